From an optimization exercise on the open Yosys and OpenROAD flow, aimed at small area and a short achievable clock period; shortcuts taken in it are not production practice.
At most, simulation tests tie the RTL to the original design; equivalence was not proved.
Order is by start time. A run may have started before the one above it ended, and the first run may already hold edits.
The series may have gaps, and a smaller design here may also do less where the tests do not look.
Only the layout flow was run in runs 5 to 9, 14 to 21, 26 to 29, 37 and 38; the RTL was not checked for function there.

$ cat flow/run.sh
#!/bin/bash
# synth_recipe.tcl (not shown) runs the flow's synth.tcl, then flattens the netlist and writes it again
# the make line also repeats each setting of config.mk as NAME=value (left out here)
make -C /OpenROAD-flow-scripts/flow DESIGN_CONFIG=/design/flow/config.mk WORK_HOME=/design/flow/orfs CLKGATE_MAP_FILE= SYNTH_SCRIPT=/design/flow/synth_recipe.tcl finish
$ cat flow/config.mk
export PLATFORM = sky130hd
export DESIGN_NAME = PE
export DESIGN_NICKNAME = PE
export VERILOG_FILES = /design/flow/design.v
export SDC_FILE = /design/flow/constraint.sdc
export NUM_CORES = 4
export LEC_CHECK = 0
export CAP_MARGIN = 20
export CORE_MARGIN = 2
export CORE_UTILIZATION = 40
export SLEW_MARGIN = 20
$ cat flow/constraint.sdc
create_clock -name core_clock -period 12.0 [get_ports {clk}]
set_input_delay 2.4000 -clock core_clock [delete_from_list [all_inputs] [get_ports {clk}]]
set_output_delay 2.4000 -clock core_clock [all_outputs]
set_load 0.01 [all_outputs]
$ cat flow/design.v
`timescale 1ns/1ps
module fp_mult (
    input logic clk,
    input logic rst,
    input logic en,
    input logic [31:0] a,
    input logic [31:0] b,
    output logic [31:0] result,  
    output logic ready
);
    logic [2:0] counter;
    logic sign_a_s1, sign_b_s1;
    logic [7:0] exp_a_s1, exp_b_s1;
    logic [23:0] mantissa_a_s1, mantissa_b_s1;
    logic [47:0] mantissa_r_s2;
    logic [7:0] exp_r_s2;
    logic sign_s2;
    logic [23:0] mantissa_r_s3;
    logic [7:0] exp_r_s3;
    logic sign_s3;
    always@(posedge clk or negedge rst) begin
        if (!rst) begin
            sign_a_s1 <= 0;
            sign_b_s1 <= 0;
            exp_a_s1 <= 8'b0;
            exp_b_s1 <= 8'b0;
            mantissa_a_s1 <= 24'b0;
            mantissa_b_s1 <= 24'b0;
            counter <= 0;
        end
        else begin
            if (en) begin
                sign_a_s1 <= a[31];
                sign_b_s1 <= b[31];
                exp_a_s1 <= a[30:23];
                exp_b_s1 <= b[30:23];
                mantissa_a_s1 <= {1'b1, a[22:0]};
                mantissa_b_s1 <= {1'b1, b[22:0]};
            end
            if (counter <= 3'b011) begin
                counter <= counter + 1;
            end 
            else begin
                counter <= 0;
            end
        end
    end
    always@(posedge clk or negedge rst) begin
        if (!rst) begin
            mantissa_r_s2 <= 48'b0;
            exp_r_s2 <= 8'b0;
            sign_s2 <= 0;
        end
        else begin
            if ((exp_a_s1 == 8'b0 && mantissa_a_s1[22:0] == 23'b0) || exp_b_s1 == 8'b0 && mantissa_b_s1[22:0] == 23'b0) begin
                mantissa_r_s2 <= 0;
                exp_r_s2 <= 0;
                sign_s2 <= 0; 
            end
            else begin
                mantissa_r_s2 <= mantissa_a_s1 * mantissa_b_s1;
                exp_r_s2 <= exp_a_s1 + exp_b_s1 - 127;
                sign_s2 <= sign_a_s1 ^ sign_b_s1;
            end
        end
    end
    always @(posedge clk or negedge rst) begin
        if (!rst) begin
            mantissa_r_s3 <= 0;
            exp_r_s3 <= 0;
            sign_s3 <= 0;
        end
        else begin
            if (mantissa_r_s2[47] == 1'b1) begin
                mantissa_r_s3 <= mantissa_r_s2[46:24];
                exp_r_s3 <= exp_r_s2 + 1;
                sign_s3 <= sign_s2;
            end
            else begin
                mantissa_r_s3 <= mantissa_r_s2[45:23];
                exp_r_s3 <= exp_r_s2;
                sign_s3 <= sign_s2;
            end
        end
    end
    always @(posedge clk or negedge rst) begin
        if (!rst) begin
            result <= 32'b0;
            ready <= 1;
        end
        else begin
            if (counter == 3'b011) begin
                if (exp_r_s3 >= 8'hFF) begin
                    result <= {sign_s3, 8'hFF, 23'b0};
                    ready <= 1;
                end
                else if (exp_r_s3 <= 8'h00) begin
                    result <= {sign_s3, 8'h00, 23'b0};
                    ready <= 1;
                end
                else begin
                    result <= {sign_s3, exp_r_s3[7:0], mantissa_r_s3[22:0]};
                    ready <= 1;
                end    
            end
            else begin
               ready <= 0; 
            end
        end
    end
endmodule
`timescale 1ns/1ps
module fp_add
(
    input logic clk,
    input logic rst,
    input logic en,
    input logic [31:0] a,
    input logic [31:0] b,
    output logic [31:0] sum,
    output logic ready
);
    logic [2:0] counter;
    logic sign_a_s1;
    logic [7:0] exp_a_s1;
    logic [23:0] mantissa_a_s1;
    logic sign_b_s1;
    logic [7:0] exp_b_s1;
    logic [23:0] mantissa_b_s1;
    logic larger_mantissa_s1;
    logic is_a_zero;
    logic is_b_zero;
    logic [7:0] exp_r_s2;
    logic [47:0] mantissa_r_s2;
    logic [7:0] exp_r_s3;
    logic [7:0] exp_r_s3_temp;
    logic [23:0] mantissa_r_s3;
    logic [47:0] mantissa_r_s3_temp;    
    logic [8:0] shift_amt;
    logic sign_r_s4;
    logic [7:0] exp_r_s4;
    logic [23:0] mantissa_r_s4;
    always @(posedge clk or negedge rst) begin
        if (!rst) begin
           sign_a_s1 <= 0;
           exp_a_s1 <= 0;
           mantissa_a_s1 <= 0;
           sign_b_s1 <= 0;
           exp_b_s1 <= 0;
           mantissa_b_s1 <= 0;
           larger_mantissa_s1 <= 0;
           is_a_zero <= 0;
           is_b_zero <= 0;
           counter <= 0;
        end
        else begin
            if (en) begin
                sign_a_s1 <= a[31];
                exp_a_s1 <= a[30:23];
                mantissa_a_s1 <= {1'b1, a[22:0]};
                sign_b_s1 <= b[31];
                exp_b_s1 <= b[30:23];
                mantissa_b_s1 <= {1'b1, b[22:0]};
                is_a_zero <= (a[30:23] == 8'b0 && a[22:0] == 23'b0);
                is_b_zero <= (b[30:23] == 8'b0 && b[22:0] == 23'b0);
                if (exp_a_s1 > exp_b_s1 || (exp_a_s1 == exp_b_s1 && mantissa_a_s1 > mantissa_b_s1)) begin
                    larger_mantissa_s1 <= 1;
                end 
                else begin
                    larger_mantissa_s1 <= 0;
                end
            end
            if (counter <= 3'b100) begin
                counter <= counter + 1;
            end
            else begin
                counter <= 0;
            end
        end
    end
    always @(posedge clk or negedge rst) begin
        if (!rst) begin
            mantissa_r_s2 <= 0;
            exp_r_s2 <= 0;
        end
        else begin
           if (is_a_zero && is_b_zero) begin
                mantissa_r_s2 <= 0;
                exp_r_s2 <= 0;
           end
           else if (!is_a_zero && is_b_zero) begin
                mantissa_r_s2 <= mantissa_a_s1;
                exp_r_s2 <= exp_a_s1;
           end
           else if (is_a_zero && !is_b_zero) begin
                mantissa_r_s2 <= mantissa_b_s1;
                exp_r_s2 <= exp_b_s1;
           end
           else begin
                if (exp_a_s1 == exp_b_s1) begin
                    mantissa_r_s2 <= mantissa_a_s1 + mantissa_b_s1;
                    exp_r_s2 <= exp_b_s1;
                end
                else if (exp_a_s1 < exp_b_s1) begin
                    mantissa_r_s2 <= (mantissa_a_s1 >> (exp_b_s1 - exp_a_s1)) + mantissa_b_s1;
                    exp_r_s2 <= exp_b_s1;
                end 
                else begin
                    mantissa_r_s2 <= (mantissa_b_s1 >> (exp_a_s1 - exp_b_s1)) + mantissa_a_s1;
                    exp_r_s2 <= exp_a_s1;
                end
           end
        end
    end
    always @(posedge clk or negedge rst) begin
        if (!rst) begin
            mantissa_r_s3 <= 0;
            exp_r_s3 <= 0;
        end
        else begin
            mantissa_r_s3_temp = mantissa_r_s2;
            exp_r_s3_temp = exp_r_s2;
            shift_amt = 9'd256 - {1'b0, exp_r_s3_temp};
            if (mantissa_r_s3_temp[23] == 0 && exp_r_s3_temp > 0) begin
                for (int k = 47; k >= 24; k--) begin
                    if (mantissa_r_s3_temp[k] && (k - 23) < shift_amt) begin
                        shift_amt = k - 23;
                    end
                end
                mantissa_r_s3_temp = mantissa_r_s3_temp >> shift_amt;
                exp_r_s3_temp = exp_r_s3_temp + shift_amt[7:0];
            end
            mantissa_r_s3 <= mantissa_r_s3_temp[23:0];
            exp_r_s3 <= exp_r_s3_temp;
        end
    end
    always@(posedge clk or negedge rst) begin
        if (!rst) begin
            sign_r_s4 <= 0;
            exp_r_s4 <= 0;
            mantissa_r_s4 <= 0;
        end
        else begin
            mantissa_r_s4 <= mantissa_r_s3;
            exp_r_s4 <= exp_r_s3;
            if (sign_a_s1 == sign_b_s1) begin
                sign_r_s4 <= sign_b_s1;
            end
            else begin
                if (larger_mantissa_s1) begin
                    sign_r_s4 <= sign_a_s1;
                end
                else begin
                    sign_r_s4 <= sign_b_s1;
                end
            end
        end
    end
    always @(posedge clk or negedge rst) begin
        if (!rst) begin
            sum <= 0;
            ready <= 1;
        end
        else begin
            if (counter == 3'b100) begin
                if (exp_r_s4 == 8'b0 && mantissa_r_s4 == 24'b0) begin
                    if (is_a_zero && is_b_zero) begin
                        sum <= 32'b0;
                        ready <= 1;
                    end
                    else if (is_a_zero) begin
                        sum <= {sign_b_s1, 31'b0};
                        ready <= 1;
                    end
                    else if (is_b_zero) begin
                        sum <= {sign_a_s1, 31'b0};
                        ready <= 1;
                    end 
                end
                else begin
                    if (exp_r_s4 > 8'hFF) begin
                        sum <= {sign_r_s4, 8'hFF, 23'b0};
                        ready <= 1;
                    end
                    else if (exp_r_s4 < 8'h00) begin
                        sum <= {sign_r_s4, 8'h00, 23'b0};
                        ready <= 1;
                    end
                    else begin
                        sum <= {sign_r_s4, exp_r_s4[7:0], mantissa_r_s4[22:0]};
                        ready <= 1; 
                    end
                end 
            end
            else begin
                ready <= 0;
            end
        end
    end
endmodule
`timescale 1ns/1ps
module PE (
    input clk,
    input rst,
    input logic [31:0] PE_in_a,
    input logic [31:0] PE_in_b,
    output logic [31:0] PE_out_r
);
    logic [31:0] accumulated_value;
    logic [31:0] mult_out;
    logic [31:0] add_out;
    logic en_mult;
    logic en_add;
    logic ready_mult;
    logic ready_add;
    logic [31:0] mult_latch;
    fp_mult uut_1(.clk(clk), 
                  .rst(rst), 
                  .en(en_mult), 
                  .a(PE_in_a), 
                  .b(PE_in_b), 
                  .result(mult_out),
                  .ready(ready_mult));
    always@(posedge clk or negedge rst) begin
        if (!rst) begin
            mult_latch <= 32'b0;
        end 
        else begin
            mult_latch <= mult_out;
        end   
    end
    fp_add uut_2(.clk(clk), 
                 .rst(rst), 
                 .en(en_add), 
                 .a(accumulated_value), 
                 .b(mult_latch), 
                 .sum(add_out),
                 .ready(ready_add));
    always@(posedge clk or negedge rst) begin
        if (!rst) begin
            accumulated_value <= 0;
            en_mult <= 1;
            en_add <= 1;
        end
        else begin
            if (ready_mult) begin
                en_mult <= 1;
            end
            else begin
               en_mult <= 0; 
            end
            if (ready_add) begin
                en_add <= 1;
                accumulated_value <= add_out;
            end
            else begin
                en_add <= 0;
            end
        end
    end
    assign PE_out_r = accumulated_value;
endmodule
==> summary.md, run 1 <==
| Metric | Value |
|---|---|
| Slew Viols, Final | 0 |
| Yosys top cell area share | 0.2502 |
| CTS tree | built |
| Least-Margin Pin Slew | 1.135 ns |
| Drt wl/cell | 21.21 um |
| Number of port buffers | 97 |
| Root buffer cell | clkbuf_16 |
| Clock Sinks | 435 |
| Endpoint class of the critical path | flop |
| Initial antenna violation count | 1 |
| Starting Density | 0.4032 |
| CP required | 12.55 ns |
| Crit path launch type | flop |
| Fin area | 47260 um2 |
| Hpwl dp | 96970 um |
| Global-route usage over all layers | 0.2332 |
| Largest cells by area after synthesis | dfrtp_1 (25%), fa_1 (23%), ha_1 (8.7%) |
| Final WL | 127600 um |
| Vias/cell | 5.478 |
| WS Path Type | reg2reg |
| Io pins | 98 |
| Hold crit path type | reg2reg |
| DRT iter0 DRCs | 2712 |
| R2R Setup Slk | 4.12 ns |
| CTS Buf Count | 51 |
| Ant. Diodes | 0 |
| Cts repair resizes | 0 |
| Post-layout util | 0.4421 |
| Unique masters post-synth | 94 |
| Final sum of negative setup slack | 0 ns |
| Synth Warn # | 3 |
| Core Area | 106900 um2 |
| Via count | 32970 |
| EDFF count, synth | 0 |
| Clock Latency Late Sink | 0.68 ns |
| Post-synth ARST share | 1.000 |
| Die area | 110400 um2 |
| # Max-Cap Violations | 0 |
| Die Height | 332.3 um |
| # hold bufs at CTS | 0 |
| FF-to-FF path depth | 23 |
| # H-tree levels | 2 |
| Outcome | timing/DRC/antenna clean |
| Hold Crit Depth | 0 |
| # fillers | 10410 |
| Leading area contributor after synthesis | dfrtp_1 |
| Period utilization | 0.6564 |
| Global route total overflow | 0 |
| GP Congestion | 0.9412 |
| Vias in the first global route | 33000 |
| Synth Area per Inst | 9.380 um2 |
| Ys flop type | dfrtp_1 |
| DRC | 0 |
| ANT nets after route | 0 |
| CTS clk-pin slew, worst paths | 0.06 ns |
| Rel. slew slack | 0.2434 |
| Final net count | 5428 |
| Upper clock frequency limit | 0.1270 GHz |
| Largest net degree at the start of global routing | 170 |
| Min cycle time layout | 7.877 ns |
| Die Span X | 332.3 um |
| Hold Fails Final Rpt | 0 |
| Post-CTS Setup Repair Bufs | 0 |
| RSZ-0062 raised after global routing | no |
| Worst Clk Skew | 0.04677 ns |
| Clock Tree Buf Depth | 3 |
| Area after DPL | 45390 um2 |
| Final Setup Violations | 0 |
| Layout area overhead | 9.652% |
| CP Max Fanout | 26 |
| Synth Instances | 4595 |
| Cell Rows | 120 |
| Share of cells above drive strength 1 | 0.08429 |
| First-pass GRT wire length | 200400 um |
| Synth Register Bits | 435 |
| Pre-antenna DRT Iters | 6 |
| Seq/Total Area, Yosys | 0.2527 |
| Cell Area, Synth | 43100 um2 |
| CP arrival | 8.43 ns |
cell families (layout without fill, tap and decap cells):
family	after synthesis	count (layout)	share of synthesized area
multiplexers	238	238	0.06532
XOR/XNOR	101	101	0.02052
AND/OR/NAND/NOR	1417	1417	0.1588
AO/OA/AOI/OAI	736	736	0.1106
flip-flops	435	435	0.2527
adder cells (fa/ha/maj)	787	787	0.3133
buffers and inverters	881	901	0.07879
synth_stat cells (7+ instances only):
cell and instances:
inv_1 645, nand2_1 627, fa_1 487, dfrtp_1 431, ha_1 300, and2_1 285
clkbuf_1 201, o21ai_0 193, a21oi_1 186, nor2_1 168, mux2_2 156, xnor2_1 67
mux2i_1 63, nor3_1 56, a21o_1 54, nand3_1 49, a22o_1 48, nor4_1 47
a211oi_1 39, nand4_1 37, xor2_1 34, nor2b_1 30, and3_1 25, a31oi_1 24
o211ai_1 23, or2_2 20, mux4_2 19, nand2b_1 19, o21bai_1 17, buf_1 15
or3_1 15, o21a_1 14, a22oi_1 13, o22ai_1 11, o31ai_1 11, a21boi_0 8
a221oi_1 8, buf_2 8, or4_1 7
metrics by stage:
step / cells / worst slack [ns] / hold WS, ns
after global placement: 5924 / 4.268 / 0.3318
after floorplan: 4595 / 4.832 / 0.3312
after detailed placement: 5924 / 4.207 / 0.3355
after CTS: 6017 / 4.166 / 0.3420
after global routing: 6018 / 3.780 / 0.3536
final: 6018 / 4.123 / 0.3390
worst max-delay path: stages, from the launching register on:
cell and delay, ns:
dfrtp_1 1.01, nand2_1 0.19, fa_1 0.57, inv_1 0.05, fa_1 0.53, inv_1 0.05, fa_1 0.45, fa_1 0.51
inv_1 0.05, fa_1 0.47, fa_1 0.55, inv_1 0.05, fa_1 0.53, inv_1 0.04, ha_1 0.33, a21o_1 0.21
a31o_2 0.23, a211oi_1 0.21, a311oi_1 0.15, a31o_2 0.39, a31o_2 0.33, a2111oi_0 0.52, nor3_1 0.12, nor3_1 0.21
routing by layer:
| metal | wire, um | track usage |
|---|---|---|
| met5 | 0 | 0 |
| met4 | 4148 | 0.07041 |
| met3 | 7391 | 0.03106 |
| met2 | 57980 | 0.3627 |
| met1 | 58090 | 0.3383 |
state kept, by name, indices dropped and copies added, names as in the netlist, 3 cells and up:
name	cells
uut_2.mantissa_r_s2	25
uut_2.mantissa_r_s3	24
mult_latch	32
uut_1.mantissa_a_s1	24
uut_1.exp_a_s1	8
uut_2.exp_b_s1	8
uut_1.exp_r_s2	8
uut_2.mantissa_a_s1	23
uut_1.mantissa_b_s1	23
uut_1.mantissa_r_s3	23
uut_1.mantissa_r_s2	25
uut_1.exp_b_s1	8
uut_2.exp_r_s2	8
uut_2.exp_a_s1	8
uut_1.counter	3
accumulated_value	32
uut_2.mantissa_r_s4	24
uut_1.exp_r_s3	8
uut_2.exp_r_s3	8
uut_2.counter	3
uut_2.sum	32
uut_1.result	32
uut_2.exp_r_s4	8
uut_2.mantissa_b_s1	24
area by class of cell:
class / instances / area, um2 / share of cell area
multi-input cells: 3279 / 28850 / 0.6105
flip-flops and latches: 435 / 10900 / 0.2306
inverters: 647 / 2429 / 0.05139
well taps: 1403 / 1755 / 0.03714
repair buffers: 161 / 1490 / 0.03153
clock buffers: 69 / 1454 / 0.03076
clock inverters: 24 / 381.6 / 0.008075
placed cells by master (no fill, tap or decap), types with 47 or more instances in the layout:
cell,n
inv_1,644
nand2_1,627
fa_1,487
dfrtp_1,431
ha_1,299
and2_1,285
o21ai_0,192
a21oi_1,185
nor2_1,165
mux2_2,156
clkdlybuf4s50_1,96
xnor2_1,67
mux2i_1,63
buf_4,61
nor3_1,56
a21o_1,54
clkbuf_16,52
nand3_1,49
a22o_1,48
nor4_1,47
final timing paths:
| kind | startpoint | end |
|---|---|---|
| worst max-delay path | uut_1.mantissa_b_s1[5]$_DFFE_PN0P_ | uut_1.mantissa_r_s2[39]$_DFF_PN0_ |
| min in group asynchronous | rst | accumulated_value[5]$_DFFE_PN0P_ |
| worst min-delay path | uut_2.mantissa_r_s3[18]$_DFF_PN0_ | uut_2.mantissa_r_s4[18]$_DFF_PN0_ |
| worst min register to register | uut_2.mantissa_r_s3[18]$_DFF_PN0_ | uut_2.mantissa_r_s4[18]$_DFF_PN0_ |
| worst max register to register | uut_1.mantissa_b_s1[5]$_DFFE_PN0P_ | uut_1.mantissa_r_s2[39]$_DFF_PN0_ |
| max in group asynchronous | rst | uut_1.mantissa_r_s2[31]$_DFF_PN0_ |
Power of run 1 is not shown: the default activity estimate is doubtful for this run.
==> inputs of run 2 (changes only) <==
==> flow/design.v (replaced) <==
`timescale 1ns/1ps
module fp_mult (
    input  logic        clk,
    input  logic [2:0]  phase,
    input  logic        skip,
    input  logic [31:0] a,
    input  logic [31:0] b,
    output logic [31:0] result
);
    logic        sgn;        
    logic [7:0]  exp_a, exp_b;
    logic [22:0] man_a;
    logic [22:0] man_b;      
    logic        nz_b;       
    logic [25:0] acc;        
    logic        first, last;
    assign first = (phase == 3'd1);
    assign last  = (phase == 3'd0);
    logic [4:0] digit;
    assign digit = last ? {2'b01, man_b[2:0]} : man_b[4:0];
    logic [30:0] step;
    assign step = (first ? 26'd0 : acc) + {1'b1, man_a, 2'b00} * digit;
    always @(posedge clk) begin
        if (last) begin
            sgn   <= a[31] ^ b[31];
            exp_a <= a[30:23];
            exp_b <= b[30:23];
            man_a <= a[22:0];
            man_b <= b[22:0];
        end
        else begin
            man_b <= man_b >> 5;
        end
        nz_b <= (first ? 1'b0 : nz_b) | (|digit[4:0] & ~last) | (|man_b[2:0] & last);
        acc  <= step[30:5];
    end
    logic [7:0] e2;
    logic       s2, z2;
    always @(posedge clk) begin
        e2 <= exp_a + exp_b + 8'd129;
        s2 <= sgn;
        z2 <= (exp_a == 8'd0 && man_a == 23'd0) ||
              (exp_b == 8'd0 && !nz_b && man_b[2:0] == 3'd0);
    end
    logic [7:0]  e3;
    logic [22:0] m3;
    assign e3 = e2 + {7'd0, acc[24]};
    assign m3 = acc[24] ? acc[23:1] : acc[22:0];
    always @(posedge clk) begin
        if (first && !skip) begin
            if (z2)
                result <= 32'd0;
            else if (e3 == 8'hFF)
                result <= {s2, 8'hFF, 23'd0};
            else if (e3 == 8'h00)
                result <= {s2, 8'h00, 23'd0};
            else
                result <= {s2, e3, m3};
        end
    end
endmodule
`timescale 1ns/1ps
module fp_add (
    input  logic        clk,
    input  logic        rst,
    input  logic [2:0]  phase,
    input  logic        run,
    input  logic [31:0] b,
    output logic [31:0] sum
);
    logic [31:0] a;
    assign a = sum;
    logic za, zb;
    assign za = (a[30:0] == 31'd0);
    assign zb = (b[30:0] == 31'd0);
    logic       swap;
    logic [4:0] shamt;
    logic [7:0] diff;
    assign diff = (a[30:23] < b[30:23]) ? b[30:23] - a[30:23] : a[30:23] - b[30:23];
    always @(posedge clk) begin
        swap <= (a[30:23] < b[30:23]);
        shamt <= (diff[7:5] != 3'd0) ? 5'd31 : diff[4:0];
    end
    logic [23:0] man_a, man_b, major, minor;
    assign man_a = {~za, a[22:0]};
    assign man_b = {~zb, b[22:0]};
    assign major   = swap ? man_b : man_a;
    assign minor = swap ? man_a : man_b;
    logic        larger;     
    logic        s_sgn;
    logic [7:0]  s_exp;
    logic [24:0] s_man;
    always @(posedge clk) begin
        if (phase == 3'd3) begin
            s_sgn <= (za && zb) ? 1'b0 : (larger ? a[31] : b[31]);
            s_exp <= swap ? b[30:23] : a[30:23];
            s_man <= {1'b0, major} + {1'b0, minor >> shamt};
        end
    end
    always @(posedge clk or negedge rst) begin
        if (!rst)
            larger <= 1'b0;
        else if (phase == 3'd3 && run)
            larger <= (a[30:0] > b[30:0]);
    end
    logic norm;
    assign norm = s_man[24] && !s_man[23] && (s_exp != 8'd0);
    always @(posedge clk or negedge rst) begin
        if (!rst)
            sum <= 32'd0;
        else if (phase == 3'd5 && run)
            sum <= {s_sgn, s_exp + {7'd0, norm}, norm ? s_man[23:1] : s_man[22:0]};
    end
endmodule
`timescale 1ns/1ps
module PE (
    input clk,
    input rst,
    input logic [31:0] PE_in_a,
    input logic [31:0] PE_in_b,
    output logic [31:0] PE_out_r
);
    logic [2:0] cm;      
    logic [2:0] ca;      
    logic       run;     
    always @(posedge clk or negedge rst) begin
        if (!rst) begin
            cm  <= 3'd0;
            ca  <= 3'd0;
            run <= 1'b0;
        end
        else begin
            cm <= (cm == 3'd4) ? 3'd0 : cm + 3'd1;
            ca <= (ca == 3'd5) ? 3'd0 : ca + 3'd1;
            if (ca == 3'd5)
                run <= 1'b1;
        end
    end
    logic [31:0] prod;
    fp_mult uut_1 (.clk(clk),
                   .phase(cm),
                   .skip(ca == 3'd2),
                   .a(PE_in_a),
                   .b(PE_in_b),
                   .result(prod));
    fp_add uut_2 (.clk(clk),
                  .rst(rst),
                  .phase(ca),
                  .run(run),
                  .b(prod),
                  .sum(PE_out_r));
endmodule
==> run 2 against run 1 <==
- sequential cell count down 223
- count of clock-buffer cells in the layout down 35
- highest routed layer unchanged
- register-to-register slack better by 0.62 ns
- critical path type unchanged
- clock skew down 0.021 ns
==> summary.md, run 2 <==
| Metric | Value |
|---|---|
| Ant. Diodes | 0 |
| Wl on met1 | 17560 um |
| Layout area overhead | 14.71% |
| Critical path buffers and inverters | 4 |
| Synth Warn # | 3 |
| Period utilization | 0.6046 |
| Hold crit path type | reg2reg |
| Slew Viols, Final | 0 |
| Final Setup Violations | 0 |
| Synth Register Bits | 212 |
| Least-Margin Pin Slew | 1.009 ns |
| Synth Instances | 1757 |
| DRC | 0 |
| Cell Rows | 74 |
| Pre-antenna DRT Iters | 5 |
| Clock Latency Late Sink | 0.56 ns |
| Count leader, synth | nand2_1 |
| CP required | 12.43 ns |
| Most frequent cells in the layout | nand2_1 (223), inv_1 (156), ha_1 (145), edfxtp_1 (106), nor2_1 (105) |
| RSZ-0062 raised after global routing | no |
| Starting Density | 0.4078 |
| Top Layer Used | met4 |
| Seq/Total Area, Yosys | 0.3291 |
| CTS tree | built |
| First-pass GRT wire length | 65510 um |
| Cell Area, Synth | 16730 um2 |
| Vias in the first global route | 12840 |
| Post-synth ARST share | 0.1887 |
| Die Span X | 208.5 um |
| Clock Sinks | 212 |
| DRT iter0 DRCs | 557 |
| Biggest regs | uut_1.result (32), uut_2.sum (32), uut_1.acc (26) |
| WL met3 | 1555 um |
| ANT nets after route | 0 |
| Global-route usage over all layers | 0.1836 |
| Synth Area per Inst | 9.521 um2 |
| Via count | 12510 |
| CP arrival | 7.69 ns |
| Core Area | 41020 um2 |
| Largest net degree at the start of global routing | 68 |
| Global route total overflow | 0 |
| Drt wl/cell | 16.45 um |
| Upper clock frequency limit | 0.1378 GHz |
| Root buffer cell | clkbuf_16 |
| Number of port buffers | 97 |
| Crit path launch type | flop |
| Min cycle time layout | 7.255 ns |
| Top delay family on crit path | adder cells |
| # hold bufs at CTS | 0 |
| Die area | 43470 um2 |
| Largest cells by area after synthesis | edfxtp_1 (19%), ha_1 (11%), fa_1 (8.4%) |
| Initial antenna violation count | 0 |
| GP Congestion | 0.8759 |
| CTS clk-pin slew, worst paths | 0.06 ns |
| Synth cell count leaders | nand2_1 (223), inv_1 (157), ha_1 (145) |
| Clock Tree Buf Depth | 3 |
| Outcome | timing/DRC/antenna clean |
| Final WL | 39130 um |
| WS Path Type | reg2reg |
| # Max-Cap Violations | 0 |
| Worst path max stage delay | 0.56 ns |
| Endpoint class of the critical path | flop |
| Post-CTS Setup Repair Bufs | 0 |
| Met2 Wirelength | 18530 um |
| Io pins | 98 |
| Hold Fails Final Rpt | 0 |
| Final sum of negative setup slack | 0 ns |
| CP Max Fanout | 38 |
| Die Height | 208.5 um |
| Yosys top cell area share | 0.1903 |
| Hpwl dp | 30300 um |
| Share of cells above drive strength 1 | 0.07688 |
| Worst Clk Skew | 0.02557 ns |
| CTS Buf Count | 26 |
| Commonest non-fill, non-tap cell in the layout | nand2_1 |
| Vias/cell | 5.259 |
| CP max-delay cell | fa_1 |
| Leading area contributor after synthesis | edfxtp_1 |
| Rel. slew slack | 0.3185 |
| Ys flop type | edfxtp_1 |
| # H-tree levels | 1 |
| Cts repair resizes | 0 |
| Unique masters post-synth | 75 |
| Final net count | 2108 |
| EDFF count, synth | 106 |
[run 2: cell types whose count changed in the layout (fill, tap and decap cells not counted), sizes merged, moves of 65 or more]
cell / previous run / this run
inv: 648 / 156
fa: 487 / 70
nand2: 628 / 223
dfrtp: 431 / 40
and2: 286 / 92
ha: 300 / 145
o21ai: 197 / 79
mux2: 156 / 44
a21oi: 188 / 82
edfxtp: 0 / 106
dfxtp: 0 / 66
nor2: 171 / 106
[run 2: final cells by class]
cell class,count,area (um2)
Clock inverter,14,212.7
Sequential cell,212,5507
Inverter,158,594.3
Fill cell,3882,21830
Timing Repair Buffer,106,1056
Clock buffer,34,733.2
Tap cell,532,665.6
Multi-Input combinational cell,1323,10420
[run 2: kinds of logic (layout without fill, tap and decap cells)]
logic type                 Yosys count  after routing  synth area share
and+or+nand+nor                    604            604            0.1757
muxes                              130            130           0.09753
DFF                                212            212            0.3291
xor gates and xnor gates            83             83           0.04346
AOI/OAI and AO/OA                  291            291            0.1120
buffers and inverters              222            312           0.04996
adders and majority gates          215            215            0.1922
[run 2: worst paths after layout]
| path | cells after the start | slack (ns) | end | startpoint |
|---|---|---|---|---|
| setup reg to reg | 26 | 4.74 | uut_1.acc[20]$_DFF_P_ | cm[0]$_DFF_PN0_ |
| setup / recovery | 26 | 4.74 | uut_1.acc[20]$_DFF_P_ | cm[0]$_DFF_PN0_ |
| max in group asynchronous | 1 | 9.71 | uut_2.sum[31]$_DFFE_PN0P_ | rst |
| hold reg to reg | 0 | 0.38 | uut_1.s2$_DFF_P_ | uut_1.sgn$_DFFE_PP_ |
| hold / removal | 0 | 0.38 | uut_1.s2$_DFF_P_ | uut_1.sgn$_DFFE_PP_ |
| min in group asynchronous | 1 | 1.87 | uut_2.sum[28]$_DFFE_PN0P_ | rst |
[run 2: through the flow]
stage                     cell area (um2)  worst slack, ns    util  std cells  hold WS [ns]
final                               19190            4.745  0.4678       2379        0.3758
after global routing                19190            4.101  0.4678       2379        0.3864
after CTS                           19160            4.728  0.4671       2378        0.3803
after detailed placement            18210            4.761  0.4440       2330        0.3572
after global placement              18210            4.864  0.4440       2330        0.3447
after floorplan                     16730            5.708       -       1757        0.3233
[run 2: layer usage]
layer,track usage,vias up
li1,-,6245
met1,0.2308,5949
met2,0.3198,243
met3,0.02823,73
met4,0.06524,0
met5,0,-
Power of run 2 is not shown: the default activity estimate is doubtful for this run.
==> inputs of run 3 (changes only) <==
--- a/flow/config.mk
+++ b/flow/config.mk
@@ -6,6 +6,8 @@
 export NUM_CORES = 4
 export LEC_CHECK = 0
+export ABC_CLOCK_PERIOD_IN_PS = 3500
 export CAP_MARGIN = 20
 export CORE_MARGIN = 2
 export CORE_UTILIZATION = 40
+export SETUP_SLACK_MARGIN = 5
 export SLEW_MARGIN = 20
==> run 3 against run 2 <==
- die area unchanged
- sequential share of layout area barely moved
- still clean
- critical path type unchanged
- non-clock buffer count stayed put
- area after synthesis unchanged
- utilization up 0.073 points
- cell count about the same
==> summary.md, run 3 <==
| Metric | Value |
|---|---|
| Period utilization | 0.5407 |
| Hold Fails Final Rpt | 0 |
| Hpwl dp | 30300 um |
| Count leader, synth | nand2_1 |
| # fillers | 3877 |
| WS Path Type | reg2reg |
| Cells after DPL | 2330 |
| CTS clk-pin slew, worst paths | 0.06 ns |
| Hold WS | 0.3758 ns |
| Final WL | 39260 um |
| Share of cells above drive strength 1 | 0.07900 |
| Synth Register Bits | 212 |
| Unique masters post-synth | 75 |
| Rel. slew slack | 0.3148 |
| Clock Latency Late Sink | 0.56 ns |
| Via count | 12540 |
| Die area | 43470 um2 |
| RSZ-0062 raised after global routing | no |
| Crit path launch type | flop |
| Post-synth ARST share | 0.1887 |
| Number of port buffers | 97 |
| Outcome | timing/DRC/antenna clean |
| Ant. Diodes | 0 |
| Largest net degree at the start of global routing | 68 |
| Layout area overhead | 14.89% |
| Final net count | 2109 |
| Vias/cell | 5.270 |
| Least-Margin Pin Slew | 1.015 ns |
| Global-route usage over all layers | 0.1835 |
| Ys flop type | edfxtp_1 |
| Cell Rows | 74 |
| DRT iter0 DRCs | 561 |
| Die Height | 208.5 um |
| CP Max Fanout | 39 |
| Worst Clk Skew | 0.02533 ns |
| ANT nets after route | 0 |
| Final sum of negative setup slack | 0 ns |
| Pre-antenna DRT Iters | 5 |
| Root buffer cell | clkbuf_16 |
| DRC | 0 |
| CTS Buf Count | 26 |
| Synth Warn # | 3 |
| Biggest regs | uut_1.result (32), uut_2.sum (32), uut_1.acc (26) |
| EDFF count, synth | 106 |
| Drt wl/cell | 16.49 um |
| Leading area contributor after synthesis | edfxtp_1 |
| Clock Sinks | 212 |
| Seq/Total Area, Yosys | 0.3291 |
| CP arrival | 6.92 ns |
| Core Area | 41020 um2 |
| CTS tree | built |
| CP required | 12.43 ns |
| Most frequent cells in the layout | nand2_1 (223), inv_1 (156), ha_1 (145), edfxtp_1 (106), nor2_1 (105) |
| Endpoint class of the critical path | flop |
| Vias in the first global route | 12840 |
| Clock Tree Buf Depth | 3 |
| # Max-Cap Violations | 0 |
| Die Span X | 208.5 um |
| Largest cells by area after synthesis | edfxtp_1 (19%), ha_1 (11%), fa_1 (8.4%) |
| Post-layout util | 0.4686 |
| Initial antenna violation count | 0 |
| Min cycle time layout | 6.489 ns |
| Slew Viols, Final | 0 |
| Starting Density | 0.4078 |
| Synth cell count leaders | nand2_1 (223), inv_1 (157), ha_1 (145) |
| Io pins | 98 |
| Commonest non-fill, non-tap cell in the layout | nand2_1 |
| GP Congestion | 0.8759 |
| Cell Area, Synth | 16730 um2 |
| # H-tree levels | 1 |
| Post-CTS Setup Repair Bufs | 0 |
| Final Non-Filler Cells | 2380 |
| First-pass GRT wire length | 65490 um |
| Synth Area per Inst | 9.521 um2 |
| Upper clock frequency limit | 0.1541 GHz |
| Final Setup Violations | 0 |
| Yosys top cell area share | 0.1903 |
| Global route total overflow | 0 |
| # hold bufs at CTS | 0 |
| Hold crit path type | reg2reg |
| Synth Instances | 1757 |
-- run 3: cell counts after synthesis --
Identical to the previous run, type by type.
-- run 3: final timing paths --
| check | from | endpoint | slack, ns | depth (start not counted) |
|---|---|---|---|---|
| hold / removal | uut_1.sgn$_DFFE_PP_ | uut_1.s2$_DFF_P_ | 0.38 | 0 |
| max in group asynchronous | rst | uut_2.sum[31]$_DFFE_PN0P_ | 9.71 | 1 |
| setup reg to reg | cm[0]$_DFF_PN0_ | uut_1.acc[20]$_DFF_P_ | 5.51 | 26 |
| min in group asynchronous | rst | uut_2.sum[28]$_DFFE_PN0P_ | 1.87 | 1 |
| hold reg to reg | uut_1.sgn$_DFFE_PP_ | uut_1.s2$_DFF_P_ | 0.38 | 0 |
| setup / recovery | cm[0]$_DFF_PN0_ | uut_1.acc[20]$_DFF_P_ | 5.51 | 26 |
-- run 3: timing repair --
action / 4_1_cts / 5_1_grt
endpoints found under the setup margin: 6 / 9
cloned: 0 / 1
gates resized for setup: 2 / 6
pin swaps: 0 / 0
-- run 3: cells by family after synthesis --
group	after synthesis	synth area share
muxes	130	0.09753
DFF	212	0.3291
xor gates and xnor gates	83	0.04346
buffers and inverters	222	0.04996
adders and majority gates	215	0.1922
AOI/OAI and AO/OA	291	0.1120
and+or+nand+nor	604	0.1757
-- run 3: metrics by stage --
stage | instance area, um2 | setup slack (ns)
floorplan | 16730 | 5.708
CTS | 19170 | 5.013
detailed placement | 18210 | 4.761
finish | 19220 | 5.511
global route | 19220 | 5.017
global placement | 18210 | 4.864
-- run 3: routing by layer --
layer / GRT usage / up-vias / share of wire / wire length (um)
met4: 0.06524 / 0 / 0.041 / 1596
met5: 0 / - / 0 / 0
li1: - / 6254 / - / -
met3: 0.02823 / 82 / 0.039 / 1545
met1: 0.2306 / 5963 / 0.45 / 17500
met2: 0.3199 / 244 / 0.47 / 18610
-- run 3: worst max-delay path: stages, from the launching register on --
cell	delay, ns
dfrtp_1	0.39
inv_1	0.06
ha_1	0.23
nand2b_1	0.12
buf_8	0.25
nand2b_4	0.14
and2_1	0.20
fa_1	0.49
fa_1	0.56
inv_1	0.06
fa_1	0.52
inv_1	0.04
ha_1	0.25
or4_4	0.55
o221a_4	0.26
or3_2	0.44
a21oi_1	0.19
xnor2_1	0.08
ha_1	0.33
nand3_1	0.08
nor2_1	0.08
o21ai_0	0.16
a21oi_2	0.22
o31ai_1	0.11
a21boi_1	0.24
mux2i_1	0.21
o211ai_1	0.10
-- run 3: cell type report --
class	count	area, um2	area share
inverter	158	594.3	0.03092
sequential	212	5507	0.2865
clock inverter	14	212.7	0.01107
multi-input combinational	1324	10440	0.5434
tap	532	665.6	0.03463
clock buffer	34	733.2	0.03815
timing repair buffer	106	1064	0.05533
Power of run 3 is not shown: the default activity estimate is doubtful for this run.
==> inputs of run 4 (changes only) <==
--- a/flow/config.mk
+++ b/flow/config.mk
@@ -10,4 +10,3 @@
 export CORE_MARGIN = 2
 export CORE_UTILIZATION = 40
-export SETUP_SLACK_MARGIN = 5
 export SLEW_MARGIN = 20
==> run 4 against run 3 <==
- fmax down 11%
- wire length is 0.32% lower
- non-clock buffer count is the same
- worst hold slack about the same
- cell count hardly changed
- design area is 0.16% lower
- count of clock-buffer cells in the layout unchanged
- utilization is 0.073 points lower
==> summary.md, run 4 <==
| Metric | Value |
|---|---|
| Outcome | timing/DRC/antenna clean |
| First-pass GRT wire length | 65510 um |
| CTS Buf Count | 26 |
| CTS tree | built |
| Drt wl/cell | 16.45 um |
| Hold Fails Final Rpt | 0 |
| Number of port buffers | 97 |
| Synth Instances | 1757 |
| Min cycle time layout | 7.255 ns |
| Vias in the first global route | 12840 |
| Pre-antenna DRT Iters | 5 |
| Vias/cell | 5.259 |
| Rel. slew slack | 0.3185 |
| Final Non-Filler Cells | 2379 |
| Leading area contributor after synthesis | edfxtp_1 |
| CP max-delay cell | fa_1 |
| DRC | 0 |
| Post-synth ARST share | 0.1887 |
| Share of cells above drive strength 1 | 0.07688 |
| Final sum of negative setup slack | 0 ns |
| Yosys top cell area share | 0.1903 |
| Largest net degree at the start of global routing | 68 |
| Multi-input logic area | 10420 um2 |
| RSZ-0062 raised after global routing | no |
| Clock Sinks | 212 |
| Initial antenna violation count | 0 |
| Synth cell count leaders | nand2_1 (223), inv_1 (157), ha_1 (145) |
| Final Setup Violations | 0 |
| EDFF count, synth | 106 |
| GP Congestion | 0.8759 |
| Synth Register Bits | 212 |
| CP arrival | 7.69 ns |
| CP required | 12.43 ns |
| Most frequent cells in the layout | nand2_1 (223), inv_1 (156), ha_1 (145), edfxtp_1 (106), nor2_1 (105) |
| Synth Area per Inst | 9.521 um2 |
| Least-Margin Pin Slew | 1.009 ns |
| ANT nets after route | 0 |
| Clock Tree Buf Depth | 3 |
| Biggest regs | uut_1.result (32), uut_2.sum (32), uut_1.acc (26) |
| Io pins | 98 |
| Cells after DPL | 2330 |
| Synth Warn # | 3 |
| Count leader, synth | nand2_1 |
| Unique masters post-synth | 75 |
| CP Max Fanout | 38 |
| Slew Viols, Final | 0 |
| Die area | 43470 um2 |
| Period utilization | 0.6046 |
| # fillers | 3882 |
| FF/Latch Area | 5507 um2 |
| Commonest non-fill, non-tap cell in the layout | nand2_1 |
| Post-CTS Setup Repair Bufs | 0 |
| Largest cells by area after synthesis | edfxtp_1 (19%), ha_1 (11%), fa_1 (8.4%) |
| Core Area | 41020 um2 |
| Seq/Total Area, Yosys | 0.3291 |
| Worst path max stage delay | 0.56 ns |
| Layout area overhead | 14.71% |
| Final WL | 39130 um |
| Hpwl dp | 30300 um |
| DRT iter0 DRCs | 557 |
| Root buffer cell | clkbuf_16 |
| Global-route usage over all layers | 0.1836 |
| # H-tree levels | 1 |
| Endpoint class of the critical path | flop |
| Final net count | 2108 |
| Crit path launch type | flop |
| WS Path Type | reg2reg |
| Die Span X | 208.5 um |
| Via count | 12510 |
| Worst Clk Skew | 0.02557 ns |
| Cell Rows | 74 |
| # Max-Cap Violations | 0 |
| Global route total overflow | 0 |
| # hold bufs at CTS | 0 |
| Starting Density | 0.4078 |
| Cell Area, Synth | 16730 um2 |
| Clock Latency Late Sink | 0.56 ns |
| Cts repair resizes | 0 |
| Hold crit path type | reg2reg |
| CTS clk-pin slew, worst paths | 0.06 ns |
| Upper clock frequency limit | 0.1378 GHz |
| Ant. Diodes | 0 |
| Ys flop type | edfxtp_1 |
| Die Height | 208.5 um |
## run 4: cell counts after synthesis
No cell type changed its count.
## run 4: final timing paths
kind / depth (start not counted) / slack (ns) / end / startpoint
max: 26 / 4.74 / uut_1.acc[20]$_DFF_P_ / cm[0]$_DFF_PN0_
min reg2reg: 0 / 0.38 / uut_1.s2$_DFF_P_ / uut_1.sgn$_DFFE_PP_
max reg2reg: 26 / 4.74 / uut_1.acc[20]$_DFF_P_ / cm[0]$_DFF_PN0_
max in group asynchronous: 1 / 9.71 / uut_2.sum[31]$_DFFE_PN0P_ / rst
min in group asynchronous: 1 / 1.87 / uut_2.sum[28]$_DFFE_PN0P_ / rst
min: 0 / 0.38 / uut_1.s2$_DFF_P_ / uut_1.sgn$_DFFE_PP_
## run 4: cells by family (layout without fill, tap and decap cells)
group,Yosys count,count (layout),share of synthesized area
AND/OR/NAND/NOR,604,604,0.1757
AO/OA/AOI/OAI,291,291,0.1120
buffers and inverters,222,312,0.04996
adder cells (fa/ha/maj),215,215,0.1922
multiplexers,130,130,0.09753
flip-flops,212,212,0.3291
XOR/XNOR,83,83,0.04346
## run 4: metrics by stage
stage | setup WS, ns | hold WS, ns | utilization | cell area (um2)
global route | 4.101 | 0.3864 | 0.4678 | 19190
CTS | 4.728 | 0.3803 | 0.4671 | 19160
detailed placement | 4.761 | 0.3572 | 0.4440 | 18210
floorplan | 5.708 | 0.3233 | - | 16730
finish | 4.745 | 0.3758 | 0.4678 | 19190
global placement | 4.864 | 0.3447 | 0.4440 | 18210
## run 4: cell type report
class	instances	area share
clock inverters	14	0.01108
clock buffers	34	0.03821
inverters	158	0.03097
flip-flops and latches	212	0.2870
repair buffers	106	0.05503
well taps	532	0.03469
multi-input cells	1323	0.5431
## run 4: routing by layer
layer	GRT usage	routed length, um
met5	0	0
met4	0.06524	1475
met3	0.02823	1555
met2	0.3198	18530
met1	0.2308	17560
## run 4: worst max-delay path: cells and delay by family (launching register included)
family / cells / cell delay [ns]
mux: 1 / 0.22
simple gates: 7 / 2.14
buf+inv: 4 / 0.50
compound gates: 7 / 1.42
xor+xnor: 1 / 0.08
fa+ha+maj: 6 / 2.37
flops: 1 / 0.39
Power of run 4 is not shown: the default activity estimate is doubtful for this run.
==> inputs of run 5 (changes only) <==
==> flow/design.v (replaced) <==
`timescale 1ns/1ps
module fp_mult (
    input  logic        clk,
    input  logic        load,
    input  logic        first,
    input  logic        store,
    input  logic [31:0] a,
    input  logic [31:0] b,
    output logic [31:0] result
);
    logic        sgn;        
    logic [7:0]  exp_a, exp_b;
    logic [22:0] man_a;
    logic [23:0] man_b;      
    logic        nz_b;       
    always @(posedge clk) begin
        if (load) begin
            sgn   <= a[31] ^ b[31];
            exp_a <= a[30:23];
            exp_b <= b[30:23];
            man_a <= a[22:0];
            man_b <= {1'b1, b[22:0]};
        end
        else begin
            man_b <= man_b >> 5;
        end
    end
    logic [4:0] digit;
    assign digit = man_b[4:0];
    always @(posedge clk)
        nz_b <= (first ? 1'b0 : nz_b) | (load ? |digit[2:0] : |digit);
    logic [25:0] acc_s, acc_c;
    logic        acc_e;
    logic [25:0] x;
    assign x = {1'b1, man_a, 2'b00};
    logic [30:0] r0, r1, r2, r3, r4, r5, r6;
    assign r0 = {5'd0, x & {26{digit[0]}}};
    assign r1 = {4'd0, x & {26{digit[1]}}, acc_e & ~first};
    assign r2 = {3'd0, x & {26{digit[2]}}, 2'd0};
    assign r3 = {2'd0, x & {26{digit[3]}}, 3'd0};
    assign r4 = {1'd0, x & {26{digit[4]}}, 4'd0};
    assign r5 = first ? 31'd0 : {5'd0, acc_s};
    assign r6 = first ? 31'd0 : {5'd0, acc_c};
    logic [30:0] s1a, c1a, s1b, c1b, s2a, c2a, s2b, c2b, s3, c3, ts, tc;
    assign s1a = r0 ^ r1 ^ r2;
    assign c1a = ((r0 & r1) | (r0 & r2) | (r1 & r2)) << 1;
    assign s1b = r3 ^ r4 ^ r5;
    assign c1b = ((r3 & r4) | (r3 & r5) | (r4 & r5)) << 1;
    assign s2a = s1a ^ c1a ^ s1b;
    assign c2a = ((s1a & c1a) | (s1a & s1b) | (c1a & s1b)) << 1;
    assign s2b = c1b ^ r6;
    assign c2b = (c1b & r6) << 1;
    assign s3  = s2a ^ c2a ^ s2b;
    assign c3  = ((s2a & c2a) | (s2a & s2b) | (c2a & s2b)) << 1;
    assign ts  = s3 ^ c3 ^ c2b;
    assign tc  = ((s3 & c3) | (s3 & c2b) | (c3 & c2b)) << 1;
    logic [5:0] low;
    assign low = {1'b0, ts[4:0]} + {1'b0, tc[4:0]};
    always @(posedge clk) begin
        acc_s <= ts[30:5];
        acc_c <= tc[30:5];
        acc_e <= low[5];
    end
    logic [7:0] e2;
    logic       s2, z2, e2_ff, e2_fe, e2_00;
    logic [7:0] e2n;
    assign e2n = exp_a + exp_b + 8'd129;
    always @(posedge clk) begin
        e2    <= e2n;
        e2_ff <= (e2n == 8'hFF);
        e2_fe <= (e2n == 8'hFE);
        e2_00 <= (e2n == 8'h00);
        s2    <= sgn;
        z2    <= (exp_a == 8'd0 && man_a == 23'd0) ||
                 (exp_b == 8'd0 && !nz_b && digit[2:0] == 3'd0);
    end
    logic [25:0] p;
    assign p = acc_s + acc_c + {25'd0, acc_e};
    logic [7:0]  e3;
    logic [22:0] m3;
    logic        ovf, unf;
    assign e3  = p[24] ? e2 + 8'd1 : e2;
    assign m3  = p[24] ? p[23:1] : p[22:0];
    assign ovf = p[24] ? e2_fe : e2_ff;
    assign unf = p[24] ? e2_ff : e2_00;
    always @(posedge clk) begin
        if (store) begin
            if (z2)
                result <= 32'd0;
            else if (ovf)
                result <= {s2, 8'hFF, 23'd0};
            else if (unf)
                result <= {s2, 8'h00, 23'd0};
            else
                result <= {s2, e3, m3};
        end
    end
endmodule
`timescale 1ns/1ps
module fp_add (
    input  logic        clk,
    input  logic        rst,
    input  logic        add,
    input  logic        update,
    input  logic        run,
    input  logic [31:0] b,
    output logic [31:0] sum
);
    logic [31:0] a;
    assign a = sum;
    logic za, zb;
    assign za = (a[30:0] == 31'd0);
    assign zb = (b[30:23] == 8'd0);
    logic       swap;
    logic [4:0] shamt;
    logic [8:0] diff;
    logic [7:0] mag;
    assign diff = {1'b0, a[30:23]} - {1'b0, b[30:23]};
    assign mag  = diff[8] ? -diff[7:0] : diff[7:0];
    always @(posedge clk) begin
        swap  <= diff[8];
        shamt <= (mag[7:5] != 3'd0) ? 5'd31 : mag[4:0];
    end
    logic [23:0] man_a, man_b, major, minor;
    assign man_a = {~za, a[22:0]};
    assign man_b = {~zb, b[22:0]};
    assign major = swap ? man_b : man_a;
    assign minor = swap ? man_a : man_b;
    logic        larger;     
    logic        s_sgn;
    logic [7:0]  s_exp;
    logic [24:0] s_man;
    always @(posedge clk) begin
        if (add) begin
            s_sgn <= (za && zb) ? 1'b0 : (larger ? a[31] : b[31]);
            s_exp <= swap ? b[30:23] : a[30:23];
            s_man <= {1'b0, major} + {1'b0, minor >> shamt};
        end
    end
    always @(posedge clk or negedge rst) begin
        if (!rst)
            larger <= 1'b0;
        else if (add && run)
            larger <= (a[30:0] > b[30:0]);
    end
    logic norm;
    assign norm = s_man[24] && !s_man[23] && (s_exp != 8'd0);
    always @(posedge clk or negedge rst) begin
        if (!rst)
            sum <= 32'd0;
        else if (update)
            sum <= {s_sgn, s_exp + {7'd0, norm}, norm ? s_man[23:1] : s_man[22:0]};
    end
endmodule
`timescale 1ns/1ps
module PE (
    input clk,
    input rst,
    input logic [31:0] PE_in_a,
    input logic [31:0] PE_in_b,
    output logic [31:0] PE_out_r
);
    logic [4:0] pm;      
    logic [5:0] pa;      
    logic       run;     
    always @(posedge clk or negedge rst) begin
        if (!rst) begin
            pm  <= 5'b00001;
            pa  <= 6'b000001;
            run <= 1'b0;
        end
        else begin
            pm <= {pm[3:0], pm[4]};
            pa <= {pa[4:0], pa[5]};
            if (pa[5])
                run <= 1'b1;
        end
    end
    logic [31:0] prod;
    fp_mult uut_1 (.clk(clk),
                   .load(pm[0]),
                   .first(pm[1]),
                   .store(pm[1] & ~pa[2]),
                   .a(PE_in_a),
                   .b(PE_in_b),
                   .result(prod));
    fp_add uut_2 (.clk(clk),
                  .rst(rst),
                  .add(pa[3]),
                  .update(pa[5] & run),
                  .run(run),
                  .b(prod),
                  .sum(PE_out_r));
endmodule
--- a/flow/config.mk
+++ b/flow/config.mk
@@ -6,7 +6,8 @@
 export NUM_CORES = 4
 export LEC_CHECK = 0
-export ABC_CLOCK_PERIOD_IN_PS = 3500
+export ABC_AREA = 1
 export CAP_MARGIN = 20
 export CORE_MARGIN = 2
 export CORE_UTILIZATION = 40
+export SETUP_SLACK_MARGIN = 5
 export SLEW_MARGIN = 20
==> run 5 against run 4 <==
- still clean on timing, DRC and antenna
- die area rose by 11%
- sequential share of layout area rose by 0.70 points
- register-to-register slack improved by 2.3 ns
- critical path depth fell by 7
==> summary.md, run 5 <==
| Metric | Value |
|---|---|
| Outcome | timing/DRC/antenna clean |
| CP Max Fanout | 103 |
| Post-synth ARST share | 0.1815 |
| ANT nets after route | 0 |
| Final net count | 2778 |
| # Max-Cap Violations | 0 |
| Die area | 48460 um2 |
| Period utilization | 0.4127 |
| CTS tree | built |
| Synth cell count leaders | nand2_1 (616), inv_1 (435), nor2_1 (186) |
| Leading area contributor after synthesis | edfxtp_1 |
| HP Start | uut_1.sgn$_DFFE_PP_ |
| Global route total overflow | 0 |
| R2R Path End | uut_2.s_man[16]$_DFFE_PP_ |
| Synth Warn # | 3 |
| Pre-antenna DRT Iters | 6 |
| Number of port buffers | 97 |
| Slew Viols, Final | 0 |
| CTS Buf Count | 31 |
| Count leader, synth | nand2_1 |
| # hold bufs at CTS | 0 |
| Core Area | 46360 um2 |
| Worst Hold End | uut_1.s2$_DFF_P_ |
| Yosys top cell area share | 0.1703 |
| Hold crit path type | reg2reg |
| Hold Crit Depth | 0 |
| WS Path Type | reg2reg |
| Largest net degree at the start of global routing | 104 |
| Die Height | 220.1 um |
| Unique masters post-synth | 46 |
| CP arrival | 5.28 ns |
| Hpwl dp | 39050 um |
| Reg-to-reg startpoint | uut_2.swap$_DFF_P_ |
| Root buffer cell | clkbuf_16 |
| Final Setup Violations | 0 |
| Initial antenna violation count | 0 |
| Synth Area per Inst | 7.825 um2 |
| CP max-delay cell | buf_4 |
| RSZ-0062 raised after global routing | no |
| Final Non-Filler Cells | 3089 |
| # H-tree levels | 1 |
| Min cycle time layout | 4.953 ns |
| Post-CTS Setup Repair Bufs | 0 |
| Rel. slew slack | 0.3089 |
| Final sum of negative setup slack | 0 ns |
| Cells after DPL | 3031 |
| Commonest non-fill, non-tap cell in the layout | nand2_1 |
| Via count | 15240 |
| FF-to-FF path depth | 19 |
| CTS clk-pin slew, worst paths | 0.06 ns |
| Largest cells by area after synthesis | edfxtp_1 (17%), fa_1 (13%), nand2_1 (12%) |
| Worst Clk Skew | 0.01959 ns |
| Cell Rows | 79 |
| Least-Margin Pin Slew | 1.034 ns |
| Global-route usage over all layers | 0.2074 |
| Clock Latency Late Sink | 0.59 ns |
| Vias/cell | 4.932 |
| Final WL | 49070 um |
| DRT iter0 DRCs | 953 |
| Endpoint class of the critical path | flop |
| Crit path launch type | flop |
| First-pass GRT wire length | 79640 um |
| CP required | 12.33 ns |
| Top delay family on crit path | compound AO/OA/AOI/OAI gates |
| Synth Register Bits | 248 |
| Most frequent cells in the layout | nand2_1 (616), inv_1 (435), nor2_1 (185), o21ai_0 (156), ha_1 (137) |
| Seq/Total Area, Yosys | 0.3347 |
| Cts repair resizes | 0 |
| Drt wl/cell | 15.88 um |
| Ys flop type | edfxtp_1 |
| Io pins | 98 |
| Ant. Diodes | 0 |
| Starting Density | 0.4031 |
| Clock Sinks | 248 |
| Hold Fails Final Rpt | 0 |
| Worst path max stage delay | 0.66 ns |
| GP Congestion | 0.9364 |
| Layout area overhead | 13.89% |
| Die Span X | 220.1 um |
| Critical path buffers and inverters | 2 |
| R2R Setup Slk | 7.05 ns |
| EDFF count, synth | 106 |
| CP cell instances | buf_4 > inv_1 > nand2_1 > nand3_1 > o21a_1 > nand2_1 > o21ai_0 > or2_2 > nand3_1 > nand2_1 > nor2_1 > a21oi_1 > ha_1 > nand3_1 > and2_1 > o21ai_0 > a21oi_1 > o21ai_0 > xor2_1 |
| Clock Tree Buf Depth | 3 |
| Synth Instances | 2388 |
| DRC | 0 |
| Upper clock frequency limit | 0.2019 GHz |
| Biggest regs | uut_1.result (32), uut_2.sum (32) |
| Cell Area, Synth | 18690 um2 |
| Share of cells above drive strength 1 | 0.04472 |
| Vias in the first global route | 15390 |
-- run 5: how the worst max path moves through the flow --
stage	from	endpoint	cells after the start
floorplan	uut_2.shamt[0]$_SDFF_PP1_	uut_2.s_man[16]$_DFFE_PP_	18
global placement	uut_2.swap$_DFF_P_	uut_2.s_man[16]$_DFFE_PP_	19
detailed placement	uut_2.swap$_DFF_P_	uut_2.s_man[16]$_DFFE_PP_	19
CTS	uut_2.swap$_DFF_P_	uut_2.s_man[16]$_DFFE_PP_	19
global route	uut_2.swap$_DFF_P_	uut_2.s_man[16]$_DFFE_PP_	19
finish	uut_2.swap$_DFF_P_	uut_2.s_man[16]$_DFFE_PP_	19
-- run 5: cell families after synthesis --
| kind of cell | Yosys count | share of synthesized area |
|---|---|---|
| AO/OA/AOI/OAI | 306 | 0.08852 |
| buffers and inverters | 510 | 0.1039 |
| multiplexers | 8 | 0.004286 |
| flip-flops | 248 | 0.3347 |
| adder cells (fa/ha/maj) | 255 | 0.2182 |
| XOR/XNOR | 62 | 0.02906 |
| AND/OR/NAND/NOR | 999 | 0.2214 |
-- run 5: final cells by class --
cell class,instances,area [um2]
Inverter,439,1648
Timing Repair Buffer,107,1044
Tap cell,607,759.5
Multi-Input combinational cell,1630,10490
Fill cell,4579,25080
Clock inverter,20,202.7
Sequential cell,248,6256
Clock buffer,38,877.1
-- run 5: worst reg2reg max path: stages (launching register included) --
cell and delay [ns]:
dfxtp_2 0.31, buf_4 0.66, inv_1 0.57, nand2_1 0.20, nand3_1 0.08, o21a_1 0.16, nand2_1 0.06, o21ai_0 0.11
or2_2 0.31, nand3_1 0.07, nand2_1 0.09, nor2_1 0.13, a21oi_1 0.08, ha_1 0.42, nand3_1 0.09, and2_1 0.19
o21ai_0 0.63, a21oi_1 0.21, o21ai_0 0.25, xor2_1 0.09
-- run 5: metrics by stage --
stage            util  hold slack [ns]  setup slack [ns]  cell area [um2]
2_1_floorplan       -           0.3233             8.736            18690
5_1_grt        0.4590           0.3494             6.711            21280
4_1_cts        0.4590           0.3431             7.203            21280
3_5_place_dp   0.4357           0.3294             7.256            20200
3_3_place_gp   0.4357           0.3306             7.278            20200
6_report       0.4590           0.3408             7.047            21280
-- run 5: metal layers --
layer	vias up	GRT usage	wire length, um
met5	-	0	0
met4	0	0.06957	1736
met3	80	0.01883	1943
met2	357	0.3788	24550
met1	7135	0.2565	20830
li1	7664	-	-
Power of run 5 is not shown: the default activity estimate is doubtful for this run.
==> inputs of run 6 (changes only) <==
--- a/flow/config.mk
+++ b/flow/config.mk
@@ -6,5 +6,4 @@
 export NUM_CORES = 4
 export LEC_CHECK = 0
-export ABC_AREA = 1
 export CAP_MARGIN = 20
 export CORE_MARGIN = 2
==> run 6 against run 5 <==
- cell count down 22%
- worst setup slack got worse by 0.26 ns
- sequential cell count is the same
- utilization rose by 0.56 points
- non-clock buffer count stayed put
- count of clock-buffer cells in the layout is 4 higher
- synthesized cell count shrank 29%
- wire length decreased by 13%
- still clean
- via count decreased by 18%
- worst hold slack got worse by 0.0046 ns
- die area down 3.7%
- design area shrank 3.2%
==> summary.md, run 6 <==
| Metric | Value |
|---|---|
| CTS tree | built |
| CP required | 12.34 ns |
| Clock Latency Late Sink | 0.58 ns |
| WS Path Type | reg2reg |
| ANT nets after route | 0 |
| Largest net degree at the start of global routing | 67 |
| Hpwl dp | 33030 um |
| Synth Warn # | 3 |
| Die Span X | 216.0 um |
| # fillers | 4176 |
| Seq/Total Area, Yosys | 0.3478 |
| Leading area contributor after synthesis | edfxtp_1 |
| Cell Area, Synth | 17980 um2 |
| EDFF count, synth | 106 |
| # hold bufs at CTS | 0 |
| Global route total overflow | 0 |
| Hold Fails Final Rpt | 0 |
| CTS clk-pin slew, worst paths | 0.07 ns |
| Number of port buffers | 97 |
| Endpoint class of the critical path | flop |
| Starting Density | 0.4057 |
| Hold crit path type | reg2reg |
| Ys flop type | edfxtp_1 |
| DRT iter0 DRCs | 821 |
| CTS Buf Count | 31 |
| RSZ-0062 raised after global routing | no |
| Largest cells by area after synthesis | edfxtp_1 (18%), fa_1 (13%), dfxtp_1 (11%) |
| Layout area overhead | 14.53% |
| Initial antenna violation count | 0 |
| Synth Instances | 1698 |
| Via count | 12440 |
| Met2 Wirelength | 20230 um |
| Period utilization | 0.4346 |
| Final sum of negative setup slack | 0 ns |
| Final Setup Violations | 0 |
| Cts repair resizes | 0 |
| Vias in the first global route | 13170 |
| Synth Area per Inst | 10.59 um2 |
| Yosys top cell area share | 0.1770 |
| Io pins | 98 |
| Least-Margin Pin Slew | 1.048 ns |
| Wl on met1 | 19000 um |
| CP arrival | 5.55 ns |
| Clock Sinks | 248 |
| Final WL | 42660 um |
| Rel. slew slack | 0.2993 |
| Die area | 46660 um2 |
| Synth cell count leaders | inv_1 (179), ha_1 (137), and2_1 (119) |
| Post-CTS Setup Repair Bufs | 0 |
| Vias/cell | 5.196 |
| Clock Tree Buf Depth | 3 |
| Top Layer Used | met4 |
| Ant. Diodes | 0 |
| Die Height | 216.0 um |
| Upper clock frequency limit | 0.1918 GHz |
| Unique masters post-synth | 69 |
| Final net count | 2098 |
| Crit path launch type | flop |
| Synth Register Bits | 248 |
| Slew Viols, Final | 0 |
| GP Congestion | 0.9100 |
| Worst Clk Skew | 0.01359 ns |
| Most frequent cells in the layout | inv_1 (179), ha_1 (137), and2_1 (118), fa_1 (118), edfxtp_1 (106) |
| Commonest non-fill, non-tap cell in the layout | inv_1 |
| # H-tree levels | 1 |
| Global-route usage over all layers | 0.1868 |
| CP Max Fanout | 5 |
| First-pass GRT wire length | 70230 um |
| DRC | 0 |
| Core Area | 44320 um2 |
| WL met3 | 2037 um |
| Drt wl/cell | 17.82 um |
| Cell Rows | 77 |
| Outcome | timing/DRC/antenna clean |
| Post-synth ARST share | 0.1815 |
| Min cycle time layout | 5.215 ns |
| Pre-antenna DRT Iters | 5 |
| # Max-Cap Violations | 0 |
| Biggest regs | uut_1.result (32), uut_2.sum (32) |
| Share of cells above drive strength 1 | 0.1093 |
| Count leader, synth | inv_1 |
| Root buffer cell | clkbuf_16 |
==> run 6: cell count changes after synthesis, sizes merged, moves of 31 or more <==
cell	change
mux2i	+39
nor2b	+56
and2	+116
mux2	+75
nand3	-84
o21ai	-110
nand2	-552
nor2	-102
a21o	+31
inv	-256
==> run 6: final timing paths <==
path                                            from                         to  slack (ns)  cells past startpoint
hold reg to reg                  uut_1.sgn$_DFFE_PP_           uut_1.s2$_DFF_P_        0.34                      0
max in group asynchronous                        rst            pa[2]$_DFF_PN0_        9.61                      2
min in group asynchronous                        rst   uut_2.sum[9]$_DFFE_PN0P_        1.95                      2
hold / removal                   uut_1.sgn$_DFFE_PP_           uut_1.s2$_DFF_P_        0.34                      0
setup reg to reg           uut_2.sum[26]$_DFFE_PN0P_  uut_2.s_man[22]$_DFFE_PP_        6.79                     18
setup / recovery           uut_2.sum[26]$_DFFE_PN0P_  uut_2.s_man[22]$_DFFE_PP_        6.79                     18
==> run 6: cell families (layout without fill, tap and decap cells) <==
| group | after synthesis | in the layout | synth area share |
|---|---|---|---|
| AND/OR/NAND/NOR | 471 | 471 | 0.1403 |
| flip-flops | 248 | 248 | 0.3478 |
| adder cells (fa/ha/maj) | 255 | 255 | 0.2267 |
| buffers and inverters | 241 | 345 | 0.05310 |
| XOR/XNOR | 65 | 65 | 0.03166 |
| multiplexers | 145 | 145 | 0.1019 |
| AO/OA/AOI/OAI | 273 | 273 | 0.09847 |
==> run 6: per-layer routing <==
metal | up-vias | track usage
li1 | 6024 | -
met1 | 6014 | 0.2443
met2 | 313 | 0.3169
met3 | 89 | 0.02974
met4 | 0 | 0.06005
met5 | - | 0
==> run 6: critical path, cell delays in order, from the launching register on <==
cell      delay, ns
dfrtp_1        0.42
nor4_1         0.62
nand4_1        0.30
nor2_1         0.21
mux4_2         0.28
o21ai_0        0.12
mux2i_1        0.28
o22ai_1        0.14
ha_1           0.24
fa_1           0.46
a21o_1         0.18
a21oi_1        0.27
o21ai_0        0.17
a31oi_1        0.38
o2111a_1       0.29
o31a_1         0.24
o21bai_1       0.10
a21oi_1        0.18
xnor2_1        0.08
==> run 6: through the flow <==
step | cell area, um2 | hold WS [ns] | worst slack [ns] | std cells | util
after floorplan | 17980 | 0.3233 | 7.652 | 1698 | -
after global routing | 20590 | 0.3553 | 6.580 | 2394 | 0.4647
final | 20590 | 0.3362 | 6.785 | 2394 | 0.4647
after detailed placement | 19510 | 0.3279 | 6.878 | 2336 | 0.4401
after global placement | 19510 | 0.3281 | 6.947 | 2336 | 0.4401
after CTS | 20590 | 0.3466 | 6.849 | 2394 | 0.4647
==> run 6: layout make-up <==
class,count,area (um2),share of cell area
clock inverter,16,177.7,0.008628
multi-input combinational,1209,10790,0.5241
inverter,180,675.6,0.03281
tap,592,740.7,0.03597
clock buffer,42,909.6,0.04417
timing repair buffer,107,1041,0.05055
sequential,248,6255,0.3037
Power of run 6 is not shown: the default activity estimate is doubtful for this run.
==> inputs of run 7 (changes only) <==
--- a/flow/design.v
+++ b/flow/design.v
@@ -110,6 +110,8 @@
     assign a = sum;
     logic za, zb;
-    assign za = (a[30:0] == 31'd0);
-    assign zb = (b[30:23] == 8'd0);
+    always @(posedge clk) begin
+        za <= (a[30:0] == 31'd0);
+        zb <= (b[30:23] == 8'd0);
+    end
     logic       swap;
     logic [4:0] shamt;
==> run 7 against run 6 <==
- clock skew up 0.0036 ns
- count of clock-buffer cells in the layout grew 5
- cell count rose by 2.0%
- via count increased by 3.3%
- sequential cell count up 2
- synthesized cell count is 2.9% higher
- first-iteration DRC count down 30%
- critical endpoint unchanged
- die area is 0.21% higher
- global-route usage rose by 0.47 points
==> summary.md, run 7 <==
| Metric | Value |
|---|---|
| Outcome | timing/DRC/antenna clean |
| Final net count | 2146 |
| Via count | 12860 |
| Upper clock frequency limit | 0.1940 GHz |
| RSZ-0062 raised after global routing | no |
| Vias/cell | 5.266 |
| Leading area contributor after synthesis | edfxtp_1 |
| Critical Path Sink | uut_2.s_man[22]$_DFFE_PP_ |
| Yosys top cell area share | 0.1767 |
| Count leader, synth | inv_1 |
| Vias in the first global route | 13330 |
| Hold Crit Depth | 0 |
| Min cycle time layout | 5.154 ns |
| Drt wl/cell | 18.08 um |
| CP max-delay cell | buf_4 |
| Clock Tree Buf Depth | 3 |
| Wl on met1 | 18850 um |
| Hpwl dp | 33950 um |
| DRC | 0 |
| FF-to-FF path depth | 18 |
| Final WL | 44150 um |
| Worst Clk Skew | 0.01719 ns |
| CTS clk-pin slew, worst paths | 0.06 ns |
| Largest net degree at the start of global routing | 67 |
| R2R Setup Slk | 6.85 ns |
| Unique masters post-synth | 73 |
| Cell Rows | 77 |
| Rel. slew slack | 0.2652 |
| Met2 Wirelength | 21960 um |
| Root buffer cell | clkbuf_16 |
| Cell Area, Synth | 18020 um2 |
| Worst path max stage delay | 0.57 ns |
| Synth Register Bits | 250 |
| CP required | 12.34 ns |
| Global route total overflow | 0 |
| CTS Buf Count | 31 |
| # H-tree levels | 1 |
| Ys flop type | edfxtp_1 |
| Seq/Total Area, Yosys | 0.3493 |
| Largest cells by area after synthesis | edfxtp_1 (18%), fa_1 (13%), dfxtp_1 (11%) |
| Synth Area per Inst | 10.31 um2 |
| Slew Viols, Final | 0 |
| Clock Latency Late Sink | 0.60 ns |
| CP cell instances | buf_4 > nor2_1 > a211oi_1 > mux2i_1 > or2_2 > nand2_1 > o21ai_0 > o22ai_1 > ha_1 > nand2_1 > nand2b_1 > or3_1 > o211ai_1 > o31ai_1 > a31o_2 > o31a_1 > a211oi_1 > xnor2_1 |
| Final sum of negative setup slack | 0 ns |
| Critical path buffers and inverters | 1 |
| Initial antenna violation count | 0 |
| Crit path launch type | flop |
| CTS tree | built |
| Cts repair resizes | 0 |
| Top delay family on crit path | compound AO/OA/AOI/OAI gates |
| # hold bufs at CTS | 0 |
| DRT iter0 DRCs | 571 |
| Period utilization | 0.4295 |
| Global-route usage over all layers | 0.1915 |
| Hold crit path type | reg2reg |
| Pre-antenna DRT Iters | 5 |
| R2R Path End | uut_2.s_man[22]$_DFFE_PP_ |
| Die Height | 216.2 um |
| Share of cells above drive strength 1 | 0.09248 |
| # Max-Cap Violations | 0 |
| Commonest non-fill, non-tap cell in the layout | inv_1 |
| CP arrival | 5.49 ns |
| Critical path startpoint | uut_2.swap$_DFF_P_ |
| Layout area overhead | 14.33% |
| Hold Fails Final Rpt | 0 |
| Endpoint class of the critical path | flop |
| Number of port buffers | 97 |
| Post-CTS Setup Repair Bufs | 0 |
| WL met3 | 1795 um |
| Clock Sinks | 250 |
| Die area | 46760 um2 |
| Io pins | 98 |
| First-pass GRT wire length | 71230 um |
| GP Congestion | 0.8751 |
| Post-synth ARST share | 0.1800 |
| Least-Margin Pin Slew | 1.092 ns |
| Ant. Diodes | 0 |
| Synth Instances | 1748 |
| Top Layer Used | met4 |
| Synth Warn # | 3 |
| Most frequent cells in the layout | inv_1 (187), ha_1 (137), and2_1 (127), fa_1 (118), nand2_1 (113) |
| Die Span X | 216.2 um |
| WS Path Type | reg2reg |
| Starting Density | 0.4066 |
| Core Area | 44320 um2 |
| ANT nets after route | 0 |
| # fillers | 4256 |
| Final Setup Violations | 0 |
| Reg-to-reg startpoint | uut_2.swap$_DFF_P_ |
| Critical Path Stages | 18 |
| CP Max Fanout | 51 |
| EDFF count, synth | 106 |
| Synth cell count leaders | inv_1 (187), ha_1 (137), and2_1 (128) |
| Biggest regs | uut_1.result (32), uut_2.sum (32) |
-- run 7: changes by cell type after synthesis, sizes merged, moves of 4 or more --
cell / before / now
inv: 179 / 187
and3: 11 / 15
nand3: 15 / 19
o31ai: 2 / 6
nand3b: 5 / 0
xor2: 32 / 19
xnor2: 33 / 48
nor3: 20 / 26
a21oi: 107 / 112
mux2: 75 / 52
nand2: 70 / 113
mux2i: 47 / 36
and2: 119 / 128
a21o: 35 / 25
-- run 7: routing by layer --
| layer | track usage | up-vias |
|---|---|---|
| met4 | 0.07009 | 0 |
| met5 | 0 | - |
| li1 | - | 6164 |
| met3 | 0.02260 | 79 |
| met2 | 0.3424 | 291 |
| met1 | 0.2371 | 6321 |
-- run 7: how the worst min path moves through the flow --
stage / from / end / slack, ns
6_report: uut_1.sgn$_DFFE_PP_ / uut_1.s2$_DFF_P_ / 0.34
5_1_grt: pm[3]$_DFF_PN0_ / pm[4]$_DFF_PN0_ / 0.36
4_1_cts: uut_1.sgn$_DFFE_PP_ / uut_1.s2$_DFF_P_ / 0.34
3_5_place_dp: uut_1.sgn$_DFFE_PP_ / uut_1.s2$_DFF_P_ / 0.33
3_3_place_gp: uut_1.sgn$_DFFE_PP_ / uut_1.s2$_DFF_P_ / 0.33
2_1_floorplan: uut_1.sgn$_DFFE_PP_ / uut_1.s2$_DFF_P_ / 0.32
-- run 7: metrics by stage --
stage	setup WS, ns	hold slack, ns	util	std cells	area [um2]
after floorplan	7.704	0.3233	-	1748	18020
after global placement	7.025	0.3317	0.4410	2384	19540
after detailed placement	6.929	0.3285	0.4410	2384	19540
after CTS	6.911	0.3397	0.4648	2441	20600
after global routing	6.486	0.3551	0.4648	2441	20600
final	6.846	0.3370	0.4648	2441	20600
-- run 7: logic make-up after synthesis --
logic type	after synthesis	share of synthesized area
xor+xnor	67	0.03257
flops	250	0.3493
mux	111	0.08124
buf+inv	252	0.05493
simple gates	523	0.1512
compound gates	290	0.1046
fa+ha+maj	255	0.2262
-- run 7: area by class of cell --
cell class,count,area (um2),share of cell area
well taps,592,740.7,0.03596
clock buffers,47,960.9,0.04665
multi-input cells,1246,10750,0.5219
repair buffers,109,1056,0.05126
inverters,187,701.9,0.03407
flip-flops and latches,250,6295,0.3056
clock inverters,10,95.09,0.004616
Power of run 7 is not shown: the default activity estimate is doubtful for this run.
==> inputs of run 8 (changes only) <==
==> flow/flow/run.sh (new file) <==
#!/bin/bash
set -euo pipefail
bash standard.sh finish SETUP_SLACK_MARGIN=8 > flow.log 2>&1
==> flow/standard.sh (new file) <==
#!/bin/bash
# synth_recipe.tcl (not shown) runs the flow's synth.tcl, then flattens the netlist and writes it again
# the make line also repeats each setting of config.mk as NAME=value (left out here)
make -C /OpenROAD-flow-scripts/flow DESIGN_CONFIG=/design/flow/config.mk WORK_HOME=/design/flow/orfs CLKGATE_MAP_FILE= SYNTH_SCRIPT=/design/flow/synth_recipe.tcl "${@:-finish}"
--- a/flow/config.mk
+++ b/flow/config.mk
@@ -9,4 +9,3 @@
 export CORE_MARGIN = 2
 export CORE_UTILIZATION = 40
-export SETUP_SLACK_MARGIN = 5
 export SLEW_MARGIN = 20
removed: flow/run.sh
==> run 8 against run 7 <==
- critical path depth increased by 3
- largest cell class unchanged
- design area increased by 4.5%
- utilization increased by 2.1 points
- register-to-register slack improved by 0.98 ns
- still clean
- critical endpoint unchanged
- synthesized cell count unchanged
==> summary.md, run 8 <==
| Metric | Value |
|---|---|
| Outcome | timing/DRC/antenna clean |
| Vias in the first global route | 13770 |
| Largest net degree at the start of global routing | 67 |
| Cell Rows | 77 |
| CTS tree | built |
| Vias/cell | 5.281 |
| FF-to-FF path depth | 21 |
| Synth Warn # | 3 |
| Layout area overhead | 19.46% |
| WS Path Type | reg2reg |
| Post-synth ARST share | 0.1800 |
| Final WL | 46650 um |
| R2R Setup Slk | 7.83 ns |
| Largest cells by area after synthesis | edfxtp_1 (18%), fa_1 (13%), dfxtp_1 (11%) |
| Clock Latency Late Sink | 0.59 ns |
| RSZ-0062 raised after global routing | yes |
| Ys flop type | edfxtp_1 |
| Count leader, synth | inv_1 |
| Core Area | 44320 um2 |
| Reg-to-reg startpoint | uut_2.shamt[0]$_SDFF_PP1_ |
| Number of port buffers | 97 |
| Unique masters post-synth | 73 |
| Critical path startpoint | uut_2.shamt[0]$_SDFF_PP1_ |
| Pre-antenna DRT Iters | 5 |
| Final Setup Violations | 0 |
| CTS Buf Count | 30 |
| Initial antenna violation count | 1 |
| # H-tree levels | 1 |
| Final sum of negative setup slack | 0 ns |
| Leading area contributor after synthesis | edfxtp_1 |
| R2R Path End | uut_2.s_man[22]$_DFFE_PP_ |
| ANT nets after route | 0 |
| Endpoint class of the critical path | flop |
| Ant. Diodes | 0 |
| Critical Path Sink | uut_2.s_man[22]$_DFFE_PP_ |
| # Max-Cap Violations | 0 |
| CP required | 12.33 ns |
| First-pass GRT wire length | 74730 um |
| Die Height | 216.2 um |
| Synth cell count leaders | inv_1 (187), ha_1 (137), and2_1 (128) |
| Hold crit path type | reg2reg |
| DRT iter0 DRCs | 732 |
| Crit path launch type | flop |
| Most frequent cells in the layout | inv_1 (184), ha_1 (133), and2_1 (124), fa_1 (117), nand2_1 (111) |
| Commonest non-fill, non-tap cell in the layout | inv_1 |
| FF/Latch Area | 6349 um2 |
| CP arrival | 4.51 ns |
| Die area | 46760 um2 |
| Synth Area per Inst | 10.31 um2 |
| Slew Viols, Final | 0 |
| CP Max Fanout | 6 |
| Global-route usage over all layers | 0.2014 |
| Seq/Total Area, Yosys | 0.3493 |
| Cell Area, Synth | 18020 um2 |
| Root buffer cell | clkbuf_16 |
| Synth Instances | 1748 |
| Period utilization | 0.3478 |
| Worst path max stage delay | 0.38 ns |
| Clock Sinks | 250 |
| Global route total overflow | 0 |
| DRC | 0 |
| Drt wl/cell | 18.59 um |
| # fillers | 4105 |
| CTS clk-pin slew, worst paths | 0.06 ns |
| Share of cells above drive strength 1 | 0.1695 |
| Starting Density | 0.4066 |
| Hold Fails Final Rpt | 0 |
| Min cycle time layout | 4.174 ns |
| Yosys top cell area share | 0.1767 |
| CP max-delay cell | mux4_2 |
| Synth Register Bits | 250 |
| Via count | 13250 |
| Worst Clk Skew | 0.01442 ns |
| Final net count | 2214 |
| Die Span X | 216.2 um |
| Multi-input logic area | 11010 um2 |
| Least-Margin Pin Slew | 1.140 ns |
| GP Congestion | 0.8738 |
| EDFF count, synth | 106 |
| Worst path most repeated cell | buf_4 |
| Clock Tree Buf Depth | 3 |
| Upper clock frequency limit | 0.2396 GHz |
| CP cell instances | buf_12 > buf_16 > mux4_2 > mux2i_4 > buf_4 > a21oi_4 > mux2i_1 > o22ai_1 > ha_2 > inv_2 > fa_2 > nor2b_2 > o21ai_2 > a21oi_2 > o211ai_1 > buf_4 > o31ai_4 > a31o_2 > o31a_1 > a211oi_2 > xnor2_1 |
| Hpwl dp | 33920 um |
| Rel. slew slack | 0.2327 |
| Biggest regs | uut_1.result (32), uut_2.sum (32) |
| Io pins | 98 |
| # hold bufs at CTS | 0 |
-- run 8: timing repair --
action,CTS,global route
resized for setup,104,21
setup buffers,57,6
gates cloned,6,0
endpoints found under the setup margin,71,34
pin swaps,28,14
-- run 8: metal layers --
layer	global-route usage	vias to the layer above	wire, um
li1	-	6308	-
met5	0	-	0
met2	0.3566	330	23030
met4	0.07466	0	1912
met3	0.02891	98	2072
met1	0.2487	6513	19630
-- run 8: cell type report --
type | count | share of cell area
clock buffer | 34 | 0.03604
sequential | 250 | 0.2949
timing repair inverter | 2 | 0.0004650
clock inverter | 22 | 0.01116
timing repair buffer | 176 | 0.07876
inverter | 187 | 0.03296
multi-input combinational | 1246 | 0.5113
tap | 592 | 0.03441
-- run 8: worst min-delay path by stage --
stage	startpoint	end	slack, ns	depth (start not counted)
after floorplan	uut_1.sgn$_DFFE_PP_	uut_1.s2$_DFF_P_	0.32	0
after global placement	uut_1.sgn$_DFFE_PP_	uut_1.s2$_DFF_P_	0.33	0
after detailed placement	uut_1.sgn$_DFFE_PP_	uut_1.s2$_DFF_P_	0.33	0
after CTS	uut_1.sgn$_DFFE_PP_	uut_1.s2$_DFF_P_	0.35	0
after global routing	pm[4]$_DFF_PN0_	pm[0]$_DFF_PN1_	0.36	0
final	uut_1.sgn$_DFFE_PP_	uut_1.s2$_DFF_P_	0.34	0
-- run 8: per-stage QoR --
step                instances  setup slack, ns  instance area (um2)  hold slack, ns  utilization
global route             2509            7.689                21530          0.3602       0.4857
floorplan                1748            8.011                18040          0.3233            -
finish                   2509            7.826                21530          0.3407       0.4857
detailed placement       2384            6.975                19550          0.3293       0.4411
CTS                      2503            7.847                21370          0.3494       0.4823
global placement         2384            7.047                19550          0.3313       0.4411
-- run 8: kinds of logic (layout without fill, tap and decap cells) --
| logic type | count (synthesis) | after routing | share of synthesized area |
|---|---|---|---|
| AND/OR/NAND/NOR | 523 | 523 | 0.1512 |
| AO/OA/AOI/OAI | 290 | 290 | 0.1046 |
| adder cells (fa/ha/maj) | 255 | 255 | 0.2262 |
| buffers and inverters | 252 | 421 | 0.05493 |
| flip-flops | 250 | 250 | 0.3493 |
| multiplexers | 111 | 111 | 0.08124 |
| XOR/XNOR | 67 | 67 | 0.03257 |
-- run 8: critical path, delay by kind of cell (launching register included) --
kind                       cells  cell delay, ns
buffers and inverters          5            0.60
DFF                            1            0.37
muxes                          3            0.56
and+or+nand+nor                1            0.13
adders and majority gates      2            0.59
xor gates and xnor gates       1            0.13
AOI/OAI and AO/OA              9            1.52
Power of run 8 is not shown: the default activity estimate is doubtful for this run.
==> inputs of run 9 (changes only) <==
--- a/flow/design.v
+++ b/flow/design.v
@@ -34,31 +34,18 @@
     logic [25:0] x;
     assign x = {1'b1, man_a, 2'b00};
-    logic [30:0] r0, r1, r2, r3, r4, r5, r6;
-    assign r0 = {5'd0, x & {26{digit[0]}}};
-    assign r1 = {4'd0, x & {26{digit[1]}}, acc_e & ~first};
-    assign r2 = {3'd0, x & {26{digit[2]}}, 2'd0};
-    assign r3 = {2'd0, x & {26{digit[3]}}, 3'd0};
-    assign r4 = {1'd0, x & {26{digit[4]}}, 4'd0};
-    assign r5 = first ? 31'd0 : {5'd0, acc_s};
-    assign r6 = first ? 31'd0 : {5'd0, acc_c};
-    logic [30:0] s1a, c1a, s1b, c1b, s2a, c2a, s2b, c2b, s3, c3, ts, tc;
-    assign s1a = r0 ^ r1 ^ r2;
-    assign c1a = ((r0 & r1) | (r0 & r2) | (r1 & r2)) << 1;
-    assign s1b = r3 ^ r4 ^ r5;
-    assign c1b = ((r3 & r4) | (r3 & r5) | (r4 & r5)) << 1;
-    assign s2a = s1a ^ c1a ^ s1b;
-    assign c2a = ((s1a & c1a) | (s1a & s1b) | (c1a & s1b)) << 1;
-    assign s2b = c1b ^ r6;
-    assign c2b = (c1b & r6) << 1;
-    assign s3  = s2a ^ c2a ^ s2b;
-    assign c3  = ((s2a & c2a) | (s2a & s2b) | (c2a & s2b)) << 1;
-    assign ts  = s3 ^ c3 ^ c2b;
-    assign tc  = ((s3 & c3) | (s3 & c2b) | (c3 & c2b)) << 1;
-    logic [5:0] low;
-    assign low = {1'b0, ts[4:0]} + {1'b0, tc[4:0]};
+    logic [25:0] ns, nc;
+    logic        ne;
+    fp_mult_step step (.x(x),
+                       .d(digit),
+                       .s(first ? 26'd0 : acc_s),
+                       .c(first ? 26'd0 : acc_c),
+                       .e(acc_e & ~first),
+                       .ns(ns),
+                       .nc(nc),
+                       .ne(ne));
     always @(posedge clk) begin
-        acc_s <= ts[30:5];
-        acc_c <= tc[30:5];
-        acc_e <= low[5];
+        acc_s <= ns;
+        acc_c <= nc;
+        acc_e <= ne;
     end
     logic [7:0] e2;
@@ -97,4 +84,586 @@
     end
 endmodule
+module fp_mult_step (
+    input  logic [25:0] x,
+    input  logic [4:0]  d,
+    input  logic [25:0] s,
+    input  logic [25:0] c,
+    input  logic        e,
+    output logic [25:0] ns,
+    output logic [25:0] nc,
+    output logic        ne
+);
+    logic [25:0] pp0;
+    assign pp0 = x & {26{d[0]}};
+    logic [25:0] pp1;
+    assign pp1 = x & {26{d[1]}};
+    logic [25:0] pp2;
+    assign pp2 = x & {26{d[2]}};
+    logic [25:0] pp3;
+    assign pp3 = x & {26{d[3]}};
+    logic [25:0] pp4;
+    assign pp4 = x & {26{d[4]}};
+    logic hs1;
+    logic hc2;
+    logic fs3;
+    logic fc4;
+    logic fs5;
+    logic fc6;
+    logic fs7;
+    logic fc8;
+    logic fs9;
+    logic fc10;
+    logic fs11;
+    logic fc12;
+    logic fs13;
+    logic fc14;
+    logic fs15;
+    logic fc16;
+    logic fs17;
+    logic fc18;
+    logic fs19;
+    logic fc20;
+    logic fs21;
+    logic fc22;
+    logic fs23;
+    logic fc24;
+    logic fs25;
+    logic fc26;
+    logic fs27;
+    logic fc28;
+    logic fs29;
+    logic fc30;
+    logic fs31;
+    logic fc32;
+    logic fs33;
+    logic fc34;
+    logic fs35;
+    logic fc36;
+    logic fs37;
+    logic fc38;
+    logic fs39;
+    logic fc40;
+    logic hs41;
+    logic hc42;
+    logic fs43;
+    logic fc44;
+    logic hs45;
+    logic hc46;
+    logic fs47;
+    logic fc48;
+    logic fs49;
+    logic fc50;
+    logic fs51;
+    logic fc52;
+    logic fs53;
+    logic fc54;
+    logic fs55;
+    logic fc56;
+    logic fs57;
+    logic fc58;
+    logic fs59;
+    logic fc60;
+    logic fs61;
+    logic fc62;
+    logic fs63;
+    logic fc64;
+    logic fs65;
+    logic fc66;
+    logic fs67;
+    logic fc68;
+    logic fs69;
+    logic fc70;
+    logic fs71;
+    logic fc72;
+    logic fs73;
+    logic fc74;
+    logic fs75;
+    logic fc76;
+    logic fs77;
+    logic fc78;
+    logic fs79;
+    logic fc80;
+    logic fs81;
+    logic fc82;
+    logic fs83;
+    logic fc84;
+    logic fs85;
+    logic fc86;
+    logic fs87;
+    logic fc88;
+    logic fs89;
+    logic fc90;
+    logic fs91;
+    logic fc92;
+    logic fs93;
+    logic fc94;
+    logic fs95;
+    logic fc96;
+    logic fs97;
+    logic fc98;
+    logic fs99;
+    logic fc100;
+    logic fs101;
+    logic fc102;
+    logic fs103;
+    logic fc104;
+    logic fs105;
+    logic fc106;
+    logic fs107;
+    logic fc108;
+    logic fs109;
+    logic fc110;
+    logic fs111;
+    logic fc112;
+    logic fs113;
+    logic fc114;
+    logic fs115;
+    logic fc116;
+    logic fs117;
+    logic fc118;
+    logic fs119;
+    logic fc120;
+    logic fs121;
+    logic fc122;
+    logic fs123;
+    logic fc124;
+    logic fs125;
+    logic fc126;
+    logic fs127;
+    logic fc128;
+    logic hs129;
+    logic hc130;
+    logic hs131;
+    logic hc132;
+    logic hs133;
+    logic hc134;
+    logic fs135;
+    logic fc136;
+    logic fs137;
+    logic fc138;
+    logic fs139;
+    logic fc140;
+    logic fs141;
+    logic fc142;
+    logic fs143;
+    logic fc144;
+    logic fs145;
+    logic fc146;
+    logic fs147;
+    logic fc148;
+    logic fs149;
+    logic fc150;
+    logic fs151;
+    logic fc152;
+    logic fs153;
+    logic fc154;
+    logic fs155;
+    logic fc156;
+    logic fs157;
+    logic fc158;
+    logic fs159;
+    logic fc160;
+    logic fs161;
+    logic fc162;
+    logic fs163;
+    logic fc164;
+    logic fs165;
+    logic fc166;
+    logic fs167;
+    logic fc168;
+    logic fs169;
+    logic fc170;
+    logic fs171;
+    logic fc172;
+    logic fs173;
+    logic fc174;
+    logic fs175;
+    logic fc176;
+    logic fs177;
+    logic fc178;
+    logic fs179;
+    logic fc180;
+    logic fs181;
+    logic fc182;
+    logic hs183;
+    logic hc184;
+    logic hs185;
+    logic hc186;
+    logic hs187;
+    logic hc188;
+    logic fs189;
+    logic fc190;
+    logic fs191;
+    logic fc192;
+    logic fs193;
+    logic fc194;
+    logic fs195;
+    logic fc196;
+    logic fs197;
+    logic fc198;
+    logic fs199;
+    logic fc200;
+    logic fs201;
+    logic fc202;
+    logic fs203;
+    logic fc204;
+    logic fs205;
+    logic fc206;
+    logic fs207;
+    logic fc208;
+    logic fs209;
+    logic fc210;
+    logic fs211;
+    logic fc212;
+    logic fs213;
+    logic fc214;
+    logic fs215;
+    logic fc216;
+    logic fs217;
+    logic fc218;
+    logic fs219;
+    logic fc220;
+    logic fs221;
+    logic fc222;
+    logic fs223;
+    logic fc224;
+    logic fs225;
+    logic fc226;
+    logic fs227;
+    logic fc228;
+    logic fs229;
+    logic fc230;
+    logic fs231;
+    logic fc232;
+    logic fs233;
+    logic fc234;
+    logic fs235;
+    logic fc236;
+    logic fs237;
+    logic fc238;
+    logic fs239;
+    logic fc240;
+    logic fs241;
+    logic fc242;
+    logic hs243;
+    logic hc244;
+    logic hs245;
+    logic hc246;
+    logic fs247;
+    logic fc248;
+    logic fs249;
+    logic fc250;
+    logic fs251;
+    logic fc252;
+    logic fs253;
+    logic fc254;
+    assign hs1 = s[6] ^ c[6];
+    assign hc2 = s[6] & c[6];
+    assign fs3 = s[7] ^ c[7] ^ pp0[7];
+    assign fc4 = (s[7] & c[7]) | (s[7] & pp0[7]) | (c[7] & pp0[7]);
+    assign fs5 = s[8] ^ c[8] ^ pp0[8];
+    assign fc6 = (s[8] & c[8]) | (s[8] & pp0[8]) | (c[8] & pp0[8]);
+    assign fs7 = s[9] ^ c[9] ^ pp0[9];
+    assign fc8 = (s[9] & c[9]) | (s[9] & pp0[9]) | (c[9] & pp0[9]);
+    assign fs9 = s[10] ^ c[10] ^ pp0[10];
+    assign fc10 = (s[10] & c[10]) | (s[10] & pp0[10]) | (c[10] & pp0[10]);
+    assign fs11 = s[11] ^ c[11] ^ pp0[11];
+    assign fc12 = (s[11] & c[11]) | (s[11] & pp0[11]) | (c[11] & pp0[11]);
+    assign fs13 = s[12] ^ c[12] ^ pp0[12];
+    assign fc14 = (s[12] & c[12]) | (s[12] & pp0[12]) | (c[12] & pp0[12]);
+    assign fs15 = s[13] ^ c[13] ^ pp0[13];
+    assign fc16 = (s[13] & c[13]) | (s[13] & pp0[13]) | (c[13] & pp0[13]);
+    assign fs17 = s[14] ^ c[14] ^ pp0[14];
+    assign fc18 = (s[14] & c[14]) | (s[14] & pp0[14]) | (c[14] & pp0[14]);
+    assign fs19 = s[15] ^ c[15] ^ pp0[15];
+    assign fc20 = (s[15] & c[15]) | (s[15] & pp0[15]) | (c[15] & pp0[15]);
+    assign fs21 = s[16] ^ c[16] ^ pp0[16];
+    assign fc22 = (s[16] & c[16]) | (s[16] & pp0[16]) | (c[16] & pp0[16]);
+    assign fs23 = s[17] ^ c[17] ^ pp0[17];
+    assign fc24 = (s[17] & c[17]) | (s[17] & pp0[17]) | (c[17] & pp0[17]);
+    assign fs25 = s[18] ^ c[18] ^ pp0[18];
+    assign fc26 = (s[18] & c[18]) | (s[18] & pp0[18]) | (c[18] & pp0[18]);
+    assign fs27 = s[19] ^ c[19] ^ pp0[19];
+    assign fc28 = (s[19] & c[19]) | (s[19] & pp0[19]) | (c[19] & pp0[19]);
+    assign fs29 = s[20] ^ c[20] ^ pp0[20];
+    assign fc30 = (s[20] & c[20]) | (s[20] & pp0[20]) | (c[20] & pp0[20]);
+    assign fs31 = s[21] ^ c[21] ^ pp0[21];
+    assign fc32 = (s[21] & c[21]) | (s[21] & pp0[21]) | (c[21] & pp0[21]);
+    assign fs33 = s[22] ^ c[22] ^ pp0[22];
+    assign fc34 = (s[22] & c[22]) | (s[22] & pp0[22]) | (c[22] & pp0[22]);
+    assign fs35 = s[23] ^ c[23] ^ pp0[23];
+    assign fc36 = (s[23] & c[23]) | (s[23] & pp0[23]) | (c[23] & pp0[23]);
+    assign fs37 = s[24] ^ c[24] ^ pp0[24];
+    assign fc38 = (s[24] & c[24]) | (s[24] & pp0[24]) | (c[24] & pp0[24]);
+    assign fs39 = s[25] ^ c[25] ^ pp0[25];
+    assign fc40 = (s[25] & c[25]) | (s[25] & pp0[25]) | (c[25] & pp0[25]);
+    assign hs41 = s[4] ^ c[4];
+    assign hc42 = s[4] & c[4];
+    assign fs43 = s[5] ^ c[5] ^ pp0[5];
+    assign fc44 = (s[5] & c[5]) | (s[5] & pp0[5]) | (c[5] & pp0[5]);
+    assign hs45 = pp1[4] ^ pp2[3];
+    assign hc46 = pp1[4] & pp2[3];
+    assign fs47 = hs1 ^ pp0[6] ^ pp1[5];
+    assign fc48 = (hs1 & pp0[6]) | (hs1 & pp1[5]) | (pp0[6] & pp1[5]);
+    assign fs49 = pp2[4] ^ pp3[3] ^ pp4[2];
+    assign fc50 = (pp2[4] & pp3[3]) | (pp2[4] & pp4[2]) | (pp3[3] & pp4[2]);
+    assign fs51 = fs3 ^ pp1[6] ^ pp2[5];
+    assign fc52 = (fs3 & pp1[6]) | (fs3 & pp2[5]) | (pp1[6] & pp2[5]);
+    assign fs53 = pp3[4] ^ pp4[3] ^ hc2;
+    assign fc54 = (pp3[4] & pp4[3]) | (pp3[4] & hc2) | (pp4[3] & hc2);
+    assign fs55 = fs5 ^ pp1[7] ^ pp2[6];
+    assign fc56 = (fs5 & pp1[7]) | (fs5 & pp2[6]) | (pp1[7] & pp2[6]);
+    assign fs57 = pp3[5] ^ pp4[4] ^ fc4;
+    assign fc58 = (pp3[5] & pp4[4]) | (pp3[5] & fc4) | (pp4[4] & fc4);
+    assign fs59 = fs7 ^ pp1[8] ^ pp2[7];
+    assign fc60 = (fs7 & pp1[8]) | (fs7 & pp2[7]) | (pp1[8] & pp2[7]);
+    assign fs61 = pp3[6] ^ pp4[5] ^ fc6;
+    assign fc62 = (pp3[6] & pp4[5]) | (pp3[6] & fc6) | (pp4[5] & fc6);
+    assign fs63 = fs9 ^ pp1[9] ^ pp2[8];
+    assign fc64 = (fs9 & pp1[9]) | (fs9 & pp2[8]) | (pp1[9] & pp2[8]);
+    assign fs65 = pp3[7] ^ pp4[6] ^ fc8;
+    assign fc66 = (pp3[7] & pp4[6]) | (pp3[7] & fc8) | (pp4[6] & fc8);
+    assign fs67 = fs11 ^ pp1[10] ^ pp2[9];
+    assign fc68 = (fs11 & pp1[10]) | (fs11 & pp2[9]) | (pp1[10] & pp2[9]);
+    assign fs69 = pp3[8] ^ pp4[7] ^ fc10;
+    assign fc70 = (pp3[8] & pp4[7]) | (pp3[8] & fc10) | (pp4[7] & fc10);
+    assign fs71 = fs13 ^ pp1[11] ^ pp2[10];
+    assign fc72 = (fs13 & pp1[11]) | (fs13 & pp2[10]) | (pp1[11] & pp2[10]);
+    assign fs73 = pp3[9] ^ pp4[8] ^ fc12;
+    assign fc74 = (pp3[9] & pp4[8]) | (pp3[9] & fc12) | (pp4[8] & fc12);
+    assign fs75 = fs15 ^ pp1[12] ^ pp2[11];
+    assign fc76 = (fs15 & pp1[12]) | (fs15 & pp2[11]) | (pp1[12] & pp2[11]);
+    assign fs77 = pp3[10] ^ pp4[9] ^ fc14;
+    assign fc78 = (pp3[10] & pp4[9]) | (pp3[10] & fc14) | (pp4[9] & fc14);
+    assign fs79 = fs17 ^ pp1[13] ^ pp2[12];
+    assign fc80 = (fs17 & pp1[13]) | (fs17 & pp2[12]) | (pp1[13] & pp2[12]);
+    assign fs81 = pp3[11] ^ pp4[10] ^ fc16;
+    assign fc82 = (pp3[11] & pp4[10]) | (pp3[11] & fc16) | (pp4[10] & fc16);
+    assign fs83 = fs19 ^ pp1[14] ^ pp2[13];
+    assign fc84 = (fs19 & pp1[14]) | (fs19 & pp2[13]) | (pp1[14] & pp2[13]);
+    assign fs85 = pp3[12] ^ pp4[11] ^ fc18;
+    assign fc86 = (pp3[12] & pp4[11]) | (pp3[12] & fc18) | (pp4[11] & fc18);
+    assign fs87 = fs21 ^ pp1[15] ^ pp2[14];
+    assign fc88 = (fs21 & pp1[15]) | (fs21 & pp2[14]) | (pp1[15] & pp2[14]);
+    assign fs89 = pp3[13] ^ pp4[12] ^ fc20;
+    assign fc90 = (pp3[13] & pp4[12]) | (pp3[13] & fc20) | (pp4[12] & fc20);
+    assign fs91 = fs23 ^ pp1[16] ^ pp2[15];
+    assign fc92 = (fs23 & pp1[16]) | (fs23 & pp2[15]) | (pp1[16] & pp2[15]);
+    assign fs93 = pp3[14] ^ pp4[13] ^ fc22;
+    assign fc94 = (pp3[14] & pp4[13]) | (pp3[14] & fc22) | (pp4[13] & fc22);
+    assign fs95 = fs25 ^ pp1[17] ^ pp2[16];
+    assign fc96 = (fs25 & pp1[17]) | (fs25 & pp2[16]) | (pp1[17] & pp2[16]);
+    assign fs97 = pp3[15] ^ pp4[14] ^ fc24;
+    assign fc98 = (pp3[15] & pp4[14]) | (pp3[15] & fc24) | (pp4[14] & fc24);
+    assign fs99 = fs27 ^ pp1[18] ^ pp2[17];
+    assign fc100 = (fs27 & pp1[18]) | (fs27 & pp2[17]) | (pp1[18] & pp2[17]);
+    assign fs101 = pp3[16] ^ pp4[15] ^ fc26;
+    assign fc102 = (pp3[16] & pp4[15]) | (pp3[16] & fc26) | (pp4[15] & fc26);
+    assign fs103 = fs29 ^ pp1[19] ^ pp2[18];
+    assign fc104 = (fs29 & pp1[19]) | (fs29 & pp2[18]) | (pp1[19] & pp2[18]);
+    assign fs105 = pp3[17] ^ pp4[16] ^ fc28;
+    assign fc106 = (pp3[17] & pp4[16]) | (pp3[17] & fc28) | (pp4[16] & fc28);
+    assign fs107 = fs31 ^ pp1[20] ^ pp2[19];
+    assign fc108 = (fs31 & pp1[20]) | (fs31 & pp2[19]) | (pp1[20] & pp2[19]);
+    assign fs109 = pp3[18] ^ pp4[17] ^ fc30;
+    assign fc110 = (pp3[18] & pp4[17]) | (pp3[18] & fc30) | (pp4[17] & fc30);
+    assign fs111 = fs33 ^ pp1[21] ^ pp2[20];
+    assign fc112 = (fs33 & pp1[21]) | (fs33 & pp2[20]) | (pp1[21] & pp2[20]);
+    assign fs113 = pp3[19] ^ pp4[18] ^ fc32;
+    assign fc114 = (pp3[19] & pp4[18]) | (pp3[19] & fc32) | (pp4[18] & fc32);
+    assign fs115 = fs35 ^ pp1[22] ^ pp2[21];
+    assign fc116 = (fs35 & pp1[22]) | (fs35 & pp2[21]) | (pp1[22] & pp2[21]);
+    assign fs117 = pp3[20] ^ pp4[19] ^ fc34;
+    assign fc118 = (pp3[20] & pp4[19]) | (pp3[20] & fc34) | (pp4[19] & fc34);
+    assign fs119 = fs37 ^ pp1[23] ^ pp2[22];
+    assign fc120 = (fs37 & pp1[23]) | (fs37 & pp2[22]) | (pp1[23] & pp2[22]);
+    assign fs121 = pp3[21] ^ pp4[20] ^ fc36;
+    assign fc122 = (pp3[21] & pp4[20]) | (pp3[21] & fc36) | (pp4[20] & fc36);
+    assign fs123 = fs39 ^ pp1[24] ^ pp2[23];
+    assign fc124 = (fs39 & pp1[24]) | (fs39 & pp2[23]) | (pp1[24] & pp2[23]);
+    assign fs125 = pp3[22] ^ pp4[21] ^ fc38;
+    assign fc126 = (pp3[22] & pp4[21]) | (pp3[22] & fc38) | (pp4[21] & fc38);
+    assign fs127 = pp1[25] ^ pp2[24] ^ pp3[23];
+    assign fc128 = (pp1[25] & pp2[24]) | (pp1[25] & pp3[23]) | (pp2[24] & pp3[23]);
+    assign hs129 = pp4[22] ^ fc40;
+    assign hc130 = pp4[22] & fc40;
+    assign hs131 = pp2[25] ^ pp3[24];
+    assign hc132 = pp2[25] & pp3[24];
+    assign hs133 = s[3] ^ c[3];
+    assign hc134 = s[3] & c[3];
+    assign fs135 = hs41 ^ pp0[4] ^ pp1[3];
+    assign fc136 = (hs41 & pp0[4]) | (hs41 & pp1[3]) | (pp0[4] & pp1[3]);
+    assign fs137 = fs43 ^ hs45 ^ pp3[2];
+    assign fc138 = (fs43 & hs45) | (fs43 & pp3[2]) | (hs45 & pp3[2]);
+    assign fs139 = fs47 ^ fs49 ^ fc44;
+    assign fc140 = (fs47 & fs49) | (fs47 & fc44) | (fs49 & fc44);
+    assign fs141 = fs51 ^ fs53 ^ fc48;
+    assign fc142 = (fs51 & fs53) | (fs51 & fc48) | (fs53 & fc48);
+    assign fs143 = fs55 ^ fs57 ^ fc52;
+    assign fc144 = (fs55 & fs57) | (fs55 & fc52) | (fs57 & fc52);
+    assign fs145 = fs59 ^ fs61 ^ fc56;
+    assign fc146 = (fs59 & fs61) | (fs59 & fc56) | (fs61 & fc56);
+    assign fs147 = fs63 ^ fs65 ^ fc60;
+    assign fc148 = (fs63 & fs65) | (fs63 & fc60) | (fs65 & fc60);
+    assign fs149 = fs67 ^ fs69 ^ fc64;
+    assign fc150 = (fs67 & fs69) | (fs67 & fc64) | (fs69 & fc64);
+    assign fs151 = fs71 ^ fs73 ^ fc68;
+    assign fc152 = (fs71 & fs73) | (fs71 & fc68) | (fs73 & fc68);
+    assign fs153 = fs75 ^ fs77 ^ fc72;
+    assign fc154 = (fs75 & fs77) | (fs75 & fc72) | (fs77 & fc72);
+    assign fs155 = fs79 ^ fs81 ^ fc76;
+    assign fc156 = (fs79 & fs81) | (fs79 & fc76) | (fs81 & fc76);
+    assign fs157 = fs83 ^ fs85 ^ fc80;
+    assign fc158 = (fs83 & fs85) | (fs83 & fc80) | (fs85 & fc80);
+    assign fs159 = fs87 ^ fs89 ^ fc84;
+    assign fc160 = (fs87 & fs89) | (fs87 & fc84) | (fs89 & fc84);
+    assign fs161 = fs91 ^ fs93 ^ fc88;
+    assign fc162 = (fs91 & fs93) | (fs91 & fc88) | (fs93 & fc88);
+    assign fs163 = fs95 ^ fs97 ^ fc92;
+    assign fc164 = (fs95 & fs97) | (fs95 & fc92) | (fs97 & fc92);
+    assign fs165 = fs99 ^ fs101 ^ fc96;
+    assign fc166 = (fs99 & fs101) | (fs99 & fc96) | (fs101 & fc96);
+    assign fs167 = fs103 ^ fs105 ^ fc100;
+    assign fc168 = (fs103 & fs105) | (fs103 & fc100) | (fs105 & fc100);
+    assign fs169 = fs107 ^ fs109 ^ fc104;
+    assign fc170 = (fs107 & fs109) | (fs107 & fc104) | (fs109 & fc104);
+    assign fs171 = fs111 ^ fs113 ^ fc108;
+    assign fc172 = (fs111 & fs113) | (fs111 & fc108) | (fs113 & fc108);
+    assign fs173 = fs115 ^ fs117 ^ fc112;
+    assign fc174 = (fs115 & fs117) | (fs115 & fc112) | (fs117 & fc112);
+    assign fs175 = fs119 ^ fs121 ^ fc116;
+    assign fc176 = (fs119 & fs121) | (fs119 & fc116) | (fs121 & fc116);
+    assign fs177 = fs123 ^ fs125 ^ fc120;
+    assign fc178 = (fs123 & fs125) | (fs123 & fc120) | (fs125 & fc120);
+    assign fs179 = fs127 ^ hs129 ^ fc124;
+    assign fc180 = (fs127 & hs129) | (fs127 & fc124) | (hs129 & fc124);
+    assign fs181 = hs131 ^ pp4[23] ^ fc128;
+    assign fc182 = (hs131 & pp4[23]) | (hs131 & fc128) | (pp4[23] & fc128);
+    assign hs183 = pp3[25] ^ pp4[24];
+    assign hc184 = pp3[25] & pp4[24];
+    assign hs185 = s[0] ^ c[0];
+    assign hc186 = s[0] & c[0];
+    assign hs187 = s[1] ^ c[1];
+    assign hc188 = s[1] & c[1];
+    assign fs189 = s[2] ^ c[2] ^ pp0[2];
+    assign fc190 = (s[2] & c[2]) | (s[2] & pp0[2]) | (c[2] & pp0[2]);
+    assign fs191 = hs133 ^ pp0[3] ^ pp1[2];
+    assign fc192 = (hs133 & pp0[3]) | (hs133 & pp1[2]) | (pp0[3] & pp1[2]);
+    assign fs193 = fs135 ^ pp2[2] ^ hc134;
+    assign fc194 = (fs135 & pp2[2]) | (fs135 & hc134) | (pp2[2] & hc134);
+    assign fs195 = fs137 ^ hc42 ^ fc136;
+    assign fc196 = (fs137 & hc42) | (fs137 & fc136) | (hc42 & fc136);
+    assign fs197 = fs139 ^ hc46 ^ fc138;
+    assign fc198 = (fs139 & hc46) | (fs139 & fc138) | (hc46 & fc138);
+    assign fs199 = fs141 ^ fc50 ^ fc140;
+    assign fc200 = (fs141 & fc50) | (fs141 & fc140) | (fc50 & fc140);
+    assign fs201 = fs143 ^ fc54 ^ fc142;
+    assign fc202 = (fs143 & fc54) | (fs143 & fc142) | (fc54 & fc142);
+    assign fs203 = fs145 ^ fc58 ^ fc144;
+    assign fc204 = (fs145 & fc58) | (fs145 & fc144) | (fc58 & fc144);
+    assign fs205 = fs147 ^ fc62 ^ fc146;
+    assign fc206 = (fs147 & fc62) | (fs147 & fc146) | (fc62 & fc146);
+    assign fs207 = fs149 ^ fc66 ^ fc148;
+    assign fc208 = (fs149 & fc66) | (fs149 & fc148) | (fc66 & fc148);
+    assign fs209 = fs151 ^ fc70 ^ fc150;
+    assign fc210 = (fs151 & fc70) | (fs151 & fc150) | (fc70 & fc150);
+    assign fs211 = fs153 ^ fc74 ^ fc152;
+    assign fc212 = (fs153 & fc74) | (fs153 & fc152) | (fc74 & fc152);
+    assign fs213 = fs155 ^ fc78 ^ fc154;
+    assign fc214 = (fs155 & fc78) | (fs155 & fc154) | (fc78 & fc154);
+    assign fs215 = fs157 ^ fc82 ^ fc156;
+    assign fc216 = (fs157 & fc82) | (fs157 & fc156) | (fc82 & fc156);
+    assign fs217 = fs159 ^ fc86 ^ fc158;
+    assign fc218 = (fs159 & fc86) | (fs159 & fc158) | (fc86 & fc158);
+    assign fs219 = fs161 ^ fc90 ^ fc160;
+    assign fc220 = (fs161 & fc90) | (fs161 & fc160) | (fc90 & fc160);
+    assign fs221 = fs163 ^ fc94 ^ fc162;
+    assign fc222 = (fs163 & fc94) | (fs163 & fc162) | (fc94 & fc162);
+    assign fs223 = fs165 ^ fc98 ^ fc164;
+    assign fc224 = (fs165 & fc98) | (fs165 & fc164) | (fc98 & fc164);
+    assign fs225 = fs167 ^ fc102 ^ fc166;
+    assign fc226 = (fs167 & fc102) | (fs167 & fc166) | (fc102 & fc166);
+    assign fs227 = fs169 ^ fc106 ^ fc168;
+    assign fc228 = (fs169 & fc106) | (fs169 & fc168) | (fc106 & fc168);
+    assign fs229 = fs171 ^ fc110 ^ fc170;
+    assign fc230 = (fs171 & fc110) | (fs171 & fc170) | (fc110 & fc170);
+    assign fs231 = fs173 ^ fc114 ^ fc172;
+    assign fc232 = (fs173 & fc114) | (fs173 & fc172) | (fc114 & fc172);
+    assign fs233 = fs175 ^ fc118 ^ fc174;
+    assign fc234 = (fs175 & fc118) | (fs175 & fc174) | (fc118 & fc174);
+    assign fs235 = fs177 ^ fc122 ^ fc176;
+    assign fc236 = (fs177 & fc122) | (fs177 & fc176) | (fc122 & fc176);
+    assign fs237 = fs179 ^ fc126 ^ fc178;
+    assign fc238 = (fs179 & fc126) | (fs179 & fc178) | (fc126 & fc178);
+    assign fs239 = fs181 ^ hc130 ^ fc180;
+    assign fc240 = (fs181 & hc130) | (fs181 & fc180) | (hc130 & fc180);
+    assign fs241 = hs183 ^ hc132 ^ fc182;
+    assign fc242 = (hs183 & hc132) | (hs183 & fc182) | (hc132 & fc182);
+    assign hs243 = pp4[25] ^ hc184;
+    assign hc244 = pp4[25] & hc184;
+    assign hs245 = hs185 ^ e;
+    assign hc246 = hs185 & e;
+    assign fs247 = hs187 ^ hc186 ^ hc246;
+    assign fc248 = (hs187 & hc186) | (hs187 & hc246) | (hc186 & hc246);
+    assign fs249 = fs189 ^ hc188 ^ fc248;
+    assign fc250 = (fs189 & hc188) | (fs189 & fc248) | (hc188 & fc248);
+    assign fs251 = fs191 ^ fc190 ^ fc250;
+    assign fc252 = (fs191 & fc190) | (fs191 & fc250) | (fc190 & fc250);
+    assign fs253 = fs193 ^ fc192 ^ fc252;
+    assign fc254 = (fs193 & fc192) | (fs193 & fc252) | (fc192 & fc252);
+    assign ns[0] = fs195;
+    assign nc[0] = fc194;
+    assign ns[1] = fs197;
+    assign nc[1] = fc196;
+    assign ns[2] = fs199;
+    assign nc[2] = fc198;
+    assign ns[3] = fs201;
+    assign nc[3] = fc200;
+    assign ns[4] = fs203;
+    assign nc[4] = fc202;
+    assign ns[5] = fs205;
+    assign nc[5] = fc204;
+    assign ns[6] = fs207;
+    assign nc[6] = fc206;
+    assign ns[7] = fs209;
+    assign nc[7] = fc208;
+    assign ns[8] = fs211;
+    assign nc[8] = fc210;
+    assign ns[9] = fs213;
+    assign nc[9] = fc212;
+    assign ns[10] = fs215;
+    assign nc[10] = fc214;
+    assign ns[11] = fs217;
+    assign nc[11] = fc216;
+    assign ns[12] = fs219;
+    assign nc[12] = fc218;
+    assign ns[13] = fs221;
+    assign nc[13] = fc220;
+    assign ns[14] = fs223;
+    assign nc[14] = fc222;
+    assign ns[15] = fs225;
+    assign nc[15] = fc224;
+    assign ns[16] = fs227;
+    assign nc[16] = fc226;
+    assign ns[17] = fs229;
+    assign nc[17] = fc228;
+    assign ns[18] = fs231;
+    assign nc[18] = fc230;
+    assign ns[19] = fs233;
+    assign nc[19] = fc232;
+    assign ns[20] = fs235;
+    assign nc[20] = fc234;
+    assign ns[21] = fs237;
+    assign nc[21] = fc236;
+    assign ns[22] = fs239;
+    assign nc[22] = fc238;
+    assign ns[23] = fs241;
+    assign nc[23] = fc240;
+    assign ns[24] = hs243;
+    assign nc[24] = fc242;
+    assign ns[25] = hc244;
+    assign nc[25] = 1'b0;
+    assign ne = fc254;
+endmodule
 `timescale 1ns/1ps
 module fp_add (
==> run 9 against run 8 <==
- design area decreased by 3.1%
- first-iteration DRC count increased by 2.9%
- register-to-register slack improved by 0.11 ns
- clock skew decreased by 0.0045 ns
- worst setup slack improved by 0.11 ns
- critical path type unchanged
- largest cell class unchanged
==> summary.md, run 9 <==
| Metric | Value |
|---|---|
| Synth Register Bits | 249 |
| Combinational family with the most area after synthesis | adder cells |
| Number of port buffers | 97 |
| Reg-to-reg startpoint | uut_2.shamt[0]$_SDFF_PP1_ |
| Leading area contributor after synthesis | edfxtp_1 |
| Hold Crit Depth | 0 |
| Synth cell count leaders | nand2_1 (193), inv_1 (191), fa_1 (116) |
| CP required | 12.33 ns |
| Ant. Diodes | 0 |
| Io pins | 98 |
| DRC | 0 |
| Period utilization | 0.3386 |
| Hold Fails Final Rpt | 0 |
| Crit path launch type | flop |
| Pre-antenna DRT Iters | 5 |
| Starting Density | 0.4039 |
| Biggest regs | uut_1.result (32), uut_2.sum (32), uut_1.acc_s (26) |
| Cell Area, Synth | 17360 um2 |
| Via count | 12750 |
| Final Non-Filler Cells | 2469 |
| RSZ-0062 raised after global routing | yes |
| Clock Tree Buf Depth | 3 |
| Most frequent cells in the layout | inv_1 (190), nand2_1 (188), fa_1 (115), edfxtp_1 (106), a21oi_1 (105) |
| Post-Synth XOR/XNOR Area | 0.03639 |
| Worst path max stage delay | 0.54 ns |
| Cell Rows | 76 |
| Place WS | 6.794 ns |
| EDFF count, synth | 106 |
| Endpoint class of the critical path | flop |
| FF-to-FF path depth | 18 |
| CP arrival | 4.39 ns |
| Final sum of negative setup slack | 0 ns |
| Drt wl/cell | 17.24 um |
| DRT iter0 DRCs | 753 |
| Die Height | 212.3 um |
| Largest net degree at the start of global routing | 67 |
| Global route total overflow | 0 |
| Largest cells by area after synthesis | edfxtp_1 (18%), fa_1 (13%), dfxtp_1 (11%) |
| # hold bufs at CTS | 0 |
| Layout area overhead | 20.18% |
| Die Span X | 212.3 um |
| Root buffer cell | clkbuf_16 |
| HP Start | uut_1.sgn$_DFFE_PP_ |
| Core Area | 42980 um2 |
| Critical Path Stages | 18 |
| Hpwl dp | 30520 um |
| Global-route usage over all layers | 0.1918 |
| Least-Margin Pin Slew | 1.375 ns |
| CTS clk-pin slew, worst paths | 0.06 ns |
| Worst Clk Skew | 0.009939 ns |
| First-pass GRT wire length | 68280 um |
| Outcome | timing/DRC/antenna clean |
| CTS Buf Count | 29 |
| Synth Area in Compound Gates | 0.09434 |
| Critical path startpoint | uut_2.shamt[0]$_SDFF_PP1_ |
| Ys flop type | edfxtp_1 |
| Vias in the first global route | 12810 |
| Initial antenna violation count | 1 |
| Critical path buffers and inverters | 2 |
| Synth Warn # | 3 |
| Share of cells above drive strength 1 | 0.1608 |
| CP max-delay cell | mux4_2 |
| Synth Instances | 1717 |
| Commonest non-fill, non-tap cell in the layout | inv_1 |
| Unique masters post-synth | 67 |
| CP Max Fanout | 6 |
| Final net count | 2150 |
| Cells after DPL | 2344 |
| # Max-Cap Violations | 0 |
| Seq/Total Area, Yosys | 0.3613 |
| Simple-gate share of the synthesized area | 0.1459 |
| Synth Area per Inst | 10.11 um2 |
| # H-tree levels | 1 |
| Upper clock frequency limit | 0.2461 GHz |
| Adder-cell share of the synthesized area | 0.2132 |
| Yosys top cell area share | 0.1833 |
| Clock Sinks | 249 |
| Hold crit path type | reg2reg |
| WS Path Type | reg2reg |
| Clock Latency Late Sink | 0.58 ns |
| Min cycle time layout | 4.064 ns |
| GP Congestion | 0.9137 |
| Rel. slew slack | 0.08039 |
| Die area | 45090 um2 |
| CTS tree | built |
| CP cell instances | buf_12 > buf_12 > mux4_2 > nand2_1 > nand2_1 > mux2i_1 > mux2_4 > o22ai_1 > ha_1 > nor2b_2 > o31a_1 > nor4_2 > nor2_2 > a41oi_2 > a21oi_2 > a31oi_2 > nor2b_4 > xnor2_1 |
| Mux cell area share after synthesis | 0.09253 |
| Post-synth ARST share | 0.1807 |
| Slew Viols, Final | 0 |
| Setup ws final | 7.936 ns |
| Vias/cell | 5.162 |
| # fillers | 4030 |
| Top delay family on crit path | compound AO/OA/AOI/OAI gates |
| Count leader, synth | nand2_1 |
| Final Setup Violations | 0 |
| ANT nets after route | 0 |
| Final WL | 42580 um |
==> run 9: cell count changes in the layout (fill, tap and decap cells not counted), moves of 10 or more <==
cell | previous run | this run
o21ai_0 | 42 | 26
buf_4 | 71 | 61
nor2b_1 | 54 | 64
nand2_1 | 111 | 188
ha_1 | 133 | 104
a211oi_1 | 3 | 16
and2_1 | 124 | 41
==> run 9: kinds of logic (layout without fill, tap and decap cells) <==
| group | Yosys count | after routing |
|---|---|---|
| muxes | 124 | 124 |
| xor gates and xnor gates | 70 | 72 |
| DFF | 249 | 249 |
| and+or+nand+nor | 529 | 529 |
| buffers and inverters | 257 | 422 |
| AOI/OAI and AO/OA | 261 | 261 |
| adders and majority gates | 227 | 227 |
==> run 9: worst paths after layout <==
check,endpoint,slack [ns]
max in group asynchronous,uut_2.sum[3]$_DFFE_PN0P_,9.70
hold reg to reg,uut_1.s2$_DFF_P_,0.34
min in group asynchronous,uut_2.sum[21]$_DFFE_PN0P_,1.84
hold / removal,uut_1.s2$_DFF_P_,0.34
setup / recovery,uut_2.s_man[20]$_DFFE_PP_,7.94
setup reg to reg,uut_2.s_man[20]$_DFFE_PP_,7.94
==> run 9: timing repair <==
action	4_1_cts	5_1_grt
resized for setup	69	44
cloned	4	1
buffers inserted	52	13
hold endpoints to repair	0	0
setup endpoints to repair	76	29
pin swaps	10	24
==> run 9: cell type report <==
type	count	area, um2	share of cell area
tap	585	732.0	0.03508
clock inverter	17	153.9	0.007376
timing repair buffer	176	1794	0.08599
sequential	249	6321	0.3030
multi-input combinational	1213	10360	0.4966
inverter	192	725.7	0.03478
clock buffer	37	775.7	0.03718
==> run 9: metrics by stage <==
step	cell area (um2)	hold slack (ns)	util
2_1_floorplan	17370	0.3233	-
3_3_place_gp	18900	0.3257	0.4398
3_5_place_dp	18900	0.3324	0.4398
4_1_cts	20560	0.3460	0.4784
5_1_grt	20870	0.3579	0.4854
6_report	20870	0.3423	0.4854
==> run 9: routing by layer <==
metal	vias up	GRT usage	part of all wire
li1	6147	-	-
met1	6247	0.2589	0.45
met2	289	0.3269	0.48
met3	63	0.02408	0.045
met4	0	0.04919	0.026
met5	-	0	0
Power of run 9 is not shown: the default activity estimate is doubtful for this run.
==> inputs of run 10 (changes only) <==
--- a/flow/design.v
+++ b/flow/design.v
@@ -696,6 +696,4 @@
     assign man_a = {~za, a[22:0]};
     assign man_b = {~zb, b[22:0]};
-    assign major = swap ? man_b : man_a;
-    assign minor = swap ? man_a : man_b;
     logic        larger;     
     logic        s_sgn;
@@ -703,10 +701,13 @@
     logic [24:0] s_man;
     always @(posedge clk) begin
+        major <= swap ? man_b : man_a;
+        minor <= (swap ? man_a : man_b) >> shamt;
         if (add) begin
             s_sgn <= (za && zb) ? 1'b0 : (larger ? a[31] : b[31]);
             s_exp <= swap ? b[30:23] : a[30:23];
-            s_man <= {1'b0, major} + {1'b0, minor >> shamt};
         end
     end
+    always @(posedge clk)
+        s_man <= {1'b0, major} + {1'b0, minor};
     always @(posedge clk or negedge rst) begin
         if (!rst)
==> flow/flow/run.sh (replaced) <==
#!/bin/bash
set -euo pipefail
bash standard.sh finish SETUP_SLACK_MARGIN=8.5 > flow.log 2>&1
==> run 10 against run 9 <==
- still clean on timing, DRC and antenna
- cell count rose by 1.5%
- count of clock-buffer cells in the layout rose by 15
- worst hold slack got worse by 0.0034 ns
- clock skew rose by 0.0084 ns
- sequential cell count rose by 48
- worst setup slack improved by 0.52 ns
- design area rose by 2.3%
- register-to-register slack improved by 0.77 ns
- critical path type is now reg2out
- largest cell class unchanged
==> summary.md, run 10 <==
| Metric | Value |
|---|---|
| Crit path launch type | flop |
| Starting Density | 0.4044 |
| Period utilization | 0.2953 |
| Most frequent cells in the layout | inv_1 (200), dfxtp_1 (168), nor2_1 (116), fa_1 (116), nand2_1 (113) |
| Min cycle time layout | 3.544 ns |
| Simple-gate share of the synthesized area | 0.1425 |
| R2R Path End | uut_1.result[19]$_SDFFCE_PP0P_ |
| ANT nets after route | 0 |
| Critical path startpoint | uut_2.sum[7]$_DFFE_PN0P_ |
| Final sum of negative setup slack | 0 ns |
| DRC | 0 |
| # fillers | 4221 |
| CTS Buf Count | 36 |
| Rel. slew slack | 0.2652 |
| Synth Instances | 1763 |
| Clock Latency Late Sink | 0.54 ns |
| Synth Area per Inst | 10.36 um2 |
| CP Max Fanout | 2 |
| CTS tree | built |
| First-pass GRT wire length | 68400 um |
| Cell Area, Synth | 18270 um2 |
| # H-tree levels | 2 |
| Cells after DPL | 2408 |
| DRT iter0 DRCs | 768 |
| CP max-delay cell | dfrtp_2 |
| # hold bufs at CTS | 0 |
| Hpwl dp | 31360 um |
| Final Setup Violations | 0 |
| Place WS | 8.109 ns |
| Ys flop type | dfxtp_1 |
| Root buffer cell | clkbuf_16 |
| Post-Synth XOR/XNOR Area | 0.03061 |
| Count leader, synth | inv_1 |
| Initial antenna violation count | 0 |
| RSZ-0062 raised after global routing | yes |
| Ant. Diodes | 0 |
| Synth cell count leaders | inv_1 (200), dfxtp_1 (171), fa_1 (116), nor2_1 (116), nand2_1 (113) |
| Post-synth ARST share | 0.1515 |
| CP arrival | 1.14 ns |
| Commonest non-fill, non-tap cell in the layout | inv_1 |
| WS Path Type | reg2out |
| EDFF count, synth | 81 |
| Cell Rows | 78 |
| Yosys top cell area share | 0.1874 |
| Die Span X | 217.7 um |
| Via count | 12800 |
| Top delay family on crit path | flip-flops |
| Clock Sinks | 297 |
| Outcome | timing/DRC/antenna clean |
| Setup ws final | 8.456 ns |
| CP cell instances | buf_6 |
| Endpoint class of the critical path | output pin |
| Mux cell area share after synthesis | 0.09258 |
| Final WL | 41970 um |
| Worst path max stage delay | 0.46 ns |
| Clock Tree Buf Depth | 3 |
| Io pins | 98 |
| Pre-antenna DRT Iters | 5 |
| # Max-Cap Violations | 0 |
| Global-route usage over all layers | 0.1819 |
| Upper clock frequency limit | 0.2822 GHz |
| CP required | 9.60 ns |
| Drt wl/cell | 16.74 um |
| Synth Register Bits | 297 |
| CTS clk-pin slew, worst paths | 0.06 ns |
| Synth Warn # | 3 |
| Largest cells by area after synthesis | dfxtp_1 (19%), edfxtp_1 (13%), fa_1 (13%) |
| Critical Path Sink | PE_out_r[7] |
| Hold crit path type | reg2reg |
| Layout area overhead | 16.78% |
| Slew Viols, Final | 0 |
| Leading area contributor after synthesis | dfxtp_1 |
| Least-Margin Pin Slew | 1.101 ns |
| Adder-cell share of the synthesized area | 0.2026 |
| Seq/Total Area, Yosys | 0.3823 |
| Final net count | 2171 |
| Reg-to-reg startpoint | uut_1.acc_e$_DFF_P_ |
| Worst Clk Skew | 0.01829 ns |
| R2R Setup Slk | 8.71 ns |
| Die Height | 217.7 um |
| Combinational family with the most area after synthesis | adder cells |
| Largest net degree at the start of global routing | 67 |
| Unique masters post-synth | 72 |
| Die area | 47400 um2 |
| Synth Area in Compound Gates | 0.09457 |
| Critical Path Stages | 1 |
| GP Congestion | 0.8782 |
| Global route total overflow | 0 |
| Post-layout util | 0.4722 |
| Share of cells above drive strength 1 | 0.1447 |
| FF-to-FF path depth | 13 |
| Core Area | 45190 um2 |
| Critical path buffers and inverters | 1 |
| Hold Fails Final Rpt | 0 |
| Vias/cell | 5.104 |
| Biggest regs | uut_1.result (32), uut_2.sum (32), uut_1.acc_s (26) |
| Number of port buffers | 97 |
| Vias in the first global route | 13310 |
| Final Non-Filler Cells | 2507 |
## run 10: changes by cell type after synthesis, sizes merged, moves of 8 or more
cell,change
nand2,-80
dfxtp,+73
and2,+42
o21ai,+26
edfxtp,-25
a21oi,-20
a21o,+14
nor2,+14
mux2i,+13
inv,+9
nor3,-8
## run 10: through the flow
stage	hold slack, ns	cell area, um2
CTS	0.3421	21240
global placement	0.3291	19820
detailed placement	0.3285	19820
floorplan	0.3233	18270
finish	0.3389	21340
global route	0.3595	21340
## run 10: final cells by class
type | instances | area (um2) | share of cell area
Clock buffer | 52 | 1064 | 0.04984
Tap cell | 600 | 750.7 | 0.03518
Clock inverter | 11 | 90.09 | 0.004222
Inverter | 200 | 750.7 | 0.03518
Timing Repair Buffer | 140 | 1301 | 0.06098
Sequential cell | 297 | 7024 | 0.3292
Multi-Input combinational cell | 1207 | 10360 | 0.4854
## run 10: how the worst min path moves through the flow
stage,from,to,slack (ns),cells after the start
3_5_place_dp,uut_1.sgn$_DFFE_PP_,uut_1.s2$_DFF_P_,0.33,0
4_1_cts,uut_1.sgn$_DFFE_PP_,uut_1.s2$_DFF_P_,0.34,0
2_1_floorplan,uut_1.sgn$_DFFE_PP_,uut_1.s2$_DFF_P_,0.32,0
5_1_grt,pm[2]$_DFF_PN0_,pm[3]$_DFF_PN0_,0.36,0
3_3_place_gp,uut_1.sgn$_DFFE_PP_,uut_1.s2$_DFF_P_,0.33,0
6_report,uut_1.sgn$_DFFE_PP_,uut_1.s2$_DFF_P_,0.34,0
## run 10: cells by family after synthesis
kind of cell,after synthesis
flip-flops,297
buffers and inverters,261
AO/OA/AOI/OAI,274
AND/OR/NAND/NOR,507
multiplexers,134
XOR/XNOR,63
adder cells (fa/ha/maj),227
## run 10: timing repair
action / 4_1_cts / 5_1_grt
setup endpoints to repair: 68 / 72
cloned: 0 / 2
gates resized for setup: 180 / 9
pin swaps: 0 / 1
buffers inserted: 31 / 3
## run 10: routing by layer
metal  track usage  part of all wire  vias up  wire length [um]
li1              -                 -     6246                 -
met2        0.3016              0.47      257             19880
met4       0.09338             0.047        0              1970
met1        0.2302              0.44     6195             18530
met5             0                 0        -                 0
met3       0.02775             0.038       97              1585
Power of run 10 is not shown: the default activity estimate is doubtful for this run.
==> inputs of run 11 (changes only) <==
==> flow/flow/run.sh (replaced) <==
#!/bin/bash
set -euo pipefail
bash standard.sh finish SETUP_SLACK_MARGIN=8.5 "BUFFER_PORTS_ARGS=-buffer_cell sky130_fd_sc_hd__buf_2" > flow.log 2>&1
==> run 11 against run 10 <==
- still clean
- sequential share of layout area is 0.61 points higher
- via count shrank 1.2%
- worst setup slack got worse by 0.020 ns
- synthesized cell count unchanged
- die area is the same
- cell count is essentially flat
- count of clock-buffer cells in the layout fell by 6
- highest routed layer unchanged
==> summary.md, run 11 <==
| Metric | Value |
|---|---|
| R2R Path End | uut_1.result[30]$_SDFFCE_PP0P_ |
| Most frequent cells in the layout | inv_1 (200), dfxtp_1 (167), nor2_1 (116), fa_1 (116), nand2_1 (113) |
| Wl on met1 | 18370 um |
| Period utilization | 0.2970 |
| Via count | 12650 |
| Least-Margin Pin Slew | 1.071 ns |
| Synth Warn # | 3 |
| ANT nets after route | 0 |
| Upper clock frequency limit | 0.2806 GHz |
| Drt wl/cell | 15.98 um |
| Cell Area, Synth | 18270 um2 |
| Min cycle time layout | 3.564 ns |
| Largest cells by area after synthesis | dfxtp_1 (19%), edfxtp_1 (13%), fa_1 (13%) |
| Leading area contributor after synthesis | dfxtp_1 |
| Clock Tree Buf Depth | 3 |
| Endpoint class of the critical path | output pin |
| Root buffer cell | clkbuf_16 |
| Synth Area per Inst | 10.36 um2 |
| Global route total overflow | 0 |
| Yosys top cell area share | 0.1874 |
| HP Start | uut_1.sgn$_DFFE_PP_ |
| Worst Clk Skew | 0.02820 ns |
| Share of cells above drive strength 1 | 0.1768 |
| Post-synth ARST share | 0.1515 |
| Clock Sinks | 297 |
| Synth Register Bits | 297 |
| Layout area overhead | 14.62% |
| Final net count | 2170 |
| Die area | 47400 um2 |
| # Max-Cap Violations | 0 |
| Slew Viols, Final | 0 |
| DRC | 0 |
| Io pins | 98 |
| Hold crit path type | reg2reg |
| DRT iter0 DRCs | 600 |
| Reg-to-reg startpoint | uut_1.acc_e$_DFF_P_ |
| Number of port buffers | 97 |
| CP Max Fanout | 2 |
| Seq/Total Area, Yosys | 0.3823 |
| Biggest regs | uut_1.result (32), uut_2.sum (32), uut_1.acc_s (26) |
| GP Congestion | 0.8918 |
| Count leader, synth | inv_1 |
| Hold Fails Final Rpt | 0 |
| # H-tree levels | 2 |
| Hold Crit Depth | 0 |
| CP required | 9.60 ns |
| RSZ-0062 raised after global routing | yes |
| Global-route usage over all layers | 0.1738 |
| Die Height | 217.7 um |
| Crit path launch type | flop |
| Core Area | 45190 um2 |
| Unique masters post-synth | 72 |
| Synth Instances | 1763 |
| Pre-antenna DRT Iters | 5 |
| WS Path Type | reg2out |
| EDFF count, synth | 81 |
| Commonest non-fill, non-tap cell in the layout | inv_1 |
| CTS Buf Count | 35 |
| Initial antenna violation count | 0 |
| R2R Setup Slk | 8.71 ns |
| Worst Hold End | uut_1.s2$_DFF_P_ |
| Met2 Wirelength | 19220 um |
| Final Setup Violations | 0 |
| Ys flop type | dfxtp_1 |
| Rel. slew slack | 0.2851 |
| # hold bufs at CTS | 0 |
| CP arrival | 1.16 ns |
| Vias in the first global route | 13080 |
| CTS tree | built |
| Final sum of negative setup slack | 0 ns |
| CTS clk-pin slew, worst paths | 0.06 ns |
| Vias/cell | 5.047 |
| Hpwl dp | 29900 um |
| Outcome | timing/DRC/antenna clean |
| Starting Density | 0.4044 |
| Clock Latency Late Sink | 0.55 ns |
| Largest net degree at the start of global routing | 67 |
| Final WL | 40050 um |
| Top Layer Used | met4 |
| Ant. Diodes | 0 |
| Die Span X | 217.7 um |
| Synth cell count leaders | inv_1 (200), dfxtp_1 (171), fa_1 (116), nor2_1 (116), nand2_1 (113) |
| FF-to-FF path depth | 14 |
| First-pass GRT wire length | 65980 um |
| Cell Rows | 78 |
| WL met3 | 1325 um |
## run 11: cell counts after synthesis
Identical to the previous run, type by type.
## run 11: timing repair
action | CTS | global route
setup buffers | 32 | 4
pin swaps | 0 | 2
resized for setup | 37 | 23
endpoints found under the setup margin | 53 | 87
endpoints found under the hold margin | 0 | 0
cloned | 0 | 2
## run 11: worst max-delay path by stage
stage / cells after the start / slack, ns / start / to
floorplan: 9 / 8.81 / pm[1]$_DFF_PN0_ / uut_1.acc_s[2]$_DFF_P_
global placement: 13 / 8.27 / uut_1.acc_c[0]$_DFF_P_ / uut_1.result[0]$_SDFFCE_PP0P_
detailed placement: 13 / 8.25 / uut_1.acc_c[0]$_DFF_P_ / uut_1.result[5]$_SDFFCE_PP0P_
CTS: 2 / 8.40 / uut_2.sum[7]$_DFFE_PN0P_ / PE_out_r[7]
global route: 2 / 8.39 / uut_2.sum[7]$_DFFE_PN0P_ / PE_out_r[7]
finish: 2 / 8.44 / uut_2.sum[7]$_DFFE_PN0P_ / PE_out_r[7]
## run 11: logic make-up after synthesis
| kind of cell | after synthesis | synth area share |
|---|---|---|
| compound gates | 274 | 0.09457 |
| mux | 134 | 0.09258 |
| fa+ha+maj | 227 | 0.2026 |
| flops | 297 | 0.3822 |
| simple gates | 507 | 0.1425 |
| xor+xnor | 63 | 0.03061 |
| buf+inv | 261 | 0.05492 |
## run 11: critical path: stages, from the launching register on
cell and delay (ns):
dfrtp_1 0.37, buf_6 0.14, buf_6 0.12
## run 11: area by class of cell
| class | instances | area, um2 |
|---|---|---|
| clock inverters | 16 | 95.09 |
| flip-flops and latches | 297 | 7022 |
| repair buffers | 140 | 997.2 |
| well taps | 600 | 750.7 |
| fillers | 4186 | 24240 |
| inverters | 200 | 750.7 |
| multi-input cells | 1207 | 10350 |
| clock buffers | 46 | 978.4 |
## run 11: stage by stage
stage	hold slack [ns]	util	instances	instance area, um2	setup slack [ns]
after detailed placement	0.3343	0.4277	2406	19320	8.247
final	0.3439	0.4635	2506	20940	8.436
after floorplan	0.3233	-	1763	18270	8.811
after CTS	0.3473	0.4590	2500	20740	8.398
after global routing	0.3585	0.4635	2506	20940	8.394
after global placement	0.3300	0.4277	2406	19320	8.274
## run 11: layer usage
| metal | GRT usage | vias to the layer above |
|---|---|---|
| li1 | - | 6236 |
| met5 | 0 | - |
| met4 | 0.05479 | 0 |
| met1 | 0.2222 | 6126 |
| met3 | 0.03291 | 71 |
| met2 | 0.2968 | 214 |
Power of run 11 is not shown: the default activity estimate is doubtful for this run.
==> inputs of run 12 (changes only) <==
--- a/flow/config.mk
+++ b/flow/config.mk
@@ -9,3 +9,5 @@
 export CORE_MARGIN = 2
 export CORE_UTILIZATION = 40
+export CTS_CLUSTER_DIAMETER = 80
+export CTS_CLUSTER_SIZE = 24
 export SLEW_MARGIN = 20
==> run 12 against run 11 <==
- cell count fell by 0.64%
- synthesized cell count did not move
- clock skew fell by 0.0086 ns
- sequential share of layout area rose by 0.35 points
- global-route usage fell by 0.42 points
- largest cell class unchanged
==> summary.md, run 12 <==
| Metric | Value |
|---|---|
| Outcome | timing/DRC/antenna clean |
| GP Congestion | 0.8918 |
| Unique masters post-synth | 72 |
| Final net count | 2161 |
| Clock Tree Buf Depth | 3 |
| CTS Buf Count | 24 |
| CP required | 9.60 ns |
| Count leader, synth | inv_1 |
| # Max-Cap Violations | 0 |
| Worst Clk Skew | 0.01961 ns |
| Upper clock frequency limit | 0.2794 GHz |
| Hold crit path type | reg2reg |
| Drt wl/cell | 15.83 um |
| Clock Sinks | 297 |
| Root buffer cell | clkbuf_16 |
| Clock Latency Late Sink | 0.55 ns |
| FF-to-FF path depth | 8 |
| Vias in the first global route | 12950 |
| Slew Viols, Final | 0 |
| Io pins | 98 |
| Most frequent cells in the layout | inv_1 (200), dfxtp_1 (167), nor2_1 (116), fa_1 (116), nand2_1 (113) |
| HP Start | uut_1.sgn$_DFFE_PP_ |
| Layout area overhead | 13.42% |
| Cell Rows | 78 |
| CTS tree | built |
| Largest net degree at the start of global routing | 67 |
| Initial antenna violation count | 0 |
| CP Max Fanout | 2 |
| Synth cell count leaders | inv_1 (200), dfxtp_1 (171), fa_1 (116), nor2_1 (116), nand2_1 (113) |
| Biggest regs | uut_1.result (32), uut_2.sum (32), uut_1.acc_s (26) |
| Rel. slew slack | 0.2945 |
| Worst Hold End | uut_1.s2$_DFF_P_ |
| Ys flop type | dfxtp_1 |
| Commonest non-fill, non-tap cell in the layout | inv_1 |
| CP cell instances | buf_6 > buf_6 |
| Period utilization | 0.2982 |
| Post-synth ARST share | 0.1515 |
| Cell Area, Synth | 18270 um2 |
| EDFF count, synth | 81 |
| Starting Density | 0.4044 |
| Die Span X | 217.7 um |
| Critical path startpoint | uut_2.sum[7]$_DFFE_PN0P_ |
| Core Area | 45190 um2 |
| Global route total overflow | 0 |
| Yosys top cell area share | 0.1874 |
| Critical path buffers and inverters | 2 |
| RSZ-0062 raised after global routing | yes |
| # hold bufs at CTS | 0 |
| Hold Crit Depth | 0 |
| Place WS | 8.247 ns |
| Fin area | 20720 um2 |
| Least-Margin Pin Slew | 1.056 ns |
| Die Height | 217.7 um |
| ANT nets after route | 0 |
| Endpoint class of the critical path | output pin |
| Seq/Total Area, Yosys | 0.3823 |
| Synth Warn # | 3 |
| Final WL | 39410 um |
| Synth Area per Inst | 10.36 um2 |
| Area after DPL | 19320 um2 |
| Reg-to-reg startpoint | pm[1]$_DFF_PN0_ |
| Largest cells by area after synthesis | dfxtp_1 (19%), edfxtp_1 (13%), fa_1 (13%) |
| Ant. Diodes | 0 |
| Final sum of negative setup slack | 0 ns |
| Global-route usage over all layers | 0.1696 |
| Crit path launch type | flop |
| Final Setup Violations | 0 |
| Top delay family on crit path | flip-flops |
| CTS clk-pin slew, worst paths | 0.09 ns |
| Number of port buffers | 97 |
| CP max-delay cell | dfrtp_1 |
| Hpwl dp | 29900 um |
| R2R Setup Slk | 8.74 ns |
| DRT iter0 DRCs | 632 |
| DRC | 0 |
| First-pass GRT wire length | 65400 um |
| Setup ws final | 8.421 ns |
| # fillers | 4178 |
| Vias/cell | 5.040 |
| Worst path most repeated cell | buf_6 |
| WS Path Type | reg2out |
| Leading area contributor after synthesis | dfxtp_1 |
| CP arrival | 1.18 ns |
| Via count | 12550 |
| Synth Instances | 1763 |
| Die area | 47400 um2 |
| Share of cells above drive strength 1 | 0.1725 |
| # H-tree levels | 1 |
| Hold Fails Final Rpt | 0 |
| R2R Path End | uut_1.acc_s[12]$_DFF_P_ |
| Pre-antenna DRT Iters | 5 |
| Min cycle time layout | 3.579 ns |
| Worst path max stage delay | 0.38 ns |
| Synth Register Bits | 297 |
-- run 12: cell counts after synthesis --
Identical to the previous run, type by type.
-- run 12: area by class of cell --
class | instances | area (um2) | area share
inverter | 200 | 750.7 | 0.03623
tap | 600 | 750.7 | 0.03623
clock inverter | 13 | 166.4 | 0.008030
clock buffer | 31 | 671.9 | 0.03242
timing repair buffer | 142 | 1018 | 0.04915
sequential | 297 | 7022 | 0.3388
multi-input combinational | 1207 | 10340 | 0.4991
-- run 12: layer usage --
metal / vias up / GRT usage / part of all wire
met3: 69 / 0.02008 / 0.026
met5: - / 0 / 0
met4: 0 / 0.05046 / 0.031
met2: 183 / 0.2934 / 0.48
met1: 6088 / 0.2224 / 0.46
li1: 6209 / - / -
-- run 12: logic make-up after synthesis --
logic type	share of synthesized area
and+or+nand+nor	0.1425
DFF	0.3822
AOI/OAI and AO/OA	0.09457
buffers and inverters	0.05492
adders and majority gates	0.2026
muxes	0.09258
xor gates and xnor gates	0.03061
-- run 12: worst register-to-register path: cells and delay by family, from the launching register on --
family	cells	cell delay, ns
fa+ha+maj	4	2.05
buf+inv	3	0.34
flops	1	0.39
simple gates	1	0.35
-- run 12: repair_timing --
item | in CTS | in global routing
pin swaps | 0 | 1
buffers inserted | 32 | 6
resized for setup | 55 | 6
setup endpoints to repair | 51 | 82
hold endpoints to repair | 0 | 0
gates cloned | 0 | 2
-- run 12: worst max-delay path by stage --
stage                     cells past startpoint  slack, ns                            end
after detailed placement                     13       8.25  uut_1.result[5]$_SDFFCE_PP0P_
final                                         2       8.42                    PE_out_r[7]
after CTS                                     2       8.38                    PE_out_r[7]
after global routing                          2       8.38                    PE_out_r[7]
after global placement                       13       8.27  uut_1.result[0]$_SDFFCE_PP0P_
after floorplan                               9       8.81         uut_1.acc_s[2]$_DFF_P_
-- run 12: per-stage QoR --
| stage | util | hold slack (ns) | cells |
|---|---|---|---|
| after floorplan | - | 0.3233 | 1763 |
| after global placement | 0.4277 | 0.3300 | 2406 |
| after detailed placement | 0.4277 | 0.3343 | 2406 |
| after CTS | 0.4561 | 0.3558 | 2482 |
| after global routing | 0.4586 | 0.3631 | 2490 |
| final | 0.4586 | 0.3521 | 2490 |
Power of run 12 is not shown: the default activity estimate is doubtful for this run.
==> inputs of run 13 (changes only) <==
--- a/flow/config.mk
+++ b/flow/config.mk
@@ -9,5 +9,6 @@
 export CORE_MARGIN = 2
 export CORE_UTILIZATION = 40
-export CTS_CLUSTER_DIAMETER = 80
-export CTS_CLUSTER_SIZE = 24
+export CTS_BUF_LIST = sky130_fd_sc_hd__clkbuf_8
+export CTS_CLUSTER_DIAMETER = 60
+export CTS_CLUSTER_SIZE = 16
 export SLEW_MARGIN = 20
==> run 13 against run 12 <==
- global-route usage is 0.076 points higher
- fmax is 3.1% lower
- sequential cell count stayed put
- critical path depth stayed put
- worst hold slack hardly changed
- utilization is 0.24 points lower
- clock skew is 0.013 ns higher
- count of clock-buffer cells in the layout stayed put
- design area is 0.52% lower
- area after synthesis stayed put
- wire length is 0.41% higher
- die area stayed put
==> summary.md, run 13 <==
| Metric | Value |
|---|---|
| Outcome | timing/DRC/antenna clean |
| CTS tree | built |
| # H-tree levels | 1 |
| # hold bufs at CTS | 0 |
| Final Setup Violations | 0 |
| CP max-delay cell | dfrtp_1 |
| Die Height | 217.7 um |
| Vias in the first global route | 12970 |
| CP Max Fanout | 2 |
| Clock Tree Buf Depth | 3 |
| CP arrival | 1.29 ns |
| CTS clk-pin slew, worst paths | 0.10 ns |
| Via count | 12620 |
| Worst Clk Skew | 0.03249 ns |
| CP required | 9.60 ns |
| Clock Sinks | 297 |
| Met1 usage | 0.2211 |
| Critical path buffers and inverters | 2 |
| Grt peak-use layer | met2 |
| Cell Area, Synth | 18270 um2 |
| Initial antenna violation count | 0 |
| Upper clock frequency limit | 0.2709 GHz |
| Die area | 47400 um2 |
| Least-Margin Pin Slew | 1.048 ns |
| First-pass GRT wire length | 65540 um |
| Worst path most repeated cell | buf_6 |
| Synth Area per Inst | 10.36 um2 |
| Count leader, synth | inv_1 |
| DRT iter0 DRCs | 559 |
| ANT nets after route | 0 |
| Hpwl dp | 29900 um |
| DRC | 0 |
| CTS Buf Count | 31 |
| # fillers | 4229 |
| Drt wl/cell | 15.80 um |
| Clock Latency Late Sink | 0.66 ns |
| Slew Viols, Final | 0 |
| # Max-Cap Violations | 0 |
| Core Area | 45190 um2 |
| Synth Register Bits | 297 |
| Root buffer cell | clkbuf_8 |
| Rel. slew slack | 0.2998 |
| Share of cells above drive strength 1 | 0.1780 |
| Final sum of negative setup slack | 0 ns |
| Ant. Diodes | 0 |
| Largest net degree at the start of global routing | 67 |
| Io pins | 98 |
| Starting Density | 0.4044 |
| Global route total overflow | 0 |
| Yosys top cell area share | 0.1874 |
| Hold Fails Final Rpt | 0 |
| Crit path launch type | flop |
| Final net count | 2169 |
| Hold crit path type | reg2reg |
| Pre-antenna DRT Iters | 5 |
| Met2 Use GR | 0.2954 |
| RSZ-0062 raised after global routing | yes |
| Final WL | 39570 um |
| Global-route usage over all layers | 0.1703 |
| Worst path max stage delay | 0.39 ns |
| GP Congestion | 0.8918 |
| Cell Rows | 78 |
| Number of port buffers | 97 |
| Leading area contributor after synthesis | dfxtp_1 |
| CP cell instances | buf_6 > buf_6 |
| Largest cells by area after synthesis | dfxtp_1 (19%), edfxtp_1 (13%), fa_1 (13%) |
| Ys flop type | dfxtp_1 |
| Period utilization | 0.3076 |
| Synth Warn # | 3 |
| Synth cell count leaders | inv_1 (200), dfxtp_1 (171), fa_1 (116), nor2_1 (116), nand2_1 (113) |
| Met3 Usage GRT | 0.02092 |
| Synth Instances | 1763 |
| Min cycle time layout | 3.692 ns |
| EDFF count, synth | 81 |
| Die Span X | 217.7 um |
| Multi-input logic area | 10350 um2 |
| Endpoint class of the critical path | output pin |
| Post-synth ARST share | 0.1515 |
| Seq/Total Area, Yosys | 0.3823 |
| WS Path Type | reg2out |
| Vias/cell | 5.036 |
| Biggest regs | uut_1.result (32), uut_2.sum (32), uut_1.acc_s (26) |
| Most frequent cells in the layout | inv_1 (206), dfxtp_1 (167), nor2_1 (116), fa_1 (116), nand2_1 (113) |
| Layout area overhead | 12.83% |
| Top delay family on crit path | flip-flops |
| Unique masters post-synth | 72 |
| Commonest non-fill, non-tap cell in the layout | inv_1 |
| FF/Latch Area | 7022 um2 |
run 13: cell counts after synthesis:
Identical to the previous run, type by type.
run 13: cells by family after synthesis:
logic type / Yosys count / synth area share
simple gates: 507 / 0.1425
flops: 297 / 0.3822
compound gates: 274 / 0.09457
buf+inv: 261 / 0.05492
fa+ha+maj: 227 / 0.2026
mux: 134 / 0.09258
xor+xnor: 63 / 0.03061
run 13: timing repair:
item	4_1_cts	5_1_grt
gates cloned	0	2
setup buffers	32	7
resized for setup	57	5
pin swaps	0	2
endpoints found under the setup margin	52	86
run 13: worst paths after layout:
kind | start | endpoint | slack, ns | depth (start not counted)
worst min-delay path | uut_1.sgn$_DFFE_PP_ | uut_1.s2$_DFF_P_ | 0.35 | 0
worst max-delay path | uut_2.sum[7]$_DFFE_PN0P_ | PE_out_r[7] | 8.31 | 2
worst min register to register | uut_1.sgn$_DFFE_PP_ | uut_1.s2$_DFF_P_ | 0.35 | 0
max in group asynchronous | rst | uut_2.sum[3]$_DFFE_PN0P_ | 9.69 | 2
min in group asynchronous | rst | pm[3]$_DFF_PN0_ | 1.85 | 2
worst max register to register | uut_1.acc_e$_DFF_P_ | uut_1.result[30]$_SDFFCE_PP0P_ | 8.72 | 14
run 13: layer usage:
metal  wire length [um]  vias to the layer above
li1                   -                     6228
met3               1231                       74
met1              18150                     6080
met4               1265                        0
met2              18920                      233
met5                  0                        -
run 13: cell type report:
| cell class | count | share of cell area |
|---|---|---|
| Clock buffer | 31 | 0.02070 |
| Clock inverter | 27 | 0.01414 |
| Inverter | 200 | 0.03641 |
| Multi-Input combinational cell | 1207 | 0.5020 |
| Sequential cell | 297 | 0.3406 |
| Tap cell | 600 | 0.03641 |
| Timing Repair Buffer | 143 | 0.04977 |
run 13: stage by stage:
step                area (um2)  hold WS [ns]  cells  setup slack (ns)  utilization
floorplan                18270        0.3233   1763             8.811            -
global placement         19320        0.3300   2406             8.274       0.4277
detailed placement       19320        0.3343   2406             8.247       0.4277
CTS                      20500        0.3560   2496             8.245       0.4537
global route             20620        0.3694   2505             8.256       0.4563
finish                   20620        0.3522   2505             8.308       0.4563
Power of run 13 is not shown: the default activity estimate is doubtful for this run.
==> inputs of run 14 (changes only) <==
--- a/flow/design.v
+++ b/flow/design.v
@@ -50,12 +50,7 @@
     end
     logic [7:0] e2;
-    logic       s2, z2, e2_ff, e2_fe, e2_00;
-    logic [7:0] e2n;
-    assign e2n = exp_a + exp_b + 8'd129;
+    logic       s2, z2;
     always @(posedge clk) begin
-        e2    <= e2n;
-        e2_ff <= (e2n == 8'hFF);
-        e2_fe <= (e2n == 8'hFE);
-        e2_00 <= (e2n == 8'h00);
+        e2    <= exp_a + exp_b + 8'd129;
         s2    <= sgn;
         z2    <= (exp_a == 8'd0 && man_a == 23'd0) ||
@@ -69,6 +64,6 @@
     assign e3  = p[24] ? e2 + 8'd1 : e2;
     assign m3  = p[24] ? p[23:1] : p[22:0];
-    assign ovf = p[24] ? e2_fe : e2_ff;
-    assign unf = p[24] ? e2_ff : e2_00;
+    assign ovf = p[24] ? (e2 == 8'hFE) : (e2 == 8'hFF);
+    assign unf = p[24] ? (e2 == 8'hFF) : (e2 == 8'h00);
     always @(posedge clk) begin
         if (store) begin
@@ -679,21 +674,24 @@
     assign a = sum;
     logic za, zb;
-    always @(posedge clk) begin
+    always @(posedge clk)
         za <= (a[30:0] == 31'd0);
-        zb <= (b[30:23] == 8'd0);
-    end
+    assign zb = (b[30:23] == 8'd0);
+    logic [23:0] man_a, man_b;
+    assign man_a = {~za, a[22:0]};
+    assign man_b = {~zb, b[22:0]};
     logic       swap;
     logic [4:0] shamt;
     logic [8:0] diff;
     logic [7:0] mag;
-    assign diff = {1'b0, a[30:23]} - {1'b0, b[30:23]};
-    assign mag  = diff[8] ? -diff[7:0] : diff[7:0];
+    assign diff  = {1'b0, a[30:23]} - {1'b0, b[30:23]};
+    assign swap  = diff[8];
+    assign mag   = swap ? -diff[7:0] : diff[7:0];
+    assign shamt = (mag[7:5] != 3'd0) ? 5'd31 : mag[4:0];
+    logic        swap_r;
+    logic [23:0] minor;
     always @(posedge clk) begin
-        swap  <= diff[8];
-        shamt <= (mag[7:5] != 3'd0) ? 5'd31 : mag[4:0];
+        swap_r <= swap;
+        minor  <= (swap ? man_a : man_b) >> shamt;
     end
-    logic [23:0] man_a, man_b, major, minor;
-    assign man_a = {~za, a[22:0]};
-    assign man_b = {~zb, b[22:0]};
     logic        larger;     
     logic        s_sgn;
@@ -701,18 +699,15 @@
     logic [24:0] s_man;
     always @(posedge clk) begin
-        major <= swap ? man_b : man_a;
-        minor <= (swap ? man_a : man_b) >> shamt;
         if (add) begin
             s_sgn <= (za && zb) ? 1'b0 : (larger ? a[31] : b[31]);
-            s_exp <= swap ? b[30:23] : a[30:23];
+            s_exp <= swap_r ? b[30:23] : a[30:23];
+            s_man <= {1'b0, swap_r ? man_b : man_a} + {1'b0, minor};
         end
     end
-    always @(posedge clk)
-        s_man <= {1'b0, major} + {1'b0, minor};
     always @(posedge clk or negedge rst) begin
         if (!rst)
             larger <= 1'b0;
         else if (add && run)
-            larger <= (a[30:0] > b[30:0]);
+            larger <= !swap && (diff[7:0] != 8'd0 || a[22:0] > b[22:0]);
     end
     logic norm;
--- a/flow/config.mk
+++ b/flow/config.mk
@@ -9,6 +9,3 @@
 export CORE_MARGIN = 2
 export CORE_UTILIZATION = 40
-export CTS_BUF_LIST = sky130_fd_sc_hd__clkbuf_8
-export CTS_CLUSTER_DIAMETER = 60
-export CTS_CLUSTER_SIZE = 16
 export SLEW_MARGIN = 20
==> run 14 against run 13 <==
- fmax fell by 8.3%
- wire length rose by 21%
- cell count rose by 4.8%
- worst hold slack got worse by 0.012 ns
- sequential cell count fell by 33
- utilization rose by 6.2 points
- still clean
- area after synthesis fell by 2.0%
==> summary.md, run 14 <==
| Metric | Value |
|---|---|
| Cell Area, Synth | 17910 um2 |
| EDFF count, synth | 106 |
| Outcome | timing/DRC/antenna clean |
| Clock Tree Buf Depth | 3 |
| Ys flop type | dfxtp_1 |
| Period utilization | 0.3353 |
| Ant. Diodes | 0 |
| First-pass GRT wire length | 76240 um |
| Core Area | 44220 um2 |
| Hpwl dp | 33280 um |
| Via count | 13830 |
| CP Max Fanout | 8 |
| Vias in the first global route | 14280 |
| Global route total overflow | 0 |
| Final net count | 2299 |
| Final sum of negative setup slack | 0 ns |
| Synth Instances | 1783 |
| Final WL | 47770 um |
| Die Height | 215.6 um |
| CP required | 12.51 ns |
| R2R Path End | uut_2.minor[1]$_DFF_P_ |
| Top delay family on crit path | simple AND/OR/NAND/NOR gates |
| Global-route usage over all layers | 0.2035 |
| Layout area overhead | 27.85% |
| CTS Buf Count | 31 |
| Starting Density | 0.4050 |
| Share of cells above drive strength 1 | 0.2911 |
| Endpoint class of the critical path | flop |
| Final Setup Violations | 0 |
| Io pins | 98 |
| FF-to-FF path depth | 16 |
| Min cycle time layout | 4.024 ns |
| Crit path launch type | flop |
| Drt wl/cell | 18.19 um |
| Biggest regs | uut_1.result (32), uut_2.sum (32), uut_1.acc_s (26) |
| Seq/Total Area, Yosys | 0.3670 |
| # H-tree levels | 1 |
| Largest cells by area after synthesis | edfxtp_1 (18%), fa_1 (13%), dfxtp_1 (13%) |
| CP max-delay cell | mux4_2 |
| CTS tree | built |
| Unique masters post-synth | 72 |
| DRT iter0 DRCs | 878 |
| Rel. slew slack | 0.2483 |
| Yosys top cell area share | 0.1777 |
| Least-Margin Pin Slew | 1.126 ns |
| Hold Fails Final Rpt | 0 |
| Die area | 46490 um2 |
| Leading area contributor after synthesis | edfxtp_1 |
| Hold Crit Depth | 0 |
| Most frequent cells in the layout | inv_1 (187), nand2_1 (150), fa_1 (112), buf_4 (109), dfxtp_1 (108) |
| Post-synth ARST share | 0.1705 |
| Synth Warn # | 3 |
| Critical Path Stages | 16 |
| CP cell instances | inv_2 > ha_4 > inv_2 > fa_2 > a211oi_4 > nor2_2 > xor2_1 > or3_4 > or3_4 > a32oi_4 > buf_12 > nor2_4 > mux2i_1 > mux2_4 > mux4_2 > o211ai_1 |
| Die Span X | 215.6 um |
| Largest net degree at the start of global routing | 67 |
| ANT nets after route | 0 |
| Cell Rows | 77 |
| Initial antenna violation count | 0 |
| Reg-to-reg startpoint | uut_2.sum[23]$_DFFE_PN0P_ |
| R2R Setup Slk | 7.98 ns |
| Vias/cell | 5.265 |
| CTS clk-pin slew, worst paths | 0.06 ns |
| Synth cell count leaders | inv_1 (194), nand2_1 (164), nor2_1 (135) |
| WS Path Type | reg2reg |
| Root buffer cell | clkbuf_16 |
| Pre-antenna DRT Iters | 5 |
| Synth Register Bits | 264 |
| Slew Viols, Final | 0 |
| Upper clock frequency limit | 0.2485 GHz |
| Synth Area per Inst | 10.05 um2 |
| Clock Latency Late Sink | 0.60 ns |
| CP arrival | 4.54 ns |
| HP Start | uut_1.sgn$_DFFE_PP_ |
| Worst Clk Skew | 0.01481 ns |
| Critical path buffers and inverters | 3 |
| Worst Hold End | uut_1.s2$_DFF_P_ |
| Number of port buffers | 97 |
| # Max-Cap Violations | 0 |
| Clock Sinks | 264 |
| Worst path max stage delay | 0.46 ns |
| Commonest non-fill, non-tap cell in the layout | inv_1 |
| DRC | 0 |
| GP Congestion | 0.8531 |
| Hold crit path type | reg2reg |
| RSZ-0062 raised after global routing | yes |
| Count leader, synth | inv_1 |
-- run 14: cell count changes after synthesis, moves of 9 or more --
cell,delta
dfxtp_1,-58
nand2_1,+51
and2_1,-42
edfxtp_1,+25
nor2_1,+19
a22oi_1,+17
mux4_2,-14
a211oi_1,+10
o21a_1,+9
o21ai_1,-9
-- run 14: layout make-up --
class / count / area [um2]
Inverter: 194 / 732.0
Multi-Input combinational cell: 1270 / 11450
Timing Repair inverter: 1 / 5.005
Timing Repair Buffer: 247 / 2143
Tap cell: 592 / 740.7
Clock buffer: 35 / 810.8
Clock inverter: 23 / 404.1
Sequential cell: 264 / 6618
Fill cell: 3925 / 21320
-- run 14: worst max path at each step --
| stage | from | end | slack (ns) |
|---|---|---|---|
| final | uut_2.sum[23]$_DFFE_PN0P_ | uut_2.minor[1]$_DFF_P_ | 7.98 |
| after global routing | uut_2.sum[23]$_DFFE_PN0P_ | uut_2.minor[3]$_DFF_P_ | 7.87 |
| after CTS | uut_2.sum[23]$_DFFE_PN0P_ | uut_2.minor[2]$_DFF_P_ | 8.03 |
| after detailed placement | uut_1.acc_e$_DFF_P_ | uut_1.result[0]$_SDFFCE_PP0P_ | 7.13 |
| after global placement | uut_1.acc_e$_DFF_P_ | uut_1.result[0]$_SDFFCE_PP0P_ | 7.22 |
| after floorplan | uut_2.sum[23]$_DFFE_PN0P_ | uut_2.minor[4]$_DFF_P_ | 8.04 |
-- run 14: repair_timing --
action                                  CTS  global route
gates cloned                             12             3
endpoints found under the setup margin   96           113
pin swaps                                60            91
setup buffers                            99            37
gates resized for setup                 222           108
hold buffers                              0             0
-- run 14: stage by stage --
stage                 util  cell area, um2  worst slack (ns)  hold slack, ns  std cells
floorplan                -           18060             8.043          0.3233       1783
global placement    0.4309           19050             7.218          0.3270       2417
detailed placement  0.4309           19050             7.132          0.3296       2417
CTS                 0.4990           22070             8.026          0.3439       2586
global route        0.5178           22900             7.867          0.3580       2626
finish              0.5178           22900             7.976          0.3404       2626
-- run 14: cells by family (layout without fill, tap and decap cells) --
group | after synthesis | after routing | synth area share
simple gates | 527 | 531 | 0.1416
compound gates | 315 | 318 | 0.1151
flops | 264 | 264 | 0.3670
buf+inv | 256 | 500 | 0.05589
fa+ha+maj | 228 | 228 | 0.2073
mux | 127 | 127 | 0.08075
xor+xnor | 66 | 66 | 0.03227
-- run 14: routing by layer --
metal | vias up | part of all wire | GRT usage
li1 | 6613 | - | -
met1 | 6746 | 0.43 | 0.2674
met2 | 374 | 0.48 | 0.3426
met3 | 94 | 0.056 | 0.03679
met4 | 0 | 0.033 | 0.06023
met5 | - | 0 | 0
Power of run 14 is not shown: the default activity estimate is doubtful for this run.
==> inputs of run 15 (changes only) <==
--- a/flow/design.v
+++ b/flow/design.v
@@ -10,13 +10,13 @@
 );
     logic        sgn;        
-    logic [7:0]  exp_a, exp_b;
+    logic [7:0]  exp_s;      
+    logic        zero;       
     logic [22:0] man_a;
     logic [23:0] man_b;      
-    logic        nz_b;       
     always @(posedge clk) begin
         if (load) begin
             sgn   <= a[31] ^ b[31];
-            exp_a <= a[30:23];
-            exp_b <= b[30:23];
+            exp_s <= a[30:23] + b[30:23] + 8'd129;
+            zero  <= (a[30:0] == 31'd0) || (b[30:0] == 31'd0);
             man_a <= a[22:0];
             man_b <= {1'b1, b[22:0]};
@@ -28,6 +28,4 @@
     logic [4:0] digit;
     assign digit = man_b[4:0];
-    always @(posedge clk)
-        nz_b <= (first ? 1'b0 : nz_b) | (load ? |digit[2:0] : |digit);
     logic [25:0] acc_s, acc_c;
     logic        acc_e;
@@ -52,8 +50,7 @@
     logic       s2, z2;
     always @(posedge clk) begin
-        e2    <= exp_a + exp_b + 8'd129;
-        s2    <= sgn;
-        z2    <= (exp_a == 8'd0 && man_a == 23'd0) ||
-                 (exp_b == 8'd0 && !nz_b && digit[2:0] == 3'd0);
+        e2 <= exp_s;
+        s2 <= sgn;
+        z2 <= zero;
     end
     logic [25:0] p;
==> run 15 against run 14 <==
- still clean on timing, DRC and antenna
- worst setup slack got worse by 0.15 ns
- design area fell by 0.58%
- fmax fell by 3.7%
- wire length rose by 3.9%
- synthesized cell count rose by 0.45%
- clock skew rose by 0.0043 ns
- sequential share of layout area fell by 0.85 points
- critical path depth rose by 4
- count of clock-buffer cells in the layout rose by 1
- cell count rose by 1.0%
- area after synthesis fell by 0.71%
- non-clock buffer count rose by 24
- critical endpoint is now uut_2.minor[0]$_DFF_P_
- highest routed layer unchanged
==> summary.md, run 15 <==
| Metric | Value |
|---|---|
| CTS tree | built |
| Drt wl/cell | 18.71 um |
| CP required | 12.47 ns |
| Share of cells above drive strength 1 | 0.2906 |
| FF/Latch Area | 6385 um2 |
| Leading area contributor after synthesis | edfxtp_1 |
| Root buffer cell | clkbuf_16 |
| R2R Setup Slk | 7.82 ns |
| Largest cells by area after synthesis | edfxtp_1 (17%), fa_1 (13%), dfxtp_1 (13%) |
| Initial antenna violation count | 0 |
| Synth Area per Inst | 9.929 um2 |
| Synth Register Bits | 256 |
| Post-synth ARST share | 0.1758 |
| Min cycle time layout | 4.177 ns |
| Count leader, synth | inv_1 |
| Number of port buffers | 97 |
| Outcome | timing/DRC/antenna clean |
| Worst path max stage delay | 0.38 ns |
| Layout area overhead | 28.02% |
| Ys flop type | dfxtp_1 |
| Clock Sinks | 256 |
| CP max-delay cell | dfrtp_1 |
| Global route total overflow | 0 |
| WS Path Type | reg2reg |
| Vias in the first global route | 14300 |
| Most frequent cells in the layout | inv_1 (177), nand2_1 (154), buf_4 (116), fa_1 (111), dfxtp_1 (109) |
| Synth Instances | 1791 |
| Slew Viols, Final | 0 |
| Clock Tree Buf Depth | 3 |
| Post-layout util | 0.5171 |
| EDFF count, synth | 99 |
| # H-tree levels | 1 |
| Via count | 14060 |
| Least-Margin Pin Slew | 1.037 ns |
| Multi-input logic area | 11460 um2 |
| Final net count | 2326 |
| Crit path launch type | flop |
| # Max-Cap Violations | 0 |
| Worst path most repeated cell | buf_4 |
| Endpoint class of the critical path | flop |
| ANT nets after route | 0 |
| CP Max Fanout | 7 |
| DRT iter0 DRCs | 837 |
| Die Span X | 214.9 um |
| Rel. slew slack | 0.3078 |
| GP Congestion | 0.8842 |
| # fillers | 3970 |
| Period utilization | 0.3481 |
| Biggest regs | uut_1.result (32), uut_2.sum (32), uut_1.acc_s (26) |
| Clock Latency Late Sink | 0.61 ns |
| Seq/Total Area, Yosys | 0.3567 |
| Global-route usage over all layers | 0.2126 |
| CP cell instances | inv_2 > ha_4 > inv_2 > fa_2 > a211oi_4 > nor2_2 > or3_4 > a2111oi_4 > buf_4 > nor3_4 > o211ai_1 > buf_4 > buf_4 > buf_12 > nand2_1 > nand3_1 > o21ai_4 > o211ai_1 > buf_4 > o211ai_1 |
| Vias/cell | 5.300 |
| Die Height | 214.9 um |
| Core Area | 44030 um2 |
| Io pins | 98 |
| Commonest non-fill, non-tap cell in the layout | inv_1 |
| Hpwl dp | 34370 um |
| CTS Buf Count | 31 |
| Largest net degree at the start of global routing | 63 |
| RSZ-0062 raised after global routing | yes |
| CTS clk-pin slew, worst paths | 0.06 ns |
| Final sum of negative setup slack | 0 ns |
| Hold crit path type | reg2reg |
| Synth cell count leaders | inv_1 (189), nand2_1 (159), fa_1 (116) |
| Hold Fails Final Rpt | 0 |
| Upper clock frequency limit | 0.2394 GHz |
| Worst Clk Skew | 0.01909 ns |
| Yosys top cell area share | 0.1672 |
| Unique masters post-synth | 78 |
| Die area | 46160 um2 |
| Starting Density | 0.4039 |
| Pre-antenna DRT Iters | 7 |
| Ant. Diodes | 0 |
| Final WL | 49630 um |
| Cell Area, Synth | 17780 um2 |
| Final Setup Violations | 0 |
| Cell Rows | 77 |
| CP arrival | 4.65 ns |
| First-pass GRT wire length | 78690 um |
| DRC | 0 |
| Synth Warn # | 3 |
-- run 15: worst max-delay path: cells and delay by family (launching register included) --
kind	cells	cell delay, ns
AOI/OAI and AO/OA	6	1.51
buffers and inverters	7	0.94
adders and majority gates	2	0.51
DFF	1	0.38
and+or+nand+nor	5	0.69
-- run 15: kinds of logic (layout without fill, tap and decap cells) --
kind of cell,count (synthesis),after routing,synth area share
AND/OR/NAND/NOR,528,528,0.1445
XOR/XNOR,74,74,0.03645
adder cells (fa/ha/maj),228,228,0.2088
multiplexers,131,131,0.08035
AO/OA/AOI/OAI,322,326,0.1186
buffers and inverters,252,518,0.05453
flip-flops,256,256,0.3567
-- run 15: timing repair --
action,CTS,global route
gates cloned,12,1
hold buffers,0,0
setup endpoints to repair,99,106
pin swaps,92,75
resized for setup,219,98
setup buffers,120,30
-- run 15: cell type report --
class / count / share of cell area
multi-input cells: 1287 / 0.5034
flip-flops and latches: 256 / 0.2804
repair buffers: 271 / 0.1062
clock buffers: 36 / 0.03583
well taps: 592 / 0.03253
inverters: 189 / 0.03144
clock inverters: 22 / 0.01017
-- run 15: path summary, 6_finish.rpt --
check,startpoint,to,cells after the start
max,uut_2.sum[23]$_DFFE_PN0P_,uut_2.minor[0]$_DFF_P_,20
min,uut_1.exp_s[0]$_DFFE_PP_,uut_1.e2[0]$_DFF_P_,0
max reg2reg,uut_2.sum[23]$_DFFE_PN0P_,uut_2.minor[0]$_DFF_P_,20
min reg2reg,uut_1.exp_s[0]$_DFFE_PP_,uut_1.e2[0]$_DFF_P_,0
max in group asynchronous,rst,uut_2.sum[28]$_DFFE_PN0P_,2
min in group asynchronous,rst,uut_2.sum[21]$_DFFE_PN0P_,2
-- run 15: layer usage --
| metal | up-vias | share of wire | global-route usage |
|---|---|---|---|
| met2 | 404 | 0.48 | 0.3551 |
| met1 | 6886 | 0.44 | 0.2855 |
| li1 | 6670 | - | - |
| met5 | - | 0 | 0 |
| met4 | 0 | 0.033 | 0.06690 |
| met3 | 101 | 0.054 | 0.02987 |
-- run 15: through the flow --
stage	hold WS (ns)	instances	cell area [um2]	worst slack, ns
6_report	0.3363	2653	22770	7.823
5_1_grt	0.3445	2653	22770	7.694
3_3_place_gp	0.3271	2431	19110	7.099
3_5_place_dp	0.3278	2431	19110	7.079
4_1_cts	0.3379	2621	22150	7.926
2_1_floorplan	0.3233	1791	18060	8.002
Power of run 15 is not shown: the default activity estimate is doubtful for this run.
==> inputs of run 16 (changes only) <==
--- a/flow/design.v
+++ b/flow/design.v
@@ -677,12 +677,14 @@
     assign man_a = {~za, a[22:0]};
     assign man_b = {~zb, b[22:0]};
-    logic       swap;
-    logic [4:0] shamt;
     logic [8:0] diff;
     logic [7:0] mag;
-    assign diff  = {1'b0, a[30:23]} - {1'b0, b[30:23]};
-    assign swap  = diff[8];
-    assign mag   = swap ? -diff[7:0] : diff[7:0];
-    assign shamt = (mag[7:5] != 3'd0) ? 5'd31 : mag[4:0];
+    assign diff = {1'b0, a[30:23]} - {1'b0, b[30:23]};
+    assign mag  = diff[8] ? -diff[7:0] : diff[7:0];
+    logic       swap;
+    logic [4:0] shamt;
+    always @(posedge clk) begin
+        swap  <= diff[8];
+        shamt <= (mag[7:5] != 3'd0) ? 5'd31 : mag[4:0];
+    end
     logic        swap_r;
     logic [23:0] minor;
@@ -706,5 +708,5 @@
             larger <= 1'b0;
         else if (add && run)
-            larger <= !swap && (diff[7:0] != 8'd0 || a[22:0] > b[22:0]);
+            larger <= !diff[8] && (diff[7:0] != 8'd0 || a[22:0] > b[22:0]);
     end
     logic norm;
@@ -751,5 +753,5 @@
     fp_add uut_2 (.clk(clk),
                   .rst(rst),
-                  .add(pa[3]),
+                  .add((pa[4] & ~pm[2]) | (pa[3] & pm[1])),
                   .update(pa[5] & run),
                   .run(run),
==> run 16 against run 15 <==
- still clean on timing, DRC and antenna
- first-iteration DRC count grew 0.24%
- design area down 9.7%
- die area is 1.3% lower
- via count down 9.4%
- critical endpoint is now uut_1.exp_s[7]$_DFFE_PP_
==> summary.md, run 16 <==
| Metric | Value |
|---|---|
| Outcome | timing/DRC/antenna clean |
| Root buffer cell | clkbuf_16 |
| Starting Density | 0.4066 |
| Final net count | 2145 |
| Clock Latency Late Sink | 0.59 ns |
| R2R Path End | uut_1.result[26]$_SDFFCE_PP0P_ |
| Hpwl dp | 31420 um |
| Least-Margin Pin Slew | 1.115 ns |
| GP Congestion | 0.8729 |
| Critical Path Sink | uut_1.exp_s[7]$_DFFE_PP_ |
| CP max-delay cell | fa_2 |
| Final sum of negative setup slack | 0 ns |
| Leading area contributor after synthesis | edfxtp_1 |
| DRT iter0 DRCs | 839 |
| Share of cells above drive strength 1 | 0.1980 |
| Clock Tree Buf Depth | 3 |
| Worst path most repeated cell | ha_4 |
| Slew Viols, Final | 0 |
| Worst Clk Skew | 0.03285 ns |
| Synth cell count leaders | inv_1 (191), nand2_1 (136), dfxtp_1 (118) |
| Clock Sinks | 262 |
| Biggest regs | uut_1.result (32), uut_2.sum (32), uut_1.acc_s (26) |
| Met2 Use GR | 0.3174 |
| Largest net degree at the start of global routing | 63 |
| Ys flop type | dfxtp_1 |
| Yosys top cell area share | 0.1693 |
| Combinational family with the most area after synthesis | adder cells |
| R2R Setup Slk | 8.62 ns |
| Die Height | 213.5 um |
| Synth Area per Inst | 10.15 um2 |
| CTS tree | built |
| Pre-antenna DRT Iters | 5 |
| # H-tree levels | 1 |
| Grt peak-use layer | met2 |
| Cell Area, Synth | 17560 um2 |
| CP required | 12.35 ns |
| Synth Warn # | 3 |
| RSZ-0062 raised after global routing | yes |
| Io pins | 98 |
| CTS Buf Count | 30 |
| First-pass GRT wire length | 67560 um |
| Commonest non-fill, non-tap cell in the layout | inv_1 |
| Hold crit path type | reg2reg |
| Vias in the first global route | 12910 |
| Met3 Usage GRT | 0.02680 |
| Count leader, synth | inv_1 |
| Seq/Total Area, Yosys | 0.3682 |
| Rel. slew slack | 0.2556 |
| Simple-gate share of the synthesized area | 0.1468 |
| CP cell instances | buf_8 > ha_4 > ha_4 > fa_2 > a21oi_2 > nor2_1 > nor2_2 > o21bai_1 > a21oi_1 > xnor2_1 |
| Adder-cell share of the synthesized area | 0.2115 |
| Upper clock frequency limit | 0.2827 GHz |
| EDFF count, synth | 99 |
| HP Start | uut_1.exp_s[0]$_DFFE_PP_ |
| Drt wl/cell | 16.96 um |
| ANT nets after route | 0 |
| Global-route usage over all layers | 0.1866 |
| Hold Fails Final Rpt | 0 |
| # Max-Cap Violations | 0 |
| Final Setup Violations | 0 |
| Number of port buffers | 97 |
| Post-synth ARST share | 0.1718 |
| Endpoint class of the critical path | flop |
| Ant. Diodes | 0 |
| Crit path launch type | primary input |
| CP arrival | 3.88 ns |
| WS Path Type | in2reg |
| Die area | 45580 um2 |
| Critical path startpoint | PE_in_b[24] |
| DRC | 0 |
| Met1 usage | 0.2534 |
| CP Max Fanout | 2 |
| Synth Instances | 1730 |
| FF-to-FF path depth | 13 |
| Largest cells by area after synthesis | edfxtp_1 (17%), dfxtp_1 (13%), fa_1 (13%) |
| Via count | 12740 |
| Reg-to-reg startpoint | uut_1.acc_s[0]$_DFF_P_ |
| CTS clk-pin slew, worst paths | 0.06 ns |
| Most frequent cells in the layout | inv_1 (184), nand2_1 (136), dfxtp_1 (115), fa_1 (113), ha_1 (102) |
| Worst path max stage delay | 0.37 ns |
| Cell Rows | 76 |
| Synth Register Bits | 262 |
| Die Span X | 213.5 um |
| Unique masters post-synth | 74 |
| Layout area overhead | 17.08% |
| Core Area | 43170 um2 |
| # hold bufs at CTS | 0 |
| Final WL | 41790 um |
| Period utilization | 0.2948 |
| Vias/cell | 5.170 |
| Synth Area in Compound Gates | 0.1087 |
| Post-Synth XOR/XNOR Area | 0.02972 |
| Min cycle time layout | 3.538 ns |
| Mux cell area share after synthesis | 0.07982 |
| Global route total overflow | 0 |
| Initial antenna violation count | 0 |
## run 16: repair_timing
action | in CTS | in global routing
pin swaps | 13 | 18
setup endpoints to repair | 69 | 103
cloned | 1 | 2
gates resized for setup | 82 | 36
buffers inserted | 38 | 10
## run 16: worst max-delay path: cells and delay by family
family                   cells  cell delay (ns)
AO/OA/AOI/OAI                3             0.37
AND/OR/NAND/NOR              2             0.17
XOR/XNOR                     1             0.09
adder cells (fa/ha/maj)      3             0.77
buffers and inverters        1             0.10
## run 16: final cells by class
cell class | instances | area (um2)
well taps | 585 | 732.0
fillers | 4052 | 22620
inverters | 192 | 720.7
clock inverters | 19 | 214.0
flip-flops and latches | 262 | 6506
clock buffers | 37 | 787.0
multi-input cells | 1214 | 10400
repair buffers | 155 | 1191
## run 16: logic make-up (layout without fill, tap and decap cells)
logic type	Yosys count	in the layout
buf+inv	256	403
flops	262	262
mux	113	113
fa+ha+maj	228	228
compound gates	296	298
xor+xnor	58	58
simple gates	517	517
## run 16: worst min-delay path by stage
stage,endpoint,slack (ns),cells after the start
floorplan,uut_1.e2[0]$_DFF_P_,0.32,0
global placement,uut_1.s2$_DFF_P_,0.33,0
detailed placement,uut_1.e2[0]$_DFF_P_,0.33,0
CTS,uut_1.e2[0]$_DFF_P_,0.34,0
global route,uut_1.e2[6]$_DFF_P_,0.35,0
finish,uut_1.e2[0]$_DFF_P_,0.34,0
## run 16: routing by layer
metal / up-vias / routed length (um)
li1: 6204 / -
met1: 6174 / 18850
met2: 301 / 20020
met3: 60 / 1985
met4: 0 / 925
met5: - / 0
## run 16: metrics by stage
| step | std cells | cell area [um2] | hold WS, ns | utilization | setup WS (ns) |
|---|---|---|---|---|---|
| 2_1_floorplan | 1730 | 17630 | 0.3233 | - | 7.998 |
| 3_3_place_gp | 2356 | 18690 | 0.3292 | 0.4329 | 7.796 |
| 3_5_place_dp | 2356 | 18690 | 0.3285 | 0.4329 | 7.749 |
| 4_1_cts | 2451 | 20290 | 0.3410 | 0.4701 | 8.430 |
| 5_1_grt | 2464 | 20550 | 0.3477 | 0.4761 | 8.433 |
| 6_report | 2464 | 20550 | 0.3406 | 0.4761 | 8.462 |
Power of run 16 is not shown: the default activity estimate is doubtful for this run.
==> inputs of run 17 (changes only) <==
==> flow/flow/run.sh (replaced) <==
#!/bin/bash
set -euo pipefail
bash standard.sh finish SETUP_SLACK_MARGIN=9 "BUFFER_PORTS_ARGS=-buffer_cell sky130_fd_sc_hd__buf_2" > flow.log 2>&1
==> run 17 against run 16 <==
- still clean on timing, DRC and antenna
- register-to-register slack better by 0.05 ns
- sequential share of layout area decreased by 3.0 points
- via count up 3.8%
==> summary.md, run 17 <==
| Metric | Value |
|---|---|
| Clock Sinks | 262 |
| CP max-delay cell | fa_2 |
| Rel. slew slack | 0.3028 |
| Leading area contributor after synthesis | edfxtp_1 |
| Worst Clk Skew | 0.01783 ns |
| Outcome | timing/DRC/antenna clean |
| ANT nets after route | 0 |
| Crit path launch type | primary input |
| Core Area | 43170 um2 |
| CP Max Fanout | 2 |
| Hold Fails Final Rpt | 0 |
| Slew Viols, Final | 0 |
| CP required | 12.34 ns |
| CTS clk-pin slew, worst paths | 0.06 ns |
| R2R Path End | uut_1.result[21]$_SDFFCE_PP0P_ |
| CP arrival | 3.91 ns |
| # Max-Cap Violations | 0 |
| Period utilization | 0.2974 |
| Vias in the first global route | 13700 |
| Cell Rows | 76 |
| Endpoint class of the critical path | flop |
| Ant. Diodes | 0 |
| Final Setup Violations | 0 |
| Global route total overflow | 0 |
| Die area | 45580 um2 |
| DRC | 0 |
| CTS tree | built |
| Cell Area, Synth | 17560 um2 |
| HP Start | uut_1.sgn$_DFFE_PP_ |
| Unique masters post-synth | 74 |
| Synth Area per Inst | 10.15 um2 |
| Count leader, synth | inv_1 |
| Yosys top cell area share | 0.1693 |
| GP Congestion | 0.8525 |
| Seq/Total Area, Yosys | 0.3682 |
| Biggest regs | uut_1.result (32), uut_2.sum (32), uut_1.acc_s (26) |
| # H-tree levels | 1 |
| Vias/cell | 5.198 |
| WS Path Type | in2reg |
| FF-to-FF path depth | 15 |
| Synth Warn # | 3 |
| Final WL | 44240 um |
| Global-route usage over all layers | 0.1970 |
| Worst Hold End | uut_1.s2$_DFF_P_ |
| Drt wl/cell | 17.40 um |
| EDFF count, synth | 99 |
| Upper clock frequency limit | 0.2802 GHz |
| Via count | 13220 |
| Largest net degree at the start of global routing | 63 |
| Ys flop type | dfxtp_1 |
| Layout area overhead | 29.34% |
| Commonest non-fill, non-tap cell in the layout | inv_1 |
| DRT iter0 DRCs | 692 |
| Hold Crit Depth | 0 |
| Least-Margin Pin Slew | 1.043 ns |
| Reg-to-reg startpoint | uut_1.acc_c[0]$_DFF_P_ |
| Starting Density | 0.4066 |
| Critical path startpoint | PE_in_b[24] |
| Share of cells above drive strength 1 | 0.3233 |
| Synth Instances | 1730 |
| Most frequent cells in the layout | inv_1 (159), nand2_1 (133), dfxtp_1 (113), nor2_1 (99), edfxtp_1 (99) |
| Synth cell count leaders | inv_1 (191), nand2_1 (136), dfxtp_1 (118) |
| Die Span X | 213.5 um |
| Clock Tree Buf Depth | 3 |
| Io pins | 98 |
| Die Height | 213.5 um |
| Post-synth ARST share | 0.1718 |
| Hpwl dp | 31090 um |
| Final net count | 2223 |
| CP cell instances | buf_8 > ha_4 > ha_4 > fa_2 > a21oi_2 > nor2_1 > nor2_1 > o21bai_1 > a21oi_1 > xnor2_1 |
| Min cycle time layout | 3.569 ns |
| Final sum of negative setup slack | 0 ns |
| R2R Setup Slk | 8.67 ns |
| Number of port buffers | 97 |
| Synth Register Bits | 262 |
| Pre-antenna DRT Iters | 5 |
| Clock Latency Late Sink | 0.59 ns |
| Worst path max stage delay | 0.36 ns |
| Largest cells by area after synthesis | edfxtp_1 (17%), dfxtp_1 (13%), fa_1 (13%) |
| Hold crit path type | reg2reg |
| First-pass GRT wire length | 71960 um |
| RSZ-0062 raised after global routing | yes |
| Initial antenna violation count | 0 |
| CTS Buf Count | 31 |
| Root buffer cell | clkbuf_16 |
[run 17: cell counts after synthesis]
No cell type changed its count.
[run 17: kinds of logic (layout without fill, tap and decap cells)]
| logic type | after synthesis | after routing | share of synthesized area |
|---|---|---|---|
| AND/OR/NAND/NOR | 517 | 517 | 0.1468 |
| AO/OA/AOI/OAI | 296 | 296 | 0.1087 |
| flip-flops | 262 | 262 | 0.3682 |
| buffers and inverters | 256 | 484 | 0.05523 |
| adder cells (fa/ha/maj) | 228 | 228 | 0.2115 |
| multiplexers | 113 | 113 | 0.07982 |
| XOR/XNOR | 58 | 58 | 0.02972 |
[run 17: repair_timing]
item | in CTS | in global routing
pin swaps | 121 | 78
hold buffers | 0 | 0
gates cloned | 10 | 0
buffers inserted | 93 | 24
endpoints found under the setup margin | 128 | 127
resized for setup | 252 | 92
[run 17: per-stage QoR]
stage | instance area, um2 | util | hold WS [ns] | instances | setup slack (ns)
final | 22710 | 0.5260 | 0.3372 | 2543 | 8.431
after global routing | 22710 | 0.5260 | 0.3510 | 2543 | 8.385
after CTS | 22080 | 0.5114 | 0.3410 | 2518 | 8.407
after detailed placement | 18930 | 0.4385 | 0.3286 | 2357 | 7.756
after global placement | 18930 | 0.4385 | 0.3260 | 2357 | 7.769
after floorplan | 17960 | - | 0.3233 | 1730 | 7.998
[run 17: final cells by class]
| type | instances | area, um2 |
|---|---|---|
| clock inverters | 18 | 285.3 |
| fillers | 3853 | 20460 |
| flip-flops and latches | 262 | 6510 |
| repair buffers | 234 | 2210 |
| well taps | 585 | 732.0 |
| inverters | 192 | 723.2 |
| clock buffers | 40 | 870.8 |
| multi-input cells | 1212 | 11380 |
[run 17: how the worst max path moves through the flow]
stage	cells past startpoint	endpoint	slack, ns
floorplan	9	uut_1.exp_s[7]$_DFFE_PP_	8.00
global placement	12	uut_1.exp_s[7]$_DFFE_PP_	7.77
detailed placement	12	uut_1.exp_s[7]$_DFFE_PP_	7.76
CTS	1	PE_out_r[30]	8.41
global route	10	uut_1.exp_s[7]$_DFFE_PP_	8.38
finish	10	uut_1.exp_s[7]$_DFFE_PP_	8.43
[run 17: routing by layer]
metal / track usage / part of all wire
met5: 0 / 0
met4: 0.05627 / 0.030
met3: 0.02182 / 0.036
met2: 0.3410 / 0.49
met1: 0.2614 / 0.44
[run 17: worst max-delay path, delay by kind of cell]
kind / cells / cell delay, ns
xor gates and xnor gates: 1 / 0.09
and+or+nand+nor: 2 / 0.20
AOI/OAI and AO/OA: 3 / 0.38
buffers and inverters: 1 / 0.10
adders and majority gates: 3 / 0.75
Power of run 17 is not shown: the default activity estimate is doubtful for this run.
==> inputs of run 18 (changes only) <==
==> flow/flow/run.sh (replaced) <==
#!/bin/bash
set -euo pipefail
bash standard.sh finish SETUP_SLACK_MARGIN=8.5 "BUFFER_PORTS_ARGS=-buffer_cell sky130_fd_sc_hd__buf_2" > flow.log 2>&1
--- a/flow/config.mk
+++ b/flow/config.mk
@@ -9,3 +9,5 @@
 export CORE_MARGIN = 2
 export CORE_UTILIZATION = 40
+export CTS_CLUSTER_DIAMETER = 80
+export CTS_CLUSTER_SIZE = 24
 export SLEW_MARGIN = 20
==> run 18 against run 17 <==
- utilization fell by 5.2 points
- worst hold slack got worse by 0.0011 ns
- critical path depth did not move
- wire length fell by 5.5%
- area after synthesis did not move
- largest cell class unchanged
==> summary.md, run 18 <==
| Metric | Value |
|---|---|
| Outcome | timing/DRC/antenna clean |
| Final net count | 2141 |
| Synth Warn # | 3 |
| Vias/cell | 5.151 |
| Critical Path Sink | uut_1.exp_s[7]$_DFFE_PP_ |
| Min cycle time layout | 3.560 ns |
| Synth Area per Inst | 10.15 um2 |
| DRT iter0 DRCs | 742 |
| Ys flop type | dfxtp_1 |
| Root buffer cell | clkbuf_16 |
| Yosys top cell area share | 0.1693 |
| Clock Tree Buf Depth | 3 |
| Global route total overflow | 0 |
| Reg-to-reg startpoint | uut_2.swap_r$_DFF_P_ |
| Ant. Diodes | 0 |
| Period utilization | 0.2966 |
| Pre-antenna DRT Iters | 5 |
| Largest net degree at the start of global routing | 63 |
| Least-Margin Pin Slew | 1.117 ns |
| Endpoint class of the critical path | flop |
| RSZ-0062 raised after global routing | yes |
| Vias in the first global route | 12820 |
| Seq/Total Area, Yosys | 0.3682 |
| Biggest regs | uut_1.result (32), uut_2.sum (32), uut_1.acc_s (26) |
| Largest cells by area after synthesis | edfxtp_1 (17%), dfxtp_1 (13%), fa_1 (13%) |
| R2R Setup Slk | 8.63 ns |
| Upper clock frequency limit | 0.2809 GHz |
| Global-route usage over all layers | 0.1875 |
| WS Path Type | in2reg |
| R2R Path End | uut_2.s_man[22]$_DFFE_PN_ |
| Unique masters post-synth | 74 |
| Clock Latency Late Sink | 0.57 ns |
| # hold bufs at CTS | 0 |
| # Max-Cap Violations | 0 |
| Share of cells above drive strength 1 | 0.1942 |
| Hpwl dp | 31420 um |
| FF-to-FF path depth | 12 |
| CP required | 12.32 ns |
| Synth Register Bits | 262 |
| Number of port buffers | 97 |
| CTS tree | built |
| Starting Density | 0.4066 |
| Worst Clk Skew | 0.02388 ns |
| Commonest non-fill, non-tap cell in the layout | inv_1 |
| CTS clk-pin slew, worst paths | 0.09 ns |
| EDFF count, synth | 99 |
| CTS Buf Count | 24 |
| Layout area overhead | 16.67% |
| Via count | 12640 |
| Initial antenna violation count | 0 |
| Critical path startpoint | PE_in_b[24] |
| Synth cell count leaders | inv_1 (191), nand2_1 (136), dfxtp_1 (118) |
| Hold Crit Depth | 0 |
| Slew Viols, Final | 0 |
| Rel. slew slack | 0.2545 |
| Most frequent cells in the layout | inv_1 (187), nand2_1 (136), dfxtp_1 (116), fa_1 (113), ha_1 (102) |
| Cell Rows | 76 |
| DRC | 0 |
| CP Max Fanout | 2 |
| Hold crit path type | reg2reg |
| Post-synth ARST share | 0.1718 |
| Cell Area, Synth | 17560 um2 |
| Post-layout util | 0.4744 |
| Die Span X | 213.5 um |
| # fillers | 4054 |
| # H-tree levels | 1 |
| CP arrival | 3.88 ns |
| Hold Fails Final Rpt | 0 |
| First-pass GRT wire length | 67650 um |
| Leading area contributor after synthesis | edfxtp_1 |
| Final WL | 41790 um |
| Clock Sinks | 262 |
| GP Congestion | 0.8729 |
| Hold WS | 0.3361 ns |
| Core Area | 43170 um2 |
| Io pins | 98 |
| Final Setup Violations | 0 |
| Drt wl/cell | 17.03 um |
| Crit path launch type | primary input |
| Count leader, synth | inv_1 |
| Final sum of negative setup slack | 0 ns |
| ANT nets after route | 0 |
| Synth Instances | 1730 |
| Die area | 45580 um2 |
| Die Height | 213.5 um |
[run 18: changes by cell type in the layout (fill, tap and decap cells not counted), sizes merged, moves of 2 or more]
| cell | change |
|---|---|
| buf | -78 |
| clkbuf | -12 |
| bufinv | -6 |
| inv | +6 |
| a311o | +2 |
[run 18: final cells by class]
| type | count | area, um2 | share of cell area |
|---|---|---|---|
| Sequential cell | 262 | 6505 | 0.3176 |
| Timing Repair Buffer | 157 | 1205 | 0.05883 |
| Clock inverter | 18 | 307.8 | 0.01503 |
| Inverter | 192 | 720.7 | 0.03519 |
| Clock buffer | 26 | 629.4 | 0.03073 |
| Multi-Input combinational cell | 1214 | 10380 | 0.5069 |
| Tap cell | 585 | 732.0 | 0.03574 |
[run 18: stage by stage]
step                      cells  area [um2]  setup WS (ns)
after floorplan            1730       17630          7.998
after global placement     2356       18690          7.796
after detailed placement   2356       18690          7.749
after CTS                  2440       20240          8.421
after global routing       2454       20480          8.413
final                      2454       20480          8.440
[run 18: critical path, cell delays in order]
cell and delay [ns]:
buf_8 0.10, ha_4 0.24, ha_4 0.16, fa_2 0.37, a21oi_2 0.13, nor2_1 0.06, nor2_2 0.11, o21bai_1 0.08
a21oi_1 0.15, xnor2_1 0.09
[run 18: cells by family (layout without fill, tap and decap cells)]
family / Yosys count / in the layout / share of synthesized area
AND/OR/NAND/NOR: 517 / 517 / 0.1468
buffers and inverters: 256 / 393 / 0.05523
AO/OA/AOI/OAI: 296 / 298 / 0.1087
multiplexers: 113 / 113 / 0.07982
XOR/XNOR: 58 / 58 / 0.02972
flip-flops: 262 / 262 / 0.3682
adder cells (fa/ha/maj): 228 / 228 / 0.2115
[run 18: worst min-delay path by stage]
stage,from,end,slack [ns]
2_1_floorplan,uut_1.exp_s[0]$_DFFE_PP_,uut_1.e2[0]$_DFF_P_,0.32
3_5_place_dp,uut_1.exp_s[0]$_DFFE_PP_,uut_1.e2[0]$_DFF_P_,0.33
6_report,uut_1.exp_s[0]$_DFFE_PP_,uut_1.e2[0]$_DFF_P_,0.34
4_1_cts,uut_1.exp_s[0]$_DFFE_PP_,uut_1.e2[0]$_DFF_P_,0.34
5_1_grt,uut_1.exp_s[0]$_DFFE_PP_,uut_1.e2[0]$_DFF_P_,0.34
3_3_place_gp,uut_1.sgn$_DFFE_PP_,uut_1.s2$_DFF_P_,0.33
[run 18: repair_timing]
item,in CTS,in global routing
endpoints found under the setup margin,73,106
setup buffers,39,10
pin swaps,14,11
gates resized for setup,83,28
gates cloned,1,3
[run 18: per-layer routing]
metal  GRT usage  wire [um]
met5           0          0
met4     0.04334       1063
met3     0.02665       1748
met2      0.3183      19900
met1      0.2543      19080
Power of run 18 is not shown: the default activity estimate is doubtful for this run.
==> inputs of run 19 (changes only) <==
--- a/flow/design.v
+++ b/flow/design.v
@@ -54,24 +54,30 @@
         z2 <= zero;
     end
+    logic [26:0] p2;
     logic [25:0] p;
-    assign p = acc_s + acc_c + {25'd0, acc_e};
-    logic [7:0]  e3;
-    logic [22:0] m3;
-    logic        ovf, unf;
-    assign e3  = p[24] ? e2 + 8'd1 : e2;
-    assign m3  = p[24] ? p[23:1] : p[22:0];
-    assign ovf = p[24] ? (e2 == 8'hFE) : (e2 == 8'hFF);
-    assign unf = p[24] ? (e2 == 8'hFF) : (e2 == 8'h00);
+    assign p2 = {acc_s, 1'b1} + {acc_c, acc_e};
+    assign p  = p2[26:1];
+    logic [31:0] r0, r1;
+    always @(*) begin
+        if (z2)
+            r0 = 32'd0;
+        else if (e2 == 8'hFF)
+            r0 = {s2, 8'hFF, 23'd0};
+        else if (e2 == 8'h00)
+            r0 = {s2, 8'h00, 23'd0};
+        else
+            r0 = {s2, e2, p[22:0]};
+        if (z2)
+            r1 = 32'd0;
+        else if (e2 == 8'hFE)
+            r1 = {s2, 8'hFF, 23'd0};
+        else if (e2 == 8'hFF)
+            r1 = {s2, 8'h00, 23'd0};
+        else
+            r1 = {s2, e2 + 8'd1, p[23:1]};
+    end
     always @(posedge clk) begin
-        if (store) begin
-            if (z2)
-                result <= 32'd0;
-            else if (ovf)
-                result <= {s2, 8'hFF, 23'd0};
-            else if (unf)
-                result <= {s2, 8'h00, 23'd0};
-            else
-                result <= {s2, e3, m3};
-        end
+        if (store)
+            result <= p[24] ? r1 : r0;
     end
 endmodule
--- a/flow/config.mk
+++ b/flow/config.mk
@@ -9,5 +9,3 @@
 export CORE_MARGIN = 2
 export CORE_UTILIZATION = 40
-export CTS_CLUSTER_DIAMETER = 80
-export CTS_CLUSTER_SIZE = 24
 export SLEW_MARGIN = 20
==> run 19 against run 18 <==
- highest routed layer unchanged
- clock skew fell by 0.0095 ns
- worst setup slack got worse by 0.085 ns
- utilization fell by 0.90 points
- synthesized cell count rose by 0.81%
- sequential cell count did not move
- first-iteration DRC count rose by 2.4%
- non-clock buffer count fell by 10
==> summary.md, run 19 <==
| Metric | Value |
|---|---|
| CP required | 9.60 ns |
| GP Congestion | 0.8802 |
| # H-tree levels | 1 |
| CP cell instances | buf_6 |
| Post-synth ARST share | 0.1718 |
| Cell Rows | 77 |
| Hold Fails Final Rpt | 0 |
| Endpoint class of the critical path | output pin |
| Synth Register Bits | 262 |
| Root buffer cell | clkbuf_16 |
| Biggest regs | uut_1.result (32), uut_2.sum (32), uut_1.acc_s (26) |
| Clock Latency Late Sink | 0.59 ns |
| Reg-to-reg startpoint | uut_2.swap_r$_DFF_P_ |
| Largest cells by area after synthesis | edfxtp_1 (17%), dfxtp_1 (13%), fa_1 (13%) |
| Synth cell count leaders | inv_1 (184), nand2_1 (149), dfxtp_1 (118) |
| Hpwl dp | 32400 um |
| Most frequent cells in the layout | inv_1 (181), nand2_1 (149), dfxtp_1 (117), fa_1 (114), nor2_1 (110) |
| Initial antenna violation count | 0 |
| WS Path Type | reg2out |
| Met2 Use GR | 0.3345 |
| Met1 usage | 0.2526 |
| Slew Viols, Final | 0 |
| Final WL | 43380 um |
| CP Max Fanout | 7 |
| Final sum of negative setup slack | 0 ns |
| Layout area overhead | 15.27% |
| Starting Density | 0.4038 |
| Upper clock frequency limit | 0.2743 GHz |
| EDFF count, synth | 99 |
| First-pass GRT wire length | 71380 um |
| Worst path max stage delay | 0.50 ns |
| Global-route usage over all layers | 0.1914 |
| Clock Tree Buf Depth | 3 |
| Ys flop type | dfxtp_1 |
| Die Height | 214.8 um |
| Largest net degree at the start of global routing | 63 |
| Ant. Diodes | 0 |
| HP Start | uut_1.exp_s[4]$_DFFE_PP_ |
| Crit path launch type | flop |
| ANT nets after route | 0 |
| CTS tree | built |
| Post-Synth XOR/XNOR Area | 0.03245 |
| Commonest non-fill, non-tap cell in the layout | inv_1 |
| Vias in the first global route | 13510 |
| Io pins | 98 |
| Met3 Usage GRT | 0.02449 |
| Die area | 46150 um2 |
| Rel. slew slack | 0.2384 |
| Worst Clk Skew | 0.01437 ns |
| Die Span X | 214.8 um |
| CP arrival | 1.25 ns |
| Least-Margin Pin Slew | 1.141 ns |
| Synth Warn # | 3 |
| Count leader, synth | inv_1 |
| Adder-cell share of the synthesized area | 0.2085 |
| Clock Sinks | 262 |
| CTS Buf Count | 31 |
| Period utilization | 0.3038 |
| Critical path startpoint | uut_2.sum[18]$_DFFE_PN0P_ |
| CTS clk-pin slew, worst paths | 0.06 ns |
| Unique masters post-synth | 84 |
| Synth Area in Compound Gates | 0.1109 |
| FF/Latch Area | 6501 um2 |
| Via count | 12930 |
| Critical path buffers and inverters | 1 |
| Top delay family on crit path | flip-flops |
| Mux cell area share after synthesis | 0.08249 |
| Share of cells above drive strength 1 | 0.1900 |
| Synth Area per Inst | 10.19 um2 |
| Final Setup Violations | 0 |
| Final net count | 2149 |
| Cell Area, Synth | 17780 um2 |
| Yosys top cell area share | 0.1672 |
| Grt peak-use layer | met2 |
| Seq/Total Area, Yosys | 0.3636 |
| # Max-Cap Violations | 0 |
| Pre-antenna DRT Iters | 7 |
| Combinational family with the most area after synthesis | adder cells |
| Hold crit path type | reg2reg |
| Simple-gate share of the synthesized area | 0.1474 |
| Synth Instances | 1744 |
| DRT iter0 DRCs | 760 |
| Number of port buffers | 97 |
| Core Area | 44030 um2 |
| Leading area contributor after synthesis | edfxtp_1 |
| CP max-delay cell | dfrtp_2 |
| Drt wl/cell | 17.52 um |
| Outcome | timing/DRC/antenna clean |
| Global route total overflow | 0 |
| DRC | 0 |
| # fillers | 4155 |
| Multi-input logic area | 10460 um2 |
| RSZ-0062 raised after global routing | yes |
| Min cycle time layout | 3.645 ns |
| Vias/cell | 5.223 |
-- run 19: changes by cell type in the layout (fill, tap and decap cells not counted), sizes merged, moves of 6 or more --
cell	delta
clkbuf	+16
nand2	+13
a21oi	+12
inv	-12
o21ai	-12
o31ai	-10
nor2	+9
buf	-8
a22o	-7
nand4	+7
xnor2	+7
nand2b	-6
-- run 19: layout make-up --
class | count | area share
Clock buffer | 44 | 0.04286
Clock inverter | 14 | 0.006778
Inverter | 185 | 0.03389
Multi-Input combinational cell | 1232 | 0.5106
Sequential cell | 262 | 0.3173
Tap cell | 592 | 0.03615
Timing Repair Buffer | 147 | 0.05245
-- run 19: cell families (layout without fill, tap and decap cells) --
family,count (synthesis),in the layout
AOI/OAI and AO/OA,296,296
muxes,116,116
buffers and inverters,250,390
xor gates and xnor gates,65,65
adders and majority gates,228,228
and+or+nand+nor,527,527
DFF,262,262
-- run 19: per-stage QoR --
| stage | cells | cell area, um2 | worst slack, ns | hold slack, ns | util |
|---|---|---|---|---|---|
| floorplan | 1744 | 17840 | 7.983 | 0.3233 | - |
| global placement | 2378 | 18890 | 7.789 | 0.3293 | 0.4290 |
| detailed placement | 2378 | 18890 | 7.760 | 0.3310 | 0.4290 |
| CTS | 2471 | 20430 | 8.340 | 0.3405 | 0.4640 |
| global route | 2476 | 20490 | 8.325 | 0.3469 | 0.4654 |
| finish | 2476 | 20490 | 8.355 | 0.3399 | 0.4654 |
-- run 19: worst register-to-register path, cell delays in order (launching register included) --
cell       delay [ns]
dfxtp_1          0.35
buf_12           0.23
mux2_2           0.37
ha_1             0.35
o21ai_0          0.11
o21bai_1         0.30
o41ai_2          0.12
buf_4            0.15
a21boi_2         0.23
o21ai_1          0.10
a2111oi_1        0.40
nor2_1           0.15
o21ai_1          0.26
xor2_1           0.10
-- run 19: layer usage --
metal,wire length (um),part of all wire
met1,19650,0.45
met5,0,0
met4,847,0.020
met3,1677,0.039
met2,21210,0.49
-- run 19: repair_timing --
action,in CTS,in global routing
gates resized for setup,72,7
endpoints found under the setup margin,40,63
hold buffers,0,0
pin swaps,9,4
setup buffers,35,5
-- run 19: final timing paths --
path	end	slack, ns	cells after the start
setup reg to reg	uut_2.s_man[23]$_DFFE_PN_	8.52	13
min in group asynchronous	uut_2.sum[0]$_DFFE_PN0P_	1.94	2
setup / recovery	PE_out_r[18]	8.35	1
hold reg to reg	uut_1.e2[4]$_DFF_P_	0.34	0
hold / removal	uut_1.e2[4]$_DFF_P_	0.34	0
max in group asynchronous	uut_2.sum[21]$_DFFE_PN0P_	9.57	2
Power of run 19 is not shown: the default activity estimate is doubtful for this run.
==> inputs of run 20 (changes only) <==
==> flow/design.v (replaced) <==
`timescale 1ns/1ps
module fp_mult (
    input  logic        clk,
    input  logic        load,
    input  logic        first,
    input  logic        store,
    input  logic [31:0] a,
    input  logic [31:0] b,
    output logic [31:0] result
);
    logic        sgn;        
    logic [7:0]  exp_s;      
    logic        zero;       
    logic [22:0] man_a;
    logic [23:0] man_b;      
    always @(posedge clk) begin
        if (load) begin
            sgn   <= a[31] ^ b[31];
            exp_s <= a[30:23] + b[30:23] + 8'd129;
            zero  <= (a[30:0] == 31'd0) || (b[30:0] == 31'd0);
            man_a <= a[22:0];
            man_b <= {1'b1, b[22:0]};
        end
        else begin
            man_b <= man_b >> 5;
        end
    end
    logic [4:0] digit;
    assign digit = man_b[4:0];
    logic [25:0] acc_s, acc_c;
    logic        acc_e;
    logic [25:0] x;
    assign x = {1'b1, man_a, 2'b00};
    logic [25:0] ns, nc;
    logic        ne;
    fp_mult_step step (.x(x),
                       .d(digit),
                       .s(first ? 26'd0 : acc_s),
                       .c(first ? 26'd0 : acc_c),
                       .e(acc_e & ~first),
                       .ns(ns),
                       .nc(nc),
                       .ne(ne));
    always @(posedge clk) begin
        acc_s <= ns;
        acc_c <= nc;
        acc_e <= ne;
    end
    logic [7:0] e2;
    logic       s2, z2;
    always @(posedge clk) begin
        e2 <= exp_s;
        s2 <= sgn;
        z2 <= zero;
    end
    logic [26:0] p2;
    logic [25:0] p;
    assign p2 = {acc_s, 1'b1} + {acc_c, acc_e};
    assign p  = p2[26:1];
    logic [31:0] r0, r1;
    always @(*) begin
        if (z2)
            r0 = 32'd0;
        else if (e2 == 8'hFF)
            r0 = {s2, 8'hFF, 23'd0};
        else if (e2 == 8'h00)
            r0 = {s2, 8'h00, 23'd0};
        else
            r0 = {s2, e2, p[22:0]};
        if (z2)
            r1 = 32'd0;
        else if (e2 == 8'hFE)
            r1 = {s2, 8'hFF, 23'd0};
        else if (e2 == 8'hFF)
            r1 = {s2, 8'h00, 23'd0};
        else
            r1 = {s2, e2 + 8'd1, p[23:1]};
    end
    always @(posedge clk) begin
        if (store)
            result <= p[24] ? r1 : r0;
    end
endmodule
module fp_mult_step (
    input  logic [25:0] x,
    input  logic [4:0]  d,
    input  logic [25:0] s,
    input  logic [25:0] c,
    input  logic        e,
    output logic [25:0] ns,
    output logic [25:0] nc,
    output logic        ne
);
    logic [25:0] pp0;
    assign pp0 = x & {26{d[0]}};
    logic [25:0] pp1;
    assign pp1 = x & {26{d[1]}};
    logic [25:0] pp2;
    assign pp2 = x & {26{d[2]}};
    logic [25:0] pp3;
    assign pp3 = x & {26{d[3]}};
    logic [25:0] pp4;
    assign pp4 = x & {26{d[4]}};
    logic hs1;
    logic hc2;
    logic fs3;
    logic fc4;
    logic fs5;
    logic fc6;
    logic fs7;
    logic fc8;
    logic fs9;
    logic fc10;
    logic fs11;
    logic fc12;
    logic fs13;
    logic fc14;
    logic fs15;
    logic fc16;
    logic fs17;
    logic fc18;
    logic fs19;
    logic fc20;
    logic fs21;
    logic fc22;
    logic fs23;
    logic fc24;
    logic fs25;
    logic fc26;
    logic fs27;
    logic fc28;
    logic fs29;
    logic fc30;
    logic fs31;
    logic fc32;
    logic fs33;
    logic fc34;
    logic fs35;
    logic fc36;
    logic fs37;
    logic fc38;
    logic fs39;
    logic fc40;
    logic hs41;
    logic hc42;
    logic fs43;
    logic fc44;
    logic hs45;
    logic hc46;
    logic fs47;
    logic fc48;
    logic fs49;
    logic fc50;
    logic fs51;
    logic fc52;
    logic fs53;
    logic fc54;
    logic fs55;
    logic fc56;
    logic fs57;
    logic fc58;
    logic fs59;
    logic fc60;
    logic fs61;
    logic fc62;
    logic fs63;
    logic fc64;
    logic fs65;
    logic fc66;
    logic fs67;
    logic fc68;
    logic fs69;
    logic fc70;
    logic fs71;
    logic fc72;
    logic fs73;
    logic fc74;
    logic fs75;
    logic fc76;
    logic fs77;
    logic fc78;
    logic fs79;
    logic fc80;
    logic fs81;
    logic fc82;
    logic fs83;
    logic fc84;
    logic fs85;
    logic fc86;
    logic fs87;
    logic fc88;
    logic fs89;
    logic fc90;
    logic fs91;
    logic fc92;
    logic fs93;
    logic fc94;
    logic fs95;
    logic fc96;
    logic fs97;
    logic fc98;
    logic fs99;
    logic fc100;
    logic fs101;
    logic fc102;
    logic fs103;
    logic fc104;
    logic fs105;
    logic fc106;
    logic fs107;
    logic fc108;
    logic fs109;
    logic fc110;
    logic fs111;
    logic fc112;
    logic fs113;
    logic fc114;
    logic fs115;
    logic fc116;
    logic fs117;
    logic fc118;
    logic fs119;
    logic fc120;
    logic fs121;
    logic fc122;
    logic fs123;
    logic fc124;
    logic fs125;
    logic fc126;
    logic fs127;
    logic fc128;
    logic hs129;
    logic hc130;
    logic hs131;
    logic hc132;
    logic hs133;
    logic hc134;
    logic fs135;
    logic fc136;
    logic fs137;
    logic fc138;
    logic fs139;
    logic fc140;
    logic fs141;
    logic fc142;
    logic fs143;
    logic fc144;
    logic fs145;
    logic fc146;
    logic fs147;
    logic fc148;
    logic fs149;
    logic fc150;
    logic fs151;
    logic fc152;
    logic fs153;
    logic fc154;
    logic fs155;
    logic fc156;
    logic fs157;
    logic fc158;
    logic fs159;
    logic fc160;
    logic fs161;
    logic fc162;
    logic fs163;
    logic fc164;
    logic fs165;
    logic fc166;
    logic fs167;
    logic fc168;
    logic fs169;
    logic fc170;
    logic fs171;
    logic fc172;
    logic fs173;
    logic fc174;
    logic fs175;
    logic fc176;
    logic fs177;
    logic fc178;
    logic fs179;
    logic fc180;
    logic fs181;
    logic fc182;
    logic hs183;
    logic hc184;
    logic hs185;
    logic hc186;
    logic hs187;
    logic hc188;
    logic fs189;
    logic fc190;
    logic fs191;
    logic fc192;
    logic fs193;
    logic fc194;
    logic fs195;
    logic fc196;
    logic fs197;
    logic fc198;
    logic fs199;
    logic fc200;
    logic fs201;
    logic fc202;
    logic fs203;
    logic fc204;
    logic fs205;
    logic fc206;
    logic fs207;
    logic fc208;
    logic fs209;
    logic fc210;
    logic fs211;
    logic fc212;
    logic fs213;
    logic fc214;
    logic fs215;
    logic fc216;
    logic fs217;
    logic fc218;
    logic fs219;
    logic fc220;
    logic fs221;
    logic fc222;
    logic fs223;
    logic fc224;
    logic fs225;
    logic fc226;
    logic fs227;
    logic fc228;
    logic fs229;
    logic fc230;
    logic fs231;
    logic fc232;
    logic fs233;
    logic fc234;
    logic fs235;
    logic fc236;
    logic fs237;
    logic fc238;
    logic fs239;
    logic fc240;
    logic fs241;
    logic fc242;
    logic hs243;
    logic hc244;
    logic hs245;
    logic hc246;
    logic fs247;
    logic fc248;
    logic fs249;
    logic fc250;
    logic fs251;
    logic fc252;
    logic fs253;
    logic fc254;
    assign hs1 = s[6] ^ c[6];
    assign hc2 = s[6] & c[6];
    fp_fa u_fs3 (.a(s[7]), .b(c[7]), .c(pp0[7]), .s(fs3), .co(fc4));
    fp_fa u_fs5 (.a(s[8]), .b(c[8]), .c(pp0[8]), .s(fs5), .co(fc6));
    fp_fa u_fs7 (.a(s[9]), .b(c[9]), .c(pp0[9]), .s(fs7), .co(fc8));
    fp_fa u_fs9 (.a(s[10]), .b(c[10]), .c(pp0[10]), .s(fs9), .co(fc10));
    fp_fa u_fs11 (.a(s[11]), .b(c[11]), .c(pp0[11]), .s(fs11), .co(fc12));
    fp_fa u_fs13 (.a(s[12]), .b(c[12]), .c(pp0[12]), .s(fs13), .co(fc14));
    fp_fa u_fs15 (.a(s[13]), .b(c[13]), .c(pp0[13]), .s(fs15), .co(fc16));
    fp_fa u_fs17 (.a(s[14]), .b(c[14]), .c(pp0[14]), .s(fs17), .co(fc18));
    fp_fa u_fs19 (.a(s[15]), .b(c[15]), .c(pp0[15]), .s(fs19), .co(fc20));
    fp_fa u_fs21 (.a(s[16]), .b(c[16]), .c(pp0[16]), .s(fs21), .co(fc22));
    fp_fa u_fs23 (.a(s[17]), .b(c[17]), .c(pp0[17]), .s(fs23), .co(fc24));
    fp_fa u_fs25 (.a(s[18]), .b(c[18]), .c(pp0[18]), .s(fs25), .co(fc26));
    fp_fa u_fs27 (.a(s[19]), .b(c[19]), .c(pp0[19]), .s(fs27), .co(fc28));
    fp_fa u_fs29 (.a(s[20]), .b(c[20]), .c(pp0[20]), .s(fs29), .co(fc30));
    fp_fa u_fs31 (.a(s[21]), .b(c[21]), .c(pp0[21]), .s(fs31), .co(fc32));
    fp_fa u_fs33 (.a(s[22]), .b(c[22]), .c(pp0[22]), .s(fs33), .co(fc34));
    fp_fa u_fs35 (.a(s[23]), .b(c[23]), .c(pp0[23]), .s(fs35), .co(fc36));
    fp_fa u_fs37 (.a(s[24]), .b(c[24]), .c(pp0[24]), .s(fs37), .co(fc38));
    fp_fa u_fs39 (.a(s[25]), .b(c[25]), .c(pp0[25]), .s(fs39), .co(fc40));
    assign hs41 = s[4] ^ c[4];
    assign hc42 = s[4] & c[4];
    fp_fa u_fs43 (.a(s[5]), .b(c[5]), .c(pp0[5]), .s(fs43), .co(fc44));
    assign hs45 = pp1[4] ^ pp2[3];
    assign hc46 = pp1[4] & pp2[3];
    fp_fa u_fs47 (.a(hs1), .b(pp0[6]), .c(pp1[5]), .s(fs47), .co(fc48));
    fp_fa u_fs49 (.a(pp2[4]), .b(pp3[3]), .c(pp4[2]), .s(fs49), .co(fc50));
    fp_fa u_fs51 (.a(fs3), .b(pp1[6]), .c(pp2[5]), .s(fs51), .co(fc52));
    fp_fa u_fs53 (.a(pp3[4]), .b(pp4[3]), .c(hc2), .s(fs53), .co(fc54));
    fp_fa u_fs55 (.a(fs5), .b(pp1[7]), .c(pp2[6]), .s(fs55), .co(fc56));
    fp_fa u_fs57 (.a(pp3[5]), .b(pp4[4]), .c(fc4), .s(fs57), .co(fc58));
    fp_fa u_fs59 (.a(fs7), .b(pp1[8]), .c(pp2[7]), .s(fs59), .co(fc60));
    fp_fa u_fs61 (.a(pp3[6]), .b(pp4[5]), .c(fc6), .s(fs61), .co(fc62));
    fp_fa u_fs63 (.a(fs9), .b(pp1[9]), .c(pp2[8]), .s(fs63), .co(fc64));
    fp_fa u_fs65 (.a(pp3[7]), .b(pp4[6]), .c(fc8), .s(fs65), .co(fc66));
    fp_fa u_fs67 (.a(fs11), .b(pp1[10]), .c(pp2[9]), .s(fs67), .co(fc68));
    fp_fa u_fs69 (.a(pp3[8]), .b(pp4[7]), .c(fc10), .s(fs69), .co(fc70));
    fp_fa u_fs71 (.a(fs13), .b(pp1[11]), .c(pp2[10]), .s(fs71), .co(fc72));
    fp_fa u_fs73 (.a(pp3[9]), .b(pp4[8]), .c(fc12), .s(fs73), .co(fc74));
    fp_fa u_fs75 (.a(fs15), .b(pp1[12]), .c(pp2[11]), .s(fs75), .co(fc76));
    fp_fa u_fs77 (.a(pp3[10]), .b(pp4[9]), .c(fc14), .s(fs77), .co(fc78));
    fp_fa u_fs79 (.a(fs17), .b(pp1[13]), .c(pp2[12]), .s(fs79), .co(fc80));
    fp_fa u_fs81 (.a(pp3[11]), .b(pp4[10]), .c(fc16), .s(fs81), .co(fc82));
    fp_fa u_fs83 (.a(fs19), .b(pp1[14]), .c(pp2[13]), .s(fs83), .co(fc84));
    fp_fa u_fs85 (.a(pp3[12]), .b(pp4[11]), .c(fc18), .s(fs85), .co(fc86));
    fp_fa u_fs87 (.a(fs21), .b(pp1[15]), .c(pp2[14]), .s(fs87), .co(fc88));
    fp_fa u_fs89 (.a(pp3[13]), .b(pp4[12]), .c(fc20), .s(fs89), .co(fc90));
    fp_fa u_fs91 (.a(fs23), .b(pp1[16]), .c(pp2[15]), .s(fs91), .co(fc92));
    fp_fa u_fs93 (.a(pp3[14]), .b(pp4[13]), .c(fc22), .s(fs93), .co(fc94));
    fp_fa u_fs95 (.a(fs25), .b(pp1[17]), .c(pp2[16]), .s(fs95), .co(fc96));
    fp_fa u_fs97 (.a(pp3[15]), .b(pp4[14]), .c(fc24), .s(fs97), .co(fc98));
    fp_fa u_fs99 (.a(fs27), .b(pp1[18]), .c(pp2[17]), .s(fs99), .co(fc100));
    fp_fa u_fs101 (.a(pp3[16]), .b(pp4[15]), .c(fc26), .s(fs101), .co(fc102));
    fp_fa u_fs103 (.a(fs29), .b(pp1[19]), .c(pp2[18]), .s(fs103), .co(fc104));
    fp_fa u_fs105 (.a(pp3[17]), .b(pp4[16]), .c(fc28), .s(fs105), .co(fc106));
    fp_fa u_fs107 (.a(fs31), .b(pp1[20]), .c(pp2[19]), .s(fs107), .co(fc108));
    fp_fa u_fs109 (.a(pp3[18]), .b(pp4[17]), .c(fc30), .s(fs109), .co(fc110));
    fp_fa u_fs111 (.a(fs33), .b(pp1[21]), .c(pp2[20]), .s(fs111), .co(fc112));
    fp_fa u_fs113 (.a(pp3[19]), .b(pp4[18]), .c(fc32), .s(fs113), .co(fc114));
    fp_fa u_fs115 (.a(fs35), .b(pp1[22]), .c(pp2[21]), .s(fs115), .co(fc116));
    fp_fa u_fs117 (.a(pp3[20]), .b(pp4[19]), .c(fc34), .s(fs117), .co(fc118));
    fp_fa u_fs119 (.a(fs37), .b(pp1[23]), .c(pp2[22]), .s(fs119), .co(fc120));
    fp_fa u_fs121 (.a(pp3[21]), .b(pp4[20]), .c(fc36), .s(fs121), .co(fc122));
    fp_fa u_fs123 (.a(fs39), .b(pp1[24]), .c(pp2[23]), .s(fs123), .co(fc124));
    fp_fa u_fs125 (.a(pp3[22]), .b(pp4[21]), .c(fc38), .s(fs125), .co(fc126));
    fp_fa u_fs127 (.a(pp1[25]), .b(pp2[24]), .c(pp3[23]), .s(fs127), .co(fc128));
    assign hs129 = pp4[22] ^ fc40;
    assign hc130 = pp4[22] & fc40;
    assign hs131 = pp2[25] ^ pp3[24];
    assign hc132 = pp2[25] & pp3[24];
    assign hs133 = s[3] ^ c[3];
    assign hc134 = s[3] & c[3];
    fp_fa u_fs135 (.a(hs41), .b(pp0[4]), .c(pp1[3]), .s(fs135), .co(fc136));
    fp_fa u_fs137 (.a(fs43), .b(hs45), .c(pp3[2]), .s(fs137), .co(fc138));
    fp_fa u_fs139 (.a(fs47), .b(fs49), .c(fc44), .s(fs139), .co(fc140));
    fp_fa u_fs141 (.a(fs51), .b(fs53), .c(fc48), .s(fs141), .co(fc142));
    fp_fa u_fs143 (.a(fs55), .b(fs57), .c(fc52), .s(fs143), .co(fc144));
    fp_fa u_fs145 (.a(fs59), .b(fs61), .c(fc56), .s(fs145), .co(fc146));
    fp_fa u_fs147 (.a(fs63), .b(fs65), .c(fc60), .s(fs147), .co(fc148));
    fp_fa u_fs149 (.a(fs67), .b(fs69), .c(fc64), .s(fs149), .co(fc150));
    fp_fa u_fs151 (.a(fs71), .b(fs73), .c(fc68), .s(fs151), .co(fc152));
    fp_fa u_fs153 (.a(fs75), .b(fs77), .c(fc72), .s(fs153), .co(fc154));
    fp_fa u_fs155 (.a(fs79), .b(fs81), .c(fc76), .s(fs155), .co(fc156));
    fp_fa u_fs157 (.a(fs83), .b(fs85), .c(fc80), .s(fs157), .co(fc158));
    fp_fa u_fs159 (.a(fs87), .b(fs89), .c(fc84), .s(fs159), .co(fc160));
    fp_fa u_fs161 (.a(fs91), .b(fs93), .c(fc88), .s(fs161), .co(fc162));
    fp_fa u_fs163 (.a(fs95), .b(fs97), .c(fc92), .s(fs163), .co(fc164));
    fp_fa u_fs165 (.a(fs99), .b(fs101), .c(fc96), .s(fs165), .co(fc166));
    fp_fa u_fs167 (.a(fs103), .b(fs105), .c(fc100), .s(fs167), .co(fc168));
    fp_fa u_fs169 (.a(fs107), .b(fs109), .c(fc104), .s(fs169), .co(fc170));
    fp_fa u_fs171 (.a(fs111), .b(fs113), .c(fc108), .s(fs171), .co(fc172));
    fp_fa u_fs173 (.a(fs115), .b(fs117), .c(fc112), .s(fs173), .co(fc174));
    fp_fa u_fs175 (.a(fs119), .b(fs121), .c(fc116), .s(fs175), .co(fc176));
    fp_fa u_fs177 (.a(fs123), .b(fs125), .c(fc120), .s(fs177), .co(fc178));
    fp_fa u_fs179 (.a(fs127), .b(hs129), .c(fc124), .s(fs179), .co(fc180));
    fp_fa u_fs181 (.a(hs131), .b(pp4[23]), .c(fc128), .s(fs181), .co(fc182));
    assign hs183 = pp3[25] ^ pp4[24];
    assign hc184 = pp3[25] & pp4[24];
    assign hs185 = s[0] ^ c[0];
    assign hc186 = s[0] & c[0];
    assign hs187 = s[1] ^ c[1];
    assign hc188 = s[1] & c[1];
    fp_fa u_fs189 (.a(s[2]), .b(c[2]), .c(pp0[2]), .s(fs189), .co(fc190));
    fp_fa u_fs191 (.a(hs133), .b(pp0[3]), .c(pp1[2]), .s(fs191), .co(fc192));
    fp_fa u_fs193 (.a(fs135), .b(pp2[2]), .c(hc134), .s(fs193), .co(fc194));
    fp_fa u_fs195 (.a(fs137), .b(hc42), .c(fc136), .s(fs195), .co(fc196));
    fp_fa u_fs197 (.a(fs139), .b(hc46), .c(fc138), .s(fs197), .co(fc198));
    fp_fa u_fs199 (.a(fs141), .b(fc50), .c(fc140), .s(fs199), .co(fc200));
    fp_fa u_fs201 (.a(fs143), .b(fc54), .c(fc142), .s(fs201), .co(fc202));
    fp_fa u_fs203 (.a(fs145), .b(fc58), .c(fc144), .s(fs203), .co(fc204));
    fp_fa u_fs205 (.a(fs147), .b(fc62), .c(fc146), .s(fs205), .co(fc206));
    fp_fa u_fs207 (.a(fs149), .b(fc66), .c(fc148), .s(fs207), .co(fc208));
    fp_fa u_fs209 (.a(fs151), .b(fc70), .c(fc150), .s(fs209), .co(fc210));
    fp_fa u_fs211 (.a(fs153), .b(fc74), .c(fc152), .s(fs211), .co(fc212));
    fp_fa u_fs213 (.a(fs155), .b(fc78), .c(fc154), .s(fs213), .co(fc214));
    fp_fa u_fs215 (.a(fs157), .b(fc82), .c(fc156), .s(fs215), .co(fc216));
    fp_fa u_fs217 (.a(fs159), .b(fc86), .c(fc158), .s(fs217), .co(fc218));
    fp_fa u_fs219 (.a(fs161), .b(fc90), .c(fc160), .s(fs219), .co(fc220));
    fp_fa u_fs221 (.a(fs163), .b(fc94), .c(fc162), .s(fs221), .co(fc222));
    fp_fa u_fs223 (.a(fs165), .b(fc98), .c(fc164), .s(fs223), .co(fc224));
    fp_fa u_fs225 (.a(fs167), .b(fc102), .c(fc166), .s(fs225), .co(fc226));
    fp_fa u_fs227 (.a(fs169), .b(fc106), .c(fc168), .s(fs227), .co(fc228));
    fp_fa u_fs229 (.a(fs171), .b(fc110), .c(fc170), .s(fs229), .co(fc230));
    fp_fa u_fs231 (.a(fs173), .b(fc114), .c(fc172), .s(fs231), .co(fc232));
    fp_fa u_fs233 (.a(fs175), .b(fc118), .c(fc174), .s(fs233), .co(fc234));
    fp_fa u_fs235 (.a(fs177), .b(fc122), .c(fc176), .s(fs235), .co(fc236));
    fp_fa u_fs237 (.a(fs179), .b(fc126), .c(fc178), .s(fs237), .co(fc238));
    fp_fa u_fs239 (.a(fs181), .b(hc130), .c(fc180), .s(fs239), .co(fc240));
    fp_fa u_fs241 (.a(hs183), .b(hc132), .c(fc182), .s(fs241), .co(fc242));
    assign hs243 = pp4[25] ^ hc184;
    assign hc244 = pp4[25] & hc184;
    assign hs245 = hs185 ^ e;
    assign hc246 = hs185 & e;
    fp_fa u_fs247 (.a(hs187), .b(hc186), .c(hc246), .s(fs247), .co(fc248));
    fp_fa u_fs249 (.a(fs189), .b(hc188), .c(fc248), .s(fs249), .co(fc250));
    fp_fa u_fs251 (.a(fs191), .b(fc190), .c(fc250), .s(fs251), .co(fc252));
    fp_fa u_fs253 (.a(fs193), .b(fc192), .c(fc252), .s(fs253), .co(fc254));
    assign ns[0] = fs195;
    assign nc[0] = fc194;
    assign ns[1] = fs197;
    assign nc[1] = fc196;
    assign ns[2] = fs199;
    assign nc[2] = fc198;
    assign ns[3] = fs201;
    assign nc[3] = fc200;
    assign ns[4] = fs203;
    assign nc[4] = fc202;
    assign ns[5] = fs205;
    assign nc[5] = fc204;
    assign ns[6] = fs207;
    assign nc[6] = fc206;
    assign ns[7] = fs209;
    assign nc[7] = fc208;
    assign ns[8] = fs211;
    assign nc[8] = fc210;
    assign ns[9] = fs213;
    assign nc[9] = fc212;
    assign ns[10] = fs215;
    assign nc[10] = fc214;
    assign ns[11] = fs217;
    assign nc[11] = fc216;
    assign ns[12] = fs219;
    assign nc[12] = fc218;
    assign ns[13] = fs221;
    assign nc[13] = fc220;
    assign ns[14] = fs223;
    assign nc[14] = fc222;
    assign ns[15] = fs225;
    assign nc[15] = fc224;
    assign ns[16] = fs227;
    assign nc[16] = fc226;
    assign ns[17] = fs229;
    assign nc[17] = fc228;
    assign ns[18] = fs231;
    assign nc[18] = fc230;
    assign ns[19] = fs233;
    assign nc[19] = fc232;
    assign ns[20] = fs235;
    assign nc[20] = fc234;
    assign ns[21] = fs237;
    assign nc[21] = fc236;
    assign ns[22] = fs239;
    assign nc[22] = fc238;
    assign ns[23] = fs241;
    assign nc[23] = fc240;
    assign ns[24] = hs243;
    assign nc[24] = fc242;
    assign ns[25] = hc244;
    assign nc[25] = 1'b0;
    assign ne = fc254;
endmodule
module fp_fa (
    input  logic a,
    input  logic b,
    input  logic c,
    output logic s,
    output logic co
);
    assign {co, s} = {1'b0, a} + {1'b0, b} + {1'b0, c};
endmodule
`timescale 1ns/1ps
module fp_add (
    input  logic        clk,
    input  logic        rst,
    input  logic        add,
    input  logic        update,
    input  logic        run,
    input  logic [31:0] b,
    output logic [31:0] sum
);
    logic [31:0] a;
    assign a = sum;
    logic za, zb;
    always @(posedge clk)
        za <= (a[30:0] == 31'd0);
    assign zb = (b[30:23] == 8'd0);
    logic [23:0] man_a, man_b;
    assign man_a = {~za, a[22:0]};
    assign man_b = {~zb, b[22:0]};
    logic [8:0] diff;
    logic [7:0] mag;
    assign diff = {1'b0, a[30:23]} - {1'b0, b[30:23]};
    assign mag  = diff[8] ? -diff[7:0] : diff[7:0];
    logic       swap;
    logic [4:0] shamt;
    always @(posedge clk) begin
        swap  <= diff[8];
        shamt <= (mag[7:5] != 3'd0) ? 5'd31 : mag[4:0];
    end
    logic        swap_r;
    logic [23:0] minor;
    always @(posedge clk) begin
        swap_r <= swap;
        minor  <= (swap ? man_a : man_b) >> shamt;
    end
    logic        larger;     
    logic        s_sgn;
    logic [7:0]  s_exp;
    logic [24:0] s_man;
    always @(posedge clk) begin
        if (add) begin
            s_sgn <= (za && zb) ? 1'b0 : (larger ? a[31] : b[31]);
            s_exp <= swap_r ? b[30:23] : a[30:23];
            s_man <= {1'b0, swap_r ? man_b : man_a} + {1'b0, minor};
        end
    end
    always @(posedge clk or negedge rst) begin
        if (!rst)
            larger <= 1'b0;
        else if (add && run)
            larger <= !diff[8] && (diff[7:0] != 8'd0 || a[22:0] > b[22:0]);
    end
    logic norm;
    assign norm = s_man[24] && !s_man[23] && (s_exp != 8'd0);
    always @(posedge clk or negedge rst) begin
        if (!rst)
            sum <= 32'd0;
        else if (update)
            sum <= {s_sgn, s_exp + {7'd0, norm}, norm ? s_man[23:1] : s_man[22:0]};
    end
endmodule
`timescale 1ns/1ps
module PE (
    input clk,
    input rst,
    input logic [31:0] PE_in_a,
    input logic [31:0] PE_in_b,
    output logic [31:0] PE_out_r
);
    logic [4:0] pm;      
    logic [5:0] pa;      
    logic       run;     
    always @(posedge clk or negedge rst) begin
        if (!rst) begin
            pm  <= 5'b00001;
            pa  <= 6'b000001;
            run <= 1'b0;
        end
        else begin
            pm <= {pm[3:0], pm[4]};
            pa <= {pa[4:0], pa[5]};
            if (pa[5])
                run <= 1'b1;
        end
    end
    logic [31:0] prod;
    fp_mult uut_1 (.clk(clk),
                   .load(pm[0]),
                   .first(pm[1]),
                   .store(pm[1] & ~pa[2]),
                   .a(PE_in_a),
                   .b(PE_in_b),
                   .result(prod));
    fp_add uut_2 (.clk(clk),
                  .rst(rst),
                  .add((pa[4] & ~pm[2]) | (pa[3] & pm[1])),
                  .update(pa[5] & run),
                  .run(run),
                  .b(prod),
                  .sum(PE_out_r));
endmodule
==> flow/flow/run.sh (replaced) <==
#!/bin/bash
set -euo pipefail
bash standard.sh finish SETUP_SLACK_MARGIN=8.5 "BUFFER_PORTS_ARGS=-buffer_cell sky130_fd_sc_hd__buf_2" SYNTH_KEEP_MODULES=fp_fa > flow.log 2>&1
==> run 20 against run 19 <==
- critical path depth rose by 8
- synthesized cell count fell by 6.6%
- critical endpoint is now uut_1.exp_s[7]$_DFFE_PP_
- highest routed layer unchanged
- clock skew is 0.0085 ns higher
- wire length decreased by 0.76%
- die area fell by 1.9%
- count of clock-buffer cells in the layout is 1 higher
==> summary.md, run 20 <==
| Metric | Value |
|---|---|
| Rel. slew slack | 0.2998 |
| Largest cells by area after synthesis | edfxtp_1 (17%), fa_1 (14%), dfxtp_1 (14%) |
| Most frequent cells in the layout | and2_1 (126), fa_1 (119), dfxtp_1 (116), nor2_1 (108), nand2_1 (105) |
| Ant. Diodes | 0 |
| Worst Hold End | uut_1.e2[1]$_DFF_P_ |
| CP arrival | 3.87 ns |
| Reg-to-reg startpoint | uut_2.swap_r$_DFF_P_ |
| Hold Fails Final Rpt | 0 |
| Post-layout util | 0.4687 |
| Hpwl dp | 32180 um |
| Worst Clk Skew | 0.02291 ns |
| Layout area overhead | 15.84% |
| Final Setup Violations | 0 |
| Leading area contributor after synthesis | edfxtp_1 |
| CTS tree | built |
| Period utilization | 0.2994 |
| Vias/cell | 5.322 |
| Cell Area, Synth | 17430 um2 |
| HP Start | uut_1.exp_s[1]$_DFFE_PP_ |
| Yosys top cell area share | 0.1706 |
| Unique masters post-synth | 79 |
| WS Path Type | in2reg |
| Synth Warn # | 3 |
| ANT nets after route | 0 |
| CTS Buf Count | 34 |
| Share of cells above drive strength 1 | 0.1990 |
| FF/Latch Area | 6507 um2 |
| Clock Sinks | 262 |
| Number of port buffers | 97 |
| Die Span X | 212.7 um |
| CTS clk-pin slew, worst paths | 0.05 ns |
| Crit path launch type | primary input |
| Multi-input logic area | 10580 um2 |
| Drt wl/cell | 18.29 um |
| Cell Rows | 76 |
| Clock Tree Buf Depth | 3 |
| R2R Path End | uut_2.s_man[19]$_DFFE_PN_ |
| GP Congestion | 0.8907 |
| Slew Viols, Final | 0 |
| EDFF count, synth | 99 |
| Largest net degree at the start of global routing | 63 |
| Outcome | timing/DRC/antenna clean |
| Ys flop type | dfxtp_1 |
| DRT iter0 DRCs | 723 |
| Synth cell count leaders | and2_1 (127), fa_1 (120), dfxtp_1 (118) |
| CP required | 12.28 ns |
| # Max-Cap Violations | 0 |
| Die Height | 212.7 um |
| FF-to-FF path depth | 11 |
| Starting Density | 0.4046 |
| # hold bufs at CTS | 0 |
| DRC | 0 |
| Hold Crit Depth | 0 |
| Global-route usage over all layers | 0.1972 |
| Via count | 12530 |
| Post-synth ARST share | 0.1718 |
| Seq/Total Area, Yosys | 0.3709 |
| Io pins | 98 |
| Final sum of negative setup slack | 0 ns |
| Final WL | 43050 um |
| Final Non-Filler Cells | 2354 |
| Clock Latency Late Sink | 0.54 ns |
| Commonest non-fill, non-tap cell in the layout | and2_1 |
| Upper clock frequency limit | 0.2783 GHz |
| Min cycle time layout | 3.593 ns |
| R2R Setup Slk | 8.64 ns |
| Synth Area per Inst | 10.70 um2 |
| # fillers | 3952 |
| Count leader, synth | and2_1 |
| Global route total overflow | 0 |
| Synth Register Bits | 262 |
| Critical path startpoint | PE_in_b[24] |
| Core Area | 43080 um2 |
| Cells after DPL | 2253 |
| Least-Margin Pin Slew | 1.048 ns |
| Die area | 45260 um2 |
| Synth Instances | 1629 |
| Biggest regs | uut_1.result (32), uut_2.sum (32), uut_1.acc_s (26) |
| # H-tree levels | 2 |
| Hold crit path type | reg2reg |
| Root buffer cell | clkbuf_16 |
| Endpoint class of the critical path | flop |
| Pre-antenna DRT Iters | 6 |
| CP Max Fanout | 2 |
| RSZ-0062 raised after global routing | yes |
| Initial antenna violation count | 1 |
| First-pass GRT wire length | 69390 um |
| Vias in the first global route | 12780 |
| Final net count | 2038 |
-- run 20: logic make-up after synthesis --
family	count (synthesis)	synth area share
AO/OA/AOI/OAI	299	0.1122
adder cells (fa/ha/maj)	228	0.2154
other	1	0.0002152
multiplexers	110	0.08077
buffers and inverters	133	0.03008
XOR/XNOR	63	0.03166
AND/OR/NAND/NOR	533	0.1588
flip-flops	262	0.3709
-- run 20: worst max-delay path, stage by stage --
cell	delay, ns
buf_8	0.10
ha_4	0.24
ha_4	0.16
fa_2	0.34
a21o_1	0.17
a21oi_2	0.14
o21bai_1	0.10
a21oi_2	0.13
xnor2_1	0.09
-- run 20: layer usage --
| layer | vias up | routed length, um | global-route usage |
|---|---|---|---|
| met1 | 6119 | 19670 | 0.2693 |
| li1 | 6017 | - | - |
| met3 | 68 | 2295 | 0.03795 |
| met4 | 0 | 1115 | 0.06028 |
| met5 | - | 0 | 0 |
| met2 | 324 | 19970 | 0.3177 |
-- run 20: worst max path at each step --
stage	to	slack (ns)	cells after the start
finish	uut_1.exp_s[7]$_DFFE_PP_	8.41	9
global route	uut_1.exp_s[7]$_DFFE_PP_	8.37	9
floorplan	uut_1.exp_s[7]$_DFFE_PP_	7.98	8
CTS	uut_1.exp_s[7]$_DFFE_PP_	8.35	9
detailed placement	uut_1.exp_s[7]$_DFFE_PP_	7.72	9
global placement	uut_1.exp_s[7]$_DFFE_PP_	7.79	9
-- run 20: area by class of cell --
class                      count  area share
multi-input combinational   1234      0.5243
sequential                   262      0.3223
timing repair buffer         146     0.05349
clock buffer                  45     0.04673
tap                          585     0.03626
inverter                      66     0.01227
clock inverter                16    0.004648
-- run 20: what timing repair did --
item | CTS | global route
cloned | 0 | 0
setup buffers | 32 | 8
setup endpoints to repair | 54 | 51
resized for setup | 66 | 16
pin swaps | 9 | 4
-- run 20: per-module statistics from Yosys (local to each module, per instance) --
module / flip-flops and latches / times used / area [um2] / cells inside
PE: 262 / 1 / 15110 / 1513
fp_fa: 0 / 116 / 20.02 / 1
-- run 20: through the flow --
stage | worst slack [ns] | hold WS, ns | cell area [um2]
5_1_grt | 8.372 | 0.3439 | 20190
4_1_cts | 8.346 | 0.3386 | 20040
2_1_floorplan | 7.983 | 0.3233 | 17490
3_3_place_gp | 7.788 | 0.3291 | 18520
3_5_place_dp | 7.719 | 0.3288 | 18540
6_report | 8.407 | 0.3410 | 20190
Power of run 20 is not shown: the default activity estimate is doubtful for this run.
==> inputs of run 21 (changes only) <==
==> flow/flow/run.sh (replaced) <==
#!/bin/bash
set -euo pipefail
bash standard.sh finish SETUP_SLACK_MARGIN=8.2 "BUFFER_PORTS_ARGS=-buffer_cell sky130_fd_sc_hd__buf_2" SYNTH_KEEP_MODULES=fp_fa > flow.log 2>&1
==> run 21 against run 20 <==
- first-iteration DRC count up 8.9%
- cell count fell by 2.0%
- largest cell class unchanged
- via count fell by 1.5%
- still clean on timing, DRC and antenna
- design area shrank 3.1%
- worst hold slack better by 0.0083 ns
==> summary.md, run 21 <==
| Metric | Value |
|---|---|
| Outcome | timing/DRC/antenna clean |
| Ys flop type | dfxtp_1 |
| Most frequent cells in the layout | and2_1 (126), fa_1 (119), dfxtp_1 (117), nor2_1 (108) |
| Cell Rows | 76 |
| Vias/cell | 5.349 |
| Global-route usage over all layers | 0.1917 |
| Final Setup Violations | 0 |
| Slew Viols, Final | 0 |
| Synth cell count leaders | and2_1 (127), fa_1 (120), dfxtp_1 (118) |
| Critical path buffers and inverters | 1 |
| # H-tree levels | 1 |
| Via count | 12350 |
| Die Height | 212.7 um |
| Vias in the first global route | 12640 |
| CP cell instances | buf_2 |
| Number of port buffers | 97 |
| Largest cells by area after synthesis | edfxtp_1 (17%), fa_1 (14%), dfxtp_1 (14%) |
| GP Congestion | 0.9209 |
| CTS Buf Count | 30 |
| Io pins | 98 |
| Largest net degree at the start of global routing | 63 |
| Root buffer cell | clkbuf_16 |
| Commonest non-fill, non-tap cell in the layout | and2_1 |
| Share of cells above drive strength 1 | 0.1579 |
| Pre-antenna DRT Iters | 7 |
| Hpwl dp | 32190 um |
| Hold Fails Final Rpt | 0 |
| Min cycle time layout | 3.761 ns |
| Yosys top cell area share | 0.1706 |
| CP required | 9.60 ns |
| Final net count | 1993 |
| Post-synth ARST share | 0.1718 |
| Final WL | 41800 um |
| CP arrival | 1.36 ns |
| Period utilization | 0.3135 |
| Endpoint class of the critical path | output pin |
| Synth Instances | 1629 |
| Starting Density | 0.4046 |
| Layout area overhead | 12.21% |
| CP Max Fanout | 7 |
| EDFF count, synth | 99 |
| Unique masters post-synth | 79 |
| Core Area | 43080 um2 |
| Worst path max stage delay | 0.58 ns |
| # Max-Cap Violations | 0 |
| CP max-delay cell | dfrtp_1 |
| Clock Sinks | 262 |
| Hold crit path type | reg2reg |
| RSZ-0062 raised after global routing | no |
| CTS tree | built |
| Ant. Diodes | 0 |
| WS Path Type | reg2out |
| Count leader, synth | and2_1 |
| DRT iter0 DRCs | 787 |
| ANT nets after route | 0 |
| Initial antenna violation count | 0 |
| First-pass GRT wire length | 68700 um |
| Rel. slew slack | 0.3299 |
| Post-CTS Setup Repair Bufs | 0 |
| Final sum of negative setup slack | 0 ns |
| Die Span X | 212.7 um |
| Synth Warn # | 3 |
| Synth Register Bits | 262 |
| Least-Margin Pin Slew | 1.004 ns |
| Clock Tree Buf Depth | 3 |
| Cell Area, Synth | 17430 um2 |
| DRC | 0 |
| Global route total overflow | 0 |
| Crit path launch type | flop |
| Biggest regs | uut_1.result (32), uut_2.sum (32), uut_1.acc_s (26) |
| Upper clock frequency limit | 0.2659 GHz |
| Clock Latency Late Sink | 0.57 ns |
| Seq/Total Area, Yosys | 0.3709 |
| Die area | 45260 um2 |
| Worst Clk Skew | 0.01468 ns |
| Top delay family on crit path | flip-flops |
| Leading area contributor after synthesis | edfxtp_1 |
| Synth Area per Inst | 10.70 um2 |
| Drt wl/cell | 18.11 um |
| CTS clk-pin slew, worst paths | 0.06 ns |
## run 21: through the flow
stage	std cells	area (um2)	util	worst slack [ns]	hold slack [ns]
after floorplan	1629	17480	-	7.983	0.3233
final	2308	19560	0.4540	8.239	0.3493
after global placement	2251	18500	0.4294	7.793	0.3332
after global routing	2308	19560	0.4540	8.210	0.3570
after detailed placement	2251	18500	0.4294	7.765	0.3364
after CTS	2307	19510	0.4529	8.200	0.3563
## run 21: per-module statistics from Yosys (local to each module, per instance)
| module | cells inside | flops+latches | area [um2] |
|---|---|---|---|
| fp_fa | 1 | 0 | 20.02 |
| PE | 1513 | 262 | 15110 |
## run 21: cell families after synthesis
| kind of cell | after synthesis | share of synthesized area |
|---|---|---|
| AOI/OAI and AO/OA | 299 | 0.1122 |
| other | 1 | 0.0002152 |
| DFF | 262 | 0.3709 |
| muxes | 110 | 0.08077 |
| and+or+nand+nor | 533 | 0.1588 |
| xor gates and xnor gates | 63 | 0.03166 |
| buffers and inverters | 133 | 0.03008 |
| adders and majority gates | 228 | 0.2154 |
## run 21: final cells by class
cell class | instances | area (um2)
sequential | 262 | 6469
clock buffer | 41 | 875.8
multi-input combinational | 1234 | 10520
fill | 4081 | 23520
inverter | 66 | 247.7
tap | 585 | 732.0
timing repair buffer | 105 | 571.8
clock inverter | 15 | 138.9
## run 21: worst reg2reg max path, cell delays in order, from the launching register on
cell and delay [ns]:
dfxtp_4 0.45, buf_6 0.26, mux2_2 0.41, fa_1 0.47, a21o_1 0.19, a21oi_2 0.20, o21ai_1 0.20, a31o_1 0.30
a41o_1 0.30, a211o_1 0.30, a21oi_1 0.18, xnor2_1 0.09
## run 21: final timing paths
path                                                from                         to  slack, ns  cells past startpoint
worst max register to register      uut_2.swap_r$_DFF_P_  uut_2.s_man[20]$_DFFE_PN_       8.41                     11
worst max-delay path            uut_2.sum[9]$_DFFE_PN0P_                PE_out_r[9]       8.24                      1
worst min-delay path                 uut_1.sgn$_DFFE_PP_           uut_1.s2$_DFF_P_       0.35                      0
min in group asynchronous                            rst  uut_2.sum[24]$_DFFE_PN0P_       1.84                      1
worst min register to register       uut_1.sgn$_DFFE_PP_           uut_1.s2$_DFF_P_       0.35                      0
max in group asynchronous                            rst   uut_2.sum[7]$_DFFE_PN0P_       9.72                      1
## run 21: per-layer routing
layer | vias up | GRT usage | share of wire
li1 | 5924 | - | -
met1 | 6066 | 0.2610 | 0.46
met2 | 291 | 0.3236 | 0.48
met3 | 64 | 0.02515 | 0.046
met4 | 0 | 0.04871 | 0.021
met5 | - | 0 | 0
## run 21: timing repair
item / CTS / global route
hold buffers: 0 / 0
resized for setup: 1 / 4
endpoints found under the setup margin: 6 / 5
Power of run 21 is not shown: the default activity estimate is doubtful for this run.
==> inputs of run 22 (changes only) <==
--- a/flow/design.v
+++ b/flow/design.v
@@ -14,8 +14,10 @@
     logic [22:0] man_a;
     logic [23:0] man_b;      
+    logic [8:0] exp_sum;
+    assign exp_sum = {a[30:23], 1'b1} + {b[30:23], 1'b1};
     always @(posedge clk) begin
         if (load) begin
             sgn   <= a[31] ^ b[31];
-            exp_s <= a[30:23] + b[30:23] + 8'd129;
+            exp_s <= exp_sum[8:1] ^ 8'h80;
             zero  <= (a[30:0] == 31'd0) || (b[30:0] == 31'd0);
             man_a <= a[22:0];
==> flow/flow/run.sh (replaced) <==
#!/bin/bash
set -euo pipefail
bash standard.sh finish SETUP_SLACK_MARGIN=8.5 "BUFFER_PORTS_ARGS=-buffer_cell sky130_fd_sc_hd__buf_2" SYNTH_KEEP_MODULES=fp_fa > flow.log 2>&1
==> run 22 against run 21 <==
- count of clock-buffer cells in the layout up 1
- sequential share of layout area fell by 0.81 points
- via count grew 0.36%
- fmax grew 7.5%
- non-clock buffer count up 40
- die area fell by 0.45%
- wire length grew 0.33%
- worst hold slack got worse by 0.0082 ns
- area after synthesis decreased by 0.46%
- register-to-register slack better by 0.23 ns
- first-iteration DRC count shrank 11%
==> summary.md, run 22 <==
| Metric | Value |
|---|---|
| Min cycle time layout | 3.500 ns |
| WS Path Type | reg2out |
| CP required | 9.60 ns |
| # hold bufs at CTS | 0 |
| Largest cells by area after synthesis | edfxtp_1 (17%), fa_1 (14%), dfxtp_1 (14%) |
| Number of port buffers | 97 |
| Ant. Diodes | 0 |
| Rel. slew slack | 0.2962 |
| Synth Register Bits | 262 |
| Vias/cell | 5.290 |
| Via count | 12390 |
| Ys flop type | dfxtp_1 |
| Synth Instances | 1620 |
| Share of cells above drive strength 1 | 0.2009 |
| GP Congestion | 0.9046 |
| Die Span X | 212.3 um |
| CTS tree | built |
| Die Height | 212.3 um |
| Hold crit path type | reg2reg |
| Crit path launch type | flop |
| Synth cell count leaders | and2_1 (122), fa_1 (120), dfxtp_1 (118) |
| CTS Buf Count | 34 |
| Global route total overflow | 0 |
| Biggest regs | uut_1.result (32), uut_2.sum (32), uut_1.acc_s (26) |
| Post-synth ARST share | 0.1718 |
| Pre-antenna DRT Iters | 5 |
| DRT iter0 DRCs | 699 |
| Final sum of negative setup slack | 0 ns |
| Hold Fails Final Rpt | 0 |
| Final Setup Violations | 0 |
| DRC | 0 |
| Io pins | 98 |
| Commonest non-fill, non-tap cell in the layout | and2_1 |
| CP arrival | 1.10 ns |
| Worst Clk Skew | 0.02888 ns |
| Critical path buffers and inverters | 1 |
| First-pass GRT wire length | 68760 um |
| Drt wl/cell | 17.90 um |
| Cell Area, Synth | 17350 um2 |
| Synth Area per Inst | 10.71 um2 |
| CTS clk-pin slew, worst paths | 0.06 ns |
| Leading area contributor after synthesis | edfxtp_1 |
| Final net count | 2020 |
| Unique masters post-synth | 83 |
| Clock Latency Late Sink | 0.54 ns |
| Die area | 45050 um2 |
| Slew Viols, Final | 0 |
| Root buffer cell | clkbuf_16 |
| Clock Sinks | 262 |
| Seq/Total Area, Yosys | 0.3726 |
| # H-tree levels | 2 |
| CP Max Fanout | 2 |
| Worst path max stage delay | 0.44 ns |
| Synth Warn # | 3 |
| Period utilization | 0.2917 |
| Cell Rows | 76 |
| Endpoint class of the critical path | output pin |
| Vias in the first global route | 12950 |
| ANT nets after route | 0 |
| Clock Tree Buf Depth | 3 |
| EDFF count, synth | 99 |
| Top delay family on crit path | flip-flops |
| CP max-delay cell | dfrtp_2 |
| Core Area | 42980 um2 |
| Yosys top cell area share | 0.1714 |
| Count leader, synth | and2_1 |
| Global-route usage over all layers | 0.1934 |
| CP cell instances | buf_6 |
| Upper clock frequency limit | 0.2857 GHz |
| Least-Margin Pin Slew | 1.054 ns |
| Outcome | timing/DRC/antenna clean |
| Initial antenna violation count | 0 |
| RSZ-0062 raised after global routing | yes |
| Most frequent cells in the layout | and2_1 (121), fa_1 (118), dfxtp_1 (117), nor2_1 (100), ha_1 (100) |
| Layout area overhead | 16.18% |
| Final WL | 41930 um |
| Largest net degree at the start of global routing | 63 |
| Hpwl dp | 31680 um |
| Starting Density | 0.4036 |
| # Max-Cap Violations | 0 |
==> run 22: cells by family (layout without fill, tap and decap cells) <==
family	Yosys count	after routing	share of synthesized area
XOR/XNOR	61	61	0.03080
flip-flops	262	262	0.3726
buffers and inverters	133	270	0.03008
multiplexers	108	108	0.07797
adder cells (fa/ha/maj)	222	222	0.2120
AO/OA/AOI/OAI	321	321	0.1208
other	1	1	0.0002162
AND/OR/NAND/NOR	512	512	0.1555
==> run 22: layer usage <==
layer  track usage  wire (um)  share of wire  vias to the layer above
li1              -          -              -                     6007
met3       0.02954       1789          0.043                       51
met2        0.3217      19700           0.47                      260
met1        0.2589      19330           0.46                     6072
met5             0          0              0                        -
met4       0.06390       1111          0.026                        0
==> run 22: through the flow <==
stage / instance area (um2) / worst slack (ns) / instances / utilization / hold WS [ns]
2_1_floorplan: 17400 / 8.239 / 1620 / - / 0.3233
3_3_place_gp: 18400 / 7.955 / 2239 / 0.4281 / 0.3283
3_5_place_dp: 18410 / 7.967 / 2239 / 0.4284 / 0.3303
4_1_cts: 19970 / 8.444 / 2336 / 0.4646 / 0.3424
5_1_grt: 20160 / 8.464 / 2342 / 0.4689 / 0.3484
6_report: 20160 / 8.500 / 2342 / 0.4689 / 0.3411
==> run 22: final timing paths <==
kind	slack [ns]	depth (start not counted)	end	start
worst min-delay path	0.34	0	uut_1.z2$_DFF_P_	uut_1.zero$_DFFE_PP_
min in group asynchronous	1.86	1	uut_2.sum[29]$_DFFE_PN0P_	rst
worst min register to register	0.34	0	uut_1.z2$_DFF_P_	uut_1.zero$_DFFE_PP_
worst max-delay path	8.50	1	PE_out_r[3]	uut_2.sum[3]$_DFFE_PN0P_
worst max register to register	8.64	11	uut_2.s_man[18]$_DFFE_PN_	uut_2.swap_r$_DFF_P_
max in group asynchronous	9.69	1	uut_2.sum[2]$_DFFE_PN0P_	rst
==> run 22: what timing repair did <==
action | in CTS | in global routing
pin swaps | 3 | 16
endpoints found under the setup margin | 37 | 36
resized for setup | 52 | 30
gates cloned | 1 | 0
setup buffers | 35 | 5
==> run 22: Yosys stat by module, one instance, submodules excluded <==
| module | copies in the design | area (um2) | cells | flops+latches |
|---|---|---|---|---|
| PE | 1 | 15030 | 1504 | 262 |
| fp_fa | 116 | 20.02 | 1 | 0 |
==> run 22: cell type report <==
class	instances	area [um2]
Clock inverter	19	162.7
Clock buffer	42	943.4
Fill cell	4085	22830
Multi-Input combinational cell	1225	10520
Timing Repair Buffer	145	1035
Inverter	64	257.7
Sequential cell	262	6504
Tap cell	585	732.0
Power of run 22 is not shown: the default activity estimate is doubtful for this run.
==> inputs of run 23 (changes only) <==
==> flow/flow/run.sh (replaced) <==
#!/bin/bash
set -euo pipefail
bash standard.sh finish SETUP_SLACK_MARGIN=8.7 "BUFFER_PORTS_ARGS=-buffer_cell sky130_fd_sc_hd__buf_2" SYNTH_KEEP_MODULES=fp_fa > flow.log 2>&1
==> run 23 against run 22 <==
- register-to-register slack improved by 0.13 ns
- critical path depth unchanged
- count of clock-buffer cells in the layout increased by 6
- die area unchanged
- utilization increased by 0.54 points
==> summary.md, run 23 <==
| Metric | Value |
|---|---|
| Ant. Diodes | 0 |
| Synth Register Bits | 262 |
| Upper clock frequency limit | 0.2828 GHz |
| Die Height | 212.3 um |
| CTS clk-pin slew, worst paths | 0.06 ns |
| Root buffer cell | clkbuf_16 |
| # Max-Cap Violations | 0 |
| Global-route usage over all layers | 0.1921 |
| Clock Sinks | 262 |
| Largest cells by area after synthesis | edfxtp_1 (17%), fa_1 (14%), dfxtp_1 (14%) |
| Most frequent cells in the layout | and2_1 (121), fa_1 (118), dfxtp_1 (115), nor2_1 (100), edfxtp_1 (99) |
| Endpoint class of the critical path | output pin |
| Biggest regs | uut_1.result (32), uut_2.sum (32), uut_1.acc_s (26) |
| Pre-antenna DRT Iters | 5 |
| Leading area contributor after synthesis | edfxtp_1 |
| Critical path buffers and inverters | 1 |
| Crit path launch type | flop |
| Synth Warn # | 3 |
| Final WL | 42060 um |
| DRT iter0 DRCs | 729 |
| Die area | 45050 um2 |
| Hold Fails Final Rpt | 0 |
| Commonest non-fill, non-tap cell in the layout | and2_1 |
| Rel. slew slack | 0.3314 |
| Ys flop type | dfxtp_1 |
| Core Area | 42980 um2 |
| GP Congestion | 0.8820 |
| Critical Path Stages | 1 |
| Synth Area per Inst | 10.71 um2 |
| CP Max Fanout | 3 |
| Layout area overhead | 17.53% |
| Worst path max stage delay | 0.40 ns |
| Post-synth ARST share | 0.1718 |
| Unique masters post-synth | 83 |
| CP cell instances | buf_2 |
| Vias in the first global route | 12970 |
| Min cycle time layout | 3.536 ns |
| Synth Instances | 1620 |
| Period utilization | 0.2947 |
| Critical Path Sink | PE_out_r[31] |
| Worst Clk Skew | 0.02011 ns |
| Multi-input logic area | 10570 um2 |
| EDFF count, synth | 99 |
| Critical path startpoint | uut_2.sum[31]$_DFFE_PN0P_ |
| Top delay family on crit path | flip-flops |
| Hpwl dp | 31770 um |
| R2R Path End | uut_2.s_man[18]$_DFFE_PN_ |
| # fillers | 4020 |
| Clock Latency Late Sink | 0.59 ns |
| Synth cell count leaders | and2_1 (122), fa_1 (120), dfxtp_1 (118) |
| Yosys top cell area share | 0.1714 |
| Largest net degree at the start of global routing | 63 |
| Slew Viols, Final | 0 |
| CP max-delay cell | dfrtp_1 |
| Clock Tree Buf Depth | 3 |
| Seq/Total Area, Yosys | 0.3726 |
| FF/Latch Area | 6509 um2 |
| CP required | 9.60 ns |
| Final sum of negative setup slack | 0 ns |
| Global route total overflow | 0 |
| Count leader, synth | and2_1 |
| DRC | 0 |
| CTS tree | built |
| # hold bufs at CTS | 0 |
| ANT nets after route | 0 |
| R2R Setup Slk | 8.77 ns |
| Vias/cell | 5.299 |
| Cell Area, Synth | 17350 um2 |
| CP arrival | 1.14 ns |
| Cell Rows | 76 |
| Share of cells above drive strength 1 | 0.2061 |
| # H-tree levels | 1 |
| Drt wl/cell | 17.89 um |
| WS Path Type | reg2out |
| Final net count | 2029 |
| Hold crit path type | reg2reg |
| First-pass GRT wire length | 68560 um |
| FF-to-FF path depth | 13 |
| Least-Margin Pin Slew | 1.001 ns |
| Die Span X | 212.3 um |
| RSZ-0062 raised after global routing | yes |
| Io pins | 98 |
| Reg-to-reg startpoint | uut_2.sum[0]$_DFFE_PN0P_ |
| CTS Buf Count | 31 |
| Outcome | timing/DRC/antenna clean |
| Via count | 12460 |
| Initial antenna violation count | 0 |
| Starting Density | 0.4036 |
| Number of port buffers | 97 |
| Final Setup Violations | 0 |
[run 23: cell counts after synthesis]
Identical to the previous run, type by type.
[run 23: worst min-delay path by stage]
stage                        startpoint                  end  slack (ns)  cells after the start
4_1_cts        uut_1.exp_s[2]$_DFFE_PP_  uut_1.e2[2]$_DFF_P_        0.34                      0
5_1_grt        uut_1.exp_s[2]$_DFFE_PP_  uut_1.e2[2]$_DFF_P_        0.35                      0
6_report       uut_1.exp_s[2]$_DFFE_PP_  uut_1.e2[2]$_DFF_P_        0.34                      0
2_1_floorplan  uut_1.exp_s[0]$_DFFE_PP_  uut_1.e2[0]$_DFF_P_        0.32                      0
3_3_place_gp   uut_1.exp_s[0]$_DFFE_PP_  uut_1.e2[0]$_DFF_P_        0.33                      0
3_5_place_dp   uut_1.exp_s[2]$_DFFE_PP_  uut_1.e2[2]$_DFF_P_        0.33                      0
[run 23: cell type report]
type	count	share of cell area
tap	585	0.03590
sequential	262	0.3192
timing repair buffer	156	0.06136
multi-input combinational	1226	0.5185
clock inverter	10	0.007118
inverter	64	0.01264
clock buffer	48	0.04529
[run 23: logic make-up after synthesis]
kind of cell,share of synthesized area
AOI/OAI and AO/OA,0.1208
xor gates and xnor gates,0.03080
adders and majority gates,0.2120
buffers and inverters,0.03008
DFF,0.3726
muxes,0.07797
other,0.0002162
and+or+nand+nor,0.1555
[run 23: layer usage]
| layer | wire length [um] | share of wire | track usage |
|---|---|---|---|
| met4 | 1023 | 0.024 | 0.04558 |
| met1 | 19150 | 0.46 | 0.2604 |
| met5 | 0 | 0 | 0 |
| met2 | 20150 | 0.48 | 0.3285 |
| met3 | 1730 | 0.041 | 0.02334 |
[run 23: per-module statistics from Yosys (local to each module, per instance)]
module | cells | area [um2] | flops+latches
fp_fa | 1 | 20.02 | 0
PE | 1504 | 15030 | 262
[run 23: per-stage QoR]
step | hold slack, ns | util | cell area [um2] | setup slack (ns) | std cells
floorplan | 0.3233 | - | 17410 | 8.239 | 1620
global placement | 0.3299 | 0.4284 | 18410 | 7.520 | 2240
detailed placement | 0.3269 | 0.4286 | 18420 | 7.935 | 2240
finish | 0.3407 | 0.4744 | 20390 | 8.464 | 2351
CTS | 0.3409 | 0.4701 | 20210 | 8.427 | 2341
global route | 0.3485 | 0.4744 | 20390 | 8.410 | 2351
[run 23: repair_timing]
item	4_1_cts	5_1_grt
setup buffers	42	8
resized for setup	99	20
pin swaps	20	21
cloned	1	1
setup endpoints to repair	70	56
Power of run 23 is not shown: the default activity estimate is doubtful for this run.
==> inputs of run 24 (changes only) <==
==> flow/flow/run.sh (replaced) <==
#!/bin/bash
set -euo pipefail
bash standard.sh finish SETUP_SLACK_MARGIN=8.4 "BUFFER_PORTS_ARGS=-buffer_cell sky130_fd_sc_hd__buf_2" SYNTH_KEEP_MODULES=fp_fa > flow.log 2>&1
==> run 24 against run 23 <==
- still clean
- count of clock-buffer cells in the layout shrank 4
- register-to-register slack got worse by 0.25 ns
- clock skew grew 0.0043 ns
- non-clock buffer count fell by 32
- critical path type unchanged
- worst setup slack got worse by 0.032 ns
- critical path depth unchanged
- wire length is 1.3% lower
- sequential share of layout area grew 0.85 points
- utilization shrank 1.3 points
- design area decreased by 2.7%
==> summary.md, run 24 <==
| Metric | Value |
|---|---|
| Outcome | timing/DRC/antenna clean |
| Synth Register Bits | 262 |
| Worst Hold End | uut_1.e2[1]$_DFF_P_ |
| Top delay family on crit path | flip-flops |
| Least-Margin Pin Slew | 1.066 ns |
| # H-tree levels | 2 |
| Grt peak-use layer | met2 |
| Final Setup Violations | 0 |
| Endpoint class of the critical path | output pin |
| RSZ-0062 raised after global routing | no |
| Layout area overhead | 14.38% |
| GP Congestion | 0.8967 |
| EDFF count, synth | 99 |
| DRC | 0 |
| Critical Path Stages | 1 |
| Vias in the first global route | 12670 |
| Final sum of negative setup slack | 0 ns |
| Commonest non-fill, non-tap cell in the layout | and2_1 |
| Synth cell count leaders | and2_1 (122), fa_1 (120), dfxtp_1 (118) |
| Die area | 45050 um2 |
| # fillers | 4041 |
| Clock Latency Late Sink | 0.53 ns |
| Biggest regs | uut_1.result (32), uut_2.sum (32), uut_1.acc_s (26) |
| Clock Tree Buf Depth | 3 |
| Global-route usage over all layers | 0.1910 |
| Synth Instances | 1620 |
| Count leader, synth | and2_1 |
| Post-synth ARST share | 0.1718 |
| CP Max Fanout | 7 |
| Number of port buffers | 97 |
| Io pins | 98 |
| R2R Path End | uut_2.s_man[22]$_DFFE_PN_ |
| Met3 Usage GRT | 0.02792 |
| CTS clk-pin slew, worst paths | 0.06 ns |
| Hpwl dp | 31730 um |
| Largest cells by area after synthesis | edfxtp_1 (17%), fa_1 (14%), dfxtp_1 (14%) |
| CP cell instances | buf_2 |
| Reg-to-reg startpoint | uut_2.swap_r$_DFF_P_ |
| Root buffer cell | clkbuf_16 |
| Rel. slew slack | 0.2895 |
| Cell Area, Synth | 17350 um2 |
| Leading area contributor after synthesis | edfxtp_1 |
| Global route total overflow | 0 |
| CP max-delay cell | dfrtp_2 |
| Yosys top cell area share | 0.1714 |
| Core Area | 42980 um2 |
| Most frequent cells in the layout | and2_1 (121), fa_1 (119), dfxtp_1 (117) |
| Hold crit path type | reg2reg |
| Unique masters post-synth | 83 |
| DRT iter0 DRCs | 703 |
| Critical path startpoint | uut_2.sum[9]$_DFFE_PN0P_ |
| Starting Density | 0.4036 |
| HP Start | uut_1.exp_s[1]$_DFFE_PP_ |
| # hold bufs at CTS | 0 |
| Worst Clk Skew | 0.02445 ns |
| Worst path max stage delay | 0.47 ns |
| Die Height | 212.3 um |
| Upper clock frequency limit | 0.2803 GHz |
| Period utilization | 0.2973 |
| Share of cells above drive strength 1 | 0.1832 |
| Vias/cell | 5.312 |
| Final WL | 41500 um |
| Clock Sinks | 262 |
| Post-layout util | 0.4617 |
| First-pass GRT wire length | 67920 um |
| Met2 Use GR | 0.3159 |
| Slew Viols, Final | 0 |
| Crit path launch type | flop |
| Synth Warn # | 3 |
| Seq/Total Area, Yosys | 0.3726 |
| CTS Buf Count | 34 |
| Hold Fails Final Rpt | 0 |
| Min cycle time layout | 3.568 ns |
| Drt wl/cell | 17.88 um |
| FF-to-FF path depth | 11 |
| # Max-Cap Violations | 0 |
| Met1 usage | 0.2583 |
| CP required | 9.60 ns |
| WS Path Type | reg2out |
| Final net count | 1999 |
| Ant. Diodes | 0 |
| CP arrival | 1.17 ns |
| CTS tree | built |
| Via count | 12330 |
| Synth Area per Inst | 10.71 um2 |
| Hold WS | 0.3413 ns |
| Pre-antenna DRT Iters | 5 |
| Largest net degree at the start of global routing | 63 |
| ANT nets after route | 0 |
| R2R Setup Slk | 8.52 ns |
| Cell Rows | 76 |
| Ys flop type | dfxtp_1 |
| Hold Crit Depth | 0 |
| Die Span X | 212.3 um |
| Critical path buffers and inverters | 1 |
| Initial antenna violation count | 0 |
==> run 24: cell counts after synthesis <==
No cell type changed its count.
==> run 24: through the flow <==
| stage | cells | cell area [um2] | setup slack, ns |
|---|---|---|---|
| 6_report | 2321 | 19840 | 8.432 |
| 4_1_cts | 2308 | 19660 | 8.403 |
| 2_1_floorplan | 1620 | 17390 | 8.181 |
| 3_3_place_gp | 2239 | 18390 | 7.920 |
| 3_5_place_dp | 2239 | 18400 | 7.935 |
| 5_1_grt | 2321 | 19840 | 8.391 |
==> run 24: kinds of logic (layout without fill, tap and decap cells) <==
group                    count (synthesis)  in the layout  synth area share
flip-flops                             262            262            0.3726
AND/OR/NAND/NOR                        512            512            0.1555
adder cells (fa/ha/maj)                222            222            0.2120
other                                    1              1         0.0002162
multiplexers                           108            108           0.07797
buffers and inverters                  133            249           0.03008
AO/OA/AOI/OAI                          321            321            0.1208
XOR/XNOR                                61             61           0.03080
==> run 24: Yosys stat by module, one instance, submodules excluded <==
module	cells inside	area, um2
fp_fa	1	20.02
PE	1504	15030
==> run 24: worst max-delay path by stage <==
stage                                          end  slack (ns)
final                                  PE_out_r[9]        8.43
after global routing      uut_1.exp_s[7]$_DFFE_PP_        8.39
after CTS                             PE_out_r[14]        8.40
after detailed placement  uut_1.exp_s[7]$_DFFE_PP_        7.94
after global placement    uut_1.exp_s[7]$_DFFE_PP_        7.92
after floorplan           uut_1.exp_s[7]$_DFFE_PP_        8.18
==> run 24: what timing repair did <==
item                                    4_1_cts  5_1_grt
pin swaps                                     0        9
hold endpoints to repair                      0        0
gates cloned                                  0        1
endpoints found under the setup margin       29       24
gates resized for setup                      29       15
setup buffers                                 8       11
==> run 24: final cells by class <==
cell class / instances / area (um2) / area share
multi-input cells: 1225 / 10450 / 0.5267
well taps: 585 / 732.0 / 0.03689
clock inverters: 17 / 219.0 / 0.01103
flip-flops and latches: 262 / 6502 / 0.3277
inverters: 64 / 257.7 / 0.01299
repair buffers: 124 / 749.5 / 0.03777
clock buffers: 44 / 930.9 / 0.04691
==> run 24: metal layers <==
layer / share of wire / vias up / wire (um)
li1: - / 5964 / -
met3: 0.041 / 58 / 1684
met1: 0.47 / 6028 / 19300
met5: 0 / - / 0
met2: 0.47 / 279 / 19370
met4: 0.028 / 0 / 1145
Power of run 24 is not shown: the default activity estimate is doubtful for this run.
==> inputs of run 25 (changes only) <==
--- a/flow/config.mk
+++ b/flow/config.mk
@@ -8,4 +8,4 @@
 export CAP_MARGIN = 20
 export CORE_MARGIN = 2
-export CORE_UTILIZATION = 40
+export CORE_UTILIZATION = 55
 export SLEW_MARGIN = 20
==> run 25 against run 24 <==
- global-route usage up 6.7 points
- clock skew decreased by 0.0062 ns
- critical path depth stayed put
- critical path type unchanged
==> summary.md, run 25 <==
| Metric | Value |
|---|---|
| Outcome | timing/DRC/antenna clean |
| Most frequent cells in the layout | and2_1 (121), fa_1 (119), dfxtp_1 (116) |
| Period utilization | 0.2971 |
| Number of port buffers | 97 |
| Biggest regs | uut_1.result (32), uut_2.sum (32), uut_1.acc_s (26) |
| Cell Area, Synth | 17350 um2 |
| Global-route usage over all layers | 0.2584 |
| Commonest non-fill, non-tap cell in the layout | and2_1 |
| Slew Viols, Final | 0 |
| Via count | 12340 |
| Share of cells above drive strength 1 | 0.1857 |
| Upper clock frequency limit | 0.2805 GHz |
| CP cell instances | buf_2 |
| Hold Fails Final Rpt | 0 |
| Vias in the first global route | 12520 |
| Unique masters post-synth | 83 |
| Largest cells by area after synthesis | edfxtp_1 (17%), fa_1 (14%), dfxtp_1 (14%) |
| Clock Latency Late Sink | 0.57 ns |
| Clock Tree Buf Depth | 3 |
| Cell Rows | 65 |
| Drt wl/cell | 19.21 um |
| Min cycle time layout | 3.565 ns |
| Clock Sinks | 262 |
| Die Span X | 181.6 um |
| Initial antenna violation count | 0 |
| Top delay family on crit path | flip-flops |
| Die area | 32980 um2 |
| FF/Latch Area | 6502 um2 |
| Crit path launch type | flop |
| Endpoint class of the critical path | output pin |
| # fillers | 2603 |
| Core Area | 31310 um2 |
| Io pins | 98 |
| Adder-cell share of the synthesized area | 0.2120 |
| CTS Buf Count | 30 |
| Pre-antenna DRT Iters | 5 |
| Simple-gate share of the synthesized area | 0.1555 |
| Root buffer cell | clkbuf_16 |
| Synth Warn # | 3 |
| Synth Register Bits | 262 |
| Multi-input logic area | 10460 um2 |
| # H-tree levels | 1 |
| Vias/cell | 5.761 |
| Synth cell count leaders | and2_1 (122), fa_1 (120), dfxtp_1 (118) |
| DRT iter0 DRCs | 705 |
| EDFF count, synth | 99 |
| Yosys top cell area share | 0.1714 |
| Rel. slew slack | 0.2639 |
| Final net count | 2003 |
| Worst path max stage delay | 0.45 ns |
| # hold bufs at CTS | 0 |
| Worst Clk Skew | 0.01825 ns |
| WS Path Type | reg2out |
| ANT nets after route | 0 |
| Layout area overhead | 12.47% |
| Synth Area per Inst | 10.71 um2 |
| Final Setup Violations | 0 |
| DRC | 0 |
| # Max-Cap Violations | 0 |
| CP arrival | 1.16 ns |
| Mux cell area share after synthesis | 0.07797 |
| Synth Area in Compound Gates | 0.1208 |
| GP Congestion | 0.9234 |
| Leading area contributor after synthesis | edfxtp_1 |
| CP Max Fanout | 5 |
| Hold crit path type | reg2reg |
| Critical path buffers and inverters | 1 |
| Post-Synth XOR/XNOR Area | 0.03080 |
| Global route total overflow | 0 |
| Final WL | 41130 um |
| Ant. Diodes | 0 |
| Post-synth ARST share | 0.1718 |
| Hpwl dp | 30750 um |
| Seq/Total Area, Yosys | 0.3726 |
| Combinational family with the most area after synthesis | adder cells |
| Synth Instances | 1620 |
| First-pass GRT wire length | 67490 um |
| CTS tree | built |
| CP max-delay cell | dfrtp_2 |
| Least-Margin Pin Slew | 1.102 ns |
| CP required | 9.60 ns |
| Final sum of negative setup slack | 0 ns |
| Ys flop type | dfxtp_1 |
| CTS clk-pin slew, worst paths | 0.06 ns |
| Largest net degree at the start of global routing | 63 |
| Starting Density | 0.5540 |
| Die Height | 181.6 um |
| Count leader, synth | and2_1 |
| RSZ-0062 raised after global routing | no |
[run 25: through the flow]
stage	hold WS (ns)	worst slack, ns	utilization	std cells	area, um2
floorplan	0.3233	8.181	-	1620	17390
global placement	0.3248	7.717	0.5806	2058	18180
detailed placement	0.3286	7.735	0.5806	2058	18180
CTS	0.3425	8.351	0.6189	2132	19380
global route	0.3469	8.400	0.6231	2141	19510
finish	0.3399	8.435	0.6231	2141	19510
[run 25: what timing repair did]
item,CTS,global route
cloned,0,0
pin swaps,0,8
gates resized for setup,29,11
setup buffers,18,9
setup endpoints to repair,32,20
[run 25: routing by layer]
layer	up-vias	part of all wire	track usage
met5	-	0	0
met4	0	0.027	0.06374
met3	65	0.042	0.03470
met2	252	0.49	0.4451
met1	6055	0.44	0.3474
li1	5963	-	-
[run 25: layout make-up]
cell class / count / area share
clock buffers: 46 / 0.04681
clock inverters: 10 / 0.005643
inverters: 64 / 0.01321
repair buffers: 132 / 0.03899
flip-flops and latches: 262 / 0.3333
well taps: 402 / 0.02578
multi-input cells: 1225 / 0.5363
[run 25: kinds of logic (layout without fill, tap and decap cells)]
kind of cell	Yosys count	count (layout)
fa+ha+maj	222	222
compound gates	321	321
buf+inv	133	252
other cells	1	1
flops	262	262
simple gates	512	512
mux	108	108
xor+xnor	61	61
[run 25: path summary, 6_finish.rpt]
check | to | depth (start not counted) | slack, ns | start
worst max register to register | uut_2.s_man[22]$_DFFE_PN_ | 12 | 8.57 | uut_1.result[0]$_DFFE_PP_
worst min-delay path | uut_1.e2[6]$_DFF_P_ | 0 | 0.34 | uut_1.exp_s[6]$_DFFE_PP_
worst max-delay path | PE_out_r[6] | 1 | 8.44 | uut_2.sum[6]$_DFFE_PN0P_
min in group asynchronous | uut_2.sum[26]$_DFFE_PN0P_ | 1 | 1.86 | rst
max in group asynchronous | uut_2.sum[14]$_DFFE_PN0P_ | 1 | 9.67 | rst
worst min register to register | uut_1.e2[6]$_DFF_P_ | 0 | 0.34 | uut_1.exp_s[6]$_DFFE_PP_
[run 25: per-module statistics from Yosys, one instance, submodules excluded]
| module | cells | flip-flops and latches |
|---|---|---|
| PE | 1504 | 262 |
| fp_fa | 1 | 0 |
Power of run 25 is not shown: the default activity estimate is doubtful for this run.
==> inputs of run 26 (changes only) <==
--- a/flow/design.v
+++ b/flow/design.v
@@ -17,8 +17,8 @@
     assign exp_sum = {a[30:23], 1'b1} + {b[30:23], 1'b1};
     always @(posedge clk) begin
+        sgn   <= a[31] ^ b[31];
+        exp_s <= exp_sum[8:1] ^ 8'h80;
+        zero  <= (a[30:0] == 31'd0) || (b[30:0] == 31'd0);
         if (load) begin
-            sgn   <= a[31] ^ b[31];
-            exp_s <= exp_sum[8:1] ^ 8'h80;
-            zero  <= (a[30:0] == 31'd0) || (b[30:0] == 31'd0);
             man_a <= a[22:0];
             man_b <= {1'b1, b[22:0]};
@@ -52,7 +52,9 @@
     logic       s2, z2;
     always @(posedge clk) begin
-        e2 <= exp_s;
-        s2 <= sgn;
-        z2 <= zero;
+        if (first) begin
+            e2 <= exp_s;
+            s2 <= sgn;
+            z2 <= zero;
+        end
     end
     logic [26:0] p2;
==> run 26 against run 25 <==
- area after synthesis is the same
- design area is 0.28% higher
- critical endpoint is now PE_out_r[2]
- worst hold slack better by 0.013 ns
- synthesized cell count unchanged
- cell count shrank 0.23%
- fmax about the same
- worst setup slack is essentially flat
- global-route usage grew 0.16 points
- count of clock-buffer cells in the layout fell by 5
- first-iteration DRC count is 4.1% higher
- highest routed layer unchanged
- largest cell class unchanged
- non-clock buffer count is 5 lower
==> summary.md, run 26 <==
| Metric | Value |
|---|---|
| DRC | 0 |
| Worst path max stage delay | 0.46 ns |
| Seq/Total Area, Yosys | 0.3726 |
| Synth Register Bits | 262 |
| Period utilization | 0.2971 |
| Critical Path Stages | 1 |
| CTS clk-pin slew, worst paths | 0.06 ns |
| Die Height | 181.6 um |
| Critical Path Sink | PE_out_r[2] |
| CTS tree | built |
| Simple-gate share of the synthesized area | 0.1555 |
| Pre-antenna DRT Iters | 5 |
| Global route total overflow | 0 |
| Vias/cell | 5.737 |
| Cell Area, Synth | 17350 um2 |
| Layout area overhead | 12.78% |
| Io pins | 98 |
| Most frequent cells in the layout | and2_1 (121), fa_1 (119), dfxtp_1 (116), ha_1 (101) |
| CP max-delay cell | dfrtp_2 |
| Synth Warn # | 3 |
| Final WL | 41150 um |
| # fillers | 2596 |
| Clock Sinks | 262 |
| # H-tree levels | 1 |
| Final sum of negative setup slack | 0 ns |
| Critical path buffers and inverters | 1 |
| EDFF count, synth | 99 |
| Share of cells above drive strength 1 | 0.1840 |
| Ant. Diodes | 0 |
| Biggest regs | uut_1.result (32), uut_2.sum (32), uut_1.acc_s (26) |
| Count leader, synth | and2_1 |
| R2R Path End | uut_2.s_man[22]$_DFFE_PN_ |
| Unique masters post-synth | 83 |
| Critical path startpoint | uut_2.sum[2]$_DFFE_PN0P_ |
| Top delay family on crit path | flip-flops |
| Clock Tree Buf Depth | 3 |
| Crit path launch type | flop |
| Synth Instances | 1620 |
| CP cell instances | buf_2 |
| Hold crit path type | reg2reg |
| Upper clock frequency limit | 0.2805 GHz |
| ANT nets after route | 0 |
| Final net count | 1998 |
| Yosys top cell area share | 0.1714 |
| Synth Area in Compound Gates | 0.1208 |
| GP Congestion | 0.8798 |
| Global-route usage over all layers | 0.2600 |
| Ys flop type | dfxtp_1 |
| Synth cell count leaders | and2_1 (122), fa_1 (120), dfxtp_1 (118) |
| Hpwl dp | 30850 um |
| DRT iter0 DRCs | 734 |
| # Max-Cap Violations | 0 |
| Vias in the first global route | 12570 |
| Slew Viols, Final | 0 |
| Least-Margin Pin Slew | 1.093 ns |
| Combinational family with the most area after synthesis | adder cells |
| Hold Fails Final Rpt | 0 |
| CTS Buf Count | 30 |
| Leading area contributor after synthesis | edfxtp_1 |
| Synth Area per Inst | 10.71 um2 |
| Commonest non-fill, non-tap cell in the layout | and2_1 |
| Initial antenna violation count | 0 |
| Mux cell area share after synthesis | 0.07797 |
| Post-synth ARST share | 0.1718 |
| Drt wl/cell | 19.26 um |
| Number of port buffers | 97 |
| Adder-cell share of the synthesized area | 0.2120 |
| Die Span X | 181.6 um |
| RSZ-0062 raised after global routing | no |
| CP arrival | 1.16 ns |
| Clock Latency Late Sink | 0.56 ns |
| FF-to-FF path depth | 12 |
| Post-Synth XOR/XNOR Area | 0.03080 |
| WS Path Type | reg2out |
| Reg-to-reg startpoint | uut_1.result[0]$_DFFE_PP_ |
| CP required | 9.60 ns |
| Core Area | 31310 um2 |
| Largest cells by area after synthesis | edfxtp_1 (17%), fa_1 (14%), dfxtp_1 (14%) |
| Largest net degree at the start of global routing | 66 |
| R2R Setup Slk | 8.58 ns |
| Endpoint class of the critical path | output pin |
| Worst Clk Skew | 0.01314 ns |
| Min cycle time layout | 3.565 ns |
| Cell Rows | 65 |
| CP Max Fanout | 6 |
| Via count | 12260 |
| Starting Density | 0.5540 |
| Rel. slew slack | 0.2703 |
| Final Setup Violations | 0 |
| Die area | 32980 um2 |
| Root buffer cell | clkbuf_16 |
| First-pass GRT wire length | 68210 um |
| Outcome | timing/DRC/antenna clean |
-- run 26: cell counts after synthesis --
No cell type changed its count.
-- run 26: modules after synthesis, one instance, submodules excluded --
| module | copies in the design | cells |
|---|---|---|
| PE | 1 | 1504 |
| fp_fa | 116 | 1 |
-- run 26: what timing repair did --
item	4_1_cts	5_1_grt
hold buffers	0	0
setup endpoints to repair	29	18
setup buffers	15	6
resized for setup	28	10
pin swaps	0	1
-- run 26: cells by family (layout without fill, tap and decap cells) --
| group | after synthesis | in the layout |
|---|---|---|
| and+or+nand+nor | 512 | 512 |
| adders and majority gates | 222 | 222 |
| buffers and inverters | 133 | 247 |
| AOI/OAI and AO/OA | 321 | 321 |
| DFF | 262 | 262 |
| muxes | 108 | 108 |
| xor gates and xnor gates | 61 | 61 |
| other | 1 | 1 |
-- run 26: metrics by stage --
step | cell area [um2] | std cells | setup slack [ns] | utilization | hold slack (ns)
after global routing | 19570 | 2136 | 8.406 | 0.6249 | 0.3582
final | 19570 | 2136 | 8.435 | 0.6249 | 0.3532
after global placement | 18170 | 2056 | 8.050 | 0.5802 | 0.3342
after CTS | 19430 | 2128 | 8.357 | 0.6206 | 0.3584
after floorplan | 17390 | 1620 | 8.318 | - | 0.3312
after detailed placement | 18190 | 2057 | 8.000 | 0.5808 | 0.3355
-- run 26: final cells by class --
cell class                      count  area [um2]  share of cell area
Sequential cell                   262        6504              0.3324
Clock buffer                       41       907.1             0.04636
Inverter                           64       257.7             0.01317
Multi-Input combinational cell   1225       10450              0.5339
Tap cell                          402       503.0             0.02571
Timing Repair Buffer              127       765.7             0.03914
Clock inverter                     15       181.4            0.009273
-- run 26: how the worst min path moves through the flow --
stage                                from              end  slack [ns]  cells past startpoint
after global routing      pm[3]$_DFF_PN0_  pm[4]$_DFF_PN0_        0.36                      0
after detailed placement  pa[1]$_DFF_PN0_  pa[2]$_DFF_PN0_        0.34                      0
final                     pm[3]$_DFF_PN0_  pm[4]$_DFF_PN0_        0.35                      0
after CTS                 pm[3]$_DFF_PN0_  pm[4]$_DFF_PN0_        0.36                      0
after global placement    pm[3]$_DFF_PN0_  pm[4]$_DFF_PN0_        0.33                      0
after floorplan           pa[1]$_DFF_PN0_  pa[2]$_DFF_PN0_        0.33                      0
-- run 26: worst register-to-register path: stages, from the launching register on --
cell and delay (ns):
edfxtp_1 0.48, nand2_1 0.10, o21ai_0 0.09, ha_1 0.25
fa_1 0.44, a21o_1 0.25, a221o_1 0.42, a221oi_4 0.34
o311a_4 0.24, a31oi_2 0.14, a21o_1 0.21, a21oi_1 0.17
xnor2_1 0.08
-- run 26: layer usage --
| layer | GRT usage | share of wire |
|---|---|---|
| met2 | 0.4435 | 0.48 |
| met1 | 0.3578 | 0.46 |
| met4 | 0.06569 | 0.026 |
| met3 | 0.02748 | 0.038 |
| met5 | 0 | 0 |
Power of run 26 is not shown: the default activity estimate is doubtful for this run.
==> inputs of run 27 (changes only) <==
--- a/flow/config.mk
+++ b/flow/config.mk
@@ -8,4 +8,4 @@
 export CAP_MARGIN = 20
 export CORE_MARGIN = 2
-export CORE_UTILIZATION = 55
+export CORE_UTILIZATION = 40
 export SLEW_MARGIN = 20
==> run 27 against run 26 <==
- synthesized cell count stayed put
- utilization is 16 points lower
- sequential cell count stayed put
- count of clock-buffer cells in the layout is 3 lower
- cell count is 9.2% higher
- non-clock buffer count is 14 higher
- area after synthesis stayed put
- via count is 1.4% higher
- register-to-register slack worse by 0.10 ns
- worst hold slack worse by 0.0046 ns
- worst setup slack worse by 0.039 ns
- critical path type unchanged
- highest routed layer unchanged
==> summary.md, run 27 <==
| Metric | Value |
|---|---|
| CP arrival | 1.20 ns |
| Fin area | 19890 um2 |
| Commonest non-fill, non-tap cell in the layout | and2_1 |
| Final Non-Filler Cells | 2333 |
| Via count | 12430 |
| Number of port buffers | 97 |
| Io pins | 98 |
| FF-to-FF path depth | 11 |
| Least-Margin Pin Slew | 0.9891 ns |
| Die Span X | 212.3 um |
| CTS Buf Count | 30 |
| Pre-antenna DRT Iters | 4 |
| Global-route usage over all layers | 0.1971 |
| Synth Register Bits | 262 |
| Final net count | 2012 |
| Count leader, synth | and2_1 |
| Final WL | 43050 um |
| Mux cell area share after synthesis | 0.07797 |
| Adder-cell share of the synthesized area | 0.2120 |
| First-pass GRT wire length | 69610 um |
| Outcome | timing/DRC/antenna clean |
| Worst Clk Skew | 0.01212 ns |
| Starting Density | 0.4036 |
| DRT iter0 DRCs | 903 |
| Combinational family with the most area after synthesis | adder cells |
| # Max-Cap Violations | 0 |
| Layout area overhead | 14.66% |
| Ys flop type | dfxtp_1 |
| Die Height | 212.3 um |
| Clock Latency Late Sink | 0.58 ns |
| Simple-gate share of the synthesized area | 0.1555 |
| # H-tree levels | 1 |
| Hpwl dp | 32210 um |
| Ant. Diodes | 0 |
| Leading area contributor after synthesis | edfxtp_1 |
| Cells after DPL | 2242 |
| Biggest regs | uut_1.result (32), uut_2.sum (32), uut_1.acc_s (26) |
| Synth cell count leaders | and2_1 (122), fa_1 (120), dfxtp_1 (118) |
| Share of cells above drive strength 1 | 0.1859 |
| Synth Area in Compound Gates | 0.1208 |
| Endpoint class of the critical path | output pin |
| Vias/cell | 5.329 |
| Post-Synth XOR/XNOR Area | 0.03080 |
| CTS tree | built |
| Unique masters post-synth | 83 |
| Final sum of negative setup slack | 0 ns |
| Cell Rows | 76 |
| CP required | 9.60 ns |
| Clock Tree Buf Depth | 3 |
| Clock Sinks | 262 |
| Hold Crit Depth | 0 |
| Upper clock frequency limit | 0.2775 GHz |
| Vias in the first global route | 12820 |
| CTS clk-pin slew, worst paths | 0.06 ns |
| Post-synth ARST share | 0.1718 |
| Initial antenna violation count | 0 |
| Hold Fails Final Rpt | 0 |
| GP Congestion | 0.8692 |
| Die area | 45050 um2 |
| Slew Viols, Final | 0 |
| Most frequent cells in the layout | and2_1 (121), fa_1 (119), dfxtp_1 (117), ha_1 (101) |
| Synth Instances | 1620 |
| Crit path launch type | flop |
| CP Max Fanout | 2 |
| ANT nets after route | 0 |
| WS Path Type | reg2out |
| Drt wl/cell | 18.45 um |
| Period utilization | 0.3003 |
| Largest cells by area after synthesis | edfxtp_1 (17%), fa_1 (14%), dfxtp_1 (14%) |
| Seq/Total Area, Yosys | 0.3726 |
| Rel. slew slack | 0.3397 |
| Root buffer cell | clkbuf_16 |
| Hold crit path type | reg2reg |
| Area after DPL | 18420 um2 |
| Yosys top cell area share | 0.1714 |
| Largest net degree at the start of global routing | 66 |
| RSZ-0062 raised after global routing | yes |
| Final Setup Violations | 0 |
| Min cycle time layout | 3.603 ns |
| Synth Area per Inst | 10.71 um2 |
| Synth Warn # | 3 |
| EDFF count, synth | 99 |
| Core Area | 42980 um2 |
| Cell Area, Synth | 17350 um2 |
| Global route total overflow | 0 |
| DRC | 0 |
==> run 27: cells by family after synthesis <==
group / count (synthesis)
multiplexers: 108
buffers and inverters: 133
AO/OA/AOI/OAI: 321
other: 1
AND/OR/NAND/NOR: 512
adder cells (fa/ha/maj): 222
XOR/XNOR: 61
flip-flops: 262
==> run 27: final timing paths <==
kind	startpoint	to	slack (ns)
max reg2reg	uut_2.swap_r$_DFF_P_	uut_2.s_man[22]$_DFFE_PN_	8.48
min	pm[4]$_DFF_PN0_	pm[0]$_DFF_PN1_	0.35
max in group asynchronous	rst	uut_2.sum[14]$_DFFE_PN0P_	9.60
max	uut_2.sum[15]$_DFFE_PN0P_	PE_out_r[15]	8.40
min reg2reg	pm[4]$_DFF_PN0_	pm[0]$_DFF_PN1_	0.35
min in group asynchronous	rst	uut_2.sum[26]$_DFFE_PN0P_	1.93
==> run 27: stage by stage <==
stage	worst slack (ns)	utilization	hold slack (ns)
after floorplan	8.318	-	0.3312
after global placement	8.087	0.4285	0.3355
after detailed placement	8.067	0.4285	0.3427
after CTS	8.369	0.4610	0.3531
after global routing	8.357	0.4628	0.3596
final	8.397	0.4628	0.3486
==> run 27: worst max-delay path, stage by stage, from the launching register on <==
cell and delay (ns):
dfrtp_1 0.37, buf_6 0.14, buf_6 0.12
==> run 27: cell type report <==
cell class,instances,area [um2]
tap,585,732.0
multi-input combinational,1225,10440
clock buffer,38,832.0
clock inverter,18,247.7
fill,4093,23090
inverter,64,257.7
sequential,262,6499
timing repair buffer,141,883.3
==> run 27: repair_timing <==
| item | CTS | global route |
|---|---|---|
| setup buffers | 29 | 3 |
| cloned | 1 | 0 |
| hold buffers | 0 | 0 |
| endpoints found under the setup margin | 34 | 11 |
| pin swaps | 1 | 3 |
| gates resized for setup | 31 | 4 |
==> run 27: layer usage <==
layer | up-vias | share of wire | track usage
li1 | 5980 | - | -
met1 | 6122 | 0.45 | 0.2649
met2 | 262 | 0.47 | 0.3323
met3 | 68 | 0.047 | 0.02939
met4 | 0 | 0.029 | 0.05353
met5 | - | 0 | 0
==> run 27: per-module statistics from Yosys, one instance, submodules excluded <==
module | area [um2] | cells
PE | 15030 | 1504
fp_fa | 20.02 | 1
Power of run 27 is not shown: the default activity estimate is doubtful for this run.
==> inputs of run 28 (changes only) <==
--- a/flow/config.mk
+++ b/flow/config.mk
@@ -8,4 +8,4 @@
 export CAP_MARGIN = 20
 export CORE_MARGIN = 2
-export CORE_UTILIZATION = 40
+export CORE_UTILIZATION = 65
 export SLEW_MARGIN = 20
==> run 28 against run 27 <==
- worst hold slack better by 0.011 ns
- clock skew is 0.0074 ns higher
- die area is 38% lower
- count of clock-buffer cells in the layout stayed put
- first-iteration DRC count is 0.89% lower
- design area is 3.2% lower
- sequential cell count stayed put
- global-route usage is 10 points higher
- critical path depth is 1 lower
- cell count is 12% lower
- register-to-register slack better by 0.07 ns
- utilization is 27 points higher
- critical path type unchanged
==> summary.md, run 28 <==
| Metric | Value |
|---|---|
| HP Start | pm[3]$_DFF_PN0_ |
| Global route total overflow | 0 |
| Critical path buffers and inverters | 1 |
| Starting Density | 0.6638 |
| Layout area overhead | 10.93% |
| Place WS | 7.963 ns |
| Most frequent cells in the layout | and2_1 (121), fa_1 (119), dfxtp_1 (116), ha_1 (101) |
| Synth Instances | 1620 |
| Ant. Diodes | 0 |
| Final net count | 1992 |
| Worst Clk Skew | 0.01949 ns |
| Hold WS | 0.3600 ns |
| Seq/Total Area, Yosys | 0.3726 |
| Hpwl dp | 29880 um |
| FF-to-FF path depth | 12 |
| Die Span X | 167.4 um |
| Multi-input logic area | 10440 um2 |
| Rel. slew slack | 0.2445 |
| Reg-to-reg startpoint | uut_1.result[0]$_DFFE_PP_ |
| GP Congestion | 0.9453 |
| DRT iter0 DRCs | 895 |
| Upper clock frequency limit | 0.2798 GHz |
| ANT nets after route | 0 |
| CP max-delay cell | dfrtp_2 |
| Synth Register Bits | 262 |
| Period utilization | 0.2979 |
| Drt wl/cell | 19.81 um |
| Worst path max stage delay | 0.46 ns |
| Initial antenna violation count | 0 |
| Setup ws final | 8.425 ns |
| Vias/cell | 6.088 |
| Number of port buffers | 97 |
| Vias in the first global route | 12780 |
| Hold Crit Depth | 0 |
| # fillers | 1900 |
| Die Height | 167.4 um |
| Ys flop type | dfxtp_1 |
| Die area | 28010 um2 |
| Min cycle time layout | 3.575 ns |
| Post-layout util | 0.7364 |
| Clock Tree Buf Depth | 3 |
| Final Setup Violations | 0 |
| FF/Latch Area | 6504 um2 |
| Largest cells by area after synthesis | edfxtp_1 (17%), fa_1 (14%), dfxtp_1 (14%) |
| WS Path Type | reg2out |
| R2R Path End | uut_2.s_man[18]$_DFFE_PN_ |
| CP Max Fanout | 7 |
| # hold bufs at CTS | 0 |
| Commonest non-fill, non-tap cell in the layout | and2_1 |
| Clock Latency Late Sink | 0.55 ns |
| # Max-Cap Violations | 0 |
| CP cell instances | buf_2 |
| CTS tree | built |
| Least-Margin Pin Slew | 1.131 ns |
| Clock Sinks | 262 |
| CTS clk-pin slew, worst paths | 0.06 ns |
| Unique masters post-synth | 83 |
| CP required | 9.60 ns |
| CTS Buf Count | 29 |
| Count leader, synth | and2_1 |
| Crit path launch type | flop |
| Biggest regs | uut_1.result (32), uut_2.sum (32), uut_1.acc_s (26) |
| Yosys top cell area share | 0.1714 |
| Top delay family on crit path | flip-flops |
| Hold crit path type | reg2reg |
| Worst Hold End | pm[4]$_DFF_PN0_ |
| Io pins | 98 |
| Largest net degree at the start of global routing | 66 |
| Core Area | 26130 um2 |
| # H-tree levels | 1 |
| First-pass GRT wire length | 66810 um |
| Endpoint class of the critical path | output pin |
| Synth Area per Inst | 10.71 um2 |
| DRC | 0 |
| Global-route usage over all layers | 0.2989 |
| Outcome | timing/DRC/antenna clean |
| Via count | 12550 |
| RSZ-0062 raised after global routing | yes |
| Root buffer cell | clkbuf_16 |
| R2R Setup Slk | 8.55 ns |
| EDFF count, synth | 99 |
| Synth cell count leaders | and2_1 (122), fa_1 (120), dfxtp_1 (118) |
| Cell Area, Synth | 17350 um2 |
| Cell Rows | 59 |
| Hold Fails Final Rpt | 0 |
| CP arrival | 1.17 ns |
| Pre-antenna DRT Iters | 25 |
| Synth Warn # | 3 |
| Leading area contributor after synthesis | edfxtp_1 |
| Final WL | 40830 um |
| Slew Viols, Final | 0 |
| Post-synth ARST share | 0.1718 |
| Share of cells above drive strength 1 | 0.1790 |
| Final sum of negative setup slack | 0 ns |
-- run 28: cell counts after synthesis --
No cell type changed its count.
-- run 28: cell type report --
class	instances	area share
multi-input combinational	1225	0.5424
sequential	262	0.3379
clock buffer	38	0.04154
timing repair buffer	122	0.03615
tap	335	0.02178
inverter	64	0.01339
clock inverter	15	0.006762
-- run 28: how the worst max path moves through the flow --
| stage | from | end | slack (ns) | depth (start not counted) |
|---|---|---|---|---|
| floorplan | PE_in_a[24] | uut_1.exp_s[7]$_DFF_P_ | 8.32 | 9 |
| global placement | PE_in_a[23] | uut_1.zero$_DFF_P_ | 8.07 | 4 |
| detailed placement | PE_in_a[23] | uut_1.zero$_DFF_P_ | 7.96 | 4 |
| CTS | uut_2.sum[20]$_DFFE_PN0P_ | PE_out_r[20] | 8.37 | 1 |
| global route | uut_2.sum[20]$_DFFE_PN0P_ | PE_out_r[20] | 8.40 | 1 |
| finish | uut_2.sum[7]$_DFFE_PN0P_ | PE_out_r[7] | 8.43 | 1 |
-- run 28: timing repair --
item	CTS	global route
buffers inserted	13	4
gates resized for setup	27	11
pin swaps	0	1
endpoints found under the setup margin	30	14
cloned	0	0
-- run 28: metal layers --
layer	part of all wire	up-vias	track usage
met1	0.43	6124	0.4008
met5	0	-	0
met4	0.035	0	0.09792
met3	0.055	91	0.04113
li1	-	5952	-
met2	0.48	381	0.5073
-- run 28: through the flow --
stage / instances / cell area (um2)
after floorplan: 1620 / 17390
after global placement: 1991 / 18100
after detailed placement: 1991 / 18100
after CTS: 2057 / 19160
after global routing: 2061 / 19240
final: 2061 / 19240
-- run 28: Yosys stat by module (local to each module, per instance) --
module | flops+latches | copies in the design
fp_fa | 0 | 116
PE | 262 | 1
-- run 28: cells by family (layout without fill, tap and decap cells) --
| family | after synthesis | after routing | share of synthesized area |
|---|---|---|---|
| compound gates | 321 | 321 | 0.1208 |
| mux | 108 | 108 | 0.07797 |
| fa+ha+maj | 222 | 222 | 0.2120 |
| xor+xnor | 61 | 61 | 0.03080 |
| flops | 262 | 262 | 0.3726 |
| buf+inv | 133 | 239 | 0.03008 |
| simple gates | 512 | 512 | 0.1555 |
| other cells | 1 | 1 | 0.0002162 |
Power of run 28 is not shown: the default activity estimate is doubtful for this run.
==> inputs of run 29 (changes only) <==
--- a/flow/config.mk
+++ b/flow/config.mk
@@ -8,4 +8,6 @@
 export CAP_MARGIN = 20
 export CORE_MARGIN = 2
-export CORE_UTILIZATION = 65
+export CORE_UTILIZATION = 55
+export CTS_CLUSTER_DIAMETER = 80
+export CTS_CLUSTER_SIZE = 24
 export SLEW_MARGIN = 20
==> run 29 against run 28 <==
- still clean on timing, DRC and antenna
- clock skew rose by 0.0035 ns
- utilization decreased by 13 points
- critical path depth is the same
- highest routed layer unchanged
- register-to-register slack better by 0.03 ns
- global-route usage down 4.2 points
- wire length decreased by 0.29%
- worst setup slack improved by 0.0043 ns
==> summary.md, run 29 <==
| Metric | Value |
|---|---|
| Outcome | timing/DRC/antenna clean |
| Count leader, synth | and2_1 |
| CP arrival | 1.17 ns |
| CP max-delay cell | dfrtp_2 |
| Synth cell count leaders | and2_1 (122), fa_1 (120), dfxtp_1 (118) |
| CTS Buf Count | 19 |
| Vias in the first global route | 12380 |
| Share of cells above drive strength 1 | 0.1706 |
| DRC | 0 |
| Most frequent cells in the layout | and2_1 (121), fa_1 (119), dfxtp_1 (116), ha_1 (101) |
| Pre-antenna DRT Iters | 5 |
| Ys flop type | dfxtp_1 |
| Final sum of negative setup slack | 0 ns |
| Final Setup Violations | 0 |
| Synth Warn # | 3 |
| Least-Margin Pin Slew | 1.091 ns |
| Critical path buffers and inverters | 1 |
| Global route total overflow | 0 |
| Io pins | 98 |
| Global-route usage over all layers | 0.2568 |
| Synth Area per Inst | 10.71 um2 |
| Final WL | 40710 um |
| CTS tree | built |
| Yosys top cell area share | 0.1714 |
| Largest net degree at the start of global routing | 66 |
| Vias/cell | 5.758 |
| Cell Area, Synth | 17350 um2 |
| Clock Sinks | 262 |
| RSZ-0062 raised after global routing | no |
| Rel. slew slack | 0.2714 |
| EDFF count, synth | 99 |
| Endpoint class of the critical path | output pin |
| Drt wl/cell | 19.31 um |
| Synth Instances | 1620 |
| Min cycle time layout | 3.570 ns |
| # H-tree levels | 1 |
| CTS clk-pin slew, worst paths | 0.09 ns |
| Core Area | 31310 um2 |
| Clock Tree Buf Depth | 3 |
| CP Max Fanout | 5 |
| Final net count | 1981 |
| Hold crit path type | reg2reg |
| Via count | 12140 |
| Slew Viols, Final | 0 |
| CP cell instances | buf_2 |
| Period utilization | 0.2975 |
| ANT nets after route | 0 |
| Initial antenna violation count | 0 |
| Synth Register Bits | 262 |
| Root buffer cell | clkbuf_16 |
| Commonest non-fill, non-tap cell in the layout | and2_1 |
| Hold Fails Final Rpt | 0 |
| Worst path max stage delay | 0.49 ns |
| Worst Clk Skew | 0.02302 ns |
| Die Height | 181.6 um |
| Top delay family on crit path | flip-flops |
| Biggest regs | uut_1.result (32), uut_2.sum (32), uut_1.acc_s (26) |
| Unique masters post-synth | 83 |
| Hpwl dp | 30850 um |
| CP required | 9.60 ns |
| Ant. Diodes | 0 |
| Upper clock frequency limit | 0.2801 GHz |
| Largest cells by area after synthesis | edfxtp_1 (17%), fa_1 (14%), dfxtp_1 (14%) |
| # hold bufs at CTS | 0 |
| Post-synth ARST share | 0.1718 |
| GP Congestion | 0.8798 |
| Layout area overhead | 9.845% |
| Starting Density | 0.5540 |
| First-pass GRT wire length | 67350 um |
| Die Span X | 181.6 um |
| Seq/Total Area, Yosys | 0.3726 |
| Die area | 32980 um2 |
| Clock Latency Late Sink | 0.53 ns |
| # Max-Cap Violations | 0 |
| Leading area contributor after synthesis | edfxtp_1 |
| Cell Rows | 65 |
| DRT iter0 DRCs | 721 |
| WS Path Type | reg2out |
| Crit path launch type | flop |
| Number of port buffers | 97 |
[run 29: cell counts after synthesis]
No cell type changed its count.
[run 29: final timing paths]
kind | startpoint | endpoint | slack [ns] | depth (start not counted)
max | uut_2.sum[30]$_DFFE_PN0P_ | PE_out_r[30] | 8.43 | 1
min | pa[1]$_DFF_PN0_ | pa[2]$_DFF_PN0_ | 0.36 | 0
max reg2reg | uut_1.result[0]$_DFFE_PP_ | uut_2.s_man[18]$_DFFE_PN_ | 8.58 | 12
min reg2reg | pa[1]$_DFF_PN0_ | pa[2]$_DFF_PN0_ | 0.36 | 0
max in group asynchronous | rst | uut_2.sum[17]$_DFFE_PN0P_ | 9.58 | 2
min in group asynchronous | rst | uut_2.sum[30]$_DFFE_PN0P_ | 1.85 | 1
[run 29: cell type report]
type	instances	area (um2)
fill	2651	12260
sequential	262	6497
multi-input combinational	1225	10450
tap	402	503.0
clock inverter	14	157.7
inverter	64	257.7
clock buffer	20	479.2
timing repair buffer	121	714.4
[run 29: routing by layer]
layer  track usage  share of wire
met4       0.06537          0.024
met5             0              0
met1        0.3565           0.46
met3       0.02246          0.032
met2        0.4379           0.48
[run 29: what timing repair did]
| action | 4_1_cts | 5_1_grt |
|---|---|---|
| gates cloned | 0 | 0 |
| hold endpoints to repair | 0 | 0 |
| pin swaps | 0 | 1 |
| resized for setup | 23 | 9 |
| endpoints found under the setup margin | 23 | 15 |
| setup buffers | 10 | 5 |
[run 29: cells by family after synthesis]
group / synth area share
compound gates: 0.1208
xor+xnor: 0.03080
fa+ha+maj: 0.2120
buf+inv: 0.03008
flops: 0.3726
mux: 0.07797
other cells: 0.0002162
simple gates: 0.1555
[run 29: modules after synthesis (local to each module, per instance)]
module / cells / flip-flops and latches / area [um2]
fp_fa: 1 / 0 / 20.02
PE: 1504 / 262 / 15030
[run 29: through the flow]
step                setup WS [ns]    util  hold slack [ns]  cells  instance area, um2
floorplan                   8.318       -           0.3312   1620               17390
global placement            8.050  0.5802           0.3342   2056               18170
detailed placement          8.000  0.5808           0.3355   2057               18190
CTS                         8.384  0.6048           0.3671   2101               18940
global route                8.401  0.6086           0.3732   2108               19060
finish                      8.430  0.6086           0.3620   2108               19060
Power of run 29 is not shown: the default activity estimate is doubtful for this run.
==> inputs of run 30 (changes only) <==
--- a/flow/design.v
+++ b/flow/design.v
@@ -574,6 +574,4 @@
     assign a = sum;
     logic za, zb;
-    always @(posedge clk)
-        za <= (a[30:0] == 31'd0);
     assign zb = (b[30:23] == 8'd0);
     logic [23:0] man_a, man_b;
@@ -615,9 +613,15 @@
     logic norm;
     assign norm = s_man[24] && !s_man[23] && (s_exp != 8'd0);
+    logic [31:0] next;
+    assign next = {s_sgn, s_exp + {7'd0, norm}, norm ? s_man[23:1] : s_man[22:0]};
     always @(posedge clk or negedge rst) begin
-        if (!rst)
+        if (!rst) begin
             sum <= 32'd0;
-        else if (update)
-            sum <= {s_sgn, s_exp + {7'd0, norm}, norm ? s_man[23:1] : s_man[22:0]};
+            za  <= 1'b1;
+        end
+        else if (update) begin
+            sum <= next;
+            za  <= (next[30:0] == 31'd0);
+        end
     end
 endmodule
==> run 30 against run 29 <==
- worst hold slack got worse by 0.0074 ns
- critical endpoint is now PE_out_r[15]
- still clean on timing, DRC and antenna
- wire length decreased by 0.43%
- sequential cell count unchanged
- worst setup slack improved by 0.0038 ns
- area after synthesis decreased by 0.24%
- highest routed layer unchanged
- first-iteration DRC count decreased by 11%
==> summary.md, run 30 <==
| Metric | Value |
|---|---|
| Clock Latency Late Sink | 0.51 ns |
| Share of cells above drive strength 1 | 0.1526 |
| Post-Synth XOR/XNOR Area | 0.03383 |
| CP arrival | 1.17 ns |
| Hpwl dp | 31260 um |
| Layout area overhead | 8.538% |
| Unique masters post-synth | 68 |
| Hold crit path type | reg2reg |
| DRC | 0 |
| FF/Latch Area | 6499 um2 |
| Min cycle time layout | 3.566 ns |
| # H-tree levels | 1 |
| R2R Path End | uut_2.s_man[22]$_DFFE_PN_ |
| Die Span X | 181.4 um |
| Commonest non-fill, non-tap cell in the layout | nand2_1 |
| Final net count | 2001 |
| Cell Area, Synth | 17310 um2 |
| Die Height | 181.4 um |
| Least-Margin Pin Slew | 1.073 ns |
| CTS clk-pin slew, worst paths | 0.08 ns |
| Outcome | timing/DRC/antenna clean |
| Die area | 32900 um2 |
| Via count | 12280 |
| Synth Area per Inst | 10.48 um2 |
| Final sum of negative setup slack | 0 ns |
| Mux cell area share after synthesis | 0.06825 |
| Post-layout util | 0.6109 |
| Simple-gate share of the synthesized area | 0.1692 |
| Worst Hold End | pm[0]$_DFF_PN1_ |
| Count leader, synth | nand2_1 |
| Initial antenna violation count | 0 |
| Rel. slew slack | 0.2782 |
| Period utilization | 0.2972 |
| Core Area | 30750 um2 |
| Final WL | 40530 um |
| Cell Rows | 64 |
| Drt wl/cell | 19.13 um |
| Final Non-Filler Cells | 2119 |
| Endpoint class of the critical path | output pin |
| ANT nets after route | 0 |
| Io pins | 98 |
| Yosys top cell area share | 0.1718 |
| Root buffer cell | clkbuf_16 |
| Global-route usage over all layers | 0.2528 |
| HP Start | pm[4]$_DFF_PN0_ |
| Leading area contributor after synthesis | edfxtp_1 |
| Starting Density | 0.5628 |
| Upper clock frequency limit | 0.2804 GHz |
| DRT iter0 DRCs | 644 |
| CP required | 9.60 ns |
| Synth cell count leaders | nand2_1 (137), and2_1 (122), fa_1 (120) |
| CTS Buf Count | 17 |
| Vias in the first global route | 12500 |
| Largest net degree at the start of global routing | 66 |
| CTS tree | built |
| R2R Setup Slk | 8.54 ns |
| Slew Viols, Final | 0 |
| Multi-input logic area | 10380 um2 |
| GP Congestion | 0.9009 |
| Seq/Total Area, Yosys | 0.3738 |
| EDFF count, synth | 99 |
| Adder-cell share of the synthesized area | 0.2126 |
| Clock Tree Buf Depth | 3 |
| CP max-delay cell | dfrtp_2 |
| Ant. Diodes | 0 |
| Cells after DPL | 2086 |
| Critical path buffers and inverters | 1 |
| Synth Register Bits | 262 |
| Hold Fails Final Rpt | 0 |
| Post-synth ARST share | 0.1756 |
| Hold Crit Depth | 0 |
| Clock Sinks | 262 |
| WS Path Type | reg2out |
| # fillers | 2595 |
| CP cell instances | buf_2 |
| Biggest regs | uut_1.result (32), uut_2.sum (32), uut_1.acc_s (26) |
| Top delay family on crit path | flip-flops |
| Synth Area in Compound Gates | 0.1117 |
| # Max-Cap Violations | 0 |
| Global route total overflow | 0 |
| Largest cells by area after synthesis | edfxtp_1 (17%), fa_1 (14%), dfxtp_1 (14%) |
| Crit path launch type | flop |
| Worst path max stage delay | 0.49 ns |
| Reg-to-reg startpoint | uut_2.swap_r$_DFF_P_ |
| Critical Path Stages | 1 |
| Number of port buffers | 97 |
| Worst Clk Skew | 0.01338 ns |
| Critical path startpoint | uut_2.sum[15]$_DFFE_PN0P_ |
| CP Max Fanout | 6 |
| Most frequent cells in the layout | nand2_1 (137), and2_1 (121), fa_1 (119), dfxtp_1 (116), nor2_1 (105) |
| # hold bufs at CTS | 0 |
| Ys flop type | dfxtp_1 |
| Vias/cell | 5.793 |
| FF-to-FF path depth | 14 |
| Pre-antenna DRT Iters | 5 |
| Final Setup Violations | 0 |
| Synth Warn # | 3 |
| Combinational family with the most area after synthesis | adder cells |
| First-pass GRT wire length | 66370 um |
| Synth Instances | 1652 |
| RSZ-0062 raised after global routing | yes |
[run 30: worst max path at each step]
stage,end,slack (ns)
after floorplan,uut_1.exp_s[6]$_DFF_P_,8.34
final,PE_out_r[15],8.43
after global routing,uut_2.s_man[22]$_DFFE_PN_,8.36
after CTS,PE_out_r[7],8.40
after global placement,uut_1.zero$_DFF_P_,7.90
after detailed placement,uut_1.zero$_DFF_P_,7.86
[run 30: cells by family after synthesis]
kind of cell | after synthesis
other | 1
buffers and inverters | 136
DFF | 262
and+or+nand+nor | 572
AOI/OAI and AO/OA | 302
xor gates and xnor gates | 66
muxes | 91
adders and majority gates | 222
[run 30: cell type report]
type | count | share of cell area
clock buffer | 20 | 0.02325
clock inverter | 9 | 0.004796
inverter | 64 | 0.01279
multi-input combinational | 1254 | 0.5525
sequential | 262 | 0.3460
tap | 396 | 0.02638
timing repair buffer | 114 | 0.03437
[run 30: metal layers]
layer	share of wire	vias to the layer above	GRT usage
met1	0.44	5989	0.3405
met3	0.037	59	0.02387
li1	-	5958	-
met2	0.49	269	0.4385
met4	0.029	0	0.07089
met5	0	-	0
[run 30: what timing repair did]
| item | in CTS | in global routing |
|---|---|---|
| resized for setup | 15 | 11 |
| gates cloned | 0 | 0 |
| buffers inserted | 1 | 2 |
| endpoints found under the setup margin | 19 | 14 |
| pin swaps | 0 | 1 |
[run 30: through the flow]
| step | hold slack (ns) | area (um2) | setup WS (ns) |
|---|---|---|---|
| 2_1_floorplan | 0.3290 | 17320 | 8.336 |
| 4_1_cts | 0.3585 | 18710 | 8.402 |
| 3_5_place_dp | 0.3367 | 18140 | 7.859 |
| 6_report | 0.3546 | 18780 | 8.434 |
| 5_1_grt | 0.3622 | 18780 | 8.359 |
| 3_3_place_gp | 0.3363 | 18140 | 7.903 |
[run 30: Yosys stat by module, one instance, submodules excluded]
module | times used | flip-flops and latches | area, um2
PE | 1 | 262 | 14980
fp_fa | 116 | 0 | 20.02
Power of run 30 is not shown: the default activity estimate is doubtful for this run.
==> inputs of run 31 (changes only) <==
==> flow/flow/run.sh (replaced) <==
#!/bin/bash
set -euo pipefail
bash standard.sh finish SETUP_SLACK_MARGIN=8.6 "BUFFER_PORTS_ARGS=-buffer_cell sky130_fd_sc_hd__buf_2" SYNTH_KEEP_MODULES=fp_fa > flow.log 2>&1
==> run 31 against run 30 <==
- non-clock buffer count rose by 46
- synthesized cell count stayed put
- worst setup slack gained 0.089 ns
- clock skew increased by 0.015 ns
- sequential share of layout area decreased by 1.3 points
- worst hold slack about the same
- utilization grew 2.5 points
- design area up 4.1%
- critical path depth stayed put
- via count grew 2.4%
==> summary.md, run 31 <==
| Metric | Value |
|---|---|
| Cell Rows | 64 |
| EDFF count, synth | 99 |
| Final net count | 2051 |
| GP Congestion | 0.8880 |
| Initial antenna violation count | 0 |
| Worst Clk Skew | 0.02793 ns |
| Seq/Total Area, Yosys | 0.3738 |
| First-pass GRT wire length | 67880 um |
| Clock Sinks | 262 |
| Critical path buffers and inverters | 1 |
| Top delay family on crit path | flip-flops |
| Period utilization | 0.2898 |
| Die area | 32900 um2 |
| Die Span X | 181.4 um |
| Hold crit path type | reg2reg |
| Endpoint class of the critical path | output pin |
| Worst path max stage delay | 0.45 ns |
| Vias/cell | 5.789 |
| Rel. slew slack | 0.1337 |
| Global route total overflow | 0 |
| # fillers | 2554 |
| Synth Area per Inst | 10.48 um2 |
| # Max-Cap Violations | 0 |
| Pre-antenna DRT Iters | 5 |
| CP cell instances | buf_6 |
| Met3 Usage GRT | 0.02507 |
| RSZ-0062 raised after global routing | yes |
| Clock Latency Late Sink | 0.52 ns |
| Synth Register Bits | 262 |
| Cell Area, Synth | 17310 um2 |
| Global-route usage over all layers | 0.2586 |
| Vias in the first global route | 12720 |
| Upper clock frequency limit | 0.2876 GHz |
| Root buffer cell | clkbuf_16 |
| Count leader, synth | nand2_1 |
| CTS Buf Count | 19 |
| Final WL | 42190 um |
| Leading area contributor after synthesis | edfxtp_1 |
| Met1 usage | 0.3576 |
| Clock Tree Buf Depth | 3 |
| Io pins | 98 |
| Number of port buffers | 97 |
| # hold bufs at CTS | 0 |
| Largest cells by area after synthesis | edfxtp_1 (17%), fa_1 (14%), dfxtp_1 (14%) |
| Crit path launch type | flop |
| Unique masters post-synth | 68 |
| CP max-delay cell | dfrtp_2 |
| Commonest non-fill, non-tap cell in the layout | nand2_1 |
| Outcome | timing/DRC/antenna clean |
| Starting Density | 0.5628 |
| Die Height | 181.4 um |
| Drt wl/cell | 19.43 um |
| FF/Latch Area | 6506 um2 |
| Share of cells above drive strength 1 | 0.1887 |
| DRT iter0 DRCs | 757 |
| Post-synth ARST share | 0.1756 |
| Most frequent cells in the layout | nand2_1 (137), and2_1 (121), fa_1 (118), dfxtp_1 (115), nor2_1 (105) |
| Biggest regs | uut_1.result (32), uut_2.sum (32), uut_1.acc_s (26) |
| Final Setup Violations | 0 |
| Min cycle time layout | 3.478 ns |
| ANT nets after route | 0 |
| WS Path Type | reg2out |
| Least-Margin Pin Slew | 1.295 ns |
| Grt peak-use layer | met2 |
| Synth Instances | 1652 |
| Multi-input logic area | 10510 um2 |
| Slew Viols, Final | 0 |
| Ys flop type | dfxtp_1 |
| Hpwl dp | 31200 um |
| Final sum of negative setup slack | 0 ns |
| Ant. Diodes | 0 |
| CTS clk-pin slew, worst paths | 0.09 ns |
| # H-tree levels | 1 |
| Synth cell count leaders | nand2_1 (137), and2_1 (122), fa_1 (120) |
| Via count | 12570 |
| CTS tree | built |
| Core Area | 30750 um2 |
| Yosys top cell area share | 0.1718 |
| CP arrival | 1.08 ns |
| CP required | 9.60 ns |
| Layout area overhead | 12.97% |
| DRC | 0 |
| CP Max Fanout | 3 |
| Hold Fails Final Rpt | 0 |
| Met2 Use GR | 0.4359 |
| Synth Warn # | 3 |
| Largest net degree at the start of global routing | 66 |
## run 31: changes by cell type in the layout (fill, tap and decap cells not counted), moves of 4 or more
cell,before,now
buf_4,15,58
a21oi_1,89,85
dfrtp_2,20,27
buf_6,0,29
a21oi_2,4,8
dfrtp_1,23,16
buf_2,97,70
## run 31: metrics by stage
stage / hold slack (ns) / cell area, um2 / utilization / instances / setup slack, ns
floorplan: 0.3290 / 17370 / - / 1652 / 8.382
global placement: 0.3349 / 18190 / 0.5915 / 2086 / 8.140
detailed placement: 0.3357 / 18190 / 0.5915 / 2086 / 8.118
CTS: 0.3533 / 19290 / 0.6274 / 2151 / 8.467
global route: 0.3584 / 19550 / 0.6358 / 2171 / 8.496
finish: 0.3551 / 19550 / 0.6358 / 2171 / 8.522
## run 31: final cells by class
type / count / share of cell area
Multi-Input combinational cell: 1256 / 0.5373
Clock inverter: 10 / 0.005568
Tap cell: 396 / 0.02534
Clock buffer: 23 / 0.02509
Inverter: 64 / 0.01331
Timing Repair Buffer: 160 / 0.06060
Sequential cell: 262 / 0.3328
## run 31: cell families after synthesis
family	count (synthesis)	synth area share
and+or+nand+nor	572	0.1692
AOI/OAI and AO/OA	302	0.1117
DFF	262	0.3738
adders and majority gates	222	0.2126
buffers and inverters	136	0.03036
muxes	91	0.06825
xor gates and xnor gates	66	0.03383
other	1	0.0002167
## run 31: timing repair
item | CTS | global route
pin swaps | 1 | 17
setup endpoints to repair | 67 | 71
cloned | 1 | 3
buffers inserted | 31 | 17
gates resized for setup | 60 | 27
## run 31: path summary, 6_finish.rpt
check | start | cells past startpoint | endpoint | slack, ns
max | uut_2.sum[27]$_DFFE_PN0P_ | 1 | PE_out_r[27] | 8.52
min | pm[4]$_DFF_PN0_ | 0 | pm[0]$_DFF_PN1_ | 0.36
max reg2reg | uut_2.swap_r$_DFF_P_ | 12 | uut_2.s_man[22]$_DFFE_PN_ | 8.67
min reg2reg | pm[4]$_DFF_PN0_ | 0 | pm[0]$_DFF_PN1_ | 0.36
max in group asynchronous | rst | 2 | uut_2.sum[19]$_DFFE_PN0P_ | 9.53
min in group asynchronous | rst | 2 | pm[2]$_DFF_PN0_ | 1.97
## run 31: per-module statistics from Yosys (local to each module, per instance)
module  area, um2  cells
PE          14980   1536
fp_fa       20.02      1
## run 31: metal layers
metal / wire [um] / vias to the layer above
met5: 0 / -
li1: - / 6058
met4: 1304 / 0
met3: 1657 / 60
met2: 20320 / 310
met1: 18910 / 6141
Power of run 31 is not shown: the default activity estimate is doubtful for this run.
==> inputs of run 32 (changes only) <==
==> flow/flow/run.sh (replaced) <==
#!/bin/bash
set -euo pipefail
bash standard.sh finish SETUP_SLACK_MARGIN=8.3 "BUFFER_PORTS_ARGS=-buffer_cell sky130_fd_sc_hd__buf_2" SYNTH_KEEP_MODULES=fp_fa > flow.log 2>&1
==> run 32 against run 31 <==
- design area down 3.5%
- sequential cell count is the same
- count of clock-buffer cells in the layout fell by 4
- fmax down 4.5%
- critical path type unchanged
==> summary.md, run 32 <==
| Metric | Value |
|---|---|
| Top delay family on crit path | flip-flops |
| Seq/Total Area, Yosys | 0.3738 |
| Clock Latency Late Sink | 0.53 ns |
| Via count | 12330 |
| Synth Warn # | 3 |
| Combinational family with the most area after synthesis | adder cells |
| Period utilization | 0.3034 |
| CP required | 9.60 ns |
| Layout area overhead | 8.986% |
| CTS tree | built |
| Cell Area, Synth | 17310 um2 |
| Worst path max stage delay | 0.53 ns |
| Post-synth ARST share | 0.1756 |
| Clock Tree Buf Depth | 3 |
| Starting Density | 0.5628 |
| Core Area | 30750 um2 |
| Ys flop type | dfxtp_1 |
| ANT nets after route | 0 |
| Crit path launch type | flop |
| RSZ-0062 raised after global routing | yes |
| Final net count | 2002 |
| DRT iter0 DRCs | 668 |
| Vias/cell | 5.812 |
| Slew Viols, Final | 0 |
| Largest cells by area after synthesis | edfxtp_1 (17%), fa_1 (14%), dfxtp_1 (14%) |
| Share of cells above drive strength 1 | 0.1460 |
| Rel. slew slack | 0.3521 |
| Met1 usage | 0.3350 |
| Die Height | 181.4 um |
| Number of port buffers | 97 |
| CP arrival | 1.24 ns |
| Hpwl dp | 31260 um |
| Synth Instances | 1652 |
| Die Span X | 181.4 um |
| Adder-cell share of the synthesized area | 0.2126 |
| CP max-delay cell | dfrtp_1 |
| HP Start | pm[3]$_DFF_PN0_ |
| Least-Margin Pin Slew | 0.9705 ns |
| Grt peak-use layer | met2 |
| Commonest non-fill, non-tap cell in the layout | nand2_1 |
| Ant. Diodes | 0 |
| Critical path startpoint | uut_2.sum[20]$_DFFE_PN0P_ |
| Worst Clk Skew | 0.01805 ns |
| Clock Sinks | 262 |
| Hold Fails Final Rpt | 0 |
| Synth Area per Inst | 10.48 um2 |
| Critical path buffers and inverters | 1 |
| CP cell instances | buf_2 |
| Met2 Use GR | 0.4265 |
| # H-tree levels | 1 |
| CTS Buf Count | 19 |
| Leading area contributor after synthesis | edfxtp_1 |
| Reg-to-reg startpoint | uut_2.swap_r$_DFF_P_ |
| Final WL | 40350 um |
| DRC | 0 |
| Global-route usage over all layers | 0.2516 |
| Synth cell count leaders | nand2_1 (137), and2_1 (122), fa_1 (120) |
| Mux cell area share after synthesis | 0.06825 |
| CP Max Fanout | 6 |
| Initial antenna violation count | 0 |
| Pre-antenna DRT Iters | 5 |
| Drt wl/cell | 19.02 um |
| Cell Rows | 64 |
| Io pins | 98 |
| # Max-Cap Violations | 0 |
| Root buffer cell | clkbuf_16 |
| First-pass GRT wire length | 66080 um |
| Synth Register Bits | 262 |
| CTS clk-pin slew, worst paths | 0.09 ns |
| Hold crit path type | reg2reg |
| Vias in the first global route | 12530 |
| Unique masters post-synth | 68 |
| # hold bufs at CTS | 0 |
| Post-Synth XOR/XNOR Area | 0.03383 |
| Die area | 32900 um2 |
| Upper clock frequency limit | 0.2746 GHz |
| Place WS | 7.877 ns |
| Synth Area in Compound Gates | 0.1117 |
| Setup ws final | 8.359 ns |
| Min cycle time layout | 3.641 ns |
| Count leader, synth | nand2_1 |
| WS Path Type | reg2out |
| Final Setup Violations | 0 |
| Endpoint class of the critical path | output pin |
| Largest net degree at the start of global routing | 66 |
| Met3 Usage GRT | 0.02627 |
| Biggest regs | uut_1.result (32), uut_2.sum (32), uut_1.acc_s (26) |
| Yosys top cell area share | 0.1718 |
| Outcome | timing/DRC/antenna clean |
| Final sum of negative setup slack | 0 ns |
| GP Congestion | 0.9105 |
| Most frequent cells in the layout | nand2_1 (137), and2_1 (121), fa_1 (119), dfxtp_1 (116), nor2_1 (105) |
| EDFF count, synth | 99 |
| Simple-gate share of the synthesized area | 0.1692 |
| Global route total overflow | 0 |
| # fillers | 2601 |
-- run 32: cell counts after synthesis --
No cell type changed its count.
-- run 32: timing repair --
| item | 4_1_cts | 5_1_grt |
|---|---|---|
| cloned | 0 | 1 |
| setup buffers | 0 | 1 |
| resized for setup | 5 | 4 |
| pin swaps | 0 | 1 |
| setup endpoints to repair | 3 | 5 |
-- run 32: cell families after synthesis --
kind of cell / after synthesis
fa+ha+maj: 222
other cells: 1
compound gates: 302
buf+inv: 136
flops: 262
mux: 91
xor+xnor: 66
simple gates: 572
-- run 32: routing by layer --
| layer | up-vias | routed length, um |
|---|---|---|
| met2 | 292 | 19320 |
| met5 | - | 0 |
| met3 | 75 | 1648 |
| met1 | 6016 | 17700 |
| met4 | 0 | 1685 |
| li1 | 5951 | - |
-- run 32: path summary, 6_finish.rpt --
check / end / slack (ns) / depth (start not counted)
setup / recovery: PE_out_r[20] / 8.36 / 1
hold / removal: pm[4]$_DFF_PN0_ / 0.37 / 0
setup reg to reg: uut_2.s_man[22]$_DFFE_PN_ / 8.40 / 12
hold reg to reg: pm[4]$_DFF_PN0_ / 0.37 / 0
max in group asynchronous: uut_2.sum[15]$_DFFE_PN0P_ / 9.56 / 2
min in group asynchronous: pa[5]$_DFF_PN0_ / 1.95 / 2
-- run 32: area by class of cell --
| type | count | area [um2] | share of cell area |
|---|---|---|---|
| clock buffers | 19 | 475.5 | 0.02521 |
| flip-flops and latches | 262 | 6475 | 0.3433 |
| inverters | 64 | 240.2 | 0.01274 |
| repair buffers | 113 | 635.6 | 0.03370 |
| clock inverters | 14 | 156.4 | 0.008292 |
| well taps | 396 | 495.5 | 0.02627 |
| multi-input cells | 1254 | 10380 | 0.5505 |
-- run 32: worst reg2reg max path, delay by kind of cell (launching register included) --
kind | cells | cell delay [ns]
AO/OA/AOI/OAI | 8 | 1.87
adder cells (fa/ha/maj) | 1 | 0.46
flip-flops | 1 | 0.40
multiplexers | 1 | 0.38
buffers and inverters | 1 | 0.17
XOR/XNOR | 1 | 0.08
-- run 32: stage by stage --
stage | util | instances | area, um2 | hold WS (ns)
4_1_cts | 0.6117 | 2120 | 18810 | 0.3697
6_report | 0.6134 | 2122 | 18860 | 0.3667
3_3_place_gp | 0.5902 | 2087 | 18150 | 0.3350
3_5_place_dp | 0.5902 | 2087 | 18150 | 0.3386
2_1_floorplan | - | 1652 | 17320 | 0.3290
5_1_grt | 0.6134 | 2122 | 18860 | 0.3661
-- run 32: per-module statistics from Yosys, one instance, submodules excluded --
module,cells,flops+latches,times used
PE,1536,262,1
fp_fa,1,0,116
Power of run 32 is not shown: the default activity estimate is doubtful for this run.
==> inputs of run 33 (changes only) <==
==> flow/flow/run.sh (replaced) <==
#!/bin/bash
set -euo pipefail
bash standard.sh finish SETUP_SLACK_MARGIN=8.4 "BUFFER_PORTS_ARGS=-buffer_cell sky130_fd_sc_hd__buf_2" SYNTH_KEEP_MODULES=fp_fa > flow.log 2>&1
--- a/flow/config.mk
+++ b/flow/config.mk
@@ -8,5 +8,5 @@
 export CAP_MARGIN = 20
 export CORE_MARGIN = 2
-export CORE_UTILIZATION = 55
+export CORE_UTILIZATION = 50
 export CTS_CLUSTER_DIAMETER = 80
 export CTS_CLUSTER_SIZE = 24
==> run 33 against run 32 <==
- still clean on timing, DRC and antenna
- utilization down 5.8 points
- worst hold slack worse by 0.0087 ns
- cell count up 3.1%
- non-clock buffer count up 8
- critical endpoint is now PE_out_r[21]
- largest cell class unchanged
- highest routed layer unchanged
==> summary.md, run 33 <==
| Metric | Value |
|---|---|
| Post-Synth XOR/XNOR Area | 0.03383 |
| Biggest regs | uut_1.result (32), uut_2.sum (32), uut_1.acc_s (26) |
| # hold bufs at CTS | 0 |
| ANT nets after route | 0 |
| RSZ-0062 raised after global routing | yes |
| Slew Viols, Final | 0 |
| Crit path launch type | flop |
| Synth Warn # | 3 |
| CTS tree | built |
| Endpoint class of the critical path | output pin |
| Met1 usage | 0.3136 |
| EDFF count, synth | 99 |
| Final WL | 41730 um |
| Starting Density | 0.5047 |
| Largest net degree at the start of global routing | 66 |
| Clock Latency Late Sink | 0.52 ns |
| Synth cell count leaders | nand2_1 (137), and2_1 (122), fa_1 (120) |
| Die area | 36120 um2 |
| Final Setup Violations | 0 |
| Ys flop type | dfxtp_1 |
| Met3 Usage GRT | 0.02084 |
| Cell Area, Synth | 17310 um2 |
| Commonest non-fill, non-tap cell in the layout | nand2_1 |
| Die Span X | 190.0 um |
| Least-Margin Pin Slew | 1.047 ns |
| Final net count | 2009 |
| Vias in the first global route | 12630 |
| Synth Area in Compound Gates | 0.1117 |
| Vias/cell | 5.639 |
| Hold crit path type | reg2reg |
| HP Start | pm[4]$_DFF_PN0_ |
| CP required | 9.60 ns |
| Global route total overflow | 0 |
| CP Max Fanout | 6 |
| Number of port buffers | 97 |
| CTS Buf Count | 18 |
| DRT iter0 DRCs | 582 |
| Hold Fails Final Rpt | 0 |
| CP arrival | 1.16 ns |
| R2R Setup Slk | 8.50 ns |
| Upper clock frequency limit | 0.2805 GHz |
| Unique masters post-synth | 68 |
| Met2 Use GR | 0.4109 |
| Via count | 12340 |
| CTS clk-pin slew, worst paths | 0.10 ns |
| Pre-antenna DRT Iters | 6 |
| Core Area | 34290 um2 |
| Synth Instances | 1652 |
| Largest cells by area after synthesis | edfxtp_1 (17%), fa_1 (14%), dfxtp_1 (14%) |
| Top delay family on crit path | flip-flops |
| Most frequent cells in the layout | nand2_1 (137), and2_1 (121), fa_1 (119), dfxtp_1 (116), nor2_1 (105) |
| # H-tree levels | 1 |
| Synth Register Bits | 262 |
| Critical path startpoint | uut_2.sum[21]$_DFFE_PN0P_ |
| Period utilization | 0.2970 |
| Io pins | 98 |
| # Max-Cap Violations | 0 |
| Root buffer cell | clkbuf_16 |
| Seq/Total Area, Yosys | 0.3738 |
| Post-synth ARST share | 0.1756 |
| Cell Rows | 68 |
| Hpwl dp | 32330 um |
| Global-route usage over all layers | 0.2347 |
| Reg-to-reg startpoint | uut_2.swap_r$_DFF_P_ |
| Combinational family with the most area after synthesis | adder cells |
| DRC | 0 |
| CP max-delay cell | dfrtp_1 |
| WS Path Type | reg2out |
| Leading area contributor after synthesis | edfxtp_1 |
| Die Height | 190.0 um |
| First-pass GRT wire length | 67110 um |
| Adder-cell share of the synthesized area | 0.2126 |
| Count leader, synth | nand2_1 |
| Mux cell area share after synthesis | 0.06825 |
| Min cycle time layout | 3.565 ns |
| Worst path max stage delay | 0.47 ns |
| Clock Tree Buf Depth | 3 |
| Simple-gate share of the synthesized area | 0.1692 |
| Grt peak-use layer | met2 |
| Final sum of negative setup slack | 0 ns |
| Rel. slew slack | 0.3013 |
| Clock Sinks | 262 |
| Worst Clk Skew | 0.02527 ns |
| Layout area overhead | 9.963% |
| Yosys top cell area share | 0.1718 |
| Critical path buffers and inverters | 1 |
| GP Congestion | 0.8877 |
| Drt wl/cell | 19.07 um |
| Initial antenna violation count | 0 |
| Outcome | timing/DRC/antenna clean |
| Ant. Diodes | 0 |
| Synth Area per Inst | 10.48 um2 |
| CP cell instances | buf_2 |
| Share of cells above drive strength 1 | 0.1575 |
## run 33: cell count changes in the layout (fill, tap and decap cells not counted), sizes merged
cell,delta
clkinv,-5
clkbuf,+6
clkinvlp,-1
buf,+8
inv,-1
## run 33: cell families (layout without fill, tap and decap cells)
| logic type | count (synthesis) | after routing |
|---|---|---|
| AO/OA/AOI/OAI | 302 | 302 |
| multiplexers | 91 | 91 |
| AND/OR/NAND/NOR | 572 | 572 |
| flip-flops | 262 | 262 |
| other | 1 | 1 |
| XOR/XNOR | 66 | 66 |
| buffers and inverters | 136 | 217 |
| adder cells (fa/ha/maj) | 222 | 222 |
## run 33: worst paths after layout
kind	cells after the start	end
min in group asynchronous	2	pm[2]$_DFF_PN0_
setup reg to reg	12	uut_2.s_man[22]$_DFFE_PN_
hold / removal	0	pm[0]$_DFF_PN1_
hold reg to reg	0	pm[0]$_DFF_PN1_
max in group asynchronous	2	pm[1]$_DFF_PN0_
setup / recovery	1	PE_out_r[21]
## run 33: per-stage QoR
stage          instances    util  cell area (um2)  setup WS, ns  hold slack (ns)
3_5_place_dp        2147  0.5319            18240         7.812           0.3379
6_report            2188  0.5550            19030         8.435           0.3580
3_3_place_gp        2147  0.5317            18230         7.668           0.3373
4_1_cts             2181  0.5520            18930         8.319           0.3615
5_1_grt             2188  0.5550            19030         8.371           0.3701
2_1_floorplan       1652       -            17320         8.336           0.3290
## run 33: Yosys stat by module (local to each module, per instance)
| module | cells inside | times used |
|---|---|---|
| PE | 1536 | 1 |
| fp_fa | 1 | 116 |
## run 33: per-layer routing
layer / wire (um) / share of wire / up-vias
met5: 0 / 0 / -
met4: 1132 / 0.027 / 0
met3: 1433 / 0.034 / 61
met2: 20490 / 0.49 / 297
met1: 18680 / 0.45 / 6009
li1: - / - / 5972
## run 33: timing repair
| action | CTS | global route |
|---|---|---|
| resized for setup | 18 | 9 |
| setup endpoints to repair | 22 | 13 |
| cloned | 0 | 1 |
| pin swaps | 0 | 1 |
| buffers inserted | 2 | 5 |
## run 33: final cells by class
class                   instances  area [um2]
flip-flops and latches        262        6499
multi-input cells            1254       10370
fillers                      3033       15260
clock inverters                 7       105.1
clock buffers                  25       529.3
well taps                     455       569.3
repair buffers                121       715.7
inverters                      64       240.2
Power of run 33 is not shown: the default activity estimate is doubtful for this run.
==> inputs of run 34 (changes only) <==
--- a/flow/config.mk
+++ b/flow/config.mk
@@ -8,6 +8,6 @@
 export CAP_MARGIN = 20
 export CORE_MARGIN = 2
-export CORE_UTILIZATION = 50
-export CTS_CLUSTER_DIAMETER = 80
-export CTS_CLUSTER_SIZE = 24
+export CORE_UTILIZATION = 55
+export CTS_CLUSTER_DIAMETER = 90
+export CTS_CLUSTER_SIZE = 30
 export SLEW_MARGIN = 20
==> run 34 against run 33 <==
- register-to-register slack improved by 0.05 ns
- area after synthesis unchanged
- sequential share of layout area is 0.42 points higher
- worst setup slack got worse by 0.013 ns
- die area decreased by 8.9%
- clock skew down 0.010 ns
- highest routed layer unchanged
==> summary.md, run 34 <==
| Metric | Value |
|---|---|
| Outcome | timing/DRC/antenna clean |
| Top delay family on crit path | flip-flops |
| Die Span X | 181.4 um |
| # hold bufs at CTS | 0 |
| Hold WS | 0.3582 ns |
| Hpwl dp | 31260 um |
| CP Max Fanout | 5 |
| R2R Setup Slk | 8.55 ns |
| Die Height | 181.4 um |
| Leading area contributor after synthesis | edfxtp_1 |
| Least-Margin Pin Slew | 1.030 ns |
| Clock Latency Late Sink | 0.51 ns |
| Drt wl/cell | 19.09 um |
| DRC | 0 |
| First-pass GRT wire length | 66030 um |
| Critical path buffers and inverters | 1 |
| Rel. slew slack | 0.3071 |
| GP Congestion | 0.9009 |
| Final sum of negative setup slack | 0 ns |
| Multi-input logic area | 10380 um2 |
| Number of port buffers | 97 |
| Final net count | 2002 |
| # Max-Cap Violations | 0 |
| WS Path Type | reg2out |
| Worst path max stage delay | 0.49 ns |
| Post-synth ARST share | 0.1756 |
| Count leader, synth | nand2_1 |
| Clock Sinks | 262 |
| CP required | 9.60 ns |
| CP max-delay cell | dfrtp_2 |
| Die area | 32900 um2 |
| Vias in the first global route | 12410 |
| CP cell instances | buf_2 |
| Pre-antenna DRT Iters | 5 |
| Core Area | 30750 um2 |
| Synth Area per Inst | 10.48 um2 |
| Cell Area, Synth | 17310 um2 |
| ANT nets after route | 0 |
| Cells after DPL | 2086 |
| Slew Viols, Final | 0 |
| Initial antenna violation count | 0 |
| Hold crit path type | reg2reg |
| Crit path launch type | flop |
| Unique masters post-synth | 68 |
| Period utilization | 0.2981 |
| Cell Rows | 64 |
| Synth cell count leaders | nand2_1 (137), and2_1 (122), fa_1 (120) |
| Endpoint class of the critical path | output pin |
| Synth Register Bits | 262 |
| FF/Latch Area | 6501 um2 |
| Ant. Diodes | 0 |
| Synth Warn # | 3 |
| DRT iter0 DRCs | 616 |
| Final WL | 40440 um |
| Share of cells above drive strength 1 | 0.1539 |
| EDFF count, synth | 99 |
| CTS clk-pin slew, worst paths | 0.11 ns |
| Io pins | 98 |
| Layout area overhead | 8.661% |
| Most frequent cells in the layout | nand2_1 (137), and2_1 (121), fa_1 (119), dfxtp_1 (116), nor2_1 (105) |
| # H-tree levels | 1 |
| Biggest regs | uut_1.result (32), uut_2.sum (32), uut_1.acc_s (26) |
| Yosys top cell area share | 0.1718 |
| Upper clock frequency limit | 0.2795 GHz |
| Seq/Total Area, Yosys | 0.3738 |
| CTS tree | built |
| Commonest non-fill, non-tap cell in the layout | nand2_1 |
| Via count | 12250 |
| Root buffer cell | clkbuf_16 |
| Ys flop type | dfxtp_1 |
| Global route total overflow | 0 |
| Global-route usage over all layers | 0.2519 |
| Largest net degree at the start of global routing | 66 |
| Min cycle time layout | 3.577 ns |
| Clock Tree Buf Depth | 3 |
| # fillers | 2594 |
| CTS Buf Count | 15 |
| CP arrival | 1.18 ns |
| Final Non-Filler Cells | 2118 |
| Synth Instances | 1652 |
| RSZ-0062 raised after global routing | yes |
| Largest cells by area after synthesis | edfxtp_1 (17%), fa_1 (14%), dfxtp_1 (14%) |
| Hold Fails Final Rpt | 0 |
| Vias/cell | 5.785 |
| Worst Clk Skew | 0.01480 ns |
| Starting Density | 0.5628 |
| Final Setup Violations | 0 |
[run 34: cell counts after synthesis]
Identical to the previous run, type by type.
[run 34: modules after synthesis (local to each module, per instance)]
module	area, um2	cells inside	flops+latches
fp_fa	20.02	1	0
PE	14980	1536	262
[run 34: path summary, 6_finish.rpt]
kind | from | endpoint | depth (start not counted)
setup / recovery | uut_2.sum[22]$_DFFE_PN0P_ | PE_out_r[22] | 1
hold / removal | pm[4]$_DFF_PN0_ | pm[0]$_DFF_PN1_ | 0
setup reg to reg | uut_2.swap_r$_DFF_P_ | uut_2.s_man[22]$_DFFE_PN_ | 14
hold reg to reg | pm[4]$_DFF_PN0_ | pm[0]$_DFF_PN1_ | 0
max in group asynchronous | rst | uut_2.sum[12]$_DFFE_PN0P_ | 2
min in group asynchronous | rst | pa[5]$_DFF_PN0_ | 2
[run 34: kinds of logic (layout without fill, tap and decap cells)]
family                     count (synthesis)  count (layout)  synth area share
AOI/OAI and AO/OA                        302             302            0.1117
xor gates and xnor gates                  66              66           0.03383
adders and majority gates                222             222            0.2126
buffers and inverters                    136             206           0.03036
DFF                                      262             262            0.3738
muxes                                     91              91           0.06825
other                                      1               1         0.0002167
and+or+nand+nor                          572             572            0.1692
[run 34: final cells by class]
type	instances	share of cell area
multi-input cells	1254	0.5518
flip-flops and latches	262	0.3457
repair buffers	117	0.03586
well taps	396	0.02635
clock buffers	17	0.02149
inverters	64	0.01277
clock inverters	8	0.005988
[run 34: per-layer routing]
| metal | part of all wire | vias up | global-route usage |
|---|---|---|---|
| li1 | - | 5952 | - |
| met1 | 0.45 | 5999 | 0.3409 |
| met2 | 0.48 | 257 | 0.4326 |
| met3 | 0.038 | 44 | 0.02627 |
| met4 | 0.027 | 0 | 0.07187 |
| met5 | 0 | - | 0 |
[run 34: stage by stage]
| step | util | instance area, um2 | setup slack (ns) |
|---|---|---|---|
| global route | 0.6116 | 18810 | 8.369 |
| finish | 0.6116 | 18810 | 8.423 |
| CTS | 0.6083 | 18700 | 8.404 |
| detailed placement | 0.5900 | 18140 | 7.859 |
| floorplan | - | 17320 | 8.336 |
| global placement | 0.5900 | 18140 | 7.903 |
[run 34: what timing repair did]
action / CTS / global route
endpoints found under the setup margin: 20 / 17
pin swaps: 0 / 1
gates resized for setup: 16 / 13
buffers inserted: 1 / 5
Power of run 34 is not shown: the default activity estimate is doubtful for this run.
==> inputs of run 35 (changes only) <==
--- a/flow/config.mk
+++ b/flow/config.mk
@@ -9,5 +9,6 @@
 export CORE_MARGIN = 2
 export CORE_UTILIZATION = 55
-export CTS_CLUSTER_DIAMETER = 90
-export CTS_CLUSTER_SIZE = 30
+export CTS_CLUSTER_DIAMETER = 80
+export CTS_CLUSTER_SIZE = 24
 export SLEW_MARGIN = 20
+export TNS_END_PERCENT = 30
==> run 35 against run 34 <==
- cell count increased by 0.14%
- synthesized cell count stayed put
- worst hold slack got worse by 0.00052 ns
- sequential share of layout area shrank 0.17 points
- utilization up 0.098 points
- critical path type unchanged
- largest cell class unchanged
==> summary.md, run 35 <==
| Metric | Value |
|---|---|
| Outcome | timing/DRC/antenna clean |
| Upper clock frequency limit | 0.2739 GHz |
| HP Start | pa[1]$_DFF_PN0_ |
| Final Non-Filler Cells | 2121 |
| Critical path startpoint | uut_2.sum[20]$_DFFE_PN0P_ |
| Top delay family on crit path | flip-flops |
| Layout area overhead | 8.835% |
| Commonest non-fill, non-tap cell in the layout | nand2_1 |
| Clock Latency Late Sink | 0.54 ns |
| Io pins | 98 |
| CP max-delay cell | dfrtp_1 |
| CTS tree | built |
| Die Span X | 181.4 um |
| Global-route usage over all layers | 0.2527 |
| Synth Warn # | 3 |
| Final Setup Violations | 0 |
| WS Path Type | reg2out |
| Period utilization | 0.3042 |
| Vias in the first global route | 12620 |
| Hold Fails Final Rpt | 0 |
| Most frequent cells in the layout | nand2_1 (137), and2_1 (121), fa_1 (119), dfxtp_1 (116), nor2_1 (105) |
| CP Max Fanout | 6 |
| Yosys top cell area share | 0.1718 |
| Count leader, synth | nand2_1 |
| CTS Buf Count | 18 |
| Worst path max stage delay | 0.53 ns |
| Synth Register Bits | 262 |
| Final WL | 40570 um |
| Largest net degree at the start of global routing | 66 |
| Hold crit path type | reg2reg |
| # Max-Cap Violations | 0 |
| Vias/cell | 5.809 |
| Hpwl dp | 31390 um |
| Cells after DPL | 2087 |
| Via count | 12320 |
| Place WS | 7.725 ns |
| Synth Instances | 1652 |
| Drt wl/cell | 19.13 um |
| Synth cell count leaders | nand2_1 (137), and2_1 (122), fa_1 (120) |
| Min cycle time layout | 3.651 ns |
| Unique masters post-synth | 68 |
| CP cell instances | buf_2 |
| Die Height | 181.4 um |
| Core Area | 30750 um2 |
| Pre-antenna DRT Iters | 5 |
| Rel. slew slack | 0.3718 |
| Starting Density | 0.5628 |
| Fin area | 18840 um2 |
| Root buffer cell | clkbuf_16 |
| CTS clk-pin slew, worst paths | 0.09 ns |
| # fillers | 2546 |
| GP Congestion | 0.8924 |
| RSZ-0062 raised after global routing | yes |
| Critical path buffers and inverters | 1 |
| EDFF count, synth | 99 |
| Seq/Total Area, Yosys | 0.3738 |
| Cell Rows | 64 |
| Synth Area per Inst | 10.48 um2 |
| Largest cells by area after synthesis | edfxtp_1 (17%), fa_1 (14%), dfxtp_1 (14%) |
| Biggest regs | uut_1.result (32), uut_2.sum (32), uut_1.acc_s (26) |
| Leading area contributor after synthesis | edfxtp_1 |
| Area after DPL | 18150 um2 |
| CP required | 9.60 ns |
| Crit path launch type | flop |
| Setup ws final | 8.349 ns |
| Worst Clk Skew | 0.03166 ns |
| Post-synth ARST share | 0.1756 |
| Least-Margin Pin Slew | 0.9411 ns |
| DRT iter0 DRCs | 685 |
| Clock Sinks | 262 |
| DRC | 0 |
| Cell Area, Synth | 17310 um2 |
| ANT nets after route | 0 |
| Reg-to-reg startpoint | uut_2.swap_r$_DFF_P_ |
| Final net count | 2001 |
| Number of port buffers | 97 |
| CP arrival | 1.25 ns |
| Final sum of negative setup slack | 0 ns |
| Die area | 32900 um2 |
| Share of cells above drive strength 1 | 0.1449 |
| Ys flop type | dfxtp_1 |
| Ant. Diodes | 0 |
| Initial antenna violation count | 0 |
| First-pass GRT wire length | 66500 um |
| Global route total overflow | 0 |
| Slew Viols, Final | 0 |
| Clock Tree Buf Depth | 3 |
| # H-tree levels | 1 |
| Endpoint class of the critical path | output pin |
==> run 35: cell counts after synthesis <==
No cell type changed its count.
==> run 35: modules after synthesis (local to each module, per instance) <==
module | copies in the design | cells inside | area, um2 | flops+latches
PE | 1 | 1536 | 14980 | 262
fp_fa | 116 | 1 | 20.02 | 0
==> run 35: kinds of logic (layout without fill, tap and decap cells) <==
| kind of cell | after synthesis | after routing | synth area share |
|---|---|---|---|
| adder cells (fa/ha/maj) | 222 | 222 | 0.2126 |
| AO/OA/AOI/OAI | 302 | 302 | 0.1117 |
| AND/OR/NAND/NOR | 572 | 572 | 0.1692 |
| XOR/XNOR | 66 | 66 | 0.03383 |
| buffers and inverters | 136 | 209 | 0.03036 |
| other | 1 | 1 | 0.0002167 |
| flip-flops | 262 | 262 | 0.3738 |
| multiplexers | 91 | 91 | 0.06825 |
==> run 35: stage by stage <==
| step | util | hold slack, ns |
|---|---|---|
| after floorplan | - | 0.3290 |
| after global placement | 0.5902 | 0.3350 |
| after detailed placement | 0.5902 | 0.3404 |
| after CTS | 0.6107 | 0.3599 |
| after global routing | 0.6125 | 0.3718 |
| final | 0.6125 | 0.3577 |
==> run 35: final cells by class <==
cell class                 count  area [um2]  area share
multi-input combinational   1254       10390      0.5516
inverter                      64       240.2     0.01275
timing repair buffer         113       635.6     0.03375
clock inverter                10       130.1    0.006908
tap                          396       495.5     0.02631
sequential                   262        6479      0.3440
clock buffer                  22       465.4     0.02471
==> run 35: final timing paths <==
path / slack, ns / cells after the start / end
min: 0.36 / 0 / pa[2]$_DFF_PN0_
max reg2reg: 8.50 / 12 / uut_2.s_man[22]$_DFFE_PN_
min reg2reg: 0.36 / 0 / pa[2]$_DFF_PN0_
max: 8.35 / 1 / PE_out_r[20]
min in group asynchronous: 1.94 / 2 / pm[3]$_DFF_PN0_
max in group asynchronous: 9.56 / 2 / uut_2.sum[14]$_DFFE_PN0P_
==> run 35: what timing repair did <==
item                                    in CTS  in global routing
gates cloned                                 0                  1
endpoints found under the setup margin      19                 22
gates resized for setup                      7                  6
pin swaps                                    0                  2
hold buffers                                 0                  0
endpoints found under the hold margin        0                  0
setup buffers                                0                  1
==> run 35: routing by layer <==
metal,vias up,wire length [um],track usage
li1,5952,-,-
met1,6007,18180,0.3431
met2,296,19260,0.4228
met3,66,1494,0.02587
met4,0,1639,0.09333
met5,-,0,0
Power of run 35 is not shown: the default activity estimate is doubtful for this run.
==> inputs of run 36 (changes only) <==
--- a/flow/config.mk
+++ b/flow/config.mk
@@ -12,3 +12,3 @@
 export CTS_CLUSTER_SIZE = 24
 export SLEW_MARGIN = 20
-export TNS_END_PERCENT = 30
+export TNS_END_PERCENT = 60
==> run 36 against run 35 <==
- global-route usage down 0.21 points
- register-to-register slack got worse by 0.03 ns
- worst setup slack gained 0.024 ns
- sequential share of layout area barely moved
- count of clock-buffer cells in the layout unchanged
- still clean
- cell count about the same
==> summary.md, run 36 <==
| Metric | Value |
|---|---|
| Starting Density | 0.5628 |
| Vias/cell | 5.840 |
| Die Height | 181.4 um |
| Biggest regs | uut_1.result (32), uut_2.sum (32), uut_1.acc_s (26) |
| Seq/Total Area, Yosys | 0.3738 |
| Synth cell count leaders | nand2_1 (137), and2_1 (122), fa_1 (120) |
| Met3 Usage GRT | 0.02066 |
| Core Area | 30750 um2 |
| Ys flop type | dfxtp_1 |
| Post-synth ARST share | 0.1756 |
| Top delay family on crit path | flip-flops |
| Slew Viols, Final | 0 |
| Global route total overflow | 0 |
| Cell Rows | 64 |
| Cell Area, Synth | 17310 um2 |
| Hold crit path type | reg2reg |
| CTS tree | built |
| CP Max Fanout | 6 |
| Upper clock frequency limit | 0.2757 GHz |
| Least-Margin Pin Slew | 0.9840 ns |
| Met1 usage | 0.3442 |
| Min cycle time layout | 3.627 ns |
| # H-tree levels | 1 |
| Rel. slew slack | 0.3431 |
| GP Congestion | 0.8846 |
| CP arrival | 1.23 ns |
| Synth Register Bits | 262 |
| CP max-delay cell | dfrtp_1 |
| # Max-Cap Violations | 0 |
| Most frequent cells in the layout | nand2_1 (137), and2_1 (121), fa_1 (119), dfxtp_1 (116), nor2_1 (105) |
| Worst Clk Skew | 0.02681 ns |
| RSZ-0062 raised after global routing | yes |
| Die area | 32900 um2 |
| Count leader, synth | nand2_1 |
| Clock Tree Buf Depth | 3 |
| # hold bufs at CTS | 0 |
| Pre-antenna DRT Iters | 6 |
| Commonest non-fill, non-tap cell in the layout | nand2_1 |
| Final WL | 41000 um |
| Final sum of negative setup slack | 0 ns |
| Synth Warn # | 3 |
| Hold Fails Final Rpt | 0 |
| ANT nets after route | 0 |
| Largest cells by area after synthesis | edfxtp_1 (17%), fa_1 (14%), dfxtp_1 (14%) |
| Ant. Diodes | 0 |
| Hold Crit Depth | 0 |
| Vias in the first global route | 12480 |
| DRC | 0 |
| Global-route usage over all layers | 0.2506 |
| Worst Hold End | pm[4]$_DFF_PN0_ |
| Synth Instances | 1652 |
| Worst path max stage delay | 0.53 ns |
| Critical path buffers and inverters | 1 |
| HP Start | pm[3]$_DFF_PN0_ |
| CP cell instances | buf_2 |
| Unique masters post-synth | 68 |
| CP required | 9.60 ns |
| Final net count | 1999 |
| Final Setup Violations | 0 |
| Endpoint class of the critical path | output pin |
| FF-to-FF path depth | 12 |
| DRT iter0 DRCs | 770 |
| Leading area contributor after synthesis | edfxtp_1 |
| Largest net degree at the start of global routing | 66 |
| Layout area overhead | 9.008% |
| Crit path launch type | flop |
| Yosys top cell area share | 0.1718 |
| CTS Buf Count | 18 |
| Via count | 12370 |
| Period utilization | 0.3023 |
| Synth Area per Inst | 10.48 um2 |
| Hpwl dp | 31590 um |
| Number of port buffers | 97 |
| Grt peak-use layer | met2 |
| Io pins | 98 |
| WS Path Type | reg2out |
| First-pass GRT wire length | 66080 um |
| R2R Path End | uut_2.s_man[22]$_DFFE_PN_ |
| Met2 Use GR | 0.4284 |
| Outcome | timing/DRC/antenna clean |
| Root buffer cell | clkbuf_16 |
| Initial antenna violation count | 0 |
| Drt wl/cell | 19.35 um |
| Clock Latency Late Sink | 0.52 ns |
| EDFF count, synth | 99 |
| Clock Sinks | 262 |
| CTS clk-pin slew, worst paths | 0.09 ns |
| Reg-to-reg startpoint | uut_2.swap_r$_DFF_P_ |
| Share of cells above drive strength 1 | 0.1480 |
| R2R Setup Slk | 8.47 ns |
| Die Span X | 181.4 um |
[run 36: kinds of logic (layout without fill, tap and decap cells)]
| family | count (synthesis) | count (layout) | share of synthesized area |
|---|---|---|---|
| other | 1 | 1 | 0.0002167 |
| buffers and inverters | 136 | 207 | 0.03036 |
| XOR/XNOR | 66 | 66 | 0.03383 |
| multiplexers | 91 | 91 | 0.06825 |
| adder cells (fa/ha/maj) | 222 | 222 | 0.2126 |
| AO/OA/AOI/OAI | 302 | 302 | 0.1117 |
| flip-flops | 262 | 262 | 0.3738 |
| AND/OR/NAND/NOR | 572 | 572 | 0.1692 |
[run 36: repair_timing]
| item | CTS | global route |
|---|---|---|
| endpoints found under the setup margin | 16 | 13 |
| cloned | 0 | 1 |
| resized for setup | 11 | 6 |
| setup buffers | 0 | 1 |
| pin swaps | 0 | 1 |
[run 36: worst max-delay path by stage]
stage / start / to / slack [ns] / depth (start not counted)
2_1_floorplan: PE_in_a[23] / uut_1.exp_s[6]$_DFF_P_ / 8.34 / 9
3_3_place_gp: PE_in_a[23] / uut_1.exp_s[6]$_DFF_P_ / 8.13 / 10
3_5_place_dp: uut_2.swap_r$_DFF_P_ / uut_2.s_man[22]$_DFFE_PN_ / 8.04 / 12
4_1_cts: uut_2.swap_r$_DFF_P_ / uut_2.s_man[22]$_DFFE_PN_ / 8.36 / 12
5_1_grt: uut_2.swap_r$_DFF_P_ / uut_2.s_man[22]$_DFFE_PN_ / 8.35 / 12
6_report: uut_2.sum[9]$_DFFE_PN0P_ / PE_out_r[9] / 8.37 / 1
[run 36: per-stage QoR]
stage	instance area [um2]	util	hold slack [ns]	setup WS, ns	instances
floorplan	17320	-	0.3290	8.336	1652
global placement	18130	0.5897	0.3334	8.134	2085
detailed placement	18130	0.5897	0.3373	8.043	2085
CTS	18800	0.6113	0.3672	8.360	2117
global route	18870	0.6135	0.3786	8.353	2119
finish	18870	0.6135	0.3615	8.373	2119
[run 36: per-module statistics from Yosys (local to each module, per instance)]
module | times used | area [um2] | cells | flops+latches
fp_fa | 116 | 20.02 | 1 | 0
PE | 1 | 14980 | 1536 | 262
[run 36: layer usage]
layer  share of wire  wire length [um]  up-vias
li1                -                 -     5948
met4           0.031              1282        0
met2            0.48             19790      350
met5               0                 0        -
met3           0.037              1498       61
met1            0.45             18430     6015
[run 36: layout make-up]
type	count	area, um2
multi-input cells	1254	10400
clock buffers	22	506.7
clock inverters	10	122.6
repair buffers	111	620.6
fillers	2599	11880
inverters	64	240.2
flip-flops and latches	262	6485
well taps	396	495.5
Power of run 36 is not shown: the default activity estimate is doubtful for this run.
==> inputs of run 37 (changes only) <==
--- a/flow/design.v
+++ b/flow/design.v
@@ -634,20 +634,23 @@
     output logic [31:0] PE_out_r
 );
-    logic [4:0] pm;      
-    logic [5:0] pa;      
+    logic [2:0] qm, qa;
     logic       run;     
     always @(posedge clk or negedge rst) begin
         if (!rst) begin
-            pm  <= 5'b00001;
-            pa  <= 6'b000001;
+            qm  <= 3'b000;
+            qa  <= 3'b000;
             run <= 1'b0;
         end
         else begin
-            pm <= {pm[3:0], pm[4]};
-            pa <= {pa[4:0], pa[5]};
-            if (pa[5])
+            qm <= {qm[1] & qm[0], qm[0], ~qm[2]};
+            qa <= {qa[1:0], ~qa[2]};
+            if (qa[2] & ~qa[1])
                 run <= 1'b1;
         end
     end
+    logic [4:0] pm;      
+    logic [5:0] pa;      
+    assign pm = {qm[2] & ~qm[0], qm[2] & qm[0], ~qm[2] & qm[1], ~qm[1] & qm[0], ~qm[1] & ~qm[0]};
+    assign pa = {qa[2] & ~qa[1], qa[1] & ~qa[0], qa[2] & qa[0], ~qa[2] & qa[1], ~qa[1] & qa[0], ~qa[2] & ~qa[0]};
     logic [31:0] prod;
     fp_mult uut_1 (.clk(clk),
--- a/flow/config.mk
+++ b/flow/config.mk
@@ -12,3 +12,2 @@
 export CTS_CLUSTER_SIZE = 24
 export SLEW_MARGIN = 20
-export TNS_END_PERCENT = 60
==> run 37 against run 36 <==
- sequential share of layout area is 0.67 points lower
- critical path depth stayed put
- worst hold slack better by 0.049 ns
- critical endpoint is now PE_out_r[7]
- utilization hardly changed
- via count is 0.90% lower
- wire length is 0.97% higher
- design area hardly changed
- area after synthesis is 0.50% lower
- clock skew is 0.010 ns higher
- worst setup slack better by 0.058 ns
- sequential cell count is 5 lower
==> summary.md, run 37 <==
| Metric | Value |
|---|---|
| Outcome | timing/DRC/antenna clean |
| Ant. Diodes | 0 |
| Io pins | 98 |
| Hpwl dp | 31860 um |
| EDFF count, synth | 99 |
| Clock Tree Buf Depth | 3 |
| Final net count | 1994 |
| Endpoint class of the critical path | output pin |
| Slew Viols, Final | 0 |
| Seq/Total Area, Yosys | 0.3683 |
| Unique masters post-synth | 72 |
| Hold Fails Final Rpt | 0 |
| Cell Rows | 64 |
| Biggest regs | uut_1.result (32), uut_2.sum (32), uut_1.acc_s (26) |
| CP arrival | 1.17 ns |
| DRC | 0 |
| Ys flop type | dfxtp_1 |
| Die area | 32740 um2 |
| Share of cells above drive strength 1 | 0.1542 |
| Largest net degree at the start of global routing | 59 |
| Initial antenna violation count | 0 |
| Min cycle time layout | 3.569 ns |
| Synth Register Bits | 257 |
| Synth Warn # | 3 |
| First-pass GRT wire length | 66990 um |
| Die Span X | 180.9 um |
| # H-tree levels | 1 |
| Most frequent cells in the layout | and2_1 (173), nand2_1 (123), fa_1 (119), dfxtp_1 (117), nor2_1 (102) |
| Root buffer cell | clkbuf_16 |
| Leading area contributor after synthesis | edfxtp_1 |
| CTS clk-pin slew, worst paths | 0.09 ns |
| Final Setup Violations | 0 |
| Core Area | 30750 um2 |
| Cell Area, Synth | 17220 um2 |
| RSZ-0062 raised after global routing | no |
| Synth cell count leaders | and2_1 (174), nand2_1 (123), fa_1 (120) |
| Upper clock frequency limit | 0.2802 GHz |
| Global-route usage over all layers | 0.2575 |
| Post-synth ARST share | 0.1595 |
| Clock Sinks | 257 |
| Vias/cell | 5.801 |
| Hold crit path type | reg2reg |
| CP Max Fanout | 6 |
| WS Path Type | reg2out |
| CTS tree | built |
| CTS Buf Count | 18 |
| GP Congestion | 0.9020 |
| Place WS | 8.084 ns |
| Pre-antenna DRT Iters | 7 |
| Layout area overhead | 9.620% |
| Count leader, synth | and2_1 |
| Crit path launch type | flop |
| Period utilization | 0.2974 |
| CP max-delay cell | dfrtp_1 |
| Die Height | 180.9 um |
| Drt wl/cell | 19.58 um |
| Synth Area per Inst | 10.55 um2 |
| Hold WS | 0.4103 ns |
| Yosys top cell area share | 0.1726 |
| Worst Clk Skew | 0.03719 ns |
| Vias in the first global route | 12550 |
| Starting Density | 0.5600 |
| Setup ws final | 8.431 ns |
| Final sum of negative setup slack | 0 ns |
| Via count | 12260 |
| Critical path buffers and inverters | 1 |
| CP required | 9.60 ns |
| CP cell instances | buf_2 |
| Global route total overflow | 0 |
| # Max-Cap Violations | 0 |
| ANT nets after route | 0 |
| Clock Latency Late Sink | 0.54 ns |
| Synth Instances | 1633 |
| DRT iter0 DRCs | 656 |
| Final WL | 41400 um |
| Top delay family on crit path | flip-flops |
| Commonest non-fill, non-tap cell in the layout | and2_1 |
| Rel. slew slack | 0.2919 |
| Largest cells by area after synthesis | edfxtp_1 (17%), fa_1 (14%), dfxtp_1 (14%) |
| Number of port buffers | 97 |
| Worst path max stage delay | 0.46 ns |
| Least-Margin Pin Slew | 1.061 ns |
-- run 37: timing repair --
item / CTS / global route
gates resized for setup: 12 / 16
endpoints found under the setup margin: 26 / 43
pin swaps: 0 / 1
hold buffers: 0 / 0
setup buffers: 2 / 5
cloned: 0 / 1
-- run 37: cell type report --
class | instances | area, um2
Fill cell | 2598 | 11870
Clock inverter | 11 | 143.9
Tap cell | 396 | 495.5
Timing Repair Buffer | 114 | 631.9
Sequential cell | 257 | 6362
Inverter | 69 | 280.3
Clock buffer | 21 | 471.7
Multi-Input combinational cell | 1246 | 10490
-- run 37: metrics by stage --
stage | area, um2 | instances | utilization
2_1_floorplan | 17260 | 1633 | -
3_3_place_gp | 18120 | 2074 | 0.5894
3_5_place_dp | 18120 | 2074 | 0.5894
4_1_cts | 18790 | 2108 | 0.6110
5_1_grt | 18880 | 2114 | 0.6139
6_report | 18880 | 2114 | 0.6139
-- run 37: per-layer routing --
layer,global-route usage,routed length (um),up-vias
met5,0,0,-
met4,0.06634,1034,0
met3,0.02499,1612,62
met2,0.4522,20590,305
met1,0.3438,18160,5966
li1,-,-,5930
-- run 37: final timing paths --
path                                             end  slack [ns]                     start  depth (start not counted)
min reg2reg                       uut_1.s2$_DFFE_PP_        0.41         uut_1.sgn$_DFF_P_                          0
min                               uut_1.s2$_DFFE_PP_        0.41         uut_1.sgn$_DFF_P_                          0
max                                      PE_out_r[7]        8.43  uut_2.sum[7]$_DFFE_PN0P_                          1
max reg2reg                  uut_1.acc_s[19]$_DFF_P_        8.56    uut_1.man_b[0]$_DFF_P_                          5
max in group asynchronous  uut_2.sum[10]$_DFFE_PN0P_        9.66                       rst                          1
min in group asynchronous  uut_2.sum[23]$_DFFE_PN0P_        1.86                       rst                          1
-- run 37: modules after synthesis, one instance, submodules excluded --
module  cell area [um2]  copies in the design  cells inside  flip-flops and latches
fp_fa             20.02                   116             1                       0
PE                14900                     1          1517                     257
-- run 37: cell families (layout without fill, tap and decap cells) --
| logic type | after synthesis | in the layout | synth area share |
|---|---|---|---|
| AND/OR/NAND/NOR | 533 | 534 | 0.1593 |
| AO/OA/AOI/OAI | 313 | 313 | 0.1160 |
| flip-flops | 257 | 257 | 0.3683 |
| adder cells (fa/ha/maj) | 222 | 222 | 0.2136 |
| buffers and inverters | 131 | 215 | 0.02899 |
| multiplexers | 115 | 115 | 0.08254 |
| XOR/XNOR | 61 | 61 | 0.03103 |
| other | 1 | 1 | 0.0002178 |
Power of run 37 is not shown: the default activity estimate is doubtful for this run.
==> inputs of run 38 (changes only) <==
--- a/flow/design.v
+++ b/flow/design.v
@@ -38,7 +38,7 @@
     fp_mult_step step (.x(x),
                        .d(digit),
-                       .s(first ? 26'd0 : acc_s),
-                       .c(first ? 26'd0 : acc_c),
-                       .e(acc_e & ~first),
+                       .s(acc_s | {26{first}}),
+                       .c(acc_c | {26{first}}),
+                       .e(acc_e | first),
                        .ns(ns),
                        .nc(nc),
@@ -60,5 +60,5 @@
     logic [26:0] p2;
     logic [25:0] p;
-    assign p2 = {acc_s, 1'b1} + {acc_c, acc_e};
+    assign p2 = {~acc_s, 1'b1} + {~acc_c, ~acc_e};
     assign p  = p2[26:1];
     logic [31:0] r0, r1;
@@ -97,15 +97,15 @@
 );
     logic [25:0] pp0;
-    assign pp0 = x & {26{d[0]}};
+    assign pp0 = ~(x & {26{d[0]}});
     logic [25:0] pp1;
-    assign pp1 = x & {26{d[1]}};
+    assign pp1 = ~(x & {26{d[1]}});
     logic [25:0] pp2;
-    assign pp2 = x & {26{d[2]}};
+    assign pp2 = ~(x & {26{d[2]}});
     logic [25:0] pp3;
-    assign pp3 = x & {26{d[3]}};
+    assign pp3 = ~(x & {26{d[3]}});
     logic [25:0] pp4;
-    assign pp4 = x & {26{d[4]}};
-    logic hs1;
-    logic hc2;
+    assign pp4 = ~(x & {26{d[4]}});
+    logic fs1;
+    logic fc2;
     logic fs3;
     logic fc4;
@@ -146,10 +146,10 @@
     logic fs39;
     logic fc40;
-    logic hs41;
-    logic hc42;
+    logic fs41;
+    logic fc42;
     logic fs43;
     logic fc44;
-    logic hs45;
-    logic hc46;
+    logic fs45;
+    logic fc46;
     logic fs47;
     logic fc48;
@@ -234,10 +234,10 @@
     logic fs127;
     logic fc128;
-    logic hs129;
-    logic hc130;
-    logic hs131;
-    logic hc132;
-    logic hs133;
-    logic hc134;
+    logic fs129;
+    logic fc130;
+    logic fs131;
+    logic fc132;
+    logic fs133;
+    logic fc134;
     logic fs135;
     logic fc136;
@@ -288,10 +288,10 @@
     logic fs181;
     logic fc182;
-    logic hs183;
-    logic hc184;
-    logic hs185;
-    logic hc186;
-    logic hs187;
-    logic hc188;
+    logic fs183;
+    logic fc184;
+    logic fs185;
+    logic fc186;
+    logic fs187;
+    logic fc188;
     logic fs189;
     logic fc190;
@@ -348,8 +348,8 @@
     logic fs241;
     logic fc242;
-    logic hs243;
-    logic hc244;
-    logic hs245;
-    logic hc246;
+    logic fs243;
+    logic fc244;
+    logic fs245;
+    logic fc246;
     logic fs247;
     logic fc248;
@@ -360,6 +360,5 @@
     logic fs253;
     logic fc254;
-    assign hs1 = s[6] ^ c[6];
-    assign hc2 = s[6] & c[6];
+    fp_fa u_fs1 (.a(s[6]), .b(c[6]), .c(1'b1), .s(fs1), .co(fc2));
     fp_fa u_fs3 (.a(s[7]), .b(c[7]), .c(pp0[7]), .s(fs3), .co(fc4));
     fp_fa u_fs5 (.a(s[8]), .b(c[8]), .c(pp0[8]), .s(fs5), .co(fc6));
@@ -381,13 +380,11 @@
     fp_fa u_fs37 (.a(s[24]), .b(c[24]), .c(pp0[24]), .s(fs37), .co(fc38));
     fp_fa u_fs39 (.a(s[25]), .b(c[25]), .c(pp0[25]), .s(fs39), .co(fc40));
-    assign hs41 = s[4] ^ c[4];
-    assign hc42 = s[4] & c[4];
+    fp_fa u_fs41 (.a(s[4]), .b(c[4]), .c(1'b1), .s(fs41), .co(fc42));
     fp_fa u_fs43 (.a(s[5]), .b(c[5]), .c(pp0[5]), .s(fs43), .co(fc44));
-    assign hs45 = pp1[4] ^ pp2[3];
-    assign hc46 = pp1[4] & pp2[3];
-    fp_fa u_fs47 (.a(hs1), .b(pp0[6]), .c(pp1[5]), .s(fs47), .co(fc48));
+    fp_fa u_fs45 (.a(pp1[4]), .b(pp2[3]), .c(1'b1), .s(fs45), .co(fc46));
+    fp_fa u_fs47 (.a(fs1), .b(pp0[6]), .c(pp1[5]), .s(fs47), .co(fc48));
     fp_fa u_fs49 (.a(pp2[4]), .b(pp3[3]), .c(pp4[2]), .s(fs49), .co(fc50));
     fp_fa u_fs51 (.a(fs3), .b(pp1[6]), .c(pp2[5]), .s(fs51), .co(fc52));
-    fp_fa u_fs53 (.a(pp3[4]), .b(pp4[3]), .c(hc2), .s(fs53), .co(fc54));
+    fp_fa u_fs53 (.a(pp3[4]), .b(pp4[3]), .c(fc2), .s(fs53), .co(fc54));
     fp_fa u_fs55 (.a(fs5), .b(pp1[7]), .c(pp2[6]), .s(fs55), .co(fc56));
     fp_fa u_fs57 (.a(pp3[5]), .b(pp4[4]), .c(fc4), .s(fs57), .co(fc58));
@@ -427,12 +424,9 @@
     fp_fa u_fs125 (.a(pp3[22]), .b(pp4[21]), .c(fc38), .s(fs125), .co(fc126));
     fp_fa u_fs127 (.a(pp1[25]), .b(pp2[24]), .c(pp3[23]), .s(fs127), .co(fc128));
-    assign hs129 = pp4[22] ^ fc40;
-    assign hc130 = pp4[22] & fc40;
-    assign hs131 = pp2[25] ^ pp3[24];
-    assign hc132 = pp2[25] & pp3[24];
-    assign hs133 = s[3] ^ c[3];
-    assign hc134 = s[3] & c[3];
-    fp_fa u_fs135 (.a(hs41), .b(pp0[4]), .c(pp1[3]), .s(fs135), .co(fc136));
-    fp_fa u_fs137 (.a(fs43), .b(hs45), .c(pp3[2]), .s(fs137), .co(fc138));
+    fp_fa u_fs129 (.a(pp4[22]), .b(fc40), .c(1'b1), .s(fs129), .co(fc130));
+    fp_fa u_fs131 (.a(pp2[25]), .b(pp3[24]), .c(1'b1), .s(fs131), .co(fc132));
+    fp_fa u_fs133 (.a(s[3]), .b(c[3]), .c(1'b1), .s(fs133), .co(fc134));
+    fp_fa u_fs135 (.a(fs41), .b(pp0[4]), .c(pp1[3]), .s(fs135), .co(fc136));
+    fp_fa u_fs137 (.a(fs43), .b(fs45), .c(pp3[2]), .s(fs137), .co(fc138));
     fp_fa u_fs139 (.a(fs47), .b(fs49), .c(fc44), .s(fs139), .co(fc140));
     fp_fa u_fs141 (.a(fs51), .b(fs53), .c(fc48), .s(fs141), .co(fc142));
@@ -455,17 +449,14 @@
     fp_fa u_fs175 (.a(fs119), .b(fs121), .c(fc116), .s(fs175), .co(fc176));
     fp_fa u_fs177 (.a(fs123), .b(fs125), .c(fc120), .s(fs177), .co(fc178));
-    fp_fa u_fs179 (.a(fs127), .b(hs129), .c(fc124), .s(fs179), .co(fc180));
-    fp_fa u_fs181 (.a(hs131), .b(pp4[23]), .c(fc128), .s(fs181), .co(fc182));
-    assign hs183 = pp3[25] ^ pp4[24];
-    assign hc184 = pp3[25] & pp4[24];
-    assign hs185 = s[0] ^ c[0];
-    assign hc186 = s[0] & c[0];
-    assign hs187 = s[1] ^ c[1];
-    assign hc188 = s[1] & c[1];
+    fp_fa u_fs179 (.a(fs127), .b(fs129), .c(fc124), .s(fs179), .co(fc180));
+    fp_fa u_fs181 (.a(fs131), .b(pp4[23]), .c(fc128), .s(fs181), .co(fc182));
+    fp_fa u_fs183 (.a(pp3[25]), .b(pp4[24]), .c(1'b1), .s(fs183), .co(fc184));
+    fp_fa u_fs185 (.a(s[0]), .b(c[0]), .c(1'b1), .s(fs185), .co(fc186));
+    fp_fa u_fs187 (.a(s[1]), .b(c[1]), .c(1'b1), .s(fs187), .co(fc188));
     fp_fa u_fs189 (.a(s[2]), .b(c[2]), .c(pp0[2]), .s(fs189), .co(fc190));
-    fp_fa u_fs191 (.a(hs133), .b(pp0[3]), .c(pp1[2]), .s(fs191), .co(fc192));
-    fp_fa u_fs193 (.a(fs135), .b(pp2[2]), .c(hc134), .s(fs193), .co(fc194));
-    fp_fa u_fs195 (.a(fs137), .b(hc42), .c(fc136), .s(fs195), .co(fc196));
-    fp_fa u_fs197 (.a(fs139), .b(hc46), .c(fc138), .s(fs197), .co(fc198));
+    fp_fa u_fs191 (.a(fs133), .b(pp0[3]), .c(pp1[2]), .s(fs191), .co(fc192));
+    fp_fa u_fs193 (.a(fs135), .b(pp2[2]), .c(fc134), .s(fs193), .co(fc194));
+    fp_fa u_fs195 (.a(fs137), .b(fc42), .c(fc136), .s(fs195), .co(fc196));
+    fp_fa u_fs197 (.a(fs139), .b(fc46), .c(fc138), .s(fs197), .co(fc198));
     fp_fa u_fs199 (.a(fs141), .b(fc50), .c(fc140), .s(fs199), .co(fc200));
     fp_fa u_fs201 (.a(fs143), .b(fc54), .c(fc142), .s(fs201), .co(fc202));
@@ -488,12 +479,10 @@
     fp_fa u_fs235 (.a(fs177), .b(fc122), .c(fc176), .s(fs235), .co(fc236));
     fp_fa u_fs237 (.a(fs179), .b(fc126), .c(fc178), .s(fs237), .co(fc238));
-    fp_fa u_fs239 (.a(fs181), .b(hc130), .c(fc180), .s(fs239), .co(fc240));
-    fp_fa u_fs241 (.a(hs183), .b(hc132), .c(fc182), .s(fs241), .co(fc242));
-    assign hs243 = pp4[25] ^ hc184;
-    assign hc244 = pp4[25] & hc184;
-    assign hs245 = hs185 ^ e;
-    assign hc246 = hs185 & e;
-    fp_fa u_fs247 (.a(hs187), .b(hc186), .c(hc246), .s(fs247), .co(fc248));
-    fp_fa u_fs249 (.a(fs189), .b(hc188), .c(fc248), .s(fs249), .co(fc250));
+    fp_fa u_fs239 (.a(fs181), .b(fc130), .c(fc180), .s(fs239), .co(fc240));
+    fp_fa u_fs241 (.a(fs183), .b(fc132), .c(fc182), .s(fs241), .co(fc242));
+    fp_fa u_fs243 (.a(pp4[25]), .b(fc184), .c(1'b1), .s(fs243), .co(fc244));
+    fp_fa u_fs245 (.a(fs185), .b(e), .c(1'b1), .s(fs245), .co(fc246));
+    fp_fa u_fs247 (.a(fs187), .b(fc186), .c(fc246), .s(fs247), .co(fc248));
+    fp_fa u_fs249 (.a(fs189), .b(fc188), .c(fc248), .s(fs249), .co(fc250));
     fp_fa u_fs251 (.a(fs191), .b(fc190), .c(fc250), .s(fs251), .co(fc252));
     fp_fa u_fs253 (.a(fs193), .b(fc192), .c(fc252), .s(fs253), .co(fc254));
@@ -546,8 +535,8 @@
     assign ns[23] = fs241;
     assign nc[23] = fc240;
-    assign ns[24] = hs243;
+    assign ns[24] = fs243;
     assign nc[24] = fc242;
-    assign ns[25] = hc244;
-    assign nc[25] = 1'b0;
+    assign ns[25] = fc244;
+    assign nc[25] = 1'b1;
     assign ne = fc254;
 endmodule
@@ -634,23 +623,20 @@
     output logic [31:0] PE_out_r
 );
-    logic [2:0] qm, qa;
+    logic [4:0] pm;      
+    logic [5:0] pa;      
     logic       run;     
     always @(posedge clk or negedge rst) begin
         if (!rst) begin
-            qm  <= 3'b000;
-            qa  <= 3'b000;
+            pm  <= 5'b00001;
+            pa  <= 6'b000001;
             run <= 1'b0;
         end
         else begin
-            qm <= {qm[1] & qm[0], qm[0], ~qm[2]};
-            qa <= {qa[1:0], ~qa[2]};
-            if (qa[2] & ~qa[1])
+            pm <= {pm[3:0], pm[4]};
+            pa <= {pa[4:0], pa[5]};
+            if (pa[5])
                 run <= 1'b1;
         end
     end
-    logic [4:0] pm;      
-    logic [5:0] pa;      
-    assign pm = {qm[2] & ~qm[0], qm[2] & qm[0], ~qm[2] & qm[1], ~qm[1] & qm[0], ~qm[1] & ~qm[0]};
-    assign pa = {qa[2] & ~qa[1], qa[1] & ~qa[0], qa[2] & qa[0], ~qa[2] & qa[1], ~qa[1] & qa[0], ~qa[2] & ~qa[0]};
     logic [31:0] prod;
     fp_mult uut_1 (.clk(clk),
==> run 38 against run 37 <==
- fmax barely moved
- area after synthesis rose by 0.34%
- clock skew fell by 0.020 ns
- die area rose by 0.33%
- non-clock buffer count fell by 3
- design area fell by 0.15%
- sequential share of layout area rose by 0.77 points
- still clean on timing, DRC and antenna
- critical endpoint is now PE_out_r[2]
- critical path depth did not move
- highest routed layer unchanged
- first-iteration DRC count fell by 34%
- count of clock-buffer cells in the layout did not move
- sequential cell count rose by 5
- utilization fell by 0.090 points
==> summary.md, run 38 <==
| Metric | Value |
|---|---|
| Seq/Total Area, Yosys | 0.3744 |
| Worst Clk Skew | 0.01702 ns |
| Largest cells by area after synthesis | edfxtp_1 (17%), fa_1 (15%), dfxtp_1 (14%) |
| EDFF count, synth | 99 |
| Yosys top cell area share | 0.1720 |
| Final Setup Violations | 0 |
| ANT nets after route | 0 |
| Hpwl dp | 29970 um |
| Initial antenna violation count | 0 |
| Final sum of negative setup slack | 0 ns |
| CP cell instances | buf_2 |
| Top delay family on crit path | flip-flops |
| Cell Area, Synth | 17280 um2 |
| Count leader, synth | nand2_1 |
| Cell Rows | 64 |
| Multi-input logic area | 10220 um2 |
| FF/Latch Area | 6497 um2 |
| RSZ-0062 raised after global routing | yes |
| DRT iter0 DRCs | 434 |
| # Max-Cap Violations | 0 |
| Global route total overflow | 0 |
| Hold Fails Final Rpt | 0 |
| Outcome | timing/DRC/antenna clean |
| WS Path Type | reg2out |
| Final WL | 37300 um |
| Vias/cell | 5.597 |
| Least-Margin Pin Slew | 1.052 ns |
| Synth Instances | 1675 |
| Slew Viols, Final | 0 |
| GP Congestion | 0.8926 |
| Die area | 32850 um2 |
| Unique masters post-synth | 77 |
| CP required | 9.60 ns |
| CP Max Fanout | 5 |
| CP arrival | 1.17 ns |
| Core Area | 30750 um2 |
| Share of cells above drive strength 1 | 0.1814 |
| Clock Tree Buf Depth | 3 |
| Rel. slew slack | 0.2975 |
| Min cycle time layout | 3.568 ns |
| Die Span X | 181.2 um |
| Upper clock frequency limit | 0.2803 GHz |
| # fillers | 2650 |
| Final net count | 2043 |
| Global-route usage over all layers | 0.2345 |
| Drt wl/cell | 17.27 um |
| CTS Buf Count | 17 |
| Period utilization | 0.2973 |
| Ant. Diodes | 0 |
| Vias in the first global route | 12330 |
| Root buffer cell | clkbuf_16 |
| Leading area contributor after synthesis | edfxtp_1 |
| Clock Sinks | 262 |
| Area after DPL | 18190 um2 |
| First-pass GRT wire length | 62330 um |
| CTS tree | built |
| Post-layout util | 0.6130 |
| CTS clk-pin slew, worst paths | 0.09 ns |
| Number of port buffers | 97 |
| Starting Density | 0.5619 |
| Post-synth ARST share | 0.1756 |
| Synth cell count leaders | nand2_1 (243), fa_1 (131), dfxtp_1 (117), inv_1 (117), edfxtp_1 (99) |
| Fin area | 18850 um2 |
| # H-tree levels | 1 |
| Biggest regs | uut_1.result (32), uut_2.sum (32), uut_1.acc_s (26) |
| Synth Area per Inst | 10.32 um2 |
| Synth Warn # | 3 |
| Most frequent cells in the layout | nand2_1 (243), fa_1 (127), dfxtp_1 (115), inv_1 (114), edfxtp_1 (99) |
| CP max-delay cell | dfrtp_1 |
| Hold crit path type | reg2reg |
| Worst path max stage delay | 0.48 ns |
| Commonest non-fill, non-tap cell in the layout | nand2_1 |
| Synth Register Bits | 262 |
| Via count | 12090 |
| Ys flop type | dfxtp_1 |
| DRC | 0 |
| Io pins | 98 |
| Clock Latency Late Sink | 0.51 ns |
| Crit path launch type | flop |
| Pre-antenna DRT Iters | 5 |
| Die Height | 181.2 um |
| Critical path buffers and inverters | 1 |
| Endpoint class of the critical path | output pin |
| Layout area overhead | 9.087% |
| Largest net degree at the start of global routing | 61 |
## run 38: cell count changes after synthesis, moves of 7 or more
| cell | change |
|---|---|
| and2_1 | -163 |
| nand2_1 | +120 |
| or2_2 | +56 |
| inv_1 | +49 |
| nor2_1 | -32 |
| fa_1 | +11 |
| a32oi_1 | -10 |
| ha_1 | -10 |
| mux2i_1 | -10 |
| and3_1 | +8 |
| a211oi_1 | -7 |
| a31oi_1 | +7 |
| o211ai_1 | -7 |
## run 38: final timing paths
check                                    startpoint                    to  slack [ns]  depth (start not counted)
min reg2reg                         pm[4]$_DFF_PN0_       pm[0]$_DFF_PN1_        0.36                          0
max reg2reg                         pm[1]$_DFF_PN0_   uut_1.acc_e$_DFF_P_        8.53                          8
min                                 pm[4]$_DFF_PN0_       pm[0]$_DFF_PN1_        0.36                          0
max in group asynchronous                       rst  uut_2.za$_DFFE_PN1P_        9.63                          2
min in group asynchronous                       rst       pm[3]$_DFF_PN0_        1.82                          1
max                        uut_2.sum[2]$_DFFE_PN0P_           PE_out_r[2]        8.43                          1
## run 38: stage by stage
| step | hold WS (ns) | cells | worst slack [ns] |
|---|---|---|---|
| after floorplan | 0.3312 | 1686 | 8.318 |
| after global placement | 0.3358 | 2127 | 8.097 |
| after detailed placement | 0.3355 | 2127 | 8.082 |
| after CTS | 0.3631 | 2158 | 8.377 |
| after global routing | 0.3664 | 2160 | 8.394 |
| final | 0.3603 | 2160 | 8.432 |
## run 38: cells by family after synthesis
family | synth area share
mux | 0.07647
xor+xnor | 0.03092
fa+ha+maj | 0.2184
buf+inv | 0.04004
other cells | 0.0002170
simple gates | 0.1430
compound gates | 0.1165
flops | 0.3744
## run 38: timing repair
| action | 4_1_cts | 5_1_grt |
|---|---|---|
| gates resized for setup | 8 | 24 |
| pin swaps | 0 | 6 |
| hold buffers | 0 | 0 |
| buffers inserted | 1 | 1 |
| endpoints found under the setup margin | 9 | 22 |
| gates cloned | 1 | 0 |
| hold endpoints to repair | 0 | 0 |
## run 38: layout make-up
type	instances	share of cell area
Sequential cell	262	0.3447
Timing Repair Buffer	111	0.03465
Clock inverter	8	0.003784
Clock buffer	21	0.02390
Tap cell	396	0.02629
Multi-Input combinational cell	1244	0.5423
Inverter	118	0.02443
## run 38: per-layer routing
metal  track usage  wire [um]  vias to the layer above
met3       0.02318       1091                       52
met1        0.3166      17260                     5847
met5             0          0                        -
met4       0.06439       1059                        0
li1              -          -                     5981
met2        0.4052      17890                      209
## run 38: per-module statistics from Yosys (local to each module, per instance)
module / copies in the design / cells inside / cell area [um2] / flops+latches
PE: 1 / 1548 / 14740 / 262
fp_fa: 127 / 1 / 20.02 / 0
Power of run 38 is not shown: the default activity estimate is doubtful for this run.
==> inputs of run 39 (changes only) <==
==> flow/design.v: back to that of run 30 <==
==> flow/flow/run.sh (replaced) <==
#!/bin/bash
set -euo pipefail
bash standard.sh finish SETUP_SLACK_MARGIN=8.45 "BUFFER_PORTS_ARGS=-buffer_cell sky130_fd_sc_hd__buf_2" SYNTH_KEEP_MODULES=fp_fa > flow.log 2>&1
==> run 39 against run 38 <==
- still clean on timing, DRC and antenna
- worst hold slack worse by 0.0040 ns
- register-to-register slack better by 0.06 ns
- sequential cell count unchanged
- via count increased by 2.5%
- cell count shrank 0.93%
- clock skew fell by 0.0051 ns
- sequential share of layout area is 0.14 points lower
- global-route usage increased by 2.0 points
- non-clock buffer count grew 24
- critical path depth unchanged
- count of clock-buffer cells in the layout is 1 lower
- critical endpoint is now PE_out_r[17]
- highest routed layer unchanged
==> summary.md, run 39 <==
| Metric | Value |
|---|---|
| Vias in the first global route | 12600 |
| Root buffer cell | clkbuf_16 |
| Rel. slew slack | 0.3616 |
| Top delay family on crit path | flip-flops |
| Synth Instances | 1652 |
| Synth Warn # | 3 |
| Met2 Wirelength | 19740 um |
| CTS tree | built |
| WL met3 | 1543 um |
| Commonest non-fill, non-tap cell in the layout | nand2_1 |
| Starting Density | 0.5628 |
| Initial antenna violation count | 0 |
| Crit path launch type | flop |
| Core Area | 30750 um2 |
| Biggest regs | uut_1.result (32), uut_2.sum (32), uut_1.acc_s (26) |
| CP cell instances | buf_2 |
| Outcome | timing/DRC/antenna clean |
| CP required | 9.60 ns |
| First-pass GRT wire length | 66790 um |
| Setup ws final | 8.478 ns |
| Synth Register Bits | 262 |
| Fin area | 18960 um2 |
| Yosys top cell area share | 0.1718 |
| CP max-delay cell | dfrtp_2 |
| Via count | 12390 |
| Pre-antenna DRT Iters | 5 |
| R2R Setup Slk | 8.59 ns |
| Global-route usage over all layers | 0.2546 |
| GP Congestion | 0.9009 |
| Number of port buffers | 97 |
| Combinational family with the most area after synthesis | adder cells |
| Layout area overhead | 9.536% |
| Cell Area, Synth | 17310 um2 |
| Simple-gate share of the synthesized area | 0.1692 |
| Share of cells above drive strength 1 | 0.1674 |
| Clock Sinks | 262 |
| Hpwl dp | 31260 um |
| Die Height | 181.4 um |
| Cell Rows | 64 |
| Adder-cell share of the synthesized area | 0.2126 |
| Leading area contributor after synthesis | edfxtp_1 |
| WS Path Type | reg2out |
| Synth Area in Compound Gates | 0.1117 |
| # H-tree levels | 1 |
| Period utilization | 0.2935 |
| # fillers | 2575 |
| Io pins | 98 |
| CP Max Fanout | 6 |
| HP Start | pm[4]$_DFF_PN0_ |
| Upper clock frequency limit | 0.2840 GHz |
| Unique masters post-synth | 68 |
| Least-Margin Pin Slew | 0.9562 ns |
| Post-Synth XOR/XNOR Area | 0.03383 |
| Hold Fails Final Rpt | 0 |
| CTS Buf Count | 17 |
| Hold crit path type | reg2reg |
| Ant. Diodes | 0 |
| Final net count | 2022 |
| Die Span X | 181.4 um |
| Place WS | 7.859 ns |
| Global route total overflow | 0 |
| Endpoint class of the critical path | output pin |
| Mux cell area share after synthesis | 0.06825 |
| Die area | 32900 um2 |
| Reg-to-reg startpoint | uut_1.man_b[0]$_DFF_P_ |
| Vias/cell | 5.789 |
| DRT iter0 DRCs | 647 |
| RSZ-0062 raised after global routing | yes |
| CP arrival | 1.12 ns |
| R2R Path End | uut_1.acc_s[6]$_DFF_P_ |
| Critical Path Stages | 1 |
| EDFF count, synth | 99 |
| Largest cells by area after synthesis | edfxtp_1 (17%), fa_1 (14%), dfxtp_1 (14%) |
| ANT nets after route | 0 |
| Min cycle time layout | 3.522 ns |
| Hold Crit Depth | 0 |
| FF-to-FF path depth | 5 |
| DRC | 0 |
| Count leader, synth | nand2_1 |
| Final Setup Violations | 0 |
| Top Layer Used | met4 |
| Slew Viols, Final | 0 |
| Critical path buffers and inverters | 1 |
| Worst Clk Skew | 0.01191 ns |
| CTS clk-pin slew, worst paths | 0.09 ns |
| Synth Area per Inst | 10.48 um2 |
| # Max-Cap Violations | 0 |
| Post-synth ARST share | 0.1756 |
| Area after DPL | 18140 um2 |
| Final WL | 40820 um |
| Final sum of negative setup slack | 0 ns |
| Worst Hold End | pm[0]$_DFF_PN1_ |
| Worst path max stage delay | 0.46 ns |
| Largest net degree at the start of global routing | 66 |
| Most frequent cells in the layout | nand2_1 (137), and2_1 (121), fa_1 (119), dfxtp_1 (116), nor2_1 (105) |
| Wl on met1 | 18220 um |
| Clock Latency Late Sink | 0.51 ns |
| Seq/Total Area, Yosys | 0.3738 |
| Synth cell count leaders | nand2_1 (137), and2_1 (122), fa_1 (120) |
| Ys flop type | dfxtp_1 |
| Clock Tree Buf Depth | 3 |
| Drt wl/cell | 19.08 um |
==> run 39: cell types whose count changed after synthesis, moves of 16 or more <==
cell | before | now
a31oi_1 | 12 | 37
and2_1 | 11 | 122
inv_1 | 117 | 63
nand2_1 | 243 | 137
nand4_1 | 14 | 30
nor2_1 | 72 | 105
nor2b_1 | 9 | 56
o21ai_0 | 88 | 52
or2_2 | 60 | 7
==> run 39: worst max path at each step <==
stage               slack (ns)                      start                         to
floorplan                 8.34                PE_in_a[23]     uut_1.exp_s[6]$_DFF_P_
CTS                       8.40       uut_2.swap_r$_DFF_P_  uut_2.s_man[22]$_DFFE_PN_
finish                    8.48  uut_2.sum[17]$_DFFE_PN0P_               PE_out_r[17]
global placement          7.90                PE_in_a[23]         uut_1.zero$_DFF_P_
global route              8.44       uut_2.swap_r$_DFF_P_  uut_2.s_man[22]$_DFFE_PN_
detailed placement        7.86                PE_in_a[23]         uut_1.zero$_DFF_P_
==> run 39: Yosys stat by module, one instance, submodules excluded <==
module  cell area, um2  cells  flops+latches  times used
PE               14980   1536            262           1
fp_fa            20.02      1              0         116
==> run 39: what timing repair did <==
action / 4_1_cts / 5_1_grt
hold buffers: 0 / 0
pin swaps: 0 / 2
gates resized for setup: 32 / 4
setup buffers: 16 / 8
setup endpoints to repair: 38 / 13
==> run 39: metrics by stage <==
step                      hold slack (ns)    util  std cells
final                              0.3562  0.6165       2140
after global routing               0.3622  0.6165       2140
after CTS                          0.3585  0.6134       2131
after detailed placement           0.3367  0.5900       2086
after global placement             0.3363  0.5900       2086
after floorplan                    0.3290       -       1652
==> run 39: logic make-up after synthesis <==
logic type | Yosys count
AO/OA/AOI/OAI | 302
XOR/XNOR | 66
adder cells (fa/ha/maj) | 222
buffers and inverters | 136
flip-flops | 262
multiplexers | 91
other | 1
AND/OR/NAND/NOR | 572
==> run 39: metal layers <==
| layer | up-vias | GRT usage |
|---|---|---|
| met3 | 59 | 0.02367 |
| met1 | 6051 | 0.3443 |
| met5 | - | 0 |
| met4 | 0 | 0.07740 |
| li1 | 5996 | - |
| met2 | 282 | 0.4374 |
==> run 39: layout make-up <==
class | instances | area [um2] | share of cell area
clock inverter | 9 | 90.09 | 0.004752
multi-input combinational | 1254 | 10380 | 0.5478
sequential | 262 | 6507 | 0.3433
tap | 396 | 495.5 | 0.02614
clock buffer | 20 | 436.7 | 0.02303
timing repair buffer | 135 | 803.3 | 0.04237
inverter | 64 | 240.2 | 0.01267
Power of run 39 is not shown: the default activity estimate is doubtful for this run.
==> inputs of run 40 (changes only) <==
==> flow/flow/run.sh (replaced) <==
#!/bin/bash
set -euo pipefail
bash standard.sh finish SETUP_SLACK_MARGIN=8.5 "BUFFER_PORTS_ARGS=-buffer_cell sky130_fd_sc_hd__buf_2" SYNTH_KEEP_MODULES=fp_fa > flow.log 2>&1
==> run 40 against run 39 <==
- wire length is 1.3% higher
- first-iteration DRC count is 1.2% lower
- sequential cell count stayed put
- utilization is 0.96 points higher
- fmax is 0.35% lower
- die area stayed put
- worst setup slack worse by 0.012 ns
- design area is 1.6% higher
- clock skew is 0.011 ns higher
- synthesized cell count stayed put
- global-route usage is 0.056 points higher
- worst hold slack better by 0.0034 ns
- critical endpoint is now PE_out_r[19]
- largest cell class unchanged
- highest routed layer unchanged
==> summary.md, run 40 <==
| Metric | Value |
|---|---|
| Outcome | timing/DRC/antenna clean |
| Count leader, synth | nand2_1 |
| CP arrival | 1.13 ns |
| Yosys top cell area share | 0.1718 |
| Upper clock frequency limit | 0.2830 GHz |
| # H-tree levels | 1 |
| CP max-delay cell | dfrtp_2 |
| Cell Rows | 64 |
| CTS clk-pin slew, worst paths | 0.09 ns |
| Met1 usage | 0.3501 |
| Starting Density | 0.5628 |
| Leading area contributor after synthesis | edfxtp_1 |
| Worst path max stage delay | 0.48 ns |
| Clock Sinks | 262 |
| Period utilization | 0.2945 |
| Io pins | 98 |
| Commonest non-fill, non-tap cell in the layout | nand2_1 |
| Seq/Total Area, Yosys | 0.3738 |
| Crit path launch type | flop |
| ANT nets after route | 0 |
| DRT iter0 DRCs | 639 |
| Synth cell count leaders | nand2_1 (137), and2_1 (122), fa_1 (120) |
| Hold Fails Final Rpt | 0 |
| Final net count | 2035 |
| Final WL | 41350 um |
| EDFF count, synth | 99 |
| Ant. Diodes | 0 |
| Cell Area, Synth | 17310 um2 |
| Unique masters post-synth | 68 |
| Hold crit path type | reg2reg |
| Hpwl dp | 31160 um |
| Core Area | 30750 um2 |
| Synth Register Bits | 262 |
| Critical path buffers and inverters | 1 |
| # Max-Cap Violations | 0 |
| CP Max Fanout | 5 |
| Clock Tree Buf Depth | 3 |
| Drt wl/cell | 19.19 um |
| FF/Latch Area | 6506 um2 |
| GP Congestion | 0.8841 |
| Ys flop type | dfxtp_1 |
| Top delay family on crit path | flip-flops |
| Root buffer cell | clkbuf_16 |
| CTS tree | built |
| Die Span X | 181.4 um |
| Share of cells above drive strength 1 | 0.1802 |
| Biggest regs | uut_1.result (32), uut_2.sum (32), uut_1.acc_s (26) |
| Die area | 32900 um2 |
| Synth Area per Inst | 10.48 um2 |
| Worst Clk Skew | 0.02261 ns |
| Met3 Usage GRT | 0.02768 |
| Multi-input logic area | 10450 um2 |
| Number of port buffers | 97 |
| Rel. slew slack | 0.3858 |
| Most frequent cells in the layout | nand2_1 (137), and2_1 (121), fa_1 (119), dfxtp_1 (115), nor2_1 (105) |
| Min cycle time layout | 3.534 ns |
| Die Height | 181.4 um |
| Via count | 12510 |
| Slew Viols, Final | 0 |
| Grt peak-use layer | met2 |
| Synth Warn # | 3 |
| Initial antenna violation count | 0 |
| Endpoint class of the critical path | output pin |
| Met2 Use GR | 0.4215 |
| First-pass GRT wire length | 66360 um |
| Largest net degree at the start of global routing | 66 |
| WS Path Type | reg2out |
| Pre-antenna DRT Iters | 5 |
| Final sum of negative setup slack | 0 ns |
| Vias/cell | 5.804 |
| Global route total overflow | 0 |
| Largest cells by area after synthesis | edfxtp_1 (17%), fa_1 (14%), dfxtp_1 (14%) |
| DRC | 0 |
| Final Setup Violations | 0 |
| Vias in the first global route | 12450 |
| Synth Instances | 1652 |
| RSZ-0062 raised after global routing | yes |
| # fillers | 2557 |
| CP cell instances | buf_6 |
| Least-Margin Pin Slew | 0.9129 ns |
| Global-route usage over all layers | 0.2552 |
| CTS Buf Count | 18 |
| CP required | 9.60 ns |
| Post-synth ARST share | 0.1756 |
| Clock Latency Late Sink | 0.52 ns |
| Layout area overhead | 11.24% |
## run 40: cell count changes in the layout (fill, tap and decap cells not counted), moves of 3 or more
cell	previous run	this run
inv_1	63	60
buf_4	36	46
buf_2	97	90
buf_6	0	10
clkinv_8	0	3
## run 40: area by class of cell
type / instances / area share
clock buffer: 21 / 0.02509
multi-input combinational: 1254 / 0.5430
inverter: 64 / 0.01339
tap: 396 / 0.02574
sequential: 262 / 0.3380
timing repair buffer: 147 / 0.04823
clock inverter: 11 / 0.006629
## run 40: worst paths after layout
check	startpoint	to	slack [ns]	cells past startpoint
max in group asynchronous	rst	uut_2.sum[15]$_DFFE_PN0P_	9.54	2
worst max-delay path	uut_2.sum[19]$_DFFE_PN0P_	PE_out_r[19]	8.47	1
worst max register to register	uut_2.swap_r$_DFF_P_	uut_2.s_man[22]$_DFFE_PN_	8.58	14
worst min-delay path	pm[4]$_DFF_PN0_	pm[0]$_DFF_PN1_	0.36	0
worst min register to register	pm[4]$_DFF_PN0_	pm[0]$_DFF_PN1_	0.36	0
min in group asynchronous	rst	pa[3]$_DFF_PN0_	1.98	2
## run 40: what timing repair did
item | CTS | global route
cloned | 0 | 1
setup buffers | 30 | 6
setup endpoints to repair | 50 | 36
pin swaps | 0 | 3
gates resized for setup | 39 | 14
hold buffers | 0 | 0
## run 40: kinds of logic (layout without fill, tap and decap cells)
family / Yosys count / in the layout / synth area share
AO/OA/AOI/OAI: 302 / 302 / 0.1117
XOR/XNOR: 66 / 66 / 0.03383
adder cells (fa/ha/maj): 222 / 222 / 0.2126
buffers and inverters: 136 / 243 / 0.03036
flip-flops: 262 / 262 / 0.3738
multiplexers: 91 / 91 / 0.06825
other: 1 / 1 / 0.0002167
AND/OR/NAND/NOR: 572 / 572 / 0.1692
## run 40: modules after synthesis, one instance, submodules excluded
module  flip-flops and latches  times used
PE                         262           1
fp_fa                        0         116
## run 40: stage by stage
stage	hold WS (ns)	cells	instance area [um2]	setup WS [ns]	util
2_1_floorplan	0.3290	1652	17370	8.382	-
4_1_cts	0.3643	2148	19140	8.397	0.6225
3_3_place_gp	0.3351	2086	18180	7.879	0.5913
3_5_place_dp	0.3380	2086	18180	7.806	0.5913
6_report	0.3596	2155	19250	8.466	0.6261
5_1_grt	0.3714	2155	19250	8.432	0.6261
## run 40: per-layer routing
| layer | share of wire | up-vias |
|---|---|---|
| met5 | 0 | - |
| met4 | 0.040 | 0 |
| met3 | 0.040 | 59 |
| met2 | 0.47 | 291 |
| met1 | 0.45 | 6132 |
| li1 | - | 6026 |
Power of run 40 is not shown: the default activity estimate is doubtful for this run.
==> inputs of run 41 (changes only) <==
==> flow/run.sh (new file) <==
#!/bin/bash
# synth_recipe.tcl (not shown) runs the flow's synth.tcl, then flattens the netlist and writes it again
# the make line also repeats each setting of config.mk as NAME=value (left out here)
make -C /OpenROAD-flow-scripts/flow DESIGN_CONFIG=/design/flow/config.mk WORK_HOME=/design/flow/orfs CLKGATE_MAP_FILE= SYNTH_SCRIPT=/design/flow/synth_recipe.tcl finish
--- a/flow/config.mk
+++ b/flow/config.mk
@@ -11,3 +11,4 @@
 export CTS_CLUSTER_DIAMETER = 80
 export CTS_CLUSTER_SIZE = 24
+export SETUP_SLACK_MARGIN = 5
 export SLEW_MARGIN = 20
removed: flow/flow/run.sh
removed: flow/standard.sh
==> run 41 against run 40 <==
- global-route usage up 0.27 points
- first-iteration DRC count down 3.4%
- still clean
- largest cell class unchanged
- count of clock-buffer cells in the layout rose by 1
- die area increased by 0.58%
- sequential cell count is the same
==> summary.md, run 41 <==
| Metric | Value |
|---|---|
| Synth Instances | 1701 |
| Via count | 12450 |
| Largest cells by area after synthesis | edfxtp_1 (17%), dfxtp_1 (13%), fa_1 (13%) |
| Critical path startpoint | uut_2.sum[19]$_DFFE_PN0P_ |
| Hold Fails Final Rpt | 0 |
| Commonest non-fill, non-tap cell in the layout | nand2_1 |
| DRT iter0 DRCs | 617 |
| Synth Area per Inst | 10.23 um2 |
| Global-route usage over all layers | 0.2579 |
| Synth Warn # | 3 |
| Fin area | 19390 um2 |
| Synth cell count leaders | nand2_1 (176), inv_1 (150), dfxtp_1 (117), nor2_1 (117), fa_1 (115) |
| Worst path max stage delay | 0.60 ns |
| Hpwl dp | 31580 um |
| Endpoint class of the critical path | output pin |
| Vias in the first global route | 12930 |
| Leading area contributor after synthesis | edfxtp_1 |
| Upper clock frequency limit | 0.2464 GHz |
| # Max-Cap Violations | 0 |
| Core Area | 31390 um2 |
| Root buffer cell | clkbuf_16 |
| Synth Register Bits | 262 |
| # H-tree levels | 1 |
| Critical path buffers and inverters | 1 |
| RSZ-0062 raised after global routing | no |
| Biggest regs | uut_1.result (32), uut_2.sum (32), uut_1.acc_s (26) |
| Cell Area, Synth | 17410 um2 |
| Pre-antenna DRT Iters | 5 |
| Starting Density | 0.5546 |
| Hold Crit Depth | 0 |
| Rel. slew slack | 0.2655 |
| CTS clk-pin slew, worst paths | 0.09 ns |
| Share of cells above drive strength 1 | 0.08319 |
| Cts repair resizes | 0 |
| Final net count | 2055 |
| Post-synth ARST share | 0.1756 |
| Global route total overflow | 0 |
| Final Setup Violations | 0 |
| Outcome | timing/DRC/antenna clean |
| Top delay family on crit path | buffers and inverters |
| Die area | 33090 um2 |
| ANT nets after route | 0 |
| CTS Buf Count | 18 |
| R2R Setup Slk | 7.97 ns |
| Period utilization | 0.3382 |
| Hold WS | 0.3600 ns |
| Initial antenna violation count | 0 |
| Least-Margin Pin Slew | 1.099 ns |
| Ant. Diodes | 0 |
| HP Start | pa[1]$_DFF_PN0_ |
| Unique masters post-synth | 76 |
| DRC | 0 |
| Clock Latency Late Sink | 0.53 ns |
| Most frequent cells in the layout | nand2_1 (176), inv_1 (150), dfxtp_1 (117), nor2_1 (116), fa_1 (115) |
| Largest net degree at the start of global routing | 66 |
| WS Path Type | reg2out |
| Crit path launch type | flop |
| Ys flop type | dfxtp_1 |
| CP arrival | 1.66 ns |
| CP Max Fanout | 6 |
| Seq/Total Area, Yosys | 0.3716 |
| Clock Sinks | 262 |
| Die Height | 181.9 um |
| Hold crit path type | reg2reg |
| Io pins | 98 |
| Vias/cell | 5.709 |
| Die Span X | 181.9 um |
| Final sum of negative setup slack | 0 ns |
| Layout area overhead | 11.41% |
| Count leader, synth | nand2_1 |
| Clock Tree Buf Depth | 3 |
| Min cycle time layout | 4.058 ns |
| CP max-delay cell | clkdlybuf4s50_1 |
| R2R Path End | uut_2.s_man[18]$_DFFE_PN_ |
| CP cell instances | clkdlybuf4s50_1 |
| Slew Viols, Final | 0 |
| Cell Rows | 65 |
| EDFF count, synth | 99 |
| Drt wl/cell | 18.82 um |
| Yosys top cell area share | 0.1708 |
| Final WL | 41040 um |
| FF-to-FF path depth | 12 |
| Worst Hold End | pa[2]$_DFF_PN0_ |
| Area after DPL | 18740 um2 |
| Worst Clk Skew | 0.01815 ns |
| CTS tree | built |
| CP required | 9.60 ns |
| GP Congestion | 0.9036 |
| Post-CTS Setup Repair Bufs | 0 |
| Number of port buffers | 97 |
| First-pass GRT wire length | 67840 um |
| # hold bufs at CTS | 0 |
| Reg-to-reg startpoint | uut_2.swap_r$_DFF_P_ |
[run 41: cell types whose count changed after synthesis, sizes merged, moves of 22 or more]
cell | before | now
a31oi | 38 | 7
and2 | 122 | 48
inv | 64 | 151
mux2i | 19 | 41
nand2 | 137 | 176
nand2b | 8 | 46
nand3 | 43 | 17
nor2b | 56 | 21
[run 41: kinds of logic (layout without fill, tap and decap cells)]
| family | Yosys count | in the layout | share of synthesized area |
|---|---|---|---|
| AO/OA/AOI/OAI | 311 | 311 | 0.1164 |
| XOR/XNOR | 62 | 62 | 0.03119 |
| adder cells (fa/ha/maj) | 222 | 222 | 0.2091 |
| buffers and inverters | 213 | 291 | 0.04679 |
| flip-flops | 262 | 262 | 0.3716 |
| multiplexers | 113 | 113 | 0.08049 |
| AND/OR/NAND/NOR | 518 | 518 | 0.1444 |
[run 41: how the worst max path moves through the flow]
stage	end	slack (ns)	cells after the start
5_1_grt	uut_2.s_man[18]$_DFFE_PN_	7.79	13
6_report	PE_out_r[19]	7.94	1
4_1_cts	PE_out_r[19]	7.93	1
3_3_place_gp	uut_1.zero$_DFF_P_	7.69	4
3_5_place_dp	uut_1.zero$_DFF_P_	7.68	4
2_1_floorplan	uut_1.exp_s[6]$_DFF_P_	8.27	10
[run 41: layout make-up]
class	count	area, um2
clock buffers	22	508.0
clock inverters	10	143.9
fillers	2633	12000
inverters	151	566.8
multi-input cells	1226	10150
flip-flops and latches	262	6471
well taps	402	503.0
repair buffers	108	1049
[run 41: metal layers]
layer	vias up	track usage	share of wire
li1	6033	-	-
met1	6064	0.3354	0.43
met2	276	0.4487	0.49
met3	78	0.02667	0.037
met4	0	0.09452	0.040
met5	-	0	0
[run 41: stage by stage]
stage | worst slack, ns | std cells | utilization
6_report | 7.942 | 2181 | 0.6178
5_1_grt | 7.791 | 2181 | 0.6178
4_1_cts | 7.934 | 2181 | 0.6177
2_1_floorplan | 8.271 | 1701 | -
3_3_place_gp | 7.686 | 2149 | 0.5970
3_5_place_dp | 7.680 | 2149 | 0.5970
Power of run 41 is not shown: the default activity estimate is doubtful for this run.

-- what the ideal ports hide --
The flow's constraints put no driver on any port. The routed layouts listed below were extracted and timed again, unchanged, in two steps. Step 1 (the two cells are an assumption about what drives the block):
set clk [get_ports {clk}]
set_driving_cell -lib_cell sky130_fd_sc_hd__clkbuf_16 $clk
set_driving_cell -lib_cell sky130_fd_sc_hd__buf_2 [delete_from_list [all_inputs] $clk]
Step 2 also shifts input and output timing later by t, the mid clock arrival at the registers, as if the neighbouring blocks saw the same clock. Three values: no drivers, after step 1, after step 2; two values: the first two.
run	shift t [ns]	setup WS [ns]	hold WS [ns]	worst setup path at the end
run 1	0.713	4.123 / 4.123 / 4.123	0.339 / 0.339 / 0.339	register to register
run 2	0.603	4.745 / 4.745 / 4.745	0.376 / 0.376 / 0.376	register to register
run 3	0.605	5.511 / 5.511 / 5.511	0.376 / 0.376 / 0.376	register to register
run 4	0.603	4.745 / 4.745 / 4.745	0.376 / 0.376 / 0.376	register to register
run 5	0.633	7.047 / 7.047 / 7.047	0.341 / 0.341 / 0.341	register to register
run 6	0.626	6.785 / 6.785 / 6.785	0.336 / 0.336 / 0.336	register to register
run 7	0.645	6.846 / 6.846 / 6.846	0.337 / 0.337 / 0.337	register to register
run 8	0.635	7.826 / 7.826 / 7.826	0.341 / 0.341 / 0.341	register to register
run 9	0.635	7.936 / 7.936 / 7.936	0.342 / 0.342 / 0.342	register to register
run 10	0.587	8.456 / 8.402 / 8.713	0.339 / 0.339 / 0.339	register to register
run 11	0.591	8.436 / 8.382 / 8.710	0.344 / 0.344 / 0.344	register to register
run 12	0.594	8.421 / 8.368 / 8.737	0.352 / 0.352 / 0.352	register to register
run 13	0.695	8.308 / 8.257 / 8.722	0.352 / 0.352 / 0.352	register to register
run 14	0.645	7.976 / 7.976 / 7.976	0.340 / 0.340 / 0.340	register to register
run 15	0.647	7.823 / 7.823 / 7.809	0.336 / 0.336 / 0.336	input to register
run 16	0.625	8.462 / 8.420 / 7.850	0.341 / 0.341 / 0.341	input to register
run 17	0.637	8.431 / 8.395 / 7.811	0.337 / 0.337 / 0.337	input to register
run 18	0.607	8.440 / 8.416 / 7.846	0.336 / 0.336 / 0.336	input to register
run 19	0.641	8.355 / 8.298 / 7.839	0.340 / 0.340 / 0.340	input to register
run 20	0.587	8.407 / 8.419 / 7.833	0.341 / 0.341 / 0.341	input to register
run 21	0.616	8.239 / 8.187 / 7.764	0.349 / 0.349 / 0.349	input to register
run 22	0.581	8.500 / 8.447 / 7.958	0.341 / 0.341 / 0.341	input to register
run 23	0.636	8.464 / 8.410 / 8.052	0.341 / 0.341 / 0.341	input to register
run 24	0.574	8.432 / 8.380 / 7.938	0.341 / 0.341 / 0.341	input to register
run 25	0.611	8.435 / 8.382 / 7.903	0.340 / 0.340 / 0.340	input to register
run 26	0.606	8.435 / 8.382 / 8.046	0.353 / 0.353 / 0.353	input to register
run 27	0.626	8.397 / 8.344 / 8.041	0.349 / 0.349 / 0.349	input to register
run 28	0.593	8.425 / 8.377 / 8.039	0.360 / 0.360 / 0.360	input to register
run 29	0.568	8.430 / 8.379 / 8.049	0.362 / 0.362 / 0.362	input to register
run 30	0.557	8.434 / 8.383 / 7.977	0.355 / 0.355 / 0.355	input to register
run 31	0.557	8.522 / 8.470 / 8.103	0.355 / 0.355 / 0.355	input to register
run 32	0.569	8.359 / 8.306 / 8.066	0.367 / 0.367 / 0.367	input to register
run 33	0.561	8.435 / 8.384 / 8.067	0.358 / 0.358 / 0.358	input to register
run 34	0.556	8.423 / 8.371 / 8.027	0.358 / 0.358 / 0.358	input to register
run 35	0.579	8.349 / 8.295 / 8.088	0.358 / 0.358 / 0.358	input to register
run 36	0.562	8.373 / 8.318 / 8.092	0.362 / 0.362 / 0.362	input to register
run 37	0.574	8.431 / 8.380 / 8.112	0.410 / 0.410 / 0.410	input to register
run 38	0.553	8.432 / 8.379 / 8.069	0.360 / 0.360 / 0.360	input to register
run 39	0.557	8.478 / 8.427 / 8.104	0.356 / 0.356 / 0.356	input to register
run 40	0.560	8.466 / 8.415 / 8.103	0.360 / 0.360 / 0.360	input to register
run 41	0.575	7.942 / 7.887 / 7.616	0.360 / 0.360 / 0.360	input to register
After both steps setup and hold are still met in every run listed. The setup slack of run 17, which loses most, moves by -0.036 ns with the drivers and by -0.620 ns with both steps.
